This is an optimization exercise on Yosys and OpenROAD, whose aim is small area, a short achievable clock period and few clock cycles per item, not a production implementation. Where RTL was checked, it was by simulation tests only, not by an equivalence proof against the original. The runs stand in the order in which they began. Some may have run side by side, so a run need not build on the results above it, and the first need not be the original design. The series may have gaps, and a smaller design here may also do less where the tests do not look. No functional check of the RTL was part of runs 11, 12, 19, 21 and 25. Power figures rest on the tool's default switching activity, not on a simulated workload.

==> flow/design.v <==
`timescale 1ns / 1ps
module PolyMult(clk, rst, start, A3, A2, A1, A0, B3, B2, B1, B0, finish, C3, C2, C1, C0);
input clk, rst, start;
input [7:0] A3, A2, A1, A0, B3 , B2 , B1 , B0;
output reg finish ;
output reg [7:0] C3, C2, C1, C0;
wire [7:0] c0 = A0*B0 - (A1*B3 + A2*B2 + A3*B1);
wire [7:0] c1 = A0*B1 + A1*B0 - (A2*B3 + A3*B2);
wire [7:0] c2 = A0*B2 + A1*B1 + A2*B0 - A3*B3;
wire [7:0] c3 = A0*B3 + A1*B2 + A2*B1 + A3*B0;
always @(posedge clk or posedge rst)
	if (rst) finish <= 1'b0;
	else     finish <= start;
always @(posedge clk) begin
	C0 <= c0;
	C1 <= c1;
	C2 <= c2;
	C3 <= c3;
end
endmodule
==> flow/run.sh <==
#!/bin/bash
# synth_recipe.tcl (not shown) runs the flow's synth.tcl, then flattens the netlist and writes it again
# the make line also repeats each setting of config.mk as NAME=value (left out here)
make -C /OpenROAD-flow-scripts/flow DESIGN_CONFIG=/design/flow/config.mk WORK_HOME=/design/flow/orfs CLKGATE_MAP_FILE= SYNTH_SCRIPT=/design/flow/synth_recipe.tcl finish
==> flow/config.mk <==
export PLATFORM = sky130hd
export DESIGN_NAME = PolyMult
export DESIGN_NICKNAME = PolyMult
export VERILOG_FILES = /design/flow/design.v
export SDC_FILE = /design/flow/constraint.sdc
export NUM_CORES = 4
export LEC_CHECK = 0
export CAP_MARGIN = 20
export CORE_MARGIN = 2
export CORE_UTILIZATION = 40
export SLEW_MARGIN = 20
==> flow/constraint.sdc <==
create_clock -name core_clock -period 6.0 [get_ports {clk}]
set_input_delay 1.2000 -clock core_clock [delete_from_list [all_inputs] [get_ports {clk}]]
set_output_delay 1.2000 -clock core_clock [all_outputs]
set_load 0.01 [all_outputs]
==> reports/results.tsv, run 1 <==
stage	metric	value	unit
run_status	status	failed layout checks	
run_status	so.violations	negative setup slack	
detailed_routing	ant_nets	0	
clocking	cts_tree	done	
place	globalplace.congestion	0.984	
global_routing	grt_pass1_wl	93600	µm
finish	fin_util	0.539	
yosys	postSynthCellCount	1903	
global_routing	antenna_found_initial	7	
die	die_x	210	µm
place	dpl_cell_area	20500	µm²
sta	finalSetupViolations	13	
worst_setup_path	path_cells	buf_12 > buf_12 > nand2_4 > fa_1 > inv_1 > fa_1 > inv_2 > fa_1 > fa_1 > fa_1 > inv_2 > fa_1 > fa_1 > fa_1 > fa_2 > a21o_1 > a21oi_4 > xnor2_2 > xnor2_1 > xnor3_1 > xnor3_1	
worst_setup_path	crit_top_cell	fa_1	
sta	worstMarginPinSlew	0.474	ns
yosys	synth_top_family_by_area	adder cells	
yosys	synth_xor_area_frac	0.139	
yosys	synth_mux_area_frac	0	
clocking	clockRootBuffer	clkbuf_16	
hold_path	worstHoldPathType	in -> async	
sta	setup_slack	-0.934	ns
sta	period_needed	6.93	ns
place	io_buffer_count	99	
worst_setup_path	worstSetupEndpointType	flip-flop	
die	die_area	44100	µm²
clocking	ctsHtreeMaxLevel	2	
finish	fin_area	22600	µm²
worst_setup_path	criticalPathCategory	in -> reg	
clocking	clk_pin_slew	0.08	ns
finish	area_delta_synth_final	33.1	%
yosys	syn-cell-area	17000	µm²
finish	multi_input_area	15000	µm²
yosys	yosysSeqAreaShare	0.0392	
die	die_h	210	µm
yosys	ys_seq_elements	33	
yosys	synth-compound-area-share	0.00664	
yosys	synth_cell_types	22	
worst_setup_path	critPathMaxStageDelay	0.57	ns
die	start_util	0.405	
worst_setup_path	crit_slowest_cell	fa_1	
clocking	clk_path_buf_depth	2	
yosys	yosys.area_share.adder	0.537	
clocking	cts_made_buffers	5	
sta	hold_slack	1.02	ns
yosys	postSynthAreaPerCell	8.92	µm²
place	hpwlAfterDp	46000	µm
worst_setup_path	crit_arrival	7.14	ns
die	fp-row-count	75	
die	core_area	41900	µm²
detailed_routing	route.detailed.drc	0	
sta	max_clock_freq	144	MHz
run	drv_cap	0	
worst_setup_path	crit_fanout	5	
clocking	clkSinkCount	33	
die	pin_count	100	
sta	max-slew-margin-rel	0.682	
sta	hold_viol_final	0	
finish	drive_gt1_frac	0.236	
finish	final_nets	2865	
global_routing	grt_pass1_vias	15100	
detailed_routing	vias_per_cell	5.07	
worst_setup_path	cp.required	6.20	ns
global_routing	grt_overflow	0	
sta	rsz0062_at_grt	yes	
sta	finalCritPeriodShare	1.16	
detailed_routing	drt_iter0_drc	1315	
yosys	yosysWarnings	1	
yosys	yosys.area_share.simple	0.169	
sta	maxSlewViolCount	0	
detailed_routing	drtPass1Iterations	5	
detailed_routing	routed_wl	62400	µm
detailed_routing	wl_per_cell	22.3	µm
finish	fillCellCount	3761	
global_routing	track_usage	0.292	
detailed_routing	dr_total_vias	14200	
worst_setup_path	cp-start-kind	input port	
global_routing	grt_max_degree	19	
finish	final-seq-area	666	µm²
-- worst paths after layout --
| path | slack, ns | to | start | cells after the start |
|---|---|---|---|---|
| min in group core_clock | 1.33 | finish | start | 1 |
| worst min-delay path | 1.02 | finish | rst | 2 |
| worst max-delay path | -0.93 | C0[7] | A0[1] | 21 |
| max in group asynchronous | 4.89 | finish | rst | 2 |
-- cells in the final DEF (no fill, tap or decap), drive strengths merged, types with 7 or more instances in the layout --
cell           synthesis  layout
clkdlybuf4s50          0      49
bufbuf                 0       7
ha                   237     237
a21oi                  9       9
dfxtp                 32      32
and2                 273     273
buf                   26     366
xnor3                  8       8
inv                  383     383
fa                   307     307
clkbuf                72      17
xor2                  43      43
a21o                   8       8
nand2                303     303
xnor2                199     199
-- synthesized netlist by cell type --
cell / number / area [µm²]
nand2_1: 299 / 1120
fa_1: 307 / 6150
xnor3_1: 8 / 180
inv_1: 383 / 1440
a21oi_1: 9 / 45.0
xnor2_2: 6 / 97.6
buf_6: 2 / 22.5
clkbuf_1: 72 / 270
ha_1: 237 / 2970
xor2_2: 1 / 16.3
and3_1: 1 / 6.26
buf_1: 1 / 3.75
buf_2: 17 / 85.1
o21bai_1: 1 / 7.51
dfrtp_1: 1 / 25.0
a21o_1: 8 / 60.1
nand2_2: 4 / 25.0
and2_1: 273 / 1710
dfxtp_1: 32 / 641
buf_4: 6 / 45.0
xor2_1: 42 / 368
xnor2_1: 193 / 1690
-- per-layer routing --
metal / wire [µm] / vias up / track usage
met1: 25200 / 7054 / 0.389
met3: 5970 / 184 / 0.0548
li1: - / 6241 / -
met2: 27400 / 712 / 0.456
met4: 3780 / 4 / 0.147
met5: 25 / - / 0
-- worst max-delay path: cells and delay by family --
family                     cells  cell delay, ns
adders and majority gates      9            4.42
xor gates and xnor gates       4            0.72
buffers and inverters          5            0.39
AOI/OAI and AO/OA              2            0.35
and+or+nand+nor                1            0.05
-- what timing repair did --
item	CTS	global route
hold buffers	0	0
buffers inserted	83	29
cloned	15	0
resized for setup	323	102
pin swaps	152	126
endpoints found under the setup margin	17	17
-- state kept, by name, indices dropped and copies added (netlist names) --
| name | count |
|---|---|
| C0 | 8 |
| C1 | 8 |
| C2 | 8 |
| C3 | 8 |
| finish | 1 |
-- final cells by class --
type / count / area share
multi-input combinational: 1389 / 0.664
timing repair buffer: 442 / 0.204
inverter: 383 / 0.0636
tap: 539 / 0.0299
sequential: 33 / 0.0295
clock buffer: 6 / 0.00615
clock inverter: 2 / 0.00166
antenna: 4 / 0.000443
-- cells by family (layout without fill, tap and decap cells) --
group / count (synthesis) / after routing
xor gates and xnor gates: 250 / 250
adders and majority gates: 544 / 544
and+or+nand+nor: 577 / 577
AOI/OAI and AO/OA: 18 / 18
buffers and inverters: 481 / 833
DFF: 33 / 33
other: 0 / 4
-- metrics by stage --
| step | TNS (ns) | cells | setup WS, ns |
|---|---|---|---|
| finish | -6.59 | 2798 | -0.934 |
| global route | -8.38 | 2794 | -1.09 |
| CTS | -5.48 | 2775 | -0.995 |
| detailed placement | -20.06 | 2672 | -1.85 |
| global placement | -19.19 | 2672 | -1.74 |
| floorplan | -4.47 | 1903 | -0.939 |
Testbench counts, summed over its fixed seeds: cycles 804, items 800.
Power of run 1 is not shown: the default activity estimate is doubtful for this run.
==> run 2: changes to the inputs <==
==> flow/design.v (replaced) <==
`timescale 1ns / 1ps
module PolyMult(clk, rst, start, A3, A2, A1, A0, B3, B2, B1, B0, finish, C3, C2, C1, C0);
input clk, rst, start;
input [7:0] A3, A2, A1, A0, B3 , B2 , B1 , B0;
output reg finish ;
output reg [7:0] C3, C2, C1, C0;
wire [7:0] c0, c1, c2, c3;
wire p0_1, p0_2, p0_3, p0_4, p0_5, p0_6, p0_7, p0_8, p0_9, p0_10, p0_11, p0_12, p0_13, p0_14, p0_15, p0_16;
wire p0_17, p0_18, p0_19, p0_20, p0_21, p0_22, p0_23, p0_24, p0_25, p0_26, p0_27, p0_28, p0_29, p0_30, p0_31, p0_32;
wire p0_33, p0_34, p0_35, p0_36, p0_37, p0_38, p0_39, p0_40, p0_41, p0_42, p0_43, p0_44, p0_45, p0_46, p0_47, p0_48;
wire p0_49, p0_50, p0_51, p0_52, p0_53, p0_54, p0_55, p0_56, p0_57, p0_58, p0_59, p0_60, p0_61, p0_62, p0_63, p0_64;
wire p0_65, p0_66, p0_67, p0_68, p0_69, p0_70, p0_71, p0_72, p0_73, p0_74, p0_75, p0_76, p0_77, p0_78, p0_79, p0_80;
wire p0_81, p0_82, p0_83, p0_84, p0_85, p0_86, p0_87, p0_88, p0_89, p0_90, p0_91, p0_92, p0_93, p0_94, p0_95, p0_96;
wire p0_97, p0_98, p0_99, p0_100, p0_101, p0_102, p0_103, p0_104, p0_105, p0_106, p0_107, p0_108, p0_109, p0_110, p0_111, p0_112;
wire p0_113, p0_114, p0_115, p0_116, p0_117, p0_118, p0_119, p0_120, p0_121, p0_122, p0_123, p0_124, p0_125, p0_126, p0_127, p0_128;
wire p0_129, p0_130, p0_131, p0_132, p0_133, p0_134, p0_135, p0_136, p0_137, p0_138, p0_139, p0_140, p0_141, p0_142, p0_143, p0_144;
wire s0_145, c0_146, s0_147, c0_148, s0_149, c0_150, s0_151, c0_152, s0_153, c0_154, s0_155, c0_156, s0_157, c0_158, s0_159, c0_160;
wire s0_161, c0_162, s0_163, c0_164, s0_165, c0_166, s0_167, c0_168, s0_169, c0_170, s0_171, c0_172, s0_173, c0_174, s0_175, c0_176;
wire s0_177, c0_178, s0_179, c0_180, s0_181, c0_182, s0_183, c0_184, s0_185, c0_186, s0_187, c0_188, s0_189, c0_190, s0_191, c0_192;
wire s0_193, c0_194, s0_195, c0_196, s0_197, c0_198, s0_199, c0_200, s0_201, c0_202, s0_203, c0_204, s0_205, c0_206, s0_207, c0_208;
wire s0_209, c0_210, s0_211, c0_212, s0_213, c0_214, s0_215, c0_216, s0_217, c0_218, s0_219, c0_220, s0_221, c0_222, s0_223, c0_224;
wire s0_225, c0_226, s0_227, c0_228, s0_229, c0_230, s0_231, c0_232, s0_233, c0_234, s0_235, c0_236, s0_237, c0_238, s0_239, c0_240;
wire s0_241, c0_242, s0_243, c0_244, s0_245, c0_246, s0_247, c0_248, s0_249, c0_250, s0_251, c0_252, s0_253, c0_254, s0_255, c0_256;
wire s0_257, c0_258, s0_259, c0_260, s0_261, c0_262, s0_263, c0_264, s0_265, c0_266, s0_267, c0_268, s0_269, c0_270, s0_271, c0_272;
wire s0_273, c0_274, s0_275, c0_276, s0_277, c0_278, s0_279, c0_280, s0_281, c0_282, s0_283, c0_284, s0_285, c0_286, s0_287, c0_288;
wire s0_289, c0_290, s0_291, c0_292, s0_293, c0_294, s0_295, c0_296, s0_297, c0_298, s0_299, c0_300, s0_301, c0_302, s0_303, c0_304;
wire s0_305, c0_306, s0_307, c0_308, s0_309, c0_310, s0_311, c0_312, s0_313, c0_314, s0_315, c0_316, s0_317, c0_318, s0_319, c0_320;
wire s0_321, c0_322, s0_323, c0_324, s0_325, c0_326, s0_327, c0_328, x0_329, x0_330, x0_331, x0_332, x0_333, x0_334, x0_335, x0_336;
wire x0_337, x0_338, x0_339, x0_340, x0_341, x0_342, x0_343, x0_344, x0_345, x0_346, x0_347, x0_348, x0_349, x0_350, x0_351, x0_352;
wire x0_353, x0_354, x0_355, x0_356, x0_357, p1_358, p1_359, p1_360, p1_361, p1_362, p1_363, p1_364, p1_365, p1_366, p1_367, p1_368;
wire p1_369, p1_370, p1_371, p1_372, p1_373, p1_374, p1_375, p1_376, p1_377, p1_378, p1_379, p1_380, p1_381, p1_382, p1_383, p1_384;
wire p1_385, p1_386, p1_387, p1_388, p1_389, p1_390, p1_391, p1_392, p1_393, p1_394, p1_395, p1_396, p1_397, p1_398, p1_399, p1_400;
wire p1_401, p1_402, p1_403, p1_404, p1_405, p1_406, p1_407, p1_408, p1_409, p1_410, p1_411, p1_412, p1_413, p1_414, p1_415, p1_416;
wire p1_417, p1_418, p1_419, p1_420, p1_421, p1_422, p1_423, p1_424, p1_425, p1_426, p1_427, p1_428, p1_429, p1_430, p1_431, p1_432;
wire p1_433, p1_434, p1_435, p1_436, p1_437, p1_438, p1_439, p1_440, p1_441, p1_442, p1_443, p1_444, p1_445, p1_446, p1_447, p1_448;
wire p1_449, p1_450, p1_451, p1_452, p1_453, p1_454, p1_455, p1_456, p1_457, p1_458, p1_459, p1_460, p1_461, p1_462, p1_463, p1_464;
wire p1_465, p1_466, p1_467, p1_468, p1_469, p1_470, p1_471, p1_472, p1_473, p1_474, p1_475, p1_476, p1_477, p1_478, p1_479, p1_480;
wire p1_481, p1_482, p1_483, p1_484, p1_485, p1_486, p1_487, p1_488, p1_489, p1_490, p1_491, p1_492, p1_493, p1_494, p1_495, p1_496;
wire p1_497, p1_498, p1_499, p1_500, p1_501, s1_502, c1_503, s1_504, c1_505, s1_506, c1_507, s1_508, c1_509, s1_510, c1_511, s1_512;
wire c1_513, s1_514, c1_515, s1_516, c1_517, s1_518, c1_519, s1_520, c1_521, s1_522, c1_523, s1_524, c1_525, s1_526, c1_527, s1_528;
wire c1_529, s1_530, c1_531, s1_532, c1_533, s1_534, c1_535, s1_536, c1_537, s1_538, c1_539, s1_540, c1_541, s1_542, c1_543, s1_544;
wire c1_545, s1_546, c1_547, s1_548, c1_549, s1_550, c1_551, s1_552, c1_553, s1_554, c1_555, s1_556, c1_557, s1_558, c1_559, s1_560;
wire c1_561, s1_562, c1_563, s1_564, c1_565, s1_566, c1_567, s1_568, c1_569, s1_570, c1_571, s1_572, c1_573, s1_574, c1_575, s1_576;
wire c1_577, s1_578, c1_579, s1_580, c1_581, s1_582, c1_583, s1_584, c1_585, s1_586, c1_587, s1_588, c1_589, s1_590, c1_591, s1_592;
wire c1_593, s1_594, c1_595, s1_596, c1_597, s1_598, c1_599, s1_600, c1_601, s1_602, c1_603, s1_604, c1_605, s1_606, c1_607, s1_608;
wire c1_609, s1_610, c1_611, s1_612, c1_613, s1_614, c1_615, s1_616, c1_617, s1_618, c1_619, s1_620, c1_621, s1_622, c1_623, s1_624;
wire c1_625, s1_626, c1_627, s1_628, c1_629, s1_630, c1_631, s1_632, c1_633, s1_634, c1_635, s1_636, c1_637, s1_638, c1_639, s1_640;
wire c1_641, s1_642, c1_643, s1_644, c1_645, s1_646, c1_647, s1_648, c1_649, s1_650, c1_651, s1_652, c1_653, s1_654, c1_655, s1_656;
wire c1_657, s1_658, c1_659, s1_660, c1_661, s1_662, c1_663, s1_664, c1_665, s1_666, c1_667, s1_668, c1_669, s1_670, c1_671, s1_672;
wire c1_673, s1_674, c1_675, s1_676, c1_677, s1_678, c1_679, s1_680, c1_681, s1_682, c1_683, s1_684, c1_685, x1_686, x1_687, x1_688;
wire x1_689, x1_690, x1_691, x1_692, x1_693, x1_694, x1_695, x1_696, x1_697, x1_698, x1_699, x1_700, x1_701, x1_702, x1_703, x1_704;
wire x1_705, x1_706, x1_707, x1_708, x1_709, x1_710, x1_711, x1_712, x1_713, x1_714, p2_715, p2_716, p2_717, p2_718, p2_719, p2_720;
wire p2_721, p2_722, p2_723, p2_724, p2_725, p2_726, p2_727, p2_728, p2_729, p2_730, p2_731, p2_732, p2_733, p2_734, p2_735, p2_736;
wire p2_737, p2_738, p2_739, p2_740, p2_741, p2_742, p2_743, p2_744, p2_745, p2_746, p2_747, p2_748, p2_749, p2_750, p2_751, p2_752;
wire p2_753, p2_754, p2_755, p2_756, p2_757, p2_758, p2_759, p2_760, p2_761, p2_762, p2_763, p2_764, p2_765, p2_766, p2_767, p2_768;
wire p2_769, p2_770, p2_771, p2_772, p2_773, p2_774, p2_775, p2_776, p2_777, p2_778, p2_779, p2_780, p2_781, p2_782, p2_783, p2_784;
wire p2_785, p2_786, p2_787, p2_788, p2_789, p2_790, p2_791, p2_792, p2_793, p2_794, p2_795, p2_796, p2_797, p2_798, p2_799, p2_800;
wire p2_801, p2_802, p2_803, p2_804, p2_805, p2_806, p2_807, p2_808, p2_809, p2_810, p2_811, p2_812, p2_813, p2_814, p2_815, p2_816;
wire p2_817, p2_818, p2_819, p2_820, p2_821, p2_822, p2_823, p2_824, p2_825, p2_826, p2_827, p2_828, p2_829, p2_830, p2_831, p2_832;
wire p2_833, p2_834, p2_835, p2_836, p2_837, p2_838, p2_839, p2_840, p2_841, p2_842, p2_843, p2_844, p2_845, p2_846, p2_847, p2_848;
wire p2_849, p2_850, p2_851, p2_852, p2_853, p2_854, p2_855, p2_856, p2_857, p2_858, s2_859, c2_860, s2_861, c2_862, s2_863, c2_864;
wire s2_865, c2_866, s2_867, c2_868, s2_869, c2_870, s2_871, c2_872, s2_873, c2_874, s2_875, c2_876, s2_877, c2_878, s2_879, c2_880;
wire s2_881, c2_882, s2_883, c2_884, s2_885, c2_886, s2_887, c2_888, s2_889, c2_890, s2_891, c2_892, s2_893, c2_894, s2_895, c2_896;
wire s2_897, c2_898, s2_899, c2_900, s2_901, c2_902, s2_903, c2_904, s2_905, c2_906, s2_907, c2_908, s2_909, c2_910, s2_911, c2_912;
wire s2_913, c2_914, s2_915, c2_916, s2_917, c2_918, s2_919, c2_920, s2_921, c2_922, s2_923, c2_924, s2_925, c2_926, s2_927, c2_928;
wire s2_929, c2_930, s2_931, c2_932, s2_933, c2_934, s2_935, c2_936, s2_937, c2_938, s2_939, c2_940, s2_941, c2_942, s2_943, c2_944;
wire s2_945, c2_946, s2_947, c2_948, s2_949, c2_950, s2_951, c2_952, s2_953, c2_954, s2_955, c2_956, s2_957, c2_958, s2_959, c2_960;
wire s2_961, c2_962, s2_963, c2_964, s2_965, c2_966, s2_967, c2_968, s2_969, c2_970, s2_971, c2_972, s2_973, c2_974, s2_975, c2_976;
wire s2_977, c2_978, s2_979, c2_980, s2_981, c2_982, s2_983, c2_984, s2_985, c2_986, s2_987, c2_988, s2_989, c2_990, s2_991, c2_992;
wire s2_993, c2_994, s2_995, c2_996, s2_997, c2_998, s2_999, c2_1000, s2_1001, c2_1002, s2_1003, c2_1004, s2_1005, c2_1006, s2_1007, c2_1008;
wire s2_1009, c2_1010, s2_1011, c2_1012, s2_1013, c2_1014, s2_1015, c2_1016, s2_1017, c2_1018, s2_1019, c2_1020, s2_1021, c2_1022, s2_1023, c2_1024;
wire s2_1025, c2_1026, s2_1027, c2_1028, s2_1029, c2_1030, s2_1031, c2_1032, s2_1033, c2_1034, s2_1035, c2_1036, s2_1037, c2_1038, s2_1039, c2_1040;
wire s2_1041, c2_1042, x2_1043, x2_1044, x2_1045, x2_1046, x2_1047, x2_1048, x2_1049, x2_1050, x2_1051, x2_1052, x2_1053, x2_1054, x2_1055, x2_1056;
wire x2_1057, x2_1058, x2_1059, x2_1060, x2_1061, x2_1062, x2_1063, x2_1064, x2_1065, x2_1066, x2_1067, x2_1068, x2_1069, x2_1070, x2_1071, p3_1072;
wire p3_1073, p3_1074, p3_1075, p3_1076, p3_1077, p3_1078, p3_1079, p3_1080, p3_1081, p3_1082, p3_1083, p3_1084, p3_1085, p3_1086, p3_1087, p3_1088;
wire p3_1089, p3_1090, p3_1091, p3_1092, p3_1093, p3_1094, p3_1095, p3_1096, p3_1097, p3_1098, p3_1099, p3_1100, p3_1101, p3_1102, p3_1103, p3_1104;
wire p3_1105, p3_1106, p3_1107, p3_1108, p3_1109, p3_1110, p3_1111, p3_1112, p3_1113, p3_1114, p3_1115, p3_1116, p3_1117, p3_1118, p3_1119, p3_1120;
wire p3_1121, p3_1122, p3_1123, p3_1124, p3_1125, p3_1126, p3_1127, p3_1128, p3_1129, p3_1130, p3_1131, p3_1132, p3_1133, p3_1134, p3_1135, p3_1136;
wire p3_1137, p3_1138, p3_1139, p3_1140, p3_1141, p3_1142, p3_1143, p3_1144, p3_1145, p3_1146, p3_1147, p3_1148, p3_1149, p3_1150, p3_1151, p3_1152;
wire p3_1153, p3_1154, p3_1155, p3_1156, p3_1157, p3_1158, p3_1159, p3_1160, p3_1161, p3_1162, p3_1163, p3_1164, p3_1165, p3_1166, p3_1167, p3_1168;
wire p3_1169, p3_1170, p3_1171, p3_1172, p3_1173, p3_1174, p3_1175, p3_1176, p3_1177, p3_1178, p3_1179, p3_1180, p3_1181, p3_1182, p3_1183, p3_1184;
wire p3_1185, p3_1186, p3_1187, p3_1188, p3_1189, p3_1190, p3_1191, p3_1192, p3_1193, p3_1194, p3_1195, p3_1196, p3_1197, p3_1198, p3_1199, p3_1200;
wire p3_1201, p3_1202, p3_1203, p3_1204, p3_1205, p3_1206, p3_1207, p3_1208, p3_1209, p3_1210, p3_1211, p3_1212, p3_1213, p3_1214, p3_1215, s3_1216;
wire c3_1217, s3_1218, c3_1219, s3_1220, c3_1221, s3_1222, c3_1223, s3_1224, c3_1225, s3_1226, c3_1227, s3_1228, c3_1229, s3_1230, c3_1231, s3_1232;
wire c3_1233, s3_1234, c3_1235, s3_1236, c3_1237, s3_1238, c3_1239, s3_1240, c3_1241, s3_1242, c3_1243, s3_1244, c3_1245, s3_1246, c3_1247, s3_1248;
wire c3_1249, s3_1250, c3_1251, s3_1252, c3_1253, s3_1254, c3_1255, s3_1256, c3_1257, s3_1258, c3_1259, s3_1260, c3_1261, s3_1262, c3_1263, s3_1264;
wire c3_1265, s3_1266, c3_1267, s3_1268, c3_1269, s3_1270, c3_1271, s3_1272, c3_1273, s3_1274, c3_1275, s3_1276, c3_1277, s3_1278, c3_1279, s3_1280;
wire c3_1281, s3_1282, c3_1283, s3_1284, c3_1285, s3_1286, c3_1287, s3_1288, c3_1289, s3_1290, c3_1291, s3_1292, c3_1293, s3_1294, c3_1295, s3_1296;
wire c3_1297, s3_1298, c3_1299, s3_1300, c3_1301, s3_1302, c3_1303, s3_1304, c3_1305, s3_1306, c3_1307, s3_1308, c3_1309, s3_1310, c3_1311, s3_1312;
wire c3_1313, s3_1314, c3_1315, s3_1316, c3_1317, s3_1318, c3_1319, s3_1320, c3_1321, s3_1322, c3_1323, s3_1324, c3_1325, s3_1326, c3_1327, s3_1328;
wire c3_1329, s3_1330, c3_1331, s3_1332, c3_1333, s3_1334, c3_1335, s3_1336, c3_1337, s3_1338, c3_1339, s3_1340, c3_1341, s3_1342, c3_1343, s3_1344;
wire c3_1345, s3_1346, c3_1347, s3_1348, c3_1349, s3_1350, c3_1351, s3_1352, c3_1353, s3_1354, c3_1355, s3_1356, c3_1357, s3_1358, c3_1359, s3_1360;
wire c3_1361, s3_1362, c3_1363, s3_1364, c3_1365, s3_1366, c3_1367, s3_1368, c3_1369, s3_1370, c3_1371, s3_1372, c3_1373, s3_1374, c3_1375, s3_1376;
wire c3_1377, s3_1378, c3_1379, s3_1380, c3_1381, s3_1382, c3_1383, s3_1384, c3_1385, s3_1386, c3_1387, s3_1388, c3_1389, x3_1390, x3_1391, x3_1392;
wire x3_1393, x3_1394, x3_1395, x3_1396, x3_1397, x3_1398, x3_1399, x3_1400, x3_1401, x3_1402, x3_1403, x3_1404, x3_1405, x3_1406, x3_1407, x3_1408;
wire x3_1409, x3_1410, x3_1411, x3_1412, x3_1413, x3_1414, x3_1415, x3_1416, x3_1417;
assign p0_1 = A0[0] & B0[0];
assign p0_2 = A0[0] & B0[1];
assign p0_3 = A0[0] & B0[2];
assign p0_4 = A0[0] & B0[3];
assign p0_5 = A0[0] & B0[4];
assign p0_6 = A0[0] & B0[5];
assign p0_7 = A0[0] & B0[6];
assign p0_8 = A0[0] & B0[7];
assign p0_9 = A0[1] & B0[0];
assign p0_10 = A0[1] & B0[1];
assign p0_11 = A0[1] & B0[2];
assign p0_12 = A0[1] & B0[3];
assign p0_13 = A0[1] & B0[4];
assign p0_14 = A0[1] & B0[5];
assign p0_15 = A0[1] & B0[6];
assign p0_16 = A0[2] & B0[0];
assign p0_17 = A0[2] & B0[1];
assign p0_18 = A0[2] & B0[2];
assign p0_19 = A0[2] & B0[3];
assign p0_20 = A0[2] & B0[4];
assign p0_21 = A0[2] & B0[5];
assign p0_22 = A0[3] & B0[0];
assign p0_23 = A0[3] & B0[1];
assign p0_24 = A0[3] & B0[2];
assign p0_25 = A0[3] & B0[3];
assign p0_26 = A0[3] & B0[4];
assign p0_27 = A0[4] & B0[0];
assign p0_28 = A0[4] & B0[1];
assign p0_29 = A0[4] & B0[2];
assign p0_30 = A0[4] & B0[3];
assign p0_31 = A0[5] & B0[0];
assign p0_32 = A0[5] & B0[1];
assign p0_33 = A0[5] & B0[2];
assign p0_34 = A0[6] & B0[0];
assign p0_35 = A0[6] & B0[1];
assign p0_36 = A0[7] & B0[0];
assign p0_37 = ~(A1[0] & B3[0]);
assign p0_38 = ~(A1[0] & B3[1]);
assign p0_39 = ~(A1[0] & B3[2]);
assign p0_40 = ~(A1[0] & B3[3]);
assign p0_41 = ~(A1[0] & B3[4]);
assign p0_42 = ~(A1[0] & B3[5]);
assign p0_43 = ~(A1[0] & B3[6]);
assign p0_44 = ~(A1[0] & B3[7]);
assign p0_45 = ~(A1[1] & B3[0]);
assign p0_46 = ~(A1[1] & B3[1]);
assign p0_47 = ~(A1[1] & B3[2]);
assign p0_48 = ~(A1[1] & B3[3]);
assign p0_49 = ~(A1[1] & B3[4]);
assign p0_50 = ~(A1[1] & B3[5]);
assign p0_51 = ~(A1[1] & B3[6]);
assign p0_52 = ~(A1[2] & B3[0]);
assign p0_53 = ~(A1[2] & B3[1]);
assign p0_54 = ~(A1[2] & B3[2]);
assign p0_55 = ~(A1[2] & B3[3]);
assign p0_56 = ~(A1[2] & B3[4]);
assign p0_57 = ~(A1[2] & B3[5]);
assign p0_58 = ~(A1[3] & B3[0]);
assign p0_59 = ~(A1[3] & B3[1]);
assign p0_60 = ~(A1[3] & B3[2]);
assign p0_61 = ~(A1[3] & B3[3]);
assign p0_62 = ~(A1[3] & B3[4]);
assign p0_63 = ~(A1[4] & B3[0]);
assign p0_64 = ~(A1[4] & B3[1]);
assign p0_65 = ~(A1[4] & B3[2]);
assign p0_66 = ~(A1[4] & B3[3]);
assign p0_67 = ~(A1[5] & B3[0]);
assign p0_68 = ~(A1[5] & B3[1]);
assign p0_69 = ~(A1[5] & B3[2]);
assign p0_70 = ~(A1[6] & B3[0]);
assign p0_71 = ~(A1[6] & B3[1]);
assign p0_72 = ~(A1[7] & B3[0]);
assign p0_73 = ~(A2[0] & B2[0]);
assign p0_74 = ~(A2[0] & B2[1]);
assign p0_75 = ~(A2[0] & B2[2]);
assign p0_76 = ~(A2[0] & B2[3]);
assign p0_77 = ~(A2[0] & B2[4]);
assign p0_78 = ~(A2[0] & B2[5]);
assign p0_79 = ~(A2[0] & B2[6]);
assign p0_80 = ~(A2[0] & B2[7]);
assign p0_81 = ~(A2[1] & B2[0]);
assign p0_82 = ~(A2[1] & B2[1]);
assign p0_83 = ~(A2[1] & B2[2]);
assign p0_84 = ~(A2[1] & B2[3]);
assign p0_85 = ~(A2[1] & B2[4]);
assign p0_86 = ~(A2[1] & B2[5]);
assign p0_87 = ~(A2[1] & B2[6]);
assign p0_88 = ~(A2[2] & B2[0]);
assign p0_89 = ~(A2[2] & B2[1]);
assign p0_90 = ~(A2[2] & B2[2]);
assign p0_91 = ~(A2[2] & B2[3]);
assign p0_92 = ~(A2[2] & B2[4]);
assign p0_93 = ~(A2[2] & B2[5]);
assign p0_94 = ~(A2[3] & B2[0]);
assign p0_95 = ~(A2[3] & B2[1]);
assign p0_96 = ~(A2[3] & B2[2]);
assign p0_97 = ~(A2[3] & B2[3]);
assign p0_98 = ~(A2[3] & B2[4]);
assign p0_99 = ~(A2[4] & B2[0]);
assign p0_100 = ~(A2[4] & B2[1]);
assign p0_101 = ~(A2[4] & B2[2]);
assign p0_102 = ~(A2[4] & B2[3]);
assign p0_103 = ~(A2[5] & B2[0]);
assign p0_104 = ~(A2[5] & B2[1]);
assign p0_105 = ~(A2[5] & B2[2]);
assign p0_106 = ~(A2[6] & B2[0]);
assign p0_107 = ~(A2[6] & B2[1]);
assign p0_108 = ~(A2[7] & B2[0]);
assign p0_109 = ~(A3[0] & B1[0]);
assign p0_110 = ~(A3[0] & B1[1]);
assign p0_111 = ~(A3[0] & B1[2]);
assign p0_112 = ~(A3[0] & B1[3]);
assign p0_113 = ~(A3[0] & B1[4]);
assign p0_114 = ~(A3[0] & B1[5]);
assign p0_115 = ~(A3[0] & B1[6]);
assign p0_116 = ~(A3[0] & B1[7]);
assign p0_117 = ~(A3[1] & B1[0]);
assign p0_118 = ~(A3[1] & B1[1]);
assign p0_119 = ~(A3[1] & B1[2]);
assign p0_120 = ~(A3[1] & B1[3]);
assign p0_121 = ~(A3[1] & B1[4]);
assign p0_122 = ~(A3[1] & B1[5]);
assign p0_123 = ~(A3[1] & B1[6]);
assign p0_124 = ~(A3[2] & B1[0]);
assign p0_125 = ~(A3[2] & B1[1]);
assign p0_126 = ~(A3[2] & B1[2]);
assign p0_127 = ~(A3[2] & B1[3]);
assign p0_128 = ~(A3[2] & B1[4]);
assign p0_129 = ~(A3[2] & B1[5]);
assign p0_130 = ~(A3[3] & B1[0]);
assign p0_131 = ~(A3[3] & B1[1]);
assign p0_132 = ~(A3[3] & B1[2]);
assign p0_133 = ~(A3[3] & B1[3]);
assign p0_134 = ~(A3[3] & B1[4]);
assign p0_135 = ~(A3[4] & B1[0]);
assign p0_136 = ~(A3[4] & B1[1]);
assign p0_137 = ~(A3[4] & B1[2]);
assign p0_138 = ~(A3[4] & B1[3]);
assign p0_139 = ~(A3[5] & B1[0]);
assign p0_140 = ~(A3[5] & B1[1]);
assign p0_141 = ~(A3[5] & B1[2]);
assign p0_142 = ~(A3[6] & B1[0]);
assign p0_143 = ~(A3[6] & B1[1]);
assign p0_144 = ~(A3[7] & B1[0]);
assign {c0_146, s0_145} = 1'b1 + p0_1 + p0_109;
assign {c0_148, s0_147} = p0_37 + p0_73 + s0_145;
assign {c0_150, s0_149} = p0_110 + p0_117 + p0_2;
assign {c0_152, s0_151} = p0_38 + p0_45 + p0_74;
assign {c0_154, s0_153} = p0_81 + p0_9 + c0_146;
assign {c0_156, s0_155} = s0_149 + s0_151 + c0_148;
assign {c0_158, s0_157} = s0_153 + s0_155;
assign {c0_160, s0_159} = 1'b1 + p0_10 + p0_111;
assign {c0_162, s0_161} = p0_118 + p0_124 + p0_16;
assign {c0_164, s0_163} = p0_3 + p0_39 + p0_46;
assign {c0_166, s0_165} = p0_52 + p0_75 + p0_82;
assign {c0_168, s0_167} = p0_88 + c0_150 + c0_152;
assign {c0_170, s0_169} = s0_159 + s0_161 + s0_163;
assign {c0_172, s0_171} = s0_165 + c0_154 + s0_167;
assign {c0_174, s0_173} = s0_169 + c0_156 + s0_171;
assign {c0_176, s0_175} = c0_158 + s0_173;
assign {c0_178, s0_177} = 1'b1 + p0_11 + p0_112;
assign {c0_180, s0_179} = p0_119 + p0_125 + p0_130;
assign {c0_182, s0_181} = p0_17 + p0_22 + p0_4;
assign {c0_184, s0_183} = p0_40 + p0_47 + p0_53;
assign {c0_186, s0_185} = p0_58 + p0_76 + p0_83;
assign {c0_188, s0_187} = p0_89 + p0_94 + c0_160;
assign {c0_190, s0_189} = c0_162 + c0_164 + c0_166;
assign {c0_192, s0_191} = s0_177 + s0_179 + s0_181;
assign {c0_194, s0_193} = s0_183 + s0_185 + c0_168;
assign {c0_196, s0_195} = c0_170 + s0_187 + s0_189;
assign {c0_198, s0_197} = s0_191 + c0_172 + s0_193;
assign {c0_200, s0_199} = s0_195 + s0_197 + c0_174;
assign {c0_202, s0_201} = c0_176 + s0_199;
assign {c0_204, s0_203} = 1'b1 + p0_113 + p0_12;
assign {c0_206, s0_205} = p0_120 + p0_126 + p0_131;
assign {c0_208, s0_207} = p0_135 + p0_18 + p0_23;
assign {c0_210, s0_209} = p0_27 + p0_41 + p0_48;
assign {c0_212, s0_211} = p0_5 + p0_54 + p0_59;
assign {c0_214, s0_213} = p0_63 + p0_77 + p0_84;
assign {c0_216, s0_215} = p0_90 + p0_95 + p0_99;
assign {c0_218, s0_217} = c0_178 + c0_180 + c0_182;
assign {c0_220, s0_219} = c0_184 + c0_186 + s0_203;
assign {c0_222, s0_221} = s0_205 + s0_207 + s0_209;
assign {c0_224, s0_223} = s0_211 + s0_213 + s0_215;
assign {c0_226, s0_225} = c0_188 + c0_190 + c0_192;
assign {c0_228, s0_227} = s0_217 + s0_219 + s0_221;
assign {c0_230, s0_229} = s0_223 + c0_194 + c0_196;
assign {c0_232, s0_231} = s0_225 + s0_227 + c0_198;
assign {c0_234, s0_233} = s0_229 + c0_200 + s0_231;
assign {c0_236, s0_235} = c0_202 + s0_233;
assign {c0_238, s0_237} = 1'b1 + p0_100 + p0_103;
assign {c0_240, s0_239} = p0_114 + p0_121 + p0_127;
assign {c0_242, s0_241} = p0_13 + p0_132 + p0_136;
assign {c0_244, s0_243} = p0_139 + p0_19 + p0_24;
assign {c0_246, s0_245} = p0_28 + p0_31 + p0_42;
assign {c0_248, s0_247} = p0_49 + p0_55 + p0_6;
assign {c0_250, s0_249} = p0_60 + p0_64 + p0_67;
assign {c0_252, s0_251} = p0_78 + p0_85 + p0_91;
assign {c0_254, s0_253} = p0_96 + c0_204 + c0_206;
assign {c0_256, s0_255} = c0_208 + c0_210 + c0_212;
assign {c0_258, s0_257} = c0_214 + c0_216 + s0_237;
assign {c0_260, s0_259} = s0_239 + s0_241 + s0_243;
assign {c0_262, s0_261} = s0_245 + s0_247 + s0_249;
assign {c0_264, s0_263} = s0_251 + c0_218 + c0_220;
assign {c0_266, s0_265} = c0_222 + c0_224 + s0_253;
assign {c0_268, s0_267} = s0_255 + s0_257 + s0_259;
assign {c0_270, s0_269} = s0_261 + c0_226 + c0_228;
assign {c0_272, s0_271} = s0_263 + s0_265 + s0_267;
assign {c0_274, s0_273} = c0_230 + s0_269 + s0_271;
assign {c0_276, s0_275} = c0_232 + s0_273 + c0_234;
assign {c0_278, s0_277} = c0_236 + s0_275;
assign {c0_280, s0_279} = 1'b1 + p0_101 + p0_104;
assign {c0_282, s0_281} = p0_106 + p0_115 + p0_122;
assign {c0_284, s0_283} = p0_128 + p0_133 + p0_137;
assign {c0_286, s0_285} = p0_14 + p0_140 + p0_142;
assign {c0_288, s0_287} = p0_20 + p0_25 + p0_29;
assign {c0_290, s0_289} = p0_32 + p0_34 + p0_43;
assign {c0_292, s0_291} = p0_50 + p0_56 + p0_61;
assign {c0_294, s0_293} = p0_65 + p0_68 + p0_7;
assign {c0_296, s0_295} = p0_70 + p0_79 + p0_86;
assign {c0_298, s0_297} = p0_92 + p0_97 + c0_238;
assign {c0_300, s0_299} = c0_240 + c0_242 + c0_244;
assign {c0_302, s0_301} = c0_246 + c0_248 + c0_250;
assign {c0_304, s0_303} = c0_252 + s0_279 + s0_281;
assign {c0_306, s0_305} = s0_283 + s0_285 + s0_287;
assign {c0_308, s0_307} = s0_289 + s0_291 + s0_293;
assign {c0_310, s0_309} = s0_295 + c0_254 + c0_256;
assign {c0_312, s0_311} = c0_258 + c0_260 + c0_262;
assign {c0_314, s0_313} = s0_297 + s0_299 + s0_301;
assign {c0_316, s0_315} = s0_303 + s0_305 + s0_307;
assign {c0_318, s0_317} = c0_264 + c0_266 + s0_309;
assign {c0_320, s0_319} = c0_268 + s0_311 + s0_313;
assign {c0_322, s0_321} = s0_315 + s0_317 + c0_270;
assign {c0_324, s0_323} = c0_272 + s0_319 + s0_321;
assign {c0_326, s0_325} = c0_274 + s0_323 + c0_276;
assign {c0_328, s0_327} = c0_278 + s0_325;
assign x0_329 = 1'b1 ^ p0_102 ^ p0_105;
assign x0_330 = p0_107 ^ p0_108 ^ p0_116;
assign x0_331 = p0_123 ^ p0_129 ^ p0_134;
assign x0_332 = p0_138 ^ p0_141 ^ p0_143;
assign x0_333 = p0_144 ^ p0_15 ^ p0_21;
assign x0_334 = p0_26 ^ p0_30 ^ p0_33;
assign x0_335 = p0_35 ^ p0_36 ^ p0_44;
assign x0_336 = p0_51 ^ p0_57 ^ p0_62;
assign x0_337 = p0_66 ^ p0_69 ^ p0_71;
assign x0_338 = p0_72 ^ p0_8 ^ p0_80;
assign x0_339 = p0_87 ^ p0_93 ^ p0_98;
assign x0_340 = x0_329 ^ x0_330 ^ x0_331;
assign x0_341 = x0_332 ^ x0_333 ^ x0_334;
assign x0_342 = x0_335 ^ x0_336 ^ x0_337;
assign x0_343 = x0_338 ^ x0_339 ^ c0_280;
assign x0_344 = c0_282 ^ c0_284 ^ c0_286;
assign x0_345 = c0_288 ^ c0_290 ^ c0_292;
assign x0_346 = c0_294 ^ c0_296 ^ x0_340;
assign x0_347 = x0_341 ^ x0_342 ^ x0_343;
assign x0_348 = x0_344 ^ x0_345 ^ c0_298;
assign x0_349 = c0_300 ^ c0_302 ^ c0_304;
assign x0_350 = c0_306 ^ c0_308 ^ x0_346;
assign x0_351 = x0_347 ^ x0_348 ^ c0_310;
assign x0_352 = x0_349 ^ c0_312 ^ c0_314;
assign x0_353 = c0_316 ^ x0_350 ^ x0_351;
assign x0_354 = x0_352 ^ c0_318 ^ c0_320;
assign x0_355 = x0_353 ^ x0_354 ^ c0_322;
assign x0_356 = x0_355 ^ c0_324 ^ c0_326;
assign x0_357 = c0_328 ^ x0_356;
assign c0 = {x0_357, s0_327, s0_277, s0_235, s0_201, s0_175, s0_157, s0_147};
assign p1_358 = A0[0] & B1[0];
assign p1_359 = A0[0] & B1[1];
assign p1_360 = A0[0] & B1[2];
assign p1_361 = A0[0] & B1[3];
assign p1_362 = A0[0] & B1[4];
assign p1_363 = A0[0] & B1[5];
assign p1_364 = A0[0] & B1[6];
assign p1_365 = A0[0] & B1[7];
assign p1_366 = A0[1] & B1[0];
assign p1_367 = A0[1] & B1[1];
assign p1_368 = A0[1] & B1[2];
assign p1_369 = A0[1] & B1[3];
assign p1_370 = A0[1] & B1[4];
assign p1_371 = A0[1] & B1[5];
assign p1_372 = A0[1] & B1[6];
assign p1_373 = A0[2] & B1[0];
assign p1_374 = A0[2] & B1[1];
assign p1_375 = A0[2] & B1[2];
assign p1_376 = A0[2] & B1[3];
assign p1_377 = A0[2] & B1[4];
assign p1_378 = A0[2] & B1[5];
assign p1_379 = A0[3] & B1[0];
assign p1_380 = A0[3] & B1[1];
assign p1_381 = A0[3] & B1[2];
assign p1_382 = A0[3] & B1[3];
assign p1_383 = A0[3] & B1[4];
assign p1_384 = A0[4] & B1[0];
assign p1_385 = A0[4] & B1[1];
assign p1_386 = A0[4] & B1[2];
assign p1_387 = A0[4] & B1[3];
assign p1_388 = A0[5] & B1[0];
assign p1_389 = A0[5] & B1[1];
assign p1_390 = A0[5] & B1[2];
assign p1_391 = A0[6] & B1[0];
assign p1_392 = A0[6] & B1[1];
assign p1_393 = A0[7] & B1[0];
assign p1_394 = A1[0] & B0[0];
assign p1_395 = A1[0] & B0[1];
assign p1_396 = A1[0] & B0[2];
assign p1_397 = A1[0] & B0[3];
assign p1_398 = A1[0] & B0[4];
assign p1_399 = A1[0] & B0[5];
assign p1_400 = A1[0] & B0[6];
assign p1_401 = A1[0] & B0[7];
assign p1_402 = A1[1] & B0[0];
assign p1_403 = A1[1] & B0[1];
assign p1_404 = A1[1] & B0[2];
assign p1_405 = A1[1] & B0[3];
assign p1_406 = A1[1] & B0[4];
assign p1_407 = A1[1] & B0[5];
assign p1_408 = A1[1] & B0[6];
assign p1_409 = A1[2] & B0[0];
assign p1_410 = A1[2] & B0[1];
assign p1_411 = A1[2] & B0[2];
assign p1_412 = A1[2] & B0[3];
assign p1_413 = A1[2] & B0[4];
assign p1_414 = A1[2] & B0[5];
assign p1_415 = A1[3] & B0[0];
assign p1_416 = A1[3] & B0[1];
assign p1_417 = A1[3] & B0[2];
assign p1_418 = A1[3] & B0[3];
assign p1_419 = A1[3] & B0[4];
assign p1_420 = A1[4] & B0[0];
assign p1_421 = A1[4] & B0[1];
assign p1_422 = A1[4] & B0[2];
assign p1_423 = A1[4] & B0[3];
assign p1_424 = A1[5] & B0[0];
assign p1_425 = A1[5] & B0[1];
assign p1_426 = A1[5] & B0[2];
assign p1_427 = A1[6] & B0[0];
assign p1_428 = A1[6] & B0[1];
assign p1_429 = A1[7] & B0[0];
assign p1_430 = ~(A2[0] & B3[0]);
assign p1_431 = ~(A2[0] & B3[1]);
assign p1_432 = ~(A2[0] & B3[2]);
assign p1_433 = ~(A2[0] & B3[3]);
assign p1_434 = ~(A2[0] & B3[4]);
assign p1_435 = ~(A2[0] & B3[5]);
assign p1_436 = ~(A2[0] & B3[6]);
assign p1_437 = ~(A2[0] & B3[7]);
assign p1_438 = ~(A2[1] & B3[0]);
assign p1_439 = ~(A2[1] & B3[1]);
assign p1_440 = ~(A2[1] & B3[2]);
assign p1_441 = ~(A2[1] & B3[3]);
assign p1_442 = ~(A2[1] & B3[4]);
assign p1_443 = ~(A2[1] & B3[5]);
assign p1_444 = ~(A2[1] & B3[6]);
assign p1_445 = ~(A2[2] & B3[0]);
assign p1_446 = ~(A2[2] & B3[1]);
assign p1_447 = ~(A2[2] & B3[2]);
assign p1_448 = ~(A2[2] & B3[3]);
assign p1_449 = ~(A2[2] & B3[4]);
assign p1_450 = ~(A2[2] & B3[5]);
assign p1_451 = ~(A2[3] & B3[0]);
assign p1_452 = ~(A2[3] & B3[1]);
assign p1_453 = ~(A2[3] & B3[2]);
assign p1_454 = ~(A2[3] & B3[3]);
assign p1_455 = ~(A2[3] & B3[4]);
assign p1_456 = ~(A2[4] & B3[0]);
assign p1_457 = ~(A2[4] & B3[1]);
assign p1_458 = ~(A2[4] & B3[2]);
assign p1_459 = ~(A2[4] & B3[3]);
assign p1_460 = ~(A2[5] & B3[0]);
assign p1_461 = ~(A2[5] & B3[1]);
assign p1_462 = ~(A2[5] & B3[2]);
assign p1_463 = ~(A2[6] & B3[0]);
assign p1_464 = ~(A2[6] & B3[1]);
assign p1_465 = ~(A2[7] & B3[0]);
assign p1_466 = ~(A3[0] & B2[0]);
assign p1_467 = ~(A3[0] & B2[1]);
assign p1_468 = ~(A3[0] & B2[2]);
assign p1_469 = ~(A3[0] & B2[3]);
assign p1_470 = ~(A3[0] & B2[4]);
assign p1_471 = ~(A3[0] & B2[5]);
assign p1_472 = ~(A3[0] & B2[6]);
assign p1_473 = ~(A3[0] & B2[7]);
assign p1_474 = ~(A3[1] & B2[0]);
assign p1_475 = ~(A3[1] & B2[1]);
assign p1_476 = ~(A3[1] & B2[2]);
assign p1_477 = ~(A3[1] & B2[3]);
assign p1_478 = ~(A3[1] & B2[4]);
assign p1_479 = ~(A3[1] & B2[5]);
assign p1_480 = ~(A3[1] & B2[6]);
assign p1_481 = ~(A3[2] & B2[0]);
assign p1_482 = ~(A3[2] & B2[1]);
assign p1_483 = ~(A3[2] & B2[2]);
assign p1_484 = ~(A3[2] & B2[3]);
assign p1_485 = ~(A3[2] & B2[4]);
assign p1_486 = ~(A3[2] & B2[5]);
assign p1_487 = ~(A3[3] & B2[0]);
assign p1_488 = ~(A3[3] & B2[1]);
assign p1_489 = ~(A3[3] & B2[2]);
assign p1_490 = ~(A3[3] & B2[3]);
assign p1_491 = ~(A3[3] & B2[4]);
assign p1_492 = ~(A3[4] & B2[0]);
assign p1_493 = ~(A3[4] & B2[1]);
assign p1_494 = ~(A3[4] & B2[2]);
assign p1_495 = ~(A3[4] & B2[3]);
assign p1_496 = ~(A3[5] & B2[0]);
assign p1_497 = ~(A3[5] & B2[1]);
assign p1_498 = ~(A3[5] & B2[2]);
assign p1_499 = ~(A3[6] & B2[0]);
assign p1_500 = ~(A3[6] & B2[1]);
assign p1_501 = ~(A3[7] & B2[0]);
assign {c1_503, s1_502} = p1_358 + p1_394 + p1_430;
assign {c1_505, s1_504} = p1_466 + s1_502;
assign {c1_507, s1_506} = 1'b1 + p1_359 + p1_366;
assign {c1_509, s1_508} = p1_395 + p1_402 + p1_431;
assign {c1_511, s1_510} = p1_438 + p1_467 + p1_474;
assign {c1_513, s1_512} = c1_503 + s1_506 + s1_508;
assign {c1_515, s1_514} = s1_510 + c1_505 + s1_512;
assign {c1_517, s1_516} = 1'b1 + p1_360 + p1_367;
assign {c1_519, s1_518} = p1_373 + p1_396 + p1_403;
assign {c1_521, s1_520} = p1_409 + p1_432 + p1_439;
assign {c1_523, s1_522} = p1_445 + p1_468 + p1_475;
assign {c1_525, s1_524} = p1_481 + c1_507 + c1_509;
assign {c1_527, s1_526} = c1_511 + s1_516 + s1_518;
assign {c1_529, s1_528} = s1_520 + s1_522 + c1_513;
assign {c1_531, s1_530} = s1_524 + s1_526 + c1_515;
assign {c1_533, s1_532} = s1_528 + s1_530;
assign {c1_535, s1_534} = 1'b1 + p1_361 + p1_368;
assign {c1_537, s1_536} = p1_374 + p1_379 + p1_397;
assign {c1_539, s1_538} = p1_404 + p1_410 + p1_415;
assign {c1_541, s1_540} = p1_433 + p1_440 + p1_446;
assign {c1_543, s1_542} = p1_451 + p1_469 + p1_476;
assign {c1_545, s1_544} = p1_482 + p1_487 + c1_517;
assign {c1_547, s1_546} = c1_519 + c1_521 + c1_523;
assign {c1_549, s1_548} = s1_534 + s1_536 + s1_538;
assign {c1_551, s1_550} = s1_540 + s1_542 + c1_525;
assign {c1_553, s1_552} = c1_527 + s1_544 + s1_546;
assign {c1_555, s1_554} = s1_548 + c1_529 + s1_550;
assign {c1_557, s1_556} = s1_552 + s1_554 + c1_531;
assign {c1_559, s1_558} = c1_533 + s1_556;
assign {c1_561, s1_560} = 1'b1 + p1_362 + p1_369;
assign {c1_563, s1_562} = p1_375 + p1_380 + p1_384;
assign {c1_565, s1_564} = p1_398 + p1_405 + p1_411;
assign {c1_567, s1_566} = p1_416 + p1_420 + p1_434;
assign {c1_569, s1_568} = p1_441 + p1_447 + p1_452;
assign {c1_571, s1_570} = p1_456 + p1_470 + p1_477;
assign {c1_573, s1_572} = p1_483 + p1_488 + p1_492;
assign {c1_575, s1_574} = c1_535 + c1_537 + c1_539;
assign {c1_577, s1_576} = c1_541 + c1_543 + s1_560;
assign {c1_579, s1_578} = s1_562 + s1_564 + s1_566;
assign {c1_581, s1_580} = s1_568 + s1_570 + s1_572;
assign {c1_583, s1_582} = c1_545 + c1_547 + c1_549;
assign {c1_585, s1_584} = s1_574 + s1_576 + s1_578;
assign {c1_587, s1_586} = s1_580 + c1_551 + c1_553;
assign {c1_589, s1_588} = s1_582 + s1_584 + c1_555;
assign {c1_591, s1_590} = s1_586 + c1_557 + s1_588;
assign {c1_593, s1_592} = c1_559 + s1_590;
assign {c1_595, s1_594} = 1'b1 + p1_363 + p1_370;
assign {c1_597, s1_596} = p1_376 + p1_381 + p1_385;
assign {c1_599, s1_598} = p1_388 + p1_399 + p1_406;
assign {c1_601, s1_600} = p1_412 + p1_417 + p1_421;
assign {c1_603, s1_602} = p1_424 + p1_435 + p1_442;
assign {c1_605, s1_604} = p1_448 + p1_453 + p1_457;
assign {c1_607, s1_606} = p1_460 + p1_471 + p1_478;
assign {c1_609, s1_608} = p1_484 + p1_489 + p1_493;
assign {c1_611, s1_610} = p1_496 + c1_561 + c1_563;
assign {c1_613, s1_612} = c1_565 + c1_567 + c1_569;
assign {c1_615, s1_614} = c1_571 + c1_573 + s1_594;
assign {c1_617, s1_616} = s1_596 + s1_598 + s1_600;
assign {c1_619, s1_618} = s1_602 + s1_604 + s1_606;
assign {c1_621, s1_620} = s1_608 + c1_575 + c1_577;
assign {c1_623, s1_622} = c1_579 + c1_581 + s1_610;
assign {c1_625, s1_624} = s1_612 + s1_614 + s1_616;
assign {c1_627, s1_626} = s1_618 + c1_583 + c1_585;
assign {c1_629, s1_628} = s1_620 + s1_622 + s1_624;
assign {c1_631, s1_630} = c1_587 + s1_626 + s1_628;
assign {c1_633, s1_632} = c1_589 + s1_630 + c1_591;
assign {c1_635, s1_634} = c1_593 + s1_632;
assign {c1_637, s1_636} = 1'b1 + p1_364 + p1_371;
assign {c1_639, s1_638} = p1_377 + p1_382 + p1_386;
assign {c1_641, s1_640} = p1_389 + p1_391 + p1_400;
assign {c1_643, s1_642} = p1_407 + p1_413 + p1_418;
assign {c1_645, s1_644} = p1_422 + p1_425 + p1_427;
assign {c1_647, s1_646} = p1_436 + p1_443 + p1_449;
assign {c1_649, s1_648} = p1_454 + p1_458 + p1_461;
assign {c1_651, s1_650} = p1_463 + p1_472 + p1_479;
assign {c1_653, s1_652} = p1_485 + p1_490 + p1_494;
assign {c1_655, s1_654} = p1_497 + p1_499 + c1_595;
assign {c1_657, s1_656} = c1_597 + c1_599 + c1_601;
assign {c1_659, s1_658} = c1_603 + c1_605 + c1_607;
assign {c1_661, s1_660} = c1_609 + s1_636 + s1_638;
assign {c1_663, s1_662} = s1_640 + s1_642 + s1_644;
assign {c1_665, s1_664} = s1_646 + s1_648 + s1_650;
assign {c1_667, s1_666} = s1_652 + c1_611 + c1_613;
assign {c1_669, s1_668} = c1_615 + c1_617 + c1_619;
assign {c1_671, s1_670} = s1_654 + s1_656 + s1_658;
assign {c1_673, s1_672} = s1_660 + s1_662 + s1_664;
assign {c1_675, s1_674} = c1_621 + c1_623 + s1_666;
assign {c1_677, s1_676} = c1_625 + s1_668 + s1_670;
assign {c1_679, s1_678} = s1_672 + s1_674 + c1_627;
assign {c1_681, s1_680} = c1_629 + s1_676 + s1_678;
assign {c1_683, s1_682} = c1_631 + s1_680 + c1_633;
assign {c1_685, s1_684} = c1_635 + s1_682;
assign x1_686 = 1'b1 ^ p1_365 ^ p1_372;
assign x1_687 = p1_378 ^ p1_383 ^ p1_387;
assign x1_688 = p1_390 ^ p1_392 ^ p1_393;
assign x1_689 = p1_401 ^ p1_408 ^ p1_414;
assign x1_690 = p1_419 ^ p1_423 ^ p1_426;
assign x1_691 = p1_428 ^ p1_429 ^ p1_437;
assign x1_692 = p1_444 ^ p1_450 ^ p1_455;
assign x1_693 = p1_459 ^ p1_462 ^ p1_464;
assign x1_694 = p1_465 ^ p1_473 ^ p1_480;
assign x1_695 = p1_486 ^ p1_491 ^ p1_495;
assign x1_696 = p1_498 ^ p1_500 ^ p1_501;
assign x1_697 = x1_686 ^ x1_687 ^ x1_688;
assign x1_698 = x1_689 ^ x1_690 ^ x1_691;
assign x1_699 = x1_692 ^ x1_693 ^ x1_694;
assign x1_700 = x1_695 ^ x1_696 ^ c1_637;
assign x1_701 = c1_639 ^ c1_641 ^ c1_643;
assign x1_702 = c1_645 ^ c1_647 ^ c1_649;
assign x1_703 = c1_651 ^ c1_653 ^ x1_697;
assign x1_704 = x1_698 ^ x1_699 ^ x1_700;
assign x1_705 = x1_701 ^ x1_702 ^ c1_655;
assign x1_706 = c1_657 ^ c1_659 ^ c1_661;
assign x1_707 = c1_663 ^ c1_665 ^ x1_703;
assign x1_708 = x1_704 ^ x1_705 ^ c1_667;
assign x1_709 = x1_706 ^ c1_669 ^ c1_671;
assign x1_710 = c1_673 ^ x1_707 ^ x1_708;
assign x1_711 = x1_709 ^ c1_675 ^ c1_677;
assign x1_712 = x1_710 ^ x1_711 ^ c1_679;
assign x1_713 = x1_712 ^ c1_681 ^ c1_683;
assign x1_714 = c1_685 ^ x1_713;
assign c1 = {x1_714, s1_684, s1_634, s1_592, s1_558, s1_532, s1_514, s1_504};
assign p2_715 = A0[0] & B2[0];
assign p2_716 = A0[0] & B2[1];
assign p2_717 = A0[0] & B2[2];
assign p2_718 = A0[0] & B2[3];
assign p2_719 = A0[0] & B2[4];
assign p2_720 = A0[0] & B2[5];
assign p2_721 = A0[0] & B2[6];
assign p2_722 = A0[0] & B2[7];
assign p2_723 = A0[1] & B2[0];
assign p2_724 = A0[1] & B2[1];
assign p2_725 = A0[1] & B2[2];
assign p2_726 = A0[1] & B2[3];
assign p2_727 = A0[1] & B2[4];
assign p2_728 = A0[1] & B2[5];
assign p2_729 = A0[1] & B2[6];
assign p2_730 = A0[2] & B2[0];
assign p2_731 = A0[2] & B2[1];
assign p2_732 = A0[2] & B2[2];
assign p2_733 = A0[2] & B2[3];
assign p2_734 = A0[2] & B2[4];
assign p2_735 = A0[2] & B2[5];
assign p2_736 = A0[3] & B2[0];
assign p2_737 = A0[3] & B2[1];
assign p2_738 = A0[3] & B2[2];
assign p2_739 = A0[3] & B2[3];
assign p2_740 = A0[3] & B2[4];
assign p2_741 = A0[4] & B2[0];
assign p2_742 = A0[4] & B2[1];
assign p2_743 = A0[4] & B2[2];
assign p2_744 = A0[4] & B2[3];
assign p2_745 = A0[5] & B2[0];
assign p2_746 = A0[5] & B2[1];
assign p2_747 = A0[5] & B2[2];
assign p2_748 = A0[6] & B2[0];
assign p2_749 = A0[6] & B2[1];
assign p2_750 = A0[7] & B2[0];
assign p2_751 = A1[0] & B1[0];
assign p2_752 = A1[0] & B1[1];
assign p2_753 = A1[0] & B1[2];
assign p2_754 = A1[0] & B1[3];
assign p2_755 = A1[0] & B1[4];
assign p2_756 = A1[0] & B1[5];
assign p2_757 = A1[0] & B1[6];
assign p2_758 = A1[0] & B1[7];
assign p2_759 = A1[1] & B1[0];
assign p2_760 = A1[1] & B1[1];
assign p2_761 = A1[1] & B1[2];
assign p2_762 = A1[1] & B1[3];
assign p2_763 = A1[1] & B1[4];
assign p2_764 = A1[1] & B1[5];
assign p2_765 = A1[1] & B1[6];
assign p2_766 = A1[2] & B1[0];
assign p2_767 = A1[2] & B1[1];
assign p2_768 = A1[2] & B1[2];
assign p2_769 = A1[2] & B1[3];
assign p2_770 = A1[2] & B1[4];
assign p2_771 = A1[2] & B1[5];
assign p2_772 = A1[3] & B1[0];
assign p2_773 = A1[3] & B1[1];
assign p2_774 = A1[3] & B1[2];
assign p2_775 = A1[3] & B1[3];
assign p2_776 = A1[3] & B1[4];
assign p2_777 = A1[4] & B1[0];
assign p2_778 = A1[4] & B1[1];
assign p2_779 = A1[4] & B1[2];
assign p2_780 = A1[4] & B1[3];
assign p2_781 = A1[5] & B1[0];
assign p2_782 = A1[5] & B1[1];
assign p2_783 = A1[5] & B1[2];
assign p2_784 = A1[6] & B1[0];
assign p2_785 = A1[6] & B1[1];
assign p2_786 = A1[7] & B1[0];
assign p2_787 = A2[0] & B0[0];
assign p2_788 = A2[0] & B0[1];
assign p2_789 = A2[0] & B0[2];
assign p2_790 = A2[0] & B0[3];
assign p2_791 = A2[0] & B0[4];
assign p2_792 = A2[0] & B0[5];
assign p2_793 = A2[0] & B0[6];
assign p2_794 = A2[0] & B0[7];
assign p2_795 = A2[1] & B0[0];
assign p2_796 = A2[1] & B0[1];
assign p2_797 = A2[1] & B0[2];
assign p2_798 = A2[1] & B0[3];
assign p2_799 = A2[1] & B0[4];
assign p2_800 = A2[1] & B0[5];
assign p2_801 = A2[1] & B0[6];
assign p2_802 = A2[2] & B0[0];
assign p2_803 = A2[2] & B0[1];
assign p2_804 = A2[2] & B0[2];
assign p2_805 = A2[2] & B0[3];
assign p2_806 = A2[2] & B0[4];
assign p2_807 = A2[2] & B0[5];
assign p2_808 = A2[3] & B0[0];
assign p2_809 = A2[3] & B0[1];
assign p2_810 = A2[3] & B0[2];
assign p2_811 = A2[3] & B0[3];
assign p2_812 = A2[3] & B0[4];
assign p2_813 = A2[4] & B0[0];
assign p2_814 = A2[4] & B0[1];
assign p2_815 = A2[4] & B0[2];
assign p2_816 = A2[4] & B0[3];
assign p2_817 = A2[5] & B0[0];
assign p2_818 = A2[5] & B0[1];
assign p2_819 = A2[5] & B0[2];
assign p2_820 = A2[6] & B0[0];
assign p2_821 = A2[6] & B0[1];
assign p2_822 = A2[7] & B0[0];
assign p2_823 = ~(A3[0] & B3[0]);
assign p2_824 = ~(A3[0] & B3[1]);
assign p2_825 = ~(A3[0] & B3[2]);
assign p2_826 = ~(A3[0] & B3[3]);
assign p2_827 = ~(A3[0] & B3[4]);
assign p2_828 = ~(A3[0] & B3[5]);
assign p2_829 = ~(A3[0] & B3[6]);
assign p2_830 = ~(A3[0] & B3[7]);
assign p2_831 = ~(A3[1] & B3[0]);
assign p2_832 = ~(A3[1] & B3[1]);
assign p2_833 = ~(A3[1] & B3[2]);
assign p2_834 = ~(A3[1] & B3[3]);
assign p2_835 = ~(A3[1] & B3[4]);
assign p2_836 = ~(A3[1] & B3[5]);
assign p2_837 = ~(A3[1] & B3[6]);
assign p2_838 = ~(A3[2] & B3[0]);
assign p2_839 = ~(A3[2] & B3[1]);
assign p2_840 = ~(A3[2] & B3[2]);
assign p2_841 = ~(A3[2] & B3[3]);
assign p2_842 = ~(A3[2] & B3[4]);
assign p2_843 = ~(A3[2] & B3[5]);
assign p2_844 = ~(A3[3] & B3[0]);
assign p2_845 = ~(A3[3] & B3[1]);
assign p2_846 = ~(A3[3] & B3[2]);
assign p2_847 = ~(A3[3] & B3[3]);
assign p2_848 = ~(A3[3] & B3[4]);
assign p2_849 = ~(A3[4] & B3[0]);
assign p2_850 = ~(A3[4] & B3[1]);
assign p2_851 = ~(A3[4] & B3[2]);
assign p2_852 = ~(A3[4] & B3[3]);
assign p2_853 = ~(A3[5] & B3[0]);
assign p2_854 = ~(A3[5] & B3[1]);
assign p2_855 = ~(A3[5] & B3[2]);
assign p2_856 = ~(A3[6] & B3[0]);
assign p2_857 = ~(A3[6] & B3[1]);
assign p2_858 = ~(A3[7] & B3[0]);
assign {c2_860, s2_859} = 1'b1 + p2_715 + p2_751;
assign {c2_862, s2_861} = p2_787 + p2_823 + s2_859;
assign {c2_864, s2_863} = 1'b1 + p2_716 + p2_723;
assign {c2_866, s2_865} = p2_752 + p2_759 + p2_788;
assign {c2_868, s2_867} = p2_795 + p2_824 + p2_831;
assign {c2_870, s2_869} = c2_860 + s2_863 + s2_865;
assign {c2_872, s2_871} = s2_867 + c2_862 + s2_869;
assign {c2_874, s2_873} = 1'b1 + p2_717 + p2_724;
assign {c2_876, s2_875} = p2_730 + p2_753 + p2_760;
assign {c2_878, s2_877} = p2_766 + p2_789 + p2_796;
assign {c2_880, s2_879} = p2_802 + p2_825 + p2_832;
assign {c2_882, s2_881} = p2_838 + c2_864 + c2_866;
assign {c2_884, s2_883} = c2_868 + s2_873 + s2_875;
assign {c2_886, s2_885} = s2_877 + s2_879 + c2_870;
assign {c2_888, s2_887} = s2_881 + s2_883 + c2_872;
assign {c2_890, s2_889} = s2_885 + s2_887;
assign {c2_892, s2_891} = 1'b1 + p2_718 + p2_725;
assign {c2_894, s2_893} = p2_731 + p2_736 + p2_754;
assign {c2_896, s2_895} = p2_761 + p2_767 + p2_772;
assign {c2_898, s2_897} = p2_790 + p2_797 + p2_803;
assign {c2_900, s2_899} = p2_808 + p2_826 + p2_833;
assign {c2_902, s2_901} = p2_839 + p2_844 + c2_874;
assign {c2_904, s2_903} = c2_876 + c2_878 + c2_880;
assign {c2_906, s2_905} = s2_891 + s2_893 + s2_895;
assign {c2_908, s2_907} = s2_897 + s2_899 + c2_882;
assign {c2_910, s2_909} = c2_884 + s2_901 + s2_903;
assign {c2_912, s2_911} = s2_905 + c2_886 + s2_907;
assign {c2_914, s2_913} = s2_909 + s2_911 + c2_888;
assign {c2_916, s2_915} = c2_890 + s2_913;
assign {c2_918, s2_917} = 1'b1 + p2_719 + p2_726;
assign {c2_920, s2_919} = p2_732 + p2_737 + p2_741;
assign {c2_922, s2_921} = p2_755 + p2_762 + p2_768;
assign {c2_924, s2_923} = p2_773 + p2_777 + p2_791;
assign {c2_926, s2_925} = p2_798 + p2_804 + p2_809;
assign {c2_928, s2_927} = p2_813 + p2_827 + p2_834;
assign {c2_930, s2_929} = p2_840 + p2_845 + p2_849;
assign {c2_932, s2_931} = c2_892 + c2_894 + c2_896;
assign {c2_934, s2_933} = c2_898 + c2_900 + s2_917;
assign {c2_936, s2_935} = s2_919 + s2_921 + s2_923;
assign {c2_938, s2_937} = s2_925 + s2_927 + s2_929;
assign {c2_940, s2_939} = c2_902 + c2_904 + c2_906;
assign {c2_942, s2_941} = s2_931 + s2_933 + s2_935;
assign {c2_944, s2_943} = s2_937 + c2_908 + c2_910;
assign {c2_946, s2_945} = s2_939 + s2_941 + c2_912;
assign {c2_948, s2_947} = s2_943 + c2_914 + s2_945;
assign {c2_950, s2_949} = c2_916 + s2_947;
assign {c2_952, s2_951} = 1'b1 + p2_720 + p2_727;
assign {c2_954, s2_953} = p2_733 + p2_738 + p2_742;
assign {c2_956, s2_955} = p2_745 + p2_756 + p2_763;
assign {c2_958, s2_957} = p2_769 + p2_774 + p2_778;
assign {c2_960, s2_959} = p2_781 + p2_792 + p2_799;
assign {c2_962, s2_961} = p2_805 + p2_810 + p2_814;
assign {c2_964, s2_963} = p2_817 + p2_828 + p2_835;
assign {c2_966, s2_965} = p2_841 + p2_846 + p2_850;
assign {c2_968, s2_967} = p2_853 + c2_918 + c2_920;
assign {c2_970, s2_969} = c2_922 + c2_924 + c2_926;
assign {c2_972, s2_971} = c2_928 + c2_930 + s2_951;
assign {c2_974, s2_973} = s2_953 + s2_955 + s2_957;
assign {c2_976, s2_975} = s2_959 + s2_961 + s2_963;
assign {c2_978, s2_977} = s2_965 + c2_932 + c2_934;
assign {c2_980, s2_979} = c2_936 + c2_938 + s2_967;
assign {c2_982, s2_981} = s2_969 + s2_971 + s2_973;
assign {c2_984, s2_983} = s2_975 + c2_940 + c2_942;
assign {c2_986, s2_985} = s2_977 + s2_979 + s2_981;
assign {c2_988, s2_987} = c2_944 + s2_983 + s2_985;
assign {c2_990, s2_989} = c2_946 + s2_987 + c2_948;
assign {c2_992, s2_991} = c2_950 + s2_989;
assign {c2_994, s2_993} = 1'b1 + p2_721 + p2_728;
assign {c2_996, s2_995} = p2_734 + p2_739 + p2_743;
assign {c2_998, s2_997} = p2_746 + p2_748 + p2_757;
assign {c2_1000, s2_999} = p2_764 + p2_770 + p2_775;
assign {c2_1002, s2_1001} = p2_779 + p2_782 + p2_784;
assign {c2_1004, s2_1003} = p2_793 + p2_800 + p2_806;
assign {c2_1006, s2_1005} = p2_811 + p2_815 + p2_818;
assign {c2_1008, s2_1007} = p2_820 + p2_829 + p2_836;
assign {c2_1010, s2_1009} = p2_842 + p2_847 + p2_851;
assign {c2_1012, s2_1011} = p2_854 + p2_856 + c2_952;
assign {c2_1014, s2_1013} = c2_954 + c2_956 + c2_958;
assign {c2_1016, s2_1015} = c2_960 + c2_962 + c2_964;
assign {c2_1018, s2_1017} = c2_966 + s2_1001 + s2_1003;
assign {c2_1020, s2_1019} = s2_1005 + s2_1007 + s2_1009;
assign {c2_1022, s2_1021} = s2_993 + s2_995 + s2_997;
assign {c2_1024, s2_1023} = s2_999 + c2_968 + c2_970;
assign {c2_1026, s2_1025} = c2_972 + c2_974 + c2_976;
assign {c2_1028, s2_1027} = s2_1011 + s2_1013 + s2_1015;
assign {c2_1030, s2_1029} = s2_1017 + s2_1019 + s2_1021;
assign {c2_1032, s2_1031} = c2_978 + c2_980 + s2_1023;
assign {c2_1034, s2_1033} = c2_982 + s2_1025 + s2_1027;
assign {c2_1036, s2_1035} = s2_1029 + s2_1031 + c2_984;
assign {c2_1038, s2_1037} = c2_986 + s2_1033 + s2_1035;
assign {c2_1040, s2_1039} = c2_988 + s2_1037 + c2_990;
assign {c2_1042, s2_1041} = c2_992 + s2_1039;
assign x2_1043 = 1'b1 ^ p2_722 ^ p2_729;
assign x2_1044 = p2_735 ^ p2_740 ^ p2_744;
assign x2_1045 = p2_747 ^ p2_749 ^ p2_750;
assign x2_1046 = p2_758 ^ p2_765 ^ p2_771;
assign x2_1047 = p2_776 ^ p2_780 ^ p2_783;
assign x2_1048 = p2_785 ^ p2_786 ^ p2_794;
assign x2_1049 = p2_801 ^ p2_807 ^ p2_812;
assign x2_1050 = p2_816 ^ p2_819 ^ p2_821;
assign x2_1051 = p2_822 ^ p2_830 ^ p2_837;
assign x2_1052 = p2_843 ^ p2_848 ^ p2_852;
assign x2_1053 = p2_855 ^ p2_857 ^ p2_858;
assign x2_1054 = x2_1043 ^ x2_1044 ^ x2_1045;
assign x2_1055 = x2_1046 ^ x2_1047 ^ x2_1048;
assign x2_1056 = x2_1049 ^ x2_1050 ^ x2_1051;
assign x2_1057 = x2_1052 ^ x2_1053 ^ c2_1000;
assign x2_1058 = c2_1002 ^ c2_1004 ^ c2_1006;
assign x2_1059 = c2_1008 ^ c2_1010 ^ c2_994;
assign x2_1060 = c2_996 ^ c2_998 ^ x2_1054;
assign x2_1061 = x2_1055 ^ x2_1056 ^ x2_1057;
assign x2_1062 = x2_1058 ^ x2_1059 ^ c2_1012;
assign x2_1063 = c2_1014 ^ c2_1016 ^ c2_1018;
assign x2_1064 = c2_1020 ^ c2_1022 ^ x2_1060;
assign x2_1065 = x2_1061 ^ x2_1062 ^ c2_1024;
assign x2_1066 = x2_1063 ^ c2_1026 ^ c2_1028;
assign x2_1067 = c2_1030 ^ x2_1064 ^ x2_1065;
assign x2_1068 = x2_1066 ^ c2_1032 ^ c2_1034;
assign x2_1069 = x2_1067 ^ x2_1068 ^ c2_1036;
assign x2_1070 = x2_1069 ^ c2_1038 ^ c2_1040;
assign x2_1071 = c2_1042 ^ x2_1070;
assign c2 = {x2_1071, s2_1041, s2_991, s2_949, s2_915, s2_889, s2_871, s2_861};
assign p3_1072 = A0[0] & B3[0];
assign p3_1073 = A0[0] & B3[1];
assign p3_1074 = A0[0] & B3[2];
assign p3_1075 = A0[0] & B3[3];
assign p3_1076 = A0[0] & B3[4];
assign p3_1077 = A0[0] & B3[5];
assign p3_1078 = A0[0] & B3[6];
assign p3_1079 = A0[0] & B3[7];
assign p3_1080 = A0[1] & B3[0];
assign p3_1081 = A0[1] & B3[1];
assign p3_1082 = A0[1] & B3[2];
assign p3_1083 = A0[1] & B3[3];
assign p3_1084 = A0[1] & B3[4];
assign p3_1085 = A0[1] & B3[5];
assign p3_1086 = A0[1] & B3[6];
assign p3_1087 = A0[2] & B3[0];
assign p3_1088 = A0[2] & B3[1];
assign p3_1089 = A0[2] & B3[2];
assign p3_1090 = A0[2] & B3[3];
assign p3_1091 = A0[2] & B3[4];
assign p3_1092 = A0[2] & B3[5];
assign p3_1093 = A0[3] & B3[0];
assign p3_1094 = A0[3] & B3[1];
assign p3_1095 = A0[3] & B3[2];
assign p3_1096 = A0[3] & B3[3];
assign p3_1097 = A0[3] & B3[4];
assign p3_1098 = A0[4] & B3[0];
assign p3_1099 = A0[4] & B3[1];
assign p3_1100 = A0[4] & B3[2];
assign p3_1101 = A0[4] & B3[3];
assign p3_1102 = A0[5] & B3[0];
assign p3_1103 = A0[5] & B3[1];
assign p3_1104 = A0[5] & B3[2];
assign p3_1105 = A0[6] & B3[0];
assign p3_1106 = A0[6] & B3[1];
assign p3_1107 = A0[7] & B3[0];
assign p3_1108 = A1[0] & B2[0];
assign p3_1109 = A1[0] & B2[1];
assign p3_1110 = A1[0] & B2[2];
assign p3_1111 = A1[0] & B2[3];
assign p3_1112 = A1[0] & B2[4];
assign p3_1113 = A1[0] & B2[5];
assign p3_1114 = A1[0] & B2[6];
assign p3_1115 = A1[0] & B2[7];
assign p3_1116 = A1[1] & B2[0];
assign p3_1117 = A1[1] & B2[1];
assign p3_1118 = A1[1] & B2[2];
assign p3_1119 = A1[1] & B2[3];
assign p3_1120 = A1[1] & B2[4];
assign p3_1121 = A1[1] & B2[5];
assign p3_1122 = A1[1] & B2[6];
assign p3_1123 = A1[2] & B2[0];
assign p3_1124 = A1[2] & B2[1];
assign p3_1125 = A1[2] & B2[2];
assign p3_1126 = A1[2] & B2[3];
assign p3_1127 = A1[2] & B2[4];
assign p3_1128 = A1[2] & B2[5];
assign p3_1129 = A1[3] & B2[0];
assign p3_1130 = A1[3] & B2[1];
assign p3_1131 = A1[3] & B2[2];
assign p3_1132 = A1[3] & B2[3];
assign p3_1133 = A1[3] & B2[4];
assign p3_1134 = A1[4] & B2[0];
assign p3_1135 = A1[4] & B2[1];
assign p3_1136 = A1[4] & B2[2];
assign p3_1137 = A1[4] & B2[3];
assign p3_1138 = A1[5] & B2[0];
assign p3_1139 = A1[5] & B2[1];
assign p3_1140 = A1[5] & B2[2];
assign p3_1141 = A1[6] & B2[0];
assign p3_1142 = A1[6] & B2[1];
assign p3_1143 = A1[7] & B2[0];
assign p3_1144 = A2[0] & B1[0];
assign p3_1145 = A2[0] & B1[1];
assign p3_1146 = A2[0] & B1[2];
assign p3_1147 = A2[0] & B1[3];
assign p3_1148 = A2[0] & B1[4];
assign p3_1149 = A2[0] & B1[5];
assign p3_1150 = A2[0] & B1[6];
assign p3_1151 = A2[0] & B1[7];
assign p3_1152 = A2[1] & B1[0];
assign p3_1153 = A2[1] & B1[1];
assign p3_1154 = A2[1] & B1[2];
assign p3_1155 = A2[1] & B1[3];
assign p3_1156 = A2[1] & B1[4];
assign p3_1157 = A2[1] & B1[5];
assign p3_1158 = A2[1] & B1[6];
assign p3_1159 = A2[2] & B1[0];
assign p3_1160 = A2[2] & B1[1];
assign p3_1161 = A2[2] & B1[2];
assign p3_1162 = A2[2] & B1[3];
assign p3_1163 = A2[2] & B1[4];
assign p3_1164 = A2[2] & B1[5];
assign p3_1165 = A2[3] & B1[0];
assign p3_1166 = A2[3] & B1[1];
assign p3_1167 = A2[3] & B1[2];
assign p3_1168 = A2[3] & B1[3];
assign p3_1169 = A2[3] & B1[4];
assign p3_1170 = A2[4] & B1[0];
assign p3_1171 = A2[4] & B1[1];
assign p3_1172 = A2[4] & B1[2];
assign p3_1173 = A2[4] & B1[3];
assign p3_1174 = A2[5] & B1[0];
assign p3_1175 = A2[5] & B1[1];
assign p3_1176 = A2[5] & B1[2];
assign p3_1177 = A2[6] & B1[0];
assign p3_1178 = A2[6] & B1[1];
assign p3_1179 = A2[7] & B1[0];
assign p3_1180 = A3[0] & B0[0];
assign p3_1181 = A3[0] & B0[1];
assign p3_1182 = A3[0] & B0[2];
assign p3_1183 = A3[0] & B0[3];
assign p3_1184 = A3[0] & B0[4];
assign p3_1185 = A3[0] & B0[5];
assign p3_1186 = A3[0] & B0[6];
assign p3_1187 = A3[0] & B0[7];
assign p3_1188 = A3[1] & B0[0];
assign p3_1189 = A3[1] & B0[1];
assign p3_1190 = A3[1] & B0[2];
assign p3_1191 = A3[1] & B0[3];
assign p3_1192 = A3[1] & B0[4];
assign p3_1193 = A3[1] & B0[5];
assign p3_1194 = A3[1] & B0[6];
assign p3_1195 = A3[2] & B0[0];
assign p3_1196 = A3[2] & B0[1];
assign p3_1197 = A3[2] & B0[2];
assign p3_1198 = A3[2] & B0[3];
assign p3_1199 = A3[2] & B0[4];
assign p3_1200 = A3[2] & B0[5];
assign p3_1201 = A3[3] & B0[0];
assign p3_1202 = A3[3] & B0[1];
assign p3_1203 = A3[3] & B0[2];
assign p3_1204 = A3[3] & B0[3];
assign p3_1205 = A3[3] & B0[4];
assign p3_1206 = A3[4] & B0[0];
assign p3_1207 = A3[4] & B0[1];
assign p3_1208 = A3[4] & B0[2];
assign p3_1209 = A3[4] & B0[3];
assign p3_1210 = A3[5] & B0[0];
assign p3_1211 = A3[5] & B0[1];
assign p3_1212 = A3[5] & B0[2];
assign p3_1213 = A3[6] & B0[0];
assign p3_1214 = A3[6] & B0[1];
assign p3_1215 = A3[7] & B0[0];
assign {c3_1217, s3_1216} = p3_1072 + p3_1108 + p3_1144;
assign {c3_1219, s3_1218} = p3_1180 + s3_1216;
assign {c3_1221, s3_1220} = p3_1073 + p3_1080 + p3_1109;
assign {c3_1223, s3_1222} = p3_1116 + p3_1145 + p3_1152;
assign {c3_1225, s3_1224} = p3_1181 + p3_1188 + c3_1217;
assign {c3_1227, s3_1226} = s3_1220 + s3_1222 + c3_1219;
assign {c3_1229, s3_1228} = s3_1224 + s3_1226;
assign {c3_1231, s3_1230} = p3_1074 + p3_1081 + p3_1087;
assign {c3_1233, s3_1232} = p3_1110 + p3_1117 + p3_1123;
assign {c3_1235, s3_1234} = p3_1146 + p3_1153 + p3_1159;
assign {c3_1237, s3_1236} = p3_1182 + p3_1189 + p3_1195;
assign {c3_1239, s3_1238} = c3_1221 + c3_1223 + s3_1230;
assign {c3_1241, s3_1240} = s3_1232 + s3_1234 + s3_1236;
assign {c3_1243, s3_1242} = c3_1225 + s3_1238 + s3_1240;
assign {c3_1245, s3_1244} = c3_1227 + c3_1229 + s3_1242;
assign {c3_1247, s3_1246} = p3_1075 + p3_1082 + p3_1088;
assign {c3_1249, s3_1248} = p3_1093 + p3_1111 + p3_1118;
assign {c3_1251, s3_1250} = p3_1124 + p3_1129 + p3_1147;
assign {c3_1253, s3_1252} = p3_1154 + p3_1160 + p3_1165;
assign {c3_1255, s3_1254} = p3_1183 + p3_1190 + p3_1196;
assign {c3_1257, s3_1256} = p3_1201 + c3_1231 + c3_1233;
assign {c3_1259, s3_1258} = c3_1235 + c3_1237 + s3_1246;
assign {c3_1261, s3_1260} = s3_1248 + s3_1250 + s3_1252;
assign {c3_1263, s3_1262} = s3_1254 + c3_1239 + c3_1241;
assign {c3_1265, s3_1264} = s3_1256 + s3_1258 + s3_1260;
assign {c3_1267, s3_1266} = c3_1243 + s3_1262 + s3_1264;
assign {c3_1269, s3_1268} = c3_1245 + s3_1266;
assign {c3_1271, s3_1270} = p3_1076 + p3_1083 + p3_1089;
assign {c3_1273, s3_1272} = p3_1094 + p3_1098 + p3_1112;
assign {c3_1275, s3_1274} = p3_1119 + p3_1125 + p3_1130;
assign {c3_1277, s3_1276} = p3_1134 + p3_1148 + p3_1155;
assign {c3_1279, s3_1278} = p3_1161 + p3_1166 + p3_1170;
assign {c3_1281, s3_1280} = p3_1184 + p3_1191 + p3_1197;
assign {c3_1283, s3_1282} = p3_1202 + p3_1206 + c3_1247;
assign {c3_1285, s3_1284} = c3_1249 + c3_1251 + c3_1253;
assign {c3_1287, s3_1286} = c3_1255 + s3_1270 + s3_1272;
assign {c3_1289, s3_1288} = s3_1274 + s3_1276 + s3_1278;
assign {c3_1291, s3_1290} = s3_1280 + c3_1257 + c3_1259;
assign {c3_1293, s3_1292} = c3_1261 + s3_1282 + s3_1284;
assign {c3_1295, s3_1294} = s3_1286 + s3_1288 + c3_1263;
assign {c3_1297, s3_1296} = c3_1265 + s3_1290 + s3_1292;
assign {c3_1299, s3_1298} = s3_1294 + c3_1267 + s3_1296;
assign {c3_1301, s3_1300} = c3_1269 + s3_1298;
assign {c3_1303, s3_1302} = p3_1077 + p3_1084 + p3_1090;
assign {c3_1305, s3_1304} = p3_1095 + p3_1099 + p3_1102;
assign {c3_1307, s3_1306} = p3_1113 + p3_1120 + p3_1126;
assign {c3_1309, s3_1308} = p3_1131 + p3_1135 + p3_1138;
assign {c3_1311, s3_1310} = p3_1149 + p3_1156 + p3_1162;
assign {c3_1313, s3_1312} = p3_1167 + p3_1171 + p3_1174;
assign {c3_1315, s3_1314} = p3_1185 + p3_1192 + p3_1198;
assign {c3_1317, s3_1316} = p3_1203 + p3_1207 + p3_1210;
assign {c3_1319, s3_1318} = c3_1271 + c3_1273 + c3_1275;
assign {c3_1321, s3_1320} = c3_1277 + c3_1279 + c3_1281;
assign {c3_1323, s3_1322} = s3_1302 + s3_1304 + s3_1306;
assign {c3_1325, s3_1324} = s3_1308 + s3_1310 + s3_1312;
assign {c3_1327, s3_1326} = s3_1314 + s3_1316 + c3_1283;
assign {c3_1329, s3_1328} = c3_1285 + c3_1287 + c3_1289;
assign {c3_1331, s3_1330} = s3_1318 + s3_1320 + s3_1322;
assign {c3_1333, s3_1332} = s3_1324 + c3_1291 + c3_1293;
assign {c3_1335, s3_1334} = s3_1326 + s3_1328 + s3_1330;
assign {c3_1337, s3_1336} = c3_1295 + s3_1332 + c3_1297;
assign {c3_1339, s3_1338} = s3_1334 + c3_1299 + s3_1336;
assign {c3_1341, s3_1340} = c3_1301 + s3_1338;
assign {c3_1343, s3_1342} = p3_1078 + p3_1085 + p3_1091;
assign {c3_1345, s3_1344} = p3_1096 + p3_1100 + p3_1103;
assign {c3_1347, s3_1346} = p3_1105 + p3_1114 + p3_1121;
assign {c3_1349, s3_1348} = p3_1127 + p3_1132 + p3_1136;
assign {c3_1351, s3_1350} = p3_1139 + p3_1141 + p3_1150;
assign {c3_1353, s3_1352} = p3_1157 + p3_1163 + p3_1168;
assign {c3_1355, s3_1354} = p3_1172 + p3_1175 + p3_1177;
assign {c3_1357, s3_1356} = p3_1186 + p3_1193 + p3_1199;
assign {c3_1359, s3_1358} = p3_1204 + p3_1208 + p3_1211;
assign {c3_1361, s3_1360} = p3_1213 + c3_1303 + c3_1305;
assign {c3_1363, s3_1362} = c3_1307 + c3_1309 + c3_1311;
assign {c3_1365, s3_1364} = c3_1313 + c3_1315 + c3_1317;
assign {c3_1367, s3_1366} = s3_1342 + s3_1344 + s3_1346;
assign {c3_1369, s3_1368} = s3_1348 + s3_1350 + s3_1352;
assign {c3_1371, s3_1370} = s3_1354 + s3_1356 + s3_1358;
assign {c3_1373, s3_1372} = c3_1319 + c3_1321 + c3_1323;
assign {c3_1375, s3_1374} = c3_1325 + s3_1360 + s3_1362;
assign {c3_1377, s3_1376} = s3_1364 + s3_1366 + s3_1368;
assign {c3_1379, s3_1378} = s3_1370 + c3_1327 + c3_1329;
assign {c3_1381, s3_1380} = c3_1331 + s3_1372 + s3_1374;
assign {c3_1383, s3_1382} = s3_1376 + c3_1333 + s3_1378;
assign {c3_1385, s3_1384} = c3_1335 + s3_1380 + c3_1337;
assign {c3_1387, s3_1386} = s3_1382 + c3_1339 + s3_1384;
assign {c3_1389, s3_1388} = c3_1341 + s3_1386;
assign x3_1390 = p3_1079 ^ p3_1086 ^ p3_1092;
assign x3_1391 = p3_1097 ^ p3_1101 ^ p3_1104;
assign x3_1392 = p3_1106 ^ p3_1107 ^ p3_1115;
assign x3_1393 = p3_1122 ^ p3_1128 ^ p3_1133;
assign x3_1394 = p3_1137 ^ p3_1140 ^ p3_1142;
assign x3_1395 = p3_1143 ^ p3_1151 ^ p3_1158;
assign x3_1396 = p3_1164 ^ p3_1169 ^ p3_1173;
assign x3_1397 = p3_1176 ^ p3_1178 ^ p3_1179;
assign x3_1398 = p3_1187 ^ p3_1194 ^ p3_1200;
assign x3_1399 = p3_1205 ^ p3_1209 ^ p3_1212;
assign x3_1400 = p3_1214 ^ p3_1215 ^ x3_1390;
assign x3_1401 = x3_1391 ^ x3_1392 ^ x3_1393;
assign x3_1402 = x3_1394 ^ x3_1395 ^ x3_1396;
assign x3_1403 = x3_1397 ^ x3_1398 ^ x3_1399;
assign x3_1404 = c3_1343 ^ c3_1345 ^ c3_1347;
assign x3_1405 = c3_1349 ^ c3_1351 ^ c3_1353;
assign x3_1406 = c3_1355 ^ c3_1357 ^ c3_1359;
assign x3_1407 = x3_1400 ^ x3_1401 ^ x3_1402;
assign x3_1408 = x3_1403 ^ x3_1404 ^ x3_1405;
assign x3_1409 = x3_1406 ^ c3_1361 ^ c3_1363;
assign x3_1410 = c3_1365 ^ c3_1367 ^ c3_1369;
assign x3_1411 = c3_1371 ^ x3_1407 ^ x3_1408;
assign x3_1412 = x3_1409 ^ x3_1410 ^ c3_1373;
assign x3_1413 = c3_1375 ^ c3_1377 ^ x3_1411;
assign x3_1414 = x3_1412 ^ c3_1379 ^ c3_1381;
assign x3_1415 = x3_1413 ^ x3_1414 ^ c3_1383;
assign x3_1416 = x3_1415 ^ c3_1385 ^ c3_1387;
assign x3_1417 = c3_1389 ^ x3_1416;
assign c3 = {x3_1417, s3_1388, s3_1340, s3_1300, s3_1268, s3_1244, s3_1228, s3_1218};
always @(posedge clk or posedge rst)
	if (rst) finish <= 1'b0;
	else     finish <= start;
always @(posedge clk) begin
	C0 <= c0;
	C1 <= c1;
	C2 <= c2;
	C3 <= c3;
end
endmodule
==> reports/results.tsv, run 2 <==
stage	metric	value	unit	change
global_routing	grt_max_degree	13		-6
run	drv_cap	0		unchanged
finish	final-seq-area	666	µm²	unchanged
global_routing	grt_pass1_vias	12900		-15%
yosys	synth_top_family_by_area	adder cells		
yosys	yosys.area_share.adder	0.515		-0.0222
yosys	synth_top_cell_by_area	fa_1		
finish	area_delta_synth_final	39.4	%	
sta	finalCritPeriodShare	1.03		-0.122
clocking	ctsHtreeMaxLevel	2		unchanged
worst_setup_path	cpLargestDelayFamily	adder cells		
worst_setup_path	cp.required	6.20	ns	about the same
die	core_area	33400	µm²	-20%
sta	period_needed	6.20	ns	-0.733 ns
sta	finalSetupViolations	4		-9
clocking	clk_pin_slew	0.08	ns	about the same
finish	fin_area	18800	µm²	-17%
detailed_routing	wl_met1	21900	µm	-13%
finish	fillCellCount	2875		-24%
sta	maxSlewViolCount	0		unchanged
die	die_x	188	µm	-11%
run_status	status	failed layout checks		
worst_setup_path	cp-start-kind	input port		
yosys	synthArstFlopShare	0.0303		unchanged
die	fp-row-count	67		-11%
detailed_routing	wl_per_cell	26.4	µm	+18%
die	pin_count	100		unchanged
clocking	cts_hold_buf	0		unchanged
clocking	clockRootBuffer	clkbuf_16		
sta	hold_slack	1.03	ns	+0.0124 ns
die	start_util	0.405		about the same
finish	final_nets	2169		-24%
detailed_routing	met2_wirelength	24600	µm	-10%
yosys	ys_seq_elements	33		unchanged
pwr	p_leak	0.00823	µW	
finish	multi_input_area	12400	µm²	-17%
worst_setup_path	crit_fanout	9		+4
detailed_routing	route.detailed.drc	0		unchanged
place	globalplace.congestion	1.02		+3.3%
worst_setup_path	crit_slowest_cell	fa_1		
clocking	cts_made_buffers	5		unchanged
yosys	synth_mux_area_frac	0		unchanged
sta	rsz0062_at_grt	yes		
finish	drive_gt1_frac	0.305		+0.0687
sta	hold_viol_final	0		unchanged
run_status	so.violations	negative setup slack		
global_routing	grt_pass1_wl	84900	µm	-9.4%
yosys	syn-cell-area	13500	µm²	-20%
yosys	synth-compound-area-share	0		-0.00664
sta	setup_slack	-0.201	ns	+0.733 ns
yosys	yosys.cell_count.top_type	and2_1		
yosys	synth-edff-count	0		unchanged
worst_setup_path	critPathMaxStageDelay	0.56	ns	about the same
place	hpwlAfterDp	38800	µm	-16%
yosys	synthTopCellsByCount	and2_1 (326), fa_1 (321), nand2_1 (243)		
pwr	ir_worst_vdd	0.000445	V	
place	io_buffer_count	99		unchanged
yosys	yosysSeqAreaShare	0.0493		+0.0101
worst_setup_path	crit_buf_inv	3		-2
detailed_routing	drtPass1Iterations	5		unchanged
detailed_routing	wl_met3	6910	µm	+16%
hold_path	worstHoldPathType	in -> async		
detailed_routing	ant_nets	0		unchanged
clocking	clkSinkCount	33		unchanged
yosys	yosys.area.top_type_share	0.476		+0.114
yosys	yosys.area_share.simple	0.222		+0.0537
detailed_routing	drt_iter0_drc	1167		-11%
pwr	powerDensity	432	nW/µm²	
clocking	cts_tree	done		
yosys	synth.area.top_cells	fa_1 (48%), and2_1 (15%), xnor2_1 (11%)		
yosys	postSynthAreaPerCell	9.53	µm²	+6.9%
detailed_routing	routed_wl	57800	µm	-7.3%
die	die_area	35200	µm²	-20%
worst_setup_path	crit_arrival	6.40	ns	-0.74 ns
place	dpl_cell_area	16900	µm²	-18%
global_routing	antenna_found_initial	1		-6
yosys	synth_xor_area_frac	0.147		+0.00804
detailed_routing	vias_per_cell	5.27		+3.8%
clocking	clk_path_buf_depth	2		unchanged
yosys	postSynthCellCount	1417		-26%
sta	worstMarginPinSlew	0.401	ns	-0.0727 ns
yosys	synth_cell_types	18		-18%
global_routing	grt_overflow	0		unchanged
worst_setup_path	criticalPathCategory	in -> reg		
sta	max-slew-margin-rel	0.732		+0.0503
yosys	synth_flop_cell	dfxtp_1		
worst_setup_path	path_cells	buf_2 > buf_12 > nand2_1 > fa_2 > fa_2 > fa_1 > fa_2 > fa_2 > fa_2 > fa_2 > fa_1 > inv_2 > ha_4 > xnor2_2 > xnor2_1 > xnor2_1 > xnor2_1 > xnor2_1 > xnor3_1		
finish	layout_commonest_cell	and2_1		
detailed_routing	dr_total_vias	11500		-19%
yosys	yosysWarnings	1		unchanged
worst_setup_path	worstSetupEndpointType	flip-flop		
detailed_routing	highest_layer	met4		
sta	max_clock_freq	161	MHz	+12%
die	die_h	188	µm	-11%
worst_setup_path	crit_path_start	A0[0]		
finish	mostFrequentLayoutCells	and2_1 (287), nand2_1 (241), fa_1 (222)		
worst_setup_path	crit_top_cell	fa_2		
global_routing	track_usage	0.339		+0.0475
run 2: changes by cell type in the layout (fill, tap and decap cells not counted), moves of 15 or more:
cell,change
and2_1,+53
buf_6,-30
fa_1,-69
fa_2,+83
ha_1,-179
ha_4,-15
inv_1,-243
nand2_1,-44
xnor2_1,-18
run 2: cell type report:
class | instances | share of cell area
diodes | 1 | 0.000133
well taps | 448 | 0.0298
repair buffers | 411 | 0.243
inverters | 130 | 0.0259
flip-flops and latches | 33 | 0.0354
multi-input cells | 1158 | 0.659
clock buffers | 6 | 0.00685
clock inverters | 2 | 0.000532
run 2: per-stage QoR:
step | power [µW] | cells | TNS [ns] | setup slack (ns) | util
after floorplan | 5340 | 1417 | -0.519 | -0.202 | -
after global placement | 7100 | 2062 | -3.54 | -0.931 | 0.507
after detailed placement | 7200 | 2062 | -3.92 | -1.02 | 0.507
after CTS | 8070 | 2187 | -0.759 | -0.213 | 0.561
after global routing | 8960 | 2188 | -1.15 | -0.345 | 0.564
final | 8140 | 2189 | -0.579 | -0.201 | 0.564
run 2: logic make-up after synthesis:
family                   after synthesis
adder cells (fa/ha/maj)              363
buffers and inverters                226
flip-flops                            33
AND/OR/NAND/NOR                      576
XOR/XNOR                             219
run 2: final timing paths:
check / end / slack, ns / cells after the start
max: C0[7] / -0.20 / 19
max in group asynchronous: finish / 4.88 / 2
min: finish / 1.03 / 2
min in group core_clock: finish / 1.35 / 1
run 2: power by group:
group,internal (µW),switching (µW)
registers,436,32.3
clock network,154,134
logic,3810,3570
run 2: timing repair:
action                     CTS  global route
setup endpoints to repair    4             4
resized for setup          265            74
cloned                      20             0
pin swaps                   88            92
setup buffers              100             3
run 2: routing by layer:
metal,vias to the layer above,GRT usage
met3,217,0.0825
met1,5758,0.443
met2,805,0.512
li1,4747,-
met4,0,0.202
met5,-,0
Testbench counts for the RTL of run 2, summed over its fixed seeds: cycles 804, items 800.
==> run 3: changes to the inputs <==
==> flow/flow/run.sh (new file) <==
#!/bin/bash
# The standard layout, except that synthesis leaves full/half adders to ABC
# instead of mapping them to the library's fa/ha cells (ADDER_MAP_FILE empty).
set -euo pipefail
bash standard.sh ADDER_MAP_FILE= finish > standard_flow.log 2>&1
==> flow/standard.sh (new file) <==
#!/bin/bash
# synth_recipe.tcl (not shown) runs the flow's synth.tcl, then flattens the netlist and writes it again
# the make line also repeats each setting of config.mk as NAME=value (left out here)
make -C /OpenROAD-flow-scripts/flow DESIGN_CONFIG=/design/flow/config.mk WORK_HOME=/design/flow/orfs CLKGATE_MAP_FILE= SYNTH_SCRIPT=/design/flow/synth_recipe.tcl "${@:-finish}"
removed: flow/run.sh
==> reports/results.tsv, run 3 <==
stage	metric	value	unit	change
pwr	switching_share	0.476		+0.0176
detailed_routing	ant_nets	0		unchanged
die	core_area	40900	µm²	+23%
clocking	cts_hold_buf	0		unchanged
clocking	cts_tree	done		
yosys	yosys.cell_count.top_type	nand2_1		
finish	fin_area	18600	µm²	-1.1%
detailed_routing	routed_wl	56300	µm	-2.7%
detailed_routing	wl_per_cell	20.8	µm	-21%
global_routing	grt_pass1_wl	86000	µm	+1.3%
yosys	syn-cell-area	16700	µm²	+23%
die	die_x	208	µm	+11%
sta	tns	0	ns	+0.579 ns
sta	worstMarginPinSlew	0.670	ns	+0.268 ns
detailed_routing	wl_met3	4190	µm	-39%
global_routing	grt_overflow	0		unchanged
global_routing	grt_pass1_vias	15000		+17%
clocking	clk_pin_slew	0.06	ns	-0.02 ns
pwr	powerDensity	461	nW/µm²	+6.7%
worst_setup_path	crit_fanout	10		+1
yosys	synth_top_cell_by_area	xnor2_1		
yosys	synthTopCellsByCount	nand2_1 (569), xnor2_1 (445), maj3_1 (234)		
die	die_area	43300	µm²	+23%
finish	antennaDiodeCount	0		-1
run	drv_cap	0		unchanged
finish	drive_gt1_frac	0.0616		-0.243
sta	finalCritPeriodShare	0.897		-0.137
yosys	yosysWarnings	1		unchanged
detailed_routing	highest_layer	met4		
sta	rsz0062_at_grt	no		
sta	period_needed	5.38	ns	-0.821 ns
finish	area_delta_synth_final	11.8	%	
pwr	ir_worst_vdd	0.000583	V	+31%
die	pin_count	100		unchanged
yosys	synth_cell_types	61		+43
pwr	p_leak	0.00761	µW	-7.5%
place	dpl_cell_area	18500	µm²	+9.3%
worst_setup_path	crit_arrival	5.57	ns	-0.83 ns
global_routing	grt_max_degree	39		+26
sta	hold_viol_final	0		unchanged
sta	max-slew-margin-rel	0.554		-0.179
clocking	cts-resized-gates	0		-100%
die	die_h	208	µm	+11%
pwr	p_switching	4090	µW	+9.6%
worst_setup_path	worstSetupEndpointType	flip-flop		
pwr	seqPwrFrac	0.054		-0.004
finish	layout_commonest_cell	nand2_1		
clocking	cts_made_buffers	5		unchanged
detailed_routing	dr_total_vias	14900		+30%
worst_setup_path	cp-start-kind	input port		
clocking	clk_path_buf_depth	2		unchanged
global_routing	antenna_found_initial	2		+1
detailed_routing	drtPass1Iterations	6		+1
detailed_routing	met2_wirelength	26400	µm	+7.3%
yosys	synthArstFlopShare	0.0303		unchanged
yosys	synth-edff-count	0		unchanged
yosys	synth.area.top_cells	xnor2_1 (23%), maj3_1 (14%), nand2_1 (13%)		
yosys	yosysSeqAreaShare	0.0400		-0.00932
yosys	synth_flop_cell	dfxtp_1		
hold_path	worstHoldPathType	in -> async		
clocking	clockRootBuffer	clkbuf_16		
yosys	postSynthAreaPerCell	7.91	µm²	-17%
clocking	cts_setup_buffers	0		-100%
yosys	postSynthCellCount	2105		+49%
finish	mostFrequentLayoutCells	nand2_1 (569), xnor2_1 (445), maj3_1 (234)		
sta	maxSlewViolCount	0		unchanged
sta	finalSetupViolations	0		-4
global_routing	track_usage	0.256		-0.0828
worst_setup_path	criticalPathCategory	in -> reg		
place	io_buffer_count	99		unchanged
yosys	yosys.area.top_type_share	0.234		-0.242
clocking	clkSinkCount	33		unchanged
pwr	p_int	4500	µW	+2.1%
die	start_util	0.407		+0.00216
place	globalplace.congestion	0.869		-14%
pwr	clkPwrFrac	0.031		-0.004
sta	max_clock_freq	186	MHz	+15%
run_status	status	finished clean		
detailed_routing	drt_iter0_drc	1389		+19%
finish	final_nets	2243		+3.4%
yosys	ys_seq_elements	33		unchanged
detailed_routing	vias_per_cell	5.51		+4.7%
detailed_routing	wl_met1	23400	µm	+6.9%
worst_setup_path	cp.required	6.19	ns	about the same
clocking	ctsHtreeMaxLevel	2		unchanged
pwr	p_comb_frac	0.915		+0.008
detailed_routing	route.detailed.drc	0		unchanged
pwr	total_power	8590	µW	+5.5%
die	fp-row-count	74		+10%
place	hpwlAfterDp	41400	µm	+6.8%
finish	fillCellCount	4063		+41%
## run 3: routing by layer
| layer | global-route usage | vias to the layer above |
|---|---|---|
| met5 | 0 | - |
| met4 | 0.0993 | 0 |
| met3 | 0.0415 | 158 |
| met2 | 0.440 | 631 |
| met1 | 0.321 | 7110 |
| li1 | - | 7037 |
## run 3: cell families (layout without fill, tap and decap cells)
group / count (synthesis) / after routing / share of synthesized area
and+or+nand+nor: 754 / 754 / 0.189
xor gates and xnor gates: 759 / 759 / 0.514
adders and majority gates: 246 / 246 / 0.149
muxes: 12 / 12 / 0.00744
buffers and inverters: 145 / 217 / 0.0426
DFF: 33 / 33 / 0.0400
AOI/OAI and AO/OA: 156 / 156 / 0.0580
## run 3: final cells by class
| class | count | area (µm²) | share of cell area |
|---|---|---|---|
| Sequential cell | 33 | 666 | 0.0358 |
| Multi-Input combinational cell | 1927 | 15300 | 0.821 |
| Tap cell | 532 | 666 | 0.0358 |
| Clock buffer | 8 | 136 | 0.00733 |
| Inverter | 20 | 75.1 | 0.00403 |
| Timing Repair Buffer | 189 | 1800 | 0.0965 |
## run 3: power groups by stage
stage	combinational, µW	sequential (µW)	clock [µW]
floorplan	6310	516	0
global placement	7720	468	0
detailed placement	7830	469	0
CTS	7910	465	277
global route	8650	471	284
finish	7860	461	268
## run 3: how the worst max path moves through the flow
stage	depth (start not counted)	from	slack, ns	end
after global placement	15	A0[0]	0.38	C3[7]
final	14	B0[2]	0.62	C2[7]
after global routing	15	A0[0]	0.33	C3[7]
after detailed placement	15	A0[0]	0.32	C3[7]
after floorplan	15	A2[0]	1.33	C2[7]
after CTS	15	A0[0]	0.63	C3[7]
## run 3: worst max-delay path: stages
cell             delay (ns)
clkdlybuf4s50_1        0.85
nand2_1                0.21
xor3_1                 0.45
maj3_1                 0.42
xor3_1                 0.44
xnor3_1                0.41
xnor2_1                0.16
xnor2_1                0.30
xnor2_1                0.15
xnor2_2                0.25
nand2_4                0.10
a21o_1                 0.18
a221o_1                0.32
xnor2_1                0.12
## run 3: metrics by stage
step | worst slack (ns) | hold slack (ns) | util | std cells
after floorplan | 1.33 | 0.929 | - | 2105
after global placement | 0.378 | 1.35 | 0.452 | 2701
after detailed placement | 0.320 | 1.34 | 0.452 | 2701
after CTS | 0.628 | 1.02 | 0.455 | 2709
after global routing | 0.332 | 1.04 | 0.455 | 2709
final | 0.620 | 1.03 | 0.455 | 2709
==> run 4: too many edits to list; what changed since run 3 <==
flow/design.v: 1164 -> 1138 lines; modules unchanged: 0
  PolyMult: edited, 1163 -> 1137 lines, shown in part
==> module PolyMult, changes in run 4, first 15 of 2131 lines <==
@@ -24,8 +24,8 @@
 wire s0_273, c0_274, s0_275, c0_276, s0_277, c0_278, s0_279, c0_280, s0_281, c0_282, s0_283, c0_284, s0_285, c0_286, s0_287, c0_288;
 wire s0_289, c0_290, s0_291, c0_292, s0_293, c0_294, s0_295, c0_296, s0_297, c0_298, s0_299, c0_300, s0_301, c0_302, s0_303, c0_304;
-wire s0_305, c0_306, s0_307, c0_308, s0_309, c0_310, s0_311, c0_312, s0_313, c0_314, s0_315, c0_316, s0_317, c0_318, s0_319, c0_320;
-wire s0_321, c0_322, s0_323, c0_324, s0_325, c0_326, s0_327, c0_328, x0_329, x0_330, x0_331, x0_332, x0_333, x0_334, x0_335, x0_336;
-wire x0_337, x0_338, x0_339, x0_340, x0_341, x0_342, x0_343, x0_344, x0_345, x0_346, x0_347, x0_348, x0_349, x0_350, x0_351, x0_352;
-wire x0_353, x0_354, x0_355, x0_356, x0_357, p1_358, p1_359, p1_360, p1_361, p1_362, p1_363, p1_364, p1_365, p1_366, p1_367, p1_368;
+wire s0_305, c0_306, s0_307, c0_308, s0_309, c0_310, s0_311, c0_312, s0_313, c0_314, s0_315, c0_316, x0_317, x0_318, x0_319, x0_320;
+wire x0_321, x0_322, x0_323, x0_324, x0_325, x0_326, x0_327, x0_328, x0_329, x0_330, x0_331, x0_332, x0_333, x0_334, x0_335, x0_336;
+wire x0_337, x0_338, x0_339, x0_340, x0_341, x0_342, x0_343, x0_344, p1_345, p1_346, p1_347, p1_348, p1_349, p1_350, p1_351, p1_352;
+wire p1_353, p1_354, p1_355, p1_356, p1_357, p1_358, p1_359, p1_360, p1_361, p1_362, p1_363, p1_364, p1_365, p1_366, p1_367, p1_368;
 wire p1_369, p1_370, p1_371, p1_372, p1_373, p1_374, p1_375, p1_376, p1_377, p1_378, p1_379, p1_380, p1_381, p1_382, p1_383, p1_384;
 wire p1_385, p1_386, p1_387, p1_388, p1_389, p1_390, p1_391, p1_392, p1_393, p1_394, p1_395, p1_396, p1_397, p1_398, p1_399, p1_400;
@@ -35,19 +35,19 @@
 wire p1_449, p1_450, p1_451, p1_452, p1_453, p1_454, p1_455, p1_456, p1_457, p1_458, p1_459, p1_460, p1_461, p1_462, p1_463, p1_464;
removed: flow/flow/run.sh
removed: flow/standard.sh
==> flow/run.sh (new file) <==
#!/bin/bash
# synth_recipe.tcl (not shown) runs the flow's synth.tcl, then flattens the netlist and writes it again
# the make line also repeats each setting of config.mk as NAME=value (left out here)
make -C /OpenROAD-flow-scripts/flow DESIGN_CONFIG=/design/flow/config.mk WORK_HOME=/design/flow/orfs CLKGATE_MAP_FILE= SYNTH_SCRIPT=/design/flow/synth_recipe.tcl finish
==> reports/results.tsv, run 4 <==
stage	metric	value	unit	change
run_status	status	finished clean		
die	fp-row-count	68		-8.1%
yosys	yosysWarnings	1		unchanged
sta	worstMarginPinSlew	0.673	ns	+0.00299 ns
place	hpwlAfterDp	40500	µm	-2.1%
global_routing	track_usage	0.291		+0.0349
worst_setup_path	critPathMaxStageDelay	0.52	ns	-0.33 ns
detailed_routing	wl_per_cell	23.6	µm	+13%
finish	drive_gt1_frac	0.104		+0.0427
worst_setup_path	endpoint	C2[7]		
hold_path	worstHoldPathType	in -> async		
sta	tns	0	ns	unchanged
run	drv_cap	0		unchanged
yosys	syn-cell-area	14100	µm²	-16%
clocking	cts_tree	done		
yosys	synth_flop_cell	dfxtp_1		
detailed_routing	drtPass1Iterations	5		-1
finish	multi_input_area	12500	µm²	-18%
die	start_util	0.406		-0.000667
die	pin_count	100		unchanged
worst_setup_path	crit_arrival	6.00	ns	+0.43 ns
die	core_area	34600	µm²	-15%
yosys	synthTopCellsByCount	and2_1 (364), fa_1 (300), nand2_1 (208)		
pwr	p_switching	3760	µW	-8.2%
worst_setup_path	crit_slowest_cell	clkdlybuf4s50_1		
sta	max-slew-margin-rel	0.550		-0.00340
place	dp.cells	2144		-21%
clocking	clk_pin_slew	0.06	ns	about the same
place	globalplace.congestion	0.997		+15%
yosys	synth_top_cell_by_area	fa_1		
sta	rsz0062_at_grt	no		
global_routing	grt_max_degree	23		-41%
worst_setup_path	cp.required	6.18	ns	about the same
pwr	p_leak	0.00764	µW	+0.46%
pwr	switching_share	0.448		-0.0283
finish	final-seq-area	666	µm²	unchanged
worst_setup_path	crit_path_start	A2[1]		
yosys	postSynthCellCount	1522		-28%
detailed_routing	dr_total_vias	11200		-25%
yosys	yosysSeqAreaShare	0.0473		+0.00735
die	die_h	192	µm	-7.9%
clocking	cts_hold_buf	0		unchanged
worst_setup_path	worstSetupEndpointType	flip-flop		
detailed_routing	vias_per_cell	5.19		-5.9%
finish	stdcell_count	2154		-20%
global_routing	grt_pass1_vias	12200		-19%
clocking	ctsHtreeMaxLevel	2		unchanged
worst_setup_path	cpLargestDelayFamily	adder cells		
detailed_routing	route.detailed.drc	0		unchanged
sta	finalCritPeriodShare	0.970		+0.0732
sta	maxSlewViolCount	0		unchanged
worst_setup_path	criticalPathCategory	in -> reg		
yosys	synthArstFlopShare	0.0303		unchanged
yosys	synth.area.top_cells	fa_1 (43%), and2_1 (16%), xnor2_1 (12%)		
yosys	yosys.area.top_type_share	0.427		+0.193
pwr	ir_worst_vdd	0.000684	V	+17%
yosys	yosys.cell_count.top_type	and2_1		
global_routing	antenna_found_initial	2		unchanged
sta	hold_slack	1.04	ns	+0.00911 ns
global_routing	grt_pass1_wl	76300	µm	-11%
detailed_routing	routed_wl	50800	µm	-9.8%
worst_setup_path	crit_buf_inv	3		+2
yosys	ys_seq_elements	33		unchanged
detailed_routing	drt_iter0_drc	1006		-28%
finish	final_nets	2138		-4.7%
pwr	powerDensity	494	nW/µm²	+7.1%
pwr	seqPwrFrac	0.057		+0.003
sta	period_needed	5.82	ns	+0.439 ns
clocking	cts_made_buffers	5		unchanged
detailed_routing	ant_nets	0		unchanged
yosys	synth-edff-count	0		unchanged
worst_setup_path	path_cells	clkdlybuf4s50_1 > buf_4 > and2_1 > fa_1 > fa_1 > fa_1 > fa_1 > fa_1 > inv_1 > ha_1 > xor2_1 > xnor2_1 > xnor2_1 > xnor2_1 > xnor2_1 > xnor3_1 > xnor2_1		
finish	mostFrequentLayoutCells	and2_1 (364), fa_1 (298), nand2_1 (208)		
sta	finalSetupViolations	0		unchanged
sta	hold_viol_final	0		unchanged
sta	max_clock_freq	172	MHz	-7.5%
finish	fillCellCount	3303		-19%
finish	area_delta_synth_final	20.6	%	
clocking	clk_path_buf_depth	2		unchanged
pwr	clkPwrFrac	0.032		about the same
clocking	clkSinkCount	33		unchanged
global_routing	grt_overflow	0		unchanged
yosys	postSynthAreaPerCell	9.24	µm²	+17%
die	die_area	36700	µm²	-15%
worst_setup_path	worst-path-stages	17		+3
yosys	synth_cell_types	21		-66%
worst_setup_path	cp-start-kind	input port		
pwr	p_comb_frac	0.911		-0.004
clocking	cts_setup_buffers	0		unchanged
place	io_buffer_count	99		unchanged
clocking	clockRootBuffer	clkbuf_16		
clocking	cts-resized-gates	0		unchanged
pwr	p_int	4630	µW	+2.9%
worst_setup_path	crit_fanout	9		-1
die	die_x	192	µm	-7.9%
finish	layout_commonest_cell	and2_1		
==> run 4: worst min-delay path by stage <==
stage,start,endpoint,depth (start not counted)
floorplan,rst,finish,1
global placement,rst,finish,2
detailed placement,rst,finish,2
CTS,rst,finish,2
global route,rst,finish,2
finish,rst,finish,2
==> run 4: power groups by stage <==
stage	Clock (µW)	Sequential [µW]	Combinational, µW
detailed placement	0	491	7670
global route	283	492	8540
finish	264	482	7640
floorplan	0	540	5670
CTS	278	486	7720
global placement	0	487	7570
==> run 4: cell type report <==
cell class / count / share of cell area
multi-input cells: 1244 / 0.735
repair buffers: 263 / 0.151
flip-flops and latches: 33 / 0.0392
well taps: 455 / 0.0335
inverters: 149 / 0.0330
clock buffers: 8 / 0.00804
diodes: 2 / 0.000295
==> run 4: kinds of logic (layout without fill, tap and decap cells) <==
| logic type | after synthesis | count (layout) | synth area share |
|---|---|---|---|
| simple gates | 584 | 584 | 0.221 |
| xor+xnor | 243 | 243 | 0.152 |
| fa+ha+maj | 375 | 375 | 0.494 |
| compound gates | 42 | 42 | 0.0181 |
| other cells | 0 | 2 | 0 |
| flops | 33 | 33 | 0.0473 |
| buf+inv | 245 | 420 | 0.0672 |
==> run 4: through the flow <==
stage                     utilization  worst slack, ns  power, µW  instance area, µm²
after CTS                       0.487            0.117       8480               16900
after floorplan                     -            0.390       6210               14100
after detailed placement        0.483           -0.185       8160               16700
after global routing            0.490          0.00254       9320               17000
after global placement          0.483           -0.130       8050               16700
final                           0.490            0.182       8380               17000
==> run 4: routing by layer <==
| layer | GRT usage | wire length (µm) |
|---|---|---|
| met4 | 0.120 | 2220 |
| met5 | 0 | 13 |
| met2 | 0.445 | 22200 |
| met3 | 0.0819 | 5860 |
| met1 | 0.388 | 20500 |
Testbench counts for the RTL of run 4, summed over its fixed seeds: cycles 804, items 800.
==> run 5: changes to the inputs <==
==> flow/design.v: back to that of run 2 <==
==> flow/flow/run.sh (new file) <==
#!/bin/bash
# The standard layout, except that synthesis leaves full/half adders to ABC
# instead of mapping them to the library's fa/ha cells (ADDER_MAP_FILE empty).
set -euo pipefail
bash standard.sh ADDER_MAP_FILE= finish > standard_flow.log 2>&1
==> flow/standard.sh (new file) <==
#!/bin/bash
# synth_recipe.tcl (not shown) runs the flow's synth.tcl, then flattens the netlist and writes it again
# the make line also repeats each setting of config.mk as NAME=value (left out here)
make -C /OpenROAD-flow-scripts/flow DESIGN_CONFIG=/design/flow/config.mk WORK_HOME=/design/flow/orfs CLKGATE_MAP_FILE= SYNTH_SCRIPT=/design/flow/synth_recipe.tcl "${@:-finish}"
--- a/flow/config.mk
+++ b/flow/config.mk
@@ -9,3 +9,4 @@
 export CORE_MARGIN = 2
 export CORE_UTILIZATION = 40
+export SETUP_SLACK_MARGIN = 2.0
 export SLEW_MARGIN = 20
removed: flow/run.sh
==> reports/results.tsv, run 5 <==
stage	metric	value	unit	change
pwr	p_leak	0.00983	µW	+29%
global_routing	grt_overflow	0		unchanged
detailed_routing	ant_nets	0		unchanged
global_routing	track_usage	0.285		-0.00605
sta	maxSlewViolCount	0		unchanged
sta	hold_viol_final	0		unchanged
global_routing	antenna_found_initial	0		-2
worst_setup_path	crit_fanout	5		-4
yosys	yosysSeqAreaShare	0.0400		-0.00735
clocking	cts_made_buffers	5		unchanged
yosys	synthTopCellsByCount	nand2_1 (569), xnor2_1 (445), maj3_1 (234)		
finish	final_nets	2475		+16%
finish	drive_gt1_frac	0.272		+0.168
die	fp-row-count	74		+8.8%
clocking	clk_path_buf_depth	2		unchanged
sta	setup_slack	1.54	ns	+1.36 ns
die	die_area	43300	µm²	+18%
detailed_routing	drt_iter0_drc	1816		+81%
detailed_routing	dr_total_vias	16600		+49%
worst_setup_path	criticalPathCategory	in -> reg		
place	hpwlAfterDp	42500	µm	+5.0%
sta	finalSetupViolations	0		unchanged
die	die_h	208	µm	+8.6%
finish	stdcell_count	2941		+37%
clocking	clkSinkCount	33		unchanged
yosys	synthArstFlopShare	0.0303		unchanged
yosys	synth.area.top_cells	xnor2_1 (23%), maj3_1 (14%), nand2_1 (13%)		
sta	rsz0062_at_grt	yes		
sta	max_clock_freq	224	MHz	+30%
detailed_routing	routed_wl	64800	µm	+28%
finish	layout_commonest_cell	nand2_1		
place	place_ws	0.452	ns	+0.637 ns
yosys	synth_flop_cell	dfxtp_1		
yosys	yosysWarnings	1		unchanged
die	start_util	0.407		+0.000667
global_routing	grt_pass1_wl	95100	µm	+25%
clocking	clk_pin_slew	0.05	ns	about the same
yosys	ys_seq_elements	33		unchanged
run	drv_cap	0		unchanged
sta	finalCritPeriodShare	0.743		-0.226
hold_path	worstHoldPathType	in -> async		
worst_setup_path	worstSetupEndpointType	flip-flop		
finish	area_delta_synth_final	35.4	%	
yosys	yosys.cell_count.top_type	nand2_1		
finish	mostFrequentLayoutCells	nand2_1 (544), xnor2_1 (402), buf_4 (210)		
detailed_routing	route.detailed.drc	0		unchanged
clocking	ctsHtreeMaxLevel	2		unchanged
place	dp.cells	2709		+26%
detailed_routing	wl_per_cell	22.0	µm	-6.5%
detailed_routing	vias_per_cell	5.66		+9.1%
place	io_buffer_count	99		unchanged
sta	tns	0	ns	unchanged
yosys	synth-edff-count	0		unchanged
worst_setup_path	cp-start-kind	input port		
die	core_area	40900	µm²	+18%
die	pin_count	100		unchanged
pwr	powerDensity	494	nW/µm²	about the same
sta	period_needed	4.46	ns	-1.36 ns
yosys	postSynthAreaPerCell	7.91	µm²	-14%
die	die_x	208	µm	+8.6%
finish	antennaDiodeCount	0		-2
yosys	postSynthCellCount	2105		+38%
global_routing	grt_pass1_vias	16500		+35%
global_routing	grt_max_degree	23		unchanged
clocking	clockRootBuffer	clkbuf_16		
yosys	syn-cell-area	16700	µm²	+18%
run_status	status	finished clean		
sta	worstMarginPinSlew	0.657	ns	-0.0157 ns
yosys	synth_top_cell_by_area	xnor2_1		
worst_setup_path	crit_arrival	4.66	ns	-1.34 ns
sta	max-slew-margin-rel	0.557		+0.00724
yosys	yosys.area.top_type_share	0.234		-0.193
detailed_routing	drtPass1Iterations	7		+2
pwr	ir_worst_vdd	0.00103	V	+51%
yosys	synth_cell_types	61		+190%
place	globalplace.congestion	0.920		-7.8%
worst_setup_path	cp.required	6.20	ns	+0.02 ns
clocking	cts_tree	done		
run 5: worst paths after layout:
kind	start	to	slack, ns	depth (start not counted)
setup / recovery	B3[2]	C2[7]	1.54	15
hold / removal	rst	finish	1.02	2
max in group asynchronous	rst	finish	4.89	2
min in group core_clock	A3[0]	C1[0]	1.30	3
run 5: area by class of cell:
cell class	count	area, µm²
Fill cell	3601	18400
Sequential cell	33	666
Multi-Input combinational cell	1927	16300
Timing Repair Buffer	421	4690
Clock buffer	7	143
Inverter	20	75.1
Tap cell	532	666
Clock inverter	1	30.0
run 5: logic make-up after synthesis:
| kind of cell | synth area share |
|---|---|
| AO/OA/AOI/OAI | 0.0580 |
| XOR/XNOR | 0.514 |
| adder cells (fa/ha/maj) | 0.149 |
| buffers and inverters | 0.0426 |
| flip-flops | 0.0400 |
| multiplexers | 0.00744 |
| AND/OR/NAND/NOR | 0.189 |
run 5: power breakdown:
group | switching, µW | internal [µW] | total, µW
sequential | 32.8 | 429 | 461
combinational | 4790 | 5570 | 10400
clock | 117 | 208 | 325
total | 4940 | 6210 | 11100
run 5: repair_timing:
action                     CTS  global route
pin swaps                  134           103
setup buffers              149            59
hold buffers                 0             0
gates resized for setup    495           141
cloned                      15             1
setup endpoints to repair   18            13
run 5: per-layer routing:
metal,up-vias,track usage,wire [µm]
met5,-,0,0
met1,7885,0.352,24500
met3,270,0.0586,6980
met2,1004,0.470,29600
li1,7488,-,-
met4,0,0.147,3740
run 5: metrics by stage:
step	hold WS (ns)	cell area, µm²	utilization	total power [µW]
CTS	1.01	21500	0.526	10100
floorplan	0.929	17000	-	7080
finish	1.02	22600	0.551	11100
global placement	1.34	18700	0.456	8410
global route	1.02	22600	0.551	12000
detailed placement	1.35	18700	0.456	8540
run 5: worst max-delay path: stages:
cell and delay [ns]:
buf_2 0.13, bufbuf_16 0.27, and2_4 0.14, xor3_1 0.43
maj3_2 0.35, xor3_1 0.24, xnor3_2 0.42, xnor2_2 0.17
xnor2_2 0.17, xnor2_2 0.28, xnor2_4 0.17, nand2_4 0.08
buf_6 0.11, a221o_1 0.35, xnor2_1 0.13
Testbench counts for the RTL of run 5, summed over its fixed seeds: cycles 804, items 800.
==> run 6: changes to the inputs <==
==> flow/design.v: back to that of run 4 <==
==> flow/flow/run.sh (replaced) <==
#!/bin/bash
# The standard layout (standard.sh) with these ORFS variables changed:
#   BUFFER_PORTS_ARGS='-buffer_cell sky130_fd_sc_hd__buf_2'
# The whole make output goes to standard_flow.log; ORFS keeps each step's log under orfs/logs/.
set -euo pipefail
bash standard.sh BUFFER_PORTS_ARGS='-buffer_cell sky130_fd_sc_hd__buf_2' finish > standard_flow.log 2>&1
--- a/flow/config.mk
+++ b/flow/config.mk
@@ -9,4 +9,3 @@
 export CORE_MARGIN = 2
 export CORE_UTILIZATION = 40
-export SETUP_SLACK_MARGIN = 2.0
 export SLEW_MARGIN = 20
==> reports/results.tsv, run 6 <==
stage	metric	value	unit	change
place	io_buffer_count	99		unchanged
sta	finalSetupViolations	0		unchanged
place	hpwlAfterDp	35600	µm	-16%
worst_setup_path	path_cells	buf_2 > nand2_1 > fa_1 > fa_1 > fa_1 > inv_1 > ha_1 > inv_1 > fa_1 > inv_1 > ha_1 > inv_1 > fa_1 > xnor2_1 > xnor2_1 > xnor2_1 > xnor2_1 > xnor2_1 > xnor2_1 > xnor2_1		
detailed_routing	drtPass1Iterations	5		-2
yosys	yosysSeqAreaShare	0.0473		+0.00735
sta	max-slew-margin-rel	0.590		+0.0321
global_routing	track_usage	0.272		-0.0132
finish	fillCellCount	3376		-6.2%
finish	fin_util	0.447		-0.104
die	die_h	192	µm	-7.9%
detailed_routing	ant_nets	0		unchanged
global_routing	grt_pass1_vias	12000		-27%
finish	antennaDiodeCount	0		unchanged
clocking	clockRootBuffer	clkbuf_16		
worst_setup_path	crit_fanout	18		+13
yosys	synth_flop_cell	dfxtp_1		
pwr	ir_worst_vdd	0.000744	V	-28%
die	start_util	0.406		-0.000667
yosys	yosys.cell_count.top_type	and2_1		
detailed_routing	wl_per_cell	22.8	µm	+3.4%
clocking	clk_path_buf_depth	2		unchanged
sta	rsz0062_at_grt	no		
global_routing	grt_pass1_wl	73000	µm	-23%
finish	mostFrequentLayoutCells	and2_1 (364), fa_1 (300), nand2_1 (208)		
worst_setup_path	criticalPathCategory	in -> reg		
clocking	cts_hold_buf	0		unchanged
yosys	yosysWarnings	1		unchanged
yosys	synth_top_cell_by_area	fa_1		
yosys	synth.area.top_cells	fa_1 (43%), and2_1 (16%), xnor2_1 (12%)		
die	core_area	34600	µm²	-15%
hold_path	worstHoldPathType	in -> async		
yosys	synth_cell_types	21		-66%
detailed_routing	vias_per_cell	5.26		-7.1%
sta	hold_viol_final	0		unchanged
yosys	postSynthCellCount	1522		-28%
sta	max_clock_freq	181	MHz	-19%
die	pin_count	100		unchanged
yosys	yosys.area.top_type_share	0.427		+0.193
finish	fin_area	15500	µm²	-31%
sta	maxSlewViolCount	0		unchanged
worst_setup_path	crit_slowest_cell	fa_1		
place	dpl_cell_area	15300	µm²	-18%
worst_setup_path	cp-start-kind	input port		
yosys	synthArstFlopShare	0.0303		unchanged
place	globalplace.congestion	0.951		+3.4%
global_routing	antenna_found_initial	5		+5
global_routing	grt_overflow	0		unchanged
detailed_routing	dr_total_vias	10800		-35%
finish	layout_commonest_cell	and2_1		
worst_setup_path	cp.required	6.18	ns	-0.02 ns
yosys	postSynthAreaPerCell	9.24	µm²	+17%
clocking	cts-resized-gates	0		-100%
yosys	synthTopCellsByCount	and2_1 (364), fa_1 (300), nand2_1 (208)		
sta	period_needed	5.53	ns	+1.07 ns
detailed_routing	routed_wl	46900	µm	-28%
die	die_x	192	µm	-7.9%
sta	worstMarginPinSlew	0.616	ns	-0.0411 ns
worst_setup_path	worstSetupEndpointType	flip-flop		
worst_setup_path	cpLargestDelayFamily	adder cells		
worst_setup_path	crit_top_cell	xnor2_1		
die	fp-row-count	68		-8.1%
finish	drive_gt1_frac	0.113		-0.159
yosys	ys_seq_elements	33		unchanged
global_routing	grt_max_degree	28		+22%
worst_setup_path	crit_buf_inv	5		+2
finish	final_nets	2045		-17%
finish	area_delta_synth_final	10.0	%	
detailed_routing	drt_iter0_drc	946		-48%
run_status	status	finished clean		
detailed_routing	route.detailed.drc	0		unchanged
clocking	clk_pin_slew	0.06	ns	about the same
clocking	cts_made_buffers	5		unchanged
worst_setup_path	crit_arrival	5.71	ns	+1.05 ns
pwr	powerDensity	507	nW/µm²	+2.6%
clocking	ctsHtreeMaxLevel	2		unchanged
die	die_area	36700	µm²	-15%
clocking	cts_setup_buffers	0		-100%
pwr	p_leak	0.00706	µW	-28%
yosys	synth-edff-count	0		unchanged
yosys	syn-cell-area	14100	µm²	-16%
clocking	clkSinkCount	33		unchanged
clocking	cts_tree	done		
sta	tns	0	ns	unchanged
run	drv_cap	0		unchanged
worst_setup_path	critPathMaxStageDelay	0.55	ns	+0.12 ns
sta	finalCritPeriodShare	0.922		+0.178
==> run 6: kinds of logic (layout without fill, tap and decap cells) <==
group,count (synthesis),after routing,synth area share
xor+xnor,243,243,0.152
flops,33,33,0.0473
buf+inv,245,327,0.0672
fa+ha+maj,375,375,0.494
compound gates,42,42,0.0181
simple gates,584,584,0.221
==> run 6: where the power goes <==
| group | total, µW | switching, µW | internal [µW] |
|---|---|---|---|
| registers | 476 | 24.5 | 452 |
| clock network | 290 | 113 | 176 |
| logic | 7080 | 3560 | 3530 |
| total | 7850 | 3700 | 4150 |
==> run 6: cell type report <==
class	count	area (µm²)	area share
clock inverters	1	5.00	0.000323
repair buffers	170	1070	0.0689
multi-input cells	1244	12500	0.805
well taps	455	569	0.0368
clock buffers	7	153	0.00986
flip-flops and latches	33	666	0.0430
inverters	149	559	0.0361
==> run 6: how the worst max path moves through the flow <==
stage	depth (start not counted)	slack, ns	end	start
floorplan	21	0.39	C2[7]	A3[0]
global placement	20	0.20	C0[7]	A0[0]
detailed placement	20	0.14	C0[7]	A0[0]
CTS	20	0.46	C0[7]	A0[0]
global route	20	0.17	C0[7]	A0[0]
finish	20	0.47	C0[7]	A0[0]
==> run 6: through the flow <==
step	total power [µW]	hold WS (ns)	instances	setup WS [ns]
2_1_floorplan	6210	0.929	1522	0.390
3_3_place_gp	7460	1.03	2051	0.204
3_5_place_dp	7600	1.03	2051	0.137
4_1_cts	7940	0.699	2059	0.459
5_1_grt	8830	0.714	2059	0.171
6_report	7850	0.715	2059	0.469
==> run 6: layer usage <==
layer	routed length, µm	global-route usage	vias up
met3	4920	0.0488	153
met1	19000	0.375	5418
met4	2490	0.126	0
met5	0	0	-
met2	20500	0.415	636
li1	-	-	4615
Testbench counts for the RTL of run 6, summed over its fixed seeds: cycles 804, items 800.
==> run 7: changes to the inputs <==
==> flow/flow/run.sh (replaced) <==
#!/bin/bash
# The standard layout (standard.sh) with these ORFS variables changed:
#   ADDER_MAP_FILE= BUFFER_PORTS_ARGS='-buffer_cell sky130_fd_sc_hd__buf_2'
# The whole make output goes to standard_flow.log; ORFS keeps each step's log under orfs/logs/.
set -euo pipefail
bash standard.sh ADDER_MAP_FILE= BUFFER_PORTS_ARGS='-buffer_cell sky130_fd_sc_hd__buf_2' finish > standard_flow.log 2>&1
==> reports/results.tsv, run 7 <==
stage	metric	value	unit	change
yosys	ys_seq_elements	33		unchanged
yosys	synthTopCellsByCount	nand2_1 (537), xnor2_1 (451), maj3_1 (238)		
global_routing	grt_max_degree	35		+25%
clocking	clockRootBuffer	clkbuf_16		
yosys	yosys.area_share.adder	0.154		-0.340
worst_setup_path	cp.required	6.19	ns	about the same
run_status	status	finished clean		
clocking	ctsHtreeMaxLevel	2		unchanged
sta	setup_slack	1.05	ns	+0.580 ns
clocking	cts_made_buffers	5		unchanged
clocking	cts_hold_buf	0		unchanged
finish	mostFrequentLayoutCells	nand2_1 (537), xnor2_1 (451), maj3_1 (238)		
yosys	synth-compound-area-share	0.0529		+0.0347
worst_setup_path	cp-start-kind	input port		
worst_setup_path	criticalPathCategory	in -> reg		
yosys	synth_flop_cell	dfxtp_1		
yosys	yosys.cell_count.top_type	nand2_1		
clocking	cts_setup_buffers	0		unchanged
yosys	synth_cell_types	59		+180%
detailed_routing	vias_per_cell	5.69		+8.4%
global_routing	busiest_layer	met2		
global_routing	grt_pass1_vias	15000		+25%
die	start_util	0.407		+0.000511
finish	layout_commonest_cell	nand2_1		
yosys	yosys.area.top_type_share	0.237		-0.190
run	drv_cap	0		unchanged
sta	tns	0	ns	unchanged
place	io_buffer_count	99		unchanged
sta	worstMarginPinSlew	0.915	ns	+0.299 ns
yosys	synth_top_family_by_area	XOR/XNOR gates		
finish	final_nets	2167		+6.0%
sta	finalCritPeriodShare	0.825		-0.0967
clocking	clkSinkCount	33		unchanged
yosys	synth_xor_area_frac	0.519		+0.366
clocking	clk_pin_slew	0.06	ns	about the same
detailed_routing	route.detailed.drc	0		unchanged
hold_path	worstHoldPathType	in -> async		
sta	period_needed	4.95	ns	-0.580 ns
clocking	clk_path_buf_depth	2		unchanged
detailed_routing	drt_iter0_drc	1369		+45%
global_routing	use_met2	0.446		+0.0310
place	hpwlAfterDp	41500	µm	+17%
die	core_area	41000	µm²	+18%
sta	max-slew-margin-rel	0.390		-0.199
sta	finalSetupViolations	0		unchanged
yosys	synthArstFlopShare	0.0303		unchanged
global_routing	use_met3	0.0411		-0.00778
sta	hold_viol_final	0		unchanged
pwr	p_leak	0.00745	µW	+5.5%
detailed_routing	ant_nets	0		unchanged
yosys	yosysSeqAreaShare	0.0399		-0.00742
yosys	synth.area.top_cells	xnor2_1 (24%), maj3_1 (14%), xnor3_1 (12%)		
detailed_routing	drtPass1Iterations	6		+1
yosys	postSynthCellCount	2072		+36%
yosys	yosysWarnings	1		unchanged
yosys	postSynthAreaPerCell	8.05	µm²	-13%
yosys	syn-cell-area	16700	µm²	+19%
die	pin_count	100		unchanged
place	globalplace.congestion	0.975		+2.5%
global_routing	grt_pass1_wl	88000	µm	+21%
worst_setup_path	worstSetupEndpointType	flip-flop		
global_routing	met1_usage	0.336		-0.0388
pwr	ir_worst_vdd	0.000710	V	-4.5%
worst_setup_path	crit_arrival	5.14	ns	-0.57 ns
die	die_area	43400	µm²	+18%
global_routing	antenna_found_initial	2		-3
detailed_routing	dr_total_vias	15000		+39%
clocking	cts-resized-gates	0		unchanged
yosys	synth_mux_area_frac	0.00187		+0.00187
finish	area_delta_synth_final	7.05	%	
pwr	powerDensity	459	nW/µm²	-9.5%
global_routing	grt_overflow	0		unchanged
yosys	yosys.area_share.simple	0.186		-0.0351
die	die_x	208	µm	+8.7%
finish	drive_gt1_frac	0.0909		-0.0226
worst_setup_path	crit_fanout	29		+11
sta	max_clock_freq	202	MHz	+12%
yosys	synth-edff-count	0		unchanged
detailed_routing	routed_wl	57700	µm	+23%
place	place_ws	0.808	ns	+0.671 ns
place	dpl_cell_area	17700	µm²	+15%
yosys	synth_top_cell_by_area	xnor2_1		
global_routing	track_usage	0.264		-0.00826
sta	rsz0062_at_grt	no		
sta	maxSlewViolCount	0		unchanged
clocking	cts_tree	done		
die	fp-row-count	74		+8.8%
die	die_h	208	µm	+8.7%
finish	fin_area	17900	µm²	+15%
detailed_routing	wl_per_cell	21.9	µm	-4.0%
run 7: metrics by stage:
stage,hold WS [ns],total power [µW],util,std cells
after CTS,0.704,8240,0.435,2633
after global routing,0.709,8900,0.435,2633
after global placement,1.03,7720,0.431,2625
after floorplan,0.929,6600,-,2072
after detailed placement,1.04,7810,0.431,2625
final,0.717,8200,0.435,2635
run 7: final timing paths:
path / from / to / slack [ns]
max: B0[1] / C0[7] / 1.05
min: rst / finish / 0.72
max in group asynchronous: rst / finish / 5.20
min in group core_clock: start / finish / 1.00
run 7: layout make-up:
type / count / area, µm²
tap: 532 / 666
fill: 4122 / 23200
clock buffer: 5 / 125
clock inverter: 3 / 65.1
multi-input combinational: 1875 / 15200
antenna: 2 / 5.00
inverter: 26 / 97.6
sequential: 33 / 666
timing repair buffer: 159 / 996
run 7: layer usage:
metal  up-vias  routed length (µm)
li1       6863                   -
met1      7187               23600
met2       765               26600
met3       191                5120
met4         0                2430
met5         -                   0
run 7: power by group:
part / switching (µW) / total [µW] / leakage (µW) / internal (µW)
Sequential: 24.1 / 458 / 0.000282 / 434
Clock: 120 / 358 / 0.0000938 / 238
Combinational: 3590 / 7390 / 0.00707 / 3800
Total: 3730 / 8200 / 0.00745 / 4470
run 7: worst max-delay path: stages:
cell	delay, ns
buf_2	0.62
and2_1	0.26
xor3_1	0.46
xnor3_1	0.41
maj3_2	0.35
xor3_1	0.40
xnor2_1	0.20
xnor2_1	0.09
buf_4	0.17
a2111oi_0	0.47
a211oi_1	0.10
a31oi_1	0.20
a211oi_2	0.07
xnor2_1	0.13
run 7: cell families after synthesis:
family                   Yosys count
XOR/XNOR                         749
AND/OR/NAND/NOR                  731
adder cells (fa/ha/maj)          254
buffers and inverters            164
AO/OA/AOI/OAI                    138
flip-flops                        33
multiplexers                       3
==> run 8: changes to the inputs <==
==> flow/flow/run.sh (replaced) <==
#!/bin/bash
# The standard layout (standard.sh) with these ORFS variables changed:
#   BUFFER_PORTS_ARGS='-buffer_cell sky130_fd_sc_hd__buf_2'
# The whole make output goes to standard_flow.log; ORFS keeps each step's log under orfs/logs/.
set -euo pipefail
bash standard.sh BUFFER_PORTS_ARGS='-buffer_cell sky130_fd_sc_hd__buf_2' finish > standard_flow.log 2>&1
--- a/flow/config.mk
+++ b/flow/config.mk
@@ -8,4 +8,4 @@
 export CAP_MARGIN = 20
 export CORE_MARGIN = 2
-export CORE_UTILIZATION = 40
+export CORE_UTILIZATION = 65
 export SLEW_MARGIN = 20
==> reports/results.tsv, run 8 <==
stage	metric	value	unit	change
yosys	postSynthCellCount	1522		-27%
yosys	synthTopCellsByCount	and2_1 (364), fa_1 (300), nand2_1 (208)		
pwr	p_leak	0.00704	µW	-5.4%
detailed_routing	met2_wirelength	19400	µm	-27%
yosys	synth.area.top_cells	fa_1 (43%), and2_1 (16%), xnor2_1 (12%)		
yosys	synth-edff-count	0		unchanged
clocking	clockRootBuffer	clkbuf_16		
sta	worstMarginPinSlew	0.661	ns	-0.254 ns
detailed_routing	wl_met3	6200	µm	+21%
die	die_h	151	µm	-27%
detailed_routing	ant_nets	0		unchanged
detailed_routing	dr_total_vias	11000		-27%
hold_path	worstHoldPathType	in -> async		
sta	finalCritPeriodShare	0.921		+0.0962
clocking	cts_tree	done		
finish	area_delta_synth_final	8.34	%	
detailed_routing	highest_layer	met5		
worst_setup_path	critPathMaxStageDelay	0.59	ns	-0.03 ns
sta	hold_viol_final	0		unchanged
sta	max_clock_freq	181	MHz	-10%
place	hpwlAfterDp	34100	µm	-18%
finish	fin_util	0.720		+0.285
yosys	ys_seq_elements	33		unchanged
worst_setup_path	crit_fanout	18		-38%
finish	stdcell_count	1876		-29%
worst_setup_path	cp.required	6.23	ns	+0.04 ns
worst_setup_path	cp-start-kind	input port		
yosys	yosysWarnings	1		unchanged
detailed_routing	routed_wl	44400	µm	-23%
pwr	powerDensity	510	nW/µm²	+11%
yosys	synth_cell_types	21		-64%
place	globalplace.congestion	1.02		+4.7%
place	io_buffer_count	99		unchanged
run	drv_cap	0		unchanged
yosys	postSynthAreaPerCell	9.24	µm²	+15%
global_routing	grt_pass1_vias	11800		-21%
yosys	yosysSeqAreaShare	0.0473		+0.00742
yosys	synth_flop_cell	dfxtp_1		
worst_setup_path	worstSetupEndpointType	flip-flop		
clocking	cts-resized-gates	0		unchanged
die	die_x	151	µm	-27%
yosys	yosys.area.top_type_share	0.427		+0.190
die	die_area	22800	µm²	-47%
run_status	status	finished clean		
clocking	cts_hold_buf	0		unchanged
clocking	cts_setup_buffers	0		unchanged
die	start_util	0.665		+0.258
yosys	synthArstFlopShare	0.0303		unchanged
detailed_routing	drtPass1Iterations	5		-1
global_routing	grt_overflow	0		unchanged
sta	max-slew-margin-rel	0.560		+0.169
finish	mostFrequentLayoutCells	and2_1 (364), fa_1 (300), nand2_1 (208)		
worst_setup_path	crit_arrival	5.75	ns	+0.61 ns
yosys	synth_top_cell_by_area	fa_1		
die	fp-row-count	53		-28%
die	pin_count	100		unchanged
pwr	ir_worst_vdd	0.00117	V	+65%
clocking	clk_path_buf_depth	2		unchanged
die	core_area	21200	µm²	-48%
sta	tns	0	ns	unchanged
sta	maxSlewViolCount	0		unchanged
sta	period_needed	5.53	ns	+0.577 ns
detailed_routing	route.detailed.drc	0		unchanged
finish	final_nets	2041		-5.8%
clocking	cts_made_buffers	5		unchanged
detailed_routing	wl_met1	16700	µm	-29%
yosys	syn-cell-area	14100	µm²	-16%
yosys	yosys.cell_count.top_type	and2_1		
global_routing	antenna_found_initial	3		+1
finish	drive_gt1_frac	0.111		+0.0197
worst_setup_path	crit_slowest_cell	fa_1		
clocking	ctsHtreeMaxLevel	2		unchanged
worst_setup_path	path_cells	buf_2 > buf_4 > and2_1 > fa_1 > fa_1 > fa_1 > fa_1 > fa_1 > inv_1 > ha_1 > xnor2_1 > xnor2_1 > xnor2_1 > xnor2_1 > xnor2_1 > xnor2_1 > xnor2_1		
place	dp.cells	1867		-29%
detailed_routing	wl_per_cell	23.7	µm	+8.2%
finish	fin_area	15200	µm²	-15%
clocking	clk_pin_slew	0.07	ns	about the same
global_routing	track_usage	0.418		+0.154
sta	rsz0062_at_grt	no		
finish	layout_commonest_cell	and2_1		
worst_setup_path	criticalPathCategory	in -> reg		
finish	fillCellCount	1679		-59%
detailed_routing	vias_per_cell	5.84		+2.6%
global_routing	grt_max_degree	32		-8.6%
place	dpl_cell_area	15100	µm²	-15%
detailed_routing	drt_iter0_drc	1091		-20%
clocking	clkSinkCount	33		unchanged
global_routing	grt_pass1_wl	68700	µm	-22%
worst_setup_path	crit_top_cell	xnor2_1		
sta	finalSetupViolations	0		unchanged
[run 8: changes by cell type after synthesis, sizes merged, moves of 51 or more]
cell and change:
o21ai -52, and2 +285, xor2 -104, xor3 -54, fa +300, inv +123, buf -93, maj3 -254
xnor2 -257, clkbuf +51, xnor3 -91, ha +75, nand2 -327
[run 8: kinds of logic (layout without fill, tap and decap cells)]
kind of cell             Yosys count  in the layout  share of synthesized area
adder cells (fa/ha/maj)          375            375                      0.494
other                              0              1                          0
AND/OR/NAND/NOR                  584            584                      0.221
buffers and inverters            245            323                     0.0672
AO/OA/AOI/OAI                     42             42                     0.0181
flip-flops                        33             33                     0.0473
XOR/XNOR                         243            243                      0.152
[run 8: stage by stage]
step	setup WS (ns)	total power [µW]	hold slack (ns)
after floorplan	0.390	6210	0.929
after global placement	0.266	7300	1.03
after detailed placement	0.199	7540	1.04
after CTS	0.491	7870	0.721
after global routing	0.256	8760	0.733
final	0.472	7780	0.719
[run 8: power by group]
part           switching (µW)  leakage (µW)  internal, µW
combinational            3510       0.00669          3520
clock                     122     0.0000706           153
sequential               25.5      0.000282           452
total                    3660       0.00704          4120
[run 8: critical path, delay by kind of cell]
family | cells | cell delay (ns)
fa+ha+maj | 6 | 2.56
xor+xnor | 7 | 1.08
buf+inv | 3 | 0.75
simple gates | 1 | 0.16
[run 8: how the worst max path moves through the flow]
stage | startpoint | endpoint | slack [ns] | depth (start not counted)
floorplan | A3[0] | C2[7] | 0.39 | 21
global placement | B2[1] | C2[7] | 0.27 | 16
detailed placement | B2[1] | C3[7] | 0.20 | 17
CTS | B2[1] | C3[7] | 0.49 | 17
global route | A1[0] | C0[7] | 0.26 | 21
finish | B2[1] | C3[7] | 0.47 | 17
[run 8: layer usage]
| metal | track usage | up-vias |
|---|---|---|
| li1 | - | 4608 |
| met1 | 0.569 | 5412 |
| met2 | 0.639 | 753 |
| met3 | 0.129 | 180 |
| met4 | 0.143 | 4 |
| met5 | 0.00909 | - |
[run 8: cell type report]
| class | count | area, µm² | area share |
|---|---|---|---|
| Inverter | 149 | 559 | 0.0367 |
| Clock buffer | 6 | 129 | 0.00846 |
| Sequential cell | 33 | 666 | 0.0437 |
| Timing Repair Buffer | 166 | 1070 | 0.0704 |
| Multi-Input combinational cell | 1244 | 12500 | 0.817 |
| Clock inverter | 2 | 10.0 | 0.000657 |
| Tap cell | 275 | 344 | 0.0226 |
| Antenna cell | 1 | 2.50 | 0.000164 |
==> run 9: changes to the inputs <==
--- a/flow/config.mk
+++ b/flow/config.mk
@@ -9,3 +9,4 @@
 export CORE_MARGIN = 2
 export CORE_UTILIZATION = 65
+export SETUP_SLACK_MARGIN = 0.6
 export SLEW_MARGIN = 20
==> reports/results.tsv, run 9 <==
stage	metric	value	unit	change
worst_setup_path	cp.required	6.19	ns	-0.04 ns
yosys	synthTopCellsByCount	and2_1 (364), fa_1 (300), nand2_1 (208)		
die	start_util	0.665		unchanged
sta	max-slew-margin-rel	0.678		+0.118
detailed_routing	drt_iter0_drc	1077		-1.3%
run	drv_cap	0		unchanged
place	globalplace.congestion	1.01		-1.5%
global_routing	grt_pass1_wl	68100	µm	-0.99%
sta	tns	0	ns	unchanged
yosys	yosysSeqAreaShare	0.0473		unchanged
yosys	syn-cell-area	14100	µm²	unchanged
worst_setup_path	critPathMaxStageDelay	0.53	ns	-0.06 ns
finish	final_nets	2032		-0.44%
yosys	ys_seq_elements	33		unchanged
finish	mostFrequentLayoutCells	and2_1 (360), fa_1 (273), nand2_1 (208)		
yosys	synth_xor_area_frac	0.152		unchanged
sta	rsz0062_at_grt	yes		
sta	finalSetupViolations	0		unchanged
detailed_routing	ant_nets	0		unchanged
yosys	synth_cell_types	21		unchanged
detailed_routing	wl_per_cell	23.7	µm	about the same
worst_setup_path	crit_top_cell	xnor2_1		
place	io_buffer_count	99		unchanged
finish	antennaDiodeCount	0		-1
detailed_routing	route.detailed.drc	0		unchanged
detailed_routing	vias_per_cell	5.90		+1.1%
global_routing	antenna_found_initial	1		-2
global_routing	track_usage	0.412		-0.00533
yosys	synth_flop_cell	dfxtp_1		
worst_setup_path	criticalPathCategory	in -> reg		
run_status	status	finished clean		
clocking	clk_path_buf_depth	2		unchanged
clocking	ctsHtreeMaxLevel	2		unchanged
finish	fin_area	15500	µm²	+1.7%
global_routing	grt_max_degree	30		-6.3%
yosys	yosysWarnings	1		unchanged
die	die_h	151	µm	unchanged
finish	drive_gt1_frac	0.134		+0.0233
hold_path	worstHoldPathType	in -> async		
yosys	yosys.area.top_type_share	0.427		unchanged
finish	fin_util	0.733		+0.0123
sta	maxSlewViolCount	0		unchanged
yosys	synth.area.top_cells	fa_1 (43%), and2_1 (16%), xnor2_1 (12%)		
yosys	synth_top_family_by_area	adder cells		
yosys	postSynthCellCount	1522		unchanged
global_routing	grt_overflow	0		unchanged
clocking	clkSinkCount	33		unchanged
place	dpl_cell_area	15000	µm²	-0.93%
place	hpwlAfterDp	32000	µm	-6.0%
clocking	clk_pin_slew	0.07	ns	about the same
worst_setup_path	path_cells	buf_6 > and2_4 > fa_2 > fa_1 > inv_1 > fa_1 > ha_2 > inv_1 > fa_2 > inv_1 > ha_2 > inv_2 > fa_2 > xnor2_2 > xnor2_1 > xnor2_1 > xnor2_1 > xnor2_1 > xnor3_1 > xnor2_1		
yosys	postSynthAreaPerCell	9.24	µm²	unchanged
die	pin_count	100		unchanged
worst_setup_path	cpLargestDelayFamily	adder cells		
worst_setup_path	worstSetupEndpointType	flip-flop		
sta	hold_viol_final	0		unchanged
sta	worstMarginPinSlew	0.480	ns	-0.181 ns
die	die_area	22800	µm²	unchanged
yosys	synth_mux_area_frac	0		unchanged
worst_setup_path	crit_fanout	24		+6
global_routing	grt_pass1_vias	11900		+1.2%
die	fp-row-count	53		unchanged
yosys	yosys.area_share.simple	0.221		unchanged
yosys	synthArstFlopShare	0.0303		unchanged
sta	finalCritPeriodShare	0.876		-0.0458
die	core_area	21200	µm²	unchanged
pwr	ir_worst_vdd	0.000898	V	-23%
finish	area_delta_synth_final	10.2	%	
yosys	synth_top_cell_by_area	fa_1		
finish	fillCellCount	1695		+0.95%
pwr	p_leak	0.00705	µW	+0.16%
sta	period_needed	5.25	ns	-0.275 ns
worst_setup_path	crit_arrival	5.44	ns	-0.31 ns
yosys	yosys.area_share.adder	0.494		unchanged
worst_setup_path	cp-start-kind	input port		
finish	layout_commonest_cell	and2_1		
detailed_routing	routed_wl	44200	µm	-0.59%
worst_setup_path	crit_buf_inv	5		+2
detailed_routing	drtPass1Iterations	5		unchanged
die	die_x	151	µm	unchanged
clocking	clockRootBuffer	clkbuf_16		
yosys	synth-compound-area-share	0.0181		unchanged
worst_setup_path	crit_slowest_cell	fa_1		
yosys	synth-edff-count	0		unchanged
clocking	cts_made_buffers	5		unchanged
detailed_routing	dr_total_vias	11000		+0.55%
sta	max_clock_freq	190	MHz	+5.2%
pwr	powerDensity	518	nW/µm²	+1.5%
clocking	cts_tree	done		
yosys	yosys.cell_count.top_type	and2_1		
## run 9: cell counts after synthesis
No cell type changed its count.
## run 9: area by class of cell
type / instances / area [µm²] / area share
tap: 275 / 344 / 0.0222
clock buffer: 6 / 129 / 0.00831
inverter: 149 / 559 / 0.0361
timing repair buffer: 157 / 1190 / 0.0767
multi-input combinational: 1244 / 12600 / 0.813
sequential: 33 / 666 / 0.0429
clock inverter: 2 / 10.0 / 0.000646
## run 9: layer usage
layer,up-vias,GRT usage,share of wire
met3,176,0.116,0.14
met1,5429,0.533,0.35
met5,-,0,0
li1,4593,-,-
met2,819,0.662,0.46
met4,0,0.163,0.049
## run 9: repair_timing
item,in CTS,in global routing
hold buffers,0,0
hold endpoints to repair,0,0
cloned,0,0
buffers inserted,0,5
pin swaps,0,29
endpoints found under the setup margin,4,4
resized for setup,23,108
## run 9: cells by family after synthesis
family / Yosys count
AO/OA/AOI/OAI: 42
XOR/XNOR: 243
adder cells (fa/ha/maj): 375
buffers and inverters: 245
flip-flops: 33
AND/OR/NAND/NOR: 584
## run 9: how the worst max path moves through the flow
stage | start | end | slack [ns] | cells past startpoint
floorplan | B1[1] | C2[7] | 0.59 | 17
global placement | A1[0] | C0[7] | 0.25 | 20
detailed placement | A1[0] | C0[7] | 0.19 | 20
CTS | A0[4] | C2[7] | 0.60 | 16
global route | A0[0] | C0[7] | 0.59 | 20
finish | B1[0] | C2[7] | 0.75 | 20
## run 9: metrics by stage
step	setup slack [ns]	std cells	hold slack (ns)	total power (µW)
2_1_floorplan	0.586	1522	0.929	6240
3_3_place_gp	0.249	1853	1.03	7290
3_5_place_dp	0.189	1853	1.04	7510
4_1_cts	0.601	1861	0.725	7840
5_1_grt	0.593	1866	0.745	8970
6_report	0.747	1866	0.725	8030
## run 9: where the power goes
part / switching (µW) / internal [µW] / total, µW / leakage (µW)
clock network: 122 / 153 / 275 / 0.0000706
registers: 20.0 / 451 / 471 / 0.000282
logic: 3600 / 3680 / 7280 / 0.00670
==> run 10: changes to the inputs <==
==> flow/flow/run.sh (replaced) <==
#!/bin/bash
# The standard layout (standard.sh) with these ORFS variables changed:
#   BUFFER_PORTS_ARGS='-buffer_cell sky130_fd_sc_hd__buf_4'
# The whole make output goes to standard_flow.log; ORFS keeps each step's log under orfs/logs/.
set -euo pipefail
bash standard.sh BUFFER_PORTS_ARGS='-buffer_cell sky130_fd_sc_hd__buf_4' finish > standard_flow.log 2>&1
--- a/flow/config.mk
+++ b/flow/config.mk
@@ -9,4 +9,3 @@
 export CORE_MARGIN = 2
 export CORE_UTILIZATION = 65
-export SETUP_SLACK_MARGIN = 0.6
 export SLEW_MARGIN = 20
==> reports/results.tsv, run 10 <==
stage	metric	value	unit	change
clocking	cts_made_buffers	5		unchanged
global_routing	grt_overflow	0		unchanged
yosys	synthTopCellsByCount	and2_1 (364), fa_1 (300), nand2_1 (208)		
worst_setup_path	cp.required	6.23	ns	+0.04 ns
sta	hold_viol_final	0		unchanged
finish	final_nets	2008		-1.2%
yosys	synth_flop_cell	dfxtp_1		
hold_path	worstHoldPathType	in -> async		
clocking	cts_hold_buf	0		unchanged
detailed_routing	ant_nets	0		unchanged
yosys	yosys.area.top_type_share	0.427		unchanged
clocking	ctsHtreeMaxLevel	2		unchanged
finish	fin_area	15200	µm²	-2.0%
yosys	postSynthAreaPerCell	9.24	µm²	unchanged
yosys	synthArstFlopShare	0.0303		unchanged
sta	max_clock_freq	181	MHz	-4.8%
yosys	synth-edff-count	0		unchanged
detailed_routing	route.detailed.drc	0		unchanged
worst_setup_path	crit_top_cell	xnor2_1		
place	dpl_cell_area	15000	µm²	+0.60%
yosys	postSynthCellCount	1522		unchanged
die	die_area	22800	µm²	unchanged
worst_setup_path	critPathMaxStageDelay	0.55	ns	+0.02 ns
worst_setup_path	crit_fanout	17		-29%
sta	finalSetupViolations	0		unchanged
worst_setup_path	crit_slowest_cell	fa_1		
global_routing	track_usage	0.413		+0.000657
sta	rsz0062_at_grt	no		
detailed_routing	drt_iter0_drc	910		-16%
die	die_h	151	µm	unchanged
sta	finalCritPeriodShare	0.919		+0.0439
clocking	clk_pin_slew	0.06	ns	about the same
yosys	synth_top_cell_by_area	fa_1		
detailed_routing	vias_per_cell	5.89		-0.25%
finish	drive_gt1_frac	0.0919		-0.0420
global_routing	grt_pass1_vias	12100		+1.3%
finish	area_delta_synth_final	7.97	%	
detailed_routing	wl_per_cell	23.7	µm	+0.14%
finish	fin_util	0.718		-0.0148
pwr	powerDensity	516	nW/µm²	-0.38%
run_status	status	finished clean		
sta	worstMarginPinSlew	0.498	ns	+0.0185 ns
clocking	clkSinkCount	33		unchanged
worst_setup_path	criticalPathCategory	in -> reg		
sta	max-slew-margin-rel	0.666		-0.0124
finish	mostFrequentLayoutCells	and2_1 (364), fa_1 (300), nand2_1 (208)		
yosys	synth_cell_types	21		unchanged
die	die_x	151	µm	unchanged
die	core_area	21200	µm²	unchanged
global_routing	grt_max_degree	33		+10%
place	io_buffer_count	99		unchanged
place	hpwlAfterDp	32000	µm	about the same
worst_setup_path	crit_path_start	A2[1]		
worst_setup_path	cp-start-kind	input port		
clocking	clk_path_buf_depth	2		unchanged
die	pin_count	100		unchanged
finish	stdcell_count	1842		-1.3%
clocking	cts_tree	done		
finish	layout_commonest_cell	and2_1		
place	dp.cells	1834		-1.0%
yosys	yosysWarnings	1		unchanged
yosys	synth.area.top_cells	fa_1 (43%), and2_1 (16%), xnor2_1 (12%)		
clocking	clockRootBuffer	clkbuf_16		
detailed_routing	routed_wl	43700	µm	-1.2%
global_routing	grt_pass1_wl	68300	µm	+0.36%
die	fp-row-count	53		unchanged
worst_setup_path	crit_arrival	5.74	ns	+0.30 ns
pwr	p_leak	0.00695	µW	-1.4%
clocking	cts_setup_buffers	0		unchanged
global_routing	antenna_found_initial	0		-1
sta	period_needed	5.52	ns	+0.264 ns
worst_setup_path	path_cells	buf_4 > buf_4 > and2_1 > fa_1 > fa_1 > fa_1 > inv_1 > ha_1 > inv_1 > fa_1 > inv_1 > ha_1 > inv_1 > fa_1 > xnor2_1 > xnor2_1 > xnor2_1 > xnor2_1 > xnor2_1 > xnor2_1 > xnor2_1		
sta	maxSlewViolCount	0		unchanged
yosys	yosysSeqAreaShare	0.0473		unchanged
clocking	cts-resized-gates	0		-100%
finish	antennaDiodeCount	0		unchanged
yosys	ys_seq_elements	33		unchanged
sta	tns	0	ns	unchanged
place	globalplace.congestion	0.957		-4.9%
die	start_util	0.665		unchanged
detailed_routing	drtPass1Iterations	7		+2
detailed_routing	dr_total_vias	10800		-1.5%
pwr	ir_worst_vdd	0.00126	V	+40%
worst_setup_path	worstSetupEndpointType	flip-flop		
yosys	yosys.cell_count.top_type	and2_1		
yosys	syn-cell-area	14100	µm²	unchanged
run	drv_cap	0		unchanged
run 10: cell count changes in the layout (fill, tap and decap cells not counted), moves of 24 or more:
cell   change
buf_2     -59
buf_4     +65
buf_6     -24
fa_1      +27
fa_2      -27
run 10: report_power, final:
group | internal [µW] | switching (µW)
registers | 452 | 25.7
clock network | 153 | 118
logic | 3570 | 3510
run 10: area by class of cell:
class                   count  area [µm²]
multi-input cells        1244       12500
fillers                  1728        5970
repair buffers            133        1020
flip-flops and latches     33         666
inverters                 149         559
well taps                 275         344
clock buffers               6         129
clock inverters             2        10.0
run 10: final timing paths:
kind                          end  slack [ns]  cells after the start
hold / removal             finish        0.74                      2
min in group core_clock    finish        1.02                      1
max in group asynchronous  finish        5.16                      2
setup / recovery            C0[7]        0.48                     21
run 10: logic make-up (layout without fill, tap and decap cells):
logic type	after synthesis	in the layout	synth area share
DFF	33	33	0.0473
buffers and inverters	245	290	0.0672
adders and majority gates	375	375	0.494
xor gates and xnor gates	243	243	0.152
and+or+nand+nor	584	584	0.221
AOI/OAI and AO/OA	42	42	0.0181
run 10: worst max-delay path: cells and delay by family:
family / cells / cell delay (ns)
xor gates and xnor gates: 7 / 1.11
buffers and inverters: 6 / 0.71
adders and majority gates: 7 / 2.52
and+or+nand+nor: 1 / 0.17
run 10: per-stage QoR:
step                      hold WS [ns]  worst slack [ns]  power (µW)
final                            0.743             0.483        7830
after global routing             0.746             0.195        8880
after CTS                        0.745             0.466        7920
after detailed placement          1.06             0.167        7610
after global placement            1.04             0.261        7350
after floorplan                  0.929             0.390        6210
run 10: per-layer routing:
layer	track usage	share of wire	wire length, µm	up-vias
met1	0.535	0.36	15700	5360
li1	-	-	-	4536
met5	0	0	0	-
met3	0.113	0.13	5870	194
met2	0.656	0.45	19700	758
met4	0.179	0.054	2360	0
## Run 11: large edit since run 10, in outline
flow/design.v: 1138 -> 1144 lines; modules unchanged: 0
  PolyMult: edited, 1137 -> 1137 lines, shown in part
  PolyMult_fa: new, 3 lines
  PolyMult_ha: new, 3 lines
==> module PolyMult as of run 11, first 18 of 1137 lines <==
module PolyMult(clk, rst, start, A3, A2, A1, A0, B3, B2, B1, B0, finish, C3, C2, C1, C0);
input clk, rst, start;
input [7:0] A3, A2, A1, A0, B3 , B2 , B1 , B0;
output reg finish ;
output reg [7:0] C3, C2, C1, C0;
wire [7:0] c0, c1, c2, c3;
wire p0_1, p0_2, p0_3, p0_4, p0_5, p0_6, p0_7, p0_8, p0_9, p0_10, p0_11, p0_12, p0_13, p0_14, p0_15, p0_16;
wire p0_17, p0_18, p0_19, p0_20, p0_21, p0_22, p0_23, p0_24, p0_25, p0_26, p0_27, p0_28, p0_29, p0_30, p0_31, p0_32;
wire p0_33, p0_34, p0_35, p0_36, p0_37, p0_38, p0_39, p0_40, p0_41, p0_42, p0_43, p0_44, p0_45, p0_46, p0_47, p0_48;
wire p0_49, p0_50, p0_51, p0_52, p0_53, p0_54, p0_55, p0_56, p0_57, p0_58, p0_59, p0_60, p0_61, p0_62, p0_63, p0_64;
wire p0_65, p0_66, p0_67, p0_68, p0_69, p0_70, p0_71, p0_72, p0_73, p0_74, p0_75, p0_76, p0_77, p0_78, p0_79, p0_80;
wire p0_81, p0_82, p0_83, p0_84, p0_85, p0_86, p0_87, p0_88, p0_89, p0_90, p0_91, p0_92, p0_93, p0_94, p0_95, p0_96;
wire p0_97, p0_98, p0_99, p0_100, p0_101, p0_102, p0_103, p0_104, p0_105, p0_106, p0_107, p0_108, p0_109, p0_110, p0_111, p0_112;
wire p0_113, p0_114, p0_115, p0_116, p0_117, p0_118, p0_119, p0_120, p0_121, p0_122, p0_123, p0_124, p0_125, p0_126, p0_127, p0_128;
wire p0_129, p0_130, p0_131, p0_132, p0_133, p0_134, p0_135, p0_136, p0_137, p0_138, p0_139, p0_140, p0_141, p0_142, p0_143, p0_144;
wire s0_145, c0_146, s0_147, c0_148, s0_149, c0_150, s0_151, c0_152, s0_153, c0_154, s0_155, c0_156, s0_157, c0_158, s0_159, c0_160;
wire s0_161, c0_162, s0_163, c0_164, s0_165, c0_166, s0_167, c0_168, s0_169, c0_170, s0_171, c0_172, s0_173, c0_174, s0_175, c0_176;
wire s0_177, c0_178, s0_179, c0_180, s0_181, c0_182, s0_183, c0_184, s0_185, c0_186, s0_187, c0_188, s0_189, c0_190, s0_191, c0_192;
==> module PolyMult_fa as of run 11 <==
module PolyMult_fa(input a, input b, input c, output s, output co);
assign {co, s} = a + b + c;
endmodule
==> module PolyMult_ha as of run 11 <==
module PolyMult_ha(input a, input b, output s, output co);
assign {co, s} = a + b;
endmodule
--- a/flow/config.mk
+++ b/flow/config.mk
@@ -10,2 +10,4 @@
 export CORE_UTILIZATION = 65
 export SLEW_MARGIN = 20
+export SYNTH_HIERARCHICAL = 1
+export SYNTH_MINIMUM_KEEP_SIZE = 0
==> reports/results.tsv, run 11 <==
stage	metric	value	unit	change
finish	fin_area	14300	µm²	-5.5%
worst_setup_path	criticalPathCategory	in -> reg		
yosys	synth.area.top_cells	fa_1 (49%), nand2_1 (13%), xnor2_1 (13%)		
pwr	ir_worst_vdd	0.00123	V	-2.2%
place	globalplace.congestion	0.968		+1.2%
sta	max-slew-margin-rel	0.665		about the same
finish	layout_commonest_cell	nand2_1		
global_routing	grt_overflow	0		unchanged
clocking	ctsHtreeMaxLevel	2		unchanged
clocking	cts_hold_buf	0		unchanged
worst_setup_path	crit_slowest_cell	fa_1		
worst_setup_path	path_cells	buf_4 > buf_4 > nand2_1 > fa_1 > fa_1 > fa_1 > ha_1 > fa_1 > ha_1 > fa_1 > xor2_1 > xnor2_1 > xnor2_1 > xnor2_1 > xnor2_1 > xnor2_1 > xnor2_1		
sta	maxSlewViolCount	0		unchanged
detailed_routing	route.detailed.drc	0		unchanged
sta	max_clock_freq	185	MHz	+2.2%
finish	area_delta_synth_final	9.06	%	
yosys	synth-edff-count	0		unchanged
worst_setup_path	cp-start-kind	input port		
global_routing	use_met3	0.123		+0.0105
sta	rsz0062_at_grt	no		
run_status	status	finished clean		
clocking	cts_setup_buffers	0		unchanged
run	drv_cap	0		unchanged
die	start_util	0.657		-0.00846
worst_setup_path	cp.required	6.23	ns	about the same
place	dpl_cell_area	14200	µm²	-5.6%
sta	finalSetupViolations	0		unchanged
pwr	powerDensity	562	nW/µm²	+9.0%
yosys	yosysSeqAreaShare	0.0506		+0.00328
finish	antennaDiodeCount	0		unchanged
global_routing	met1_usage	0.530		-0.00419
die	pin_count	100		unchanged
finish	final_nets	1908		-5.0%
die	fp-row-count	52		-1.9%
global_routing	use_met2	0.662		+0.00589
clocking	cts_tree	done		
die	die_h	146	µm	-3.2%
yosys	postSynthAreaPerCell	9.40	µm²	+1.7%
yosys	ys_seq_elements	33		unchanged
die	core_area	20000	µm²	-5.3%
detailed_routing	drtPass1Iterations	5		-2
yosys	yosys.area.top_type_share	0.491		+0.0646
finish	drive_gt1_frac	0.101		+0.00899
detailed_routing	vias_per_cell	6.14		+4.2%
detailed_routing	dr_total_vias	10700		-1.7%
worst_setup_path	crit_fanout	21		+4
die	die_x	146	µm	-3.2%
pwr	p_leak	0.00574	µW	-17%
sta	hold_viol_final	0		unchanged
yosys	synth_flop_cell	dfxtp_1		
yosys	synthTopCellsByCount	nand2_1 (462), fa_1 (323), xnor2_1 (193)		
worst_setup_path	critPathMaxStageDelay	0.50	ns	-0.05 ns
detailed_routing	ant_nets	0		unchanged
yosys	postSynthCellCount	1400		-8.0%
finish	mostFrequentLayoutCells	nand2_1 (462), fa_1 (323), xnor2_1 (193)		
global_routing	antenna_found_initial	0		unchanged
yosys	synthArstFlopShare	0.0303		unchanged
detailed_routing	routed_wl	43200	µm	-1.1%
global_routing	track_usage	0.424		+0.0112
clocking	clockRootBuffer	clkbuf_16		
clocking	clk_path_buf_depth	2		unchanged
clocking	cts_made_buffers	5		unchanged
worst_setup_path	worstSetupEndpointType	flip-flop		
worst_setup_path	crit_top_cell	xnor2_1		
die	die_area	21400	µm²	-6.3%
clocking	clk_pin_slew	0.07	ns	about the same
yosys	yosysWarnings	7		+6
detailed_routing	wl_per_cell	24.9	µm	+4.9%
detailed_routing	drt_iter0_drc	1031		+13%
sta	worstMarginPinSlew	0.502	ns	+0.00424 ns
global_routing	busiest_layer	met2		
place	io_buffer_count	99		unchanged
global_routing	grt_pass1_vias	11800		-2.7%
hold_path	worstHoldPathType	in -> async		
worst_setup_path	crit_arrival	5.63	ns	-0.11 ns
sta	finalCritPeriodShare	0.900		-0.0199
global_routing	grt_max_degree	33		unchanged
clocking	clkSinkCount	33		unchanged
place	hpwlAfterDp	30600	µm	-4.3%
sta	tns	0	ns	unchanged
clocking	cts-resized-gates	0		unchanged
yosys	yosys.cell_count.top_type	nand2_1		
sta	period_needed	5.40	ns	-0.120 ns
yosys	synth_cell_types	22		+4.8%
global_routing	grt_pass1_wl	67000	µm	-1.8%
yosys	syn-cell-area	13200	µm²	-6.5%
yosys	synth_top_cell_by_area	fa_1		
[run 11: changes by cell type in the layout (fill, tap and decap cells not counted), sizes merged]
cell / delta
ha: -23
conb: +23
xnor2: -3
inv: -128
nand2: +254
buf: +5
fa: +23
xor2: +3
and2: -254
[run 11: area by class of cell]
cell class | count | area [µm²]
well taps | 270 | 338
flip-flops and latches | 33 | 666
clock buffers | 6 | 129
clock inverters | 2 | 10.0
inverters | 21 | 78.8
repair buffers | 138 | 1050
fillers | 1663 | 5690
multi-input cells | 1267 | 12100
[run 11: how the worst max path moves through the flow]
stage	startpoint	end	slack (ns)	cells after the start
floorplan	B2[0]	C2[7]	0.37	17
CTS	A1[0]	C0[7]	0.59	17
finish	A1[0]	C0[7]	0.60	17
detailed placement	A1[0]	C0[7]	0.31	17
global placement	A1[0]	C1[7]	0.37	16
global route	A3[0]	C0[7]	0.36	17
[run 11: worst max-delay path, delay by kind of cell]
family        cells  cell delay, ns
fa+ha+maj         7            2.59
buf+inv           2            0.58
simple gates      1            0.11
xor+xnor          7            1.13
[run 11: Yosys stat by module (local to each module, per instance)]
module | cells | cell area (µm²) | times used
PolyMult_fa | 1 | 20.0 | 319
PolyMult_ha | 1 | 12.5 | 24
PolyMult | 1057 | 6470 | 1
[run 11: routing by layer]
metal	part of all wire	vias up	routed length, µm
li1	-	4287	-
met1	0.34	5249	14800
met2	0.45	879	19400
met3	0.14	244	5950
met4	0.071	0	3070
met5	0	-	0
[run 11: cells by family (layout without fill, tap and decap cells)]
kind of cell    count (synthesis)  count (layout)  share of synthesized area
compound gates                 42              42                     0.0194
xor+xnor                      243             243                      0.163
fa+ha+maj                     375             375                      0.541
buf+inv                       122             167                     0.0376
flops                          33              33                     0.0506
other cells                     1              23                   0.000285
simple gates                  584             584                      0.188
[run 11: power by group]
group	internal, µW	leakage, µW	switching, µW
registers	461	0.000282	27.7
clock network	153	0.0000706	127
logic	3690	0.00539	3610
[run 11: per-stage QoR]
step / hold WS, ns / utilization / instances / setup slack [ns] / power, µW
finish: 0.726 / 0.716 / 1737 / 0.603 / 8070
global route: 0.737 / 0.716 / 1737 / 0.359 / 9020
CTS: 0.724 / 0.716 / 1737 / 0.590 / 8130
detailed placement: 1.05 / 0.709 / 1729 / 0.306 / 7800
global placement: 1.04 / 0.709 / 1729 / 0.371 / 7560
floorplan: 0.929 / - / 1422 / 0.374 / 6360
==> run 12: changes to the inputs <==
==> flow/flow/run.sh (replaced) <==
#!/bin/bash
# The standard layout (standard.sh) with these ORFS variables changed:
#   BUFFER_PORTS_ARGS='-buffer_cell sky130_fd_sc_hd__buf_2'
# The whole make output goes to standard_flow.log; ORFS keeps each step's log under orfs/logs/.
set -euo pipefail
bash standard.sh BUFFER_PORTS_ARGS='-buffer_cell sky130_fd_sc_hd__buf_2' finish > standard_flow.log 2>&1
--- a/flow/config.mk
+++ b/flow/config.mk
@@ -9,4 +9,5 @@
 export CORE_MARGIN = 2
 export CORE_UTILIZATION = 65
+export SETUP_SLACK_MARGIN = 1.0
 export SLEW_MARGIN = 20
 export SYNTH_HIERARCHICAL = 1
==> reports/results.tsv, run 12 <==
stage	metric	value	unit	change
detailed_routing	drt_iter0_drc	1626		+58%
yosys	synthTopCellsByCount	nand2_1 (462), fa_1 (323), xnor2_1 (193)		
detailed_routing	route.detailed.drc	0		unchanged
global_routing	grt_max_degree	32		-3.0%
finish	fillCellCount	1316		-21%
sta	maxSlewViolCount	0		unchanged
yosys	yosys.cell_count.top_type	nand2_1		
detailed_routing	routed_wl	49500	µm	+15%
worst_setup_path	crit_arrival	5.45	ns	-0.18 ns
pwr	p_leak	0.00649	µW	+13%
place	globalplace.congestion	0.956		-1.3%
global_routing	grt_pass1_vias	12600		+7.2%
yosys	yosys.area.top_type_share	0.491		unchanged
global_routing	track_usage	0.478		+0.0541
clocking	clk_path_buf_depth	2		unchanged
sta	finalSetupViolations	0		unchanged
clocking	cts_tree	done		
worst_setup_path	cp.required	6.19	ns	-0.04 ns
clocking	cts_hold_buf	0		unchanged
yosys	synth_cell_types	22		unchanged
die	die_area	21400	µm²	unchanged
detailed_routing	ant_nets	0		unchanged
die	die_h	146	µm	unchanged
yosys	synthArstFlopShare	0.0303		unchanged
run_status	status	finished clean		
finish	area_delta_synth_final	23.2	%	
finish	final_nets	1997		+4.7%
yosys	yosysWarnings	7		unchanged
yosys	postSynthAreaPerCell	9.40	µm²	unchanged
finish	fin_area	16200	µm²	+13%
pwr	ir_worst_vdd	0.000973	V	-21%
sta	finalCritPeriodShare	0.876		-0.0230
yosys	ys_seq_elements	33		unchanged
finish	layout_commonest_cell	nand2_1		
die	pin_count	100		unchanged
clocking	clockRootBuffer	clkbuf_16		
die	fp-row-count	52		unchanged
clocking	cts_made_buffers	5		unchanged
clocking	clk_pin_slew	0.07	ns	about the same
run	drv_cap	0		unchanged
worst_setup_path	crit_fanout	9		-57%
sta	max-slew-margin-rel	0.515		-0.150
die	core_area	20000	µm²	unchanged
sta	worstMarginPinSlew	0.722	ns	+0.219 ns
yosys	synth-edff-count	0		unchanged
global_routing	antenna_found_initial	2		+2
sta	period_needed	5.26	ns	-0.138 ns
place	dpl_cell_area	14600	µm²	+2.7%
detailed_routing	dr_total_vias	11500		+8.1%
pwr	powerDensity	566	nW/µm²	+0.62%
yosys	synth_top_cell_by_area	fa_1		
sta	max_clock_freq	190	MHz	+2.6%
yosys	postSynthCellCount	1400		unchanged
yosys	yosysSeqAreaShare	0.0506		unchanged
clocking	clkSinkCount	33		unchanged
yosys	synth.area.top_cells	fa_1 (49%), nand2_1 (13%), xnor2_1 (13%)		
sta	hold_viol_final	0		unchanged
place	hpwlAfterDp	31200	µm	+1.8%
worst_setup_path	cp-start-kind	input port		
die	start_util	0.657		unchanged
global_routing	grt_pass1_wl	74300	µm	+11%
die	die_x	146	µm	unchanged
finish	mostFrequentLayoutCells	nand2_1 (454), fa_1 (242), xnor2_1 (186)		
clocking	ctsHtreeMaxLevel	2		unchanged
yosys	syn-cell-area	13200	µm²	unchanged
worst_setup_path	worstSetupEndpointType	flip-flop		
global_routing	grt_overflow	0		unchanged
sta	rsz0062_at_grt	yes		
finish	drive_gt1_frac	0.229		+0.128
place	io_buffer_count	99		unchanged
sta	tns	0	ns	unchanged
detailed_routing	drtPass1Iterations	6		+1
finish	final-seq-area	666	µm²	unchanged
yosys	synth_flop_cell	dfxtp_1		
worst_setup_path	criticalPathCategory	in -> reg		
hold_path	worstHoldPathType	in -> async		
detailed_routing	vias_per_cell	6.30		+2.7%
detailed_routing	wl_per_cell	27.1	µm	+8.9%
finish	multi_input_area	12500	µm²	+3.4%
## run 12: final timing paths
kind	startpoint	to	slack, ns	cells past startpoint
worst min-delay path	rst	finish	0.72	2
min in group core_clock	start	finish	1.00	1
worst max-delay path	B1[1]	C2[7]	0.74	16
max in group asynchronous	rst	finish	5.19	2
## run 12: worst max-delay path, cell delays in order
cell and delay [ns]:
buf_12 0.11, buf_12 0.15, nand2_2 0.08, fa_1 0.59
fa_1 0.46, fa_1 0.55, fa_1 0.45, fa_2 0.39
ha_4 0.18, xor2_2 0.18, xnor2_2 0.15, xnor2_2 0.15
xnor2_1 0.14, xnor2_1 0.22, xnor3_1 0.28, xnor2_1 0.14
## run 12: Yosys stat by module (local to each module, per instance)
module / cells / cell area [µm²]
PolyMult: 1057 / 6470
PolyMult_fa: 1 / 20.0
PolyMult_ha: 1 / 12.5
## run 12: report_power, final
part	switching [µW]	internal [µW]	total (µW)
logic	4090	4260	8340
clock network	125	208	334
registers	34.8	460	495
## run 12: area by class of cell
class	instances	share of cell area
antenna	3	0.000463
clock buffer	7	0.00880
clock inverter	1	0.00185
inverter	21	0.00486
multi-input combinational	1267	0.771
sequential	33	0.0411
tap	270	0.0208
timing repair buffer	227	0.151
## run 12: cell families (layout without fill, tap and decap cells)
family,after synthesis,in the layout,synth area share
and+or+nand+nor,584,584,0.188
AOI/OAI and AO/OA,42,42,0.0194
other,1,26,0.000285
adders and majority gates,375,375,0.541
buffers and inverters,122,256,0.0376
xor gates and xnor gates,243,243,0.163
DFF,33,33,0.0506
## run 12: what timing repair did
action,CTS,global route
pin swaps,74,48
gates resized for setup,122,57
setup endpoints to repair,4,4
setup buffers,40,5
gates cloned,10,0
## run 12: per-stage QoR
stage               total power (µW)  cells  hold slack [ns]  worst slack [ns]  utilization
floorplan                       6510   1422            0.929             0.789            -
global placement                7770   1763             1.03             0.233        0.729
detailed placement              8030   1763             1.04             0.112        0.729
CTS                             8660   1821            0.716             0.827        0.793
global route                   10000   1826            0.733             0.629        0.809
finish                          9170   1829            0.722             0.741        0.809
## run 12: layer usage
layer  GRT usage  share of wire  vias to the layer above
li1            -              -                     4504
met1       0.601           0.33                     5567
met2       0.691           0.43                     1108
met3       0.188           0.16                      346
met4       0.314          0.086                        0
met5           0              0                        -
## Run 13: large edit since run 12, in outline
flow/design.v: 1144 -> 1266 lines; modules unchanged: 2
  PolyMult: edited, 1137 -> 1256 lines, shown in part
  PolyMult_x2: new, 3 lines
==> module PolyMult as of run 13, first 18 of 1256 lines <==
module PolyMult(clk, rst, start, A3, A2, A1, A0, B3, B2, B1, B0, finish, C3, C2, C1, C0);
input clk, rst, start;
input [7:0] A3, A2, A1, A0, B3 , B2 , B1 , B0;
output reg finish ;
output reg [7:0] C3, C2, C1, C0;
wire [7:0] c0, c1, c2, c3;
wire p0_1, p0_2, p0_3, p0_4, p0_5, p0_6, p0_7, p0_8, p0_9, p0_10, p0_11, p0_12, p0_13, p0_14, p0_15, p0_16;
wire p0_17, p0_18, p0_19, p0_20, p0_21, p0_22, p0_23, p0_24, p0_25, p0_26, p0_27, p0_28, p0_29, p0_30, p0_31, p0_32;
wire p0_33, p0_34, p0_35, p0_36, p0_37, p0_38, p0_39, p0_40, p0_41, p0_42, p0_43, p0_44, p0_45, p0_46, p0_47, p0_48;
wire p0_49, p0_50, p0_51, p0_52, p0_53, p0_54, p0_55, p0_56, p0_57, p0_58, p0_59, p0_60, p0_61, p0_62, p0_63, p0_64;
wire p0_65, p0_66, p0_67, p0_68, p0_69, p0_70, p0_71, p0_72, p0_73, p0_74, p0_75, p0_76, p0_77, p0_78, p0_79, p0_80;
wire p0_81, p0_82, p0_83, p0_84, p0_85, p0_86, p0_87, p0_88, p0_89, p0_90, p0_91, p0_92, p0_93, p0_94, p0_95, p0_96;
wire p0_97, p0_98, p0_99, p0_100, p0_101, p0_102, p0_103, p0_104, p0_105, p0_106, p0_107, p0_108, p0_109, p0_110, p0_111, p0_112;
wire p0_113, p0_114, p0_115, p0_116, p0_117, p0_118, p0_119, p0_120, p0_121, p0_122, p0_123, p0_124, p0_125, p0_126, p0_127, p0_128;
wire p0_129, p0_130, p0_131, p0_132, p0_133, p0_134, p0_135, p0_136, p0_137, p0_138, p0_139, p0_140, p0_141, p0_142, p0_143, p0_144;
wire s0_145, c0_146, s0_147, c0_148, s0_149, c0_150, s0_151, c0_152, s0_153, c0_154, s0_155, c0_156, s0_157, c0_158, s0_159, c0_160;
wire s0_161, c0_162, s0_163, c0_164, s0_165, c0_166, s0_167, c0_168, s0_169, c0_170, s0_171, c0_172, s0_173, c0_174, s0_175, c0_176;
wire s0_177, c0_178, s0_179, c0_180, s0_181, c0_182, s0_183, c0_184, s0_185, c0_186, s0_187, c0_188, s0_189, c0_190, s0_191, c0_192;
==> module PolyMult_x2 as of run 13 <==
module PolyMult_x2(input a, input b, output y);
assign y = a ^ b;
endmodule
==> flow/flow/run.sh (replaced) <==
#!/bin/bash
# The standard layout (standard.sh) with these ORFS variables changed:
#   BUFFER_PORTS_ARGS='-buffer_cell sky130_fd_sc_hd__buf_4'
# The whole make output goes to standard_flow.log; ORFS keeps each step's log under orfs/logs/.
set -euo pipefail
bash standard.sh BUFFER_PORTS_ARGS='-buffer_cell sky130_fd_sc_hd__buf_4' finish > standard_flow.log 2>&1
--- a/flow/config.mk
+++ b/flow/config.mk
@@ -9,5 +9,4 @@
 export CORE_MARGIN = 2
 export CORE_UTILIZATION = 65
-export SETUP_SLACK_MARGIN = 1.0
 export SLEW_MARGIN = 20
 export SYNTH_HIERARCHICAL = 1
==> reports/results.tsv, run 13 <==
stage	metric	value	unit	change
run_status	status	finished clean		
detailed_routing	wl_per_cell	24.0	µm	-11%
detailed_routing	route.detailed.drc	0		unchanged
place	hpwlAfterDp	26800	µm	-14%
finish	antennaDiodeCount	0		-3
worst_setup_path	cp-start-kind	input port		
finish	final_nets	1894		-5.2%
worst_setup_path	cp.required	6.18	ns	about the same
finish	drive_gt1_frac	0.0812		-0.148
global_routing	grt_overflow	0		unchanged
yosys	synthTopCellsByCount	nand2_1 (438), fa_1 (323), xor2_1 (231)		
yosys	postSynthCellCount	1418		+1.3%
worst_setup_path	worstSetupEndpointType	flip-flop		
run	drv_cap	0		unchanged
detailed_routing	drt_iter0_drc	1067		-34%
sta	finalCritPeriodShare	0.857		-0.0194
clocking	cts_hold_buf	0		unchanged
hold_path	worstHoldPathType	in -> async		
sta	max_clock_freq	194	MHz	+2.3%
die	pin_count	100		unchanged
pwr	ir_worst_vdd	0.000915	V	-6.0%
worst_setup_path	crit_path_start	B3[0]		
finish	layout_commonest_cell	nand2_1		
clocking	clk_path_buf_depth	2		unchanged
finish	stdcell_count	1723		-5.8%
finish	area_delta_synth_final	7.13	%	
die	die_area	21700	µm²	+1.6%
detailed_routing	dr_total_vias	10600		-7.8%
die	die_h	147	µm	+0.78%
worst_setup_path	criticalPathCategory	in -> reg		
global_routing	grt_pass1_wl	65000	µm	-12%
detailed_routing	met2_wirelength	19300	µm	-8.3%
yosys	synthArstFlopShare	0.0303		unchanged
yosys	syn-cell-area	13400	µm²	+1.6%
detailed_routing	highest_layer	met4		
clocking	ctsHtreeMaxLevel	2		unchanged
clocking	cts_setup_buffers	0		-100%
yosys	synth.area.top_cells	fa_1 (48%), xor2_1 (15%), nand2_1 (12%)		
detailed_routing	routed_wl	41400	µm	-16%
detailed_routing	wl_met3	5100	µm	-36%
sta	period_needed	5.14	ns	-0.116 ns
global_routing	track_usage	0.402		-0.0761
sta	worstMarginPinSlew	0.526	ns	-0.196 ns
detailed_routing	ant_nets	0		unchanged
worst_setup_path	crit_arrival	5.32	ns	-0.13 ns
place	globalplace.congestion	0.865		-9.5%
global_routing	grt_max_degree	33		+3.1%
yosys	synth_cell_types	33		+50%
sta	rsz0062_at_grt	no		
place	dp.cells	1715		-2.7%
clocking	clk_pin_slew	0.07	ns	about the same
pwr	p_leak	0.00600	µW	-7.5%
place	io_buffer_count	99		unchanged
clocking	cts-resized-gates	0		-100%
sta	tns	0	ns	unchanged
yosys	yosysSeqAreaShare	0.0498		-0.000800
yosys	yosysWarnings	7		unchanged
finish	fillCellCount	1649		+25%
die	start_util	0.661		+0.00412
yosys	yosys.cell_count.top_type	nand2_1		
clocking	clockRootBuffer	clkbuf_16		
yosys	yosys.area.top_type_share	0.484		-0.00777
worst_setup_path	crit_fanout	32		+23
die	die_x	147	µm	+0.78%
die	core_area	20200	µm²	+0.97%
finish	mostFrequentLayoutCells	nand2_1 (438), fa_1 (323), xor2_1 (231)		
yosys	synth-edff-count	0		unchanged
detailed_routing	vias_per_cell	6.17		-2.1%
sta	hold_viol_final	0		unchanged
sta	max-slew-margin-rel	0.649		+0.134
pwr	powerDensity	558	nW/µm²	-1.3%
yosys	synth_flop_cell	dfxtp_1		
detailed_routing	wl_met1	14900	µm	-8.5%
detailed_routing	drtPass1Iterations	6		unchanged
yosys	postSynthAreaPerCell	9.43	µm²	+0.32%
die	fp-row-count	52		unchanged
global_routing	grt_pass1_vias	11500		-8.6%
clocking	cts_tree	done		
clocking	clkSinkCount	33		unchanged
clocking	cts_made_buffers	5		unchanged
sta	finalSetupViolations	0		unchanged
global_routing	antenna_found_initial	0		-2
yosys	ys_seq_elements	33		unchanged
sta	maxSlewViolCount	0		unchanged
yosys	synth_top_cell_by_area	fa_1		
-- run 13: changes by cell type after synthesis, moves of 6 or more --
| cell | before | now |
|---|---|---|
| xor2_1 | 49 | 231 |
| xnor2_1 | 193 | 13 |
| and2_1 | 111 | 144 |
| clkbuf_1 | 67 | 97 |
| nand2_1 | 462 | 438 |
| buf_2 | 23 | 0 |
| a21oi_1 | 24 | 10 |
| buf_1 | 9 | 2 |
| nor2b_1 | 0 | 6 |
| o21ai_0 | 0 | 6 |
| o21bai_1 | 8 | 2 |
-- run 13: cell type report --
| cell class | count | area (µm²) | share of cell area |
|---|---|---|---|
| Tap cell | 270 | 338 | 0.0236 |
| Timing Repair Buffer | 100 | 751 | 0.0524 |
| Clock buffer | 6 | 129 | 0.00900 |
| Multi-Input combinational cell | 1293 | 12400 | 0.863 |
| Clock inverter | 2 | 10.0 | 0.000699 |
| Inverter | 19 | 71.3 | 0.00498 |
| Sequential cell | 33 | 666 | 0.0465 |
-- run 13: critical path, cell delays in order --
cell      delay [ns]
buf_4           0.43
nand2_1         0.20
fa_1            0.55
fa_1            0.44
fa_1            0.43
fa_1            0.54
fa_1            0.42
ha_1            0.33
ha_1            0.31
inv_1           0.10
nor3_1          0.06
a221oi_1        0.22
nand2_1         0.10
-- run 13: power by group --
group | switching [µW] | total (µW) | internal (µW)
logic | 3860 | 7230 | 3370
registers | 29.4 | 486 | 457
clock network | 124 | 278 | 153
-- run 13: path summary, 6_finish.rpt --
| check | to | slack (ns) | depth (start not counted) |
|---|---|---|---|
| max | C0[6] | 0.86 | 13 |
| min | finish | 0.73 | 2 |
| max in group asynchronous | finish | 5.18 | 2 |
| min in group core_clock | finish | 1.01 | 1 |
-- run 13: kinds of logic (layout without fill, tap and decap cells) --
logic type                 after synthesis  count (layout)  share of synthesized area
muxes                                    2               2                    0.00150
DFF                                     33              33                     0.0498
xor gates and xnor gates               244             244                      0.160
adders and majority gates              375             375                      0.532
buffers and inverters                  118             127                     0.0331
and+or+nand+nor                        609             609                      0.201
AOI/OAI and AO/OA                       36              36                     0.0220
other                                    1              27                   0.000281
-- run 13: per-stage QoR --
stage | cell area, µm² | power (µW) | worst slack, ns | hold WS (ns) | utilization
floorplan | 13500 | 6240 | 0.722 | 0.929 | -
global placement | 14200 | 7450 | 0.716 | 1.04 | 0.701
detailed placement | 14200 | 7690 | 0.649 | 1.05 | 0.701
CTS | 14300 | 8020 | 0.954 | 0.726 | 0.708
global route | 14300 | 8930 | 0.692 | 0.726 | 0.708
finish | 14300 | 8000 | 0.857 | 0.731 | 0.708
-- run 13: modules after synthesis (local to each module, per instance) --
module | flops+latches | cells inside | cell area [µm²]
PolyMult | 33 | 851 | 4720
PolyMult_fa | 0 | 1 | 20.0
PolyMult_ha | 0 | 1 | 12.5
PolyMult_x2 | 0 | 1 | 8.76
-- run 13: metal layers --
layer / vias to the layer above / track usage
met5: - / 0
met4: 0 / 0.184
met3: 174 / 0.0969
met2: 853 / 0.641
met1: 5310 / 0.528
li1: 4289 / -
Testbench counts for the RTL of run 13, summed over its fixed seeds: cycles 804, items 800.
--- run 14: outline of the changes from run 13 ---
flow/design.v: 1266 -> 1292 lines; modules unchanged: 3
  PolyMult: edited, 1256 -> 1282 lines, shown in part
==> module PolyMult, changes in run 14, first 14 of 2151 lines <==
@@ -24,10 +24,10 @@
 wire s0_273, c0_274, s0_275, c0_276, s0_277, c0_278, s0_279, c0_280, s0_281, c0_282, s0_283, c0_284, s0_285, c0_286, s0_287, c0_288;
 wire s0_289, c0_290, s0_291, c0_292, s0_293, c0_294, s0_295, c0_296, s0_297, c0_298, s0_299, c0_300, s0_301, c0_302, s0_303, c0_304;
-wire s0_305, c0_306, s0_307, c0_308, s0_309, c0_310, s0_311, c0_312, s0_313, c0_314, s0_315, c0_316, x0_317, x0_318, x0_319, x0_320;
-wire x0_321, x0_322, x0_323, x0_324, x0_325, x0_326, x0_327, x0_328, x0_329, x0_330, x0_331, x0_332, x0_333, x0_334, x0_335, x0_336;
+wire s0_305, c0_306, s0_307, c0_308, s0_309, c0_310, s0_311, c0_312, s0_313, c0_314, s0_315, c0_316, s0_317, c0_318, s0_319, c0_320;
+wire s0_321, c0_322, s0_323, c0_324, s0_325, c0_326, s0_327, c0_328, x0_329, x0_330, x0_331, x0_332, x0_333, x0_334, x0_335, x0_336;
 wire x0_337, x0_338, x0_339, x0_340, x0_341, x0_342, x0_343, x0_344, x0_345, x0_346, x0_347, x0_348, x0_349, x0_350, x0_351, x0_352;
 wire x0_353, x0_354, x0_355, x0_356, x0_357, x0_358, x0_359, x0_360, x0_361, x0_362, x0_363, x0_364, x0_365, x0_366, x0_367, x0_368;
-wire x0_369, x0_370, x0_371, x0_372, p1_373, p1_374, p1_375, p1_376, p1_377, p1_378, p1_379, p1_380, p1_381, p1_382, p1_383, p1_384;
-wire p1_385, p1_386, p1_387, p1_388, p1_389, p1_390, p1_391, p1_392, p1_393, p1_394, p1_395, p1_396, p1_397, p1_398, p1_399, p1_400;
+wire x0_369, x0_370, x0_371, x0_372, x0_373, x0_374, x0_375, x0_376, x0_377, x0_378, x0_379, x0_380, x0_381, x0_382, x0_383, x0_384;
+wire x0_385, p1_386, p1_387, p1_388, p1_389, p1_390, p1_391, p1_392, p1_393, p1_394, p1_395, p1_396, p1_397, p1_398, p1_399, p1_400;
 wire p1_401, p1_402, p1_403, p1_404, p1_405, p1_406, p1_407, p1_408, p1_409, p1_410, p1_411, p1_412, p1_413, p1_414, p1_415, p1_416;
==> reports/results.tsv, run 14 <==
stage	metric	value	unit	change
run_status	status	finished clean		
detailed_routing	route.detailed.drc	0		unchanged
run	drv_cap	0		unchanged
finish	fillCellCount	1474		-11%
global_routing	track_usage	0.411		+0.00862
finish	final-seq-area	666	µm²	unchanged
die	die_area	21000	µm²	-3.5%
yosys	yosys.area.top_type_share	0.534		+0.0506
worst_setup_path	criticalPathCategory	in -> reg		
clocking	clk_path_buf_depth	2		unchanged
sta	period_needed	5.39	ns	+0.251 ns
pwr	clkPwrFrac	0.048		+0.013
detailed_routing	wl_met1	13900	µm	-6.8%
place	hpwlAfterDp	27800	µm	+3.6%
yosys	synthTopCellsByCount	nand2_1 (432), fa_1 (344), xor2_1 (227)		
finish	layout_commonest_cell	nand2_1		
worst_setup_path	cp.required	6.19	ns	about the same
pwr	p_comb_frac	0.872		-0.032
pwr	p_switching	2960	µW	-26%
yosys	postSynthCellCount	1316		-7.2%
worst_setup_path	crit_top_cell	fa_1		
clocking	clockRootBuffer	clkbuf_16		
sta	hold_viol_final	0		unchanged
clocking	ctsHtreeMaxLevel	2		unchanged
yosys	synth_flop_cell	dfxtp_1		
pwr	switching_share	0.492		-0.0101
yosys	synth_cell_types	15		-55%
yosys	yosysWarnings	7		unchanged
die	core_area	19500	µm²	-3.8%
place	io_buffer_count	99		unchanged
yosys	synthArstFlopShare	0.0303		unchanged
global_routing	grt_overflow	0		unchanged
detailed_routing	drt_iter0_drc	1242		+16%
clocking	cts_made_buffers	5		unchanged
pwr	seqPwrFrac	0.080		+0.019
yosys	yosysSeqAreaShare	0.0516		+0.00185
yosys	postSynthAreaPerCell	9.79	µm²	+3.9%
die	die_h	145	µm	-1.8%
worst_setup_path	crit_buf_inv	2		unchanged
finish	final_nets	1809		-4.5%
detailed_routing	wl_met3	5940	µm	+16%
die	die_x	145	µm	-1.8%
worst_setup_path	worstSetupEndpointType	flip-flop		
worst_setup_path	cpLargestDelayFamily	adder cells		
sta	finalSetupViolations	0		unchanged
global_routing	grt_pass1_wl	61200	µm	-5.9%
worst_setup_path	crit_arrival	5.58	ns	+0.26 ns
worst_setup_path	crit_slowest_cell	fa_1		
place	globalplace.congestion	0.946		+9.3%
pwr	p_leak	0.00581	µW	-3.1%
finish	drive_gt1_frac	0.0993		+0.0181
hold_path	worstHoldPathType	in -> async		
sta	finalCritPeriodShare	0.899		+0.0419
yosys	syn-cell-area	12900	µm²	-3.6%
detailed_routing	wl_per_cell	24.6	µm	+2.5%
yosys	synth.area.top_cells	fa_1 (53%), xor2_1 (15%), nand2_1 (13%)		
detailed_routing	dr_total_vias	9979		-6.1%
pwr	p_int	3060	µW	-23%
yosys	synth_top_cell_by_area	fa_1		
finish	area_delta_synth_final	8.05	%	
die	fp-row-count	51		-1.9%
clocking	cts_hold_buf	0		unchanged
sta	tns	0	ns	unchanged
detailed_routing	vias_per_cell	6.06		-1.7%
clocking	clk_pin_slew	0.06	ns	about the same
detailed_routing	drtPass1Iterations	16		+10
clocking	clkSinkCount	33		unchanged
pwr	ir_worst_vdd	0.000644	V	-30%
yosys	synth-edff-count	0		unchanged
sta	maxSlewViolCount	0		unchanged
global_routing	grt_max_degree	30		-9.1%
yosys	yosys.cell_count.top_type	nand2_1		
clocking	cts-resized-gates	0		unchanged
global_routing	antenna_found_initial	4		+4
finish	mostFrequentLayoutCells	nand2_1 (432), fa_1 (344), xor2_1 (227)		
yosys	ys_seq_elements	33		unchanged
pwr	powerDensity	432	nW/µm²	-23%
finish	multi_input_area	11700	µm²	-5.0%
clocking	cts_setup_buffers	0		unchanged
worst_setup_path	cp-start-kind	input port		
detailed_routing	highest_layer	met4		
worst_setup_path	path_cells	buf_4 > nand2_1 > fa_1 > fa_1 > fa_1 > fa_1 > fa_1 > fa_1 > fa_1 > fa_1 > ha_1 > xor2_1 > inv_1		
finish	fin_util	0.716		+0.00776
detailed_routing	routed_wl	40500	µm	-2.1%
worst_setup_path	crit_fanout	27		-16%
sta	max_clock_freq	185	MHz	-4.7%
die	start_util	0.662		+0.00158
detailed_routing	ant_nets	0		unchanged
sta	rsz0062_at_grt	no		
worst_setup_path	critPathMaxStageDelay	0.48	ns	-0.07 ns
clocking	cts_tree	done		
global_routing	grt_pass1_vias	10800		-6.0%
die	pin_count	100		unchanged
detailed_routing	met2_wirelength	18600	µm	-3.4%
run 14: cell types whose count changed after synthesis, sizes merged, moves of 10 or more:
| cell | delta |
|---|---|
| clkbuf | -90 |
| buf | +90 |
| xnor2 | -13 |
| a21oi | -12 |
| nor2 | -10 |
| ha | -33 |
| fa | +21 |
run 14: kinds of logic (layout without fill, tap and decap cells):
logic type,count (synthesis),in the layout,share of synthesized area
xor gates and xnor gates,227,227,0.154
adders and majority gates,363,363,0.553
DFF,33,33,0.0516
and+or+nand+nor,576,576,0.196
buffers and inverters,116,154,0.0453
other,1,28,0.000291
run 14: power by group through the flow:
stage / Combinational [µW] / Sequential, µW / Clock (µW)
floorplan: 4000 / 535 / 0
global placement: 5080 / 484 / 0
detailed placement: 5340 / 485 / 0
CTS: 5320 / 483 / 292
global route: 6030 / 494 / 301
finish: 5250 / 482 / 289
run 14: layer usage:
layer / vias to the layer above / track usage
li1: 3954 / -
met2: 866 / 0.648
met5: - / 0
met3: 180 / 0.137
met1: 4979 / 0.517
met4: 0 / 0.190
run 14: per-stage QoR:
stage / cell area, µm² / cells / setup slack [ns] / hold WS [ns] / power, µW
floorplan: 13000 / 1342 / 0.523 / 0.929 / 4530
global placement: 13800 / 1637 / 0.359 / 1.04 / 5560
detailed placement: 13800 / 1637 / 0.286 / 1.05 / 5820
CTS: 13900 / 1645 / 0.591 / 0.739 / 6100
global route: 13900 / 1645 / 0.478 / 0.749 / 6820
finish: 13900 / 1646 / 0.606 / 0.740 / 6020
run 14: path summary, 6_finish.rpt:
path | from | endpoint | slack [ns] | depth (start not counted)
min | rst | finish | 0.74 | 2
max | A0[0] | C2[7] | 0.61 | 13
max in group asynchronous | rst | finish | 5.17 | 2
min in group core_clock | start | finish | 1.01 | 1
run 14: area by class of cell:
class	instances	area share
antenna	1	0.000180
clock buffer	7	0.0110
clock inverter	1	0.000359
inverter	17	0.00458
multi-input combinational	1193	0.843
sequential	33	0.0478
tap	265	0.0238
timing repair buffer	129	0.0695
run 14: Yosys stat by module, one instance, submodules excluded:
| module | flops+latches | copies in the design | cells inside |
|---|---|---|---|
| PolyMult_fa | 0 | 344 | 1 |
| PolyMult | 33 | 1 | 726 |
| PolyMult_ha | 0 | 19 | 1 |
| PolyMult_x2 | 0 | 227 | 1 |
Testbench counts for the RTL of run 14, summed over its fixed seeds: cycles 804, items 800.
==> run 15: changes to the inputs <==
==> flow/design.v: back to that of run 13 <==
--- a/flow/config.mk
+++ b/flow/config.mk
@@ -9,4 +9,5 @@
 export CORE_MARGIN = 2
 export CORE_UTILIZATION = 65
+export SETUP_SLACK_MARGIN = 0.3
 export SLEW_MARGIN = 20
 export SYNTH_HIERARCHICAL = 1
==> reports/results.tsv, run 15 <==
stage	metric	value	unit	change
run_status	status	finished clean		
pwr	p_leak	0.00600	µW	+3.2%
yosys	synthArstFlopShare	0.0303		unchanged
finish	antennaDiodeCount	0		-1
worst_setup_path	crit_fanout	32		+19%
detailed_routing	dr_total_vias	10600		+6.5%
sta	finalCritPeriodShare	0.857		-0.0419
detailed_routing	drt_iter0_drc	1067		-14%
yosys	synth.area.top_cells	fa_1 (48%), xor2_1 (15%), nand2_1 (12%)		
global_routing	grt_max_degree	33		+10%
place	globalplace.congestion	0.865		-8.5%
finish	mostFrequentLayoutCells	nand2_1 (438), fa_1 (323), xor2_1 (231)		
yosys	yosysWarnings	7		unchanged
yosys	yosys.cell_count.top_type	nand2_1		
global_routing	grt_overflow	0		unchanged
yosys	synthTopCellsByCount	nand2_1 (438), fa_1 (323), xor2_1 (231)		
finish	layout_commonest_cell	nand2_1		
die	fp-row-count	52		+2.0%
clocking	ctsHtreeMaxLevel	2		unchanged
sta	worstMarginPinSlew	0.526	ns	
detailed_routing	drtPass1Iterations	6		-10
finish	fillCellCount	1649		+12%
sta	hold_viol_final	0		unchanged
finish	final_nets	1894		+4.7%
finish	stdcell_count	1723		+4.7%
pwr	total_power	8000	µW	+33%
sta	max_clock_freq	194	MHz	+4.9%
clocking	clkSinkCount	33		unchanged
sta	hold_slack	0.731	ns	-0.00914 ns
finish	area_delta_synth_final	7.13	%	
worst_setup_path	crit_slowest_cell	fa_1		
worst_setup_path	criticalPathCategory	in -> reg		
finish	drive_gt1_frac	0.0812		-0.0181
place	dp.cells	1715		+4.8%
yosys	synth_cell_types	33		+18
place	hpwlAfterDp	26800	µm	-3.5%
global_routing	grt_pass1_wl	65000	µm	+6.3%
sta	period_needed	5.14	ns	-0.251 ns
clocking	cts_setup_buffers	0		unchanged
clocking	cts_made_buffers	5		unchanged
sta	max-slew-margin-rel	0.649		
worst_setup_path	cp-start-kind	input port		
detailed_routing	ant_nets	0		unchanged
yosys	synth_flop_cell	dfxtp_1		
detailed_routing	route.detailed.drc	0		unchanged
run	drv_cap	0		unchanged
yosys	yosysSeqAreaShare	0.0498		-0.00185
clocking	clk_pin_slew	0.07	ns	about the same
die	die_x	147	µm	+1.8%
yosys	synth_top_cell_by_area	fa_1		
sta	rsz0062_at_grt	no		
die	die_h	147	µm	+1.8%
yosys	yosys.area.top_type_share	0.484		-0.0506
clocking	clk_path_buf_depth	2		unchanged
clocking	cts_tree	done		
die	die_area	21700	µm²	+3.6%
die	pin_count	100		unchanged
yosys	ys_seq_elements	33		unchanged
global_routing	grt_pass1_vias	11500		+6.4%
worst_setup_path	crit_arrival	5.32	ns	-0.26 ns
global_routing	antenna_found_initial	0		-4
pwr	ir_worst_vdd	0.000915	V	+42%
clocking	cts-resized-gates	0		unchanged
detailed_routing	routed_wl	41400	µm	+2.1%
pwr	powerDensity	558	nW/µm²	+29%
clocking	cts_hold_buf	0		unchanged
global_routing	track_usage	0.402		-0.00862
sta	finalSetupViolations	0		unchanged
worst_setup_path	worstSetupEndpointType	flip-flop		
place	io_buffer_count	99		unchanged
die	start_util	0.661		-0.00158
yosys	syn-cell-area	13400	µm²	+3.7%
clocking	clockRootBuffer	clkbuf_16		
die	core_area	20200	µm²	+4.0%
worst_setup_path	crit_top_cell	fa_1		
yosys	synth-edff-count	0		unchanged
detailed_routing	vias_per_cell	6.17		+1.7%
worst_setup_path	critPathMaxStageDelay	0.55	ns	+0.07 ns
worst_setup_path	cp.required	6.18	ns	about the same
yosys	postSynthAreaPerCell	9.43	µm²	-3.7%
worst_setup_path	path_cells	buf_4 > nand2_1 > fa_1 > fa_1 > fa_1 > fa_1 > fa_1 > ha_1 > ha_1 > inv_1 > nor3_1 > a221oi_1 > nand2_1		
detailed_routing	wl_per_cell	24.0	µm	-2.5%
hold_path	worstHoldPathType	in -> async		
sta	maxSlewViolCount	0		unchanged
sta	tns	0	ns	unchanged
yosys	postSynthCellCount	1418		+7.8%
-- run 15: changes by cell type in the layout (fill, tap and decap cells not counted), moves of 4 or more --
cell and change:
nor2b_1 +6, buf_4 -29, nor3_1 +5, o21ai_0 +6, nor2_1 +10, xor2_1 +4, nand2_1 +6, ha_1 +33
xnor2_1 +13, fa_1 -21, a21oi_1 +10
-- run 15: worst paths after layout --
kind / start / end / slack (ns)
setup / recovery: B3[0] / C0[6] / 0.86
hold / removal: rst / finish / 0.73
max in group asynchronous: rst / finish / 5.18
min in group core_clock: start / finish / 1.01
-- run 15: per-layer routing --
metal,GRT usage,routed length (µm),share of wire,vias up
met2,0.641,19300,0.47,853
met4,0.184,2090,0.051,0
met1,0.528,14900,0.36,5310
met3,0.0969,5100,0.12,174
li1,-,-,-,4289
met5,0,0,0,-
-- run 15: cell families (layout without fill, tap and decap cells) --
| logic type | count (synthesis) | in the layout | synth area share |
|---|---|---|---|
| simple gates | 609 | 609 | 0.201 |
| fa+ha+maj | 375 | 375 | 0.532 |
| flops | 33 | 33 | 0.0498 |
| buf+inv | 118 | 127 | 0.0331 |
| other cells | 1 | 27 | 0.000281 |
| compound gates | 36 | 36 | 0.0220 |
| xor+xnor | 244 | 244 | 0.160 |
| mux | 2 | 2 | 0.00150 |
-- run 15: power by group --
part | internal, µW | total, µW | switching, µW
Sequential | 457 | 486 | 29.4
Clock | 153 | 278 | 124
Combinational | 3370 | 7230 | 3860
-- run 15: through the flow --
stage / cell area [µm²] / setup slack [ns] / util
6_report: 14300 / 0.857 / 0.708
5_1_grt: 14300 / 0.692 / 0.708
4_1_cts: 14300 / 0.954 / 0.708
3_5_place_dp: 14200 / 0.649 / 0.701
3_3_place_gp: 14200 / 0.716 / 0.701
2_1_floorplan: 13500 / 0.722 / -
-- run 15: layout make-up --
cell class,count,area (µm²),share of cell area
clock buffers,6,129,0.00900
repair buffers,100,751,0.0524
inverters,19,71.3,0.00498
clock inverters,2,10.0,0.000699
well taps,270,338,0.0236
flip-flops and latches,33,666,0.0465
multi-input cells,1293,12400,0.863
-- run 15: per-module statistics from Yosys, one instance, submodules excluded --
module | cells inside | copies in the design
PolyMult_fa | 1 | 319
PolyMult | 851 | 1
PolyMult_ha | 1 | 24
PolyMult_x2 | 1 | 224
-- run 15: worst max-delay path: cells and delay by family --
kind	cells	cell delay [ns]
buf+inv	2	0.53
simple gates	3	0.36
compound gates	1	0.22
fa+ha+maj	7	3.02
Testbench counts for the RTL of run 15, summed over its fixed seeds: cycles 804, items 800.
==> run 16: changes to the inputs <==
--- a/flow/config.mk
+++ b/flow/config.mk
@@ -8,6 +8,5 @@
 export CAP_MARGIN = 20
 export CORE_MARGIN = 2
-export CORE_UTILIZATION = 65
-export SETUP_SLACK_MARGIN = 0.3
+export CORE_UTILIZATION = 80
 export SLEW_MARGIN = 20
 export SYNTH_HIERARCHICAL = 1
==> reports/results.tsv, run 16 <==
stage	metric	value	unit	change
run_status	status	finished clean		
die	start_util	0.812		+0.151
detailed_routing	wl_met3	6760	µm	+33%
yosys	postSynthCellCount	1418		unchanged
worst_setup_path	crit_fanout	28		-13%
detailed_routing	routed_wl	41600	µm	+0.68%
worst_setup_path	crit_slowest_cell	fa_1		
clocking	clk_path_buf_depth	2		unchanged
pwr	p_switching	4110	µW	+2.3%
worst_setup_path	cp.required	6.18	ns	about the same
pwr	powerDensity	569	nW/µm²	+1.9%
yosys	yosys.area.top_type_share	0.484		unchanged
yosys	ys_seq_elements	33		unchanged
detailed_routing	vias_per_cell	6.80		+10%
worst_setup_path	path_cells	buf_4 > nand2_1 > fa_1 > fa_1 > fa_1 > ha_1 > fa_1 > ha_1 > fa_1 > ha_1 > o21ai_0 > nand2b_1 > o31ai_4 > xor2_1		
die	die_h	133	µm	-9.6%
sta	worstMarginPinSlew	0.506	ns	-0.0200 ns
yosys	synth_top_family_by_area	adder cells		
finish	layout_commonest_cell	nand2_1		
pwr	clkPwrFrac	0.033		-0.002
global_routing	antenna_found_initial	0		unchanged
worst_setup_path	crit_top_cell	fa_1		
worst_setup_path	crit_arrival	5.34	ns	+0.02 ns
yosys	yosysSeqAreaShare	0.0498		unchanged
yosys	yosys.area_share.adder	0.532		unchanged
clocking	clkSinkCount	33		unchanged
pwr	p_comb_frac	0.907		+0.003
worst_setup_path	critPathMaxStageDelay	0.54	ns	about the same
worst_setup_path	cpLargestDelayFamily	adder cells		
yosys	yosys.area_share.simple	0.201		unchanged
sta	hold_viol_final	0		unchanged
sta	period_needed	5.16	ns	+0.0222 ns
pwr	switching_share	0.507		+0.00454
detailed_routing	wl_met1	12700	µm	-15%
sta	max-slew-margin-rel	0.663		+0.0133
finish	drive_gt1_frac	0.0792		-0.00201
finish	antennaDiodeCount	0		unchanged
sta	tns	0	ns	unchanged
sta	maxSlewViolCount	0		unchanged
hold_path	worstHoldPathType	in -> async		
yosys	synth_cell_types	33		unchanged
place	hpwlAfterDp	27200	µm	+1.6%
worst_setup_path	worstSetupEndpointType	flip-flop		
pwr	ir_worst_vdd	0.00118	V	+28%
yosys	yosysWarnings	7		unchanged
pwr	p_leak	0.00599	µW	-0.17%
finish	fin_area	14200	µm²	-0.51%
clocking	cts-resized-gates	0		unchanged
global_routing	grt_overflow	0		unchanged
global_routing	grt_pass1_vias	12600		+9.0%
yosys	synth.area.top_cells	fa_1 (48%), xor2_1 (15%), nand2_1 (12%)		
yosys	synth-edff-count	0		unchanged
worst_setup_path	crit_buf_inv	1		-1
detailed_routing	drtPass1Iterations	8		+2
die	die_area	17800	µm²	-18%
global_routing	grt_pass1_wl	64700	µm	-0.49%
pwr	seqPwrFrac	0.060		about the same
clocking	ctsHtreeMaxLevel	2		unchanged
finish	area_delta_synth_final	6.59	%	
yosys	yosys.cell_count.top_type	nand2_1		
sta	hold_slack	0.741	ns	+0.00947 ns
finish	final_nets	1893		-0.053%
place	place_ws	0.625	ns	-0.0233 ns
clocking	cts_tree	done		
clocking	cts_setup_buffers	0		unchanged
sta	max_clock_freq	194	MHz	-0.43%
worst_setup_path	worst-path-stages	14		+1
detailed_routing	wl_per_cell	24.9	µm	+3.8%
detailed_routing	met2_wirelength	18500	µm	-4.2%
yosys	synth_flop_cell	dfxtp_1		
yosys	postSynthAreaPerCell	9.43	µm²	unchanged
sta	finalSetupViolations	0		unchanged
clocking	cts_hold_buf	0		unchanged
die	die_x	133	µm	-9.6%
place	dpl_cell_area	14100	µm²	-0.49%
yosys	synthTopCellsByCount	nand2_1 (438), fa_1 (323), xor2_1 (231)		
sta	setup_slack	0.835	ns	-0.0222 ns
yosys	synth_mux_area_frac	0.00150		unchanged
run	drv_cap	0		unchanged
global_routing	grt_max_degree	33		unchanged
detailed_routing	ant_nets	0		unchanged
detailed_routing	drt_iter0_drc	1798		+69%
worst_setup_path	cp-start-kind	input port		
yosys	synth_top_cell_by_area	fa_1		
yosys	synth-compound-area-share	0.0220		unchanged
sta	finalCritPeriodShare	0.861		+0.00370
worst_setup_path	criticalPathCategory	in -> reg		
detailed_routing	dr_total_vias	11400		+7.0%
global_routing	track_usage	0.488		+0.0856
sta	rsz0062_at_grt	no		
yosys	synth_xor_area_frac	0.160		unchanged
clocking	clk_pin_slew	0.06	ns	about the same
detailed_routing	route.detailed.drc	0		unchanged
die	pin_count	100		unchanged
yosys	synthArstFlopShare	0.0303		unchanged
finish	mostFrequentLayoutCells	nand2_1 (438), fa_1 (323), xor2_1 (231)		
place	io_buffer_count	99		unchanged
clocking	cts_made_buffers	5		unchanged
place	globalplace.congestion	0.923		+6.6%
die	core_area	16500	µm²	-19%
die	fp-row-count	47		-9.6%
yosys	syn-cell-area	13400	µm²	unchanged
pwr	p_int	4000	µW	+0.44%
clocking	clockRootBuffer	clkbuf_16		
detailed_routing	highest_layer	met4		
## run 16: cell counts after synthesis
Identical to the previous run, type by type.
## run 16: final cells by class
cell class                      count  area, µm²
Clock buffer                        8        136
Fill cell                         928       2220
Inverter                           19       71.3
Multi-Input combinational cell   1293      12400
Sequential cell                    33        666
Tap cell                          220        275
Timing Repair Buffer               99        743
## run 16: cell families after synthesis
| logic type | Yosys count |
|---|---|
| compound gates | 36 |
| xor+xnor | 244 |
| fa+ha+maj | 375 |
| buf+inv | 118 |
| flops | 33 |
| mux | 2 |
| other cells | 1 |
| simple gates | 609 |
## run 16: path summary, 6_finish.rpt
check | startpoint | to | slack (ns)
max | B3[1] | C3[7] | 0.84
max in group asynchronous | rst | finish | 5.17
min | rst | finish | 0.74
min in group core_clock | start | finish | 1.02
## run 16: layer usage
metal / global-route usage / up-vias
met3: 0.171 / 473
met2: 0.767 / 1244
li1: - / 4289
met5: 0 / -
met4: 0.317 / 0
met1: 0.574 / 5360
## run 16: power groups by stage
stage               combinational (µW)  clock [µW]  sequential, µW
finish                            7350         265             488
global route                      8200         278             496
CTS                               7290         266             489
detailed placement                7240           0             492
global placement                  6860           0             488
floorplan                         5700           0             545
## run 16: through the flow
stage | utilization | std cells | total power (µW)
after floorplan | - | 1444 | 6240
after global placement | 0.857 | 1664 | 7340
after detailed placement | 0.857 | 1664 | 7730
after CTS | 0.865 | 1672 | 8050
after global routing | 0.865 | 1672 | 8970
final | 0.865 | 1672 | 8110
## run 16: per-module statistics from Yosys, one instance, submodules excluded
module / area [µm²] / flip-flops and latches
PolyMult_fa: 20.0 / 0
PolyMult_ha: 12.5 / 0
PolyMult: 4720 / 33
PolyMult_x2: 8.76 / 0
==> run 17: changes to the inputs <==
==> flow/flow/run.sh (replaced) <==
#!/bin/bash
# The standard layout (standard.sh) with these ORFS variables changed:
#   port buffers: sky130_fd_sc_hd__buf_4, then resized after global placement by their load
#   
# The whole make output goes to standard_flow.log; ORFS keeps each step's log under orfs/logs/.
set -euo pipefail
bash standard.sh BUFFER_PORTS_ARGS='-buffer_cell sky130_fd_sc_hd__buf_4' POST_GLOBAL_PLACE_TCL=$(pwd)/flow/post_gpl.tcl  finish > standard_flow.log 2>&1
==> flow/flow/post_gpl.tcl (new file) <==
# After global placement: the output ports drive only a 10 fF load and have
# ample slack, so their port buffers are made the smallest buffer.
foreach inst [get_cells output*] {
  if {[get_property $inst ref_name] eq "sky130_fd_sc_hd__buf_4"} {
    replace_cell $inst sky130_fd_sc_hd__buf_1
  }
}
# Input port buffers sized by the number of gates they drive.
foreach inst [get_cells input*] {
  if {[get_property $inst ref_name] ne "sky130_fd_sc_hd__buf_4"} continue
  set loads [get_pins -quiet -of_objects [get_nets -of_objects [get_pins $inst/X]] -filter "direction == input"]
  set fo [llength $loads]
  if {$fo >= 24} {
    replace_cell $inst sky130_fd_sc_hd__buf_6
  } elseif {$fo <= 8} {
    replace_cell $inst sky130_fd_sc_hd__buf_2
  }
}
--- a/flow/config.mk
+++ b/flow/config.mk
@@ -8,5 +8,5 @@
 export CAP_MARGIN = 20
 export CORE_MARGIN = 2
-export CORE_UTILIZATION = 80
+export CORE_UTILIZATION = 65
 export SLEW_MARGIN = 20
 export SYNTH_HIERARCHICAL = 1
==> reports/results.tsv, run 17 <==
stage	metric	value	unit	change
run_status	status	finished clean		
die	start_util	0.661		-0.151
finish	area_delta_synth_final	4.97	%	
yosys	synth_cell_types	33		unchanged
yosys	synth_flop_cell	dfxtp_1		
sta	max_clock_freq	186	MHz	-4.2%
detailed_routing	vias_per_cell	6.12		-9.9%
clocking	cts_setup_buffers	0		unchanged
worst_setup_path	crit_slowest_cell	buf_2		
worst_setup_path	crit_fanout	32		+14%
pwr	ir_worst_vdd	0.000849	V	-28%
yosys	synthTopCellsByCount	nand2_1 (438), fa_1 (323), xor2_1 (231)		
clocking	cts_made_buffers	5		unchanged
yosys	postSynthCellCount	1418		unchanged
global_routing	grt_pass1_wl	63600	µm	-1.7%
detailed_routing	wl_per_cell	23.8	µm	-4.5%
detailed_routing	drtPass1Iterations	6		-2
detailed_routing	ant_nets	0		unchanged
clocking	cts-resized-gates	0		unchanged
worst_setup_path	cp-start-kind	input port		
sta	maxSlewViolCount	0		unchanged
sta	finalCritPeriodShare	0.898		+0.0376
worst_setup_path	crit_top_cell	fa_1		
die	fp-row-count	52		+11%
global_routing	grt_max_degree	33		unchanged
yosys	synth_top_cell_by_area	fa_1		
pwr	powerDensity	562	nW/µm²	-1.2%
yosys	synth.area.top_cells	fa_1 (48%), xor2_1 (15%), nand2_1 (12%)		
die	pin_count	100		unchanged
sta	finalSetupViolations	0		unchanged
sta	rsz0062_at_grt	no		
run	drv_cap	0		unchanged
die	core_area	20200	µm²	+23%
yosys	yosysSeqAreaShare	0.0498		unchanged
sta	hold_viol_final	0		unchanged
clocking	ctsHtreeMaxLevel	2		unchanged
sta	worstMarginPinSlew	0.899	ns	+0.392 ns
finish	antennaDiodeCount	0		unchanged
sta	period_needed	5.39	ns	+0.225 ns
finish	mostFrequentLayoutCells	nand2_1 (438), fa_1 (323), xor2_1 (231)		
die	die_x	147	µm	+11%
worst_setup_path	cp.required	6.19	ns	about the same
worst_setup_path	criticalPathCategory	in -> reg		
finish	layout_commonest_cell	nand2_1		
worst_setup_path	crit_arrival	5.58	ns	+0.24 ns
global_routing	grt_pass1_vias	11300		-9.8%
worst_setup_path	path_cells	buf_2 > nand2_1 > fa_1 > fa_1 > fa_1 > fa_1 > fa_1 > ha_1 > ha_1 > inv_1 > nor3_1 > a221oi_1 > nand2_1		
clocking	clk_pin_slew	0.07	ns	about the same
worst_setup_path	critPathMaxStageDelay	0.66	ns	+0.12 ns
global_routing	track_usage	0.395		-0.0922
die	die_h	147	µm	+11%
hold_path	worstHoldPathType	in -> async		
finish	fin_util	0.693		-0.172
sta	tns	0	ns	unchanged
finish	drive_gt1_frac	0.0585		-0.0207
die	die_area	21700	µm²	+22%
pwr	p_leak	0.00582	µW	-2.8%
global_routing	antenna_found_initial	0		unchanged
clocking	clk_path_buf_depth	2		unchanged
yosys	postSynthAreaPerCell	9.43	µm²	unchanged
detailed_routing	routed_wl	41000	µm	-1.5%
yosys	synth-edff-count	0		unchanged
clocking	cts_hold_buf	0		unchanged
clocking	clockRootBuffer	clkbuf_16		
clocking	clkSinkCount	33		unchanged
global_routing	grt_overflow	0		unchanged
yosys	syn-cell-area	13400	µm²	unchanged
yosys	ys_seq_elements	33		unchanged
yosys	yosysWarnings	7		unchanged
yosys	yosys.area.top_type_share	0.484		unchanged
detailed_routing	route.detailed.drc	0		unchanged
yosys	yosys.cell_count.top_type	nand2_1		
sta	max-slew-margin-rel	0.401		-0.262
detailed_routing	drt_iter0_drc	1064		-41%
finish	final_nets	1894		+0.053%
place	hpwlAfterDp	26700	µm	-2.1%
detailed_routing	dr_total_vias	10600		-7.2%
clocking	cts_tree	done		
yosys	synthArstFlopShare	0.0303		unchanged
worst_setup_path	worstSetupEndpointType	flip-flop		
place	io_buffer_count	99		unchanged
run 17: per-stage QoR:
stage	instances	power (µW)	setup WS, ns	area, µm²	hold slack (ns)
after CTS	1723	7920	0.662	14000	0.714
after floorplan	1444	6240	0.722	13500	0.929
after global placement	1715	7450	0.716	14200	1.04
after detailed placement	1715	7580	0.353	13900	1.03
after global routing	1723	8880	0.433	14000	0.720
final	1723	7880	0.610	14000	0.715
run 17: layout make-up:
type | count | area (µm²)
Clock buffer | 6 | 129
Clock inverter | 2 | 10.0
Fill cell | 1661 | 6200
Inverter | 19 | 71.3
Multi-Input combinational cell | 1293 | 12400
Sequential cell | 33 | 666
Tap cell | 270 | 338
Timing Repair Buffer | 100 | 462
run 17: Yosys stat by module, one instance, submodules excluded:
module       copies in the design  cell area (µm²)  flops+latches
PolyMult_ha                    24             12.5              0
PolyMult                        1             4720             33
PolyMult_x2                   224             8.76              0
PolyMult_fa                   319             20.0              0
run 17: worst max-delay path: cells and delay by family:
family          cells  cell delay, ns
compound gates      1            0.21
simple gates        3            0.37
fa+ha+maj           7            3.03
buf+inv             2            0.76
run 17: where the power goes:
part	switching (µW)	internal (µW)
registers	25.9	457
logic	3850	3280
clock network	124	153
run 17: metal layers:
layer	track usage	part of all wire
met5	0	0
met4	0.165	0.048
met3	0.104	0.12
met2	0.640	0.47
met1	0.512	0.36
run 17: kinds of logic (layout without fill, tap and decap cells):
family                     Yosys count  count (layout)  share of synthesized area
AOI/OAI and AO/OA                   36              36                     0.0220
other                                1              27                   0.000281
buffers and inverters              118             127                     0.0331
adders and majority gates          375             375                      0.532
DFF                                 33              33                     0.0498
xor gates and xnor gates           244             244                      0.160
and+or+nand+nor                    609             609                      0.201
muxes                                2               2                    0.00150
run 17: how the worst max path moves through the flow:
stage	start	to	slack, ns	cells after the start
finish	B3[0]	C0[6]	0.61	13
global route	B3[0]	C0[6]	0.43	13
CTS	B2[0]	C2[7]	0.66	14
detailed placement	B2[0]	C2[7]	0.35	14
global placement	B0[1]	C0[6]	0.72	14
floorplan	A2[1]	C1[6]	0.72	14
==> run 18: changes to the inputs <==
--- a/flow/flow/run.sh
+++ b/flow/flow/run.sh
@@ -1,5 +1,5 @@
 #!/bin/bash
 # The standard layout (standard.sh) with these ORFS variables changed:
-#   port buffers: sky130_fd_sc_hd__buf_4, then resized after global placement by their load
+#   port buffers: sky130_fd_sc_hd__buf_4, then output ones resized after global placement
 #   
 # The whole make output goes to standard_flow.log; ORFS keeps each step's log under orfs/logs/.
==> flow/flow/post_gpl.tcl (replaced) <==
# After global placement: the output ports drive only a 10 fF load and have
# ample slack, so their port buffers are made the smallest buffer.
foreach inst [get_cells output*] {
  if {[get_property $inst ref_name] eq "sky130_fd_sc_hd__buf_4"} {
    replace_cell $inst sky130_fd_sc_hd__buf_1
  }
}
==> reports/results.tsv, run 18 <==
stage	metric	value	unit	change
sta	finalSetupViolations	0		unchanged
global_routing	track_usage	0.396		+0.000474
detailed_routing	dr_total_vias	10500		-0.038%
sta	max-slew-margin-rel	0.651		+0.250
yosys	synth_mux_area_frac	0.00150		unchanged
hold_path	worstHoldPathType	in -> async		
run_status	status	finished clean		
clocking	cts-resized-gates	0		unchanged
yosys	synth_top_family_by_area	adder cells		
clocking	cts_hold_buf	0		unchanged
yosys	synth_xor_area_frac	0.160		unchanged
yosys	synth_top_cell_by_area	fa_1		
worst_setup_path	crit_fanout	32		unchanged
finish	area_delta_synth_final	6.21	%	
clocking	cts_tree	done		
yosys	synth.area.top_cells	fa_1 (48%), xor2_1 (15%), nand2_1 (12%)		
clocking	cts_setup_buffers	0		unchanged
pwr	powerDensity	558	nW/µm²	-0.77%
detailed_routing	drtPass1Iterations	5		-1
finish	final_nets	1894		unchanged
yosys	synth-compound-area-share	0.0220		unchanged
die	die_area	21700	µm²	unchanged
detailed_routing	ant_nets	0		unchanged
pwr	ir_worst_vdd	0.000920	V	+8.3%
yosys	yosysWarnings	7		unchanged
detailed_routing	route.detailed.drc	0		unchanged
global_routing	grt_pass1_vias	11400		+0.42%
finish	mostFrequentLayoutCells	nand2_1 (438), fa_1 (323), xor2_1 (231)		
clocking	clockRootBuffer	clkbuf_16		
place	io_buffer_count	99		unchanged
global_routing	grt_pass1_wl	63900	µm	+0.48%
die	pin_count	100		unchanged
place	hpwlAfterDp	26600	µm	-0.13%
detailed_routing	vias_per_cell	6.12		about the same
clocking	cts_made_buffers	5		unchanged
yosys	synth_flop_cell	dfxtp_1		
sta	max_clock_freq	196	MHz	+5.9%
sta	worstMarginPinSlew	0.524	ns	-0.375 ns
worst_setup_path	criticalPathCategory	in -> reg		
die	fp-row-count	52		unchanged
yosys	synthTopCellsByCount	nand2_1 (438), fa_1 (323), xor2_1 (231)		
finish	antennaDiodeCount	0		unchanged
yosys	yosys.cell_count.top_type	nand2_1		
yosys	synth-edff-count	0		unchanged
worst_setup_path	crit_arrival	5.28	ns	-0.30 ns
yosys	ys_seq_elements	33		unchanged
yosys	yosys.area_share.simple	0.201		unchanged
yosys	postSynthCellCount	1418		unchanged
clocking	clk_path_buf_depth	2		unchanged
yosys	syn-cell-area	13400	µm²	unchanged
sta	hold_viol_final	0		unchanged
clocking	clkSinkCount	33		unchanged
clocking	ctsHtreeMaxLevel	2		unchanged
yosys	synth_cell_types	33		unchanged
finish	fillCellCount	1642		-1.1%
worst_setup_path	worstSetupEndpointType	flip-flop		
sta	finalCritPeriodShare	0.848		-0.0499
sta	rsz0062_at_grt	no		
die	die_h	147	µm	unchanged
worst_setup_path	cp-start-kind	input port		
global_routing	antenna_found_initial	0		unchanged
die	die_x	147	µm	unchanged
pwr	p_leak	0.00588	µW	+0.99%
yosys	postSynthAreaPerCell	9.43	µm²	unchanged
clocking	clk_pin_slew	0.07	ns	about the same
global_routing	grt_max_degree	33		unchanged
finish	fin_area	14200	µm²	+1.2%
yosys	yosysSeqAreaShare	0.0498		unchanged
detailed_routing	routed_wl	41100	µm	+0.23%
global_routing	grt_overflow	0		unchanged
run	drv_cap	0		unchanged
place	dpl_cell_area	14100	µm²	+1.2%
finish	layout_commonest_cell	nand2_1		
die	start_util	0.661		unchanged
pwr	total_power	7920	µW	+0.40%
sta	maxSlewViolCount	0		unchanged
detailed_routing	drt_iter0_drc	1056		-0.75%
die	core_area	20200	µm²	unchanged
worst_setup_path	cp.required	6.19	ns	about the same
sta	period_needed	5.09	ns	-0.300 ns
yosys	yosys.area.top_type_share	0.484		unchanged
sta	tns	0	ns	unchanged
yosys	yosys.area_share.adder	0.532		unchanged
yosys	synthArstFlopShare	0.0303		unchanged
finish	drive_gt1_frac	0.0585		unchanged
detailed_routing	wl_per_cell	23.9	µm	+0.23%
-- run 18: cell counts after synthesis --
No cell type changed its count.
-- run 18: critical path, stage by stage --
cell and delay [ns]:
buf_4 0.41, nand2_1 0.19, fa_1 0.55, fa_1 0.44
fa_1 0.43, fa_1 0.54, fa_1 0.42, ha_1 0.33
ha_1 0.31, inv_1 0.10, nor3_1 0.06, a221oi_1 0.21
nand2_1 0.08
-- run 18: logic make-up (layout without fill, tap and decap cells) --
group | after synthesis | in the layout
AO/OA/AOI/OAI | 36 | 36
XOR/XNOR | 244 | 244
adder cells (fa/ha/maj) | 375 | 375
buffers and inverters | 118 | 127
flip-flops | 33 | 33
multiplexers | 2 | 2
other | 1 | 27
AND/OR/NAND/NOR | 609 | 609
-- run 18: area by class of cell --
| cell class | instances | area [µm²] | share of cell area |
|---|---|---|---|
| clock inverter | 2 | 10.0 | 0.000705 |
| multi-input combinational | 1293 | 12400 | 0.870 |
| sequential | 33 | 666 | 0.0469 |
| timing repair buffer | 100 | 627 | 0.0442 |
| tap | 270 | 338 | 0.0238 |
| inverter | 19 | 71.3 | 0.00502 |
| clock buffer | 6 | 129 | 0.00908 |
-- run 18: per-stage QoR --
step / setup WS, ns / std cells / util / hold WS [ns]
finish: 0.909 / 1723 / 0.702 / 0.728
global route: 0.734 / 1723 / 0.702 / 0.724
CTS: 0.969 / 1723 / 0.702 / 0.721
detailed placement: 0.667 / 1715 / 0.695 / 1.05
global placement: 0.716 / 1715 / 0.701 / 1.04
floorplan: 0.722 / 1444 / - / 0.929
-- run 18: per-module statistics from Yosys, one instance, submodules excluded --
module | flops+latches | cells
PolyMult_fa | 0 | 1
PolyMult | 33 | 851
PolyMult_ha | 0 | 1
PolyMult_x2 | 0 | 1
-- run 18: final timing paths --
kind	from	to	slack [ns]	cells past startpoint
max in group asynchronous	rst	finish	5.18	2
min in group core_clock	start	finish	1.01	1
setup / recovery	B3[0]	C0[6]	0.91	13
hold / removal	rst	finish	0.73	2
-- run 18: per-layer routing --
| metal | up-vias | GRT usage | share of wire | wire (µm) |
|---|---|---|---|---|
| li1 | 4292 | - | - | - |
| met1 | 5312 | 0.528 | 0.37 | 15300 |
| met2 | 783 | 0.642 | 0.47 | 19400 |
| met3 | 159 | 0.0812 | 0.11 | 4540 |
| met4 | 0 | 0.163 | 0.046 | 1890 |
| met5 | - | 0 | 0 | 0 |
-- run 18: where the power goes --
part | internal, µW | total, µW | switching [µW] | leakage, µW
logic | 3290 | 7150 | 3860 | 0.00553
registers | 457 | 484 | 27.6 | 0.000282
clock network | 153 | 278 | 125 | 0.0000706
==> run 19: changes to the inputs <==
--- a/flow/design.v
+++ b/flow/design.v
@@ -244,9 +244,9 @@
 assign p0_144 = ~A3[7] | ~B1[0];
 PolyMult_fa u_s0_145 (.a(1'b1), .b(p0_1), .c(p0_109), .s(s0_145), .co(c0_146));
-PolyMult_ha u_s0_147 (.a(p0_37), .b(p0_73), .s(s0_147), .co(c0_148));
+PolyMult_fa u_s0_147 (.a(p0_37), .b(p0_73), .c(s0_145), .s(s0_147), .co(c0_148));
 PolyMult_fa u_s0_149 (.a(p0_110), .b(p0_117), .c(p0_2), .s(s0_149), .co(c0_150));
 PolyMult_fa u_s0_151 (.a(p0_38), .b(p0_45), .c(p0_74), .s(s0_151), .co(c0_152));
-PolyMult_fa u_s0_153 (.a(p0_81), .b(p0_9), .c(c0_148), .s(s0_153), .co(c0_154));
-PolyMult_fa u_s0_155 (.a(c0_146), .b(s0_149), .c(s0_151), .s(s0_155), .co(c0_156));
+PolyMult_fa u_s0_153 (.a(p0_81), .b(p0_9), .c(c0_146), .s(s0_153), .co(c0_154));
+PolyMult_fa u_s0_155 (.a(s0_149), .b(s0_151), .c(c0_148), .s(s0_155), .co(c0_156));
 PolyMult_fa u_s0_157 (.a(1'b1), .b(p0_10), .c(p0_111), .s(s0_157), .co(c0_158));
 PolyMult_fa u_s0_159 (.a(p0_118), .b(p0_124), .c(p0_16), .s(s0_159), .co(c0_160));
@@ -255,6 +255,6 @@
 PolyMult_fa u_s0_165 (.a(p0_88), .b(c0_150), .c(c0_152), .s(s0_165), .co(c0_166));
 PolyMult_fa u_s0_167 (.a(s0_157), .b(s0_159), .c(s0_161), .s(s0_167), .co(c0_168));
-PolyMult_fa u_s0_169 (.a(s0_163), .b(c0_154), .c(c0_156), .s(s0_169), .co(c0_170));
-PolyMult_ha u_s0_171 (.a(s0_165), .b(s0_167), .s(s0_171), .co(c0_172));
+PolyMult_fa u_s0_169 (.a(s0_163), .b(c0_154), .c(s0_165), .s(s0_169), .co(c0_170));
+PolyMult_fa u_s0_171 (.a(s0_167), .b(c0_156), .c(s0_169), .s(s0_171), .co(c0_172));
 PolyMult_fa u_s0_173 (.a(1'b1), .b(p0_11), .c(p0_112), .s(s0_173), .co(c0_174));
 PolyMult_fa u_s0_175 (.a(p0_119), .b(p0_125), .c(p0_130), .s(s0_175), .co(c0_176));
@@ -267,6 +267,6 @@
 PolyMult_fa u_s0_189 (.a(s0_179), .b(s0_181), .c(c0_166), .s(s0_189), .co(c0_190));
 PolyMult_fa u_s0_191 (.a(c0_168), .b(s0_183), .c(s0_185), .s(s0_191), .co(c0_192));
-PolyMult_fa u_s0_193 (.a(s0_187), .b(c0_172), .c(c0_170), .s(s0_193), .co(c0_194));
-PolyMult_ha u_s0_195 (.a(s0_189), .b(s0_191), .s(s0_195), .co(c0_196));
+PolyMult_fa u_s0_193 (.a(s0_187), .b(c0_170), .c(s0_189), .s(s0_193), .co(c0_194));
+PolyMult_fa u_s0_195 (.a(s0_191), .b(c0_172), .c(s0_193), .s(s0_195), .co(c0_196));
 PolyMult_fa u_s0_197 (.a(1'b1), .b(p0_113), .c(p0_12), .s(s0_197), .co(c0_198));
 PolyMult_fa u_s0_199 (.a(p0_120), .b(p0_126), .c(p0_131), .s(s0_199), .co(c0_200));
@@ -283,6 +283,6 @@
 PolyMult_fa u_s0_221 (.a(s0_211), .b(s0_213), .c(s0_215), .s(s0_221), .co(c0_222));
 PolyMult_fa u_s0_223 (.a(s0_217), .b(c0_190), .c(c0_192), .s(s0_223), .co(c0_224));
-PolyMult_fa u_s0_225 (.a(s0_219), .b(s0_221), .c(c0_196), .s(s0_225), .co(c0_226));
-PolyMult_ha u_s0_227 (.a(c0_194), .b(s0_223), .s(s0_227), .co(c0_228));
+PolyMult_fa u_s0_225 (.a(s0_219), .b(s0_221), .c(c0_194), .s(s0_225), .co(c0_226));
+PolyMult_fa u_s0_227 (.a(s0_223), .b(c0_196), .c(s0_225), .s(s0_227), .co(c0_228));
 PolyMult_fa u_s0_229 (.a(1'b1), .b(p0_100), .c(p0_103), .s(s0_229), .co(c0_230));
 PolyMult_fa u_s0_231 (.a(p0_114), .b(p0_121), .c(p0_127), .s(s0_231), .co(c0_232));
@@ -304,5 +304,5 @@
 PolyMult_fa u_s0_263 (.a(s0_255), .b(s0_257), .c(s0_259), .s(s0_263), .co(c0_264));
 PolyMult_fa u_s0_265 (.a(c0_224), .b(s0_261), .c(s0_263), .s(s0_265), .co(c0_266));
-PolyMult_ha u_s0_267 (.a(c0_226), .b(c0_228), .s(s0_267), .co(c0_268));
+PolyMult_fa u_s0_267 (.a(c0_226), .b(s0_265), .c(c0_228), .s(s0_267), .co(c0_268));
 PolyMult_fa u_s0_269 (.a(1'b1), .b(p0_101), .c(p0_104), .s(s0_269), .co(c0_270));
 PolyMult_fa u_s0_271 (.a(p0_106), .b(p0_115), .c(p0_122), .s(s0_271), .co(c0_272));
@@ -327,6 +327,6 @@
 PolyMult_fa u_s0_309 (.a(c0_260), .b(s0_301), .c(s0_303), .s(s0_309), .co(c0_310));
 PolyMult_fa u_s0_311 (.a(s0_305), .b(c0_262), .c(s0_307), .s(s0_311), .co(c0_312));
-PolyMult_fa u_s0_313 (.a(c0_264), .b(s0_309), .c(c0_268), .s(s0_313), .co(c0_314));
-PolyMult_ha u_s0_315 (.a(s0_311), .b(c0_266), .s(s0_315), .co(c0_316));
+PolyMult_fa u_s0_313 (.a(c0_264), .b(s0_309), .c(s0_311), .s(s0_313), .co(c0_314));
+PolyMult_fa u_s0_315 (.a(c0_266), .b(s0_313), .c(c0_268), .s(s0_315), .co(c0_316));
 PolyMult_x2 u_x0_317 (.a(1'b1), .b(p0_102), .y(x0_317));
 PolyMult_x2 u_x0_318 (.a(p0_105), .b(p0_107), .y(x0_318));
@@ -383,7 +383,7 @@
 PolyMult_x2 u_x0_369 (.a(x0_367), .b(x0_368), .y(x0_369));
 PolyMult_x2 u_x0_370 (.a(x0_369), .b(c0_312), .y(x0_370));
-PolyMult_x2 u_x0_371 (.a(x0_370), .b(c0_316), .y(x0_371));
-PolyMult_x2 u_x0_372 (.a(c0_314), .b(x0_371), .y(x0_372));
-assign c0 = ({x0_372, s0_315, s0_267, s0_225, s0_195, s0_171, s0_153, s0_147} + {1'b0, s0_313, s0_265, s0_227, s0_193, s0_169, s0_155, s0_145});
+PolyMult_x2 u_x0_371 (.a(x0_370), .b(c0_314), .y(x0_371));
+PolyMult_x2 u_x0_372 (.a(x0_371), .b(c0_316), .y(x0_372));
+assign c0 = ({x0_372, s0_315, s0_267, s0_227, s0_195, s0_171, s0_153, s0_147} + {1'b0, 1'b0, 1'b0, 1'b0, 1'b0, 1'b0, s0_155, 1'b0});
 assign p1_373 = A0[0] & B1[0];
 assign p1_374 = A0[0] & B1[1];
@@ -542,5 +542,5 @@
 PolyMult_fa u_s1_537 (.a(c1_524), .b(s1_527), .c(s1_529), .s(s1_537), .co(c1_538));
 PolyMult_fa u_s1_539 (.a(s1_531), .b(s1_533), .c(c1_526), .s(s1_539), .co(c1_540));
-PolyMult_ha u_s1_541 (.a(s1_535), .b(s1_537), .s(s1_541), .co(c1_542));
+PolyMult_fa u_s1_541 (.a(s1_535), .b(s1_537), .c(s1_539), .s(s1_541), .co(c1_542));
 PolyMult_fa u_s1_543 (.a(1'b1), .b(p1_376), .c(p1_383), .s(s1_543), .co(c1_544));
 PolyMult_fa u_s1_545 (.a(p1_389), .b(p1_394), .c(p1_412), .s(s1_545), .co(c1_546));
@@ -553,6 +553,6 @@
 PolyMult_fa u_s1_559 (.a(s1_549), .b(s1_551), .c(c1_536), .s(s1_559), .co(c1_560));
 PolyMult_fa u_s1_561 (.a(c1_538), .b(s1_553), .c(s1_555), .s(s1_561), .co(c1_562));
-PolyMult_fa u_s1_563 (.a(s1_557), .b(c1_542), .c(c1_540), .s(s1_563), .co(c1_564));
-PolyMult_ha u_s1_565 (.a(s1_559), .b(s1_561), .s(s1_565), .co(c1_566));
+PolyMult_fa u_s1_563 (.a(s1_557), .b(c1_540), .c(s1_559), .s(s1_563), .co(c1_564));
+PolyMult_fa u_s1_565 (.a(s1_561), .b(c1_542), .c(s1_563), .s(s1_565), .co(c1_566));
 PolyMult_fa u_s1_567 (.a(1'b1), .b(p1_377), .c(p1_384), .s(s1_567), .co(c1_568));
 PolyMult_fa u_s1_569 (.a(p1_390), .b(p1_395), .c(p1_399), .s(s1_569), .co(c1_570));
@@ -569,6 +569,6 @@
 PolyMult_fa u_s1_591 (.a(s1_581), .b(s1_583), .c(s1_585), .s(s1_591), .co(c1_592));
 PolyMult_fa u_s1_593 (.a(s1_587), .b(c1_560), .c(c1_562), .s(s1_593), .co(c1_594));
-PolyMult_fa u_s1_595 (.a(s1_589), .b(s1_591), .c(c1_566), .s(s1_595), .co(c1_596));
-PolyMult_ha u_s1_597 (.a(c1_564), .b(s1_593), .s(s1_597), .co(c1_598));
+PolyMult_fa u_s1_595 (.a(s1_589), .b(s1_591), .c(c1_564), .s(s1_595), .co(c1_596));
+PolyMult_fa u_s1_597 (.a(s1_593), .b(c1_566), .c(s1_595), .s(s1_597), .co(c1_598));
 PolyMult_fa u_s1_599 (.a(1'b1), .b(p1_378), .c(p1_385), .s(s1_599), .co(c1_600));
 PolyMult_fa u_s1_601 (.a(p1_391), .b(p1_396), .c(p1_400), .s(s1_601), .co(c1_602));
@@ -590,5 +590,5 @@
 PolyMult_fa u_s1_633 (.a(s1_625), .b(s1_627), .c(s1_629), .s(s1_633), .co(c1_634));
 PolyMult_fa u_s1_635 (.a(c1_594), .b(s1_631), .c(s1_633), .s(s1_635), .co(c1_636));
-PolyMult_ha u_s1_637 (.a(c1_596), .b(c1_598), .s(s1_637), .co(c1_638));
+PolyMult_fa u_s1_637 (.a(c1_596), .b(s1_635), .c(c1_598), .s(s1_637), .co(c1_638));
 PolyMult_fa u_s1_639 (.a(1'b1), .b(p1_379), .c(p1_386), .s(s1_639), .co(c1_640));
 PolyMult_fa u_s1_641 (.a(p1_392), .b(p1_397), .c(p1_401), .s(s1_641), .co(c1_642));
@@ -613,6 +613,6 @@
 PolyMult_fa u_s1_679 (.a(c1_630), .b(s1_671), .c(s1_673), .s(s1_679), .co(c1_680));
 PolyMult_fa u_s1_681 (.a(s1_675), .b(c1_632), .c(s1_677), .s(s1_681), .co(c1_682));
-PolyMult_fa u_s1_683 (.a(c1_634), .b(s1_679), .c(c1_638), .s(s1_683), .co(c1_684));
-PolyMult_ha u_s1_685 (.a(s1_681), .b(c1_636), .s(s1_685), .co(c1_686));
+PolyMult_fa u_s1_683 (.a(c1_634), .b(s1_679), .c(s1_681), .s(s1_683), .co(c1_684));
+PolyMult_fa u_s1_685 (.a(c1_636), .b(s1_683), .c(c1_638), .s(s1_685), .co(c1_686));
 PolyMult_x2 u_x1_687 (.a(1'b1), .b(p1_380), .y(x1_687));
 PolyMult_x2 u_x1_688 (.a(p1_387), .b(p1_393), .y(x1_688));
@@ -669,7 +669,7 @@
 PolyMult_x2 u_x1_739 (.a(x1_737), .b(x1_738), .y(x1_739));
 PolyMult_x2 u_x1_740 (.a(x1_739), .b(c1_682), .y(x1_740));
-PolyMult_x2 u_x1_741 (.a(x1_740), .b(c1_686), .y(x1_741));
-PolyMult_x2 u_x1_742 (.a(c1_684), .b(x1_741), .y(x1_742));
-assign c1 = ({x1_742, s1_685, s1_637, s1_595, s1_565, s1_541, s1_523, p1_481} + {1'b0, s1_683, s1_635, s1_597, s1_563, s1_539, s1_525, s1_517});
+PolyMult_x2 u_x1_741 (.a(x1_740), .b(c1_684), .y(x1_741));
+PolyMult_x2 u_x1_742 (.a(x1_741), .b(c1_686), .y(x1_742));
+assign c1 = ({x1_742, s1_685, s1_637, s1_597, s1_565, s1_541, s1_523, p1_481} + {1'b0, 1'b0, 1'b0, 1'b0, 1'b0, 1'b0, s1_525, s1_517});
 assign p2_743 = ~A0[0] | ~B2[0];
 assign p2_744 = ~A0[0] | ~B2[1];
@@ -820,5 +820,5 @@
 PolyMult_fa u_s2_891 (.a(p2_787), .b(p2_816), .c(p2_823), .s(s2_891), .co(c2_892));
 PolyMult_fa u_s2_893 (.a(p2_852), .b(p2_859), .c(c2_888), .s(s2_893), .co(c2_894));
-PolyMult_ha u_s2_895 (.a(s2_889), .b(s2_891), .s(s2_895), .co(c2_896));
+PolyMult_fa u_s2_895 (.a(s2_889), .b(s2_891), .c(s2_893), .s(s2_895), .co(c2_896));
 PolyMult_fa u_s2_897 (.a(1'b1), .b(p2_745), .c(p2_752), .s(s2_897), .co(c2_898));
 PolyMult_fa u_s2_899 (.a(p2_758), .b(p2_781), .c(p2_788), .s(s2_899), .co(c2_900));
@@ -827,6 +827,6 @@
 PolyMult_fa u_s2_905 (.a(p2_866), .b(c2_890), .c(c2_892), .s(s2_905), .co(c2_906));
 PolyMult_fa u_s2_907 (.a(s2_897), .b(s2_899), .c(s2_901), .s(s2_907), .co(c2_908));
-PolyMult_fa u_s2_909 (.a(s2_903), .b(c2_896), .c(c2_894), .s(s2_909), .co(c2_910));
-PolyMult_ha u_s2_911 (.a(s2_905), .b(s2_907), .s(s2_911), .co(c2_912));
+PolyMult_fa u_s2_909 (.a(s2_903), .b(c2_894), .c(s2_905), .s(s2_909), .co(c2_910));
+PolyMult_fa u_s2_911 (.a(s2_907), .b(c2_896), .c(s2_909), .s(s2_911), .co(c2_912));
 PolyMult_fa u_s2_913 (.a(1'b1), .b(p2_746), .c(p2_753), .s(s2_913), .co(c2_914));
 PolyMult_fa u_s2_915 (.a(p2_759), .b(p2_764), .c(p2_782), .s(s2_915), .co(c2_916));
@@ -839,6 +839,6 @@
 PolyMult_fa u_s2_929 (.a(s2_919), .b(s2_921), .c(c2_906), .s(s2_929), .co(c2_930));
 PolyMult_fa u_s2_931 (.a(c2_908), .b(s2_923), .c(s2_925), .s(s2_931), .co(c2_932));
-PolyMult_fa u_s2_933 (.a(s2_927), .b(c2_912), .c(c2_910), .s(s2_933), .co(c2_934));
-PolyMult_ha u_s2_935 (.a(s2_929), .b(s2_931), .s(s2_935), .co(c2_936));
+PolyMult_fa u_s2_933 (.a(s2_927), .b(c2_910), .c(s2_929), .s(s2_933), .co(c2_934));
+PolyMult_fa u_s2_935 (.a(s2_931), .b(c2_912), .c(s2_933), .s(s2_935), .co(c2_936));
 PolyMult_fa u_s2_937 (.a(1'b1), .b(p2_747), .c(p2_754), .s(s2_937), .co(c2_938));
 PolyMult_fa u_s2_939 (.a(p2_760), .b(p2_765), .c(p2_769), .s(s2_939), .co(c2_940));
@@ -855,6 +855,6 @@
 PolyMult_fa u_s2_961 (.a(s2_951), .b(s2_953), .c(s2_955), .s(s2_961), .co(c2_962));
 PolyMult_fa u_s2_963 (.a(s2_957), .b(c2_930), .c(c2_932), .s(s2_963), .co(c2_964));
-PolyMult_fa u_s2_965 (.a(s2_959), .b(s2_961), .c(c2_936), .s(s2_965), .co(c2_966));
-PolyMult_ha u_s2_967 (.a(c2_934), .b(s2_963), .s(s2_967), .co(c2_968));
+PolyMult_fa u_s2_965 (.a(s2_959), .b(s2_961), .c(c2_934), .s(s2_965), .co(c2_966));
+PolyMult_fa u_s2_967 (.a(s2_963), .b(c2_936), .c(s2_965), .s(s2_967), .co(c2_968));
 PolyMult_fa u_s2_969 (.a(1'b1), .b(p2_748), .c(p2_755), .s(s2_969), .co(c2_970));
 PolyMult_fa u_s2_971 (.a(p2_761), .b(p2_766), .c(p2_770), .s(s2_971), .co(c2_972));
@@ -876,5 +876,5 @@
 PolyMult_fa u_s2_1003 (.a(s2_995), .b(s2_997), .c(s2_999), .s(s2_1003), .co(c2_1004));
 PolyMult_fa u_s2_1005 (.a(c2_964), .b(s2_1001), .c(s2_1003), .s(s2_1005), .co(c2_1006));
-PolyMult_ha u_s2_1007 (.a(c2_966), .b(c2_968), .s(s2_1007), .co(c2_1008));
+PolyMult_fa u_s2_1007 (.a(c2_966), .b(s2_1005), .c(c2_968), .s(s2_1007), .co(c2_1008));
 PolyMult_fa u_s2_1009 (.a(1'b1), .b(p2_749), .c(p2_756), .s(s2_1009), .co(c2_1010));
 PolyMult_fa u_s2_1011 (.a(p2_762), .b(p2_767), .c(p2_771), .s(s2_1011), .co(c2_1012));
@@ -899,6 +899,6 @@
 PolyMult_fa u_s2_1049 (.a(c2_1000), .b(s2_1041), .c(s2_1043), .s(s2_1049), .co(c2_1050));
 PolyMult_fa u_s2_1051 (.a(s2_1045), .b(c2_1002), .c(s2_1047), .s(s2_1051), .co(c2_1052));
-PolyMult_fa u_s2_1053 (.a(c2_1004), .b(s2_1049), .c(c2_1008), .s(s2_1053), .co(c2_1054));
-PolyMult_ha u_s2_1055 (.a(s2_1051), .b(c2_1006), .s(s2_1055), .co(c2_1056));
+PolyMult_fa u_s2_1053 (.a(c2_1004), .b(s2_1049), .c(s2_1051), .s(s2_1053), .co(c2_1054));
+PolyMult_fa u_s2_1055 (.a(c2_1006), .b(s2_1053), .c(c2_1008), .s(s2_1055), .co(c2_1056));
 PolyMult_x2 u_x2_1057 (.a(1'b1), .b(p2_750), .y(x2_1057));
 PolyMult_x2 u_x2_1058 (.a(p2_757), .b(p2_763), .y(x2_1058));
@@ -955,7 +955,7 @@
 PolyMult_x2 u_x2_1109 (.a(x2_1107), .b(x2_1108), .y(x2_1109));
 PolyMult_x2 u_x2_1110 (.a(x2_1109), .b(c2_1052), .y(x2_1110));
-PolyMult_x2 u_x2_1111 (.a(x2_1110), .b(c2_1056), .y(x2_1111));
-PolyMult_x2 u_x2_1112 (.a(c2_1054), .b(x2_1111), .y(x2_1112));
-assign c2 = ~({x2_1112, s2_1055, s2_1007, s2_965, s2_935, s2_911, s2_895, p2_851} + {1'b0, s2_1053, s2_1005, s2_967, s2_933, s2_909, s2_893, s2_887});
+PolyMult_x2 u_x2_1111 (.a(x2_1110), .b(c2_1054), .y(x2_1111));
+PolyMult_x2 u_x2_1112 (.a(x2_1111), .b(c2_1056), .y(x2_1112));
+assign c2 = ~({x2_1112, s2_1055, s2_1007, s2_967, s2_935, s2_911, s2_895, p2_851} + {1'b0, 1'b0, 1'b0, 1'b0, 1'b0, 1'b0, 1'b0, s2_887});
 assign p3_1113 = ~A0[0] | ~B3[0];
 assign p3_1114 = ~A0[0] | ~B3[1];
@@ -1103,10 +1103,10 @@
 assign p3_1256 = ~A3[7] | ~B0[0];
 PolyMult_fa u_s3_1257 (.a(1'b1), .b(p3_1113), .c(p3_1149), .s(s3_1257), .co(c3_1258));
-PolyMult_ha u_s3_1259 (.a(p3_1185), .b(p3_1221), .s(s3_1259), .co(c3_1260));
+PolyMult_fa u_s3_1259 (.a(p3_1185), .b(p3_1221), .c(s3_1257), .s(s3_1259), .co(c3_1260));
 PolyMult_fa u_s3_1261 (.a(1'b1), .b(p3_1114), .c(p3_1121), .s(s3_1261), .co(c3_1262));
 PolyMult_fa u_s3_1263 (.a(p3_1150), .b(p3_1157), .c(p3_1186), .s(s3_1263), .co(c3_1264));
 PolyMult_fa u_s3_1265 (.a(p3_1193), .b(p3_1222), .c(p3_1229), .s(s3_1265), .co(c3_1266));
-PolyMult_fa u_s3_1267 (.a(c3_1260), .b(c3_1258), .c(s3_1261), .s(s3_1267), .co(c3_1268));
-PolyMult_ha u_s3_1269 (.a(s3_1263), .b(s3_1265), .s(s3_1269), .co(c3_1270));
+PolyMult_fa u_s3_1267 (.a(c3_1258), .b(s3_1261), .c(s3_1263), .s(s3_1267), .co(c3_1268));
+PolyMult_fa u_s3_1269 (.a(s3_1265), .b(c3_1260), .c(s3_1267), .s(s3_1269), .co(c3_1270));
 PolyMult_fa u_s3_1271 (.a(p3_1115), .b(p3_1122), .c(p3_1128), .s(s3_1271), .co(c3_1272));
 PolyMult_fa u_s3_1273 (.a(p3_1151), .b(p3_1158), .c(p3_1164), .s(s3_1273), .co(c3_1274));
@@ -1115,6 +1115,6 @@
 PolyMult_fa u_s3_1279 (.a(c3_1262), .b(c3_1264), .c(c3_1266), .s(s3_1279), .co(c3_1280));
 PolyMult_fa u_s3_1281 (.a(s3_1271), .b(s3_1273), .c(s3_1275), .s(s3_1281), .co(c3_1282));
-PolyMult_fa u_s3_1283 (.a(s3_1277), .b(c3_1270), .c(c3_1268), .s(s3_1283), .co(c3_1284));
-PolyMult_ha u_s3_1285 (.a(s3_1279), .b(s3_1281), .s(s3_1285), .co(c3_1286));
+PolyMult_fa u_s3_1283 (.a(s3_1277), .b(c3_1268), .c(s3_1279), .s(s3_1283), .co(c3_1284));
+PolyMult_fa u_s3_1285 (.a(s3_1281), .b(c3_1270), .c(s3_1283), .s(s3_1285), .co(c3_1286));
 PolyMult_fa u_s3_1287 (.a(1'b1), .b(p3_1116), .c(p3_1123), .s(s3_1287), .co(c3_1288));
 PolyMult_fa u_s3_1289 (.a(p3_1129), .b(p3_1134), .c(p3_1152), .s(s3_1289), .co(c3_1290));
@@ -1127,6 +1127,6 @@
 PolyMult_fa u_s3_1303 (.a(s3_1293), .b(s3_1295), .c(c3_1280), .s(s3_1303), .co(c3_1304));
 PolyMult_fa u_s3_1305 (.a(c3_1282), .b(s3_1297), .c(s3_1299), .s(s3_1305), .co(c3_1306));
-PolyMult_fa u_s3_1307 (.a(s3_1301), .b(c3_1286), .c(c3_1284), .s(s3_1307), .co(c3_1308));
-PolyMult_ha u_s3_1309 (.a(s3_1303), .b(s3_1305), .s(s3_1309), .co(c3_1310));
+PolyMult_fa u_s3_1307 (.a(s3_1301), .b(c3_1284), .c(s3_1303), .s(s3_1307), .co(c3_1308));
+PolyMult_fa u_s3_1309 (.a(s3_1305), .b(c3_1286), .c(s3_1307), .s(s3_1309), .co(c3_1310));
 PolyMult_fa u_s3_1311 (.a(1'b1), .b(p3_1117), .c(p3_1124), .s(s3_1311), .co(c3_1312));
 PolyMult_fa u_s3_1313 (.a(p3_1130), .b(p3_1135), .c(p3_1139), .s(s3_1313), .co(c3_1314));
@@ -1143,6 +1143,6 @@
 PolyMult_fa u_s3_1335 (.a(s3_1325), .b(s3_1327), .c(s3_1329), .s(s3_1335), .co(c3_1336));
 PolyMult_fa u_s3_1337 (.a(s3_1331), .b(c3_1304), .c(c3_1306), .s(s3_1337), .co(c3_1338));
-PolyMult_fa u_s3_1339 (.a(s3_1333), .b(s3_1335), .c(c3_1310), .s(s3_1339), .co(c3_1340));
-PolyMult_ha u_s3_1341 (.a(c3_1308), .b(s3_1337), .s(s3_1341), .co(c3_1342));
+PolyMult_fa u_s3_1339 (.a(s3_1333), .b(s3_1335), .c(c3_1308), .s(s3_1339), .co(c3_1340));
+PolyMult_fa u_s3_1341 (.a(s3_1337), .b(c3_1310), .c(s3_1339), .s(s3_1341), .co(c3_1342));
 PolyMult_fa u_s3_1343 (.a(1'b1), .b(p3_1118), .c(p3_1125), .s(s3_1343), .co(c3_1344));
 PolyMult_fa u_s3_1345 (.a(p3_1131), .b(p3_1136), .c(p3_1140), .s(s3_1345), .co(c3_1346));
@@ -1164,5 +1164,5 @@
 PolyMult_fa u_s3_1377 (.a(s3_1369), .b(s3_1371), .c(s3_1373), .s(s3_1377), .co(c3_1378));
 PolyMult_fa u_s3_1379 (.a(c3_1338), .b(s3_1375), .c(s3_1377), .s(s3_1379), .co(c3_1380));
-PolyMult_ha u_s3_1381 (.a(c3_1340), .b(c3_1342), .s(s3_1381), .co(c3_1382));
+PolyMult_fa u_s3_1381 (.a(c3_1340), .b(s3_1379), .c(c3_1342), .s(s3_1381), .co(c3_1382));
 PolyMult_fa u_s3_1383 (.a(1'b1), .b(p3_1119), .c(p3_1126), .s(s3_1383), .co(c3_1384));
 PolyMult_fa u_s3_1385 (.a(p3_1132), .b(p3_1137), .c(p3_1141), .s(s3_1385), .co(c3_1386));
@@ -1187,6 +1187,6 @@
 PolyMult_fa u_s3_1423 (.a(c3_1374), .b(s3_1415), .c(s3_1417), .s(s3_1423), .co(c3_1424));
 PolyMult_fa u_s3_1425 (.a(s3_1419), .b(c3_1376), .c(s3_1421), .s(s3_1425), .co(c3_1426));
-PolyMult_fa u_s3_1427 (.a(c3_1378), .b(s3_1423), .c(c3_1382), .s(s3_1427), .co(c3_1428));
-PolyMult_ha u_s3_1429 (.a(s3_1425), .b(c3_1380), .s(s3_1429), .co(c3_1430));
+PolyMult_fa u_s3_1427 (.a(c3_1378), .b(s3_1423), .c(s3_1425), .s(s3_1427), .co(c3_1428));
+PolyMult_fa u_s3_1429 (.a(c3_1380), .b(s3_1427), .c(c3_1382), .s(s3_1429), .co(c3_1430));
 PolyMult_x2 u_x3_1431 (.a(1'b1), .b(p3_1120), .y(x3_1431));
 PolyMult_x2 u_x3_1432 (.a(p3_1127), .b(p3_1133), .y(x3_1432));
@@ -1243,7 +1243,7 @@
 PolyMult_x2 u_x3_1483 (.a(x3_1481), .b(x3_1482), .y(x3_1483));
 PolyMult_x2 u_x3_1484 (.a(x3_1483), .b(c3_1426), .y(x3_1484));
-PolyMult_x2 u_x3_1485 (.a(x3_1484), .b(c3_1430), .y(x3_1485));
-PolyMult_x2 u_x3_1486 (.a(c3_1428), .b(x3_1485), .y(x3_1486));
-assign c3 = ~({x3_1486, s3_1429, s3_1381, s3_1339, s3_1309, s3_1285, s3_1269, s3_1259} + {1'b0, s3_1427, s3_1379, s3_1341, s3_1307, s3_1283, s3_1267, s3_1257});
+PolyMult_x2 u_x3_1485 (.a(x3_1484), .b(c3_1428), .y(x3_1485));
+PolyMult_x2 u_x3_1486 (.a(x3_1485), .b(c3_1430), .y(x3_1486));
+assign c3 = ~({x3_1486, s3_1429, s3_1381, s3_1341, s3_1309, s3_1285, s3_1269, s3_1259} + {1'b0, 1'b0, 1'b0, 1'b0, 1'b0, 1'b0, 1'b0, 1'b0});
 always @(posedge clk or posedge rst)
 	if (rst) finish <= 1'b0;
==> reports/results.tsv, run 19 <==
stage	metric	value	unit	change
sta	maxSlewViolCount	0		unchanged
worst_setup_path	cp-start-kind	input port		
clocking	cts_made_buffers	5		unchanged
detailed_routing	route.detailed.drc	0		unchanged
sta	tns	0	ns	unchanged
global_routing	grt_pass1_wl	62100	µm	-2.8%
yosys	yosysWarnings	7		unchanged
worst_setup_path	criticalPathCategory	in -> reg		
sta	period_needed	5.42	ns	+0.330 ns
pwr	powerDensity	466	nW/µm²	-16%
yosys	ys_seq_elements	33		unchanged
place	io_buffer_count	99		unchanged
global_routing	grt_max_degree	33		unchanged
sta	finalSetupViolations	0		unchanged
finish	mostFrequentLayoutCells	nand2_1 (436), fa_1 (344), xor2_1 (231)		
die	start_util	0.661		about the same
yosys	synthTopCellsByCount	nand2_1 (436), fa_1 (344), xor2_1 (231)		
detailed_routing	routed_wl	40300	µm	-1.9%
yosys	yosysSeqAreaShare	0.0517		+0.00194
yosys	yosys.cell_count.top_type	nand2_1		
detailed_routing	dr_total_vias	10000		-4.8%
finish	antennaDiodeCount	0		unchanged
pwr	p_leak	0.00561	µW	-4.5%
yosys	synth_cell_types	20		-39%
yosys	synth_top_cell_by_area	fa_1		
place	dp.cells	1653		-3.6%
worst_setup_path	cp.required	6.22	ns	+0.03 ns
clocking	cts_setup_buffers	0		unchanged
clocking	clk_path_buf_depth	2		unchanged
die	fp-row-count	51		-1.9%
place	hpwlAfterDp	27900	µm	+4.6%
worst_setup_path	crit_arrival	5.64	ns	+0.36 ns
finish	drive_gt1_frac	0.0752		+0.0167
yosys	yosys.area.top_type_share	0.535		+0.0515
finish	final_nets	1812		-4.3%
clocking	cts_hold_buf	0		unchanged
global_routing	track_usage	0.414		+0.0176
die	die_x	145	µm	-1.8%
clocking	cts-resized-gates	0		unchanged
place	place_ws	0.318	ns	-0.349 ns
yosys	postSynthCellCount	1331		-6.1%
detailed_routing	ant_nets	0		unchanged
clocking	clkSinkCount	33		unchanged
worst_setup_path	worstSetupEndpointType	flip-flop		
run	drv_cap	0		unchanged
sta	finalCritPeriodShare	0.904		+0.0551
global_routing	grt_overflow	0		unchanged
sta	rsz0062_at_grt	no		
yosys	synth.area.top_cells	fa_1 (54%), xor2_1 (16%), nand2_1 (13%)		
global_routing	antenna_found_initial	0		unchanged
die	pin_count	100		unchanged
yosys	syn-cell-area	12900	µm²	-3.8%
die	die_h	145	µm	-1.8%
clocking	ctsHtreeMaxLevel	2		unchanged
yosys	synthArstFlopShare	0.0303		unchanged
sta	hold_viol_final	0		unchanged
global_routing	grt_pass1_vias	10900		-4.4%
sta	setup_slack	0.579	ns	-0.330 ns
sta	max_clock_freq	184	MHz	-6.1%
finish	area_delta_synth_final	7.60	%	
yosys	synth-edff-count	0		unchanged
finish	stdcell_count	1661		-3.6%
run_status	status	finished clean		
clocking	cts_tree	done		
clocking	clockRootBuffer	clkbuf_16		
die	core_area	19500	µm²	-3.8%
detailed_routing	drt_iter0_drc	1007		-4.6%
yosys	synth_flop_cell	dfxtp_1		
clocking	clk_pin_slew	0.06	ns	about the same
die	die_area	20900	µm²	-3.7%
detailed_routing	wl_per_cell	24.3	µm	+1.8%
worst_setup_path	crit_fanout	32		unchanged
detailed_routing	vias_per_cell	6.04		-1.3%
yosys	postSynthAreaPerCell	9.67	µm²	+2.5%
pwr	ir_worst_vdd	0.00104	V	+13%
detailed_routing	drtPass1Iterations	6		+1
finish	layout_commonest_cell	nand2_1		
hold_path	worstHoldPathType	in -> async		
-- run 19: cell type report --
type                            instances  area (µm²)
Inverter                               11        41.3
Fill cell                            1580        5620
Timing Repair Buffer                  130         852
Multi-Input combinational cell       1214       11800
Tap cell                              265         332
Clock buffer                            8         146
Sequential cell                        33         666
-- run 19: power by group --
group	leakage (µW)	switching [µW]	total [µW]	internal, µW
sequential	0.000282	23.9	465	441
clock	0.0000712	109	275	166
combinational	0.00526	3010	5710	2700
total	0.00561	3150	6450	3310
-- run 19: per-layer routing --
layer	vias up	global-route usage	part of all wire
li1	4011	-	-
met5	-	0	0
met3	178	0.0941	0.12
met1	5064	0.554	0.36
met4	0	0.200	0.057
met2	786	0.646	0.46
-- run 19: final timing paths --
check	endpoint	slack (ns)	cells after the start	startpoint
max	C2[7]	0.58	13	B1[0]
min	finish	0.74	2	rst
max in group asynchronous	finish	5.18	2	rst
min in group core_clock	finish	1.01	1	start
-- run 19: logic make-up (layout without fill, tap and decap cells) --
kind of cell	Yosys count	count (layout)	synth area share
XOR/XNOR	241	241	0.164
flip-flops	33	33	0.0517
adder cells (fa/ha/maj)	350	350	0.541
AND/OR/NAND/NOR	595	595	0.204
buffers and inverters	110	149	0.0381
AO/OA/AOI/OAI	1	1	0.000584
other	1	27	0.000291
-- run 19: worst max-delay path: stages --
cell,delay (ns)
buf_4,0.39
nand2_1,0.18
fa_1,0.46
fa_1,0.51
fa_1,0.42
fa_1,0.40
fa_1,0.42
fa_1,0.41
fa_1,0.39
fa_1,0.53
nand2_1,0.07
nor3_2,0.12
xnor2_1,0.13
-- run 19: modules after synthesis, one instance, submodules excluded --
module,cells,flip-flops and latches
PolyMult_fa,1,0
PolyMult_x2,1,0
PolyMult,764,33
-- run 19: metrics by stage --
step	hold WS [ns]	power, µW	instance area, µm²	util
after floorplan	0.929	5130	13000	-
after global placement	1.04	6100	13800	0.710
after detailed placement	1.05	6230	13700	0.704
after CTS	0.734	6530	13800	0.711
after global routing	0.738	7280	13800	0.711
final	0.736	6450	13800	0.711
==> run 20: changes to the inputs <==
--- a/flow/design.v
+++ b/flow/design.v
@@ -243,11 +243,13 @@
 assign p0_143 = ~A3[6] | ~B1[1];
 assign p0_144 = ~A3[7] | ~B1[0];
-PolyMult_fa u_s0_145 (.a(1'b1), .b(p0_1), .c(p0_109), .s(s0_145), .co(c0_146));
-PolyMult_fa u_s0_147 (.a(p0_37), .b(p0_73), .c(s0_145), .s(s0_147), .co(c0_148));
+assign s0_145 = ~(p0_1 ^ p0_109);
+assign c0_146 = p0_1 | p0_109;
+PolyMult_ha u_s0_147 (.a(p0_37), .b(p0_73), .s(s0_147), .co(c0_148));
 PolyMult_fa u_s0_149 (.a(p0_110), .b(p0_117), .c(p0_2), .s(s0_149), .co(c0_150));
 PolyMult_fa u_s0_151 (.a(p0_38), .b(p0_45), .c(p0_74), .s(s0_151), .co(c0_152));
-PolyMult_fa u_s0_153 (.a(p0_81), .b(p0_9), .c(c0_146), .s(s0_153), .co(c0_154));
-PolyMult_fa u_s0_155 (.a(s0_149), .b(s0_151), .c(c0_148), .s(s0_155), .co(c0_156));
-PolyMult_fa u_s0_157 (.a(1'b1), .b(p0_10), .c(p0_111), .s(s0_157), .co(c0_158));
+PolyMult_fa u_s0_153 (.a(p0_81), .b(p0_9), .c(c0_148), .s(s0_153), .co(c0_154));
+PolyMult_fa u_s0_155 (.a(c0_146), .b(s0_149), .c(s0_151), .s(s0_155), .co(c0_156));
+assign s0_157 = ~(p0_10 ^ p0_111);
+assign c0_158 = p0_10 | p0_111;
 PolyMult_fa u_s0_159 (.a(p0_118), .b(p0_124), .c(p0_16), .s(s0_159), .co(c0_160));
 PolyMult_fa u_s0_161 (.a(p0_3), .b(p0_39), .c(p0_46), .s(s0_161), .co(c0_162));
@@ -255,7 +257,8 @@
 PolyMult_fa u_s0_165 (.a(p0_88), .b(c0_150), .c(c0_152), .s(s0_165), .co(c0_166));
 PolyMult_fa u_s0_167 (.a(s0_157), .b(s0_159), .c(s0_161), .s(s0_167), .co(c0_168));
-PolyMult_fa u_s0_169 (.a(s0_163), .b(c0_154), .c(s0_165), .s(s0_169), .co(c0_170));
-PolyMult_fa u_s0_171 (.a(s0_167), .b(c0_156), .c(s0_169), .s(s0_171), .co(c0_172));
-PolyMult_fa u_s0_173 (.a(1'b1), .b(p0_11), .c(p0_112), .s(s0_173), .co(c0_174));
+PolyMult_fa u_s0_169 (.a(s0_163), .b(c0_154), .c(c0_156), .s(s0_169), .co(c0_170));
+PolyMult_ha u_s0_171 (.a(s0_165), .b(s0_167), .s(s0_171), .co(c0_172));
+assign s0_173 = ~(p0_11 ^ p0_112);
+assign c0_174 = p0_11 | p0_112;
 PolyMult_fa u_s0_175 (.a(p0_119), .b(p0_125), .c(p0_130), .s(s0_175), .co(c0_176));
 PolyMult_fa u_s0_177 (.a(p0_17), .b(p0_22), .c(p0_4), .s(s0_177), .co(c0_178));
@@ -267,7 +270,8 @@
 PolyMult_fa u_s0_189 (.a(s0_179), .b(s0_181), .c(c0_166), .s(s0_189), .co(c0_190));
 PolyMult_fa u_s0_191 (.a(c0_168), .b(s0_183), .c(s0_185), .s(s0_191), .co(c0_192));
-PolyMult_fa u_s0_193 (.a(s0_187), .b(c0_170), .c(s0_189), .s(s0_193), .co(c0_194));
-PolyMult_fa u_s0_195 (.a(s0_191), .b(c0_172), .c(s0_193), .s(s0_195), .co(c0_196));
-PolyMult_fa u_s0_197 (.a(1'b1), .b(p0_113), .c(p0_12), .s(s0_197), .co(c0_198));
+PolyMult_fa u_s0_193 (.a(s0_187), .b(c0_172), .c(c0_170), .s(s0_193), .co(c0_194));
+PolyMult_ha u_s0_195 (.a(s0_189), .b(s0_191), .s(s0_195), .co(c0_196));
+assign s0_197 = ~(p0_113 ^ p0_12);
+assign c0_198 = p0_113 | p0_12;
 PolyMult_fa u_s0_199 (.a(p0_120), .b(p0_126), .c(p0_131), .s(s0_199), .co(c0_200));
 PolyMult_fa u_s0_201 (.a(p0_135), .b(p0_18), .c(p0_23), .s(s0_201), .co(c0_202));
@@ -283,7 +287,8 @@
 PolyMult_fa u_s0_221 (.a(s0_211), .b(s0_213), .c(s0_215), .s(s0_221), .co(c0_222));
 PolyMult_fa u_s0_223 (.a(s0_217), .b(c0_190), .c(c0_192), .s(s0_223), .co(c0_224));
-PolyMult_fa u_s0_225 (.a(s0_219), .b(s0_221), .c(c0_194), .s(s0_225), .co(c0_226));
-PolyMult_fa u_s0_227 (.a(s0_223), .b(c0_196), .c(s0_225), .s(s0_227), .co(c0_228));
-PolyMult_fa u_s0_229 (.a(1'b1), .b(p0_100), .c(p0_103), .s(s0_229), .co(c0_230));
+PolyMult_fa u_s0_225 (.a(s0_219), .b(s0_221), .c(c0_196), .s(s0_225), .co(c0_226));
+PolyMult_ha u_s0_227 (.a(c0_194), .b(s0_223), .s(s0_227), .co(c0_228));
+assign s0_229 = ~(p0_100 ^ p0_103);
+assign c0_230 = p0_100 | p0_103;
 PolyMult_fa u_s0_231 (.a(p0_114), .b(p0_121), .c(p0_127), .s(s0_231), .co(c0_232));
 PolyMult_fa u_s0_233 (.a(p0_13), .b(p0_132), .c(p0_136), .s(s0_233), .co(c0_234));
@@ -304,6 +309,7 @@
 PolyMult_fa u_s0_263 (.a(s0_255), .b(s0_257), .c(s0_259), .s(s0_263), .co(c0_264));
 PolyMult_fa u_s0_265 (.a(c0_224), .b(s0_261), .c(s0_263), .s(s0_265), .co(c0_266));
-PolyMult_fa u_s0_267 (.a(c0_226), .b(s0_265), .c(c0_228), .s(s0_267), .co(c0_268));
-PolyMult_fa u_s0_269 (.a(1'b1), .b(p0_101), .c(p0_104), .s(s0_269), .co(c0_270));
+PolyMult_ha u_s0_267 (.a(c0_226), .b(c0_228), .s(s0_267), .co(c0_268));
+assign s0_269 = ~(p0_101 ^ p0_104);
+assign c0_270 = p0_101 | p0_104;
 PolyMult_fa u_s0_271 (.a(p0_106), .b(p0_115), .c(p0_122), .s(s0_271), .co(c0_272));
 PolyMult_fa u_s0_273 (.a(p0_128), .b(p0_133), .c(p0_137), .s(s0_273), .co(c0_274));
@@ -327,7 +333,7 @@
 PolyMult_fa u_s0_309 (.a(c0_260), .b(s0_301), .c(s0_303), .s(s0_309), .co(c0_310));
 PolyMult_fa u_s0_311 (.a(s0_305), .b(c0_262), .c(s0_307), .s(s0_311), .co(c0_312));
-PolyMult_fa u_s0_313 (.a(c0_264), .b(s0_309), .c(s0_311), .s(s0_313), .co(c0_314));
-PolyMult_fa u_s0_315 (.a(c0_266), .b(s0_313), .c(c0_268), .s(s0_315), .co(c0_316));
-PolyMult_x2 u_x0_317 (.a(1'b1), .b(p0_102), .y(x0_317));
+PolyMult_fa u_s0_313 (.a(c0_264), .b(s0_309), .c(c0_268), .s(s0_313), .co(c0_314));
+PolyMult_ha u_s0_315 (.a(s0_311), .b(c0_266), .s(s0_315), .co(c0_316));
+assign x0_317 = ~p0_102;
 PolyMult_x2 u_x0_318 (.a(p0_105), .b(p0_107), .y(x0_318));
 PolyMult_x2 u_x0_319 (.a(p0_108), .b(p0_116), .y(x0_319));
@@ -383,7 +389,7 @@
 PolyMult_x2 u_x0_369 (.a(x0_367), .b(x0_368), .y(x0_369));
 PolyMult_x2 u_x0_370 (.a(x0_369), .b(c0_312), .y(x0_370));
-PolyMult_x2 u_x0_371 (.a(x0_370), .b(c0_314), .y(x0_371));
-PolyMult_x2 u_x0_372 (.a(x0_371), .b(c0_316), .y(x0_372));
-assign c0 = ({x0_372, s0_315, s0_267, s0_227, s0_195, s0_171, s0_153, s0_147} + {1'b0, 1'b0, 1'b0, 1'b0, 1'b0, 1'b0, s0_155, 1'b0});
+PolyMult_x2 u_x0_371 (.a(x0_370), .b(c0_316), .y(x0_371));
+PolyMult_x2 u_x0_372 (.a(c0_314), .b(x0_371), .y(x0_372));
+assign c0 = ({x0_372, s0_315, s0_267, s0_225, s0_195, s0_171, s0_153, s0_147} + {1'b0, s0_313, s0_265, s0_227, s0_193, s0_169, s0_155, s0_145});
 assign p1_373 = A0[0] & B1[0];
 assign p1_374 = A0[0] & B1[1];
@@ -531,9 +537,11 @@
 assign p1_516 = ~A3[7] | ~B2[0];
 PolyMult_fa u_s1_517 (.a(p1_373), .b(p1_409), .c(p1_445), .s(s1_517), .co(c1_518));
-PolyMult_fa u_s1_519 (.a(1'b1), .b(p1_374), .c(p1_381), .s(s1_519), .co(c1_520));
+assign s1_519 = ~(p1_374 ^ p1_381);
+assign c1_520 = p1_374 | p1_381;
 PolyMult_fa u_s1_521 (.a(p1_410), .b(p1_417), .c(p1_446), .s(s1_521), .co(c1_522));
 PolyMult_fa u_s1_523 (.a(p1_453), .b(p1_482), .c(p1_489), .s(s1_523), .co(c1_524));
 PolyMult_fa u_s1_525 (.a(c1_518), .b(s1_519), .c(s1_521), .s(s1_525), .co(c1_526));
-PolyMult_fa u_s1_527 (.a(1'b1), .b(p1_375), .c(p1_382), .s(s1_527), .co(c1_528));
+assign s1_527 = ~(p1_375 ^ p1_382);
+assign c1_528 = p1_375 | p1_382;
 PolyMult_fa u_s1_529 (.a(p1_388), .b(p1_411), .c(p1_418), .s(s1_529), .co(c1_530));
 PolyMult_fa u_s1_531 (.a(p1_424), .b(p1_447), .c(p1_454), .s(s1_531), .co(c1_532));
@@ -542,6 +550,7 @@
 PolyMult_fa u_s1_537 (.a(c1_524), .b(s1_527), .c(s1_529), .s(s1_537), .co(c1_538));
 PolyMult_fa u_s1_539 (.a(s1_531), .b(s1_533), .c(c1_526), .s(s1_539), .co(c1_540));
-PolyMult_fa u_s1_541 (.a(s1_535), .b(s1_537), .c(s1_539), .s(s1_541), .co(c1_542));
-PolyMult_fa u_s1_543 (.a(1'b1), .b(p1_376), .c(p1_383), .s(s1_543), .co(c1_544));
+PolyMult_ha u_s1_541 (.a(s1_535), .b(s1_537), .s(s1_541), .co(c1_542));
+assign s1_543 = ~(p1_376 ^ p1_383);
+assign c1_544 = p1_376 | p1_383;
 PolyMult_fa u_s1_545 (.a(p1_389), .b(p1_394), .c(p1_412), .s(s1_545), .co(c1_546));
 PolyMult_fa u_s1_547 (.a(p1_419), .b(p1_425), .c(p1_430), .s(s1_547), .co(c1_548));
@@ -553,7 +562,8 @@
 PolyMult_fa u_s1_559 (.a(s1_549), .b(s1_551), .c(c1_536), .s(s1_559), .co(c1_560));
 PolyMult_fa u_s1_561 (.a(c1_538), .b(s1_553), .c(s1_555), .s(s1_561), .co(c1_562));
-PolyMult_fa u_s1_563 (.a(s1_557), .b(c1_540), .c(s1_559), .s(s1_563), .co(c1_564));
-PolyMult_fa u_s1_565 (.a(s1_561), .b(c1_542), .c(s1_563), .s(s1_565), .co(c1_566));
-PolyMult_fa u_s1_567 (.a(1'b1), .b(p1_377), .c(p1_384), .s(s1_567), .co(c1_568));
+PolyMult_fa u_s1_563 (.a(s1_557), .b(c1_542), .c(c1_540), .s(s1_563), .co(c1_564));
+PolyMult_ha u_s1_565 (.a(s1_559), .b(s1_561), .s(s1_565), .co(c1_566));
+assign s1_567 = ~(p1_377 ^ p1_384);
+assign c1_568 = p1_377 | p1_384;
 PolyMult_fa u_s1_569 (.a(p1_390), .b(p1_395), .c(p1_399), .s(s1_569), .co(c1_570));
 PolyMult_fa u_s1_571 (.a(p1_413), .b(p1_420), .c(p1_426), .s(s1_571), .co(c1_572));
@@ -569,7 +579,8 @@
 PolyMult_fa u_s1_591 (.a(s1_581), .b(s1_583), .c(s1_585), .s(s1_591), .co(c1_592));
 PolyMult_fa u_s1_593 (.a(s1_587), .b(c1_560), .c(c1_562), .s(s1_593), .co(c1_594));
-PolyMult_fa u_s1_595 (.a(s1_589), .b(s1_591), .c(c1_564), .s(s1_595), .co(c1_596));
-PolyMult_fa u_s1_597 (.a(s1_593), .b(c1_566), .c(s1_595), .s(s1_597), .co(c1_598));
-PolyMult_fa u_s1_599 (.a(1'b1), .b(p1_378), .c(p1_385), .s(s1_599), .co(c1_600));
+PolyMult_fa u_s1_595 (.a(s1_589), .b(s1_591), .c(c1_566), .s(s1_595), .co(c1_596));
+PolyMult_ha u_s1_597 (.a(c1_564), .b(s1_593), .s(s1_597), .co(c1_598));
+assign s1_599 = ~(p1_378 ^ p1_385);
+assign c1_600 = p1_378 | p1_385;
 PolyMult_fa u_s1_601 (.a(p1_391), .b(p1_396), .c(p1_400), .s(s1_601), .co(c1_602));
 PolyMult_fa u_s1_603 (.a(p1_403), .b(p1_414), .c(p1_421), .s(s1_603), .co(c1_604));
@@ -590,6 +601,7 @@
 PolyMult_fa u_s1_633 (.a(s1_625), .b(s1_627), .c(s1_629), .s(s1_633), .co(c1_634));
 PolyMult_fa u_s1_635 (.a(c1_594), .b(s1_631), .c(s1_633), .s(s1_635), .co(c1_636));
-PolyMult_fa u_s1_637 (.a(c1_596), .b(s1_635), .c(c1_598), .s(s1_637), .co(c1_638));
-PolyMult_fa u_s1_639 (.a(1'b1), .b(p1_379), .c(p1_386), .s(s1_639), .co(c1_640));
+PolyMult_ha u_s1_637 (.a(c1_596), .b(c1_598), .s(s1_637), .co(c1_638));
+assign s1_639 = ~(p1_379 ^ p1_386);
+assign c1_640 = p1_379 | p1_386;
 PolyMult_fa u_s1_641 (.a(p1_392), .b(p1_397), .c(p1_401), .s(s1_641), .co(c1_642));
 PolyMult_fa u_s1_643 (.a(p1_404), .b(p1_406), .c(p1_415), .s(s1_643), .co(c1_644));
@@ -613,7 +625,7 @@
 PolyMult_fa u_s1_679 (.a(c1_630), .b(s1_671), .c(s1_673), .s(s1_679), .co(c1_680));
 PolyMult_fa u_s1_681 (.a(s1_675), .b(c1_632), .c(s1_677), .s(s1_681), .co(c1_682));
-PolyMult_fa u_s1_683 (.a(c1_634), .b(s1_679), .c(s1_681), .s(s1_683), .co(c1_684));
-PolyMult_fa u_s1_685 (.a(c1_636), .b(s1_683), .c(c1_638), .s(s1_685), .co(c1_686));
-PolyMult_x2 u_x1_687 (.a(1'b1), .b(p1_380), .y(x1_687));
+PolyMult_fa u_s1_683 (.a(c1_634), .b(s1_679), .c(c1_638), .s(s1_683), .co(c1_684));
+PolyMult_ha u_s1_685 (.a(s1_681), .b(c1_636), .s(s1_685), .co(c1_686));
+assign x1_687 = ~p1_380;
 PolyMult_x2 u_x1_688 (.a(p1_387), .b(p1_393), .y(x1_688));
 PolyMult_x2 u_x1_689 (.a(p1_398), .b(p1_402), .y(x1_689));
@@ -669,7 +681,7 @@
 PolyMult_x2 u_x1_739 (.a(x1_737), .b(x1_738), .y(x1_739));
 PolyMult_x2 u_x1_740 (.a(x1_739), .b(c1_682), .y(x1_740));
-PolyMult_x2 u_x1_741 (.a(x1_740), .b(c1_684), .y(x1_741));
-PolyMult_x2 u_x1_742 (.a(x1_741), .b(c1_686), .y(x1_742));
-assign c1 = ({x1_742, s1_685, s1_637, s1_597, s1_565, s1_541, s1_523, p1_481} + {1'b0, 1'b0, 1'b0, 1'b0, 1'b0, 1'b0, s1_525, s1_517});
+PolyMult_x2 u_x1_741 (.a(x1_740), .b(c1_686), .y(x1_741));
+PolyMult_x2 u_x1_742 (.a(c1_684), .b(x1_741), .y(x1_742));
+assign c1 = ({x1_742, s1_685, s1_637, s1_595, s1_565, s1_541, s1_523, p1_481} + {1'b0, s1_683, s1_635, s1_597, s1_563, s1_539, s1_525, s1_517});
 assign p2_743 = ~A0[0] | ~B2[0];
 assign p2_744 = ~A0[0] | ~B2[1];
@@ -820,6 +832,7 @@
 PolyMult_fa u_s2_891 (.a(p2_787), .b(p2_816), .c(p2_823), .s(s2_891), .co(c2_892));
 PolyMult_fa u_s2_893 (.a(p2_852), .b(p2_859), .c(c2_888), .s(s2_893), .co(c2_894));
-PolyMult_fa u_s2_895 (.a(s2_889), .b(s2_891), .c(s2_893), .s(s2_895), .co(c2_896));
-PolyMult_fa u_s2_897 (.a(1'b1), .b(p2_745), .c(p2_752), .s(s2_897), .co(c2_898));
+PolyMult_ha u_s2_895 (.a(s2_889), .b(s2_891), .s(s2_895), .co(c2_896));
+assign s2_897 = ~(p2_745 ^ p2_752);
+assign c2_898 = p2_745 | p2_752;
 PolyMult_fa u_s2_899 (.a(p2_758), .b(p2_781), .c(p2_788), .s(s2_899), .co(c2_900));
 PolyMult_fa u_s2_901 (.a(p2_794), .b(p2_817), .c(p2_824), .s(s2_901), .co(c2_902));
@@ -827,7 +840,8 @@
 PolyMult_fa u_s2_905 (.a(p2_866), .b(c2_890), .c(c2_892), .s(s2_905), .co(c2_906));
 PolyMult_fa u_s2_907 (.a(s2_897), .b(s2_899), .c(s2_901), .s(s2_907), .co(c2_908));
-PolyMult_fa u_s2_909 (.a(s2_903), .b(c2_894), .c(s2_905), .s(s2_909), .co(c2_910));
-PolyMult_fa u_s2_911 (.a(s2_907), .b(c2_896), .c(s2_909), .s(s2_911), .co(c2_912));
-PolyMult_fa u_s2_913 (.a(1'b1), .b(p2_746), .c(p2_753), .s(s2_913), .co(c2_914));
+PolyMult_fa u_s2_909 (.a(s2_903), .b(c2_896), .c(c2_894), .s(s2_909), .co(c2_910));
+PolyMult_ha u_s2_911 (.a(s2_905), .b(s2_907), .s(s2_911), .co(c2_912));
+assign s2_913 = ~(p2_746 ^ p2_753);
+assign c2_914 = p2_746 | p2_753;
 PolyMult_fa u_s2_915 (.a(p2_759), .b(p2_764), .c(p2_782), .s(s2_915), .co(c2_916));
 PolyMult_fa u_s2_917 (.a(p2_789), .b(p2_795), .c(p2_800), .s(s2_917), .co(c2_918));
@@ -839,7 +853,8 @@
 PolyMult_fa u_s2_929 (.a(s2_919), .b(s2_921), .c(c2_906), .s(s2_929), .co(c2_930));
 PolyMult_fa u_s2_931 (.a(c2_908), .b(s2_923), .c(s2_925), .s(s2_931), .co(c2_932));
-PolyMult_fa u_s2_933 (.a(s2_927), .b(c2_910), .c(s2_929), .s(s2_933), .co(c2_934));
-PolyMult_fa u_s2_935 (.a(s2_931), .b(c2_912), .c(s2_933), .s(s2_935), .co(c2_936));
-PolyMult_fa u_s2_937 (.a(1'b1), .b(p2_747), .c(p2_754), .s(s2_937), .co(c2_938));
+PolyMult_fa u_s2_933 (.a(s2_927), .b(c2_912), .c(c2_910), .s(s2_933), .co(c2_934));
+PolyMult_ha u_s2_935 (.a(s2_929), .b(s2_931), .s(s2_935), .co(c2_936));
+assign s2_937 = ~(p2_747 ^ p2_754);
+assign c2_938 = p2_747 | p2_754;
 PolyMult_fa u_s2_939 (.a(p2_760), .b(p2_765), .c(p2_769), .s(s2_939), .co(c2_940));
 PolyMult_fa u_s2_941 (.a(p2_783), .b(p2_790), .c(p2_796), .s(s2_941), .co(c2_942));
@@ -855,7 +870,8 @@
 PolyMult_fa u_s2_961 (.a(s2_951), .b(s2_953), .c(s2_955), .s(s2_961), .co(c2_962));
 PolyMult_fa u_s2_963 (.a(s2_957), .b(c2_930), .c(c2_932), .s(s2_963), .co(c2_964));
-PolyMult_fa u_s2_965 (.a(s2_959), .b(s2_961), .c(c2_934), .s(s2_965), .co(c2_966));
-PolyMult_fa u_s2_967 (.a(s2_963), .b(c2_936), .c(s2_965), .s(s2_967), .co(c2_968));
-PolyMult_fa u_s2_969 (.a(1'b1), .b(p2_748), .c(p2_755), .s(s2_969), .co(c2_970));
+PolyMult_fa u_s2_965 (.a(s2_959), .b(s2_961), .c(c2_936), .s(s2_965), .co(c2_966));
+PolyMult_ha u_s2_967 (.a(c2_934), .b(s2_963), .s(s2_967), .co(c2_968));
+assign s2_969 = ~(p2_748 ^ p2_755);
+assign c2_970 = p2_748 | p2_755;
 PolyMult_fa u_s2_971 (.a(p2_761), .b(p2_766), .c(p2_770), .s(s2_971), .co(c2_972));
 PolyMult_fa u_s2_973 (.a(p2_773), .b(p2_784), .c(p2_791), .s(s2_973), .co(c2_974));
@@ -876,6 +892,7 @@
 PolyMult_fa u_s2_1003 (.a(s2_995), .b(s2_997), .c(s2_999), .s(s2_1003), .co(c2_1004));
 PolyMult_fa u_s2_1005 (.a(c2_964), .b(s2_1001), .c(s2_1003), .s(s2_1005), .co(c2_1006));
-PolyMult_fa u_s2_1007 (.a(c2_966), .b(s2_1005), .c(c2_968), .s(s2_1007), .co(c2_1008));
-PolyMult_fa u_s2_1009 (.a(1'b1), .b(p2_749), .c(p2_756), .s(s2_1009), .co(c2_1010));
+PolyMult_ha u_s2_1007 (.a(c2_966), .b(c2_968), .s(s2_1007), .co(c2_1008));
+assign s2_1009 = ~(p2_749 ^ p2_756);
+assign c2_1010 = p2_749 | p2_756;
 PolyMult_fa u_s2_1011 (.a(p2_762), .b(p2_767), .c(p2_771), .s(s2_1011), .co(c2_1012));
 PolyMult_fa u_s2_1013 (.a(p2_774), .b(p2_776), .c(p2_785), .s(s2_1013), .co(c2_1014));
@@ -899,7 +916,7 @@
 PolyMult_fa u_s2_1049 (.a(c2_1000), .b(s2_1041), .c(s2_1043), .s(s2_1049), .co(c2_1050));
 PolyMult_fa u_s2_1051 (.a(s2_1045), .b(c2_1002), .c(s2_1047), .s(s2_1051), .co(c2_1052));
-PolyMult_fa u_s2_1053 (.a(c2_1004), .b(s2_1049), .c(s2_1051), .s(s2_1053), .co(c2_1054));
-PolyMult_fa u_s2_1055 (.a(c2_1006), .b(s2_1053), .c(c2_1008), .s(s2_1055), .co(c2_1056));
-PolyMult_x2 u_x2_1057 (.a(1'b1), .b(p2_750), .y(x2_1057));
+PolyMult_fa u_s2_1053 (.a(c2_1004), .b(s2_1049), .c(c2_1008), .s(s2_1053), .co(c2_1054));
+PolyMult_ha u_s2_1055 (.a(s2_1051), .b(c2_1006), .s(s2_1055), .co(c2_1056));
+assign x2_1057 = ~p2_750;
 PolyMult_x2 u_x2_1058 (.a(p2_757), .b(p2_763), .y(x2_1058));
 PolyMult_x2 u_x2_1059 (.a(p2_768), .b(p2_772), .y(x2_1059));
@@ -955,7 +972,7 @@
 PolyMult_x2 u_x2_1109 (.a(x2_1107), .b(x2_1108), .y(x2_1109));
 PolyMult_x2 u_x2_1110 (.a(x2_1109), .b(c2_1052), .y(x2_1110));
-PolyMult_x2 u_x2_1111 (.a(x2_1110), .b(c2_1054), .y(x2_1111));
-PolyMult_x2 u_x2_1112 (.a(x2_1111), .b(c2_1056), .y(x2_1112));
-assign c2 = ~({x2_1112, s2_1055, s2_1007, s2_967, s2_935, s2_911, s2_895, p2_851} + {1'b0, 1'b0, 1'b0, 1'b0, 1'b0, 1'b0, 1'b0, s2_887});
+PolyMult_x2 u_x2_1111 (.a(x2_1110), .b(c2_1056), .y(x2_1111));
+PolyMult_x2 u_x2_1112 (.a(c2_1054), .b(x2_1111), .y(x2_1112));
+assign c2 = ~({x2_1112, s2_1055, s2_1007, s2_965, s2_935, s2_911, s2_895, p2_851} + {1'b0, s2_1053, s2_1005, s2_967, s2_933, s2_909, s2_893, s2_887});
 assign p3_1113 = ~A0[0] | ~B3[0];
 assign p3_1114 = ~A0[0] | ~B3[1];
@@ -1102,11 +1119,13 @@
 assign p3_1255 = ~A3[6] | ~B0[1];
 assign p3_1256 = ~A3[7] | ~B0[0];
-PolyMult_fa u_s3_1257 (.a(1'b1), .b(p3_1113), .c(p3_1149), .s(s3_1257), .co(c3_1258));
-PolyMult_fa u_s3_1259 (.a(p3_1185), .b(p3_1221), .c(s3_1257), .s(s3_1259), .co(c3_1260));
-PolyMult_fa u_s3_1261 (.a(1'b1), .b(p3_1114), .c(p3_1121), .s(s3_1261), .co(c3_1262));
+assign s3_1257 = ~(p3_1113 ^ p3_1149);
+assign c3_1258 = p3_1113 | p3_1149;
+PolyMult_ha u_s3_1259 (.a(p3_1185), .b(p3_1221), .s(s3_1259), .co(c3_1260));
+assign s3_1261 = ~(p3_1114 ^ p3_1121);
+assign c3_1262 = p3_1114 | p3_1121;
 PolyMult_fa u_s3_1263 (.a(p3_1150), .b(p3_1157), .c(p3_1186), .s(s3_1263), .co(c3_1264));
 PolyMult_fa u_s3_1265 (.a(p3_1193), .b(p3_1222), .c(p3_1229), .s(s3_1265), .co(c3_1266));
-PolyMult_fa u_s3_1267 (.a(c3_1258), .b(s3_1261), .c(s3_1263), .s(s3_1267), .co(c3_1268));
-PolyMult_fa u_s3_1269 (.a(s3_1265), .b(c3_1260), .c(s3_1267), .s(s3_1269), .co(c3_1270));
+PolyMult_fa u_s3_1267 (.a(c3_1260), .b(c3_1258), .c(s3_1261), .s(s3_1267), .co(c3_1268));
+PolyMult_ha u_s3_1269 (.a(s3_1263), .b(s3_1265), .s(s3_1269), .co(c3_1270));
 PolyMult_fa u_s3_1271 (.a(p3_1115), .b(p3_1122), .c(p3_1128), .s(s3_1271), .co(c3_1272));
 PolyMult_fa u_s3_1273 (.a(p3_1151), .b(p3_1158), .c(p3_1164), .s(s3_1273), .co(c3_1274));
@@ -1115,7 +1134,8 @@
 PolyMult_fa u_s3_1279 (.a(c3_1262), .b(c3_1264), .c(c3_1266), .s(s3_1279), .co(c3_1280));
 PolyMult_fa u_s3_1281 (.a(s3_1271), .b(s3_1273), .c(s3_1275), .s(s3_1281), .co(c3_1282));
-PolyMult_fa u_s3_1283 (.a(s3_1277), .b(c3_1268), .c(s3_1279), .s(s3_1283), .co(c3_1284));
-PolyMult_fa u_s3_1285 (.a(s3_1281), .b(c3_1270), .c(s3_1283), .s(s3_1285), .co(c3_1286));
-PolyMult_fa u_s3_1287 (.a(1'b1), .b(p3_1116), .c(p3_1123), .s(s3_1287), .co(c3_1288));
+PolyMult_fa u_s3_1283 (.a(s3_1277), .b(c3_1270), .c(c3_1268), .s(s3_1283), .co(c3_1284));
+PolyMult_ha u_s3_1285 (.a(s3_1279), .b(s3_1281), .s(s3_1285), .co(c3_1286));
+assign s3_1287 = ~(p3_1116 ^ p3_1123);
+assign c3_1288 = p3_1116 | p3_1123;
 PolyMult_fa u_s3_1289 (.a(p3_1129), .b(p3_1134), .c(p3_1152), .s(s3_1289), .co(c3_1290));
 PolyMult_fa u_s3_1291 (.a(p3_1159), .b(p3_1165), .c(p3_1170), .s(s3_1291), .co(c3_1292));
@@ -1127,7 +1147,8 @@
 PolyMult_fa u_s3_1303 (.a(s3_1293), .b(s3_1295), .c(c3_1280), .s(s3_1303), .co(c3_1304));
 PolyMult_fa u_s3_1305 (.a(c3_1282), .b(s3_1297), .c(s3_1299), .s(s3_1305), .co(c3_1306));
-PolyMult_fa u_s3_1307 (.a(s3_1301), .b(c3_1284), .c(s3_1303), .s(s3_1307), .co(c3_1308));
-PolyMult_fa u_s3_1309 (.a(s3_1305), .b(c3_1286), .c(s3_1307), .s(s3_1309), .co(c3_1310));
-PolyMult_fa u_s3_1311 (.a(1'b1), .b(p3_1117), .c(p3_1124), .s(s3_1311), .co(c3_1312));
+PolyMult_fa u_s3_1307 (.a(s3_1301), .b(c3_1286), .c(c3_1284), .s(s3_1307), .co(c3_1308));
+PolyMult_ha u_s3_1309 (.a(s3_1303), .b(s3_1305), .s(s3_1309), .co(c3_1310));
+assign s3_1311 = ~(p3_1117 ^ p3_1124);
+assign c3_1312 = p3_1117 | p3_1124;
 PolyMult_fa u_s3_1313 (.a(p3_1130), .b(p3_1135), .c(p3_1139), .s(s3_1313), .co(c3_1314));
 PolyMult_fa u_s3_1315 (.a(p3_1153), .b(p3_1160), .c(p3_1166), .s(s3_1315), .co(c3_1316));
@@ -1143,7 +1164,8 @@
 PolyMult_fa u_s3_1335 (.a(s3_1325), .b(s3_1327), .c(s3_1329), .s(s3_1335), .co(c3_1336));
 PolyMult_fa u_s3_1337 (.a(s3_1331), .b(c3_1304), .c(c3_1306), .s(s3_1337), .co(c3_1338));
-PolyMult_fa u_s3_1339 (.a(s3_1333), .b(s3_1335), .c(c3_1308), .s(s3_1339), .co(c3_1340));
-PolyMult_fa u_s3_1341 (.a(s3_1337), .b(c3_1310), .c(s3_1339), .s(s3_1341), .co(c3_1342));
-PolyMult_fa u_s3_1343 (.a(1'b1), .b(p3_1118), .c(p3_1125), .s(s3_1343), .co(c3_1344));
+PolyMult_fa u_s3_1339 (.a(s3_1333), .b(s3_1335), .c(c3_1310), .s(s3_1339), .co(c3_1340));
+PolyMult_ha u_s3_1341 (.a(c3_1308), .b(s3_1337), .s(s3_1341), .co(c3_1342));
+assign s3_1343 = ~(p3_1118 ^ p3_1125);
+assign c3_1344 = p3_1118 | p3_1125;
 PolyMult_fa u_s3_1345 (.a(p3_1131), .b(p3_1136), .c(p3_1140), .s(s3_1345), .co(c3_1346));
 PolyMult_fa u_s3_1347 (.a(p3_1143), .b(p3_1154), .c(p3_1161), .s(s3_1347), .co(c3_1348));
@@ -1164,6 +1186,7 @@
 PolyMult_fa u_s3_1377 (.a(s3_1369), .b(s3_1371), .c(s3_1373), .s(s3_1377), .co(c3_1378));
 PolyMult_fa u_s3_1379 (.a(c3_1338), .b(s3_1375), .c(s3_1377), .s(s3_1379), .co(c3_1380));
-PolyMult_fa u_s3_1381 (.a(c3_1340), .b(s3_1379), .c(c3_1342), .s(s3_1381), .co(c3_1382));
-PolyMult_fa u_s3_1383 (.a(1'b1), .b(p3_1119), .c(p3_1126), .s(s3_1383), .co(c3_1384));
+PolyMult_ha u_s3_1381 (.a(c3_1340), .b(c3_1342), .s(s3_1381), .co(c3_1382));
+assign s3_1383 = ~(p3_1119 ^ p3_1126);
+assign c3_1384 = p3_1119 | p3_1126;
 PolyMult_fa u_s3_1385 (.a(p3_1132), .b(p3_1137), .c(p3_1141), .s(s3_1385), .co(c3_1386));
 PolyMult_fa u_s3_1387 (.a(p3_1144), .b(p3_1146), .c(p3_1155), .s(s3_1387), .co(c3_1388));
@@ -1187,7 +1210,7 @@
 PolyMult_fa u_s3_1423 (.a(c3_1374), .b(s3_1415), .c(s3_1417), .s(s3_1423), .co(c3_1424));
 PolyMult_fa u_s3_1425 (.a(s3_1419), .b(c3_1376), .c(s3_1421), .s(s3_1425), .co(c3_1426));
-PolyMult_fa u_s3_1427 (.a(c3_1378), .b(s3_1423), .c(s3_1425), .s(s3_1427), .co(c3_1428));
-PolyMult_fa u_s3_1429 (.a(c3_1380), .b(s3_1427), .c(c3_1382), .s(s3_1429), .co(c3_1430));
-PolyMult_x2 u_x3_1431 (.a(1'b1), .b(p3_1120), .y(x3_1431));
+PolyMult_fa u_s3_1427 (.a(c3_1378), .b(s3_1423), .c(c3_1382), .s(s3_1427), .co(c3_1428));
+PolyMult_ha u_s3_1429 (.a(s3_1425), .b(c3_1380), .s(s3_1429), .co(c3_1430));
+assign x3_1431 = ~p3_1120;
 PolyMult_x2 u_x3_1432 (.a(p3_1127), .b(p3_1133), .y(x3_1432));
 PolyMult_x2 u_x3_1433 (.a(p3_1138), .b(p3_1142), .y(x3_1433));
@@ -1243,7 +1266,7 @@
 PolyMult_x2 u_x3_1483 (.a(x3_1481), .b(x3_1482), .y(x3_1483));
 PolyMult_x2 u_x3_1484 (.a(x3_1483), .b(c3_1426), .y(x3_1484));
-PolyMult_x2 u_x3_1485 (.a(x3_1484), .b(c3_1428), .y(x3_1485));
-PolyMult_x2 u_x3_1486 (.a(x3_1485), .b(c3_1430), .y(x3_1486));
-assign c3 = ~({x3_1486, s3_1429, s3_1381, s3_1341, s3_1309, s3_1285, s3_1269, s3_1259} + {1'b0, 1'b0, 1'b0, 1'b0, 1'b0, 1'b0, 1'b0, 1'b0});
+PolyMult_x2 u_x3_1485 (.a(x3_1484), .b(c3_1430), .y(x3_1485));
+PolyMult_x2 u_x3_1486 (.a(c3_1428), .b(x3_1485), .y(x3_1486));
+assign c3 = ~({x3_1486, s3_1429, s3_1381, s3_1339, s3_1309, s3_1285, s3_1269, s3_1259} + {1'b0, s3_1427, s3_1379, s3_1341, s3_1307, s3_1283, s3_1267, s3_1257});
 always @(posedge clk or posedge rst)
 	if (rst) finish <= 1'b0;
==> reports/results.tsv, run 20 <==
stage	metric	value	unit	change
pwr	ir_worst_vdd	0.00116	V	+12%
clocking	cts_setup_buffers	0		unchanged
yosys	syn-cell-area	13300	µm²	+3.7%
clocking	cts_hold_buf	0		unchanged
hold_path	worstHoldPathType	in -> async		
clocking	cts_tree	done		
global_routing	grt_pass1_wl	63800	µm	+2.7%
die	die_area	21700	µm²	+3.6%
sta	max-slew-margin-rel	0.672		
detailed_routing	wl_per_cell	23.4	µm	-3.7%
pwr	p_leak	0.00595	µW	+5.9%
sta	worstMarginPinSlew	0.492	ns	
worst_setup_path	worstSetupEndpointType	flip-flop		
clocking	clk_path_buf_depth	2		unchanged
pwr	total_power	7310	µW	+13%
worst_setup_path	crit_fanout	32		unchanged
detailed_routing	ant_nets	0		unchanged
yosys	postSynthAreaPerCell	9.17	µm²	-5.2%
detailed_routing	drtPass1Iterations	5		-1
sta	finalSetupViolations	0		unchanged
die	fp-row-count	52		+2.0%
worst_setup_path	cp.required	6.19	ns	-0.03 ns
detailed_routing	routed_wl	40600	µm	+0.65%
finish	final_nets	1907		+5.2%
yosys	synth.area.top_cells	fa_1 (45%), xor2_1 (15%), nand2_1 (12%)		
clocking	clockRootBuffer	clkbuf_16		
sta	hold_slack	0.726	ns	-0.0101 ns
finish	drive_gt1_frac	0.0580		-0.0172
detailed_routing	dr_total_vias	10600		+5.2%
sta	period_needed	5.08	ns	-0.344 ns
finish	area_delta_synth_final	5.77	%	
finish	stdcell_count	1736		+4.5%
clocking	ctsHtreeMaxLevel	2		unchanged
yosys	synth_top_cell_by_area	fa_1		
clocking	clkSinkCount	33		unchanged
worst_setup_path	crit_arrival	5.27	ns	-0.37 ns
die	die_h	147	µm	+1.8%
sta	finalCritPeriodShare	0.846		-0.0573
sta	maxSlewViolCount	0		unchanged
worst_setup_path	cp-start-kind	input port		
place	dp.cells	1728		+4.5%
die	pin_count	100		unchanged
die	core_area	20200	µm²	+3.6%
yosys	ys_seq_elements	33		unchanged
yosys	yosys.area.top_type_share	0.450		-0.0850
sta	max_clock_freq	197	MHz	+6.8%
global_routing	track_usage	0.396		-0.0172
run	drv_cap	0		unchanged
yosys	synthArstFlopShare	0.0303		unchanged
run_status	status	finished clean		
yosys	synthTopCellsByCount	nand2_1 (422), fa_1 (300), xor2_1 (228)		
place	io_buffer_count	99		unchanged
finish	layout_commonest_cell	nand2_1		
clocking	clk_pin_slew	0.06	ns	about the same
die	die_x	147	µm	+1.8%
worst_setup_path	criticalPathCategory	in -> reg		
yosys	yosys.cell_count.top_type	nand2_1		
global_routing	grt_overflow	0		unchanged
finish	mostFrequentLayoutCells	nand2_1 (422), fa_1 (300), xor2_1 (228)		
pwr	powerDensity	518	nW/µm²	+11%
place	hpwlAfterDp	26400	µm	-5.3%
detailed_routing	vias_per_cell	6.08		+0.63%
global_routing	grt_max_degree	33		unchanged
finish	antennaDiodeCount	0		unchanged
clocking	cts_made_buffers	5		unchanged
sta	tns	0	ns	unchanged
clocking	cts-resized-gates	0		unchanged
yosys	postSynthCellCount	1455		+9.3%
global_routing	grt_pass1_vias	11500		+5.7%
yosys	synth_cell_types	36		+80%
detailed_routing	route.detailed.drc	0		unchanged
yosys	yosysSeqAreaShare	0.0499		-0.00183
yosys	synth-edff-count	0		unchanged
sta	rsz0062_at_grt	no		
yosys	yosysWarnings	7		unchanged
die	start_util	0.661		about the same
yosys	synth_flop_cell	dfxtp_1		
global_routing	antenna_found_initial	0		unchanged
detailed_routing	drt_iter0_drc	986		-2.1%
sta	hold_viol_final	0		unchanged
[run 20: cell count changes in the layout (fill, tap and decap cells not counted), sizes merged, moves of 16 or more]
cell / delta
inv: +55
and2: +16
fa: -44
a21oi: +16
conb: -27
buf: -31
ha: +69
[run 20: power breakdown]
group / internal, µW / leakage (µW) / total, µW / switching [µW]
clock network: 208 / 0.0000841 / 331 / 123
registers: 447 / 0.000282 / 469 / 22.1
logic: 3000 / 0.00558 / 6510 / 3510
total: 3650 / 0.00595 / 7310 / 3660
[run 20: final cells by class]
cell class              count  area (µm²)
multi-input cells        1260       12100
fillers                  1640        6060
flip-flops and latches     33         666
repair buffers             99         619
well taps                 270         338
inverters                  66         248
clock buffers               7         143
clock inverters             1        30.0
[run 20: Yosys stat by module, one instance, submodules excluded]
module       cell area, µm²  cells  flip-flops and latches
PolyMult_ha            12.5      1                       0
PolyMult               5180    915                      33
PolyMult_x2            8.76      1                       0
PolyMult_fa            20.0      1                       0
[run 20: critical path, stage by stage]
cell	delay, ns
buf_4	0.35
nand2_1	0.16
fa_1	0.54
fa_1	0.60
fa_1	0.44
fa_1	0.51
fa_1	0.42
ha_1	0.37
or2_2	0.31
a21oi_1	0.15
a21oi_1	0.07
xor2_1	0.15
[run 20: final timing paths]
kind,from,end,slack (ns),cells past startpoint
hold / removal,rst,finish,0.73,2
setup / recovery,A3[0],C0[7],0.92,12
min in group core_clock,start,finish,1.00,1
max in group asynchronous,rst,finish,5.19,2
[run 20: per-layer routing]
metal	global-route usage	wire length, µm	up-vias
li1	-	-	4371
met1	0.510	14500	5191
met2	0.631	18600	805
met3	0.0997	5350	191
met4	0.197	2170	0
met5	0	0	-
[run 20: per-stage QoR]
| stage | utilization | instance area, µm² | setup WS [ns] |
|---|---|---|---|
| global placement | 0.697 | 14100 | 0.675 |
| floorplan | - | 13300 | 0.657 |
| global route | 0.699 | 14100 | 0.764 |
| CTS | 0.699 | 14100 | 0.938 |
| detailed placement | 0.691 | 13900 | 0.617 |
| finish | 0.699 | 14100 | 0.923 |
[run 20: cell families (layout without fill, tap and decap cells)]
kind of cell	Yosys count	after routing	share of synthesized area
AND/OR/NAND/NOR	607	607	0.204
XOR/XNOR	240	240	0.158
flip-flops	33	33	0.0499
adder cells (fa/ha/maj)	375	375	0.521
AO/OA/AOI/OAI	38	38	0.0220
buffers and inverters	162	173	0.0456
Testbench counts for the RTL of run 20, summed over its fixed seeds: cycles 804, items 800.
==> run 21: changes to the inputs <==
--- a/flow/design.v
+++ b/flow/design.v
@@ -6,4 +6,16 @@
 output reg [7:0] C3, C2, C1, C0;
 wire [7:0] c0, c1, c2, c3;
+wire [7:0] nA0;
+PolyMult_inv u_nA0 (.a(A0), .y(nA0));
+wire [7:0] nA1;
+PolyMult_inv u_nA1 (.a(A1), .y(nA1));
+wire [7:0] nA3;
+PolyMult_inv u_nA3 (.a(A3), .y(nA3));
+wire [7:0] nB0;
+PolyMult_inv u_nB0 (.a(B0), .y(nB0));
+wire [7:0] nB1;
+PolyMult_inv u_nB1 (.a(B1), .y(nB1));
+wire [7:0] nB3;
+PolyMult_inv u_nB3 (.a(B3), .y(nB3));
 wire p0_1, p0_2, p0_3, p0_4, p0_5, p0_6, p0_7, p0_8, p0_9, p0_10, p0_11, p0_12, p0_13, p0_14, p0_15, p0_16;
 wire p0_17, p0_18, p0_19, p0_20, p0_21, p0_22, p0_23, p0_24, p0_25, p0_26, p0_27, p0_28, p0_29, p0_30, p0_31, p0_32;
@@ -99,40 +111,40 @@
 wire x3_1457, x3_1458, x3_1459, x3_1460, x3_1461, x3_1462, x3_1463, x3_1464, x3_1465, x3_1466, x3_1467, x3_1468, x3_1469, x3_1470, x3_1471, x3_1472;
 wire x3_1473, x3_1474, x3_1475, x3_1476, x3_1477, x3_1478, x3_1479, x3_1480, x3_1481, x3_1482, x3_1483, x3_1484, x3_1485, x3_1486;
-assign p0_1 = A0[0] & B0[0];
-assign p0_2 = A0[0] & B0[1];
-assign p0_3 = A0[0] & B0[2];
-assign p0_4 = A0[0] & B0[3];
-assign p0_5 = A0[0] & B0[4];
-assign p0_6 = A0[0] & B0[5];
-assign p0_7 = A0[0] & B0[6];
-assign p0_8 = A0[0] & B0[7];
-assign p0_9 = A0[1] & B0[0];
-assign p0_10 = A0[1] & B0[1];
-assign p0_11 = A0[1] & B0[2];
-assign p0_12 = A0[1] & B0[3];
-assign p0_13 = A0[1] & B0[4];
-assign p0_14 = A0[1] & B0[5];
-assign p0_15 = A0[1] & B0[6];
-assign p0_16 = A0[2] & B0[0];
-assign p0_17 = A0[2] & B0[1];
-assign p0_18 = A0[2] & B0[2];
-assign p0_19 = A0[2] & B0[3];
-assign p0_20 = A0[2] & B0[4];
-assign p0_21 = A0[2] & B0[5];
-assign p0_22 = A0[3] & B0[0];
-assign p0_23 = A0[3] & B0[1];
-assign p0_24 = A0[3] & B0[2];
-assign p0_25 = A0[3] & B0[3];
-assign p0_26 = A0[3] & B0[4];
-assign p0_27 = A0[4] & B0[0];
-assign p0_28 = A0[4] & B0[1];
-assign p0_29 = A0[4] & B0[2];
-assign p0_30 = A0[4] & B0[3];
-assign p0_31 = A0[5] & B0[0];
-assign p0_32 = A0[5] & B0[1];
-assign p0_33 = A0[5] & B0[2];
-assign p0_34 = A0[6] & B0[0];
-assign p0_35 = A0[6] & B0[1];
-assign p0_36 = A0[7] & B0[0];
+assign p0_1 = ~(nA0[0] | nB0[0]);
+assign p0_2 = ~(nA0[0] | nB0[1]);
+assign p0_3 = ~(nA0[0] | nB0[2]);
+assign p0_4 = ~(nA0[0] | nB0[3]);
+assign p0_5 = ~(nA0[0] | nB0[4]);
+assign p0_6 = ~(nA0[0] | nB0[5]);
+assign p0_7 = ~(nA0[0] | nB0[6]);
+assign p0_8 = ~(nA0[0] | nB0[7]);
+assign p0_9 = ~(nA0[1] | nB0[0]);
+assign p0_10 = ~(nA0[1] | nB0[1]);
+assign p0_11 = ~(nA0[1] | nB0[2]);
+assign p0_12 = ~(nA0[1] | nB0[3]);
+assign p0_13 = ~(nA0[1] | nB0[4]);
+assign p0_14 = ~(nA0[1] | nB0[5]);
+assign p0_15 = ~(nA0[1] | nB0[6]);
+assign p0_16 = ~(nA0[2] | nB0[0]);
+assign p0_17 = ~(nA0[2] | nB0[1]);
+assign p0_18 = ~(nA0[2] | nB0[2]);
+assign p0_19 = ~(nA0[2] | nB0[3]);
+assign p0_20 = ~(nA0[2] | nB0[4]);
+assign p0_21 = ~(nA0[2] | nB0[5]);
+assign p0_22 = ~(nA0[3] | nB0[0]);
+assign p0_23 = ~(nA0[3] | nB0[1]);
+assign p0_24 = ~(nA0[3] | nB0[2]);
+assign p0_25 = ~(nA0[3] | nB0[3]);
+assign p0_26 = ~(nA0[3] | nB0[4]);
+assign p0_27 = ~(nA0[4] | nB0[0]);
+assign p0_28 = ~(nA0[4] | nB0[1]);
+assign p0_29 = ~(nA0[4] | nB0[2]);
+assign p0_30 = ~(nA0[4] | nB0[3]);
+assign p0_31 = ~(nA0[5] | nB0[0]);
+assign p0_32 = ~(nA0[5] | nB0[1]);
+assign p0_33 = ~(nA0[5] | nB0[2]);
+assign p0_34 = ~(nA0[6] | nB0[0]);
+assign p0_35 = ~(nA0[6] | nB0[1]);
+assign p0_36 = ~(nA0[7] | nB0[0]);
 assign p0_37 = ~A1[0] | ~B3[0];
 assign p0_38 = ~A1[0] | ~B3[1];
@@ -392,76 +404,76 @@
 PolyMult_x2 u_x0_372 (.a(c0_314), .b(x0_371), .y(x0_372));
 assign c0 = ({x0_372, s0_315, s0_267, s0_225, s0_195, s0_171, s0_153, s0_147} + {1'b0, s0_313, s0_265, s0_227, s0_193, s0_169, s0_155, s0_145});
-assign p1_373 = A0[0] & B1[0];
-assign p1_374 = A0[0] & B1[1];
-assign p1_375 = A0[0] & B1[2];
-assign p1_376 = A0[0] & B1[3];
-assign p1_377 = A0[0] & B1[4];
-assign p1_378 = A0[0] & B1[5];
-assign p1_379 = A0[0] & B1[6];
-assign p1_380 = A0[0] & B1[7];
-assign p1_381 = A0[1] & B1[0];
-assign p1_382 = A0[1] & B1[1];
-assign p1_383 = A0[1] & B1[2];
-assign p1_384 = A0[1] & B1[3];
-assign p1_385 = A0[1] & B1[4];
-assign p1_386 = A0[1] & B1[5];
-assign p1_387 = A0[1] & B1[6];
-assign p1_388 = A0[2] & B1[0];
-assign p1_389 = A0[2] & B1[1];
-assign p1_390 = A0[2] & B1[2];
-assign p1_391 = A0[2] & B1[3];
-assign p1_392 = A0[2] & B1[4];
-assign p1_393 = A0[2] & B1[5];
-assign p1_394 = A0[3] & B1[0];
-assign p1_395 = A0[3] & B1[1];
-assign p1_396 = A0[3] & B1[2];
-assign p1_397 = A0[3] & B1[3];
-assign p1_398 = A0[3] & B1[4];
-assign p1_399 = A0[4] & B1[0];
-assign p1_400 = A0[4] & B1[1];
-assign p1_401 = A0[4] & B1[2];
-assign p1_402 = A0[4] & B1[3];
-assign p1_403 = A0[5] & B1[0];
-assign p1_404 = A0[5] & B1[1];
-assign p1_405 = A0[5] & B1[2];
-assign p1_406 = A0[6] & B1[0];
-assign p1_407 = A0[6] & B1[1];
-assign p1_408 = A0[7] & B1[0];
-assign p1_409 = A1[0] & B0[0];
-assign p1_410 = A1[0] & B0[1];
-assign p1_411 = A1[0] & B0[2];
-assign p1_412 = A1[0] & B0[3];
-assign p1_413 = A1[0] & B0[4];
-assign p1_414 = A1[0] & B0[5];
-assign p1_415 = A1[0] & B0[6];
-assign p1_416 = A1[0] & B0[7];
-assign p1_417 = A1[1] & B0[0];
-assign p1_418 = A1[1] & B0[1];
-assign p1_419 = A1[1] & B0[2];
-assign p1_420 = A1[1] & B0[3];
-assign p1_421 = A1[1] & B0[4];
-assign p1_422 = A1[1] & B0[5];
-assign p1_423 = A1[1] & B0[6];
-assign p1_424 = A1[2] & B0[0];
-assign p1_425 = A1[2] & B0[1];
-assign p1_426 = A1[2] & B0[2];
-assign p1_427 = A1[2] & B0[3];
-assign p1_428 = A1[2] & B0[4];
-assign p1_429 = A1[2] & B0[5];
-assign p1_430 = A1[3] & B0[0];
-assign p1_431 = A1[3] & B0[1];
-assign p1_432 = A1[3] & B0[2];
-assign p1_433 = A1[3] & B0[3];
-assign p1_434 = A1[3] & B0[4];
-assign p1_435 = A1[4] & B0[0];
-assign p1_436 = A1[4] & B0[1];
-assign p1_437 = A1[4] & B0[2];
-assign p1_438 = A1[4] & B0[3];
-assign p1_439 = A1[5] & B0[0];
-assign p1_440 = A1[5] & B0[1];
-assign p1_441 = A1[5] & B0[2];
-assign p1_442 = A1[6] & B0[0];
-assign p1_443 = A1[6] & B0[1];
-assign p1_444 = A1[7] & B0[0];
+assign p1_373 = ~(nA0[0] | nB1[0]);
+assign p1_374 = ~(nA0[0] | nB1[1]);
+assign p1_375 = ~(nA0[0] | nB1[2]);
+assign p1_376 = ~(nA0[0] | nB1[3]);
+assign p1_377 = ~(nA0[0] | nB1[4]);
+assign p1_378 = ~(nA0[0] | nB1[5]);
+assign p1_379 = ~(nA0[0] | nB1[6]);
+assign p1_380 = ~(nA0[0] | nB1[7]);
+assign p1_381 = ~(nA0[1] | nB1[0]);
+assign p1_382 = ~(nA0[1] | nB1[1]);
+assign p1_383 = ~(nA0[1] | nB1[2]);
+assign p1_384 = ~(nA0[1] | nB1[3]);
+assign p1_385 = ~(nA0[1] | nB1[4]);
+assign p1_386 = ~(nA0[1] | nB1[5]);
+assign p1_387 = ~(nA0[1] | nB1[6]);
+assign p1_388 = ~(nA0[2] | nB1[0]);
+assign p1_389 = ~(nA0[2] | nB1[1]);
+assign p1_390 = ~(nA0[2] | nB1[2]);
+assign p1_391 = ~(nA0[2] | nB1[3]);
+assign p1_392 = ~(nA0[2] | nB1[4]);
+assign p1_393 = ~(nA0[2] | nB1[5]);
+assign p1_394 = ~(nA0[3] | nB1[0]);
+assign p1_395 = ~(nA0[3] | nB1[1]);
+assign p1_396 = ~(nA0[3] | nB1[2]);
+assign p1_397 = ~(nA0[3] | nB1[3]);
+assign p1_398 = ~(nA0[3] | nB1[4]);
+assign p1_399 = ~(nA0[4] | nB1[0]);
+assign p1_400 = ~(nA0[4] | nB1[1]);
+assign p1_401 = ~(nA0[4] | nB1[2]);
+assign p1_402 = ~(nA0[4] | nB1[3]);
+assign p1_403 = ~(nA0[5] | nB1[0]);
+assign p1_404 = ~(nA0[5] | nB1[1]);
+assign p1_405 = ~(nA0[5] | nB1[2]);
+assign p1_406 = ~(nA0[6] | nB1[0]);
+assign p1_407 = ~(nA0[6] | nB1[1]);
+assign p1_408 = ~(nA0[7] | nB1[0]);
+assign p1_409 = ~(nA1[0] | nB0[0]);
+assign p1_410 = ~(nA1[0] | nB0[1]);
+assign p1_411 = ~(nA1[0] | nB0[2]);
+assign p1_412 = ~(nA1[0] | nB0[3]);
+assign p1_413 = ~(nA1[0] | nB0[4]);
+assign p1_414 = ~(nA1[0] | nB0[5]);
+assign p1_415 = ~(nA1[0] | nB0[6]);
+assign p1_416 = ~(nA1[0] | nB0[7]);
+assign p1_417 = ~(nA1[1] | nB0[0]);
+assign p1_418 = ~(nA1[1] | nB0[1]);
+assign p1_419 = ~(nA1[1] | nB0[2]);
+assign p1_420 = ~(nA1[1] | nB0[3]);
+assign p1_421 = ~(nA1[1] | nB0[4]);
+assign p1_422 = ~(nA1[1] | nB0[5]);
+assign p1_423 = ~(nA1[1] | nB0[6]);
+assign p1_424 = ~(nA1[2] | nB0[0]);
+assign p1_425 = ~(nA1[2] | nB0[1]);
+assign p1_426 = ~(nA1[2] | nB0[2]);
+assign p1_427 = ~(nA1[2] | nB0[3]);
+assign p1_428 = ~(nA1[2] | nB0[4]);
+assign p1_429 = ~(nA1[2] | nB0[5]);
+assign p1_430 = ~(nA1[3] | nB0[0]);
+assign p1_431 = ~(nA1[3] | nB0[1]);
+assign p1_432 = ~(nA1[3] | nB0[2]);
+assign p1_433 = ~(nA1[3] | nB0[3]);
+assign p1_434 = ~(nA1[3] | nB0[4]);
+assign p1_435 = ~(nA1[4] | nB0[0]);
+assign p1_436 = ~(nA1[4] | nB0[1]);
+assign p1_437 = ~(nA1[4] | nB0[2]);
+assign p1_438 = ~(nA1[4] | nB0[3]);
+assign p1_439 = ~(nA1[5] | nB0[0]);
+assign p1_440 = ~(nA1[5] | nB0[1]);
+assign p1_441 = ~(nA1[5] | nB0[2]);
+assign p1_442 = ~(nA1[6] | nB0[0]);
+assign p1_443 = ~(nA1[6] | nB0[1]);
+assign p1_444 = ~(nA1[7] | nB0[0]);
 assign p1_445 = ~A2[0] | ~B3[0];
 assign p1_446 = ~A2[0] | ~B3[1];
@@ -792,40 +804,40 @@
 assign p2_849 = ~A2[6] | ~B0[1];
 assign p2_850 = ~A2[7] | ~B0[0];
-assign p2_851 = A3[0] & B3[0];
-assign p2_852 = A3[0] & B3[1];
-assign p2_853 = A3[0] & B3[2];
-assign p2_854 = A3[0] & B3[3];
-assign p2_855 = A3[0] & B3[4];
-assign p2_856 = A3[0] & B3[5];
-assign p2_857 = A3[0] & B3[6];
-assign p2_858 = A3[0] & B3[7];
-assign p2_859 = A3[1] & B3[0];
-assign p2_860 = A3[1] & B3[1];
-assign p2_861 = A3[1] & B3[2];
-assign p2_862 = A3[1] & B3[3];
-assign p2_863 = A3[1] & B3[4];
-assign p2_864 = A3[1] & B3[5];
-assign p2_865 = A3[1] & B3[6];
-assign p2_866 = A3[2] & B3[0];
-assign p2_867 = A3[2] & B3[1];
-assign p2_868 = A3[2] & B3[2];
-assign p2_869 = A3[2] & B3[3];
-assign p2_870 = A3[2] & B3[4];
-assign p2_871 = A3[2] & B3[5];
-assign p2_872 = A3[3] & B3[0];
-assign p2_873 = A3[3] & B3[1];
-assign p2_874 = A3[3] & B3[2];
-assign p2_875 = A3[3] & B3[3];
-assign p2_876 = A3[3] & B3[4];
-assign p2_877 = A3[4] & B3[0];
-assign p2_878 = A3[4] & B3[1];
-assign p2_879 = A3[4] & B3[2];
-assign p2_880 = A3[4] & B3[3];
-assign p2_881 = A3[5] & B3[0];
-assign p2_882 = A3[5] & B3[1];
-assign p2_883 = A3[5] & B3[2];
-assign p2_884 = A3[6] & B3[0];
-assign p2_885 = A3[6] & B3[1];
-assign p2_886 = A3[7] & B3[0];
+assign p2_851 = ~(nA3[0] | nB3[0]);
+assign p2_852 = ~(nA3[0] | nB3[1]);
+assign p2_853 = ~(nA3[0] | nB3[2]);
+assign p2_854 = ~(nA3[0] | nB3[3]);
+assign p2_855 = ~(nA3[0] | nB3[4]);
+assign p2_856 = ~(nA3[0] | nB3[5]);
+assign p2_857 = ~(nA3[0] | nB3[6]);
+assign p2_858 = ~(nA3[0] | nB3[7]);
+assign p2_859 = ~(nA3[1] | nB3[0]);
+assign p2_860 = ~(nA3[1] | nB3[1]);
+assign p2_861 = ~(nA3[1] | nB3[2]);
+assign p2_862 = ~(nA3[1] | nB3[3]);
+assign p2_863 = ~(nA3[1] | nB3[4]);
+assign p2_864 = ~(nA3[1] | nB3[5]);
+assign p2_865 = ~(nA3[1] | nB3[6]);
+assign p2_866 = ~(nA3[2] | nB3[0]);
+assign p2_867 = ~(nA3[2] | nB3[1]);
+assign p2_868 = ~(nA3[2] | nB3[2]);
+assign p2_869 = ~(nA3[2] | nB3[3]);
+assign p2_870 = ~(nA3[2] | nB3[4]);
+assign p2_871 = ~(nA3[2] | nB3[5]);
+assign p2_872 = ~(nA3[3] | nB3[0]);
+assign p2_873 = ~(nA3[3] | nB3[1]);
+assign p2_874 = ~(nA3[3] | nB3[2]);
+assign p2_875 = ~(nA3[3] | nB3[3]);
+assign p2_876 = ~(nA3[3] | nB3[4]);
+assign p2_877 = ~(nA3[4] | nB3[0]);
+assign p2_878 = ~(nA3[4] | nB3[1]);
+assign p2_879 = ~(nA3[4] | nB3[2]);
+assign p2_880 = ~(nA3[4] | nB3[3]);
+assign p2_881 = ~(nA3[5] | nB3[0]);
+assign p2_882 = ~(nA3[5] | nB3[1]);
+assign p2_883 = ~(nA3[5] | nB3[2]);
+assign p2_884 = ~(nA3[6] | nB3[0]);
+assign p2_885 = ~(nA3[6] | nB3[1]);
+assign p2_886 = ~(nA3[7] | nB3[0]);
 PolyMult_fa u_s2_887 (.a(p2_743), .b(p2_779), .c(p2_815), .s(s2_887), .co(c2_888));
 PolyMult_fa u_s2_889 (.a(p2_744), .b(p2_751), .c(p2_780), .s(s2_889), .co(c2_890));
@@ -1279,4 +1291,7 @@
 end
 endmodule
+module PolyMult_inv(input [7:0] a, output [7:0] y);
+assign y = ~a;
+endmodule
 module PolyMult_x2(input a, input b, output y);
 assign y = a ^ b;
==> reports/results.tsv, run 21 <==
stage	metric	value	unit	change
worst_setup_path	criticalPathCategory	in -> reg		
yosys	yosysSeqAreaShare	0.0504		+0.000516
sta	maxSlewViolCount	0		unchanged
global_routing	antenna_found_initial	0		unchanged
yosys	synth_xor_area_frac	0.159		+0.00163
die	die_x	147	µm	-0.50%
yosys	synth_cell_types	36		unchanged
sta	max_clock_freq	187	MHz	-4.8%
run	drv_cap	0		unchanged
global_routing	grt_pass1_vias	11400		-0.64%
detailed_routing	dr_total_vias	10900		+3.3%
finish	fillCellCount	1644		+0.24%
detailed_routing	ant_nets	0		unchanged
yosys	postSynthAreaPerCell	8.84	µm²	-3.5%
sta	worstMarginPinSlew	0.695	ns	+0.203 ns
global_routing	grt_max_degree	33		unchanged
clocking	cts_setup_buffers	0		unchanged
sta	hold_slack	0.732	ns	+0.00549 ns
global_routing	grt_overflow	0		unchanged
yosys	ys_seq_elements	33		unchanged
yosys	synth_top_cell_by_area	fa_1		
sta	finalSetupViolations	0		unchanged
detailed_routing	route.detailed.drc	0		unchanged
sta	max-slew-margin-rel	0.536		-0.136
finish	mostFrequentLayoutCells	nand2_1 (405), fa_1 (300), xor2_1 (228)		
global_routing	use_met2	0.604		-0.0273
worst_setup_path	cp-start-kind	input port		
die	die_area	21500	µm²	-1.0%
detailed_routing	drtPass1Iterations	6		+1
yosys	synthTopCellsByCount	nand2_1 (405), fa_1 (300), xor2_1 (228)		
sta	hold_viol_final	0		unchanged
worst_setup_path	cp.required	6.18	ns	about the same
sta	period_needed	5.33	ns	+0.257 ns
detailed_routing	wl_per_cell	23.0	µm	-1.5%
yosys	synth_mux_area_frac	0		unchanged
clocking	cts_tree	done		
finish	drive_gt1_frac	0.0752		+0.0172
sta	finalCritPeriodShare	0.889		+0.0428
yosys	synth.area.top_cells	fa_1 (45%), xor2_1 (15%), nand2_1 (12%)		
worst_setup_path	crit_fanout	16		-50%
die	core_area	20100	µm²	-0.32%
global_routing	use_met3	0.106		+0.00625
clocking	cts_hold_buf	0		unchanged
yosys	synth-edff-count	0		unchanged
clocking	clk_path_buf_depth	2		unchanged
global_routing	grt_pass1_wl	64300	µm	+0.77%
die	start_util	0.657		-0.00464
pwr	powerDensity	521	nW/µm²	+0.46%
sta	tns	0	ns	unchanged
sta	rsz0062_at_grt	no		
yosys	yosysWarnings	7		unchanged
finish	area_delta_synth_final	6.77	%	
finish	stdcell_count	1799		+3.6%
yosys	yosys.area.top_type_share	0.455		+0.00465
detailed_routing	routed_wl	41400	µm	+2.1%
die	pin_count	100		unchanged
global_routing	busiest_layer	met2		
hold_path	worstHoldPathType	in -> async		
finish	antennaDiodeCount	0		unchanged
finish	final_nets	1970		+3.3%
clocking	clkSinkCount	33		unchanged
worst_setup_path	crit_arrival	5.52	ns	+0.25 ns
yosys	syn-cell-area	13200	µm²	-1.0%
detailed_routing	drt_iter0_drc	1205		+22%
yosys	synthArstFlopShare	0.0303		unchanged
finish	layout_commonest_cell	nand2_1		
clocking	clockRootBuffer	clkbuf_16		
place	io_buffer_count	99		unchanged
detailed_routing	vias_per_cell	6.06		-0.34%
pwr	ir_worst_vdd	0.00146	V	+25%
yosys	yosys.cell_count.top_type	nand2_1		
yosys	yosys.area_share.simple	0.185		-0.0187
die	die_h	147	µm	-0.50%
pwr	p_leak	0.00618	µW	+3.9%
yosys	yosys.area_share.adder	0.526		+0.00538
clocking	clk_pin_slew	0.06	ns	about the same
place	hpwlAfterDp	29000	µm	+10%
yosys	synth-compound-area-share	0.0220		-0.0000566
clocking	cts_made_buffers	5		unchanged
place	dp.cells	1791		+3.6%
clocking	ctsHtreeMaxLevel	2		unchanged
yosys	synth_top_family_by_area	adder cells		
clocking	cts-resized-gates	0		unchanged
worst_setup_path	worstSetupEndpointType	flip-flop		
run_status	status	finished clean		
die	fp-row-count	52		unchanged
yosys	postSynthCellCount	1493		+2.6%
yosys	synth_flop_cell	dfxtp_1		
global_routing	met1_usage	0.559		+0.0500
global_routing	track_usage	0.402		+0.00526
[run 21: kinds of logic after synthesis]
kind of cell    Yosys count
simple gates            607
flops                    33
fa+ha+maj               375
buf+inv                 200
xor+xnor                240
compound gates           38
[run 21: worst paths after layout]
path,startpoint,to,slack [ns]
worst max-delay path,B0[0],C1[6],0.67
worst min-delay path,rst,finish,0.73
max in group asynchronous,rst,finish,5.18
min in group core_clock,start,finish,1.01
[run 21: per-module statistics from Yosys, one instance, submodules excluded]
module        copies in the design  area (µm²)
PolyMult_fa                    296        20.0
PolyMult_x2                    220        8.76
PolyMult                         1        4870
PolyMult_inv                     6        30.0
PolyMult_ha                     24        12.5
[run 21: area by class of cell]
| type | instances | area [µm²] | share of cell area |
|---|---|---|---|
| flip-flops and latches | 33 | 666 | 0.0472 |
| clock buffers | 8 | 146 | 0.0104 |
| well taps | 270 | 338 | 0.0240 |
| inverters | 114 | 428 | 0.0304 |
| repair buffers | 114 | 732 | 0.0519 |
| multi-input cells | 1260 | 11800 | 0.836 |
[run 21: critical path, stage by stage]
cell,delay (ns)
buf_4,0.11
inv_1,0.50
nor2_1,0.16
fa_1,0.47
fa_1,0.53
fa_1,0.42
ha_1,0.20
fa_1,0.36
ha_1,0.24
fa_1,0.44
ha_1,0.32
inv_1,0.14
o211ai_1,0.12
a311o_1,0.29
[run 21: stage by stage]
step	total power [µW]	setup slack, ns	cell area [µm²]	util
final	7340	0.666	14100	0.701
after global routing	8160	0.535	14100	0.701
after CTS	7380	0.701	14100	0.701
after detailed placement	7030	0.398	13900	0.694
after global placement	6900	0.434	14100	0.700
after floorplan	5750	0.669	13200	-
[run 21: where the power goes]
group | switching [µW] | internal, µW | total, µW
registers | 22.5 | 447 | 470
clock network | 119 | 166 | 286
logic | 3570 | 3010 | 6580
[run 21: per-layer routing]
metal,up-vias,share of wire
met5,-,0
met4,0,0.046
met3,167,0.14
met2,869,0.44
met1,5380,0.38
li1,4488,-
==> run 22: changes to the inputs <==
==> flow/design.v: back to that of run 20 <==
--- a/flow/config.mk
+++ b/flow/config.mk
@@ -9,4 +9,5 @@
 export CORE_MARGIN = 2
 export CORE_UTILIZATION = 65
+export PLACE_DENSITY = 0.75
 export SLEW_MARGIN = 20
 export SYNTH_HIERARCHICAL = 1
==> reports/results.tsv, run 22 <==
stage	metric	value	unit	change
yosys	synth-edff-count	0		unchanged
die	core_area	20200	µm²	+0.32%
finish	antennaDiodeCount	0		unchanged
finish	drive_gt1_frac	0.0587		-0.0165
sta	finalSetupViolations	0		unchanged
yosys	yosys.cell_count.top_type	nand2_1		
global_routing	track_usage	0.382		-0.0195
sta	max-slew-margin-rel	0.657		+0.121
finish	mostFrequentLayoutCells	nand2_1 (422), fa_1 (300), xor2_1 (228)		
place	place_ws	0.630	ns	+0.232 ns
hold_path	worstHoldPathType	in -> async		
yosys	synth_flop_cell	dfxtp_1		
sta	worstMarginPinSlew	0.514	ns	-0.181 ns
die	die_area	21700	µm²	+1.0%
clocking	cts_made_buffers	5		unchanged
die	die_h	147	µm	+0.50%
clocking	ctsHtreeMaxLevel	2		unchanged
pwr	powerDensity	513	nW/µm²	-1.5%
detailed_routing	vias_per_cell	6.13		+1.1%
detailed_routing	route.detailed.drc	0		unchanged
yosys	postSynthAreaPerCell	9.17	µm²	+3.7%
detailed_routing	dr_total_vias	10600		-2.4%
clocking	clockRootBuffer	clkbuf_16		
yosys	synthTopCellsByCount	nand2_1 (422), fa_1 (300), xor2_1 (228)		
worst_setup_path	worstSetupEndpointType	flip-flop		
global_routing	grt_overflow	0		unchanged
detailed_routing	ant_nets	0		unchanged
yosys	synth.area.top_cells	fa_1 (45%), xor2_1 (15%), nand2_1 (12%)		
finish	area_delta_synth_final	5.66	%	
detailed_routing	drtPass1Iterations	6		unchanged
sta	hold_viol_final	0		unchanged
clocking	cts-resized-gates	0		unchanged
clocking	cts_setup_buffers	0		unchanged
clocking	cts_hold_buf	0		unchanged
yosys	synthArstFlopShare	0.0303		unchanged
sta	tns	0	ns	unchanged
detailed_routing	wl_per_cell	22.8	µm	-0.85%
global_routing	antenna_found_initial	0		unchanged
worst_setup_path	cp-start-kind	input port		
global_routing	grt_max_degree	33		unchanged
global_routing	grt_pass1_vias	11500		+0.87%
finish	layout_commonest_cell	nand2_1		
yosys	yosysSeqAreaShare	0.0499		-0.000516
yosys	syn-cell-area	13300	µm²	+1.0%
yosys	synth_top_cell_by_area	fa_1		
worst_setup_path	cp.required	6.18	ns	about the same
worst_setup_path	crit_path_start	B3[0]		
finish	fin_util	0.699		-0.00239
die	die_x	147	µm	+0.50%
yosys	ys_seq_elements	33		unchanged
place	io_buffer_count	99		unchanged
yosys	yosys.area.top_type_share	0.450		-0.00465
clocking	clkSinkCount	33		unchanged
sta	rsz0062_at_grt	no		
worst_setup_path	crit_fanout	32		+16
die	pin_count	100		unchanged
detailed_routing	routed_wl	39700	µm	-4.3%
run	drv_cap	0		unchanged
worst_setup_path	criticalPathCategory	in -> reg		
yosys	postSynthCellCount	1455		-2.5%
global_routing	grt_pass1_wl	62600	µm	-2.7%
die	start_util	0.661		+0.00464
finish	final_nets	1907		-3.2%
yosys	synth_cell_types	36		unchanged
run_status	status	finished clean		
clocking	clk_pin_slew	0.06	ns	about the same
clocking	clk_path_buf_depth	2		unchanged
die	fp-row-count	52		unchanged
clocking	cts_tree	done		
pwr	p_leak	0.00594	µW	-3.8%
detailed_routing	drt_iter0_drc	1139		-5.5%
sta	maxSlewViolCount	0		unchanged
place	hpwlAfterDp	26000	µm	-11%
sta	finalCritPeriodShare	0.855		-0.0344
pwr	ir_worst_vdd	0.000661	V	-55%
sta	period_needed	5.13	ns	-0.206 ns
sta	max_clock_freq	195	MHz	+4.0%
sta	setup_slack	0.872	ns	+0.206 ns
yosys	yosysWarnings	7		unchanged
worst_setup_path	crit_arrival	5.31	ns	-0.21 ns
run 22: cell count changes after synthesis:
| cell | change |
|---|---|
| inv_1 | -48 |
| nor2_1 | -127 |
| or2_2 | -17 |
| a21oi_2 | +1 |
| nand2_1 | +17 |
| a21oi_1 | -1 |
| clkbuf_1 | +10 |
| and2_1 | +127 |
run 22: power by group:
group / switching, µW / internal [µW]
clock: 112 / 176
sequential: 21.8 / 447
combinational: 3460 / 3010
run 22: per-stage QoR:
| stage | cell area [µm²] | hold WS (ns) | cells | total power (µW) |
|---|---|---|---|---|
| final | 14100 | 0.732 | 1736 | 7230 |
| after floorplan | 13300 | 0.929 | 1455 | 5750 |
| after global routing | 14100 | 0.736 | 1736 | 8080 |
| after global placement | 14100 | 1.04 | 1728 | 6820 |
| after detailed placement | 13900 | 1.05 | 1728 | 6920 |
| after CTS | 14100 | 0.731 | 1736 | 7270 |
run 22: per-layer routing:
metal / vias up / GRT usage / share of wire
li1: 4368 / - / -
met1: 5237 / 0.494 / 0.36
met2: 849 / 0.617 / 0.46
met3: 186 / 0.0851 / 0.13
met4: 0 / 0.181 / 0.049
met5: - / 0 / 0
run 22: path summary, 6_finish.rpt:
| path | to | slack, ns |
|---|---|---|
| worst max-delay path | C0[6] | 0.87 |
| worst min-delay path | finish | 0.73 |
| max in group asynchronous | finish | 5.18 |
| min in group core_clock | finish | 1.00 |
run 22: per-module statistics from Yosys (local to each module, per instance):
module       cell area [µm²]  cells inside  times used  flops+latches
PolyMult                5180           915           1             33
PolyMult_fa             20.0             1         296              0
PolyMult_ha             12.5             1          24              0
PolyMult_x2             8.76             1         220              0
run 22: layout make-up:
| class | count | area [µm²] |
|---|---|---|
| clock buffers | 7 | 153 |
| repair buffers | 99 | 619 |
| clock inverters | 1 | 5.00 |
| fillers | 1597 | 6080 |
| inverters | 66 | 248 |
| multi-input cells | 1260 | 12100 |
| well taps | 270 | 338 |
| flip-flops and latches | 33 | 666 |
run 22: critical path, stage by stage:
cell and delay, ns:
buf_4 0.42, nand2_1 0.19, fa_1 0.55, fa_1 0.43
fa_1 0.43, fa_1 0.53, fa_1 0.42, ha_1 0.31
ha_1 0.29, inv_1 0.08, nand3_1 0.09, o211ai_1 0.08
a311o_1 0.28
run 22: cells by family (layout without fill, tap and decap cells):
family / Yosys count / count (layout) / share of synthesized area
XOR/XNOR: 240 / 240 / 0.158
flip-flops: 33 / 33 / 0.0499
adder cells (fa/ha/maj): 375 / 375 / 0.521
AO/OA/AOI/OAI: 38 / 38 / 0.0220
buffers and inverters: 162 / 173 / 0.0456
AND/OR/NAND/NOR: 607 / 607 / 0.204
Testbench counts for the RTL of run 22, summed over its fixed seeds: cycles 804, items 800.
==> run 23: changes to the inputs <==
--- a/flow/flow/run.sh
+++ b/flow/flow/run.sh
@@ -1,5 +1,5 @@
 #!/bin/bash
 # The standard layout (standard.sh) with these ORFS variables changed:
-#   port buffers: sky130_fd_sc_hd__buf_4, then output ones resized after global placement
+#   port buffers: sky130_fd_sc_hd__buf_4, then resized after global placement by their load
 #   
 # The whole make output goes to standard_flow.log; ORFS keeps each step's log under orfs/logs/.
--- a/flow/flow/post_gpl.tcl
+++ b/flow/flow/post_gpl.tcl
@@ -6,2 +6,14 @@
   }
 }
+foreach inst [get_cells input*] {
+  if {[get_property $inst ref_name] ne "sky130_fd_sc_hd__buf_4"} continue
+  set port [get_full_name [get_nets -of_objects [get_pins [get_full_name $inst]/A]]]
+  if {![regexp {^[AB][0-3]\[([0-7])\]$} $port -> bit]} continue
+  if {$bit <= 2} {
+    replace_cell $inst sky130_fd_sc_hd__buf_8
+  } elseif {$bit <= 4} {
+    replace_cell $inst sky130_fd_sc_hd__buf_6
+  } elseif {$bit >= 6} {
+    replace_cell $inst sky130_fd_sc_hd__buf_2
+  }
+}
--- a/flow/config.mk
+++ b/flow/config.mk
@@ -9,5 +9,4 @@
 export CORE_MARGIN = 2
 export CORE_UTILIZATION = 65
-export PLACE_DENSITY = 0.75
 export SLEW_MARGIN = 20
 export SYNTH_HIERARCHICAL = 1
==> reports/results.tsv, run 23 <==
stage	metric	value	unit	change
clocking	clockRootBuffer	clkbuf_16		
clocking	clkSinkCount	33		unchanged
die	die_h	147	µm	unchanged
detailed_routing	wl_per_cell	23.6	µm	+3.2%
sta	finalCritPeriodShare	0.819		-0.0356
sta	finalSetupViolations	0		unchanged
die	die_area	21700	µm²	unchanged
global_routing	antenna_found_initial	0		unchanged
global_routing	grt_overflow	0		unchanged
detailed_routing	ant_nets	0		unchanged
detailed_routing	routed_wl	40900	µm	+3.2%
yosys	synth.area.top_cells	fa_1 (45%), xor2_1 (15%), nand2_1 (12%)		
finish	mostFrequentLayoutCells	nand2_1 (422), fa_1 (300), xor2_1 (228)		
yosys	postSynthAreaPerCell	9.17	µm²	unchanged
place	io_buffer_count	99		unchanged
run	drv_cap	0		unchanged
clocking	cts_hold_buf	0		unchanged
clocking	cts_made_buffers	5		unchanged
die	core_area	20200	µm²	unchanged
die	pin_count	100		unchanged
sta	period_needed	4.91	ns	-0.213 ns
finish	drive_gt1_frac	0.0573		-0.00136
yosys	yosysSeqAreaShare	0.0499		unchanged
finish	fillCellCount	1624		+1.7%
clocking	cts_tree	done		
sta	rsz0062_at_grt	no		
yosys	syn-cell-area	13300	µm²	unchanged
clocking	ctsHtreeMaxLevel	2		unchanged
yosys	synth_flop_cell	dfxtp_1		
worst_setup_path	path_cells	buf_6 > nand2_1 > fa_1 > fa_1 > fa_1 > fa_1 > fa_1 > ha_1 > ha_1 > inv_1 > nand3_1 > o211ai_1 > a311o_1		
sta	worstMarginPinSlew	0.358	ns	-0.156 ns
sta	tns	0	ns	unchanged
yosys	yosysWarnings	7		unchanged
yosys	yosys.area.top_type_share	0.450		unchanged
worst_setup_path	crit_top_cell	fa_1		
die	die_x	147	µm	unchanged
pwr	p_leak	0.00600	µW	+1.0%
yosys	synth_cell_types	36		unchanged
detailed_routing	dr_total_vias	10600		+0.066%
pwr	clkPwrFrac	0.039		about the same
sta	hold_viol_final	0		unchanged
pwr	p_switching	3660	µW	+1.8%
worst_setup_path	crit_path_start	B1[3]		
yosys	postSynthCellCount	1455		unchanged
detailed_routing	drtPass1Iterations	5		-1
sta	maxSlewViolCount	0		unchanged
sta	max-slew-margin-rel	0.761		+0.104
worst_setup_path	crit_slowest_cell	fa_1		
worst_setup_path	critPathMaxStageDelay	0.53	ns	-0.02 ns
yosys	ys_seq_elements	33		unchanged
global_routing	grt_pass1_vias	11700		+1.2%
worst_setup_path	crit_arrival	5.11	ns	-0.20 ns
finish	area_delta_synth_final	7.07	%	
run_status	status	finished clean		
finish	antennaDiodeCount	0		unchanged
finish	final_nets	1907		unchanged
clocking	cts-resized-gates	0		unchanged
clocking	cts_setup_buffers	0		unchanged
finish	fin_util	0.708		+0.00937
detailed_routing	vias_per_cell	6.13		about the same
global_routing	track_usage	0.398		+0.0162
yosys	synth_top_cell_by_area	fa_1		
worst_setup_path	crit_fanout	20		-38%
yosys	yosys.cell_count.top_type	nand2_1		
die	fp-row-count	52		unchanged
die	start_util	0.661		unchanged
finish	multi_input_area	12100	µm²	unchanged
yosys	synthArstFlopShare	0.0303		unchanged
global_routing	grt_pass1_wl	64400	µm	+2.9%
pwr	p_comb_frac	0.896		about the same
place	hpwlAfterDp	26500	µm	+2.2%
worst_setup_path	cp.required	6.19	ns	about the same
global_routing	grt_max_degree	33		unchanged
hold_path	worstHoldPathType	in -> async		
sta	max_clock_freq	203	MHz	+4.3%
finish	final-seq-area	666	µm²	unchanged
detailed_routing	drt_iter0_drc	1117		-1.9%
yosys	synth-edff-count	0		unchanged
finish	layout_commonest_cell	nand2_1		
worst_setup_path	criticalPathCategory	in -> reg		
yosys	synthTopCellsByCount	nand2_1 (422), fa_1 (300), xor2_1 (228)		
pwr	ir_worst_vdd	0.00101	V	+53%
worst_setup_path	worstSetupEndpointType	flip-flop		
pwr	p_int	3630	µW	about the same
pwr	switching_share	0.502		+0.00464
worst_setup_path	endpoint	C0[6]		
pwr	seqPwrFrac	0.064		about the same
detailed_routing	route.detailed.drc	0		unchanged
clocking	clk_path_buf_depth	2		unchanged
worst_setup_path	cp-start-kind	input port		
pwr	powerDensity	511	nW/µm²	-0.46%
clocking	clk_pin_slew	0.06	ns	about the same
-- run 23: cell counts after synthesis --
No cell type changed its count.
-- run 23: worst max-delay path, delay by kind of cell --
family | cells | cell delay [ns]
and+or+nand+nor | 2 | 0.21
buffers and inverters | 2 | 0.31
adders and majority gates | 7 | 3.00
AOI/OAI and AO/OA | 2 | 0.35
-- run 23: kinds of logic after synthesis --
kind of cell               count (synthesis)  share of synthesized area
adders and majority gates                375                      0.521
and+or+nand+nor                          607                      0.204
DFF                                       33                     0.0499
buffers and inverters                    162                     0.0456
AOI/OAI and AO/OA                         38                     0.0220
xor gates and xnor gates                 240                      0.158
-- run 23: final cells by class --
type	count	area share
sequential	33	0.0466
inverter	66	0.0173
timing repair buffer	99	0.0574
multi-input combinational	1260	0.845
clock buffer	8	0.0103
tap	270	0.0237
-- run 23: modules after synthesis, one instance, submodules excluded --
module	cells	flip-flops and latches	times used	cell area [µm²]
PolyMult_ha	1	0	24	12.5
PolyMult_fa	1	0	296	20.0
PolyMult	915	33	1	5180
PolyMult_x2	1	0	220	8.76
-- run 23: layer usage --
layer,GRT usage,share of wire,vias up
li1,-,-,4373
met1,0.518,0.37,5295
met2,0.635,0.46,810
met3,0.108,0.12,169
met4,0.170,0.044,0
met5,0,0,-
-- run 23: power by group through the flow --
stage          Sequential (µW)  Clock [µW]  Combinational (µW)
6_report                   470         286                6540
5_1_grt                    482         298                7490
4_1_cts                    472         290                6580
3_5_place_dp               476           0                6510
3_3_place_gp               477           0                6410
2_1_floorplan              536           0                5220
-- run 23: per-stage QoR --
stage / power, µW / area, µm² / hold WS (ns) / worst slack (ns) / instances
after global placement: 6880 / 14100 / 1.04 / 0.675 / 1728
after global routing: 8270 / 14300 / 0.735 / 0.939 / 1736
final: 7290 / 14300 / 0.727 / 1.09 / 1736
after floorplan: 5750 / 13300 / 0.929 / 0.657 / 1455
after detailed placement: 6990 / 14100 / 1.05 / 0.760 / 1728
after CTS: 7340 / 14300 / 0.730 / 1.08 / 1736
-- run 23: how the worst min path moves through the flow --
| stage | start | endpoint | slack [ns] | depth (start not counted) |
|---|---|---|---|---|
| finish | rst | finish | 0.73 | 2 |
| detailed placement | rst | finish | 1.05 | 2 |
| global placement | rst | finish | 1.04 | 2 |
| global route | rst | finish | 0.74 | 2 |
| floorplan | rst | finish | 0.93 | 1 |
| CTS | rst | finish | 0.73 | 2 |
==> run 24: changes to the inputs <==
--- a/flow/flow/post_gpl.tcl
+++ b/flow/flow/post_gpl.tcl
@@ -10,10 +10,10 @@
   set port [get_full_name [get_nets -of_objects [get_pins [get_full_name $inst]/A]]]
   if {![regexp {^[AB][0-3]\[([0-7])\]$} $port -> bit]} continue
-  if {$bit <= 2} {
+  if {$bit <= 1} {
+    replace_cell $inst sky130_fd_sc_hd__buf_12
+  } elseif {$bit <= 3} {
     replace_cell $inst sky130_fd_sc_hd__buf_8
-  } elseif {$bit <= 4} {
+  } elseif {$bit <= 5} {
     replace_cell $inst sky130_fd_sc_hd__buf_6
-  } elseif {$bit >= 6} {
-    replace_cell $inst sky130_fd_sc_hd__buf_2
   }
 }
==> reports/results.tsv, run 24 <==
stage	metric	value	unit	change
run_status	status	finished clean		
place	dp.cells	1728		unchanged
clocking	cts-resized-gates	0		unchanged
finish	area_delta_synth_final	8.62	%	
global_routing	grt_pass1_wl	64100	µm	-0.47%
sta	max-slew-margin-rel	0.781		+0.0195
die	die_h	147	µm	unchanged
finish	fin_area	14500	µm²	+1.4%
detailed_routing	wl_per_cell	23.5	µm	-0.17%
sta	setup_slack	1.09	ns	+0.00620 ns
sta	maxSlewViolCount	0		unchanged
worst_setup_path	cp.required	6.19	ns	about the same
worst_setup_path	crit_fanout	24		+20%
yosys	synthTopCellsByCount	nand2_1 (422), fa_1 (300), xor2_1 (228)		
sta	rsz0062_at_grt	no		
yosys	synth_cell_types	36		unchanged
finish	drive_gt1_frac	0.0580		+0.000682
global_routing	antenna_found_initial	1		+1
sta	period_needed	4.91	ns	-0.00620 ns
worst_setup_path	crit_arrival	5.09	ns	-0.02 ns
yosys	yosysSeqAreaShare	0.0499		unchanged
sta	max_clock_freq	204	MHz	+0.13%
global_routing	grt_max_degree	33		unchanged
sta	hold_viol_final	0		unchanged
clocking	clk_path_buf_depth	2		unchanged
worst_setup_path	worstSetupEndpointType	flip-flop		
clocking	cts_made_buffers	5		unchanged
detailed_routing	dr_total_vias	10600		-0.82%
clocking	cts_tree	done		
finish	fin_util	0.718		+0.0102
sta	worstMarginPinSlew	0.328	ns	-0.0303 ns
clocking	clk_pin_slew	0.07	ns	about the same
clocking	clkSinkCount	33		unchanged
clocking	cts_setup_buffers	0		unchanged
yosys	postSynthCellCount	1455		unchanged
worst_setup_path	cp-start-kind	input port		
place	hpwlAfterDp	26700	µm	+0.50%
finish	final_nets	1907		unchanged
clocking	cts_hold_buf	0		unchanged
finish	layout_commonest_cell	nand2_1		
die	fp-row-count	52		unchanged
yosys	yosysWarnings	7		unchanged
detailed_routing	drt_iter0_drc	1121		+0.36%
die	pin_count	100		unchanged
finish	stdcell_count	1736		unchanged
place	io_buffer_count	99		unchanged
clocking	ctsHtreeMaxLevel	2		unchanged
detailed_routing	route.detailed.drc	0		unchanged
yosys	synth-edff-count	0		unchanged
die	core_area	20200	µm²	unchanged
run	drv_cap	0		unchanged
yosys	yosys.cell_count.top_type	nand2_1		
pwr	ir_worst_vdd	0.000923	V	-9.0%
yosys	ys_seq_elements	33		unchanged
finish	mostFrequentLayoutCells	nand2_1 (422), fa_1 (300), xor2_1 (228)		
yosys	synth_top_cell_by_area	fa_1		
global_routing	track_usage	0.397		-0.00104
clocking	clockRootBuffer	clkbuf_16		
detailed_routing	vias_per_cell	6.08		-0.82%
yosys	syn-cell-area	13300	µm²	unchanged
worst_setup_path	criticalPathCategory	in -> reg		
place	place_ws	0.761	ns	+0.000723 ns
global_routing	grt_pass1_vias	11500		-1.2%
die	start_util	0.661		unchanged
die	die_area	21700	µm²	unchanged
global_routing	grt_overflow	0		unchanged
detailed_routing	ant_nets	0		unchanged
detailed_routing	routed_wl	40900	µm	-0.17%
sta	finalSetupViolations	0		unchanged
yosys	synth_flop_cell	dfxtp_1		
pwr	powerDensity	507	nW/µm²	-0.73%
yosys	synthArstFlopShare	0.0303		unchanged
yosys	yosys.area.top_type_share	0.450		unchanged
place	dpl_cell_area	14300	µm²	+1.3%
yosys	postSynthAreaPerCell	9.17	µm²	unchanged
sta	finalCritPeriodShare	0.818		-0.00103
yosys	synth.area.top_cells	fa_1 (45%), xor2_1 (15%), nand2_1 (12%)		
finish	antennaDiodeCount	0		unchanged
die	die_x	147	µm	unchanged
sta	tns	0	ns	unchanged
pwr	p_leak	0.00608	µW	+1.3%
hold_path	worstHoldPathType	in -> async		
detailed_routing	drtPass1Iterations	7		+2
[run 24: cell counts after synthesis]
Identical to the previous run, type by type.
[run 24: worst max-delay path, cell delays in order]
cell	delay, ns
buf_8	0.15
and2_1	0.21
fa_1	0.45
fa_1	0.58
fa_1	0.42
ha_1	0.20
fa_1	0.38
ha_1	0.23
fa_1	0.44
ha_1	0.32
inv_1	0.13
nor4_1	0.07
a311o_1	0.31
[run 24: cells by family (layout without fill, tap and decap cells)]
kind of cell | after synthesis | in the layout | share of synthesized area
AOI/OAI and AO/OA | 38 | 38 | 0.0220
adders and majority gates | 375 | 375 | 0.521
xor gates and xnor gates | 240 | 240 | 0.158
buffers and inverters | 162 | 173 | 0.0456
and+or+nand+nor | 607 | 607 | 0.204
DFF | 33 | 33 | 0.0499
[run 24: Yosys stat by module, one instance, submodules excluded]
module	copies in the design	flip-flops and latches	area, µm²
PolyMult	1	33	5180
PolyMult_ha	24	0	12.5
PolyMult_fa	296	0	20.0
PolyMult_x2	220	0	8.76
[run 24: per-stage QoR]
step                power (µW)  hold slack (ns)
floorplan                 5750            0.929
global placement          6880             1.04
detailed placement        6990             1.05
CTS                       7380            0.736
global route              8310            0.742
finish                    7340            0.740
[run 24: final timing paths]
kind                          end  slack, ns   from
max in group asynchronous  finish       5.17    rst
min in group core_clock    finish       1.01  start
max                         C1[6]       1.09  A0[2]
min                        finish       0.74    rst
[run 24: power breakdown]
part / switching [µW] / internal (µW)
sequential: 22.5 / 447
combinational: 3520 / 3030
clock: 117 / 208
total: 3660 / 3690
[run 24: cell type report]
type                       instances  area, µm²
multi-input combinational       1260      12100
tap                              270        338
clock inverter                     1       30.0
inverter                          66        248
timing repair buffer              99       1000
fill                            1578       5680
sequential                        33        666
clock buffer                       7        143
[run 24: metal layers]
layer | GRT usage | up-vias | routed length (µm) | part of all wire
met5 | 0 | - | 13 | 0.00032
met4 | 0.172 | 2 | 1960 | 0.048
met3 | 0.102 | 189 | 5220 | 0.13
met2 | 0.636 | 799 | 19000 | 0.47
met1 | 0.517 | 5198 | 14600 | 0.36
li1 | - | 4372 | - | -
## Run 25: large edit since run 24, in outline
flow/design.v: 1289 -> 1408 lines; modules unchanged: 3
  PolyMult: edited, 1279 -> 1398 lines, shown in part
==> module PolyMult as of run 25, first 18 of 1398 lines <==
module PolyMult(clk, rst, start, A3, A2, A1, A0, B3, B2, B1, B0, finish, C3, C2, C1, C0);
input clk, rst, start;
input [7:0] A3, A2, A1, A0, B3 , B2 , B1 , B0;
output reg finish ;
output reg [7:0] C3, C2, C1, C0;
wire [7:0] c0, c1, c2, c3;
wire p0_1, p0_2, p0_3, p0_4, p0_5, p0_6, p0_7, p0_8, p0_9, p0_10, p0_11, p0_12, p0_13, p0_14, p0_15, p0_16;
wire p0_17, p0_18, p0_19, p0_20, p0_21, p0_22, p0_23, p0_24, p0_25, p0_26, p0_27, p0_28, p0_29, p0_30, p0_31, p0_32;
wire p0_33, p0_34, p0_35, p0_36, p0_37, p0_38, p0_39, p0_40, p0_41, p0_42, p0_43, p0_44, p0_45, p0_46, p0_47, p0_48;
wire p0_49, p0_50, p0_51, p0_52, p0_53, p0_54, p0_55, p0_56, p0_57, p0_58, p0_59, p0_60, p0_61, p0_62, p0_63, p0_64;
wire p0_65, p0_66, p0_67, p0_68, p0_69, p0_70, p0_71, p0_72, p0_73, p0_74, p0_75, p0_76, p0_77, p0_78, p0_79, p0_80;
wire p0_81, p0_82, p0_83, p0_84, p0_85, p0_86, p0_87, p0_88, p0_89, p0_90, p0_91, p0_92, p0_93, p0_94, p0_95, p0_96;
wire p0_97, p0_98, p0_99, p0_100, p0_101, p0_102, p0_103, p0_104, p0_105, p0_106, p0_107, p0_108, p0_109, p0_110, p0_111, p0_112;
wire p0_113, p0_114, p0_115, p0_116, p0_117, p0_118, p0_119, p0_120, p0_121, p0_122, p0_123, p0_124, p0_125, p0_126, p0_127, p0_128;
wire p0_129, p0_130, p0_131, p0_132, p0_133, p0_134, p0_135, p0_136, p0_137, p0_138, p0_139, p0_140, p0_141, p0_142, p0_143, p0_144;
wire s0_145, c0_146, s0_147, c0_148, s0_149, c0_150, s0_151, c0_152, s0_153, c0_154, s0_155, c0_156, s0_157, c0_158, s0_159, c0_160;
wire s0_161, c0_162, s0_163, c0_164, s0_165, c0_166, s0_167, c0_168, s0_169, c0_170, s0_171, c0_172, s0_173, c0_174, s0_175, c0_176;
wire s0_177, c0_178, s0_179, c0_180, s0_181, c0_182, s0_183, c0_184, s0_185, c0_186, s0_187, c0_188, s0_189, c0_190, s0_191, c0_192;
--- a/flow/flow/post_gpl.tcl
+++ b/flow/flow/post_gpl.tcl
@@ -10,10 +10,10 @@
   set port [get_full_name [get_nets -of_objects [get_pins [get_full_name $inst]/A]]]
   if {![regexp {^[AB][0-3]\[([0-7])\]$} $port -> bit]} continue
-  if {$bit <= 1} {
-    replace_cell $inst sky130_fd_sc_hd__buf_12
-  } elseif {$bit <= 3} {
+  if {$bit <= 2} {
     replace_cell $inst sky130_fd_sc_hd__buf_8
-  } elseif {$bit <= 5} {
+  } elseif {$bit <= 4} {
     replace_cell $inst sky130_fd_sc_hd__buf_6
+  } elseif {$bit >= 6} {
+    replace_cell $inst sky130_fd_sc_hd__buf_2
   }
 }
==> reports/results.tsv, run 25 <==
stage	metric	value	unit	change
run_status	status	finished clean		
sta	hold_viol_final	0		unchanged
worst_setup_path	cpLargestDelayFamily	adder cells		
yosys	yosys.area.top_type_share	0.448		-0.00239
finish	fillCellCount	1628		+3.2%
detailed_routing	highest_layer	met4		
clocking	cts-resized-gates	0		unchanged
global_routing	grt_pass1_vias	11500		-0.32%
sta	hold_slack	0.741	ns	+0.000665 ns
clocking	clk_pin_slew	0.05	ns	-0.02 ns
detailed_routing	wl_met3	5360	µm	+2.7%
worst_setup_path	worst-path-stages	15		+2
yosys	synth_top_family_by_area	adder cells		
detailed_routing	wl_met1	14900	µm	+1.8%
worst_setup_path	criticalPathCategory	in -> reg		
place	hpwlAfterDp	27200	µm	+2.0%
worst_setup_path	crit_slowest_cell	fa_1		
yosys	synth-edff-count	0		unchanged
clocking	cts_setup_buffers	0		unchanged
pwr	p_leak	0.00603	µW	-0.79%
worst_setup_path	path_cells	buf_8 > buf_4 > nand2_1 > fa_1 > fa_1 > fa_1 > fa_1 > ha_1 > ha_1 > fa_1 > xor2_1 > nand3_1 > o21ai_0 > xor2_1 > inv_1		
global_routing	grt_overflow	0		unchanged
finish	final_nets	1883		-1.3%
detailed_routing	route.detailed.drc	0		unchanged
pwr	powerDensity	501	nW/µm²	-1.1%
global_routing	antenna_found_initial	1		unchanged
yosys	ys_seq_elements	33		unchanged
yosys	synthArstFlopShare	0.0303		unchanged
clocking	ctsHtreeMaxLevel	2		unchanged
pwr	p_switching	3670	µW	+0.48%
yosys	synth_flop_cell	dfxtp_1		
sta	period_needed	5.04	ns	+0.132 ns
yosys	postSynthAreaPerCell	9.07	µm²	-1.1%
yosys	synth-compound-area-share	0.0237		+0.00169
pwr	switching_share	0.515		+0.0171
run	drv_cap	0		unchanged
sta	finalCritPeriodShare	0.840		+0.0219
yosys	synth_mux_area_frac	0		unchanged
clocking	clkSinkCount	33		unchanged
sta	worstMarginPinSlew	0.330	ns	+0.00210 ns
sta	maxSlewViolCount	0		unchanged
die	fp-row-count	52		unchanged
die	start_util	0.658		-0.00321
finish	layout_commonest_cell	nand2_1		
pwr	p_int	3460	µW	-6.2%
die	die_area	21500	µm²	-0.79%
pwr	clkPwrFrac	0.046		+0.002
die	pin_count	100		unchanged
worst_setup_path	cp-start-kind	input port		
pwr	ir_worst_vdd	0.000797	V	-14%
finish	stdcell_count	1745		+0.52%
clocking	cts_tree	done		
sta	max-slew-margin-rel	0.779		-0.00140
global_routing	grt_pass1_wl	65100	µm	+1.6%
die	core_area	20100	µm²	-0.32%
yosys	syn-cell-area	13200	µm²	-0.81%
worst_setup_path	crit_fanout	15		-38%
clocking	cts_hold_buf	0		unchanged
yosys	synth_xor_area_frac	0.183		+0.0251
worst_setup_path	critPathMaxStageDelay	0.52	ns	-0.06 ns
hold_path	worstHoldPathType	in -> async		
yosys	yosysSeqAreaShare	0.0503		+0.000406
clocking	cts_made_buffers	5		unchanged
worst_setup_path	cp.required	6.19	ns	about the same
detailed_routing	dr_total_vias	10700		+1.3%
pwr	seqPwrFrac	0.067		+0.003
yosys	synth_top_cell_by_area	fa_1		
detailed_routing	met2_wirelength	19300	µm	+1.4%
worst_setup_path	worstSetupEndpointType	flip-flop		
die	die_h	147	µm	-0.39%
finish	drive_gt1_frac	0.0583		+0.000364
clocking	clockRootBuffer	clkbuf_16		
yosys	postSynthCellCount	1459		+0.27%
detailed_routing	wl_per_cell	23.8	µm	+1.1%
place	dp.cells	1736		+0.46%
yosys	synth.area.top_cells	fa_1 (45%), xor2_1 (18%), nand2_1 (12%)		
sta	rsz0062_at_grt	no		
finish	area_delta_synth_final	7.58	%	
finish	mostFrequentLayoutCells	nand2_1 (433), fa_1 (296), xor2_1 (276)		
global_routing	track_usage	0.404		+0.00691
detailed_routing	ant_nets	0		unchanged
yosys	yosys.cell_count.top_type	nand2_1		
yosys	yosys.area_share.simple	0.204		about the same
detailed_routing	vias_per_cell	6.13		+0.78%
worst_setup_path	crit_buf_inv	3		+1
detailed_routing	routed_wl	41500	µm	+1.6%
yosys	synthTopCellsByCount	nand2_1 (433), fa_1 (296), xor2_1 (276)		
detailed_routing	drtPass1Iterations	5		-2
worst_setup_path	crit_arrival	5.23	ns	+0.14 ns
pwr	p_comb_frac	0.887		-0.005
global_routing	grt_max_degree	36		+9.1%
die	die_x	147	µm	-0.39%
detailed_routing	drt_iter0_drc	1096		-2.2%
yosys	yosys.area_share.adder	0.492		-0.0283
worst_setup_path	crit_top_cell	fa_1		
yosys	yosysWarnings	7		unchanged
sta	tns	0	ns	unchanged
yosys	synth_cell_types	30		-17%
sta	max_clock_freq	198	MHz	-2.6%
sta	finalSetupViolations	0		unchanged
clocking	clk_path_buf_depth	2		unchanged
place	io_buffer_count	99		unchanged
-- run 25: cell count changes in the layout (fill, tap and decap cells not counted), moves of 8 or more --
cell,previous run,this run
xnor2_1,12,0
buf_2,0,16
buf_12,16,0
buf_8,16,24
ha_1,75,47
nand2_1,422,433
xor2_1,228,276
a21oi_1,14,2
-- run 25: per-layer routing --
layer  vias to the layer above  global-route usage
li1                       4379                   -
met1                      5314               0.528
met2                       831               0.655
met3                       174              0.0963
met4                         0               0.164
met5                         -                   0
-- run 25: cells by family (layout without fill, tap and decap cells) --
group,count (synthesis),in the layout
adder cells (fa/ha/maj),343,343
other,0,1
flip-flops,33,33
buffers and inverters,164,179
AO/OA/AOI/OAI,38,38
XOR/XNOR,276,276
AND/OR/NAND/NOR,605,605
-- run 25: modules after synthesis, one instance, submodules excluded --
| module | times used | cells |
|---|---|---|
| PolyMult | 1 | 863 |
| PolyMult_fa | 296 | 1 |
| PolyMult_ha | 24 | 1 |
| PolyMult_x2 | 276 | 1 |
-- run 25: final timing paths --
check                      startpoint  endpoint  slack (ns)
max in group asynchronous         rst    finish        5.17
min in group core_clock         start    finish        1.01
min                               rst    finish        0.74
max                             A2[1]     C3[7]        0.96
-- run 25: metrics by stage --
| step | instance area, µm² | util | total power [µW] | setup slack, ns |
|---|---|---|---|---|
| finish | 14200 | 0.708 | 7130 | 0.960 |
| global route | 14200 | 0.708 | 7950 | 0.778 |
| CTS | 14200 | 0.708 | 7150 | 0.977 |
| detailed placement | 14100 | 0.699 | 6770 | 0.675 |
| global placement | 14000 | 0.695 | 6590 | 0.602 |
| floorplan | 13200 | - | 5570 | 0.629 |
-- run 25: layout make-up --
cell class                      count  area [µm²]  area share
Multi-Input combinational cell   1262       11900       0.839
Timing Repair Buffer              104         857      0.0602
Sequential cell                    33         666      0.0468
Tap cell                          270         338      0.0237
Inverter                           67         251      0.0177
Clock buffer                        7         143      0.0100
Clock inverter                      1        30.0     0.00211
Antenna cell                        1        2.50    0.000176
-- run 25: power by group through the flow --
stage | registers [µW] | clock network (µW) | logic, µW
after floorplan | 542 | 0 | 5030
after global placement | 483 | 0 | 6110
after detailed placement | 484 | 0 | 6290
after CTS | 479 | 331 | 6330
after global routing | 487 | 340 | 7130
final | 478 | 327 | 6330
==> run 26: changes to the inputs <==
==> flow/design.v: back to that of run 20 <==
--- a/flow/flow/post_gpl.tcl
+++ b/flow/flow/post_gpl.tcl
@@ -10,7 +10,5 @@
   set port [get_full_name [get_nets -of_objects [get_pins [get_full_name $inst]/A]]]
   if {![regexp {^[AB][0-3]\[([0-7])\]$} $port -> bit]} continue
-  if {$bit <= 2} {
-    replace_cell $inst sky130_fd_sc_hd__buf_8
-  } elseif {$bit <= 4} {
+  if {$bit <= 3} {
     replace_cell $inst sky130_fd_sc_hd__buf_6
   } elseif {$bit >= 6} {
==> reports/results.tsv, run 26 <==
stage	metric	value	unit	change
pwr	clkPwrFrac	0.039		-0.007
run	drv_cap	0		unchanged
global_routing	grt_max_degree	33		-8.3%
yosys	synthArstFlopShare	0.0303		unchanged
pwr	p_switching	3640	µW	-1.0%
worst_setup_path	worstSetupEndpointType	flip-flop		
sta	tns	0	ns	unchanged
die	pin_count	100		unchanged
yosys	yosys.area.top_type_share	0.450		+0.00239
pwr	p_leak	0.00596	µW	-1.2%
worst_setup_path	cp.required	6.19	ns	about the same
place	io_buffer_count	99		unchanged
clocking	cts_setup_buffers	0		unchanged
global_routing	grt_pass1_wl	63600	µm	-2.3%
worst_setup_path	crit_arrival	5.15	ns	-0.08 ns
global_routing	track_usage	0.395		-0.00943
detailed_routing	routed_wl	40700	µm	-1.9%
detailed_routing	drtPass1Iterations	5		unchanged
sta	period_needed	4.96	ns	-0.0808 ns
sta	finalCritPeriodShare	0.827		-0.0135
detailed_routing	highest_layer	met4		
die	die_area	21700	µm²	+0.79%
finish	final_nets	1907		+1.3%
detailed_routing	vias_per_cell	6.09		-0.71%
die	core_area	20200	µm²	+0.32%
yosys	synth.area.top_cells	fa_1 (45%), xor2_1 (15%), nand2_1 (12%)		
yosys	yosys.cell_count.top_type	nand2_1		
detailed_routing	ant_nets	0		unchanged
pwr	p_int	3610	µW	+4.5%
sta	maxSlewViolCount	0		unchanged
finish	mostFrequentLayoutCells	nand2_1 (422), fa_1 (300), xor2_1 (228)		
global_routing	grt_pass1_vias	11500		-0.23%
sta	rsz0062_at_grt	no		
clocking	clkSinkCount	33		unchanged
run_status	status	finished clean		
global_routing	antenna_found_initial	0		-1
finish	drive_gt1_frac	0.0573		-0.00105
yosys	synth_cell_types	36		+20%
yosys	synth_flop_cell	dfxtp_1		
clocking	cts-resized-gates	0		unchanged
clocking	ctsHtreeMaxLevel	2		unchanged
yosys	synthTopCellsByCount	nand2_1 (422), fa_1 (300), xor2_1 (228)		
yosys	postSynthCellCount	1455		-0.27%
detailed_routing	drt_iter0_drc	966		-12%
pwr	switching_share	0.502		-0.0135
clocking	cts_tree	done		
yosys	syn-cell-area	13300	µm²	+0.81%
detailed_routing	wl_per_cell	23.5	µm	-1.4%
sta	finalSetupViolations	0		unchanged
pwr	ir_worst_vdd	0.00116	V	+45%
detailed_routing	wl_met3	5250	µm	-2.1%
clocking	clk_pin_slew	0.06	ns	about the same
yosys	ys_seq_elements	33		unchanged
yosys	synth_top_cell_by_area	fa_1		
die	die_h	147	µm	+0.40%
die	start_util	0.661		+0.00321
pwr	p_comb_frac	0.896		+0.009
worst_setup_path	crit_fanout	32		+17
finish	antennaDiodeCount	0		-1
yosys	yosysWarnings	7		unchanged
finish	fillCellCount	1652		+1.5%
die	fp-row-count	52		unchanged
detailed_routing	route.detailed.drc	0		unchanged
die	die_x	147	µm	+0.40%
clocking	cts_made_buffers	5		unchanged
yosys	yosysSeqAreaShare	0.0499		-0.000406
clocking	clockRootBuffer	clkbuf_16		
global_routing	grt_overflow	0		unchanged
finish	area_delta_synth_final	6.17	%	
detailed_routing	wl_met1	14800	µm	-0.95%
pwr	seqPwrFrac	0.065		-0.002
sta	hold_viol_final	0		unchanged
worst_setup_path	criticalPathCategory	in -> reg		
worst_setup_path	cp-start-kind	input port		
detailed_routing	met2_wirelength	18900	µm	-2.0%
finish	layout_commonest_cell	nand2_1		
finish	fin_util	0.702		-0.00582
detailed_routing	dr_total_vias	10600		-1.2%
pwr	powerDensity	512	nW/µm²	+2.2%
yosys	postSynthAreaPerCell	9.17	µm²	+1.1%
sta	max-slew-margin-rel	0.751		-0.0284
yosys	synth-edff-count	0		unchanged
clocking	clk_path_buf_depth	2		unchanged
sta	worstMarginPinSlew	0.373	ns	+0.0437 ns
hold_path	worstHoldPathType	in -> async		
place	hpwlAfterDp	26400	µm	-2.9%
clocking	cts_hold_buf	0		unchanged
sta	max_clock_freq	202	MHz	+1.6%
## run 26: cell count changes after synthesis, moves of 3 or more
cell      delta
a21oi_1     +12
a22o_1       -7
a31o_2       -3
a32o_1       -4
a32oi_1      -4
fa_1         +4
ha_1        +28
nand2_1     -11
nor2_1       +6
o21ai_0      -3
o21bai_1     +3
xnor2_1     +12
xor2_1      -48
## run 26: cell families (layout without fill, tap and decap cells)
group	after synthesis	count (layout)	synth area share
flip-flops	33	33	0.0499
AO/OA/AOI/OAI	38	38	0.0220
buffers and inverters	162	173	0.0456
adder cells (fa/ha/maj)	375	375	0.521
AND/OR/NAND/NOR	607	607	0.204
XOR/XNOR	240	240	0.158
## run 26: modules after synthesis (local to each module, per instance)
| module | cells inside | flip-flops and latches |
|---|---|---|
| PolyMult | 915 | 33 |
| PolyMult_fa | 1 | 0 |
| PolyMult_ha | 1 | 0 |
| PolyMult_x2 | 1 | 0 |
## run 26: metal layers
| metal | global-route usage | vias to the layer above |
|---|---|---|
| met3 | 0.108 | 156 |
| met5 | 0 | - |
| met2 | 0.628 | 784 |
| met1 | 0.516 | 5253 |
| li1 | - | 4374 |
| met4 | 0.164 | 0 |
## run 26: final timing paths
check	startpoint	depth (start not counted)	to	slack, ns
worst max-delay path	B3[0]	13	C1[6]	1.04
worst min-delay path	rst	2	finish	0.73
max in group asynchronous	rst	2	finish	5.18
min in group core_clock	start	1	finish	1.01
## run 26: worst max-delay path: stages
cell and delay (ns):
buf_6 0.31, nand2_1 0.14, fa_1 0.47, fa_1 0.53
fa_1 0.42, ha_1 0.20, fa_1 0.37, ha_1 0.23
fa_1 0.44, ha_1 0.32, inv_1 0.13, nor4_1 0.07
a311o_1 0.31
## run 26: cell type report
type	instances	area, µm²	share of cell area
multi-input cells	1260	12100	0.852
repair buffers	99	699	0.0494
flip-flops and latches	33	666	0.0470
well taps	270	338	0.0239
inverters	66	248	0.0175
clock buffers	8	146	0.0103
## run 26: stage by stage
step	worst slack (ns)	total power, µW	std cells	instance area, µm²	hold WS [ns]
2_1_floorplan	0.657	5750	1455	13300	0.929
3_3_place_gp	0.675	6880	1728	14100	1.04
3_5_place_dp	0.734	6970	1728	14000	1.05
4_1_cts	1.05	7310	1736	14200	0.729
5_1_grt	0.894	8220	1736	14200	0.736
6_report	1.04	7250	1736	14200	0.731
## run 26: power groups by stage
| stage | registers (µW) | clock network [µW] | logic [µW] |
|---|---|---|---|
| floorplan | 536 | 0 | 5220 |
| global placement | 477 | 0 | 6410 |
| detailed placement | 476 | 0 | 6490 |
| CTS | 471 | 291 | 6550 |
| global route | 479 | 297 | 7450 |
| finish | 469 | 286 | 6500 |
Testbench counts for the RTL of run 26, summed over its fixed seeds: cycles 804, items 800.
==> run 27: changes to the inputs <==
--- a/flow/flow/post_gpl.tcl
+++ b/flow/flow/post_gpl.tcl
@@ -10,5 +10,7 @@
   set port [get_full_name [get_nets -of_objects [get_pins [get_full_name $inst]/A]]]
   if {![regexp {^[AB][0-3]\[([0-7])\]$} $port -> bit]} continue
-  if {$bit <= 3} {
+  if {$bit <= 2} {
+    replace_cell $inst sky130_fd_sc_hd__buf_8
+  } elseif {$bit <= 4} {
     replace_cell $inst sky130_fd_sc_hd__buf_6
   } elseif {$bit >= 6} {
--- a/flow/config.mk
+++ b/flow/config.mk
@@ -8,5 +8,5 @@
 export CAP_MARGIN = 20
 export CORE_MARGIN = 2
-export CORE_UTILIZATION = 65
+export CORE_UTILIZATION = 55
 export SLEW_MARGIN = 20
 export SYNTH_HIERARCHICAL = 1
==> reports/results.tsv, run 27 <==
stage	metric	value	unit	change
run_status	status	finished clean		
yosys	synth.area.top_cells	fa_1 (45%), xor2_1 (15%), nand2_1 (12%)		
pwr	powerDensity	511	nW/µm²	-0.22%
worst_setup_path	cp-start-kind	input port		
finish	fillCellCount	2101		+27%
place	dpl_cell_area	14200	µm²	+1.3%
sta	finalCritPeriodShare	0.821		-0.00530
worst_setup_path	crit_path_start	A3[1]		
finish	stdcell_count	1786		+2.9%
clocking	clockRootBuffer	clkbuf_16		
die	start_util	0.565		-0.0964
clocking	clkSinkCount	33		unchanged
detailed_routing	vias_per_cell	5.78		-5.1%
clocking	cts-resized-gates	0		unchanged
finish	fin_util	0.609		-0.0933
sta	worstMarginPinSlew	0.326	ns	-0.0474 ns
sta	finalSetupViolations	0		unchanged
finish	fin_area	14400	µm²	+1.5%
sta	hold_viol_final	0		unchanged
sta	hold_slack	0.728	ns	-0.00366 ns
clocking	cts_made_buffers	5		unchanged
global_routing	grt_pass1_wl	66900	µm	+5.2%
clocking	ctsHtreeMaxLevel	2		unchanged
clocking	cts_tree	done		
sta	rsz0062_at_grt	no		
yosys	synthTopCellsByCount	nand2_1 (422), fa_1 (300), xor2_1 (228)		
detailed_routing	wl_per_cell	23.9	µm	+1.7%
yosys	yosys.area.top_type_share	0.450		unchanged
global_routing	track_usage	0.349		-0.0454
yosys	syn-cell-area	13300	µm²	unchanged
pwr	ir_worst_vdd	0.00128	V	+10%
global_routing	antenna_found_initial	0		unchanged
yosys	yosysSeqAreaShare	0.0499		unchanged
clocking	cts_setup_buffers	0		unchanged
finish	drive_gt1_frac	0.0586		+0.00132
worst_setup_path	crit_fanout	28		-13%
finish	layout_commonest_cell	nand2_1		
yosys	synthArstFlopShare	0.0303		unchanged
global_routing	grt_pass1_vias	11500		+0.81%
clocking	cts_hold_buf	0		unchanged
finish	area_delta_synth_final	7.79	%	
worst_setup_path	crit_arrival	5.12	ns	-0.03 ns
finish	mostFrequentLayoutCells	nand2_1 (422), fa_1 (300), xor2_1 (228)		
yosys	postSynthAreaPerCell	9.17	µm²	unchanged
worst_setup_path	criticalPathCategory	in -> reg		
yosys	synth_flop_cell	dfxtp_1		
sta	period_needed	4.93	ns	-0.0318 ns
sta	tns	0	ns	unchanged
worst_setup_path	cp.required	6.19	ns	about the same
finish	final_nets	1908		+0.052%
sta	max-slew-margin-rel	0.783		+0.0316
yosys	synth_top_cell_by_area	fa_1		
global_routing	grt_overflow	0		unchanged
finish	antennaDiodeCount	0		unchanged
die	die_h	160	µm	+8.5%
run	drv_cap	0		unchanged
detailed_routing	ant_nets	0		unchanged
worst_setup_path	worstSetupEndpointType	flip-flop		
yosys	yosys.cell_count.top_type	nand2_1		
die	fp-row-count	56		+7.7%
detailed_routing	drt_iter0_drc	913		-5.5%
worst_setup_path	endpoint	C0[6]		
die	die_area	25500	µm²	+18%
sta	max_clock_freq	203	MHz	+0.65%
place	io_buffer_count	99		unchanged
die	pin_count	100		unchanged
global_routing	grt_max_degree	33		unchanged
yosys	synth-edff-count	0		unchanged
detailed_routing	drtPass1Iterations	5		unchanged
hold_path	worstHoldPathType	in -> async		
yosys	synth_cell_types	36		unchanged
die	core_area	23600	µm²	+17%
yosys	yosysWarnings	7		unchanged
clocking	clk_path_buf_depth	2		unchanged
place	dp.cells	1778		+2.9%
pwr	p_leak	0.00602	µW	+1.0%
detailed_routing	routed_wl	42600	µm	+4.6%
clocking	clk_pin_slew	0.07	ns	about the same
die	die_x	160	µm	+8.5%
yosys	ys_seq_elements	33		unchanged
detailed_routing	route.detailed.drc	0		unchanged
yosys	postSynthCellCount	1455		unchanged
place	hpwlAfterDp	27800	µm	+5.2%
detailed_routing	dr_total_vias	10300		-2.3%
sta	maxSlewViolCount	0		unchanged
run 27: cell counts after synthesis:
No cell type changed its count.
run 27: power breakdown:
group	leakage (µW)	total (µW)	switching [µW]	internal, µW
Sequential	0.000282	470	22.7	447
Clock	0.0000841	337	128	209
Combinational	0.00565	6540	3520	3020
Total	0.00602	7350	3670	3680
run 27: modules after synthesis (local to each module, per instance):
module,cells inside,area [µm²],flip-flops and latches,copies in the design
PolyMult_fa,1,20.0,0,296
PolyMult,915,5180,33,1
PolyMult_ha,1,12.5,0,24
PolyMult_x2,1,8.76,0,220
run 27: routing by layer:
metal  GRT usage  vias up  part of all wire  routed length, µm
li1            -     4372                 -                  -
met1       0.470     5201              0.40              16900
met2       0.568      643              0.47              19900
met3      0.0761      103              0.10               4380
met4       0.112        0             0.032               1340
met5           0        -                 0                  0
run 27: how the worst min path moves through the flow:
stage / from / end / slack [ns] / depth (start not counted)
4_1_cts: rst / finish / 0.72 / 2
5_1_grt: rst / finish / 0.73 / 2
6_report: rst / finish / 0.73 / 2
3_3_place_gp: rst / finish / 1.04 / 2
2_1_floorplan: rst / finish / 0.93 / 1
3_5_place_dp: rst / finish / 1.05 / 2
run 27: kinds of logic after synthesis:
| kind of cell | after synthesis | synth area share |
|---|---|---|
| AO/OA/AOI/OAI | 38 | 0.0220 |
| XOR/XNOR | 240 | 0.158 |
| adder cells (fa/ha/maj) | 375 | 0.521 |
| buffers and inverters | 162 | 0.0456 |
| flip-flops | 33 | 0.0499 |
| AND/OR/NAND/NOR | 607 | 0.204 |
run 27: final cells by class:
class | instances | area, µm² | area share
Tap cell | 319 | 399 | 0.0278
Clock buffer | 7 | 143 | 0.00992
Multi-Input combinational cell | 1260 | 12100 | 0.839
Clock inverter | 1 | 30.0 | 0.00209
Timing Repair Buffer | 100 | 827 | 0.0575
Inverter | 66 | 248 | 0.0172
Sequential cell | 33 | 666 | 0.0463
run 27: critical path, cell delays in order:
cell	delay [ns]
buf_8	0.23
nand2_1	0.13
fa_1	0.52
fa_1	0.47
fa_1	0.45
fa_1	0.53
fa_1	0.41
ha_1	0.31
ha_1	0.30
inv_1	0.08
nand3_1	0.09
o211ai_1	0.09
a311o_1	0.27
run 27: through the flow:
stage	setup WS [ns]	total power [µW]
after floorplan	0.657	5750
after global placement	0.600	6970
after detailed placement	0.768	7010
after CTS	1.09	7410
after global routing	0.874	8270
final	1.07	7350
==> run 28: changes to the inputs <==
--- a/flow/config.mk
+++ b/flow/config.mk
@@ -8,5 +8,6 @@
 export CAP_MARGIN = 20
 export CORE_MARGIN = 2
-export CORE_UTILIZATION = 55
+export CORE_UTILIZATION = 65
+export GPL_ROUTABILITY_DRIVEN = 0
 export SLEW_MARGIN = 20
 export SYNTH_HIERARCHICAL = 1
==> reports/results.tsv, run 28 <==
stage	metric	value	unit	change
yosys	yosysWarnings	7		unchanged
clocking	cts_made_buffers	5		unchanged
yosys	synth_flop_cell	dfxtp_1		
die	core_area	20200	µm²	-15%
die	die_area	21700	µm²	-15%
sta	finalCritPeriodShare	0.819		-0.00214
detailed_routing	dr_total_vias	10600		+3.2%
place	io_buffer_count	99		unchanged
yosys	synth_top_cell_by_area	fa_1		
yosys	synth_cell_types	36		unchanged
sta	tns	0	ns	unchanged
die	die_h	147	µm	-7.8%
sta	finalSetupViolations	0		unchanged
yosys	synth-edff-count	0		unchanged
worst_setup_path	crit_path_start	B1[3]		
die	die_x	147	µm	-7.8%
clocking	clk_pin_slew	0.06	ns	about the same
finish	layout_commonest_cell	nand2_1		
pwr	p_leak	0.00600	µW	-0.30%
yosys	syn-cell-area	13300	µm²	unchanged
clocking	cts_hold_buf	0		unchanged
die	pin_count	100		unchanged
global_routing	antenna_found_initial	0		unchanged
die	fp-row-count	52		-7.1%
detailed_routing	routed_wl	40900	µm	-3.9%
yosys	synthArstFlopShare	0.0303		unchanged
sta	rsz0062_at_grt	no		
yosys	postSynthCellCount	1455		unchanged
finish	antennaDiodeCount	0		unchanged
global_routing	grt_overflow	0		unchanged
clocking	clockRootBuffer	clkbuf_16		
finish	mostFrequentLayoutCells	nand2_1 (422), fa_1 (300), xor2_1 (228)		
sta	hold_viol_final	0		unchanged
clocking	cts_setup_buffers	0		unchanged
worst_setup_path	crit_arrival	5.11	ns	about the same
worst_setup_path	crit_fanout	20		-29%
yosys	yosysSeqAreaShare	0.0499		unchanged
run_status	status	finished clean		
finish	area_delta_synth_final	7.07	%	
sta	period_needed	4.91	ns	-0.0129 ns
global_routing	grt_max_degree	33		unchanged
finish	stdcell_count	1736		-2.8%
detailed_routing	vias_per_cell	6.13		+6.2%
yosys	synthTopCellsByCount	nand2_1 (422), fa_1 (300), xor2_1 (228)		
sta	max_clock_freq	203	MHz	+0.26%
detailed_routing	route.detailed.drc	0		unchanged
global_routing	track_usage	0.398		+0.0489
yosys	synth.area.top_cells	fa_1 (45%), xor2_1 (15%), nand2_1 (12%)		
pwr	powerDensity	511	nW/µm²	about the same
sta	maxSlewViolCount	0		unchanged
detailed_routing	drtPass1Iterations	5		unchanged
global_routing	grt_pass1_wl	64400	µm	-3.8%
detailed_routing	drt_iter0_drc	1117		+22%
finish	final_nets	1907		-0.052%
yosys	yosys.area.top_type_share	0.450		unchanged
sta	worstMarginPinSlew	0.358	ns	+0.0320 ns
worst_setup_path	cp.required	6.19	ns	about the same
detailed_routing	ant_nets	0		unchanged
worst_setup_path	endpoint	C0[6]		
place	dp.cells	1728		-2.8%
hold_path	worstHoldPathType	in -> async		
clocking	clkSinkCount	33		unchanged
pwr	ir_worst_vdd	0.00101	V	-21%
yosys	yosys.cell_count.top_type	nand2_1		
yosys	ys_seq_elements	33		unchanged
worst_setup_path	cp-start-kind	input port		
worst_setup_path	criticalPathCategory	in -> reg		
detailed_routing	wl_per_cell	23.6	µm	-1.1%
worst_setup_path	worstSetupEndpointType	flip-flop		
clocking	cts_tree	done		
yosys	postSynthAreaPerCell	9.17	µm²	unchanged
place	hpwlAfterDp	26500	µm	-4.5%
clocking	ctsHtreeMaxLevel	2		unchanged
sta	max-slew-margin-rel	0.761		-0.0213
global_routing	grt_pass1_vias	11700		+0.94%
clocking	clk_path_buf_depth	2		unchanged
clocking	cts-resized-gates	0		unchanged
finish	drive_gt1_frac	0.0573		-0.00132
run	drv_cap	0		unchanged
die	start_util	0.661		+0.0964
finish	fillCellCount	1624		-23%
-- run 28: cell counts after synthesis --
Identical to the previous run, type by type.
-- run 28: per-layer routing --
| layer | GRT usage | routed length, µm | up-vias |
|---|---|---|---|
| met2 | 0.635 | 18900 | 810 |
| met4 | 0.170 | 1810 | 0 |
| met5 | 0 | 0 | - |
| met3 | 0.108 | 5080 | 169 |
| li1 | - | - | 4373 |
| met1 | 0.518 | 15100 | 5295 |
-- run 28: kinds of logic (layout without fill, tap and decap cells) --
kind of cell	after synthesis	after routing	share of synthesized area
DFF	33	33	0.0499
xor gates and xnor gates	240	240	0.158
buffers and inverters	162	173	0.0456
adders and majority gates	375	375	0.521
AOI/OAI and AO/OA	38	38	0.0220
and+or+nand+nor	607	607	0.204
-- run 28: how the worst min path moves through the flow --
stage	start	slack, ns	endpoint	depth (start not counted)
3_3_place_gp	rst	1.04	finish	2
3_5_place_dp	rst	1.05	finish	2
6_report	rst	0.73	finish	2
4_1_cts	rst	0.73	finish	2
5_1_grt	rst	0.74	finish	2
2_1_floorplan	rst	0.93	finish	1
-- run 28: where the power goes --
| group | internal [µW] | switching [µW] | total (µW) |
|---|---|---|---|
| Clock | 166 | 120 | 286 |
| Sequential | 447 | 22.5 | 470 |
| Combinational | 3020 | 3520 | 6540 |
-- run 28: Yosys stat by module, one instance, submodules excluded --
| module | cell area [µm²] | cells | times used |
|---|---|---|---|
| PolyMult | 5180 | 915 | 1 |
| PolyMult_fa | 20.0 | 1 | 296 |
| PolyMult_ha | 12.5 | 1 | 24 |
| PolyMult_x2 | 8.76 | 1 | 220 |
-- run 28: cell type report --
type | count | area, µm² | share of cell area
Multi-Input combinational cell | 1260 | 12100 | 0.845
Timing Repair Buffer | 99 | 820 | 0.0574
Sequential cell | 33 | 666 | 0.0466
Tap cell | 270 | 338 | 0.0237
Inverter | 66 | 248 | 0.0173
Clock buffer | 8 | 146 | 0.0103
-- run 28: critical path, cell delays in order --
cell and delay, ns:
buf_6 0.22, nand2_1 0.12, fa_1 0.53, fa_1 0.47, fa_1 0.45, fa_1 0.53
fa_1 0.42, ha_1 0.31, ha_1 0.29, inv_1 0.09, nand3_1 0.09, o211ai_1 0.08
a311o_1 0.27
-- run 28: through the flow --
stage | utilization | hold WS (ns) | worst slack [ns] | total power (µW) | cell area (µm²)
finish | 0.708 | 0.727 | 1.09 | 7290 | 14300
CTS | 0.708 | 0.730 | 1.08 | 7340 | 14300
floorplan | - | 0.929 | 0.657 | 5750 | 13300
detailed placement | 0.701 | 1.05 | 0.760 | 6990 | 14100
global placement | 0.697 | 1.04 | 0.675 | 6880 | 14100
global route | 0.708 | 0.735 | 0.939 | 8270 | 14300
==> run 29: too many edits to list; what changed since run 28 <==
flow/design.v: 1289 -> 1414 lines; modules unchanged: 3
  PolyMult: edited, 1279 -> 1398 lines, shown in part
  PolyMult_xn2: new, 3 lines
  PolyMult_ao: new, 3 lines
==> module PolyMult as of run 29, first 18 of 1398 lines <==
module PolyMult(clk, rst, start, A3, A2, A1, A0, B3, B2, B1, B0, finish, C3, C2, C1, C0);
input clk, rst, start;
input [7:0] A3, A2, A1, A0, B3 , B2 , B1 , B0;
output reg finish ;
output reg [7:0] C3, C2, C1, C0;
wire [7:0] c0, c1, c2, c3;
wire p0_1, p0_2, p0_3, p0_4, p0_5, p0_6, p0_7, p0_8, p0_9, p0_10, p0_11, p0_12, p0_13, p0_14, p0_15, p0_16;
wire p0_17, p0_18, p0_19, p0_20, p0_21, p0_22, p0_23, p0_24, p0_25, p0_26, p0_27, p0_28, p0_29, p0_30, p0_31, p0_32;
wire p0_33, p0_34, p0_35, p0_36, p0_37, p0_38, p0_39, p0_40, p0_41, p0_42, p0_43, p0_44, p0_45, p0_46, p0_47, p0_48;
wire p0_49, p0_50, p0_51, p0_52, p0_53, p0_54, p0_55, p0_56, p0_57, p0_58, p0_59, p0_60, p0_61, p0_62, p0_63, p0_64;
wire p0_65, p0_66, p0_67, p0_68, p0_69, p0_70, p0_71, p0_72, p0_73, p0_74, p0_75, p0_76, p0_77, p0_78, p0_79, p0_80;
wire p0_81, p0_82, p0_83, p0_84, p0_85, p0_86, p0_87, p0_88, p0_89, p0_90, p0_91, p0_92, p0_93, p0_94, p0_95, p0_96;
wire p0_97, p0_98, p0_99, p0_100, p0_101, p0_102, p0_103, p0_104, p0_105, p0_106, p0_107, p0_108, p0_109, p0_110, p0_111, p0_112;
wire p0_113, p0_114, p0_115, p0_116, p0_117, p0_118, p0_119, p0_120, p0_121, p0_122, p0_123, p0_124, p0_125, p0_126, p0_127, p0_128;
wire p0_129, p0_130, p0_131, p0_132, p0_133, p0_134, p0_135, p0_136, p0_137, p0_138, p0_139, p0_140, p0_141, p0_142, p0_143, p0_144;
wire s0_145, c0_146, s0_147, c0_148, s0_149, c0_150, s0_151, c0_152, s0_153, c0_154, s0_155, c0_156, s0_157, c0_158, s0_159, c0_160;
wire s0_161, c0_162, s0_163, c0_164, s0_165, c0_166, s0_167, c0_168, s0_169, c0_170, s0_171, c0_172, s0_173, c0_174, s0_175, c0_176;
wire s0_177, c0_178, s0_179, c0_180, s0_181, c0_182, s0_183, c0_184, s0_185, c0_186, s0_187, c0_188, s0_189, c0_190, s0_191, c0_192;
==> module PolyMult_xn2 as of run 29 <==
module PolyMult_xn2(input a, input b, output y);
assign y = ~(a ^ b);
endmodule
==> module PolyMult_ao as of run 29 <==
module PolyMult_ao(input g, input p, input c, output y);
assign y = g | (p & c);
endmodule
--- a/flow/config.mk
+++ b/flow/config.mk
@@ -9,5 +9,4 @@
 export CORE_MARGIN = 2
 export CORE_UTILIZATION = 65
-export GPL_ROUTABILITY_DRIVEN = 0
 export SLEW_MARGIN = 20
 export SYNTH_HIERARCHICAL = 1
==> reports/results.tsv, run 29 <==
stage	metric	value	unit	change
run_status	status	finished clean		
pwr	p_leak	0.00593	µW	-1.2%
die	fp-row-count	52		unchanged
detailed_routing	drt_iter0_drc	1023		-8.4%
yosys	yosys.area_share.simple	0.207		+0.00274
worst_setup_path	cp-start-kind	input port		
detailed_routing	route.detailed.drc	0		unchanged
sta	worstMarginPinSlew	0.360	ns	+0.00170 ns
detailed_routing	ant_nets	0		unchanged
yosys	synth.area.top_cells	fa_1 (45%), xor2_1 (17%), nand2_1 (12%)		
sta	tns	0	ns	unchanged
yosys	ys_seq_elements	33		unchanged
yosys	yosysWarnings	7		unchanged
hold_path	worstHoldPathType	in -> async		
sta	finalCritPeriodShare	0.781		-0.0378
yosys	synth_flop_cell	dfxtp_1		
yosys	synthTopCellsByCount	nand2_1 (416), fa_1 (296), xor2_1 (262)		
finish	drive_gt1_frac	0.0494		-0.00786
pwr	powerDensity	466	nW/µm²	-8.7%
finish	antennaDiodeCount	0		unchanged
yosys	synth_xor_area_frac	0.183		+0.0256
global_routing	grt_pass1_vias	11100		-5.1%
run	drv_cap	0		unchanged
yosys	synth-compound-area-share	0.0142		-0.00782
sta	hold_viol_final	0		unchanged
die	start_util	0.656		-0.00483
global_routing	track_usage	0.385		-0.0137
sta	max_clock_freq	213	MHz	+4.8%
yosys	synthArstFlopShare	0.0303		unchanged
global_routing	grt_max_degree	35		+6.1%
die	die_x	146	µm	-0.51%
detailed_routing	routed_wl	39600	µm	-3.2%
worst_setup_path	crit_fanout	33		+65%
clocking	clkSinkCount	33		unchanged
detailed_routing	vias_per_cell	6.05		-1.4%
clocking	ctsHtreeMaxLevel	2		unchanged
detailed_routing	dr_total_vias	10300		-3.1%
clocking	clk_pin_slew	0.05	ns	about the same
place	io_buffer_count	99		unchanged
yosys	yosys.cell_count.top_type	nand2_1		
worst_setup_path	critPathMaxStageDelay	0.58	ns	+0.05 ns
sta	hold_slack	0.738	ns	+0.0109 ns
global_routing	grt_overflow	0		unchanged
sta	rsz0062_at_grt	no		
clocking	cts_made_buffers	5		unchanged
yosys	synth-edff-count	0		unchanged
die	pin_count	100		unchanged
worst_setup_path	crit_arrival	4.90	ns	-0.21 ns
place	hpwlAfterDp	25700	µm	-3.1%
worst_setup_path	path_cells	buf_8 > nand2_1 > fa_1 > fa_1 > fa_1 > ha_1 > fa_1 > ha_1 > fa_1 > xor2_1 > a21o_1 > xnor2_1		
yosys	synth_mux_area_frac	0		unchanged
detailed_routing	wl_per_cell	23.2	µm	-1.5%
finish	mostFrequentLayoutCells	nand2_1 (416), fa_1 (296), xor2_1 (262)		
global_routing	antenna_found_initial	0		unchanged
die	core_area	20100	µm²	-0.32%
yosys	syn-cell-area	13200	µm²	-1.1%
worst_setup_path	criticalPathCategory	in -> reg		
clocking	clk_path_buf_depth	2		unchanged
clocking	cts_tree	done		
yosys	synth_cell_types	17		-53%
detailed_routing	drtPass1Iterations	6		+1
worst_setup_path	cp.required	6.21	ns	+0.02 ns
yosys	yosysSeqAreaShare	0.0504		+0.000530
clocking	cts_setup_buffers	0		unchanged
yosys	synth_top_cell_by_area	fa_1		
finish	fin_util	0.696		-0.0120
worst_setup_path	crit_slowest_cell	fa_1		
clocking	clockRootBuffer	clkbuf_16		
yosys	postSynthCellCount	1425		-2.1%
clocking	cts_hold_buf	0		unchanged
global_routing	grt_pass1_wl	62000	µm	-3.6%
pwr	ir_worst_vdd	0.00101	V	-0.59%
die	die_area	21500	µm²	-1.0%
sta	max-slew-margin-rel	0.759		-0.00195
finish	area_delta_synth_final	6.03	%	
die	die_h	146	µm	-0.51%
sta	maxSlewViolCount	0		unchanged
sta	finalSetupViolations	0		unchanged
sta	period_needed	4.69	ns	-0.227 ns
worst_setup_path	worstSetupEndpointType	flip-flop		
yosys	yosys.area_share.adder	0.494		-0.0271
yosys	yosys.area.top_type_share	0.449		-0.00129
worst_setup_path	crit_top_cell	fa_1		
finish	layout_commonest_cell	nand2_1		
yosys	synth_top_family_by_area	adder cells		
clocking	cts-resized-gates	0		unchanged
yosys	postSynthAreaPerCell	9.26	µm²	+1.0%
finish	final_nets	1845		-3.3%
## run 29: changes by cell type in the layout (fill, tap and decap cells not counted), moves of 4 or more
cell     delta
a21o_1     +22
nand2_1     -6
and2_1     +24
a21oi_1    -14
ha_1       -28
fa_1        -4
xor2_1     +34
nor2_1      -8
inv_1      -17
## run 29: through the flow
| step | std cells | setup WS [ns] | cell area [µm²] | power, µW |
|---|---|---|---|---|
| finish | 1706 | 1.31 | 14000 | 6520 |
| floorplan | 1425 | 1.13 | 13200 | 5210 |
| global route | 1706 | 1.14 | 14000 | 7310 |
| CTS | 1706 | 1.31 | 14000 | 6580 |
| detailed placement | 1698 | 1.00 | 13900 | 6280 |
| global placement | 1698 | 0.933 | 13800 | 6140 |
## run 29: routing by layer
metal / track usage / vias up / share of wire
li1: - / 4228 / -
met5: 0 / - / 0
met3: 0.103 / 133 / 0.13
met1: 0.497 / 5130 / 0.36
met2: 0.623 / 828 / 0.47
met4: 0.152 / 0 / 0.041
## run 29: area by class of cell
class,instances,area (µm²)
flip-flops and latches,33,666
multi-input cells,1247,11900
clock buffers,8,136
well taps,270,338
inverters,49,184
fillers,1650,6110
repair buffers,99,820
## run 29: worst paths after layout
path / from / to / slack [ns] / cells after the start
setup / recovery: B2[0] / C2[7] / 1.31 / 12
max in group asynchronous: rst / finish / 5.17 / 2
hold / removal: rst / finish / 0.74 / 2
min in group core_clock: start / finish / 1.01 / 1
## run 29: where the power goes
part	internal [µW]	switching, µW
Clock	155	106
Sequential	451	25.1
Combinational	2760	3030
Total	3360	3160
## run 29: logic make-up after synthesis
family / count (synthesis)
XOR/XNOR: 276
adder cells (fa/ha/maj): 343
buffers and inverters: 145
AND/OR/NAND/NOR: 603
AO/OA/AOI/OAI: 25
flip-flops: 33
## run 29: critical path, delay by kind of cell
kind	cells	cell delay (ns)
simple gates	1	0.13
fa+ha+maj	7	2.79
xor+xnor	2	0.36
compound gates	1	0.17
buf+inv	1	0.25
## run 29: per-module statistics from Yosys, one instance, submodules excluded
module / flip-flops and latches / area, µm² / cells inside
PolyMult_xn2: 0 / 8.76 / 1
PolyMult: 33 / 4370 / 805
PolyMult_fa: 0 / 20.0 / 1
PolyMult_ha: 0 / 12.5 / 1
PolyMult_x2: 0 / 8.76 / 1
PolyMult_ao: 0 / 7.51 / 1
Testbench counts for the RTL of run 29, summed over its fixed seeds: cycles 804, items 800.
==> run 30: changes to the inputs <==
--- a/flow/flow/post_gpl.tcl
+++ b/flow/flow/post_gpl.tcl
@@ -10,7 +10,5 @@
   set port [get_full_name [get_nets -of_objects [get_pins [get_full_name $inst]/A]]]
   if {![regexp {^[AB][0-3]\[([0-7])\]$} $port -> bit]} continue
-  if {$bit <= 2} {
-    replace_cell $inst sky130_fd_sc_hd__buf_8
-  } elseif {$bit <= 4} {
+  if {$bit <= 3} {
     replace_cell $inst sky130_fd_sc_hd__buf_6
   } elseif {$bit >= 6} {
==> reports/results.tsv, run 30 <==
stage	metric	value	unit	change
worst_setup_path	crit_slowest_cell	fa_1		
yosys	synth-compound-area-share	0.0142		unchanged
pwr	clkPwrFrac	0.040		about the same
yosys	postSynthAreaPerCell	9.26	µm²	unchanged
clocking	clockRootBuffer	clkbuf_16		
clocking	clkSinkCount	33		unchanged
worst_setup_path	cp-start-kind	input port		
detailed_routing	route.detailed.drc	0		unchanged
clocking	cts_tree	done		
worst_setup_path	crit_fanout	33		unchanged
pwr	p_leak	0.00589	µW	-0.72%
finish	final_nets	1845		unchanged
clocking	cts_made_buffers	5		unchanged
sta	hold_viol_final	0		unchanged
sta	period_needed	4.73	ns	+0.0411 ns
global_routing	antenna_found_initial	1		+1
finish	mostFrequentLayoutCells	nand2_1 (416), fa_1 (296), xor2_1 (262)		
worst_setup_path	cp.required	6.21	ns	about the same
yosys	synth_top_family_by_area	adder cells		
worst_setup_path	criticalPathCategory	in -> reg		
finish	layout_commonest_cell	nand2_1		
place	hpwlAfterDp	25600	µm	-0.43%
yosys	yosys.area_share.simple	0.207		unchanged
sta	rsz0062_at_grt	no		
global_routing	grt_pass1_vias	11000		-0.82%
worst_setup_path	worstSetupEndpointType	flip-flop		
pwr	p_comb_frac	0.887		about the same
pwr	p_int	3350	µW	-0.22%
yosys	ys_seq_elements	33		unchanged
global_routing	grt_overflow	0		unchanged
sta	maxSlewViolCount	0		unchanged
worst_setup_path	crit_top_cell	fa_1		
detailed_routing	routed_wl	39300	µm	-0.73%
yosys	syn-cell-area	13200	µm²	unchanged
die	fp-row-count	52		unchanged
yosys	yosys.area_share.adder	0.494		unchanged
yosys	synth_mux_area_frac	0		unchanged
sta	finalCritPeriodShare	0.788		+0.00686
clocking	cts_setup_buffers	0		unchanged
detailed_routing	vias_per_cell	6.07		+0.39%
detailed_routing	ant_nets	0		unchanged
detailed_routing	dr_total_vias	10400		+0.39%
yosys	postSynthCellCount	1425		unchanged
yosys	synthArstFlopShare	0.0303		unchanged
pwr	ir_worst_vdd	0.000977	V	-3.1%
yosys	yosysWarnings	7		unchanged
sta	max-slew-margin-rel	0.754		-0.00551
pwr	p_switching	3140	µW	-0.61%
die	core_area	20100	µm²	unchanged
yosys	yosys.area.top_type_share	0.449		unchanged
clocking	ctsHtreeMaxLevel	2		unchanged
yosys	yosysSeqAreaShare	0.0504		unchanged
sta	tns	0	ns	unchanged
global_routing	grt_pass1_wl	61400	µm	-1.0%
clocking	cts-resized-gates	0		unchanged
finish	area_delta_synth_final	5.12	%	
finish	antennaDiodeCount	0		unchanged
yosys	synth_xor_area_frac	0.183		unchanged
die	die_area	21500	µm²	unchanged
sta	worstMarginPinSlew	0.369	ns	+0.00949 ns
worst_setup_path	critPathMaxStageDelay	0.57	ns	about the same
die	die_x	146	µm	unchanged
pwr	powerDensity	468	nW/µm²	+0.45%
yosys	synthTopCellsByCount	nand2_1 (416), fa_1 (296), xor2_1 (262)		
yosys	synth-edff-count	0		unchanged
finish	drive_gt1_frac	0.0494		unchanged
pwr	switching_share	0.484		-0.000972
detailed_routing	wl_per_cell	23.1	µm	-0.73%
yosys	synth_flop_cell	dfxtp_1		
run	drv_cap	0		unchanged
worst_setup_path	crit_arrival	4.94	ns	+0.04 ns
yosys	synth.area.top_cells	fa_1 (45%), xor2_1 (17%), nand2_1 (12%)		
yosys	synth_top_cell_by_area	fa_1		
clocking	clk_path_buf_depth	2		unchanged
worst_setup_path	path_cells	buf_6 > nand2_1 > fa_1 > fa_1 > fa_1 > ha_1 > fa_1 > ha_1 > fa_1 > xor2_1 > a21o_1 > xnor2_1		
global_routing	track_usage	0.383		-0.00133
hold_path	worstHoldPathType	in -> async		
clocking	cts_hold_buf	0		unchanged
place	io_buffer_count	99		unchanged
run_status	status	finished clean		
pwr	seqPwrFrac	0.073		about the same
pwr	total_power	6500	µW	-0.41%
global_routing	grt_max_degree	35		unchanged
die	start_util	0.656		unchanged
clocking	clk_pin_slew	0.05	ns	about the same
die	die_h	146	µm	unchanged
sta	max_clock_freq	211	MHz	-0.87%
sta	finalSetupViolations	0		unchanged
die	pin_count	100		unchanged
yosys	yosys.cell_count.top_type	nand2_1		
detailed_routing	drtPass1Iterations	6		unchanged
yosys	synth_cell_types	17		unchanged
detailed_routing	drt_iter0_drc	1062		+3.8%
run 30: cell count changes in the layout (fill, tap and decap cells not counted):
cell | previous run | this run
buf_4 | 10 | 18
buf_8 | 24 | 0
buf_6 | 16 | 32
run 30: metal layers:
| metal | share of wire | wire length, µm | global-route usage |
|---|---|---|---|
| met1 | 0.36 | 14200 | 0.496 |
| met3 | 0.13 | 5300 | 0.115 |
| met5 | 0 | 0 | 0 |
| met4 | 0.052 | 2060 | 0.168 |
| met2 | 0.45 | 17700 | 0.603 |
run 30: cell families (layout without fill, tap and decap cells):
| family | after synthesis | in the layout |
|---|---|---|
| AOI/OAI and AO/OA | 25 | 25 |
| buffers and inverters | 145 | 156 |
| adders and majority gates | 343 | 343 |
| and+or+nand+nor | 603 | 603 |
| DFF | 33 | 33 |
| xor gates and xnor gates | 276 | 276 |
run 30: final cells by class:
class	count	area, µm²
inverters	49	184
multi-input cells	1247	11900
well taps	270	338
repair buffers	99	699
clock buffers	8	136
flip-flops and latches	33	666
fillers	1671	6230
run 30: per-stage QoR:
step / setup WS, ns / hold WS (ns) / cell area (µm²) / util / cells
floorplan: 1.13 / 0.929 / 13200 / - / 1425
global placement: 0.933 / 1.04 / 13800 / 0.685 / 1698
detailed placement: 0.937 / 1.05 / 13700 / 0.683 / 1698
CTS: 1.25 / 0.732 / 13900 / 0.690 / 1706
global route: 1.11 / 0.746 / 13900 / 0.690 / 1706
finish: 1.27 / 0.739 / 13900 / 0.690 / 1706
run 30: worst max-delay path: cells and delay by family:
family / cells / cell delay [ns]
compound gates: 1 / 0.19
xor+xnor: 2 / 0.38
fa+ha+maj: 7 / 2.71
buf+inv: 1 / 0.30
simple gates: 1 / 0.13
run 30: modules after synthesis (local to each module, per instance):
module	times used	flip-flops and latches	cells inside	cell area, µm²
PolyMult	1	33	805	4370
PolyMult_ao	24	0	1	7.51
PolyMult_fa	296	0	1	20.0
PolyMult_ha	24	0	1	12.5
PolyMult_x2	262	0	1	8.76
PolyMult_xn2	14	0	1	8.76
run 30: path summary, 6_finish.rpt:
path / from / to / cells after the start / slack, ns
worst max-delay path: B2[0] / C2[7] / 12 / 1.27
worst min-delay path: rst / finish / 2 / 0.74
max in group asynchronous: rst / finish / 2 / 5.17
min in group core_clock: start / finish / 1 / 1.01
run 30: power groups by stage:
stage | clock (µW) | combinational (µW) | sequential (µW)
after floorplan | 0 | 4670 | 539
after global placement | 0 | 5660 | 484
after detailed placement | 0 | 5790 | 482
after CTS | 267 | 5820 | 478
after global routing | 273 | 6550 | 486
final | 260 | 5760 | 476
==> run 31: changes to the inputs <==
--- a/flow/flow/post_gpl.tcl
+++ b/flow/flow/post_gpl.tcl
@@ -10,5 +10,7 @@
   set port [get_full_name [get_nets -of_objects [get_pins [get_full_name $inst]/A]]]
   if {![regexp {^[AB][0-3]\[([0-7])\]$} $port -> bit]} continue
-  if {$bit <= 3} {
+  if {$bit <= 2} {
+    replace_cell $inst sky130_fd_sc_hd__buf_8
+  } elseif {$bit <= 4} {
     replace_cell $inst sky130_fd_sc_hd__buf_6
   } elseif {$bit >= 6} {
--- a/flow/config.mk
+++ b/flow/config.mk
@@ -8,5 +8,6 @@
 export CAP_MARGIN = 20
 export CORE_MARGIN = 2
-export CORE_UTILIZATION = 65
+export CORE_UTILIZATION = 72
+export PLACE_DENSITY = 0.7
 export SLEW_MARGIN = 20
 export SYNTH_HIERARCHICAL = 1
==> reports/results.tsv, run 31 <==
stage	metric	value	unit	change
clocking	cts-resized-gates	0		unchanged
die	die_h	139	µm	-4.8%
yosys	synth_cell_types	17		unchanged
worst_setup_path	crit_arrival	4.89	ns	-0.05 ns
clocking	clk_pin_slew	0.06	ns	about the same
sta	finalSetupViolations	0		unchanged
worst_setup_path	criticalPathCategory	in -> reg		
pwr	powerDensity	475	nW/µm²	+1.4%
global_routing	antenna_found_initial	0		-1
pwr	clkPwrFrac	0.044		+0.004
place	io_buffer_count	99		unchanged
detailed_routing	wl_per_cell	23.5	µm	+2.1%
die	fp-row-count	49		-5.8%
global_routing	met1_usage	0.536		+0.0395
clocking	clockRootBuffer	clkbuf_16		
finish	fillCellCount	1295		-23%
pwr	p_int	3400	µW	+1.5%
detailed_routing	route.detailed.drc	0		unchanged
finish	stdcell_count	1665		-2.4%
pwr	p_leak	0.00594	µW	+0.98%
yosys	synth.area.top_cells	fa_1 (45%), xor2_1 (17%), nand2_1 (12%)		
worst_setup_path	cp-start-kind	input port		
yosys	postSynthAreaPerCell	9.26	µm²	unchanged
sta	finalCritPeriodShare	0.783		-0.00508
global_routing	grt_pass1_vias	11700		+6.3%
detailed_routing	drtPass1Iterations	8		+2
run	drv_cap	0		unchanged
sta	maxSlewViolCount	0		unchanged
pwr	p_comb_frac	0.884		-0.003
finish	drive_gt1_frac	0.0515		+0.00209
die	core_area	18000	µm²	-11%
detailed_routing	vias_per_cell	6.36		+4.8%
pwr	p_switching	3220	µW	+2.6%
clocking	clkSinkCount	33		unchanged
worst_setup_path	crit_fanout	28		-15%
clocking	cts_setup_buffers	0		unchanged
yosys	yosys.cell_count.top_type	nand2_1		
sta	max_clock_freq	213	MHz	+0.65%
global_routing	grt_max_degree	35		unchanged
yosys	syn-cell-area	13200	µm²	unchanged
worst_setup_path	worstSetupEndpointType	flip-flop		
pwr	seqPwrFrac	0.072		about the same
sta	period_needed	4.70	ns	-0.0305 ns
yosys	synthArstFlopShare	0.0303		unchanged
finish	final_nets	1845		unchanged
run_status	status	finished clean		
sta	rsz0062_at_grt	no		
sta	tns	0	ns	unchanged
detailed_routing	ant_nets	0		unchanged
clocking	clk_path_buf_depth	2		unchanged
global_routing	track_usage	0.419		+0.0359
yosys	yosysSeqAreaShare	0.0504		unchanged
die	pin_count	100		unchanged
sta	hold_slack	0.738	ns	-0.000552 ns
die	die_x	139	µm	-4.8%
yosys	synth_top_cell_by_area	fa_1		
detailed_routing	routed_wl	39200	µm	-0.36%
pwr	ir_worst_vdd	0.00106	V	+8.5%
yosys	yosysWarnings	7		unchanged
die	die_area	19400	µm²	-9.5%
global_routing	use_met3	0.118		+0.00306
sta	worstMarginPinSlew	0.342	ns	-0.0272 ns
global_routing	grt_pass1_wl	61900	µm	+0.77%
global_routing	grt_overflow	0		unchanged
finish	antennaDiodeCount	0		unchanged
detailed_routing	dr_total_vias	10600		+2.2%
sta	hold_viol_final	0		unchanged
global_routing	use_met2	0.656		+0.0527
place	dp.cells	1657		-2.4%
detailed_routing	drt_iter0_drc	1233		+16%
yosys	postSynthCellCount	1425		unchanged
place	hpwlAfterDp	25700	µm	+0.40%
clocking	cts_tree	done		
clocking	ctsHtreeMaxLevel	2		unchanged
finish	layout_commonest_cell	nand2_1		
finish	area_delta_synth_final	5.80	%	
pwr	switching_share	0.486		+0.00278
hold_path	worstHoldPathType	in -> async		
sta	max-slew-margin-rel	0.770		+0.0161
clocking	cts_made_buffers	5		unchanged
clocking	cts_hold_buf	0		unchanged
yosys	ys_seq_elements	33		unchanged
finish	mostFrequentLayoutCells	nand2_1 (416), fa_1 (296), xor2_1 (262)		
global_routing	busiest_layer	met2		
worst_setup_path	cp.required	6.19	ns	-0.02 ns
yosys	yosys.area.top_type_share	0.449		unchanged
yosys	synth_flop_cell	dfxtp_1		
yosys	synth-edff-count	0		unchanged
finish	fin_util	0.777		+0.0873
yosys	synthTopCellsByCount	nand2_1 (416), fa_1 (296), xor2_1 (262)		
die	start_util	0.735		+0.0782
[run 31: cell counts after synthesis]
Identical to the previous run, type by type.
[run 31: worst max-delay path, stage by stage]
cell	delay, ns
buf_8	0.23
nand2_1	0.12
fa_1	0.47
fa_1	0.60
fa_1	0.43
ha_1	0.20
fa_1	0.36
ha_1	0.24
fa_1	0.47
xor2_1	0.20
a21o_1	0.20
xor2_1	0.15
[run 31: power groups by stage]
stage	clock network [µW]	registers (µW)	logic, µW
2_1_floorplan	0	539	4670
3_3_place_gp	0	483	5630
3_5_place_dp	0	482	5850
4_1_cts	294	478	5880
5_1_grt	300	486	6600
6_report	291	476	5860
[run 31: logic make-up after synthesis]
kind of cell    Yosys count  share of synthesized area
compound gates           25                     0.0142
fa+ha+maj               343                      0.494
flops                    33                     0.0504
simple gates            603                      0.207
xor+xnor                276                      0.183
buf+inv                 145                     0.0517
[run 31: per-stage QoR]
step | worst slack, ns | cell area [µm²] | power (µW)
after floorplan | 1.13 | 13200 | 5210
after global placement | 0.942 | 13700 | 6120
after detailed placement | 1.00 | 13800 | 6330
after CTS | 1.32 | 14000 | 6650
after global routing | 1.18 | 14000 | 7380
final | 1.30 | 14000 | 6630
[run 31: final cells by class]
type	instances	area [µm²]	share of cell area
clock buffers	7	153	0.0109
clock inverters	1	5.00	0.000358
inverters	49	184	0.0132
multi-input cells	1247	11900	0.849
flip-flops and latches	33	666	0.0477
well taps	229	287	0.0205
repair buffers	99	820	0.0587
[run 31: final timing paths]
path	start	end	slack, ns	cells after the start
worst max-delay path	B1[1]	C0[7]	1.30	12
worst min-delay path	rst	finish	0.74	2
max in group asynchronous	rst	finish	5.17	2
min in group core_clock	start	finish	1.01	1
[run 31: per-module statistics from Yosys, one instance, submodules excluded]
module	copies in the design	flip-flops and latches	cell area (µm²)
PolyMult	1	33	4370
PolyMult_fa	296	0	20.0
PolyMult_ha	24	0	12.5
PolyMult_x2	262	0	8.76
PolyMult_xn2	14	0	8.76
PolyMult_ao	24	0	7.51
[run 31: layer usage]
metal | vias up | part of all wire
li1 | 4231 | -
met1 | 5183 | 0.34
met2 | 954 | 0.46
met3 | 224 | 0.14
met4 | 0 | 0.059
met5 | - | 0
==> run 32: changes to the inputs <==
--- a/flow/config.mk
+++ b/flow/config.mk
@@ -8,6 +8,6 @@
 export CAP_MARGIN = 20
 export CORE_MARGIN = 2
-export CORE_UTILIZATION = 72
-export PLACE_DENSITY = 0.7
+export CORE_UTILIZATION = 65
+export SETUP_SLACK_MARGIN = 1.5
 export SLEW_MARGIN = 20
 export SYNTH_HIERARCHICAL = 1
==> reports/results.tsv, run 32 <==
stage	metric	value	unit	change
worst_setup_path	cp.required	6.19	ns	about the same
yosys	ys_seq_elements	33		unchanged
die	fp-row-count	52		+6.1%
yosys	synth.area.top_cells	fa_1 (45%), xor2_1 (17%), nand2_1 (12%)		
detailed_routing	ant_nets	0		unchanged
finish	mostFrequentLayoutCells	nand2_1 (415), xor2_1 (253), fa_1 (241)		
yosys	synth-edff-count	0		unchanged
finish	antennaDiodeCount	0		unchanged
finish	drive_gt1_frac	0.143		+0.0913
sta	tns	0	ns	unchanged
sta	finalCritPeriodShare	0.756		-0.0268
die	core_area	20100	µm²	+12%
hold_path	worstHoldPathType	in -> async		
worst_setup_path	crit_fanout	12		-57%
detailed_routing	drt_iter0_drc	1633		+32%
run_status	status	finished clean		
pwr	p_switching	3470	µW	+7.7%
finish	final_nets	1886		+2.2%
pwr	p_int	3880	µW	+14%
die	die_h	146	µm	+5.1%
worst_setup_path	cp-start-kind	input port		
die	start_util	0.656		-0.0782
clocking	ctsHtreeMaxLevel	2		unchanged
global_routing	antenna_found_initial	0		unchanged
worst_setup_path	criticalPathCategory	in -> reg		
worst_setup_path	crit_arrival	4.73	ns	-0.16 ns
clocking	clk_path_buf_depth	2		unchanged
place	dp.cells	1698		+2.5%
finish	stdcell_count	1747		+4.9%
global_routing	grt_overflow	0		unchanged
sta	rsz0062_at_grt	yes		
finish	fillCellCount	1381		+6.6%
yosys	yosys.area.top_type_share	0.449		unchanged
global_routing	grt_max_degree	35		unchanged
pwr	powerDensity	473	nW/µm²	-0.32%
yosys	synth_flop_cell	dfxtp_1		
yosys	synth_top_cell_by_area	fa_1		
clocking	clk_pin_slew	0.07	ns	about the same
sta	max_clock_freq	220	MHz	+3.5%
die	pin_count	100		unchanged
clocking	clockRootBuffer	clkbuf_16		
sta	worstMarginPinSlew	0.395	ns	+0.0526 ns
clocking	cts_tree	done		
detailed_routing	vias_per_cell	6.40		+0.60%
pwr	ir_worst_vdd	0.00109	V	+2.5%
worst_setup_path	worstSetupEndpointType	flip-flop		
clocking	cts_made_buffers	5		unchanged
place	io_buffer_count	99		unchanged
place	hpwlAfterDp	26100	µm	+1.6%
global_routing	grt_pass1_wl	66600	µm	+7.6%
yosys	yosysWarnings	7		unchanged
yosys	postSynthCellCount	1425		unchanged
detailed_routing	routed_wl	47500	µm	+21%
yosys	yosysSeqAreaShare	0.0504		unchanged
global_routing	grt_pass1_vias	11700		+0.51%
yosys	synth_cell_types	17		unchanged
sta	finalSetupViolations	0		unchanged
finish	layout_commonest_cell	nand2_1		
pwr	p_leak	0.00655	µW	+10%
pwr	p_comb_frac	0.897		+0.013
yosys	synthArstFlopShare	0.0303		unchanged
detailed_routing	drtPass1Iterations	8		unchanged
clocking	clkSinkCount	33		unchanged
global_routing	track_usage	0.420		+0.00123
yosys	syn-cell-area	13200	µm²	unchanged
pwr	switching_share	0.472		-0.0144
detailed_routing	route.detailed.drc	0		unchanged
yosys	postSynthAreaPerCell	9.26	µm²	unchanged
sta	hold_viol_final	0		unchanged
yosys	synthTopCellsByCount	nand2_1 (416), fa_1 (296), xor2_1 (262)		
die	die_x	146	µm	+5.1%
die	die_area	21500	µm²	+10%
finish	area_delta_synth_final	17.8	%	
detailed_routing	dr_total_vias	11200		+5.6%
detailed_routing	wl_per_cell	27.2	µm	+16%
sta	max-slew-margin-rel	0.735		-0.0354
sta	maxSlewViolCount	0		unchanged
pwr	clkPwrFrac	0.038		-0.006
sta	period_needed	4.54	ns	-0.161 ns
pwr	seqPwrFrac	0.065		-0.007
yosys	yosys.cell_count.top_type	nand2_1		
run	drv_cap	0		unchanged
run 32: area by class of cell:
type                            instances  area [µm²]  share of cell area
Clock inverter                          2        10.0            0.000644
Tap cell                              270         338              0.0217
Clock buffer                            6         129             0.00829
Inverter                               49         184              0.0118
Sequential cell                        33         666              0.0428
Multi-Input combinational cell       1247       12200               0.784
Timing Repair Buffer                  140        2040               0.131
run 32: power by group through the flow:
stage | clock network, µW | registers, µW | logic [µW]
floorplan | 0 | 539 | 4800
global placement | 0 | 482 | 5810
detailed placement | 0 | 480 | 5920
CTS | 282 | 475 | 6230
global route | 288 | 484 | 7340
finish | 279 | 475 | 6600
run 32: worst paths after layout:
path,startpoint,to,slack [ns]
worst max-delay path,A3[5],C0[7],1.46
worst min-delay path,rst,finish,0.73
max in group asynchronous,rst,finish,5.17
min in group core_clock,start,finish,1.01
run 32: modules after synthesis, one instance, submodules excluded:
| module | area, µm² | flops+latches | times used | cells inside |
|---|---|---|---|---|
| PolyMult | 4370 | 33 | 1 | 805 |
| PolyMult_ao | 7.51 | 0 | 24 | 1 |
| PolyMult_fa | 20.0 | 0 | 296 | 1 |
| PolyMult_x2 | 8.76 | 0 | 262 | 1 |
| PolyMult_xn2 | 8.76 | 0 | 14 | 1 |
| PolyMult_ha | 12.5 | 0 | 24 | 1 |
run 32: kinds of logic (layout without fill, tap and decap cells):
logic type | after synthesis | in the layout | synth area share
flip-flops | 33 | 33 | 0.0504
AND/OR/NAND/NOR | 603 | 603 | 0.207
AO/OA/AOI/OAI | 25 | 25 | 0.0142
adder cells (fa/ha/maj) | 343 | 343 | 0.494
buffers and inverters | 145 | 197 | 0.0517
XOR/XNOR | 276 | 276 | 0.183
run 32: critical path: stages:
cell     delay, ns
buf_8         0.18
nand2_1       0.12
fa_1          0.52
fa_1          0.57
fa_1          0.43
fa_1          0.51
fa_1          0.47
xor2_2        0.22
a21o_1        0.21
a21o_1        0.16
xor2_1        0.13
run 32: timing repair:
action	CTS	global route
setup buffers	11	13
pin swaps	15	53
cloned	7	10
gates resized for setup	62	68
hold buffers	0	0
setup endpoints to repair	4	7
run 32: per-stage QoR:
stage                     worst slack (ns)  area (µm²)   util  total power, µW  hold slack (ns)
after detailed placement              1.09       14000  0.697             6400             1.06
after global placement               0.967       13900  0.693             6290             1.04
after floorplan                       1.29       13500      -             5340            0.929
after global routing                  1.35       15500  0.773             8110            0.733
after CTS                             1.48       14800  0.737             6990            0.734
final                                 1.46       15500  0.773             7350            0.731
run 32: routing by layer:
metal  share of wire  vias up  global-route usage
met5               0        -                   0
met2            0.44     1124               0.660
li1                -     4322                   -
met4           0.066        0               0.196
met1            0.33     5459               0.536
met3            0.16      275               0.133

==> what the ideal ports hide <==
How much do the figures lean on ideal ports? The routed layouts below were timed once more, with nothing changed but the port constraints.
Step 1, drivers: a clkbuf_16 drives clk and a buf_2 each remaining input, both assumed.
Step 2 moves the port delays by t, midway between the first and last clock arrival at a register: inputs arrive t later, outputs are due t later. That takes back most of the time a late clock gives input paths.
Slacks: ideal / step 1 / step 2; pairs: ideal / step 1.
run | t, ns | setup slack, ns | slew at the worst register clock pin (ns)
run 1 | 0.361 | -0.934 / -0.946 / -1.307 | 0.08 / 0.08
run 2 | 0.363 | -0.201 / -0.176 / -0.539 | 0.08 / 0.08
run 3 | 0.353 | 0.620 / 0.646 / 0.293 | 0.06 / 0.06
run 4 | 0.343 | 0.182 / 0.208 / -0.135 | 0.06 / 0.06
run 5 | 0.377 | 1.540 / 1.466 / 1.089 | 0.06 / 0.06
run 6 | 0.349 | 0.469 / 0.496 / 0.147 | 0.06 / 0.06
run 7 | 0.351 | 1.049 / 1.056 / 0.705 | 0.06 / 0.06
run 8 | 0.339 | 0.472 / 0.472 / 0.133 | 0.07 / 0.07
run 9 | 0.343 | 0.747 / 0.763 / 0.420 | 0.07 / 0.07
run 10 | 0.340 | 0.483 / 0.483 / 0.143 | 0.06 / 0.06
run 11 | 0.346 | 0.603 / 0.617 / 0.272 | 0.07 / 0.07
run 12 | 0.348 | 0.741 / 0.728 / 0.380 | 0.07 / 0.07
run 13 | 0.344 | 0.857 / 0.881 / 0.538 | 0.07 / 0.07
run 14 | 0.343 | 0.606 / 0.625 / 0.282 | 0.06 / 0.06
run 15 | 0.344 | 0.857 / 0.881 / 0.538 | 0.07 / 0.07
run 16 | 0.341 | 0.835 / 0.862 / 0.521 | 0.06 / 0.06
run 17 | 0.345 | 0.610 / 0.634 / 0.289 | 0.07 / 0.07
run 18 | 0.347 | 0.909 / 0.932 / 0.585 | 0.07 / 0.07
run 19 | 0.341 | 0.579 / 0.598 / 0.257 | 0.06 / 0.06
run 20 | 0.354 | 0.923 / 0.945 / 0.591 | 0.06 / 0.06
run 21 | 0.346 | 0.666 / 0.675 / 0.329 | 0.07 / 0.07
run 22 | 0.336 | 0.872 / 0.883 / 0.547 | 0.06 / 0.06
run 23 | 0.349 | 1.086 / 1.086 / 0.737 | 0.06 / 0.06
run 24 | 0.342 | 1.092 / 1.100 / 0.758 | 0.07 / 0.07
run 25 | 0.340 | 0.960 / 0.955 / 0.616 | 0.07 / 0.07
run 26 | 0.347 | 1.041 / 1.045 / 0.698 | 0.06 / 0.06
run 27 | 0.344 | 1.073 / 1.063 / 0.720 | 0.07 / 0.07
run 28 | 0.349 | 1.086 / 1.086 / 0.737 | 0.06 / 0.06
run 29 | 0.337 | 1.312 / 1.302 / 0.965 | 0.06 / 0.06
run 30 | 0.337 | 1.271 / 1.278 / 0.941 | 0.06 / 0.06
run 31 | 0.341 | 1.302 / 1.297 / 0.957 | 0.06 / 0.06
run 32 | 0.344 | 1.462 / 1.294 / 0.950 | 0.07 / 0.07
With both steps, setup timing fails in run 4, where it was met with ideal ports. For run 32, which loses most, drivers alone change the setup slack by -0.168 ns; drivers and shift together by -0.512 ns.
